This is an optimization exercise on Yosys and OpenROAD, whose aim is small area, not a production implementation. Function was checked by simulation only, so behaviour that the tests miss may differ from the original. The runs stand in the order in which they began. Some may have run side by side, so a run need not build on the results above it, and the first need not be the original design. The series may have gaps, and a smaller design here may also do less where the tests do not look. Power is estimated from default activity; no workload was simulated.

### flow/config.mk
export PLATFORM = sky130hd
export DESIGN_NAME = slink_ll
export DESIGN_NICKNAME = slink_ll
export VERILOG_FILES = /design/flow/design.v
export SDC_FILE = /design/flow/constraint.sdc
export NUM_CORES = 4
export LEC_CHECK = 0
export CAP_MARGIN = 20
export CORE_MARGIN = 2
export CORE_UTILIZATION = 40
export SLEW_MARGIN = 20
### flow/design.v
localparam    TS1_BYTE0 = 8'h1e,
              TS1_BYTEX = 8'h55,  
              TS2_BYTE0 = 8'h2d,  
              TS2_BYTEX = 8'haa,  
              SDS_BYTE0 = 8'he1,  
              SDS_BYTEX = 8'hab;  
localparam    SNYC_B0   = 8'h00;
localparam    SNYC_B1   = 8'hff;
localparam    SH_DATA   = 2'b10;
localparam    SH_CTRL   = 2'b01;
localparam    P1_REQ_B0   = 8'hd1, 
              P2_REQ_B0   = 8'hd2,
              P3_REQ_B0   = 8'hd3,
              P_START_B0  = 8'hd8,
              PX_FILLER   = 8'h76;
localparam    ATTR_RD_B0  = 8'ha0,
              ATTR_WR_B0  = 8'ha1,
              ATTR_RSP_B0 = 8'ha3,
              ATTR_FILLER = 8'h17;
localparam    NOP_DATAID = 8'h01,
              NOP_WC0    = 8'hfe,
              NOP_WC1    = 8'hfd;
localparam    IDL_SYM    = 8'h00;
localparam    ONE_LANE       = 'd0,
              TWO_LANE       = 'd1,
              FOUR_LANE      = 'd2,
              EIGHT_LANE     = 'd3,
              SIXTEEN_LANE   = 'd4;
localparam    ATTR_ADDR       = 8'h02,
              ATTR_DATA       = 8'h03,
              ATTR_REQ        = 8'h04,
              ATTR_RSP        = 8'h05;
localparam    PX_REQ          = 8'h06,     
              PX_START        = 8'h08;     
localparam    ATTR_MAX_TXS    = 16'h0,
              ATTR_MAX_RXS    = 16'h1,
              ATTR_ACTIVE_TXS = 16'h2,
              ATTR_ACTIVE_RXS = 16'h3,
              ATTR_HARD_RESET_US  = 16'h8,
              ATTR_P1_TS1_TX  = 16'h20,
              ATTR_P1_TS1_RX  = 16'h21,
              ATTR_P1_TS2_TX  = 16'h22,
              ATTR_P1_TS2_RX  = 16'h23,
              ATTR_P2_TS1_TX  = 16'h24,
              ATTR_P2_TS1_RX  = 16'h25,
              ATTR_P2_TS2_TX  = 16'h26,
              ATTR_P2_TS2_RX  = 16'h27,
              ATTR_P3R_TS1_TX  = 16'h28,
              ATTR_P3R_TS1_RX  = 16'h29,
              ATTR_P3R_TS2_TX  = 16'h2a,
              ATTR_P3R_TS2_RX  = 16'h2b;
localparam    BIST_PAYLOAD_1010       = 4'h0,
              BIST_PAYLOAD_1100       = 4'h1,
              BIST_PAYLOAD_1111_0000  = 4'h2,
              BIST_PAYLOAD_COUNT      = 4'h8,
              BIST_PAYLOAD_PRBS9      = 4'h9,
              BIST_PAYLOAD_PRBS11     = 4'ha,
              BIST_PAYLOAD_PRBS18     = 4'hb;
module slink_crc_8_16bit_compute(
  input  wire           clk,
  input  wire           reset,
  input  wire [7:0]     data_in,
  input  wire           valid,
  input  wire           init,
  input  wire [15:0]    crc_prev,
  output wire [15:0]    crc_next,
  output reg  [15:0]    crc
);
wire  [15:0] crc_in16;
wire  [15:0] crc_in8;
reg   [15:0] crc_in8_xfix;
always @(posedge clk or posedge reset) begin
  if(reset) begin
    crc       <= 16'hffff;
  end else begin
    crc       <= init   ? 16'hffff : 
                 valid  ? crc_in8_xfix  : crc;
  end
end
assign crc_next = valid ? crc_in8_xfix  : 16'hffff;
assign crc_in8[15] = data_in[7] ^ data_in[3] ^ crc_prev[3] ^ crc_prev[7];
assign crc_in8[14] = data_in[6] ^ data_in[2] ^ crc_prev[2] ^ crc_prev[6];
assign crc_in8[13] = data_in[5] ^ data_in[1] ^ crc_prev[1] ^ crc_prev[5];
assign crc_in8[12] = data_in[4] ^ data_in[0] ^ crc_prev[0] ^ crc_prev[4];
assign crc_in8[11] = data_in[3] ^ crc_prev[3];
assign crc_in8[10] = data_in[7] ^ data_in[3] ^ crc_prev[3] ^ crc_prev[7] ^ data_in[2] ^ crc_prev[2];
assign crc_in8[ 9] = data_in[6] ^ data_in[2] ^ crc_prev[2] ^ crc_prev[6] ^ data_in[1] ^ crc_prev[1];
assign crc_in8[ 8] = data_in[5] ^ data_in[1] ^ crc_prev[1] ^ crc_prev[5] ^ data_in[0] ^ crc_prev[0];
assign crc_in8[ 7] = data_in[4] ^ data_in[0] ^ crc_prev[0] ^ crc_prev[4] ^ crc_prev[15];
assign crc_in8[ 6] = data_in[3] ^ crc_prev[3] ^ crc_prev[14];
assign crc_in8[ 5] = data_in[2] ^ crc_prev[2] ^ crc_prev[13];
assign crc_in8[ 4] = data_in[1] ^ crc_prev[1] ^ crc_prev[12];
assign crc_in8[ 3] = data_in[7] ^ data_in[3] ^ crc_prev[3] ^ crc_prev[7] ^ data_in[0] ^ crc_prev[0] ^ crc_prev[11];
assign crc_in8[ 2] = data_in[6] ^ data_in[2] ^ crc_prev[2] ^ crc_prev[6] ^ crc_prev[10];
assign crc_in8[ 1] = data_in[5] ^ data_in[1] ^ crc_prev[1] ^ crc_prev[5] ^ crc_prev[9];
assign crc_in8[ 0] = data_in[4] ^ data_in[0] ^ crc_prev[0] ^ crc_prev[4] ^ crc_prev[8];
always @(*) begin
  crc_in8_xfix  = crc_in8;
end
endmodule
module slink_ecc_syndrome(
  input  wire [23:0]      ph_in,             
  input  wire [7:0]       rx_ecc,            
  output wire [7:0]       calc_ecc,          
  output reg  [23:0]      corrected_ph,      
  output reg              corrected,         
  output reg              corrupt            
);
wire [7:0]      ecc;     
wire [7:0]      syndrome;
assign ecc[0]   = ph_in[0] ^ 
                  ph_in[1] ^ 
                  ph_in[2] ^ 
                  ph_in[4] ^ 
                  ph_in[5] ^ 
                  ph_in[7] ^ 
                  ph_in[10] ^ 
                  ph_in[11] ^ 
                  ph_in[13] ^ 
                  ph_in[16] ^ 
                  ph_in[20] ^ 
                  ph_in[21] ^ 
                  ph_in[22] ^ 
                  ph_in[23];
assign ecc[1]   = ph_in[0] ^ 
                  ph_in[1] ^ 
                  ph_in[3] ^ 
                  ph_in[4] ^ 
                  ph_in[6] ^ 
                  ph_in[8] ^ 
                  ph_in[10] ^ 
                  ph_in[12] ^ 
                  ph_in[14] ^ 
                  ph_in[17] ^ 
                  ph_in[20] ^ 
                  ph_in[21] ^ 
                  ph_in[22] ^ 
                  ph_in[23];
assign ecc[2]   = ph_in[0] ^ 
                  ph_in[2] ^ 
                  ph_in[3] ^ 
                  ph_in[5] ^ 
                  ph_in[6] ^ 
                  ph_in[9] ^ 
                  ph_in[11] ^ 
                  ph_in[12] ^ 
                  ph_in[15] ^ 
                  ph_in[18] ^ 
                  ph_in[20] ^ 
                  ph_in[21] ^ 
                  ph_in[22];
assign ecc[3]   = ph_in[1] ^ 
                  ph_in[2] ^ 
                  ph_in[3] ^ 
                  ph_in[7] ^ 
                  ph_in[8] ^ 
                  ph_in[9] ^ 
                  ph_in[13] ^ 
                  ph_in[14] ^ 
                  ph_in[15] ^ 
                  ph_in[19] ^ 
                  ph_in[20] ^ 
                  ph_in[21] ^ 
                  ph_in[23];
assign ecc[4]   = ph_in[4] ^ 
                  ph_in[5] ^ 
                  ph_in[6] ^ 
                  ph_in[7] ^ 
                  ph_in[8] ^ 
                  ph_in[9] ^ 
                  ph_in[16] ^ 
                  ph_in[17] ^ 
                  ph_in[18] ^ 
                  ph_in[19] ^ 
                  ph_in[20] ^ 
                  ph_in[22] ^ 
                  ph_in[23];
assign ecc[5]   = ph_in[10] ^ 
                  ph_in[11] ^ 
                  ph_in[12] ^ 
                  ph_in[13] ^ 
                  ph_in[14] ^ 
                  ph_in[15] ^ 
                  ph_in[16] ^ 
                  ph_in[17] ^ 
                  ph_in[18] ^ 
                  ph_in[19] ^ 
                  ph_in[21] ^ 
                  ph_in[22] ^ 
                  ph_in[23];
assign ecc[7:6] = 2'b00;
assign syndrome = ecc ^ rx_ecc;
assign calc_ecc = ecc;
always @(*) begin
  corrected = 1'b0; 
  corrupt   = 1'b0;
  case(syndrome[5:0])
    'h00 : corrected_ph = ph_in; 
    6'h07 : begin corrected_ph = {ph_in[23:1],  ~ph_in[0]              }; corrected = 1'b1; end
    6'h0B : begin corrected_ph = {ph_in[23:2],  ~ph_in[1],  ph_in[0]   }; corrected = 1'b1; end
    6'h0D : begin corrected_ph = {ph_in[23:3],  ~ph_in[2],  ph_in[1:0] }; corrected = 1'b1; end
    6'h0E : begin corrected_ph = {ph_in[23:4],  ~ph_in[3],  ph_in[2:0] }; corrected = 1'b1; end
    6'h13 : begin corrected_ph = {ph_in[23:5],  ~ph_in[4],  ph_in[3:0] }; corrected = 1'b1; end
    6'h15 : begin corrected_ph = {ph_in[23:6],  ~ph_in[5],  ph_in[4:0] }; corrected = 1'b1; end
    6'h16 : begin corrected_ph = {ph_in[23:7],  ~ph_in[6],  ph_in[5:0] }; corrected = 1'b1; end
    6'h19 : begin corrected_ph = {ph_in[23:8],  ~ph_in[7],  ph_in[6:0] }; corrected = 1'b1; end
    6'h1A : begin corrected_ph = {ph_in[23:9],  ~ph_in[8],  ph_in[7:0] }; corrected = 1'b1; end
    6'h1C : begin corrected_ph = {ph_in[23:10], ~ph_in[9],  ph_in[8:0] }; corrected = 1'b1; end
    6'h23 : begin corrected_ph = {ph_in[23:11], ~ph_in[10], ph_in[9:0] }; corrected = 1'b1; end
    6'h25 : begin corrected_ph = {ph_in[23:12], ~ph_in[11], ph_in[10:0]}; corrected = 1'b1; end
    6'h26 : begin corrected_ph = {ph_in[23:13], ~ph_in[12], ph_in[11:0]}; corrected = 1'b1; end
    6'h29 : begin corrected_ph = {ph_in[23:14], ~ph_in[13], ph_in[12:0]}; corrected = 1'b1; end
    6'h2A : begin corrected_ph = {ph_in[23:15], ~ph_in[14], ph_in[13:0]}; corrected = 1'b1; end
    6'h2C : begin corrected_ph = {ph_in[23:16], ~ph_in[15], ph_in[14:0]}; corrected = 1'b1; end
    6'h31 : begin corrected_ph = {ph_in[23:17], ~ph_in[16], ph_in[15:0]}; corrected = 1'b1; end
    6'h32 : begin corrected_ph = {ph_in[23:18], ~ph_in[17], ph_in[16:0]}; corrected = 1'b1; end
    6'h34 : begin corrected_ph = {ph_in[23:19], ~ph_in[18], ph_in[17:0]}; corrected = 1'b1; end
    6'h38 : begin corrected_ph = {ph_in[23:20], ~ph_in[19], ph_in[18:0]}; corrected = 1'b1; end
    6'h1F : begin corrected_ph = {ph_in[23:21], ~ph_in[20], ph_in[19:0]}; corrected = 1'b1; end
    6'h2F : begin corrected_ph = {ph_in[23:22], ~ph_in[21], ph_in[20:0]}; corrected = 1'b1; end
    6'h37 : begin corrected_ph = {ph_in[23],    ~ph_in[22], ph_in[21:0]}; corrected = 1'b1; end
    6'h3B : begin corrected_ph = {              ~ph_in[23], ph_in[22:0]}; corrected = 1'b1; end
    6'h01 : begin corrected_ph = ph_in; corrected = 1'b1; end
    6'h02 : begin corrected_ph = ph_in; corrected = 1'b1; end
    6'h04 : begin corrected_ph = ph_in; corrected = 1'b1; end
    6'h08 : begin corrected_ph = ph_in; corrected = 1'b1; end
    6'h10 : begin corrected_ph = ph_in; corrected = 1'b1; end
    6'h20 : begin corrected_ph = ph_in; corrected = 1'b1; end
    default : begin
      begin corrected_ph = ph_in; corrupt = 1'b1; end
    end
  endcase
end
endmodule
module slink_ll_rx_pkt_filt (
  input  wire             clk,
  input  wire             reset,
  input  wire             sop,
  input  wire [7:0]       data_id,
  input  wire [15:0]      word_count,
  input  wire             valid,
  output wire             sop_app,
  output wire             valid_app
);
localparam    TS1_BYTE0 = 8'h1e,
              TS1_BYTEX = 8'h55,  
              TS2_BYTE0 = 8'h2d,  
              TS2_BYTEX = 8'haa,  
              SDS_BYTE0 = 8'he1,  
              SDS_BYTEX = 8'hab;  
localparam    SNYC_B0   = 8'h00;
localparam    SNYC_B1   = 8'hff;
localparam    SH_DATA   = 2'b10;
localparam    SH_CTRL   = 2'b01;
localparam    P1_REQ_B0   = 8'hd1, 
              P2_REQ_B0   = 8'hd2,
              P3_REQ_B0   = 8'hd3,
              P_START_B0  = 8'hd8,
              PX_FILLER   = 8'h76;
localparam    ATTR_RD_B0  = 8'ha0,
              ATTR_WR_B0  = 8'ha1,
              ATTR_RSP_B0 = 8'ha3,
              ATTR_FILLER = 8'h17;
localparam    NOP_DATAID = 8'h01,
              NOP_WC0    = 8'hfe,
              NOP_WC1    = 8'hfd;
localparam    IDL_SYM    = 8'h00;
localparam    ONE_LANE       = 'd0,
              TWO_LANE       = 'd1,
              FOUR_LANE      = 'd2,
              EIGHT_LANE     = 'd3,
              SIXTEEN_LANE   = 'd4;
localparam    ATTR_ADDR       = 8'h02,
              ATTR_DATA       = 8'h03,
              ATTR_REQ        = 8'h04,
              ATTR_RSP        = 8'h05;
localparam    PX_REQ          = 8'h06,     
              PX_START        = 8'h08;     
localparam    ATTR_MAX_TXS    = 16'h0,
              ATTR_MAX_RXS    = 16'h1,
              ATTR_ACTIVE_TXS = 16'h2,
              ATTR_ACTIVE_RXS = 16'h3,
              ATTR_HARD_RESET_US  = 16'h8,
              ATTR_P1_TS1_TX  = 16'h20,
              ATTR_P1_TS1_RX  = 16'h21,
              ATTR_P1_TS2_TX  = 16'h22,
              ATTR_P1_TS2_RX  = 16'h23,
              ATTR_P2_TS1_TX  = 16'h24,
              ATTR_P2_TS1_RX  = 16'h25,
              ATTR_P2_TS2_TX  = 16'h26,
              ATTR_P2_TS2_RX  = 16'h27,
              ATTR_P3R_TS1_TX  = 16'h28,
              ATTR_P3R_TS1_RX  = 16'h29,
              ATTR_P3R_TS2_TX  = 16'h2a,
              ATTR_P3R_TS2_RX  = 16'h2b;
localparam    BIST_PAYLOAD_1010       = 4'h0,
              BIST_PAYLOAD_1100       = 4'h1,
              BIST_PAYLOAD_1111_0000  = 4'h2,
              BIST_PAYLOAD_COUNT      = 4'h8,
              BIST_PAYLOAD_PRBS9      = 4'h9,
              BIST_PAYLOAD_PRBS11     = 4'ha,
              BIST_PAYLOAD_PRBS18     = 4'hb;
wire  pkt_is_internal;
wire  attr_addr_pkt;
wire  attr_data_pkt;
wire  attr_req_pkt;
assign pkt_is_internal  = (data_id == NOP_DATAID)  ||
                          (data_id == IDL_SYM);
assign sop_app          = ~pkt_is_internal && sop;
assign valid_app        = ~pkt_is_internal && valid;
endmodule
module slink_ll_tx #(
  parameter     NUM_LANES             = 4,
  parameter     DATA_WIDTH            = 8,
  parameter     APP_DATA_WIDTH        = 32,          
  parameter     APP_DATA_BYTES        = APP_DATA_WIDTH >> 3,
  parameter     APP_DATA_BYTES_CLOG2  = APP_DATA_BYTES == 1 ? 1 : $clog2(APP_DATA_BYTES),  
  parameter     AUX_FIFO_ADDR_WIDTH   = 3
)(
  input  wire                                 clk,
  input  wire                                 reset,
  input  wire                                 enable,
  input  wire [7:0]                           swi_short_packet_max,
  input  wire                                 sop,
  input  wire [7:0]                           data_id,
  input  wire [15:0]                          word_count,
  input  wire [(APP_DATA_BYTES*8)-1:0]        app_data,
  input  wire                                 valid,
  output wire                                 advance,
  input  wire [1:0]                           delimeter,  
  input  wire [2:0]                           active_lanes,
  input  wire                                 sds_sent,
  input  wire                                 ll_tx_valid,
  output wire [(NUM_LANES*DATA_WIDTH)-1:0]    link_data,
  output reg                                  link_idle,
  output wire [3:0]                           ll_tx_state
);
localparam    TS1_BYTE0 = 8'h1e,
              TS1_BYTEX = 8'h55,  
              TS2_BYTE0 = 8'h2d,  
              TS2_BYTEX = 8'haa,  
              SDS_BYTE0 = 8'he1,  
              SDS_BYTEX = 8'hab;  
localparam    SNYC_B0   = 8'h00;
localparam    SNYC_B1   = 8'hff;
localparam    SH_DATA   = 2'b10;
localparam    SH_CTRL   = 2'b01;
localparam    P1_REQ_B0   = 8'hd1, 
              P2_REQ_B0   = 8'hd2,
              P3_REQ_B0   = 8'hd3,
              P_START_B0  = 8'hd8,
              PX_FILLER   = 8'h76;
localparam    ATTR_RD_B0  = 8'ha0,
              ATTR_WR_B0  = 8'ha1,
              ATTR_RSP_B0 = 8'ha3,
              ATTR_FILLER = 8'h17;
localparam    NOP_DATAID = 8'h01,
              NOP_WC0    = 8'hfe,
              NOP_WC1    = 8'hfd;
localparam    IDL_SYM    = 8'h00;
localparam    ONE_LANE       = 'd0,
              TWO_LANE       = 'd1,
              FOUR_LANE      = 'd2,
              EIGHT_LANE     = 'd3,
              SIXTEEN_LANE   = 'd4;
localparam    ATTR_ADDR       = 8'h02,
              ATTR_DATA       = 8'h03,
              ATTR_REQ        = 8'h04,
              ATTR_RSP        = 8'h05;
localparam    PX_REQ          = 8'h06,     
              PX_START        = 8'h08;     
localparam    ATTR_MAX_TXS    = 16'h0,
              ATTR_MAX_RXS    = 16'h1,
              ATTR_ACTIVE_TXS = 16'h2,
              ATTR_ACTIVE_RXS = 16'h3,
              ATTR_HARD_RESET_US  = 16'h8,
              ATTR_P1_TS1_TX  = 16'h20,
              ATTR_P1_TS1_RX  = 16'h21,
              ATTR_P1_TS2_TX  = 16'h22,
              ATTR_P1_TS2_RX  = 16'h23,
              ATTR_P2_TS1_TX  = 16'h24,
              ATTR_P2_TS1_RX  = 16'h25,
              ATTR_P2_TS2_TX  = 16'h26,
              ATTR_P2_TS2_RX  = 16'h27,
              ATTR_P3R_TS1_TX  = 16'h28,
              ATTR_P3R_TS1_RX  = 16'h29,
              ATTR_P3R_TS2_TX  = 16'h2a,
              ATTR_P3R_TS2_RX  = 16'h2b;
localparam    BIST_PAYLOAD_1010       = 4'h0,
              BIST_PAYLOAD_1100       = 4'h1,
              BIST_PAYLOAD_1111_0000  = 4'h2,
              BIST_PAYLOAD_COUNT      = 4'h8,
              BIST_PAYLOAD_PRBS9      = 4'h9,
              BIST_PAYLOAD_PRBS11     = 4'ha,
              BIST_PAYLOAD_PRBS18     = 4'hb;
localparam      WAIT_SDS      = 'd0,
                IDLE          = 'd1,
                HEADER_DI     = 'd2,
                HEADER_WC0    = 'd3,
                HEADER_WC1    = 'd4,
                HEADER_ECC    = 'd5,
                LONG_DATA     = 'd6,
                CRC0          = 'd7,
                CRC1          = 'd8,
                IDL_SYM_ST    = 'd9;
reg   [3:0]                               state, nstate;
wire  [3:0]                               nstate_idle_check;
reg   [(NUM_LANES*DATA_WIDTH)-1:0]        link_data_reg, link_data_reg_in;
reg   [15:0]                              byte_count, byte_count_in;
wire  [7:0]                               calculated_ecc;
reg   [23:0]                              packet_header_syn_in;
reg                                       advance_in;
reg   [15:0]                              word_count_reg, word_count_reg_in;
reg   [7:0]                               data_id_reg, data_id_reg_in;
wire                                      is_short_pkt;
reg                                       is_short_pkt_reg;
reg                                       is_short_pkt_reg_in;
reg                                           crc_init;
reg   [(NUM_LANES * (DATA_WIDTH/8))-1:0]      crc_valid;
wire  [((NUM_LANES * (DATA_WIDTH/8))*16)-1:0] crc_next, crc_prev, crc_reg;
reg   [(NUM_LANES * DATA_WIDTH)-1:0]          crc_input;
reg   [1:0]                               delim_count;
wire  [1:0]                               delim_count_in;
wire                                      delim_adv;
wire                                      delim_start;
localparam  APP_DATA_SAVED_SIZE = ((NUM_LANES*DATA_WIDTH) - 32) == 0 ? 1 : 32;
reg   [APP_DATA_SAVED_SIZE-1:0] app_data_saved, app_data_saved_in;
reg                             advance_prev;
always @(posedge clk or posedge reset) begin
  if(reset) begin
    state               <= WAIT_SDS;
    link_data_reg       <= {(NUM_LANES*DATA_WIDTH){1'b0}};
    byte_count          <= 16'd0;
    word_count_reg      <= 16'd0;
    data_id_reg         <= 8'd0;
    delim_count         <= 'd0;
    app_data_saved      <= {APP_DATA_SAVED_SIZE{1'b0}};
    advance_prev        <= 1'b0;
    is_short_pkt_reg    <= 1'b0;
  end else begin
    state               <= nstate;
    link_data_reg       <= link_data_reg_in;
    byte_count          <= byte_count_in;
    word_count_reg      <= word_count_reg_in;
    data_id_reg         <= data_id_reg_in;
    delim_count         <= delim_count_in;
    app_data_saved      <= app_data_saved_in;
    advance_prev        <= ~ll_tx_valid ? advance_prev : advance;  
    is_short_pkt_reg    <= is_short_pkt_reg_in;
  end
end
assign ll_tx_state        = state;
assign is_short_pkt       = data_id <= swi_short_packet_max;
assign delim_count_in     = enable ? ll_tx_valid ? (nstate == WAIT_SDS) || delim_adv ? 'd0 : delim_count + 'd1 : delim_count : 'd0;
assign delim_adv          = delim_count == delimeter;
assign nstate_idle_check  = delim_adv ? IDLE : IDL_SYM_ST;
assign delim_start        = delim_count == 'd0;
always @(*) begin
  nstate                  = state;
  link_data_reg_in        = link_data_reg;
  byte_count_in           = byte_count;
  advance_in              = 1'b0;
  word_count_reg_in       = word_count_reg;
  data_id_reg_in          = data_id_reg;
  crc_valid               = {(NUM_LANES * (DATA_WIDTH/8)){1'b0}};
  crc_init                = 1'b0;
  packet_header_syn_in    = {word_count_reg, data_id_reg};
  app_data_saved_in       = app_data_saved;
  crc_input               = {(NUM_LANES * DATA_WIDTH){1'b0}};
  link_idle               = 1'b0;
  is_short_pkt_reg_in     = is_short_pkt_reg;
  case(state)
    WAIT_SDS : begin      
      crc_init                        = 1'b1;
      packet_header_syn_in            = {NOP_WC1, NOP_WC0, NOP_DATAID};
      link_data_reg_in                = {(NUM_LANES * DATA_WIDTH){1'b0}};
      if(sds_sent) begin   
        nstate                        = IDLE;
        case(active_lanes)
          ONE_LANE : begin
            if(DATA_WIDTH==8) begin
              link_data_reg_in      = {NOP_DATAID};
              byte_count_in         = 'd1;
            end
            if(DATA_WIDTH==16) begin
              link_data_reg_in      = {NOP_WC0, NOP_DATAID};
              byte_count_in         = 'd2;
            end
          end
          TWO_LANE : begin
            if(NUM_LANES >= 2) begin
              if(DATA_WIDTH==8) begin
                link_data_reg_in      = {NOP_WC0, NOP_DATAID};
                byte_count_in         = 'd1;
              end
              if(DATA_WIDTH==16) begin
                link_data_reg_in      = {calculated_ecc, NOP_WC0, NOP_WC1, NOP_DATAID};
                byte_count_in         = 'd0;
              end
            end
          end
          FOUR_LANE : begin
            if(NUM_LANES >= 4) begin
              if(DATA_WIDTH==8) begin
                link_data_reg_in      = {calculated_ecc, NOP_WC1, NOP_WC0, NOP_DATAID};
                byte_count_in         = 'd0;
              end
              if(DATA_WIDTH==16) begin
                link_data_reg_in      = {{2{calculated_ecc}}, {2{NOP_WC1}}, {2{NOP_WC0}}, {2{NOP_DATAID}}};
                byte_count_in         = 'd0;
              end
            end
          end
          EIGHT_LANE : begin
            if(NUM_LANES >= 8) begin
              if(DATA_WIDTH==8) begin
                link_data_reg_in      = {{2{calculated_ecc, NOP_WC1, NOP_WC0, NOP_DATAID}}};
                byte_count_in         = 'd0;
              end
              if(DATA_WIDTH==16) begin
                link_data_reg_in      = {{2{calculated_ecc}}, {2{NOP_WC1}}, {2{NOP_WC0}}, {2{NOP_DATAID}},
                                                                             {2{calculated_ecc}}, {2{NOP_WC1}}, {2{NOP_WC0}}, {2{NOP_DATAID}}};
                byte_count_in         = 'd0;
              end
            end
          end                    
        endcase
      end
    end
    IDLE : begin
      crc_init                        = 1'b1;
      packet_header_syn_in            = {NOP_WC1, NOP_WC0, NOP_DATAID};
      if(ll_tx_valid) begin
        if(byte_count) begin
          case(active_lanes)
            ONE_LANE : begin
              if(DATA_WIDTH==8) begin
                case(byte_count)
                  'd1 : begin
                    link_data_reg_in = {NOP_WC0};
                    byte_count_in    = 'd2;
                  end
                  'd2 : begin
                    link_data_reg_in = {NOP_WC1};
                    byte_count_in    = 'd3;
                  end
                  'd3 : begin
                    link_data_reg_in = {calculated_ecc};
                    byte_count_in    = 'd0;
                  end
                endcase
              end
              if(DATA_WIDTH==16) begin
                case(byte_count)
                  'd2 : begin
                    link_data_reg_in = {calculated_ecc, NOP_WC1};
                    byte_count_in    = 'd0;
                  end
                endcase
              end              
            end
            TWO_LANE : begin
              if(NUM_LANES >= 2) begin
                if(DATA_WIDTH==8) begin
                  link_data_reg_in    = {calculated_ecc, NOP_WC1};
                  byte_count_in       = 'd0;
                end
              end
            end
          endcase
        end else if(sop && delim_start) begin
          data_id_reg_in                = data_id;
          word_count_reg_in             = word_count;
          crc_init                      = 1'b1;
          packet_header_syn_in          = {word_count_reg_in, data_id_reg_in};
          is_short_pkt_reg_in           = is_short_pkt;
          case(active_lanes)
            ONE_LANE : begin
              if(DATA_WIDTH==8) begin
                link_data_reg_in      = {data_id};
                byte_count_in         = 'd0;
                nstate                = HEADER_WC0;
              end
              if(DATA_WIDTH==16) begin
                link_data_reg_in      = {word_count[ 7: 0], data_id};
                byte_count_in         = 'd1;
                nstate                = HEADER_WC1;
              end
            end
            TWO_LANE : begin
              if(NUM_LANES >= 2) begin
                if(DATA_WIDTH==8) begin
                  link_data_reg_in      = {word_count[ 7: 0], data_id};
                  byte_count_in         = 'd1;
                  nstate                = HEADER_WC1;
                end
                if(DATA_WIDTH==16) begin
                  link_data_reg_in      = {calculated_ecc, word_count_reg_in[ 7: 0],   word_count_reg_in[15: 8],   data_id};
                  byte_count_in         = 'd0;
                  advance_in            = is_short_pkt;
                  nstate                = is_short_pkt ? IDLE : LONG_DATA;
                end
              end
            end
            FOUR_LANE : begin            
              if(NUM_LANES >= 4) begin
                if(DATA_WIDTH==8) begin
                  link_data_reg_in      = {calculated_ecc, word_count[15: 0],          data_id};
                  byte_count_in         = 'd0;
                  advance_in            = is_short_pkt;
                  nstate                = is_short_pkt ? IDLE : LONG_DATA;
                end
                if(DATA_WIDTH==16) begin
                  if(is_short_pkt) begin
                    link_data_reg_in    = {IDL_SYM, calculated_ecc, IDL_SYM, word_count[15: 8], IDL_SYM, word_count[ 7: 0], IDL_SYM, data_id};
                    advance_in          = 1'b1;
                    nstate              = IDLE;
                  end else begin
                    crc_init            = 1'b0;
                    byte_count_in       = 'd4;
                    advance_in          = (APP_DATA_BYTES - byte_count_in[APP_DATA_BYTES_CLOG2-1:0]) == 'd4;
                    crc_input           = {app_data[31:0], 32'h0};
                    if(byte_count_in >= word_count) begin
                      advance_in        = 1'b1;
                      case(word_count)
                        'd1 : begin
                          crc_valid         = 'h10;
                          link_data_reg_in  = {IDL_SYM,
                                                                                   calculated_ecc, 
                                                                                   crc_next  [79:72],
                                                                                   word_count[15: 8],  
                                                                                   crc_next  [71:64],  
                                                                                   word_count[ 7: 0],  
                                                                                   app_data  [ 7: 0],
                                                                                   data_id};
                          nstate            = nstate_idle_check;
                          byte_count_in     = 'd0;
                        end
                        'd2 : begin
                          crc_valid         = 'h30;
                          link_data_reg_in  = {crc_next  [95:88],
                                                                                   calculated_ecc, 
                                                                                   crc_next  [87:80],
                                                                                   word_count[15: 8],  
                                                                                   app_data  [15: 8], 
                                                                                   word_count[ 7: 0],  
                                                                                   app_data  [ 7: 0],
                                                                                   data_id};
                          nstate            = nstate_idle_check;
                          byte_count_in     = 'd0;
                        end
                        'd3 : begin
                          crc_valid         = 'h70;
                          link_data_reg_in  = {crc_next  [103:96],
                                                                                   calculated_ecc, 
                                                                                   app_data  [23:16],
                                                                                   word_count[15: 8],  
                                                                                   app_data  [15: 8], 
                                                                                   word_count[ 7: 0],  
                                                                                   app_data  [ 7: 0],
                                                                                   data_id};
                          nstate            = CRC1;
                        end
                        'd4 : begin
                          crc_valid         = 'hf0;
                          link_data_reg_in  = {app_data  [31:24],
                                                                                   calculated_ecc, 
                                                                                   app_data  [23:16],
                                                                                   word_count[15: 8],  
                                                                                   app_data  [15: 8], 
                                                                                   word_count[ 7: 0],  
                                                                                   app_data  [ 7: 0],
                                                                                   data_id};
                          nstate            = CRC0;
                        end
                      endcase
                    end else begin
                      crc_valid         = 'hf0;
                      link_data_reg_in  = {app_data  [31:24],
                                                                               calculated_ecc, 
                                                                               app_data  [23:16],
                                                                               word_count[15: 8],  
                                                                               app_data  [15: 8], 
                                                                               word_count[ 7: 0],  
                                                                               app_data  [ 7: 0],  
                                                                               data_id};
                      if(advance_in) begin
                        app_data_saved_in = app_data[APP_DATA_WIDTH-1 -: APP_DATA_SAVED_SIZE];
                      end
                      nstate            = LONG_DATA;
                    end
                  end
                end
              end
            end
            EIGHT_LANE : begin
              if(NUM_LANES >= 8) begin
                if(DATA_WIDTH==8) begin
                  if(is_short_pkt) begin
                    link_data_reg_in    = {{4{IDL_SYM}}, calculated_ecc, word_count, data_id};
                    advance_in          = 1'b1;
                    nstate              = IDLE;
                  end else begin
                    crc_init            = 1'b0;
                    byte_count_in       = 'd4;
                    advance_in          = (APP_DATA_BYTES - byte_count_in[APP_DATA_BYTES_CLOG2-1:0]) == 'd4;
                    crc_input           = {app_data[31:0], 32'h0};
                    if(word_count <= 'd4) begin
                      advance_in        = 1'b1;
                      case(word_count)
                        'd1 : begin
                          crc_valid         = 'h10;
                          link_data_reg_in  = {IDL_SYM,
                                                                                   crc_next  [79:72],
                                                                                   crc_next  [71:64],
                                                                                   app_data  [ 7: 0],
                                                                                   calculated_ecc, 
                                                                                   word_count[15: 8],  
                                                                                   word_count[ 7: 0], 
                                                                                   data_id};
                          nstate            = nstate_idle_check;
                          byte_count_in     = 'd0;
                        end
                        'd2 : begin
                          crc_valid         = 'h30;
                          link_data_reg_in  = {crc_next  [95:88],
                                                                                   crc_next  [87:80],
                                                                                   app_data  [15: 8],
                                                                                   app_data  [ 7: 0],
                                                                                   calculated_ecc, 
                                                                                   word_count[15: 8],  
                                                                                   word_count[ 7: 0], 
                                                                                   data_id};
                          nstate            = nstate_idle_check;
                          byte_count_in     = 'd0;
                        end
                        'd3 : begin
                          crc_valid         = 'h70;
                          link_data_reg_in  = {crc_next  [103:96],
                                                                                   app_data  [23:16],
                                                                                   app_data  [15: 8],
                                                                                   app_data  [ 7: 0],
                                                                                   calculated_ecc, 
                                                                                   word_count[15: 8],  
                                                                                   word_count[ 7: 0], 
                                                                                   data_id};
                          nstate            = CRC1;
                        end
                        'd4 : begin
                          crc_valid         = 'hf0;
                          link_data_reg_in  = {app_data  [31:24],
                                                                                   app_data  [23:16],
                                                                                   app_data  [15: 8],
                                                                                   app_data  [ 7: 0],
                                                                                   calculated_ecc, 
                                                                                   word_count[15: 8],  
                                                                                   word_count[ 7: 0], 
                                                                                   data_id};
                          nstate            = CRC0;
                        end
                      endcase
                    end else begin
                      crc_valid             = 'hff0;
                      link_data_reg_in      = {app_data  [31:24],
                                                                                   app_data  [23:16],
                                                                                   app_data  [15: 8],
                                                                                   app_data  [ 7: 0],
                                                                                   calculated_ecc, 
                                                                                   word_count[15: 8],  
                                                                                   word_count[ 7: 0], 
                                                                                   data_id};
                      app_data_saved_in = app_data[APP_DATA_WIDTH-1 -: APP_DATA_SAVED_SIZE];
                      nstate            = LONG_DATA;
                    end
                  end
                end
                if(DATA_WIDTH==16) begin
                  if(is_short_pkt) begin
                    link_data_reg_in    = {{5{IDL_SYM}}, calculated_ecc, IDL_SYM, word_count[15:8], IDL_SYM, word_count[7:0], IDL_SYM, data_id};
                    advance_in          = 1'b1;
                    nstate              = IDLE;
                  end else begin
                    crc_init            = 1'b0;
                    byte_count_in       = 'd12;
                    advance_in          = (APP_DATA_BYTES - byte_count_in[APP_DATA_BYTES_CLOG2-1:0]) == 'd4;
                    crc_input           = {app_data[95:0], 32'h0};
                    if(word_count <= 'd12) begin
                      advance_in        = 1'b1;
                      case(word_count) 
                        'd1 : begin
                          crc_valid         = 'h10;
                          link_data_reg_in  = {IDL_SYM,
                                                                                   IDL_SYM,
                                                                                   IDL_SYM,
                                                                                   crc_next[79:72],
                                                                                   IDL_SYM,
                                                                                   crc_next[71:64],
                                                                                   IDL_SYM,
                                                                                   app_data[ 7: 0],
                                                                                   IDL_SYM,
                                                                                   calculated_ecc, 
                                                                                   IDL_SYM,
                                                                                   word_count[15: 8],  
                                                                                   IDL_SYM,
                                                                                   word_count[ 7: 0], 
                                                                                   IDL_SYM,
                                                                                   data_id};
                          nstate            = nstate_idle_check;
                          byte_count_in     = 'd0;
                        end
                        'd2 : begin
                          crc_valid         = 'h30;
                          link_data_reg_in  = {IDL_SYM,
                                                                                   crc_next[95:88],
                                                                                   IDL_SYM,
                                                                                   crc_next[87:80],
                                                                                   IDL_SYM,
                                                                                   app_data[15: 8],
                                                                                   IDL_SYM,
                                                                                   app_data[ 7: 0],
                                                                                   IDL_SYM,
                                                                                   calculated_ecc, 
                                                                                   IDL_SYM,
                                                                                   word_count[15: 8],  
                                                                                   IDL_SYM,
                                                                                   word_count[ 7: 0], 
                                                                                   IDL_SYM,
                                                                                   data_id};
                          nstate            = nstate_idle_check;
                          byte_count_in     = 'd0;
                        end
                        'd3 : begin
                          crc_valid         = 'h70;
                          link_data_reg_in  = {IDL_SYM,
                                                                                   crc_next[103:96],
                                                                                   IDL_SYM,
                                                                                   app_data[23:16],
                                                                                   IDL_SYM,
                                                                                   app_data[15: 8],
                                                                                   IDL_SYM,
                                                                                   app_data[ 7: 0],
                                                                                   IDL_SYM,
                                                                                   calculated_ecc, 
                                                                                   IDL_SYM,
                                                                                   word_count[15: 8],  
                                                                                   IDL_SYM,
                                                                                   word_count[ 7: 0], 
                                                                                   crc_next[111:104],
                                                                                   data_id};
                          nstate            = nstate_idle_check;
                          byte_count_in     = 'd0;
                        end
                        'd4 : begin
                          crc_valid         = 'hf0;
                          link_data_reg_in  = {IDL_SYM,
                                                                                   app_data[31:24],
                                                                                   IDL_SYM,
                                                                                   app_data[23:16],
                                                                                   IDL_SYM,
                                                                                   app_data[15: 8],
                                                                                   IDL_SYM,
                                                                                   app_data[ 7: 0],
                                                                                   IDL_SYM,
                                                                                   calculated_ecc, 
                                                                                   IDL_SYM,
                                                                                   word_count[15: 8],  
                                                                                   crc_next[127:120],
                                                                                   word_count[ 7: 0], 
                                                                                   crc_next[119:112],
                                                                                   data_id};
                          nstate            = nstate_idle_check;
                          byte_count_in     = 'd0;
                        end
                        'd5 : begin
                          crc_valid         = 'h1f0;
                          link_data_reg_in  = {IDL_SYM,
                                                                                   app_data[31:24],
                                                                                   IDL_SYM,
                                                                                   app_data[23:16],
                                                                                   IDL_SYM,
                                                                                   app_data[15: 8],
                                                                                   IDL_SYM,
                                                                                   app_data[ 7: 0],
                                                                                   IDL_SYM,
                                                                                   calculated_ecc, 
                                                                                   crc_next[143:136],
                                                                                   word_count[15: 8],  
                                                                                   crc_next[135:128],
                                                                                   word_count[ 7: 0], 
                                                                                   app_data[39:32],
                                                                                   data_id};
                          nstate            = nstate_idle_check;
                          byte_count_in     = 'd0;
                        end
                        'd6 : begin
                          crc_valid         = 'h3f0;
                          link_data_reg_in  = {IDL_SYM,
                                                                                   app_data[31:24],
                                                                                   IDL_SYM,
                                                                                   app_data[23:16],
                                                                                   IDL_SYM,
                                                                                   app_data[15: 8],
                                                                                   IDL_SYM,
                                                                                   app_data[ 7: 0],
                                                                                   crc_next[159:152],
                                                                                   calculated_ecc, 
                                                                                   crc_next[151:144],
                                                                                   word_count[15: 8],  
                                                                                   app_data[47:40],
                                                                                   word_count[ 7: 0], 
                                                                                   app_data[39:32],
                                                                                   data_id};
                          nstate            = nstate_idle_check;
                          byte_count_in     = 'd0;
                        end
                        'd7 : begin
                          crc_valid         = 'h7f0;
                          link_data_reg_in  = {IDL_SYM,
                                                                                   app_data[31:24],
                                                                                   IDL_SYM,
                                                                                   app_data[23:16],
                                                                                   IDL_SYM,
                                                                                   app_data[15: 8],
                                                                                   crc_next[175:168],
                                                                                   app_data[ 7: 0],
                                                                                   crc_next[167:160],
                                                                                   calculated_ecc, 
                                                                                   app_data[55:48],
                                                                                   word_count[15: 8],  
                                                                                   app_data[47:40],
                                                                                   word_count[ 7: 0], 
                                                                                   app_data[39:32],
                                                                                   data_id};
                          nstate            = nstate_idle_check;
                          byte_count_in     = 'd0;
                        end
                        'd8 : begin
                          crc_valid         = 'hff0;
                          link_data_reg_in  = {IDL_SYM,
                                                                                   app_data[31:24],
                                                                                   IDL_SYM,
                                                                                   app_data[23:16],
                                                                                   crc_next[191:184],
                                                                                   app_data[15: 8],
                                                                                   crc_next[183:176],
                                                                                   app_data[ 7: 0],
                                                                                   app_data[63:56],
                                                                                   calculated_ecc, 
                                                                                   app_data[55:48],
                                                                                   word_count[15: 8],  
                                                                                   app_data[47:40],
                                                                                   word_count[ 7: 0], 
                                                                                   app_data[39:32],
                                                                                   data_id};
                          nstate            = nstate_idle_check;
                          byte_count_in     = 'd0;
                        end
                        'd9 : begin
                          crc_valid         = 'h1ff0;
                          link_data_reg_in  = {IDL_SYM,
                                                                                   app_data[31:24],
                                                                                   crc_next[207:200],
                                                                                   app_data[23:16],
                                                                                   crc_next[199:192],
                                                                                   app_data[15: 8],
                                                                                   app_data[71:64],
                                                                                   app_data[ 7: 0],
                                                                                   app_data[63:56],
                                                                                   calculated_ecc, 
                                                                                   app_data[55:48],
                                                                                   word_count[15: 8],  
                                                                                   app_data[47:40],
                                                                                   word_count[ 7: 0], 
                                                                                   app_data[39:32],
                                                                                   data_id};
                          nstate            = nstate_idle_check;
                          byte_count_in     = 'd0;
                        end
                        'd10 : begin
                          crc_valid         = 'h3ff0;
                          link_data_reg_in  = {crc_next[223:216],
                                                                                   app_data[31:24],
                                                                                   crc_next[215:208],
                                                                                   app_data[23:16],
                                                                                   app_data[79:72],
                                                                                   app_data[15: 8],
                                                                                   app_data[71:64],
                                                                                   app_data[ 7: 0],
                                                                                   app_data[63:56],
                                                                                   calculated_ecc, 
                                                                                   app_data[55:48],
                                                                                   word_count[15: 8],  
                                                                                   app_data[47:40],
                                                                                   word_count[ 7: 0], 
                                                                                   app_data[39:32],
                                                                                   data_id};
                          nstate            = nstate_idle_check;
                          byte_count_in     = 'd0;
                        end
                        'd11 : begin
                          crc_valid         = 'h7ff0;
                          link_data_reg_in  = {crc_next[231:224],
                                                                                   app_data[31:24],
                                                                                   app_data[87:80],
                                                                                   app_data[23:16],
                                                                                   app_data[79:72],
                                                                                   app_data[15: 8],
                                                                                   app_data[71:64],
                                                                                   app_data[ 7: 0],
                                                                                   app_data[63:56],
                                                                                   calculated_ecc, 
                                                                                   app_data[55:48],
                                                                                   word_count[15: 8],  
                                                                                   app_data[47:40],
                                                                                   word_count[ 7: 0], 
                                                                                   app_data[39:32],
                                                                                   data_id};
                          nstate            = CRC1;
                          byte_count_in     = 'd0;
                        end
                        'd12 : begin
                          crc_valid         = 'hfff0;
                          link_data_reg_in  = {app_data[95:88],
                                                                                   app_data[31:24],
                                                                                   app_data[87:80],
                                                                                   app_data[23:16],
                                                                                   app_data[79:72],
                                                                                   app_data[15: 8],
                                                                                   app_data[71:64],
                                                                                   app_data[ 7: 0],
                                                                                   app_data[63:56],
                                                                                   calculated_ecc, 
                                                                                   app_data[55:48],
                                                                                   word_count[15: 8],  
                                                                                   app_data[47:40],
                                                                                   word_count[ 7: 0], 
                                                                                   app_data[39:32],
                                                                                   data_id};
                          nstate            = CRC0;
                          byte_count_in     = 'd0;
                        end
                      endcase
                    end else begin
                      crc_valid         = 'hfff0;
                      link_data_reg_in  = {app_data[95:88],
                                                                               app_data[31:24],
                                                                               app_data[87:80],
                                                                               app_data[23:16],
                                                                               app_data[79:72],
                                                                               app_data[15: 8],
                                                                               app_data[71:64],
                                                                               app_data[ 7: 0],
                                                                               app_data[63:56],
                                                                               calculated_ecc, 
                                                                               app_data[55:48],
                                                                               word_count[15: 8],  
                                                                               app_data[47:40],
                                                                               word_count[ 7: 0], 
                                                                               app_data[39:32],
                                                                               data_id};
                      if(advance_in) begin
                        app_data_saved_in = app_data[APP_DATA_WIDTH-1 -: APP_DATA_SAVED_SIZE];
                      end
                      nstate            = LONG_DATA;
                    end
                  end
                end
              end
            end
          endcase
        end else begin
          link_idle                   = 1'b1;
          case(active_lanes)
            ONE_LANE : begin
              if(DATA_WIDTH==8) begin
                link_data_reg_in      = {NOP_DATAID};
                byte_count_in         = 'd1;
              end
              if(DATA_WIDTH==16) begin
                link_data_reg_in      = {NOP_WC0, NOP_DATAID};
                byte_count_in         = 'd2;
              end
            end
            TWO_LANE : begin
              if(NUM_LANES >= 2) begin
                if(DATA_WIDTH==8) begin
                  link_data_reg_in      = {NOP_WC0, NOP_DATAID};
                  byte_count_in         = 'd1;
                end
                if(DATA_WIDTH==16) begin
                  link_data_reg_in      = {calculated_ecc, NOP_WC0, NOP_WC1, NOP_DATAID};
                  byte_count_in         = 'd0;
                end
              end
            end    
            FOUR_LANE : begin
              if(NUM_LANES >= 4) begin
                if(DATA_WIDTH==8) begin
                  link_data_reg_in    = {calculated_ecc, NOP_WC1, NOP_WC0, NOP_DATAID};
                  byte_count_in       = 'd0;
                end
                if(DATA_WIDTH==16) begin
                  link_data_reg_in    = {{2{calculated_ecc}}, {2{NOP_WC1}}, {2{NOP_WC0}}, {2{NOP_DATAID}}};
                  byte_count_in       = 'd0;
                end
              end
            end        
            EIGHT_LANE : begin
              if(NUM_LANES >= 8) begin
                if(DATA_WIDTH==8) begin
                  link_data_reg_in      = {{2{calculated_ecc, NOP_WC1, NOP_WC0, NOP_DATAID}}};
                  byte_count_in         = 'd0;
                end
                if(DATA_WIDTH==16) begin
                  link_data_reg_in      = {{2{calculated_ecc}}, {2{NOP_WC1}}, {2{NOP_WC0}}, {2{NOP_DATAID}},
                                                                               {2{calculated_ecc}}, {2{NOP_WC1}}, {2{NOP_WC0}}, {2{NOP_DATAID}}};
                  byte_count_in         = 'd0;
                end
              end
            end
          endcase
        end
      end 
    end
    HEADER_WC0 : begin
      crc_init                  = 1'b1;
      if(ll_tx_valid) begin
        if(DATA_WIDTH==8) begin
          link_data_reg_in      = {word_count[ 7: 0]};
          nstate                = HEADER_WC1;
        end
      end
    end
    HEADER_WC1 : begin
      crc_init                  = 1'b1;
      if(ll_tx_valid) begin
        case(active_lanes)
          ONE_LANE : begin
            if(DATA_WIDTH==8) begin
              link_data_reg_in  = {word_count[15: 8]};
              nstate            = HEADER_ECC;
              advance_in        = is_short_pkt_reg;
            end
            if(DATA_WIDTH==16) begin
              link_data_reg_in  = {calculated_ecc, word_count[15: 8]};
              nstate            = is_short_pkt_reg ? IDLE : LONG_DATA;
              advance_in        = is_short_pkt_reg;
              byte_count_in     = 'd0;
            end
          end
          TWO_LANE : begin
            if(NUM_LANES >= 2) begin
              if(DATA_WIDTH==8) begin
                link_data_reg_in  = {calculated_ecc, word_count[15: 8]};
                nstate            = is_short_pkt_reg ? IDLE : LONG_DATA;
                advance_in        = is_short_pkt_reg;
                byte_count_in     = 'd0;
              end
            end
          end
        endcase
      end
    end
    HEADER_ECC : begin
      crc_init                  = 1'b1;
      if(ll_tx_valid) begin
        if(DATA_WIDTH==8) begin
          link_data_reg_in      = {calculated_ecc};
          nstate                = is_short_pkt_reg ? IDLE : (~(|word_count_reg) ? CRC0 : LONG_DATA);
          advance_in            = 1'b0;  
          byte_count_in         = 'd0;
        end
      end
    end
    LONG_DATA : begin
      if(ll_tx_valid) begin
        case(active_lanes)
          ONE_LANE : begin
            if(DATA_WIDTH==8) begin
              crc_valid         = 'd1;
              link_data_reg_in  = APP_DATA_BYTES == 1 ? {app_data[ 7: 0]} :
                                                        {app_data[(byte_count[APP_DATA_BYTES_CLOG2-1:0]*8) +: 8]};
              crc_input         = link_data_reg_in;
              byte_count_in     = byte_count + 'd1;
              advance_in        = APP_DATA_BYTES == 1 ? 1'b1 : &byte_count[APP_DATA_BYTES_CLOG2-1:0];  
              if(byte_count_in >= word_count_reg) begin
                nstate          = CRC0;
                advance_in      = 1'b1;
              end
            end
            if(DATA_WIDTH==16) begin
              crc_valid         = 'h3;
              link_data_reg_in  = {app_data[(byte_count[APP_DATA_BYTES_CLOG2-1:0]*8) +: 16]};
              crc_input         = link_data_reg_in;
              byte_count_in     = byte_count + 'd2;
              advance_in        = byte_count[APP_DATA_BYTES_CLOG2-1:0] == {{APP_DATA_BYTES_CLOG2-1{1'b1}}, 1'b0} ;
              if(byte_count_in >= word_count_reg) begin   
                advance_in      = 1'b1;
                nstate          = CRC0;
                if(word_count_reg[0]) begin  
                  link_data_reg_in  = {crc_next[ 7: 0], app_data[(byte_count[APP_DATA_BYTES_CLOG2-1:0]*8) +: 8]};
                  nstate            = CRC1;
                end
              end
            end
          end
          TWO_LANE : begin
            if(NUM_LANES >= 2) begin
              if(DATA_WIDTH==8) begin
                crc_valid         = 'h3;
                link_data_reg_in  = {app_data[(byte_count[APP_DATA_BYTES_CLOG2-1:0]*8) +: 16]};
                crc_input         = link_data_reg_in;
                byte_count_in     = byte_count + 'd2;
                advance_in        = byte_count[APP_DATA_BYTES_CLOG2-1:0] == {{APP_DATA_BYTES_CLOG2-1{1'b1}}, 1'b0} ; 
                if(byte_count_in >= word_count_reg) begin   
                  advance_in      = 1'b1;
                  nstate          = CRC0;
                  if(word_count_reg[0]) begin  
                    link_data_reg_in  = {crc_next[ 7: 0], app_data[(byte_count[APP_DATA_BYTES_CLOG2-1:0]*8) +: 8]};
                    nstate            = CRC1;
                  end
                end
              end
              if(DATA_WIDTH==16) begin
                crc_valid         = 'hf;
                link_data_reg_in  = {app_data[((byte_count[APP_DATA_BYTES_CLOG2-1:0]+3)*8) +: 8],
                                                                         app_data[((byte_count[APP_DATA_BYTES_CLOG2-1:0]+1)*8) +: 8],
                                                                         app_data[((byte_count[APP_DATA_BYTES_CLOG2-1:0]+2)*8) +: 8],
                                                                         app_data[((byte_count[APP_DATA_BYTES_CLOG2-1:0]+0)*8) +: 8]};
                crc_input         = {app_data[((byte_count[APP_DATA_BYTES_CLOG2-1:0]+3)*8) +: 8],    
                                                                         app_data[((byte_count[APP_DATA_BYTES_CLOG2-1:0]+2)*8) +: 8],
                                                                         app_data[((byte_count[APP_DATA_BYTES_CLOG2-1:0]+1)*8) +: 8],
                                                                         app_data[((byte_count[APP_DATA_BYTES_CLOG2-1:0]+0)*8) +: 8]};
                byte_count_in     = byte_count + 'd4;
                advance_in        = byte_count[APP_DATA_BYTES_CLOG2-1:0] == {{APP_DATA_BYTES_CLOG2-2{1'b1}}, 2'b00};
                if(byte_count_in >= word_count_reg) begin   
                  advance_in      = 1'b1;
                  nstate          = CRC0;
                  case(word_count_reg[1:0]) 
                    2'b00 : begin
                      link_data_reg_in  = {app_data[((byte_count[APP_DATA_BYTES_CLOG2-1:0]+3)*8) +: 8],
                                                                               app_data[((byte_count[APP_DATA_BYTES_CLOG2-1:0]+1)*8) +: 8],
                                                                               app_data[((byte_count[APP_DATA_BYTES_CLOG2-1:0]+2)*8) +: 8],
                                                                               app_data[((byte_count[APP_DATA_BYTES_CLOG2-1:0]+0)*8) +: 8]};
                      byte_count_in     = 'd0;
                      nstate            = CRC0;
                    end
                    2'b01 : begin  
                      crc_valid         = 'h1;
                      link_data_reg_in  = {IDL_SYM,
                                                                               crc_next[ 7: 0],
                                                                               crc_next[15: 8],
                                                                               app_data[((byte_count[APP_DATA_BYTES_CLOG2-1:0]+0)*8) +: 8]};
                      byte_count_in     = 'd0;
                      nstate            = nstate_idle_check;
                    end
                    2'b10 : begin  
                      crc_valid         = 'h3;
                      link_data_reg_in  = {crc_next[31:24],
                                                                               app_data[((byte_count[APP_DATA_BYTES_CLOG2-1:0]+1)*8) +: 8],
                                                                               crc_next[23:16],
                                                                               app_data[((byte_count[APP_DATA_BYTES_CLOG2-1:0]+0)*8) +: 8]};
                      byte_count_in     = 'd0;
                      nstate            = nstate_idle_check;
                    end
                    2'b11 : begin  
                      crc_valid         = 'h7;
                      link_data_reg_in  = {crc_next[39:32],
                                                                               app_data[((byte_count[APP_DATA_BYTES_CLOG2-1:0]+1)*8) +: 8],
                                                                               app_data[((byte_count[APP_DATA_BYTES_CLOG2-1:0]+2)*8) +: 8],
                                                                               app_data[((byte_count[APP_DATA_BYTES_CLOG2-1:0]+0)*8) +: 8]};
                      nstate            = CRC1;
                    end
                  endcase
                end 
              end
            end
          end
          FOUR_LANE : begin
            if(NUM_LANES >= 4) begin
              if(DATA_WIDTH==8) begin
                crc_valid         = 'hf;
                link_data_reg_in  = {app_data[(byte_count[APP_DATA_BYTES_CLOG2-1:0]*8) +: 32]};
                crc_input         = link_data_reg_in;
                byte_count_in     = byte_count + 'd4;
                advance_in        = byte_count[APP_DATA_BYTES_CLOG2-1:0] == {{APP_DATA_BYTES_CLOG2-2{1'b1}}, 2'b00};
                if(byte_count_in >= word_count_reg) begin   
                  advance_in      = 1'b1;
                  nstate          = CRC0;
                  case(word_count_reg[1:0])
                    2'b00 : begin
                      link_data_reg_in  = {app_data[(byte_count[APP_DATA_BYTES_CLOG2-1:0]*8) +: 32]};
                      byte_count_in     = 'd0;
                      nstate            = CRC0;
                    end
                    2'b01 : begin  
                      crc_valid         = 'h1;
                      link_data_reg_in  = {IDL_SYM, crc_next[15:0], app_data[(byte_count[APP_DATA_BYTES_CLOG2-1:0]*8) +: 8]};
                      byte_count_in     = 'd0;
                      nstate            = nstate_idle_check;
                    end
                    2'b10 : begin  
                      crc_valid         = 'h3;
                      link_data_reg_in  = {crc_next[31:16], app_data[(byte_count[APP_DATA_BYTES_CLOG2-1:0]*8) +: 16]};
                      byte_count_in     = 'd0;
                      nstate            = nstate_idle_check;
                    end
                    2'b11 : begin  
                      crc_valid         = 'h7;
                      link_data_reg_in  = {crc_next[39:32], app_data[(byte_count[APP_DATA_BYTES_CLOG2-1:0]*8) +: 24]};
                      nstate            = CRC1;
                    end
                  endcase
                end 
              end
              if(DATA_WIDTH==16) begin
                crc_valid         = 'hff;
                link_data_reg_in  = {(advance_prev ? app_data      [31:24] : app_data[((byte_count[APP_DATA_BYTES_CLOG2-1:0]+7)*8) +: 8]),
                                                                        (advance_prev ? app_data_saved[31:24] : app_data[((byte_count[APP_DATA_BYTES_CLOG2-1:0]+3)*8) +: 8]),
                                                                        (advance_prev ? app_data      [23:16] : app_data[((byte_count[APP_DATA_BYTES_CLOG2-1:0]+6)*8) +: 8]),
                                                                        (advance_prev ? app_data_saved[23:16] : app_data[((byte_count[APP_DATA_BYTES_CLOG2-1:0]+2)*8) +: 8]),
                                                                        (advance_prev ? app_data      [15: 8] : app_data[((byte_count[APP_DATA_BYTES_CLOG2-1:0]+5)*8) +: 8]),
                                                                        (advance_prev ? app_data_saved[15: 8] : app_data[((byte_count[APP_DATA_BYTES_CLOG2-1:0]+1)*8) +: 8]),
                                                                        (advance_prev ? app_data      [ 7: 0] : app_data[((byte_count[APP_DATA_BYTES_CLOG2-1:0]+4)*8) +: 8]),
                                                                        (advance_prev ? app_data_saved[ 7: 0] : app_data[((byte_count[APP_DATA_BYTES_CLOG2-1:0]+0)*8) +: 8])};
                crc_input         = {(advance_prev ? app_data      [31:24] : app_data[((byte_count[APP_DATA_BYTES_CLOG2-1:0]+7)*8) +: 8]),
                                                                        (advance_prev ? app_data      [23:16] : app_data[((byte_count[APP_DATA_BYTES_CLOG2-1:0]+6)*8) +: 8]),
                                                                        (advance_prev ? app_data      [15: 8] : app_data[((byte_count[APP_DATA_BYTES_CLOG2-1:0]+5)*8) +: 8]),
                                                                        (advance_prev ? app_data      [ 7: 0] : app_data[((byte_count[APP_DATA_BYTES_CLOG2-1:0]+4)*8) +: 8]),
                                                                        (advance_prev ? app_data_saved[31:24] : app_data[((byte_count[APP_DATA_BYTES_CLOG2-1:0]+3)*8) +: 8]),
                                                                        (advance_prev ? app_data_saved[23:16] : app_data[((byte_count[APP_DATA_BYTES_CLOG2-1:0]+2)*8) +: 8]),
                                                                        (advance_prev ? app_data_saved[15: 8] : app_data[((byte_count[APP_DATA_BYTES_CLOG2-1:0]+1)*8) +: 8]),
                                                                        (advance_prev ? app_data_saved[ 7: 0] : app_data[((byte_count[APP_DATA_BYTES_CLOG2-1:0]+0)*8) +: 8])};
                byte_count_in     = byte_count + 'd8;
                advance_in          = (APP_DATA_BYTES - byte_count_in[APP_DATA_BYTES_CLOG2-1:0]) == 'd4;
                if(advance_in) begin
                  app_data_saved_in = app_data[APP_DATA_WIDTH-1 -: APP_DATA_SAVED_SIZE];
                end
                if(byte_count_in >= word_count_reg) begin   
                  advance_in      = advance_prev && (word_count_reg - byte_count <= 'd4) ? 1'b0 : 1'b1;
                  case(byte_count_in - word_count_reg)     
                    'd0 : begin 
                      nstate                    = CRC0;
                    end
                    'd1 : begin
                      crc_input[63:56]          = 8'd0;
                      link_data_reg_in[63:56]   = crc_next[103:96];
                      nstate                    = CRC1;
                    end
                    'd2 : begin
                      crc_input[63:48]          = 16'd0;
                      link_data_reg_in[63:56]   = crc_next[95:88];
                      link_data_reg_in[47:40]   = crc_next[87:80];
                      byte_count_in             = 'd0;
                      nstate                    = IDLE;
                    end
                    'd3 : begin
                      crc_input[63:40]          = 24'd0;
                      link_data_reg_in[63:56]   = IDL_SYM;
                      link_data_reg_in[47:40]   = crc_next[79:72];
                      link_data_reg_in[31:24]   = crc_next[71:64];
                      byte_count_in             = 'd0;
                      nstate                    = IDLE;
                    end
                    'd4 : begin
                      crc_input[63:32]          = 32'd0;
                      link_data_reg_in[63:56]   = IDL_SYM;
                      link_data_reg_in[47:40]   = IDL_SYM;
                      link_data_reg_in[31:24]   = crc_next[63:56];
                      link_data_reg_in[15: 8]   = crc_next[55:48];
                      byte_count_in             = 'd0;
                      nstate                    = IDLE;
                    end
                    'd5 : begin
                      crc_input[63:24]          = 40'd0;
                      link_data_reg_in[63:56]   = IDL_SYM;
                      link_data_reg_in[47:40]   = IDL_SYM;
                      link_data_reg_in[31:24]   = IDL_SYM;
                      link_data_reg_in[15: 8]   = crc_next[47:40];
                      link_data_reg_in[55:48]   = crc_next[39:32];
                      byte_count_in             = 'd0;
                      nstate                    = IDLE;
                    end
                    'd6 : begin
                      crc_input[63:16]          = 48'd0;
                      link_data_reg_in[63:56]   = IDL_SYM;
                      link_data_reg_in[47:40]   = IDL_SYM;
                      link_data_reg_in[31:24]   = IDL_SYM;
                      link_data_reg_in[15: 8]   = IDL_SYM;
                      link_data_reg_in[55:48]   = crc_next[31:24];
                      link_data_reg_in[39:32]   = crc_next[23:16];
                      byte_count_in             = 'd0;
                      nstate                    = IDLE;
                    end
                    'd7 : begin
                      crc_input[63: 8]          = 56'd0;
                      link_data_reg_in[63:56]   = IDL_SYM;
                      link_data_reg_in[47:40]   = IDL_SYM;
                      link_data_reg_in[31:24]   = IDL_SYM;
                      link_data_reg_in[15: 8]   = IDL_SYM;
                      link_data_reg_in[55:48]   = IDL_SYM;
                      link_data_reg_in[39:32]   = crc_next[15: 8];
                      link_data_reg_in[23:16]   = crc_next[ 7: 0];
                      byte_count_in             = 'd0;
                      nstate                    = IDLE;
                    end
                  endcase
                end
              end
            end
          end
          EIGHT_LANE : begin
            if(NUM_LANES >= 8) begin
              if(DATA_WIDTH==8) begin
                crc_valid         = 'hff;
                link_data_reg_in  = {(advance_prev ? app_data      [31:24] : app_data[((byte_count[APP_DATA_BYTES_CLOG2-1:0]+7)*8) +: 8]),
                                                                        (advance_prev ? app_data      [23:16] : app_data[((byte_count[APP_DATA_BYTES_CLOG2-1:0]+6)*8) +: 8]),
                                                                        (advance_prev ? app_data      [15: 8] : app_data[((byte_count[APP_DATA_BYTES_CLOG2-1:0]+5)*8) +: 8]),
                                                                        (advance_prev ? app_data      [ 7: 0] : app_data[((byte_count[APP_DATA_BYTES_CLOG2-1:0]+4)*8) +: 8]),
                                                                        (advance_prev ? app_data_saved[31:24] : app_data[((byte_count[APP_DATA_BYTES_CLOG2-1:0]+3)*8) +: 8]),
                                                                        (advance_prev ? app_data_saved[23:16] : app_data[((byte_count[APP_DATA_BYTES_CLOG2-1:0]+2)*8) +: 8]),
                                                                        (advance_prev ? app_data_saved[15: 8] : app_data[((byte_count[APP_DATA_BYTES_CLOG2-1:0]+1)*8) +: 8]),
                                                                        (advance_prev ? app_data_saved[ 7: 0] : app_data[((byte_count[APP_DATA_BYTES_CLOG2-1:0]+0)*8) +: 8])};
                crc_input         = {(advance_prev ? app_data      [31:24] : app_data[((byte_count[APP_DATA_BYTES_CLOG2-1:0]+7)*8) +: 8]),
                                                                        (advance_prev ? app_data      [23:16] : app_data[((byte_count[APP_DATA_BYTES_CLOG2-1:0]+6)*8) +: 8]),
                                                                        (advance_prev ? app_data      [15: 8] : app_data[((byte_count[APP_DATA_BYTES_CLOG2-1:0]+5)*8) +: 8]),
                                                                        (advance_prev ? app_data      [ 7: 0] : app_data[((byte_count[APP_DATA_BYTES_CLOG2-1:0]+4)*8) +: 8]),
                                                                        (advance_prev ? app_data_saved[31:24] : app_data[((byte_count[APP_DATA_BYTES_CLOG2-1:0]+3)*8) +: 8]),
                                                                        (advance_prev ? app_data_saved[23:16] : app_data[((byte_count[APP_DATA_BYTES_CLOG2-1:0]+2)*8) +: 8]),
                                                                        (advance_prev ? app_data_saved[15: 8] : app_data[((byte_count[APP_DATA_BYTES_CLOG2-1:0]+1)*8) +: 8]),
                                                                        (advance_prev ? app_data_saved[ 7: 0] : app_data[((byte_count[APP_DATA_BYTES_CLOG2-1:0]+0)*8) +: 8])};
                byte_count_in     = byte_count + 'd8;
                advance_in          = (APP_DATA_BYTES - byte_count_in[APP_DATA_BYTES_CLOG2-1:0]) == 'd4;
                if(advance_in) begin
                  app_data_saved_in = app_data[APP_DATA_WIDTH-1 -: APP_DATA_SAVED_SIZE];
                end
                if(byte_count_in >= word_count_reg) begin   
                  advance_in      = advance_prev && (word_count_reg - byte_count <= 'd4) ? 1'b0 : 1'b1;
                  case(byte_count_in - word_count_reg)     
                    'd0 : begin 
                      nstate                    = CRC0;
                    end
                    'd1 : begin
                      crc_input[63:56]          = 8'd0;
                      link_data_reg_in[63:56]   = crc_next[103:96];
                      nstate                    = CRC1;
                    end
                    'd2 : begin
                      crc_input[63:48]          = 16'd0;
                      link_data_reg_in[63:56]   = crc_next[95:88];
                      link_data_reg_in[55:48]   = crc_next[87:80];
                      byte_count_in             = 'd0;
                      nstate                    = IDLE;
                    end
                    'd3 : begin
                      crc_input[63:40]          = 24'd0;
                      link_data_reg_in[63:56]   = IDL_SYM;
                      link_data_reg_in[55:48]   = crc_next[79:72];
                      link_data_reg_in[47:40]   = crc_next[71:64];
                      byte_count_in             = 'd0;
                      nstate                    = IDLE;
                    end
                    'd4 : begin
                      crc_input[63:32]          = 32'd0;
                      link_data_reg_in[63:56]   = IDL_SYM;
                      link_data_reg_in[55:48]   = IDL_SYM;
                      link_data_reg_in[47:40]   = crc_next[63:56];
                      link_data_reg_in[39:32]   = crc_next[55:48];
                      byte_count_in             = 'd0;
                      nstate                    = IDLE;
                    end
                    'd5 : begin
                      crc_input[63:24]          = 40'd0;
                      link_data_reg_in[63:56]   = IDL_SYM;
                      link_data_reg_in[55:48]   = IDL_SYM;
                      link_data_reg_in[47:40]   = IDL_SYM;
                      link_data_reg_in[39:32]   = crc_next[47:40];
                      link_data_reg_in[31:24]   = crc_next[39:32];
                      byte_count_in             = 'd0;
                      nstate                    = IDLE;
                    end
                    'd6 : begin
                      crc_input[63:16]          = 48'd0;
                      link_data_reg_in[63:56]   = IDL_SYM;
                      link_data_reg_in[55:48]   = IDL_SYM;
                      link_data_reg_in[47:40]   = IDL_SYM;
                      link_data_reg_in[39:32]   = IDL_SYM;
                      link_data_reg_in[31:24]   = crc_next[31:24];
                      link_data_reg_in[23:16]   = crc_next[23:16];
                      byte_count_in             = 'd0;
                      nstate                    = IDLE;
                    end
                    'd7 : begin
                      crc_input[63: 8]          = 56'd0;
                      link_data_reg_in[63:56]   = IDL_SYM;
                      link_data_reg_in[55:48]   = IDL_SYM;
                      link_data_reg_in[47:40]   = IDL_SYM;
                      link_data_reg_in[39:32]   = IDL_SYM;
                      link_data_reg_in[31:24]   = IDL_SYM;
                      link_data_reg_in[23:16]   = crc_next[15: 8];
                      link_data_reg_in[15: 8]   = crc_next[ 7: 0];
                      byte_count_in             = 'd0;
                      nstate                    = IDLE;
                    end
                  endcase
                end              
              end
              if(DATA_WIDTH==16) begin
                crc_valid         = 'hffff;
                link_data_reg_in  = {(advance_prev ? app_data      [95:88] : app_data[((byte_count[APP_DATA_BYTES_CLOG2-1:0]+15)*8) +: 8]),
                                                                        (advance_prev ? app_data      [31:24] : app_data[((byte_count[APP_DATA_BYTES_CLOG2-1:0]+ 7)*8) +: 8]),
                                                                        (advance_prev ? app_data      [87:80] : app_data[((byte_count[APP_DATA_BYTES_CLOG2-1:0]+14)*8) +: 8]),
                                                                        (advance_prev ? app_data      [23:16] : app_data[((byte_count[APP_DATA_BYTES_CLOG2-1:0]+ 6)*8) +: 8]),
                                                                        (advance_prev ? app_data      [79:72] : app_data[((byte_count[APP_DATA_BYTES_CLOG2-1:0]+13)*8) +: 8]),
                                                                        (advance_prev ? app_data      [15: 8] : app_data[((byte_count[APP_DATA_BYTES_CLOG2-1:0]+ 5)*8) +: 8]),
                                                                        (advance_prev ? app_data      [71:64] : app_data[((byte_count[APP_DATA_BYTES_CLOG2-1:0]+12)*8) +: 8]),
                                                                        (advance_prev ? app_data      [ 7: 0] : app_data[((byte_count[APP_DATA_BYTES_CLOG2-1:0]+ 4)*8) +: 8]),
                                                                        (advance_prev ? app_data      [63:56] : app_data[((byte_count[APP_DATA_BYTES_CLOG2-1:0]+11)*8) +: 8]),
                                                                        (advance_prev ? app_data_saved[31:24] : app_data[((byte_count[APP_DATA_BYTES_CLOG2-1:0]+ 3)*8) +: 8]),
                                                                        (advance_prev ? app_data      [55:48] : app_data[((byte_count[APP_DATA_BYTES_CLOG2-1:0]+10)*8) +: 8]),
                                                                        (advance_prev ? app_data_saved[23:16] : app_data[((byte_count[APP_DATA_BYTES_CLOG2-1:0]+ 2)*8) +: 8]),
                                                                        (advance_prev ? app_data      [47:40] : app_data[((byte_count[APP_DATA_BYTES_CLOG2-1:0]+ 9)*8) +: 8]),
                                                                        (advance_prev ? app_data_saved[15: 8] : app_data[((byte_count[APP_DATA_BYTES_CLOG2-1:0]+ 1)*8) +: 8]),
                                                                        (advance_prev ? app_data      [39:32] : app_data[((byte_count[APP_DATA_BYTES_CLOG2-1:0]+ 8)*8) +: 8]),
                                                                        (advance_prev ? app_data_saved[ 7: 0] : app_data[((byte_count[APP_DATA_BYTES_CLOG2-1:0]+ 0)*8) +: 8])};
                crc_input         = {(advance_prev ? app_data      [95:88] : app_data[((byte_count[APP_DATA_BYTES_CLOG2-1:0]+15)*8) +: 8]),
                                                                        (advance_prev ? app_data      [87:80] : app_data[((byte_count[APP_DATA_BYTES_CLOG2-1:0]+14)*8) +: 8]),
                                                                        (advance_prev ? app_data      [79:72] : app_data[((byte_count[APP_DATA_BYTES_CLOG2-1:0]+13)*8) +: 8]),
                                                                        (advance_prev ? app_data      [71:64] : app_data[((byte_count[APP_DATA_BYTES_CLOG2-1:0]+12)*8) +: 8]),
                                                                        (advance_prev ? app_data      [63:56] : app_data[((byte_count[APP_DATA_BYTES_CLOG2-1:0]+11)*8) +: 8]),
                                                                        (advance_prev ? app_data      [55:48] : app_data[((byte_count[APP_DATA_BYTES_CLOG2-1:0]+10)*8) +: 8]),
                                                                        (advance_prev ? app_data      [47:40] : app_data[((byte_count[APP_DATA_BYTES_CLOG2-1:0]+ 9)*8) +: 8]),
                                                                        (advance_prev ? app_data      [39:32] : app_data[((byte_count[APP_DATA_BYTES_CLOG2-1:0]+ 8)*8) +: 8]),
                                                                        (advance_prev ? app_data      [31:24] : app_data[((byte_count[APP_DATA_BYTES_CLOG2-1:0]+ 7)*8) +: 8]),
                                                                        (advance_prev ? app_data      [23:16] : app_data[((byte_count[APP_DATA_BYTES_CLOG2-1:0]+ 6)*8) +: 8]),
                                                                        (advance_prev ? app_data      [15: 8] : app_data[((byte_count[APP_DATA_BYTES_CLOG2-1:0]+ 5)*8) +: 8]),
                                                                        (advance_prev ? app_data      [ 7: 0] : app_data[((byte_count[APP_DATA_BYTES_CLOG2-1:0]+ 4)*8) +: 8]),
                                                                        (advance_prev ? app_data_saved[31:24] : app_data[((byte_count[APP_DATA_BYTES_CLOG2-1:0]+ 3)*8) +: 8]),
                                                                        (advance_prev ? app_data_saved[23:16] : app_data[((byte_count[APP_DATA_BYTES_CLOG2-1:0]+ 2)*8) +: 8]),
                                                                        (advance_prev ? app_data_saved[15: 8] : app_data[((byte_count[APP_DATA_BYTES_CLOG2-1:0]+ 1)*8) +: 8]),
                                                                        (advance_prev ? app_data_saved[ 7: 0] : app_data[((byte_count[APP_DATA_BYTES_CLOG2-1:0]+ 0)*8) +: 8])};
                byte_count_in     = byte_count + 'd16;
                advance_in          = (APP_DATA_BYTES - byte_count_in[APP_DATA_BYTES_CLOG2-1:0]) == 'd4;
                if(advance_in) begin
                  app_data_saved_in = app_data[APP_DATA_WIDTH-1 -: APP_DATA_SAVED_SIZE];
                end
                if(byte_count_in >= word_count_reg) begin
                  advance_in      = advance_prev && (word_count_reg - byte_count <= 'd4) ? 1'b0 : 1'b1;   
                  case(byte_count_in - word_count_reg)
                    'd0 : begin
                      nstate                    = CRC0;
                    end
                    'd1 : begin
                      crc_input[127:120]        = 8'd0;
                      link_data_reg_in[127:120] = crc_next[231:224];
                      nstate                    = CRC1;
                    end
                    'd2 : begin
                      crc_input[127:112]        = 16'd0;
                      link_data_reg_in[127:120] = crc_next[223:216];
                      link_data_reg_in[111:104] = crc_next[215:208];
                      byte_count_in             = 'd0;
                      nstate                    = IDLE;
                    end
                    'd3 : begin
                      crc_input[127:104]        = 24'd0;
                      link_data_reg_in[127:120] = IDL_SYM;
                      link_data_reg_in[111:104] = crc_next[207:200];
                      link_data_reg_in[ 95: 88] = crc_next[199:192];
                      byte_count_in             = 'd0;
                      nstate                    = IDLE;
                    end
                    'd4 : begin
                      crc_input[127: 96]        = 32'd0;
                      link_data_reg_in[127:120] = IDL_SYM;
                      link_data_reg_in[111:104] = IDL_SYM;
                      link_data_reg_in[ 95: 88] = crc_next[191:184];
                      link_data_reg_in[ 79: 72] = crc_next[183:176];
                      byte_count_in             = 'd0;
                      nstate                    = IDLE;
                    end
                    'd5 : begin
                      crc_input[127: 88]        = 40'd0;
                      link_data_reg_in[127:120] = IDL_SYM;
                      link_data_reg_in[111:104] = IDL_SYM;
                      link_data_reg_in[ 95: 88] = IDL_SYM;
                      link_data_reg_in[ 79: 72] = crc_next[175:168];
                      link_data_reg_in[ 63: 56] = crc_next[167:160];
                      byte_count_in             = 'd0;
                      nstate                    = IDLE;
                    end
                    'd6 : begin
                      crc_input[127: 80]        = 48'd0;
                      link_data_reg_in[127:120] = IDL_SYM;
                      link_data_reg_in[111:104] = IDL_SYM;
                      link_data_reg_in[ 95: 88] = IDL_SYM;
                      link_data_reg_in[ 79: 72] = IDL_SYM;
                      link_data_reg_in[ 63: 56] = crc_next[159:152];
                      link_data_reg_in[ 47: 40] = crc_next[151:144];
                      byte_count_in             = 'd0;
                      nstate                    = IDLE;
                    end
                    'd7 : begin
                      crc_input[127: 72]        = 56'd0;
                      link_data_reg_in[127:120] = IDL_SYM;
                      link_data_reg_in[111:104] = IDL_SYM;
                      link_data_reg_in[ 95: 88] = IDL_SYM;
                      link_data_reg_in[ 79: 72] = IDL_SYM;
                      link_data_reg_in[ 63: 56] = IDL_SYM;
                      link_data_reg_in[ 47: 40] = crc_next[143:136];
                      link_data_reg_in[ 31: 24] = crc_next[135:128];
                      byte_count_in             = 'd0;
                      nstate                    = IDLE;
                    end
                    'd8 : begin
                      crc_input[127: 64]        = 64'd0;
                      link_data_reg_in[127:120] = IDL_SYM;
                      link_data_reg_in[111:104] = IDL_SYM;
                      link_data_reg_in[ 95: 88] = IDL_SYM;
                      link_data_reg_in[ 79: 72] = IDL_SYM;
                      link_data_reg_in[ 63: 56] = IDL_SYM;
                      link_data_reg_in[ 47: 40] = IDL_SYM;
                      link_data_reg_in[ 31: 24] = crc_next[127:120];
                      link_data_reg_in[ 15:  8] = crc_next[119:112];
                      byte_count_in             = 'd0;
                      nstate                    = IDLE;
                    end
                    'd9 : begin
                      crc_input[127: 56]        = 72'd0;
                      link_data_reg_in[127:120] = IDL_SYM;
                      link_data_reg_in[111:104] = IDL_SYM;
                      link_data_reg_in[ 95: 88] = IDL_SYM;
                      link_data_reg_in[ 79: 72] = IDL_SYM;
                      link_data_reg_in[ 63: 56] = IDL_SYM;
                      link_data_reg_in[ 47: 40] = IDL_SYM;
                      link_data_reg_in[ 31: 24] = IDL_SYM;
                      link_data_reg_in[ 15:  8] = crc_next[111:104];
                      link_data_reg_in[119:112] = crc_next[103: 96];
                      byte_count_in             = 'd0;
                      nstate                    = IDLE;
                    end
                    'd10 : begin
                      crc_input[127: 48]        = 80'd0;
                      link_data_reg_in[127:120] = IDL_SYM;
                      link_data_reg_in[111:104] = IDL_SYM;
                      link_data_reg_in[ 95: 88] = IDL_SYM;
                      link_data_reg_in[ 79: 72] = IDL_SYM;
                      link_data_reg_in[ 63: 56] = IDL_SYM;
                      link_data_reg_in[ 47: 40] = IDL_SYM;
                      link_data_reg_in[ 31: 24] = IDL_SYM;
                      link_data_reg_in[ 15:  8] = IDL_SYM;
                      link_data_reg_in[119:112] = crc_next[ 95: 88];
                      link_data_reg_in[103: 96] = crc_next[ 87: 80];
                      byte_count_in             = 'd0;
                      nstate                    = IDLE;
                    end
                    'd11 : begin
                      crc_input[127: 40]        = 88'd0;
                      link_data_reg_in[127:120] = IDL_SYM;
                      link_data_reg_in[111:104] = IDL_SYM;
                      link_data_reg_in[ 95: 88] = IDL_SYM;
                      link_data_reg_in[ 79: 72] = IDL_SYM;
                      link_data_reg_in[ 63: 56] = IDL_SYM;
                      link_data_reg_in[ 47: 40] = IDL_SYM;
                      link_data_reg_in[ 31: 24] = IDL_SYM;
                      link_data_reg_in[ 15:  8] = IDL_SYM;
                      link_data_reg_in[119:112] = IDL_SYM;
                      link_data_reg_in[103: 96] = crc_next[ 79: 72];
                      link_data_reg_in[ 87: 80] = crc_next[ 71: 64];
                      byte_count_in             = 'd0;
                      nstate                    = IDLE;
                    end
                    'd12 : begin
                      crc_input[127: 32]        = 96'd0;
                      link_data_reg_in[127:120] = IDL_SYM;
                      link_data_reg_in[111:104] = IDL_SYM;
                      link_data_reg_in[ 95: 88] = IDL_SYM;
                      link_data_reg_in[ 79: 72] = IDL_SYM;
                      link_data_reg_in[ 63: 56] = IDL_SYM;
                      link_data_reg_in[ 47: 40] = IDL_SYM;
                      link_data_reg_in[ 31: 24] = IDL_SYM;
                      link_data_reg_in[ 15:  8] = IDL_SYM;
                      link_data_reg_in[119:112] = IDL_SYM;
                      link_data_reg_in[103: 96] = IDL_SYM;
                      link_data_reg_in[ 87: 80] = crc_next[ 63: 56];
                      link_data_reg_in[ 71: 64] = crc_next[ 55: 48];
                      byte_count_in             = 'd0;
                      nstate                    = IDLE;
                    end
                    'd13 : begin
                      crc_input[127: 24]        = 104'd0;
                      link_data_reg_in[127:120] = IDL_SYM;
                      link_data_reg_in[111:104] = IDL_SYM;
                      link_data_reg_in[ 95: 88] = IDL_SYM;
                      link_data_reg_in[ 79: 72] = IDL_SYM;
                      link_data_reg_in[ 63: 56] = IDL_SYM;
                      link_data_reg_in[ 47: 40] = IDL_SYM;
                      link_data_reg_in[ 31: 24] = IDL_SYM;
                      link_data_reg_in[ 15:  8] = IDL_SYM;
                      link_data_reg_in[119:112] = IDL_SYM;
                      link_data_reg_in[103: 96] = IDL_SYM;
                      link_data_reg_in[ 87: 80] = IDL_SYM;
                      link_data_reg_in[ 71: 64] = crc_next[ 47: 40];
                      link_data_reg_in[ 55: 48] = crc_next[ 39: 32];
                      byte_count_in             = 'd0;
                      nstate                    = IDLE;
                    end
                    'd14 : begin
                      crc_input[127: 16]        = 112'd0;
                      link_data_reg_in[127:120] = IDL_SYM;
                      link_data_reg_in[111:104] = IDL_SYM;
                      link_data_reg_in[ 95: 88] = IDL_SYM;
                      link_data_reg_in[ 79: 72] = IDL_SYM;
                      link_data_reg_in[ 63: 56] = IDL_SYM;
                      link_data_reg_in[ 47: 40] = IDL_SYM;
                      link_data_reg_in[ 31: 24] = IDL_SYM;
                      link_data_reg_in[ 15:  8] = IDL_SYM;
                      link_data_reg_in[119:112] = IDL_SYM;
                      link_data_reg_in[103: 96] = IDL_SYM;
                      link_data_reg_in[ 87: 80] = IDL_SYM;
                      link_data_reg_in[ 71: 64] = IDL_SYM;
                      link_data_reg_in[ 55: 48] = crc_next[ 31: 24];
                      link_data_reg_in[ 39: 32] = crc_next[ 23: 16];
                      byte_count_in             = 'd0;
                      nstate                    = IDLE;
                    end
                    'd15 : begin
                      crc_input[127:  8]        = 120'd0;
                      link_data_reg_in[127:120] = IDL_SYM;
                      link_data_reg_in[111:104] = IDL_SYM;
                      link_data_reg_in[ 95: 88] = IDL_SYM;
                      link_data_reg_in[ 79: 72] = IDL_SYM;
                      link_data_reg_in[ 63: 56] = IDL_SYM;
                      link_data_reg_in[ 47: 40] = IDL_SYM;
                      link_data_reg_in[ 31: 24] = IDL_SYM;
                      link_data_reg_in[ 15:  8] = IDL_SYM;
                      link_data_reg_in[119:112] = IDL_SYM;
                      link_data_reg_in[103: 96] = IDL_SYM;
                      link_data_reg_in[ 87: 80] = IDL_SYM;
                      link_data_reg_in[ 71: 64] = IDL_SYM;
                      link_data_reg_in[ 55: 48] = IDL_SYM;
                      link_data_reg_in[ 39: 32] = crc_next[ 15:  8];
                      link_data_reg_in[ 23: 16] = crc_next[  7:  0];
                      byte_count_in             = 'd0;
                      nstate                    = IDLE;
                    end
                  endcase
                end
              end
            end
          end
        endcase
      end
    end
    CRC0 : begin
      byte_count_in     = 'd0;
      if(ll_tx_valid) begin
        case(active_lanes)
          ONE_LANE : begin
            if(DATA_WIDTH==8) begin
              link_data_reg_in  = {crc_reg[7:0]};    
              nstate            = CRC1;
            end
            if(DATA_WIDTH==16) begin
              link_data_reg_in  = {crc_reg[31:16]}; 
              nstate            = nstate_idle_check;
            end
          end
          TWO_LANE : begin
            if(NUM_LANES >= 2) begin
              if(DATA_WIDTH==8) begin
                link_data_reg_in  = {crc_reg[31:16]}; 
                nstate            = nstate_idle_check;
              end
              if(DATA_WIDTH==16) begin
                link_data_reg_in  = {IDL_SYM, crc_reg[63:56], IDL_SYM, crc_reg[55:48]}; 
                nstate            = nstate_idle_check;
              end
            end
          end
          FOUR_LANE : begin
            if(NUM_LANES >= 4) begin
              if(DATA_WIDTH==8) begin
                link_data_reg_in  = {{2{IDL_SYM}}, crc_reg[63:48]}; 
                nstate            = nstate_idle_check;
              end
              if(DATA_WIDTH==16) begin
                link_data_reg_in  = {{4{IDL_SYM}}, IDL_SYM, crc_reg[127:120], IDL_SYM, crc_reg[119:112]}; 
                nstate            = nstate_idle_check;                
              end 
            end
          end
          EIGHT_LANE : begin
            if(NUM_LANES >= 8) begin
              if(DATA_WIDTH==8) begin
                link_data_reg_in  = {{6{IDL_SYM}}, crc_reg[127:112]}; 
                nstate            = nstate_idle_check;
              end
              if(DATA_WIDTH==16) begin
                link_data_reg_in  = {{13{IDL_SYM}}, crc_reg[255:248], IDL_SYM, crc_reg[247:240]}; 
                nstate            = nstate_idle_check;
              end
            end
          end
        endcase
      end
    end
    CRC1 : begin
      if(ll_tx_valid) begin
        case(active_lanes)
          ONE_LANE : begin
            if(DATA_WIDTH==8) begin
              link_data_reg_in    = {crc_reg[15:8]};  
              nstate              = nstate_idle_check;
              byte_count_in       = 'd0;
            end
            if(DATA_WIDTH==16) begin
              link_data_reg_in    = {crc_reg[15:8]};  
              nstate              = nstate_idle_check;
              byte_count_in       = 'd0;
            end
          end
          TWO_LANE : begin
            if(NUM_LANES >= 2) begin
              if(DATA_WIDTH==8) begin
                link_data_reg_in    = {crc_reg[15:8]};  
                nstate              = nstate_idle_check;
                byte_count_in       = 'd0;
              end
              if(DATA_WIDTH==16) begin
                link_data_reg_in    = {{3{IDL_SYM}}, crc_reg[47:40]};
                nstate              = nstate_idle_check;
                byte_count_in       = 'd0;
              end
            end
          end
          FOUR_LANE : begin
            if(NUM_LANES >= 4) begin
              if(DATA_WIDTH==8) begin
                link_data_reg_in    = {{3{IDL_SYM}}, crc_reg[47:40]};
                nstate              = nstate_idle_check;
                byte_count_in       = 'd0;
              end
              if(DATA_WIDTH==16) begin
                link_data_reg_in    = {{7{IDL_SYM}}, crc_reg[111:104]};
                nstate              = nstate_idle_check;
                byte_count_in       = 'd0;
              end
            end
          end
          EIGHT_LANE : begin
            if(NUM_LANES >= 8) begin
              if(DATA_WIDTH==8) begin
                link_data_reg_in    = {{7{IDL_SYM}}, crc_reg[111:104]};
                nstate              = nstate_idle_check;
                byte_count_in       = 'd0;
              end
              if(DATA_WIDTH==16) begin
                link_data_reg_in    = {{15{IDL_SYM}}, crc_reg[239:232]};
                nstate              = nstate_idle_check;
                byte_count_in       = 'd0;
              end
            end
          end
        endcase
      end
    end
    IDL_SYM_ST : begin
      if(ll_tx_valid) begin
        nstate                      = nstate_idle_check;
        link_data_reg_in            = {(NUM_LANES*(DATA_WIDTH/8)){IDL_SYM}};
      end
    end
    default : begin
      nstate              = WAIT_SDS;
    end
  endcase
  if(~enable) begin
    nstate                = WAIT_SDS;
  end
end
assign advance          = advance_in;
assign link_data        = link_data_reg;
slink_ecc_syndrome u_slink_ecc_syndrome (
  .ph_in           ( packet_header_syn_in ),     
  .rx_ecc          ( 8'd0                 ),    
  .calc_ecc        ( calculated_ecc       ),  
  .corrected_ph    (                      ),          
  .corrected       (                      ),   
  .corrupt         (                      )); 
genvar genloop;
generate
  for(genloop = 0; genloop < (NUM_LANES * (DATA_WIDTH/8)); genloop = genloop + 1) begin : crc_calc_gen
    slink_crc_8_16bit_compute u_slink_crc_8_16bit_compute (
      .clk         ( clk                                          ),  
      .reset       ( reset                                        ),  
      .data_in     ( crc_input[((genloop+1)*8)-1 : genloop*8]     ),  
      .valid       ( crc_valid[genloop]                           ),  
      .init        ( crc_init                                     ),  
      .crc_prev    ( crc_prev[((genloop+1)*16)-1 : (genloop*16)]  ),    
      .crc_next    ( crc_next[((genloop+1)*16)-1 : (genloop*16)]  ),    
      .crc         ( crc_reg [((genloop+1)*16)-1 : (genloop*16)]  )); 
    if(genloop == 0) begin
      assign crc_prev[15:0] = (state == IDLE) ? 16'hffff : crc_reg[(((DATA_WIDTH/8) << active_lanes)-1) * 16 +: 16];
    end else begin
      assign crc_prev[((genloop+1)*16)-1 : (genloop*16)] = crc_next[(genloop*16)-1 : ((genloop-1)*16)];
    end
  end
endgenerate
endmodule
module slink_ll_rx #(
  parameter     NUM_LANES             = 4,
  parameter     DATA_WIDTH            = 8,
  parameter     APP_DATA_WIDTH        = 32,          
  parameter     APP_DATA_BYTES        = APP_DATA_WIDTH >> 3,
  parameter     APP_DATA_BYTES_CLOG2  = APP_DATA_BYTES == 1 ? 1 : $clog2(APP_DATA_BYTES),
  parameter     AUX_FIFO_ADDR_WIDTH   = 3
)(
  input  wire                               clk,
  input  wire                               reset,
  input  wire                               enable,
  input  wire [7:0]                         swi_short_packet_max,
  output reg                                sop,
  output wire [7:0]                         data_id,
  output wire [15:0]                        word_count,
  output wire [(APP_DATA_BYTES*8)-1:0]      app_data,
  output reg                                valid,
  input  wire [2:0]                         active_lanes,
  input  wire [1:0]                         delimeter,
  input  wire                               swi_allow_ecc_corrected,
  input  wire                               swi_ecc_corrected_causes_reset,
  input  wire                               swi_ecc_corrupted_causes_reset,
  input  wire                               swi_crc_corrupted_causes_reset,
  input  wire                               sds_received,
  output wire                               ecc_corrected,
  output wire                               ecc_corrupted,
  output reg                                crc_corrupted,
  input  wire                               external_link_reset_condition,
  output reg                                link_reset_condition,
  input  wire [(NUM_LANES*DATA_WIDTH)-1:0]  link_data,
  input  wire                               ll_rx_valid,
  output wire [3:0]                         ll_rx_state
);
localparam    TS1_BYTE0 = 8'h1e,
              TS1_BYTEX = 8'h55,  
              TS2_BYTE0 = 8'h2d,  
              TS2_BYTEX = 8'haa,  
              SDS_BYTE0 = 8'he1,  
              SDS_BYTEX = 8'hab;  
localparam    SNYC_B0   = 8'h00;
localparam    SNYC_B1   = 8'hff;
localparam    SH_DATA   = 2'b10;
localparam    SH_CTRL   = 2'b01;
localparam    P1_REQ_B0   = 8'hd1, 
              P2_REQ_B0   = 8'hd2,
              P3_REQ_B0   = 8'hd3,
              P_START_B0  = 8'hd8,
              PX_FILLER   = 8'h76;
localparam    ATTR_RD_B0  = 8'ha0,
              ATTR_WR_B0  = 8'ha1,
              ATTR_RSP_B0 = 8'ha3,
              ATTR_FILLER = 8'h17;
localparam    NOP_DATAID = 8'h01,
              NOP_WC0    = 8'hfe,
              NOP_WC1    = 8'hfd;
localparam    IDL_SYM    = 8'h00;
localparam    ONE_LANE       = 'd0,
              TWO_LANE       = 'd1,
              FOUR_LANE      = 'd2,
              EIGHT_LANE     = 'd3,
              SIXTEEN_LANE   = 'd4;
localparam    ATTR_ADDR       = 8'h02,
              ATTR_DATA       = 8'h03,
              ATTR_REQ        = 8'h04,
              ATTR_RSP        = 8'h05;
localparam    PX_REQ          = 8'h06,     
              PX_START        = 8'h08;     
localparam    ATTR_MAX_TXS    = 16'h0,
              ATTR_MAX_RXS    = 16'h1,
              ATTR_ACTIVE_TXS = 16'h2,
              ATTR_ACTIVE_RXS = 16'h3,
              ATTR_HARD_RESET_US  = 16'h8,
              ATTR_P1_TS1_TX  = 16'h20,
              ATTR_P1_TS1_RX  = 16'h21,
              ATTR_P1_TS2_TX  = 16'h22,
              ATTR_P1_TS2_RX  = 16'h23,
              ATTR_P2_TS1_TX  = 16'h24,
              ATTR_P2_TS1_RX  = 16'h25,
              ATTR_P2_TS2_TX  = 16'h26,
              ATTR_P2_TS2_RX  = 16'h27,
              ATTR_P3R_TS1_TX  = 16'h28,
              ATTR_P3R_TS1_RX  = 16'h29,
              ATTR_P3R_TS2_TX  = 16'h2a,
              ATTR_P3R_TS2_RX  = 16'h2b;
localparam    BIST_PAYLOAD_1010       = 4'h0,
              BIST_PAYLOAD_1100       = 4'h1,
              BIST_PAYLOAD_1111_0000  = 4'h2,
              BIST_PAYLOAD_COUNT      = 4'h8,
              BIST_PAYLOAD_PRBS9      = 4'h9,
              BIST_PAYLOAD_PRBS11     = 4'ha,
              BIST_PAYLOAD_PRBS18     = 4'hb;
localparam    WAIT_SDS      = 'd0,
              IDLE          = 'd1,
              HEADER_DI     = 'd2,
              HEADER_WC0    = 'd3,
              HEADER_WC1    = 'd4,
              HEADER_ECC    = 'd5,
              LONG_DATA     = 'd6,
              CRC0          = 'd7,
              CRC1          = 'd8;
reg   [3:0]                           state, nstate;
reg   [(APP_DATA_BYTES*8)-1:0]        app_data_reg, app_data_reg_in;
reg   [15:0]                          byte_count, byte_count_in;
wire  [7:0]                           calculated_ecc;
reg   [7:0]                           data_id_reg, data_id_reg_in;
reg                                   is_short_pkt, is_short_pkt_in;
wire                                  short_pkt_check;
reg   [15:0]                          word_count_reg, word_count_reg_in;
reg   [7:0]                           rx_ecc;
reg   [23:0]                          ph_check;
wire  [23:0]                          corrected_ph;
wire                                  short_pkt_check_corrected;
wire                                  corrected;
wire                                  corrupt;
reg                                   sop_in;
reg                                   valid_in;
reg                                   sop_sent, sop_sent_in;
wire                                  sop_app;
wire                                  valid_app;
reg                                           crc_init;
reg   [(NUM_LANES * (DATA_WIDTH/8))-1:0]      crc_valid;
wire  [((NUM_LANES * (DATA_WIDTH/8))*16)-1:0] crc_next, crc_prev, crc_reg;
reg                                           crc_corr_prev, crc_corr_prev_in;
reg                                           crc_corrupted_in;
reg   [(NUM_LANES * DATA_WIDTH)-1:0]          crc_input;
wire                                  block_app_for_ecc_error;
wire                                  ecc_corrected_cond;
wire                                  link_reset_condition_in;
reg   [1:0]                           delim_count;
wire  [1:0]                           delim_count_in;
wire                                  delim_adv;
localparam  APP_DATA_SAVED_SIZE = ((NUM_LANES*DATA_WIDTH) - 32) <= 0 ? 1 : (NUM_LANES*DATA_WIDTH) - 32;
reg   [APP_DATA_SAVED_SIZE-1:0] app_data_saved, app_data_saved_in;
reg                             send_saved, send_saved_in;
reg                             send_saved_sop, send_saved_sop_in;
reg   [7:0]                     send_saved_di, send_saved_di_in;
reg   [15:0]                    send_saved_wc, send_saved_wc_in;
reg                             valid_prev;
wire                            valid_cond;
wire                            short_pkt_corrected_cond;
always @(posedge clk or posedge reset) begin
  if(reset) begin
    state               <= WAIT_SDS;
    app_data_reg        <= {(APP_DATA_BYTES*8){1'b0}};
    is_short_pkt        <= 1'b0;
    data_id_reg         <= 8'd0;
    word_count_reg      <= 16'd0;
    sop                 <= 1'b0;
    valid               <= 1'b0;
    byte_count          <= 16'd0;
    sop_sent            <= 1'b0;
    crc_corr_prev       <= 1'b0;
    crc_corrupted       <= 1'b0;
    link_reset_condition<= 1'b0;
    delim_count         <= 'd0;
    app_data_saved      <= {APP_DATA_SAVED_SIZE{1'b0}};
    send_saved          <= 1'b0;
    send_saved_sop      <= 1'b0;
    send_saved_di       <= 8'd0;
    send_saved_wc       <= 16'd0;
    valid_prev          <= 1'b0;
  end else begin
    state               <= nstate;
    app_data_reg        <= app_data_reg_in;
    is_short_pkt        <= is_short_pkt_in;
    data_id_reg         <= data_id_reg_in;
    word_count_reg      <= word_count_reg_in;
    sop                 <= sop_app;
    valid               <= valid_app;
    byte_count          <= byte_count_in;
    sop_sent            <= sop_sent_in;
    crc_corr_prev       <= crc_corr_prev_in;
    crc_corrupted       <= crc_corrupted_in;
    link_reset_condition<= link_reset_condition_in;
    delim_count         <= delim_count_in;
    app_data_saved      <= app_data_saved_in;
    send_saved          <= send_saved_in;
    send_saved_sop      <= send_saved_sop_in;
    send_saved_di       <= send_saved_di_in;
    send_saved_wc       <= send_saved_wc_in;
    valid_prev          <= ~ll_rx_valid ? valid_prev : valid_app;
  end
end
assign delim_count_in             = enable ? ll_rx_valid ? ((state == WAIT_SDS) || (delim_count == delimeter) ? 'd0 : delim_count + 'd1) : delim_count : 'd0;
assign delim_adv                  = delim_count == 'd0; 
assign ll_rx_state                = state;
assign short_pkt_check            = link_data[7:0]    <= swi_short_packet_max;
assign short_pkt_check_corrected  = corrected_ph[7:0] <= swi_short_packet_max;
assign block_app_for_ecc_error    = ecc_corrupted || (ecc_corrected && ~swi_allow_ecc_corrected);
assign ecc_corrected_cond         = ecc_corrected && swi_allow_ecc_corrected;
assign link_reset_condition_in    = (swi_ecc_corrected_causes_reset && ecc_corrected) ||
                                    (swi_ecc_corrupted_causes_reset && ecc_corrupted) ||
                                    (swi_crc_corrupted_causes_reset && crc_corrupted);
assign valid_cond                 = (state == LONG_DATA) && ((APP_DATA_BYTES - byte_count[APP_DATA_BYTES_CLOG2-1:0]) == 'd4);
assign short_pkt_corrected_cond   = short_pkt_check_corrected && ~block_app_for_ecc_error;
always @(*) begin
  nstate                = state;
  is_short_pkt_in       = is_short_pkt;
  app_data_reg_in       = app_data_reg;
  data_id_reg_in        = data_id_reg;
  word_count_reg_in     = word_count_reg;
  ph_check              = 24'd0;
  rx_ecc                = 8'd0;
  sop_in                = 1'b0;
  valid_in              = 1'b0;
  byte_count_in         = byte_count;
  sop_sent_in           = sop_sent;
  crc_init              = 1'b1;
  crc_valid             = {(NUM_LANES * (DATA_WIDTH/8)){1'b0}};
  crc_corrupted_in      = 1'b0;
  crc_corr_prev_in      = crc_corr_prev;
  app_data_saved_in     = app_data_saved;
  send_saved_in         = 1'b0;
  send_saved_sop_in     = 1'b0;
  send_saved_di_in      = send_saved_di;
  send_saved_wc_in      = send_saved_wc;
  crc_input             = {(NUM_LANES * DATA_WIDTH){1'b0}};
  case(state)
    WAIT_SDS : begin
      if(sds_received) begin
        nstate          = IDLE;
      end
    end
    IDLE : begin
      crc_corr_prev_in                = 1'b0;
      sop_sent_in                     = 1'b0;
      byte_count_in                   = 'd0;
      app_data_reg_in                 = {APP_DATA_BYTES{8'h00}};
      if(send_saved) begin
        valid_in                      = 1'b1;
        sop_in                        = send_saved_sop;
        crc_corrupted_in              = crc_corr_prev;
        case(active_lanes)
          FOUR_LANE : begin
            if(NUM_LANES >= 4) begin
              if(DATA_WIDTH==16) begin
                app_data_reg_in         = {APP_DATA_BYTES{8'h00}};
                app_data_reg_in[ 7: 0]  = app_data_saved[ 7: 0];
                app_data_reg_in[15: 8]  = app_data_saved[15: 8];
                app_data_reg_in[23:16]  = app_data_saved[23:16];
                app_data_reg_in[31:24]  = app_data_saved[31:24];
              end
            end
          end
          EIGHT_LANE : begin
            if(NUM_LANES >= 8) begin
              if(DATA_WIDTH==8) begin 
                app_data_reg_in         = {APP_DATA_BYTES{8'h00}};
                app_data_reg_in[ 7: 0]  = app_data_saved[ 7: 0];
                app_data_reg_in[15: 8]  = app_data_saved[15: 8];
                app_data_reg_in[23:16]  = app_data_saved[23:16];
                app_data_reg_in[31:24]  = app_data_saved[31:24];
              end
              if(DATA_WIDTH==16) begin
                app_data_reg_in         = {APP_DATA_BYTES{8'h00}};
                app_data_reg_in[ 7: 0]  = app_data_saved[ 7: 0];
                app_data_reg_in[15: 8]  = app_data_saved[15: 8];
                app_data_reg_in[23:16]  = app_data_saved[23:16];
                app_data_reg_in[31:24]  = app_data_saved[31:24];
                app_data_reg_in[39:32]  = app_data_saved[39:32];
                app_data_reg_in[47:40]  = app_data_saved[47:40];
                app_data_reg_in[55:48]  = app_data_saved[55:48];
                app_data_reg_in[63:56]  = app_data_saved[63:56];
                app_data_reg_in[71:64]  = app_data_saved[71:64];
                app_data_reg_in[79:72]  = app_data_saved[79:72];
                app_data_reg_in[87:80]  = app_data_saved[87:80];
                app_data_reg_in[95:88]  = app_data_saved[95:88];
              end
            end
          end
        endcase
      end
      if(delim_adv && ll_rx_valid) begin
        case(active_lanes)
          ONE_LANE : begin
            if(DATA_WIDTH==8) begin
              data_id_reg_in          = link_data[7:0];
              is_short_pkt_in         = short_pkt_check;
              nstate                  = HEADER_WC0;
            end
            if(DATA_WIDTH==16) begin
              data_id_reg_in          = link_data[7:0];
              word_count_reg_in       = {8'd0, link_data[15:8]};
              is_short_pkt_in         = short_pkt_check;
              nstate                  = HEADER_WC1;
            end
          end
          TWO_LANE : begin
            if(NUM_LANES >= 2) begin
              if(DATA_WIDTH==8) begin
                data_id_reg_in          = link_data[7:0];
                word_count_reg_in       = {8'd0, link_data[15:8]};
                is_short_pkt_in         = short_pkt_check;
                nstate                  = HEADER_WC1;
              end
              if(DATA_WIDTH==16) begin
                ph_check                = {link_data[15:8], link_data[23:16], link_data[7:0]};
                data_id_reg_in          = corrected_ph[ 7:0];
                word_count_reg_in       = corrected_ph[23:8];
                rx_ecc                  = link_data[31:24];
                is_short_pkt_in         = short_pkt_corrected_cond;
                sop_in                  = short_pkt_corrected_cond;
                valid_in                = short_pkt_corrected_cond;
                nstate                  = short_pkt_check_corrected ? IDLE : LONG_DATA;
              end
            end
          end
          FOUR_LANE : begin
            if(NUM_LANES >= 4) begin
              if(DATA_WIDTH==8) begin
                ph_check                = link_data[23:0];
                data_id_reg_in          = corrected_ph[ 7:0];
                word_count_reg_in       = corrected_ph[23:8];
                rx_ecc                  = link_data[31:24];
                is_short_pkt_in         = short_pkt_corrected_cond;
                sop_in                  = short_pkt_corrected_cond;
                valid_in                = short_pkt_corrected_cond;
                nstate                  = short_pkt_check_corrected ? IDLE : LONG_DATA;
              end
              if(DATA_WIDTH==16) begin
                ph_check                = {link_data[39:32], link_data[23:16], link_data[7:0]};
                rx_ecc                  = link_data[55:48];
                data_id_reg_in          = corrected_ph[ 7:0];
                word_count_reg_in       = corrected_ph[23:8];
                is_short_pkt_in         = short_pkt_corrected_cond;
                send_saved_di_in        = corrected_ph[ 7:0];
                send_saved_wc_in        = corrected_ph[23:8];
                if(send_saved) begin
                  send_saved_sop_in     = short_pkt_corrected_cond;
                  send_saved_in         = short_pkt_corrected_cond;
                end else begin
                  sop_in                = short_pkt_corrected_cond;
                  valid_in              = short_pkt_corrected_cond;
                end
                nstate                  = short_pkt_check_corrected ? IDLE : LONG_DATA;
                crc_input[63:32]        = {link_data[63:56],
                                           link_data[47:40],
                                           link_data[31:24],
                                           link_data[15: 8]};
                byte_count_in           = 'd4;
                if(~short_pkt_check_corrected) begin
                  crc_init              = 1'b0;
                  if(send_saved) begin
                    app_data_saved_in[ 7: 0] = link_data[15: 8];
                    app_data_saved_in[15: 8] = link_data[31:24];
                    app_data_saved_in[23:16] = link_data[47:40];
                    app_data_saved_in[31:24] = link_data[63:56];
                  end else begin
                    app_data_reg_in[ 7: 0] = link_data[15: 8];
                    app_data_reg_in[15: 8] = link_data[31:24];
                    app_data_reg_in[23:16] = link_data[47:40];
                    app_data_reg_in[31:24] = link_data[63:56];
                  end
                  case(word_count_reg_in)
                    'd1 : begin  
                      crc_valid           = 'h10;
                      if(send_saved) begin
                        send_saved_in     = 1'b1;
                        send_saved_sop_in = 1'b1;
                        crc_corr_prev_in  = crc_next[79:64] != {link_data[47:40], link_data[31:24]};
                      end else begin
                        valid_in          = 1'b1;
                        sop_in            = 1'b1;
                        crc_corrupted_in  = crc_next[79:64] != {link_data[47:40], link_data[31:24]};
                      end
                      nstate              = IDLE;
                    end
                    'd2 : begin  
                      crc_valid           = 'h30;
                      if(send_saved) begin
                        send_saved_in     = 1'b1;
                        send_saved_sop_in = 1'b1;
                        crc_corr_prev_in  = crc_next[95:80] != {link_data[63:56], link_data[47:40]};
                      end else begin
                        valid_in          = 1'b1;
                        sop_in            = 1'b1;
                        crc_corrupted_in  = crc_next[95:80] != {link_data[63:56], link_data[47:40]};
                      end
                      nstate              = IDLE;
                    end
                    'd3 : begin  
                      crc_valid           = 'h70;
                      crc_corr_prev_in    = crc_next[103:96] != link_data[63:56];
                      nstate              = CRC1;
                    end
                    'd4 : begin  
                      crc_valid           = 'hf0;
                      nstate              = CRC0;
                    end
                    default : begin
                      crc_valid         = 'hf0;
                    end
                  endcase
                end
              end
            end
          end
          EIGHT_LANE : begin
            if(NUM_LANES >= 8) begin
              if(DATA_WIDTH==8) begin
                ph_check                = link_data[23:0];
                data_id_reg_in          = corrected_ph[ 7:0];
                word_count_reg_in       = corrected_ph[23:8];
                rx_ecc                  = link_data[31:24];
                is_short_pkt_in         = short_pkt_corrected_cond;
                send_saved_di_in        = corrected_ph[ 7:0];
                send_saved_wc_in        = corrected_ph[23:8];
                if(send_saved) begin
                  send_saved_sop_in     = short_pkt_corrected_cond;
                  send_saved_in         = short_pkt_corrected_cond;
                end else begin
                  sop_in                = short_pkt_corrected_cond;
                  valid_in              = short_pkt_corrected_cond;
                end
                nstate                  = short_pkt_check_corrected ? IDLE : LONG_DATA;
                crc_input[63:32]        = {link_data[63:32]};
                byte_count_in           = 'd4;
                if(~short_pkt_check_corrected) begin
                  crc_init              = 1'b0;
                  crc_valid             = 'hf0;
                  if(send_saved) begin
                    app_data_saved_in [31: 0] = link_data[63:32];
                  end else begin
                    app_data_reg_in   [31: 0] = link_data[63:32];
                  end
                  case(word_count_reg_in)
                    'd1 : begin
                      crc_valid           = 'h10;
                      if(send_saved) begin
                        send_saved_in     = 1'b1;
                        send_saved_sop_in = 1'b1;
                        crc_corr_prev_in  = crc_next[79:64] != link_data[55:40];
                      end else begin
                        valid_in          = 1'b1;
                        sop_in            = 1'b1;
                        crc_corrupted_in  = crc_next[79:64] != link_data[55:40];
                      end
                      nstate              = IDLE;
                    end
                    'd2 : begin
                      crc_valid           = 'h30;
                      if(send_saved) begin
                        send_saved_in     = 1'b1;
                        send_saved_sop_in = 1'b1;
                        crc_corr_prev_in  = crc_next[95:80] != link_data[63:48];
                      end else begin
                        valid_in          = 1'b1;
                        sop_in            = 1'b1;
                        crc_corrupted_in  = crc_next[95:80] != link_data[63:48];
                      end
                      nstate              = IDLE;
                    end
                    'd3 : begin
                      crc_valid           = 'h70;
                      crc_corr_prev_in    = crc_next[103:96] != link_data[63:56];
                      nstate              = CRC1;
                    end
                    'd4 : begin
                      crc_valid           = 'hf0;
                      nstate              = CRC0;
                    end
                    default : begin
                      crc_valid           = 'hf0;
                    end
                  endcase
                end
              end
              if(DATA_WIDTH==16) begin
                ph_check                = {link_data[39:32], link_data[23:16], link_data[7:0]};
                rx_ecc                  = link_data[55:48];
                data_id_reg_in          = corrected_ph[ 7:0];
                word_count_reg_in       = corrected_ph[23:8];
                is_short_pkt_in         = short_pkt_corrected_cond;
                send_saved_di_in        = corrected_ph[ 7:0];
                send_saved_wc_in        = corrected_ph[23:8];
                if(send_saved) begin
                  send_saved_sop_in     = short_pkt_corrected_cond;
                  send_saved_in         = short_pkt_corrected_cond;
                end else begin
                  sop_in                = short_pkt_corrected_cond;
                  valid_in              = short_pkt_corrected_cond;
                end
                nstate                  = short_pkt_check_corrected ? IDLE : LONG_DATA;
                crc_input[127: 32]      = {link_data[127:120],
                                           link_data[111:104],
                                           link_data[ 95: 88],
                                           link_data[ 79: 72],
                                           link_data[ 63: 56],
                                           link_data[ 47: 40],
                                           link_data[ 31: 24],
                                           link_data[ 15:  8],
                                           link_data[119:112],
                                           link_data[103: 96],
                                           link_data[ 87: 80],
                                           link_data[ 71: 64]};
                byte_count_in           = 'd12;
                if(~short_pkt_check_corrected) begin
                  crc_init              = 1'b0;
                  if(send_saved) begin
                    app_data_saved_in[  7:  0]  = link_data[ 71: 64];
                    app_data_saved_in[ 15:  8]  = link_data[ 87: 80];
                    app_data_saved_in[ 23: 16]  = link_data[103: 96];
                    app_data_saved_in[ 31: 24]  = link_data[119:112];
                    app_data_saved_in[ 39: 32]  = link_data[ 15:  8];
                    app_data_saved_in[ 47: 40]  = link_data[ 31: 24];
                    app_data_saved_in[ 55: 48]  = link_data[ 47: 40];
                    app_data_saved_in[ 63: 56]  = link_data[ 63: 56];
                    app_data_saved_in[ 71: 64]  = link_data[ 79: 72];
                    app_data_saved_in[ 79: 72]  = link_data[ 95: 88];
                    app_data_saved_in[ 87: 80]  = link_data[111:104];
                    app_data_saved_in[ 95: 88]  = link_data[127:120];
                  end else begin
                    app_data_reg_in[  7:  0]    =                              link_data[ 71: 64];
                    app_data_reg_in[ 15:  8]    = (word_count_reg_in >  'd1) ? link_data[ 87: 80] : 8'd0;
                    app_data_reg_in[ 23: 16]    = (word_count_reg_in >  'd2) ? link_data[103: 96] : 8'd0;
                    app_data_reg_in[ 31: 24]    = (word_count_reg_in >  'd3) ? link_data[119:112] : 8'd0;
                    app_data_reg_in[ 39: 32]    = (word_count_reg_in >  'd4) ? link_data[ 15:  8] : 8'd0;
                    app_data_reg_in[ 47: 40]    = (word_count_reg_in >  'd5) ? link_data[ 31: 24] : 8'd0;
                    app_data_reg_in[ 55: 48]    = (word_count_reg_in >  'd6) ? link_data[ 47: 40] : 8'd0;
                    app_data_reg_in[ 63: 56]    = (word_count_reg_in >  'd7) ? link_data[ 63: 56] : 8'd0;
                    app_data_reg_in[ 71: 64]    = (word_count_reg_in >  'd8) ? link_data[ 79: 72] : 8'd0;
                    app_data_reg_in[ 79: 72]    = (word_count_reg_in >  'd9) ? link_data[ 95: 88] : 8'd0;
                    app_data_reg_in[ 87: 80]    = (word_count_reg_in >  'd0) ? link_data[111:104] : 8'd0;
                    app_data_reg_in[ 95: 88]    = (word_count_reg_in >  'd11)? link_data[127:120] : 8'd0;
                  end
                  case(word_count_reg_in) 
                    'd1 : begin
                      crc_valid                 = 'h10;
                      if(send_saved) begin
                        send_saved_in           = 1'b1;
                        send_saved_sop_in       = 1'b1;
                        crc_corr_prev_in        = crc_next[ 79: 64] != {link_data[103:96], link_data[ 87: 80]};
                      end else begin
                        valid_in                = 1'b1;
                        sop_in                  = 1'b1;
                        crc_corrupted_in        = crc_next[ 79: 64] != {link_data[103:96], link_data[ 87: 80]};
                      end
                      nstate                    = IDLE;                      
                    end
                    'd2 : begin
                      crc_valid                 = 'h30;
                      if(send_saved) begin
                        send_saved_in           = 1'b1;
                        send_saved_sop_in       = 1'b1;
                        crc_corr_prev_in        = crc_next[ 95: 80] != {link_data[119:112], link_data[103: 96]};
                      end else begin
                        valid_in                = 1'b1;
                        sop_in                  = 1'b1;
                        crc_corrupted_in        = crc_next[ 95: 80] != {link_data[119:112], link_data[103: 96]};
                      end
                      nstate                    = IDLE;                      
                    end
                    'd3 : begin
                      crc_valid                 = 'h70;
                      if(send_saved) begin
                        send_saved_in           = 1'b1;
                        send_saved_sop_in       = 1'b1;
                        crc_corr_prev_in        = crc_next[111: 96] != {link_data[ 15:  8], link_data[119:112]};
                      end else begin
                        valid_in                = 1'b1;
                        sop_in                  = 1'b1;
                        crc_corrupted_in        = crc_next[111: 96] != {link_data[ 15:  8], link_data[119:112]};
                      end
                      nstate                    = IDLE;                      
                    end
                    'd4 : begin
                      crc_valid                 = 'hf0;
                      if(send_saved) begin
                        send_saved_in           = 1'b1;
                        send_saved_sop_in       = 1'b1;
                        crc_corr_prev_in        = crc_next[127:112] != {link_data[ 31: 24], link_data[ 15:  8]};    
                      end else begin
                        valid_in                = 1'b1;
                        sop_in                  = 1'b1;
                        crc_corrupted_in        = crc_next[127:112] != {link_data[ 31: 24], link_data[ 15:  8]};                    
                      end
                      nstate                    = IDLE;                      
                    end
                    'd5 : begin
                      crc_valid                 = 'h1f0;
                      if(send_saved) begin
                        send_saved_in           = 1'b1;
                        send_saved_sop_in       = 1'b1;
                        crc_corr_prev_in        = crc_next[143:128] != {link_data[ 47: 40], link_data[ 31: 24]};                      
                      end else begin
                        valid_in                = 1'b1;
                        sop_in                  = 1'b1;
                        crc_corrupted_in        = crc_next[143:128] != {link_data[ 47: 40], link_data[ 31: 24]};
                      end
                      nstate                    = IDLE;                      
                    end
                    'd6 : begin
                      crc_valid                 = 'h3f0;
                      if(send_saved) begin
                        send_saved_in           = 1'b1;
                        send_saved_sop_in       = 1'b1;
                        crc_corr_prev_in        = crc_next[159:144] != {link_data[ 63: 56], link_data[ 47: 40]}; 
                      end else begin
                        valid_in                = 1'b1;
                        sop_in                  = 1'b1;
                        crc_corrupted_in        = crc_next[159:144] != {link_data[ 63: 56], link_data[ 47: 40]};                      
                      end                      
                      nstate                    = IDLE;                      
                    end
                    'd7 : begin
                      crc_valid                 = 'h7f0;
                      if(send_saved) begin
                        send_saved_in           = 1'b1;
                        send_saved_sop_in       = 1'b1;
                        crc_corr_prev_in        = crc_next[175:160] != {link_data[ 79: 72], link_data[ 63: 56]}; 
                      end else begin
                        valid_in                = 1'b1;
                        sop_in                  = 1'b1;
                        crc_corrupted_in        = crc_next[175:160] != {link_data[ 79: 72], link_data[ 63: 56]};
                      end
                      nstate                    = IDLE;                      
                    end
                    'd8 : begin
                      crc_valid                 = 'hff0;
                      if(send_saved) begin
                        send_saved_in           = 1'b1;
                        send_saved_sop_in       = 1'b1;
                        crc_corr_prev_in        = crc_next[191:176] != {link_data[ 95: 88], link_data[ 79: 72]};
                      end else begin
                        valid_in                = 1'b1;
                        sop_in                  = 1'b1;
                        crc_corrupted_in        = crc_next[191:176] != {link_data[ 95: 88], link_data[ 79: 72]};
                      end
                      nstate                    = IDLE;                      
                    end
                    'd9 : begin
                      crc_valid                 = 'h1ff0;
                      if(send_saved) begin
                        send_saved_in           = 1'b1;
                        send_saved_sop_in       = 1'b1;
                        crc_corr_prev_in        = crc_next[207:192] != {link_data[111:104], link_data[ 95: 88]};
                      end else begin
                        valid_in                = 1'b1;
                        sop_in                  = 1'b1;
                        crc_corrupted_in        = crc_next[207:192] != {link_data[111:104], link_data[ 95: 88]};
                      end
                      nstate                    = IDLE;                      
                    end
                    'd10 : begin
                      crc_valid                 = 'h3ff0;
                      if(send_saved) begin
                        send_saved_in           = 1'b1;
                        send_saved_sop_in       = 1'b1;
                        crc_corr_prev_in        = crc_next[223:208] != {link_data[127:120], link_data[111:104]};
                      end else begin
                        valid_in                = 1'b1;
                        sop_in                  = 1'b1;
                        crc_corrupted_in        = crc_next[223:208] != {link_data[127:120], link_data[111:104]};
                      end
                      nstate                    = IDLE;                      
                    end
                    'd11 : begin
                      crc_valid                 = 'h7ff0;
                      crc_corr_prev_in          = crc_next[231:224] != link_data[127:120];
                      nstate                    = CRC1;                      
                    end
                    'd12 : begin
                      crc_valid                 = 'hfff0;
                      nstate                    = CRC0;                      
                    end
                    default : begin
                      crc_valid                 = 'hfff0;
                      nstate                    = LONG_DATA;   
                    end
                  endcase
                end
              end
            end
          end
        endcase
      end
    end
    HEADER_WC0 : begin
      if(ll_rx_valid) begin
        case(active_lanes)
          ONE_LANE : begin
            if(DATA_WIDTH==8) begin
              word_count_reg_in       = {8'd0, link_data[7:0]};
              nstate                  = HEADER_WC1;
            end
          end
        endcase
      end
    end
    HEADER_WC1 : begin
      if(ll_rx_valid) begin
        case(active_lanes)
          ONE_LANE : begin
            if(DATA_WIDTH==8) begin
              word_count_reg_in       = {link_data[7:0], word_count_reg[7:0]};
              nstate                  = HEADER_ECC;
            end
            if(DATA_WIDTH==16) begin
              ph_check                = {link_data[7:0], word_count_reg[7:0], data_id_reg};
              rx_ecc                  = link_data[15:8];
              data_id_reg_in          = corrected_ph[7:0];
              word_count_reg_in       = corrected_ph[23:8];
              nstate                  = short_pkt_check_corrected ? IDLE : LONG_DATA;
              sop_in                  = short_pkt_corrected_cond;
              valid_in                = short_pkt_corrected_cond;
              byte_count_in           = 'd0;
            end
          end
          TWO_LANE : begin
            if(NUM_LANES >= 2) begin
              if(DATA_WIDTH==8) begin
                ph_check                = {link_data[7:0], word_count_reg[7:0], data_id_reg};
                rx_ecc                  = link_data[15:8];
                data_id_reg_in          = corrected_ph[7:0];
                word_count_reg_in       = corrected_ph[23:8];
                nstate                  = short_pkt_check_corrected ? IDLE : LONG_DATA;
                sop_in                  = short_pkt_corrected_cond;
                valid_in                = short_pkt_corrected_cond;
                byte_count_in           = 'd0;
              end
            end
          end
        endcase
      end
    end
    HEADER_ECC : begin
      if(ll_rx_valid) begin
        case(active_lanes)
          ONE_LANE : begin
            if(DATA_WIDTH==8) begin
              ph_check                = {word_count_reg, data_id_reg};
              rx_ecc                  = link_data[7:0];
              data_id_reg_in          = corrected_ph[7:0];
              word_count_reg_in       = corrected_ph[23:8];
              nstate                  = short_pkt_check_corrected ? IDLE : LONG_DATA;
              sop_in                  = short_pkt_corrected_cond;
              valid_in                = short_pkt_corrected_cond;
              byte_count_in           = 'd0;
            end
          end
        endcase
      end
    end
    LONG_DATA : begin
      crc_init                        = 1'b0;
      if(ll_rx_valid) begin
        case(active_lanes)
          ONE_LANE : begin
            if(DATA_WIDTH==8) begin
              crc_valid               = 'h1;
              if(APP_DATA_BYTES == 1) begin
                app_data_reg_in[7:0] = link_data[7:0];
              end else begin
                app_data_reg_in[(byte_count[APP_DATA_BYTES_CLOG2-1:0]*8) +: 8] = link_data[7:0];
              end
              crc_input[ 7: 0]        = link_data[7:0];
              valid_in                = APP_DATA_BYTES == 1 ? 1'b1 : &byte_count[APP_DATA_BYTES_CLOG2-1:0];
              byte_count_in           = byte_count + 'd1;
              if(byte_count_in >= word_count_reg) begin
                nstate                = CRC0;
                valid_in              = 1'b0;
              end
            end
            if(DATA_WIDTH==16) begin
              crc_valid               = 'h3;
              app_data_reg_in[(byte_count[APP_DATA_BYTES_CLOG2-1:0]*8) +: 16] = link_data[15:0];
              crc_input[15: 0]        = link_data[15:0];
              valid_in                = byte_count[APP_DATA_BYTES_CLOG2-1:0] == {{APP_DATA_BYTES_CLOG2-1{1'b1}}, 1'b0};
              byte_count_in           = byte_count + 'd2;
              if(byte_count_in >= word_count_reg) begin
                valid_in              = 1'b0;
                if(word_count_reg[0]) begin
                  nstate              = CRC1;
                  crc_corrupted_in    = link_data[15:8] != crc_next[7:0];
                end else begin
                  nstate              = CRC0;
                end
                byte_count_in         = 'd0;
              end
            end
          end
          TWO_LANE : begin
            if(NUM_LANES >= 2) begin
              if(DATA_WIDTH==8) begin
                crc_valid               = 'h3;
                app_data_reg_in[(byte_count[APP_DATA_BYTES_CLOG2-1:0]*8) +: 16] = link_data[15:0];
                crc_input[15: 0]        = link_data[15:0];
                valid_in                = byte_count[APP_DATA_BYTES_CLOG2-1:0] == {{APP_DATA_BYTES_CLOG2-1{1'b1}}, 1'b0}; 
                byte_count_in           = byte_count + 'd2;
                if(byte_count_in >= word_count_reg) begin
                  valid_in              = 1'b0;
                  if(word_count_reg[0]) begin
                    nstate              = CRC1;
                    crc_valid           = 'd1;
                    crc_corrupted_in    = link_data[15:8] != crc_next[7:0];
                  end else begin
                    nstate              = CRC0;
                  end
                  byte_count_in         = 'd0;
                end
              end
              if(DATA_WIDTH==16) begin
                crc_valid               = 'hf;
                app_data_reg_in[(byte_count[APP_DATA_BYTES_CLOG2-1:0]*8) +: 32] = {link_data[31:24],
                                                                                   link_data[15: 8],
                                                                                   link_data[23:16],
                                                                                   link_data[ 7: 0]};
                crc_input[31: 0]        = {link_data[31:24],
                                           link_data[15: 8],
                                           link_data[23:16],
                                           link_data[ 7: 0]};
                valid_in                = byte_count[APP_DATA_BYTES_CLOG2-1:0] == {{APP_DATA_BYTES_CLOG2-2{1'b1}}, 2'b00};
                byte_count_in           = byte_count + 'd4;
                if(byte_count_in >= word_count_reg) begin
                  case(word_count_reg[1:0]) 
                    2'b00 : begin    
                      nstate            = CRC0;
                      valid_in          = 1'b0;
                    end
                    2'b01 : begin    
                      crc_corrupted_in  = crc_next[15:0] != {link_data[15:8], link_data[23:16]};
                      valid_in          = 1'b1;
                      nstate            = IDLE;
                      app_data_reg_in[((byte_count[APP_DATA_BYTES_CLOG2-1:0]+1)*8) +: 8] = 8'd0;
                      app_data_reg_in[((byte_count[APP_DATA_BYTES_CLOG2-1:0]+2)*8) +: 8] = 8'd0;
                      app_data_reg_in[((byte_count[APP_DATA_BYTES_CLOG2-1:0]+3)*8) +: 8] = 8'd0;
                    end
                    2'b10 : begin    
                      crc_corrupted_in  = crc_next[31:16] != {link_data[31:24], link_data[15:8]};
                      valid_in          = 1'b1;
                      nstate            = IDLE;
                      app_data_reg_in[((byte_count[APP_DATA_BYTES_CLOG2-1:0]+2)*8) +: 8] = 8'd0;
                      app_data_reg_in[((byte_count[APP_DATA_BYTES_CLOG2-1:0]+3)*8) +: 8] = 8'd0;
                    end
                    2'b11 : begin    
                      crc_corr_prev_in  = crc_next[39:32] != link_data[31:24];
                      valid_in          = 1'b0;
                      nstate            = CRC1;
                      app_data_reg_in[((byte_count[APP_DATA_BYTES_CLOG2-1:0]+3)*8) +: 8] = 8'd0;
                    end
                  endcase 
                  byte_count_in         = 'd0;
                end
              end
            end
          end
          FOUR_LANE : begin
            if(NUM_LANES >= 4) begin
              if(DATA_WIDTH==8) begin
                crc_valid               = 'hf;
                app_data_reg_in[(byte_count[APP_DATA_BYTES_CLOG2-1:0]*8) +: 32] = link_data[31:0];
                crc_input[31: 0]        = link_data[31:0];
                valid_in                = byte_count[APP_DATA_BYTES_CLOG2-1:0] == {{APP_DATA_BYTES_CLOG2-2{1'b1}}, 2'b00};
                byte_count_in           = byte_count + 'd4;
                if(byte_count_in >= word_count_reg) begin
                  case(word_count_reg[1:0]) 
                    2'b00 : begin    
                      nstate            = CRC0;
                      valid_in          = 1'b0;
                    end
                    2'b01 : begin    
                      crc_corrupted_in  = crc_next[15:0] != link_data[23:8];
                      valid_in          = 1'b1;
                      nstate            = IDLE;
                      app_data_reg_in[(byte_count[APP_DATA_BYTES_CLOG2-1:0]*8) +: 32] = {24'd0, link_data[7:0]};
                    end
                    2'b10 : begin    
                      crc_corrupted_in  = crc_next[31:16] != link_data[31:16];
                      valid_in          = 1'b1;
                      nstate            = IDLE;
                      app_data_reg_in[(byte_count[APP_DATA_BYTES_CLOG2-1:0]*8) +: 32] = {16'd0, link_data[15:0]};
                    end
                    2'b11 : begin    
                      crc_corr_prev_in  = crc_next[39:32] != link_data[31:24];
                      valid_in          = 1'b0;
                      nstate            = CRC1;
                      app_data_reg_in[(byte_count[APP_DATA_BYTES_CLOG2-1:0]*8) +: 32] = {8'd0, link_data[23:0]};
                    end
                  endcase 
                  byte_count_in         = 'd0;
                end
              end
              if(DATA_WIDTH==16) begin
                crc_valid               = 'hff;
                byte_count_in           = byte_count + 'd8;
                crc_input[63: 0]        = {link_data[63:56],
                                           link_data[47:40],
                                           link_data[31:24],
                                           link_data[15: 8],
                                           link_data[55:48],
                                           link_data[39:32],
                                           link_data[23:16],
                                           link_data[ 7: 0]};
                valid_in                = (APP_DATA_BYTES - byte_count[APP_DATA_BYTES_CLOG2-1:0]) == 'd4;
                if(valid_prev) begin
                  app_data_reg_in        = {APP_DATA_BYTES{8'h00}};
                  app_data_reg_in[ 7: 0] = app_data_saved[ 7: 0];
                  app_data_reg_in[15: 8] = app_data_saved[15: 8];
                  app_data_reg_in[23:16] = app_data_saved[23:16];
                  app_data_reg_in[31:24] = app_data_saved[31:24];
                end 
                app_data_reg_in[((byte_count[APP_DATA_BYTES_CLOG2-1:0]+0)*8) +: 8] = link_data[ 7: 0];
                app_data_reg_in[((byte_count[APP_DATA_BYTES_CLOG2-1:0]+1)*8) +: 8] = link_data[23:16];
                app_data_reg_in[((byte_count[APP_DATA_BYTES_CLOG2-1:0]+2)*8) +: 8] = link_data[39:32];
                app_data_reg_in[((byte_count[APP_DATA_BYTES_CLOG2-1:0]+3)*8) +: 8] = link_data[55:48];
                app_data_reg_in[((byte_count[APP_DATA_BYTES_CLOG2-1:0]+4)*8) +: 8] = link_data[15: 8];  
                app_data_reg_in[((byte_count[APP_DATA_BYTES_CLOG2-1:0]+5)*8) +: 8] = link_data[31:24];
                app_data_reg_in[((byte_count[APP_DATA_BYTES_CLOG2-1:0]+6)*8) +: 8] = link_data[47:40];
                app_data_reg_in[((byte_count[APP_DATA_BYTES_CLOG2-1:0]+7)*8) +: 8] = link_data[63:56];
                if(valid_in) begin
                  app_data_saved_in[ 7: 0] = link_data[15: 8];
                  app_data_saved_in[15: 8] = link_data[31:24];
                  app_data_saved_in[23:16] = link_data[47:40];
                  app_data_saved_in[31:24] = link_data[63:56];
                end
                if(byte_count_in >= word_count_reg) begin
                  valid_in                  = 1'b1;
                  case(byte_count_in - word_count_reg)
                    'd0 : begin  
                      nstate                = CRC0;
                    end
                    'd1 : begin  
                      crc_corr_prev_in      = crc_next[103:96] != link_data[63:56];
                      nstate                = CRC1;
                    end
                    'd2 : begin
                      crc_corr_prev_in      = crc_next[95:80] != {link_data[63:56], link_data[47:40]};
                      nstate                = IDLE;
                      send_saved_in         = valid_cond;
                    end
                    'd3 : begin
                      crc_corr_prev_in      = crc_next[79:64] != {link_data[47:40], link_data[31:24]};
                      nstate                = IDLE;
                      send_saved_in         = valid_cond;
                    end
                    'd4 : begin
                      crc_corrupted_in      = crc_next[63:48] != {link_data[31:24], link_data[15: 8]};
                      nstate                = IDLE;
                    end
                    'd5 : begin
                      crc_corrupted_in      = crc_next[47:32] != {link_data[15: 8], link_data[55:48]};
                      nstate                = IDLE;
                    end
                    'd6 : begin
                      crc_corrupted_in      = crc_next[31:16] != {link_data[55:48], link_data[39:32]};
                      nstate                = IDLE;
                    end
                    'd7 : begin
                      crc_corrupted_in      = crc_next[15: 0] != {link_data[39:32], link_data[23:16]};
                      nstate                = IDLE;
                    end
                  endcase
                  byte_count_in             = 'd0;
                end
              end
            end
          end
          EIGHT_LANE : begin
            if(NUM_LANES >= 8) begin
              if(DATA_WIDTH==8) begin
                crc_valid               = 'hff;
                byte_count_in           = byte_count + 'd8;
                crc_input[63: 0]        = link_data[63: 0];
                valid_in                = (APP_DATA_BYTES - byte_count[APP_DATA_BYTES_CLOG2-1:0]) == 'd4;
                if(valid_prev) begin
                  app_data_reg_in        = {APP_DATA_BYTES{8'h00}};
                  app_data_reg_in[ 7: 0] = app_data_saved[ 7: 0];
                  app_data_reg_in[15: 8] = app_data_saved[15: 8];
                  app_data_reg_in[23:16] = app_data_saved[23:16];
                  app_data_reg_in[31:24] = app_data_saved[31:24];
                end 
                app_data_reg_in[((byte_count[APP_DATA_BYTES_CLOG2-1:0]+0)*8) +: 32] = link_data[31: 0];
                if(valid_in) begin
                  app_data_saved_in[31: 0] = link_data[63:32];
                end else begin
                  app_data_reg_in[((byte_count[APP_DATA_BYTES_CLOG2-1:0]+4)*8) +: 32] = link_data[63:32];
                end
                if(byte_count_in >= word_count_reg) begin
                  valid_in                  = 1'b1;
                  case(byte_count_in - word_count_reg)
                    'd0 : begin  
                      nstate                = CRC0;
                    end
                    'd1 : begin  
                      crc_corr_prev_in      = crc_next[103:96] != link_data[63:56];
                      nstate                = CRC1;
                    end
                    'd2 : begin
                      crc_corr_prev_in      = crc_next[95:80] != link_data[63:48];
                      nstate                = IDLE;
                      send_saved_in         = valid_cond;
                    end
                    'd3 : begin
                      crc_corr_prev_in      = crc_next[79:64] != link_data[55:40];
                      nstate                = IDLE;
                      send_saved_in         = valid_cond;
                    end
                    'd4 : begin
                      crc_corrupted_in      = crc_next[63:48] != link_data[47:32];
                      nstate                = IDLE;
                    end
                    'd5 : begin
                      crc_corrupted_in      = crc_next[47:32] != link_data[39:24];
                      nstate                = IDLE;
                    end
                    'd6 : begin
                      crc_corrupted_in      = crc_next[31:16] != link_data[31:16];
                      nstate                = IDLE;
                    end
                    'd7 : begin
                      crc_corrupted_in      = crc_next[15: 0] != link_data[23: 8];
                      nstate                = IDLE;
                    end
                  endcase
                  byte_count_in         = 'd0;
                end              
              end
              if(DATA_WIDTH==16) begin
                crc_valid               = 'hffff;
                byte_count_in           = byte_count + 'd16;
                crc_input[127:  0]      = {link_data[127:120],   
                                           link_data[111:104],   
                                           link_data[ 95: 88],   
                                           link_data[ 79: 72],   
                                           link_data[ 63: 56],   
                                           link_data[ 47: 40],   
                                           link_data[ 31: 24],   
                                           link_data[ 15:  8],   
                                           link_data[119:112],   
                                           link_data[103: 96],   
                                           link_data[ 87: 80],   
                                           link_data[ 71: 64],   
                                           link_data[ 55: 48],   
                                           link_data[ 39: 32],   
                                           link_data[ 23: 16],   
                                           link_data[  7:  0]};  
                valid_in                = (APP_DATA_BYTES - byte_count[APP_DATA_BYTES_CLOG2-1:0]) == 'd4;
                if(valid_prev) begin
                  app_data_reg_in        = {APP_DATA_BYTES{8'h00}};
                  app_data_reg_in[95: 0] = app_data_saved[95: 0];
                end
                app_data_reg_in[((byte_count[APP_DATA_BYTES_CLOG2-1:0]+ 0)*8) +: 8] = link_data[  7:  0];
                app_data_reg_in[((byte_count[APP_DATA_BYTES_CLOG2-1:0]+ 1)*8) +: 8] = link_data[ 23: 16];
                app_data_reg_in[((byte_count[APP_DATA_BYTES_CLOG2-1:0]+ 2)*8) +: 8] = link_data[ 39: 32];
                app_data_reg_in[((byte_count[APP_DATA_BYTES_CLOG2-1:0]+ 3)*8) +: 8] = link_data[ 55: 48];
                if(valid_in) begin
                  app_data_saved_in[ 7: 0]  = link_data[ 71: 64];
                  app_data_saved_in[15: 8]  = link_data[ 87: 80];
                  app_data_saved_in[23:16]  = link_data[103: 96];
                  app_data_saved_in[31:24]  = link_data[119:112];
                  app_data_saved_in[39:32]  = link_data[ 15:  8];
                  app_data_saved_in[47:40]  = link_data[ 31: 24];
                  app_data_saved_in[55:48]  = link_data[ 47: 40];
                  app_data_saved_in[63:56]  = link_data[ 63: 56];
                  app_data_saved_in[71:64]  = link_data[ 79: 72];
                  app_data_saved_in[79:72]  = link_data[ 95: 88];
                  app_data_saved_in[87:80]  = link_data[111:104];
                  app_data_saved_in[95:88]  = link_data[127:120];
                end else begin
                  app_data_reg_in[((byte_count[APP_DATA_BYTES_CLOG2-1:0]+ 4)*8) +: 8] = link_data[ 71: 64];  
                  app_data_reg_in[((byte_count[APP_DATA_BYTES_CLOG2-1:0]+ 5)*8) +: 8] = link_data[ 87: 80];
                  app_data_reg_in[((byte_count[APP_DATA_BYTES_CLOG2-1:0]+ 6)*8) +: 8] = link_data[103: 96];
                  app_data_reg_in[((byte_count[APP_DATA_BYTES_CLOG2-1:0]+ 7)*8) +: 8] = link_data[119:112];
                  app_data_reg_in[((byte_count[APP_DATA_BYTES_CLOG2-1:0]+ 8)*8) +: 8] = link_data[ 15:  8];
                  app_data_reg_in[((byte_count[APP_DATA_BYTES_CLOG2-1:0]+ 9)*8) +: 8] = link_data[ 31: 24];
                  app_data_reg_in[((byte_count[APP_DATA_BYTES_CLOG2-1:0]+10)*8) +: 8] = link_data[ 47: 40];
                  app_data_reg_in[((byte_count[APP_DATA_BYTES_CLOG2-1:0]+11)*8) +: 8] = link_data[ 63: 56];
                  app_data_reg_in[((byte_count[APP_DATA_BYTES_CLOG2-1:0]+12)*8) +: 8] = link_data[ 79: 72];
                  app_data_reg_in[((byte_count[APP_DATA_BYTES_CLOG2-1:0]+13)*8) +: 8] = link_data[ 95: 88];
                  app_data_reg_in[((byte_count[APP_DATA_BYTES_CLOG2-1:0]+14)*8) +: 8] = link_data[111:104];
                  app_data_reg_in[((byte_count[APP_DATA_BYTES_CLOG2-1:0]+15)*8) +: 8] = link_data[127:120];
                end
                if(byte_count_in >= word_count_reg) begin
                  valid_in                  = 1'b1;
                  case(byte_count_in - word_count_reg)
                    'd0 : begin
                      nstate                = CRC0;
                    end
                    'd1 : begin
                      crc_corr_prev_in      = crc_next[231:224] != link_data[127:120];
                      nstate                = CRC1;
                    end
                    'd2 : begin
                      crc_corr_prev_in      = crc_next[223:208] != {link_data[127:120], link_data[111:104]};
                      nstate                = IDLE;
                      send_saved_in         = valid_cond;
                    end
                    'd3 : begin
                      crc_corr_prev_in      = crc_next[207:192] != {link_data[111:104], link_data[ 95: 88]};
                      nstate                = IDLE;
                      send_saved_in         = valid_cond;
                    end
                    'd4 : begin
                      crc_corr_prev_in      = crc_next[191:176] != {link_data[ 95: 88], link_data[ 79: 72]};
                      nstate                = IDLE;
                      send_saved_in         = valid_cond;
                    end
                    'd5 : begin
                      crc_corr_prev_in      = crc_next[175:160] != {link_data[ 79: 72], link_data[ 63: 56]};
                      nstate                = IDLE;
                      send_saved_in         = valid_cond;
                    end
                    'd6 : begin
                      crc_corr_prev_in      = crc_next[159:144] != {link_data[ 63: 56], link_data[ 47: 40]};
                      nstate                = IDLE;
                      send_saved_in         = valid_cond;
                    end
                    'd7 : begin
                      crc_corr_prev_in      = crc_next[143:128] != {link_data[ 47: 40], link_data[ 31: 24]};
                      nstate                = IDLE;
                      send_saved_in         = valid_cond;
                    end
                    'd8 : begin
                      crc_corr_prev_in      = crc_next[127:112] != {link_data[ 31: 24], link_data[ 15:  8]};
                      nstate                = IDLE;
                      send_saved_in         = valid_cond;
                    end
                    'd9 : begin
                      crc_corr_prev_in      = crc_next[111: 96] != {link_data[ 15:  8], link_data[119:112]};
                      nstate                = IDLE;
                      send_saved_in         = valid_cond;
                    end
                    'd10 : begin
                      crc_corr_prev_in      = crc_next[ 95: 80] != {link_data[119:112], link_data[103: 96]};
                      nstate                = IDLE;
                      send_saved_in         = valid_cond;
                    end
                    'd11 : begin
                      crc_corr_prev_in      = crc_next[ 79: 64] != {link_data[103: 96], link_data[ 87: 80]};
                      nstate                = IDLE;
                      send_saved_in         = valid_cond;
                    end
                    'd12 : begin
                      crc_corrupted_in      = crc_next[ 63: 48] != {link_data[ 87: 80], link_data[ 71: 64]};
                      nstate                = IDLE;
                    end
                    'd13 : begin
                      crc_corrupted_in      = crc_next[ 47: 32] != {link_data[ 71: 64], link_data[ 55: 48]};
                      nstate                = IDLE;
                    end
                    'd14 : begin
                      crc_corrupted_in      = crc_next[ 31: 16] != {link_data[ 55: 48], link_data[ 39: 32]};
                      nstate                = IDLE;
                    end
                    'd15 : begin
                      crc_corrupted_in      = crc_next[ 15:  0] != {link_data[ 39: 32], link_data[ 23: 16]};
                      nstate                = IDLE;
                    end
                  endcase
                  byte_count_in             = 'd0;
                end
              end
            end
          end
        endcase
        sop_in                  = valid_in && ~sop_sent;
        sop_sent_in             = valid_in ? 1'b1 : sop_sent;
      end
    end
    CRC0 : begin
      crc_init                        = 1'b0;
      if(ll_rx_valid) begin
        case(active_lanes)
          ONE_LANE : begin
            if(DATA_WIDTH==8) begin
              nstate                  = CRC1;
              crc_corr_prev_in        = crc_reg[ 7: 0] != link_data[ 7: 0];
            end
            if(DATA_WIDTH==16) begin
              nstate                  = IDLE;
              crc_corrupted_in        = crc_reg[31:16] != link_data[15: 0];
              valid_in                = 1'b1;
            end
          end
          TWO_LANE : begin
            if(NUM_LANES >= 2) begin
              if(DATA_WIDTH==8) begin
                nstate                  = IDLE;
                crc_corrupted_in        = crc_reg[31:16] != link_data[15: 0];
                valid_in                = 1'b1;
              end
              if(DATA_WIDTH==16) begin
                nstate                  = IDLE;
                crc_corrupted_in        = crc_reg[63:48] != {link_data[23:16], link_data[7: 0]};
                valid_in                = 1'b1;
              end
            end
          end
          FOUR_LANE : begin
            if(NUM_LANES >= 4) begin
              if(DATA_WIDTH==8) begin
                nstate                    = IDLE;
                crc_corrupted_in          = crc_reg[63:48] != link_data[15: 0];
                valid_in                  = 1'b1;
              end
              if(DATA_WIDTH==16) begin
                nstate                    = IDLE;
                crc_corrupted_in          = crc_reg[127:112] != {link_data[23:16], link_data[7: 0]};
                valid_in                  = 1'b1;
                if(valid_prev) begin
                  app_data_reg_in         = {APP_DATA_BYTES{8'h00}};
                  app_data_reg_in[ 7: 0]  = app_data_saved[ 7: 0];
                  app_data_reg_in[15: 8]  = app_data_saved[15: 8];
                  app_data_reg_in[23:16]  = app_data_saved[23:16];
                  app_data_reg_in[31:24]  = app_data_saved[31:24];
                end
              end
            end
          end
          EIGHT_LANE : begin
            if(NUM_LANES >= 8) begin
              if(DATA_WIDTH==8) begin
                nstate                    = IDLE;
                crc_corrupted_in          = crc_reg[127:112] != link_data[15: 0];
                valid_in                  = 1'b1;
                if(valid_prev) begin
                  app_data_reg_in         = {APP_DATA_BYTES{8'h00}};
                  app_data_reg_in[ 7: 0]  = app_data_saved[ 7: 0];
                  app_data_reg_in[15: 8]  = app_data_saved[15: 8];
                  app_data_reg_in[23:16]  = app_data_saved[23:16];
                  app_data_reg_in[31:24]  = app_data_saved[31:24];
                end
              end
              if(DATA_WIDTH==16) begin
                nstate                    = IDLE;
                crc_corrupted_in          = crc_reg[255:240] != {link_data[23:16], link_data[ 7: 0]};
                valid_in                  = 1'b1;
                if(valid_prev) begin   
                  app_data_reg_in         = {APP_DATA_BYTES{8'h00}};
                  app_data_reg_in[ 7: 0]  = app_data_saved[ 7: 0];
                  app_data_reg_in[15: 8]  = app_data_saved[15: 8];
                  app_data_reg_in[23:16]  = app_data_saved[23:16];
                  app_data_reg_in[31:24]  = app_data_saved[31:24];
                  app_data_reg_in[39:32]  = app_data_saved[39:32];
                  app_data_reg_in[47:40]  = app_data_saved[47:40];
                  app_data_reg_in[55:48]  = app_data_saved[55:48];
                  app_data_reg_in[63:56]  = app_data_saved[63:56];
                  app_data_reg_in[71:64]  = app_data_saved[71:64];
                  app_data_reg_in[79:72]  = app_data_saved[79:72];
                  app_data_reg_in[87:80]  = app_data_saved[87:80];
                  app_data_reg_in[95:88]  = app_data_saved[95:88];
                end
              end
            end
          end
        endcase
        sop_in                  = valid_in && ~sop_sent;
        sop_sent_in             = valid_in ? 1'b1 : sop_sent;
      end else begin
        crc_init                = 1'b0;
      end
    end
    CRC1 : begin
      if(ll_rx_valid) begin
        case(active_lanes)
          ONE_LANE : begin
            if(DATA_WIDTH==8) begin
              nstate                  = IDLE;
              crc_corrupted_in        = (crc_reg[15: 8] != link_data[ 7: 0]) || crc_corr_prev;
              valid_in                = 1'b1;
            end
            if(DATA_WIDTH==16) begin
              nstate                  = IDLE;
              crc_corrupted_in        = (crc_reg[15: 8] != link_data[ 7: 0]) || crc_corr_prev;
              valid_in                = 1'b1;
            end
          end
          TWO_LANE : begin
            if(NUM_LANES >= 2) begin
              if(DATA_WIDTH==8) begin
                nstate                  = IDLE;
                crc_corrupted_in        = (crc_reg[15: 8] != link_data[ 7: 0]) || crc_corr_prev;
                valid_in                = 1'b1;
              end
              if(DATA_WIDTH==16) begin
                nstate                = IDLE;
                crc_corrupted_in      = (crc_reg[47:40] != link_data[ 7: 0]) || crc_corr_prev;
                valid_in              = 1'b1;
              end
            end
          end
          FOUR_LANE : begin
            if(NUM_LANES >= 4) begin
              if(DATA_WIDTH==8) begin
                nstate                = IDLE;
                crc_corrupted_in      = (crc_reg[47:40] != link_data[ 7: 0]) || crc_corr_prev;
                valid_in              = 1'b1;
              end
              if(DATA_WIDTH==16) begin
                nstate                = IDLE;
                crc_corrupted_in      = (crc_reg[111:104] != link_data[ 7: 0]) || crc_corr_prev;
                valid_in              = 1'b1;
                if(valid_prev) begin
                  app_data_reg_in         = {APP_DATA_BYTES{8'h00}};
                  app_data_reg_in[ 7: 0]  = app_data_saved[ 7: 0];
                  app_data_reg_in[15: 8]  = app_data_saved[15: 8];
                  app_data_reg_in[23:16]  = app_data_saved[23:16];
                  app_data_reg_in[31:24]  = app_data_saved[31:24];
                end
              end
            end
          end
          EIGHT_LANE : begin
            if(NUM_LANES >= 8) begin
              if(DATA_WIDTH==8) begin
                nstate                = IDLE;
                crc_corrupted_in      = (crc_reg[111:104] != link_data[ 7: 0]) || crc_corr_prev;      
                valid_in              = 1'b1;
                if(valid_prev) begin
                  app_data_reg_in         = {APP_DATA_BYTES{8'h00}};
                  app_data_reg_in[ 7: 0]  = app_data_saved[ 7: 0];
                  app_data_reg_in[15: 8]  = app_data_saved[15: 8];
                  app_data_reg_in[23:16]  = app_data_saved[23:16];
                  app_data_reg_in[31:24]  = app_data_saved[31:24];
                end
              end
              if(DATA_WIDTH==16) begin
                nstate                = IDLE;
                crc_corrupted_in      = (crc_reg[239:232] != link_data[ 7: 0]) || crc_corr_prev;
                valid_in              = 1'b1;
                if(valid_prev) begin
                  app_data_reg_in         = {APP_DATA_BYTES{8'h00}};
                  app_data_reg_in[ 7: 0]  = app_data_saved[ 7: 0];
                  app_data_reg_in[15: 8]  = app_data_saved[15: 8];
                  app_data_reg_in[23:16]  = app_data_saved[23:16];
                  app_data_reg_in[31:24]  = app_data_saved[31:24];
                  app_data_reg_in[39:32]  = app_data_saved[39:32];
                  app_data_reg_in[47:40]  = app_data_saved[47:40];
                  app_data_reg_in[55:48]  = app_data_saved[55:48];
                  app_data_reg_in[63:56]  = app_data_saved[63:56];
                  app_data_reg_in[71:64]  = app_data_saved[71:64];
                  app_data_reg_in[79:72]  = app_data_saved[79:72];
                  app_data_reg_in[87:80]  = app_data_saved[87:80];
                  app_data_reg_in[95:88]  = app_data_saved[95:88];
                end
              end
            end
          end
        endcase
        sop_in                  = valid_in && ~sop_sent;
        sop_sent_in             = valid_in ? 1'b1 : sop_sent;
      end else begin
        crc_init                = 1'b0;
      end
    end 
    default : begin
      nstate    = WAIT_SDS;
    end
  endcase
  if(link_reset_condition || external_link_reset_condition || ~enable) begin
    nstate      = WAIT_SDS;
  end
end
assign data_id        = data_id_reg;
assign word_count     = word_count_reg;
assign app_data       = app_data_reg;
wire [7:0]  data_id_sel;
wire [15:0] word_count_sel;
assign data_id_sel      = send_saved ? send_saved_di : data_id_reg_in;
assign word_count_sel   = send_saved ? send_saved_wc : word_count_reg_in;
slink_ll_rx_pkt_filt u_slink_ll_rx_pkt_filt (
  .clk                  ( clk             ),
  .reset                ( reset           ),
  .sop                  ( sop_in          ), 
  .data_id              ( data_id_sel     ),  
  .word_count           ( word_count_sel  ), 
  .valid                ( valid_in        ), 
  .sop_app              ( sop_app         ), 
  .valid_app            ( valid_app       ));
assign ecc_corrected  = active_lanes == ONE_LANE ? corrected && ((state == HEADER_ECC && DATA_WIDTH==8) || (state == HEADER_WC1 && DATA_WIDTH==16)) && (nstate != WAIT_SDS) :
                        active_lanes == TWO_LANE ? corrected && ((state == HEADER_WC1 && DATA_WIDTH==8) || (state == IDLE       && DATA_WIDTH==16)) && (nstate != WAIT_SDS) : corrected && (state == IDLE);
assign ecc_corrupted  = active_lanes == ONE_LANE ? corrupt   && ((state == HEADER_ECC && DATA_WIDTH==8) || (state == HEADER_WC1 && DATA_WIDTH==16)) && (nstate != WAIT_SDS) :
                        active_lanes == TWO_LANE ? corrupt   && ((state == HEADER_WC1 && DATA_WIDTH==8) || (state == IDLE       && DATA_WIDTH==16)) && (nstate != WAIT_SDS) : corrupt   && (state == IDLE);
slink_ecc_syndrome u_slink_ecc_syndrome (
  .ph_in           ( ph_check         ),               
  .rx_ecc          ( rx_ecc           ),              
  .calc_ecc        (                  ),              
  .corrected_ph    ( corrected_ph     ),  
  .corrected       ( corrected        ),  
  .corrupt         ( corrupt          )); 
genvar genloop;
generate
  for(genloop = 0; genloop < (NUM_LANES * (DATA_WIDTH/8)); genloop = genloop + 1) begin : crc_calc_gen
    slink_crc_8_16bit_compute u_slink_crc_8_16bit_compute (
      .clk         ( clk                                          ),  
      .reset       ( reset                                        ),  
      .data_in     ( crc_input[((genloop+1)*8)-1 : genloop*8]     ),  
      .valid       ( crc_valid[genloop]                           ),  
      .init        ( crc_init                                     ),  
      .crc_prev    ( crc_prev[((genloop+1)*16)-1 : (genloop*16)]  ),    
      .crc_next    ( crc_next[((genloop+1)*16)-1 : (genloop*16)]  ),    
      .crc         ( crc_reg [((genloop+1)*16)-1 : (genloop*16)]  )); 
    if(genloop == 0) begin
      if(DATA_WIDTH == 8) begin
        assign crc_prev[15:0] = crc_reg[((1 << active_lanes)-1) * 16 +: 16];
      end else begin
        assign crc_prev[15:0] = crc_reg[((2 << active_lanes)-1) * 16 +: 16];
      end
    end else begin
      assign crc_prev[((genloop+1)*16)-1 : (genloop*16)] = crc_next[(genloop*16)-1 : ((genloop-1)*16)];
    end
  end
endgenerate
endmodule
module slink_ll (
  input  wire         clk,
  input  wire         reset,
  input  wire         enable,
  input  wire [7:0]   swi_short_packet_max,
  input  wire [1:0]   delimeter,
  input  wire [2:0]   tx_active_lanes,
  input  wire [2:0]   rx_active_lanes,
  input  wire         swi_allow_ecc_corrected,
  input  wire         swi_ecc_corrected_causes_reset,
  input  wire         swi_ecc_corrupted_causes_reset,
  input  wire         swi_crc_corrupted_causes_reset,
  input  wire         tx_sop,
  input  wire [7:0]   tx_data_id,
  input  wire [15:0]  tx_word_count,
  input  wire [31:0]  tx_app_data,
  output wire         tx_advance,
  input  wire         tx_sds_sent,
  input  wire         tx_ll_valid,
  output wire [31:0]  tx_link_data,
  output wire         tx_link_idle,
  input  wire         rx_sds_received,
  input  wire         rx_ll_valid,
  input  wire [31:0]  rx_link_data,
  input  wire         external_link_reset_condition,
  output wire         rx_sop,
  output wire [7:0]   rx_data_id,
  output wire [15:0]  rx_word_count,
  output wire [31:0]  rx_app_data,
  output wire         rx_valid,
  output wire         rx_ecc_corrected,
  output wire         rx_ecc_corrupted,
  output wire         rx_crc_corrupted,
  output wire         link_reset_condition
);
slink_ll_tx #(
  .DATA_WIDTH         ( 8   ),
  .NUM_LANES          ( 4   ),
  .APP_DATA_WIDTH     ( 32  )
) u_slink_ll_tx (
  .clk                      ( clk                   ),
  .reset                    ( reset                 ),
  .enable                   ( enable                ),
  .swi_short_packet_max     ( swi_short_packet_max  ),
  .sop                      ( tx_sop                ),
  .data_id                  ( tx_data_id            ),
  .word_count               ( tx_word_count         ),
  .app_data                 ( tx_app_data           ),
  .valid                    ( 1'b0                  ),
  .advance                  ( tx_advance            ),
  .delimeter                ( delimeter             ),
  .active_lanes             ( tx_active_lanes       ),
  .sds_sent                 ( tx_sds_sent           ),
  .link_data                ( tx_link_data          ),
  .ll_tx_valid              ( tx_ll_valid           ),
  .link_idle                ( tx_link_idle          ),
  .ll_tx_state              (                       ));
slink_ll_rx #(
  .APP_DATA_WIDTH     ( 32  ),
  .NUM_LANES          ( 4   ),
  .DATA_WIDTH         ( 8   )
) u_slink_ll_rx (
  .clk                                ( clk                             ),
  .reset                              ( reset                           ),
  .enable                             ( enable                          ),
  .swi_short_packet_max               ( swi_short_packet_max            ),
  .sop                                ( rx_sop                          ),
  .data_id                            ( rx_data_id                      ),
  .word_count                         ( rx_word_count                   ),
  .app_data                           ( rx_app_data                     ),
  .valid                              ( rx_valid                        ),
  .active_lanes                       ( rx_active_lanes                 ),
  .delimeter                          ( delimeter                       ),
  .swi_allow_ecc_corrected            ( swi_allow_ecc_corrected         ),
  .swi_ecc_corrected_causes_reset     ( swi_ecc_corrected_causes_reset  ),
  .swi_ecc_corrupted_causes_reset     ( swi_ecc_corrupted_causes_reset  ),
  .swi_crc_corrupted_causes_reset     ( swi_crc_corrupted_causes_reset  ),
  .sds_received                       ( rx_sds_received                 ),
  .ecc_corrected                      ( rx_ecc_corrected                ),
  .ecc_corrupted                      ( rx_ecc_corrupted                ),
  .crc_corrupted                      ( rx_crc_corrupted                ),
  .external_link_reset_condition      ( external_link_reset_condition   ),
  .link_reset_condition               ( link_reset_condition            ),
  .link_data                          ( rx_link_data                    ),
  .ll_rx_valid                        ( rx_ll_valid                     ),
  .ll_rx_state                        (                                 ));
endmodule
### flow/run.sh
#!/bin/bash
# synth_recipe.tcl (not shown) runs the flow's synth.tcl, then flattens the netlist and writes it again
# the make line also repeats each setting of config.mk as NAME=value (left out here)
make -C /OpenROAD-flow-scripts/flow DESIGN_CONFIG=/design/flow/config.mk WORK_HOME=/design/flow/orfs CLKGATE_MAP_FILE= SYNTH_SCRIPT=/design/flow/synth_recipe.tcl finish
### flow/constraint.sdc
create_clock -name core_clock -period 12.0 [get_ports {clk}]
set_input_delay 2.4000 -clock core_clock [delete_from_list [all_inputs] [get_ports {clk}]]
set_output_delay 2.4000 -clock core_clock [all_outputs]
set_load 0.01 [all_outputs]
==> flow_summary.toml, run 1 <==
[placed_design]
numPortBuffers = 212
dp_hpwl_um = 110000
finalWeightedCongestion = 1.02

[die]
io_pins = 213
initial_core_util_pct = 40.5
dieWidth_um = 293
die_h_um = 293
core_area_sq_um = 82200
rows = 105
dieArea_sq_um = 85700

[logic_synthesis]
synth_top_area_share_pct = 12.2
synth_common_cells = "nand2_1 (465), nor2_1 (430), o21ai_0 (388)"
ys_ff_latch = 291
synthFlopType = "dfrtp_1"
yosysSeqAreaShare_pct = 22.3
ys_warn_count = 4
postSynthNetCount = 4625
synth_edf_count = 0
async_flop_share_pct = 100
yosysTopAreaCell = "dfrtp_1"
synth_area_per_cell_sq_um = 7.64
yosysMostFrequentCell = "nand2_1"
yosysUniqueCellTypes = 123
synth_cells = 4366
syn_area_sq_um = 33300
synth_area_leaders = "dfrtp_1 (12%), dfstp_2 (10%), xnor2_1 (6.4%), o21ai_0 (5.8%), ha_1 (5.3%)"

[routing]
first_iter_violations = 4511
drc_errors = 0
vias_per_cell = 6.50
wirelength_um = 149000
vias = 35700
wire_per_inst_um = 27.1
final_antenna_net_count = 0
drt_pass1_iterations = 9

[worst_setup_path]
cp_max_fo = 34
crit_arrival_ns = 8.53
cp-start-kind = "primary input"
critPathRequiredTime_ns = 9.60
worstSetupPathType = "in2out"
critPathCaptureType = "output pin"

[timing]
finalMaxSlewViolations = 0
hold_viol = 0
setup_tns_ns = 0
max_freq_mhz = 91.5
fin_skew_ns = 0.0634
tightest_slew_ns = 1.17
whs_ns = 0.492
rsz0062_at_grt = "no"
setup_viol = 0
max_slew_margin_pct = 21.9
period_needed_ns = 10.93
period_share_pct = 91.1

[clocking]
h-tree-depth = 2
post_cts_buffers = 0
root_buffer = "clkbuf_16"
clkSlewWorstSetupHoldPaths_ns = 0.06
clock-sinks = 291
cts_tree = "built"
cts_buffers = 41
cts_buffer_depth = 3
holdBufCountCts = 0
cts_resized = 0
clock_latency_ns = 0.61

[global_route]
first_global_vias = 33800
grt_first_pass_wirelength_um = 220000
grt_max_degree = 104
antenna_found_initial = 3
grt-ovfl-total = 0
grt_usage_pct = 33.6

[layout]
area_delta_synth_final_pct = 13.6
layout-drive-gt1-share_pct = 10.2
finalNetCount = 4648
num-fill-cells = 8251

[pwr]
intPower_w = 0.00265
p_comb_share_pct = 42.7
ir_worst_vdd_uv = 116
p_per_area_nw_per_um2 = 121
static-leakage-power_nw = 14.7
power_switching_share_pct = 42.1
seqPwrFrac_pct = 27.0
power_switching_w = 0.00193
power.clock.fraction_pct = 30.4

[status]
outcome = "finished clean"

[hold_path]
hold_class = "reg2reg"

[run]
max-cap-violations = 0
[cell families (layout without fill, tap and decap cells)]
family / after synthesis / count (layout) / synth area share (%)
AO/OA/AOI/OAI: 1413 / 1413 / 27.6
adder cells (fa/ha/maj): 142 / 142 / 5.33
XOR/XNOR: 432 / 432 / 13.3
AND/OR/NAND/NOR: 1457 / 1457 / 20.4
other: 0 / 3 / 0
flip-flops: 291 / 291 / 22.3
multiplexers: 156 / 156 / 5.33
buffers and inverters: 475 / 531 / 5.69
[area by class of cell]
class / count / area, sq um / share of cell area [%]
multi-input cells: 3600 / 24100 / 63.7
flip-flops and latches: 291 / 7440 / 19.7
repair buffers: 319 / 2940 / 7.75
well taps: 1070 / 1340 / 3.54
clock buffers: 50 / 1100 / 2.90
inverters: 136 / 518 / 1.37
clock inverters: 26 / 397 / 1.05
diodes: 3 / 7.51 / 0.0198
[worst max-delay path, stage by stage]
cell	delay [ns]
clkdlybuf4s50_1	1.00
nor3b_4	0.60
inv_2	0.10
nor3_4	0.43
buf_4	0.46
a221o_1	0.35
xor2_1	0.18
xnor3_1	0.26
xnor2_1	0.66
xnor2_1	0.39
nand3_1	0.18
nand4_1	0.16
a222oi_1	0.33
nand3_1	0.15
o31a_1	0.37
clkdlybuf4s50_1	0.49
[per-stage QoR]
| step | util (%) | total power (W) | std cells | area [sq um] | setup WS (ns) |
|---|---|---|---|---|---|
| floorplan | - | 0.00242 | 4366 | 33300 | 1.78 |
| global placement | 44.2 | 0.00313 | 5415 | 36300 | 1.34 |
| finish | 46.0 | 0.00458 | 5495 | 37900 | 1.07 |
| global route | 46.0 | 0.00478 | 5493 | 37900 | 0.790 |
| detailed placement | 44.2 | 0.00314 | 5415 | 36300 | 1.26 |
| CTS | 46.0 | 0.00454 | 5491 | 37800 | 1.26 |
[power by group through the flow]
stage | sequential [W] | clock, W | combinational, W
after floorplan | 0.00121 | 0 | 0.00120
after global placement | 0.00125 | 0 | 0.00188
after detailed placement | 0.00124 | 0 | 0.00189
after CTS | 0.00123 | 0.00141 | 0.00191
after global routing | 0.00125 | 0.00144 | 0.00209
final | 0.00124 | 0.00139 | 0.00196
[layer usage]
metal | share of wire (%) | track usage, %
met2 | 44 | 52.9
met4 | 7.0 | 20.3
met1 | 39 | 42.3
met5 | 0.015 | 0
met3 | 10 | 6.78
[cell usage in the layout, fill, tap and decap left out, types with 16 or more instances in the layout]
| cell | netlist | layout |
|---|---|---|
| o211ai_1 | 44 | 44 |
| nor4_1 | 29 | 29 |
| a31oi_1 | 55 | 54 |
| dfrtp_1 | 163 | 161 |
| a21o_1 | 41 | 41 |
| nor2b_1 | 47 | 47 |
| or2_2 | 17 | 17 |
| nand3_1 | 137 | 136 |
| o21a_1 | 40 | 40 |
| inv_1 | 126 | 125 |
| clkbuf_16 | 0 | 41 |
| ha_1 | 142 | 141 |
| o21ai_0 | 388 | 386 |
| a221oi_1 | 39 | 39 |
| and2_1 | 25 | 25 |
| xor2_1 | 138 | 138 |
| dfstp_2 | 128 | 128 |
| xnor2_1 | 244 | 244 |
| o31ai_1 | 27 | 26 |
| a21oi_1 | 312 | 309 |
| nor3_1 | 110 | 107 |
| a22oi_1 | 59 | 59 |
| buf_4 | 10 | 105 |
| mux2i_1 | 120 | 120 |
| nand2_1 | 465 | 465 |
| a222oi_1 | 28 | 28 |
| clkdlybuf4s50_1 | 0 | 212 |
| a211oi_1 | 54 | 53 |
| a22o_1 | 16 | 16 |
| nor2_1 | 430 | 425 |
| and3_1 | 38 | 38 |
| o22ai_1 | 80 | 80 |
| nand4_1 | 34 | 34 |
| xnor3_1 | 30 | 30 |
| nand2b_1 | 45 | 45 |
| or3_1 | 16 | 16 |
| mux2_2 | 18 | 18 |
[final timing paths]
| kind | depth (start not counted) | slack [ns] | to | from |
|---|---|---|---|---|
| max | 16 | 1.07 | rx_ecc_corrected | rx_active_lanes[1] |
| min | 2 | 0.49 | u_slink_ll_tx.data_id_reg[6] | u_slink_ll_tx.data_id_reg[6] |
| max reg2reg | 25 | 4.32 | u_slink_ll_rx.state[2] | u_slink_ll_rx.state[1] |
| min in group asynchronous | 2 | 2.39 | u_slink_ll_rx.app_data_reg[20] | reset |
| max in group asynchronous | 3 | 8.13 | u_slink_ll_tx.byte_count[0] | reset |
| min reg2reg | 2 | 0.49 | u_slink_ll_tx.data_id_reg[6] | u_slink_ll_tx.data_id_reg[6] |
==> run 2: changes to the inputs <==
==> flow/design.v (replaced) <==
localparam    TS1_BYTE0 = 8'h1e,
              TS1_BYTEX = 8'h55,  
              TS2_BYTE0 = 8'h2d,  
              TS2_BYTEX = 8'haa,  
              SDS_BYTE0 = 8'he1,  
              SDS_BYTEX = 8'hab;  
localparam    SNYC_B0   = 8'h00;
localparam    SNYC_B1   = 8'hff;
localparam    SH_DATA   = 2'b10;
localparam    SH_CTRL   = 2'b01;
localparam    P1_REQ_B0   = 8'hd1, 
              P2_REQ_B0   = 8'hd2,
              P3_REQ_B0   = 8'hd3,
              P_START_B0  = 8'hd8,
              PX_FILLER   = 8'h76;
localparam    ATTR_RD_B0  = 8'ha0,
              ATTR_WR_B0  = 8'ha1,
              ATTR_RSP_B0 = 8'ha3,
              ATTR_FILLER = 8'h17;
localparam    NOP_DATAID = 8'h01,
              NOP_WC0    = 8'hfe,
              NOP_WC1    = 8'hfd;
localparam    IDL_SYM    = 8'h00;
localparam    ONE_LANE       = 'd0,
              TWO_LANE       = 'd1,
              FOUR_LANE      = 'd2,
              EIGHT_LANE     = 'd3,
              SIXTEEN_LANE   = 'd4;
localparam    ATTR_ADDR       = 8'h02,
              ATTR_DATA       = 8'h03,
              ATTR_REQ        = 8'h04,
              ATTR_RSP        = 8'h05;
localparam    PX_REQ          = 8'h06,     
              PX_START        = 8'h08;     
localparam    ATTR_MAX_TXS    = 16'h0,
              ATTR_MAX_RXS    = 16'h1,
              ATTR_ACTIVE_TXS = 16'h2,
              ATTR_ACTIVE_RXS = 16'h3,
              ATTR_HARD_RESET_US  = 16'h8,
              ATTR_P1_TS1_TX  = 16'h20,
              ATTR_P1_TS1_RX  = 16'h21,
              ATTR_P1_TS2_TX  = 16'h22,
              ATTR_P1_TS2_RX  = 16'h23,
              ATTR_P2_TS1_TX  = 16'h24,
              ATTR_P2_TS1_RX  = 16'h25,
              ATTR_P2_TS2_TX  = 16'h26,
              ATTR_P2_TS2_RX  = 16'h27,
              ATTR_P3R_TS1_TX  = 16'h28,
              ATTR_P3R_TS1_RX  = 16'h29,
              ATTR_P3R_TS2_TX  = 16'h2a,
              ATTR_P3R_TS2_RX  = 16'h2b;
localparam    BIST_PAYLOAD_1010       = 4'h0,
              BIST_PAYLOAD_1100       = 4'h1,
              BIST_PAYLOAD_1111_0000  = 4'h2,
              BIST_PAYLOAD_COUNT      = 4'h8,
              BIST_PAYLOAD_PRBS9      = 4'h9,
              BIST_PAYLOAD_PRBS11     = 4'ha,
              BIST_PAYLOAD_PRBS18     = 4'hb;
module slink_crc_8_16bit_compute(
  input  wire [7:0]     data_in,
  input  wire [15:0]    crc_prev,
  output wire [15:0]    crc_next
);
wire [7:0] x = data_in ^ crc_prev[7:0];
assign crc_next[15] = x[7] ^ x[3];
assign crc_next[14] = x[6] ^ x[2];
assign crc_next[13] = x[5] ^ x[1];
assign crc_next[12] = x[4] ^ x[0];
assign crc_next[11] = x[3];
assign crc_next[10] = x[7] ^ x[3] ^ x[2];
assign crc_next[ 9] = x[6] ^ x[2] ^ x[1];
assign crc_next[ 8] = x[5] ^ x[1] ^ x[0];
assign crc_next[ 7] = x[4] ^ x[0] ^ crc_prev[15];
assign crc_next[ 6] = x[3] ^ crc_prev[14];
assign crc_next[ 5] = x[2] ^ crc_prev[13];
assign crc_next[ 4] = x[1] ^ crc_prev[12];
assign crc_next[ 3] = x[7] ^ x[3] ^ x[0] ^ crc_prev[11];
assign crc_next[ 2] = x[6] ^ x[2] ^ crc_prev[10];
assign crc_next[ 1] = x[5] ^ x[1] ^ crc_prev[9];
assign crc_next[ 0] = x[4] ^ x[0] ^ crc_prev[8];
endmodule
module slink_ecc_calc(
  input  wire [23:0]      ph_in,
  output wire [5:0]       ecc
);
assign ecc[0] = ph_in[0] ^ ph_in[1] ^ ph_in[2] ^ ph_in[4] ^ ph_in[5] ^ ph_in[7] ^ ph_in[10] ^
                ph_in[11] ^ ph_in[13] ^ ph_in[16] ^ ph_in[20] ^ ph_in[21] ^ ph_in[22] ^ ph_in[23];
assign ecc[1] = ph_in[0] ^ ph_in[1] ^ ph_in[3] ^ ph_in[4] ^ ph_in[6] ^ ph_in[8] ^ ph_in[10] ^
                ph_in[12] ^ ph_in[14] ^ ph_in[17] ^ ph_in[20] ^ ph_in[21] ^ ph_in[22] ^ ph_in[23];
assign ecc[2] = ph_in[0] ^ ph_in[2] ^ ph_in[3] ^ ph_in[5] ^ ph_in[6] ^ ph_in[9] ^ ph_in[11] ^
                ph_in[12] ^ ph_in[15] ^ ph_in[18] ^ ph_in[20] ^ ph_in[21] ^ ph_in[22];
assign ecc[3] = ph_in[1] ^ ph_in[2] ^ ph_in[3] ^ ph_in[7] ^ ph_in[8] ^ ph_in[9] ^ ph_in[13] ^
                ph_in[14] ^ ph_in[15] ^ ph_in[19] ^ ph_in[20] ^ ph_in[21] ^ ph_in[23];
assign ecc[4] = ph_in[4] ^ ph_in[5] ^ ph_in[6] ^ ph_in[7] ^ ph_in[8] ^ ph_in[9] ^ ph_in[16] ^
                ph_in[17] ^ ph_in[18] ^ ph_in[19] ^ ph_in[20] ^ ph_in[22] ^ ph_in[23];
assign ecc[5] = ph_in[10] ^ ph_in[11] ^ ph_in[12] ^ ph_in[13] ^ ph_in[14] ^ ph_in[15] ^ ph_in[16] ^
                ph_in[17] ^ ph_in[18] ^ ph_in[19] ^ ph_in[21] ^ ph_in[22] ^ ph_in[23];
endmodule
module slink_ecc_syndrome(
  input  wire [23:0]      ph_in,             
  input  wire [5:0]       rx_ecc,            
  output reg  [23:0]      corrected_ph,      
  output reg              corrected,         
  output wire             corrupt            
);
wire [5:0] ecc;
wire [5:0] syndrome;
slink_ecc_calc u_calc (.ph_in(ph_in), .ecc(ecc));
assign syndrome = ecc ^ rx_ecc;
reg [23:0] flip;
always @(*) begin
  flip = 24'd0;
  case(syndrome)
    6'h07 : flip[0]  = 1'b1;
    6'h0B : flip[1]  = 1'b1;
    6'h0D : flip[2]  = 1'b1;
    6'h0E : flip[3]  = 1'b1;
    6'h13 : flip[4]  = 1'b1;
    6'h15 : flip[5]  = 1'b1;
    6'h16 : flip[6]  = 1'b1;
    6'h19 : flip[7]  = 1'b1;
    6'h1A : flip[8]  = 1'b1;
    6'h1C : flip[9]  = 1'b1;
    6'h23 : flip[10] = 1'b1;
    6'h25 : flip[11] = 1'b1;
    6'h26 : flip[12] = 1'b1;
    6'h29 : flip[13] = 1'b1;
    6'h2A : flip[14] = 1'b1;
    6'h2C : flip[15] = 1'b1;
    6'h31 : flip[16] = 1'b1;
    6'h32 : flip[17] = 1'b1;
    6'h34 : flip[18] = 1'b1;
    6'h38 : flip[19] = 1'b1;
    6'h1F : flip[20] = 1'b1;
    6'h2F : flip[21] = 1'b1;
    6'h37 : flip[22] = 1'b1;
    6'h3B : flip[23] = 1'b1;
    default : ;
  endcase
  corrected_ph = ph_in ^ flip;
  corrected    = (|flip) || (syndrome == 6'h01) || (syndrome == 6'h02) || (syndrome == 6'h04) ||
                 (syndrome == 6'h08) || (syndrome == 6'h10) || (syndrome == 6'h20);
end
assign corrupt = (|syndrome) && ~corrected;
endmodule
module slink_ll_rx_pkt_filt (
  input  wire             sop,
  input  wire [7:0]       data_id,
  input  wire             valid,
  output wire             sop_app,
  output wire             valid_app
);
wire  pkt_is_internal = (data_id[7:1] == 7'd0);   
assign sop_app          = ~pkt_is_internal && sop;
assign valid_app        = ~pkt_is_internal && valid;
endmodule
module slink_ll_tx (
  input  wire         clk,
  input  wire         reset,
  input  wire         enable,
  input  wire [7:0]   swi_short_packet_max,
  input  wire         sop,
  input  wire [7:0]   data_id,
  input  wire [15:0]  word_count,
  input  wire [31:0]  app_data,
  output reg          advance,
  input  wire [1:0]   delimeter,
  input  wire [2:0]   active_lanes,
  input  wire         sds_sent,
  input  wire         ll_tx_valid,
  output wire [31:0]  link_data,
  output reg          link_idle
);
localparam    TS1_BYTE0 = 8'h1e,
              TS1_BYTEX = 8'h55,  
              TS2_BYTE0 = 8'h2d,  
              TS2_BYTEX = 8'haa,  
              SDS_BYTE0 = 8'he1,  
              SDS_BYTEX = 8'hab;  
localparam    SNYC_B0   = 8'h00;
localparam    SNYC_B1   = 8'hff;
localparam    SH_DATA   = 2'b10;
localparam    SH_CTRL   = 2'b01;
localparam    P1_REQ_B0   = 8'hd1, 
              P2_REQ_B0   = 8'hd2,
              P3_REQ_B0   = 8'hd3,
              P_START_B0  = 8'hd8,
              PX_FILLER   = 8'h76;
localparam    ATTR_RD_B0  = 8'ha0,
              ATTR_WR_B0  = 8'ha1,
              ATTR_RSP_B0 = 8'ha3,
              ATTR_FILLER = 8'h17;
localparam    NOP_DATAID = 8'h01,
              NOP_WC0    = 8'hfe,
              NOP_WC1    = 8'hfd;
localparam    IDL_SYM    = 8'h00;
localparam    ONE_LANE       = 'd0,
              TWO_LANE       = 'd1,
              FOUR_LANE      = 'd2,
              EIGHT_LANE     = 'd3,
              SIXTEEN_LANE   = 'd4;
localparam    ATTR_ADDR       = 8'h02,
              ATTR_DATA       = 8'h03,
              ATTR_REQ        = 8'h04,
              ATTR_RSP        = 8'h05;
localparam    PX_REQ          = 8'h06,     
              PX_START        = 8'h08;     
localparam    ATTR_MAX_TXS    = 16'h0,
              ATTR_MAX_RXS    = 16'h1,
              ATTR_ACTIVE_TXS = 16'h2,
              ATTR_ACTIVE_RXS = 16'h3,
              ATTR_HARD_RESET_US  = 16'h8,
              ATTR_P1_TS1_TX  = 16'h20,
              ATTR_P1_TS1_RX  = 16'h21,
              ATTR_P1_TS2_TX  = 16'h22,
              ATTR_P1_TS2_RX  = 16'h23,
              ATTR_P2_TS1_TX  = 16'h24,
              ATTR_P2_TS1_RX  = 16'h25,
              ATTR_P2_TS2_TX  = 16'h26,
              ATTR_P2_TS2_RX  = 16'h27,
              ATTR_P3R_TS1_TX  = 16'h28,
              ATTR_P3R_TS1_RX  = 16'h29,
              ATTR_P3R_TS2_TX  = 16'h2a,
              ATTR_P3R_TS2_RX  = 16'h2b;
localparam    BIST_PAYLOAD_1010       = 4'h0,
              BIST_PAYLOAD_1100       = 4'h1,
              BIST_PAYLOAD_1111_0000  = 4'h2,
              BIST_PAYLOAD_COUNT      = 4'h8,
              BIST_PAYLOAD_PRBS9      = 4'h9,
              BIST_PAYLOAD_PRBS11     = 4'ha,
              BIST_PAYLOAD_PRBS18     = 4'hb;
localparam      WAIT_SDS      = 4'd0,
                IDLE          = 4'd1,
                HEADER_WC0    = 4'd3,
                HEADER_WC1    = 4'd4,
                HEADER_ECC    = 4'd5,
                LONG_DATA     = 4'd6,
                CRC0          = 4'd7,
                CRC1          = 4'd8,
                IDL_SYM_ST    = 4'd9;
localparam [23:0] NOP_PH = {NOP_WC1, NOP_WC0, NOP_DATAID};
reg   [3:0]   state, nstate;
reg   [31:0]  link_data_reg, link_data_reg_in;
reg   [15:0]  byte_count, byte_count_in;
reg   [15:0]  word_count_reg;
reg   [5:0]   ecc_reg;
reg           is_short_pkt_reg;
reg   [1:0]   delim_count;
wire  [1:0]   delim_count_in;
reg   [15:0]  crc, crc_in;
reg           hdr_load;
wire lane1 = ~active_lanes[1] & ~active_lanes[0];
wire lane2 = active_lanes[0];
wire lane4 = active_lanes[1];
wire [5:0]  nop_ecc;
wire [5:0]  hdr_ecc;
slink_ecc_calc u_nop_ecc (.ph_in(NOP_PH),                  .ecc(nop_ecc));
slink_ecc_calc u_hdr_ecc (.ph_in({word_count, data_id}),   .ecc(hdr_ecc));
wire        is_short_pkt  = data_id <= swi_short_packet_max;
wire        delim_adv     = delim_count == delimeter;
wire        delim_start   = delim_count == 2'd0;
wire [3:0]  nstate_idle_check = delim_adv ? IDLE : IDL_SYM_ST;
assign delim_count_in = enable ? ll_tx_valid ? ((nstate == WAIT_SDS) || delim_adv ? 2'd0 : delim_count + 2'd1) : delim_count : 2'd0;
wire [31:0] nop_first = lane4 ? {2'b00, nop_ecc, NOP_WC1, NOP_WC0, NOP_DATAID} :
                        lane2 ? {16'd0, NOP_WC0, NOP_DATAID} : {24'd0, NOP_DATAID};
wire [7:0]  byte1 = app_data[byte_count[1:0]*8 +: 8];
wire [15:0] half2 = byte_count[1] ? app_data[31:16] : app_data[15:0];
wire [31:0] crc_data = lane4 ? app_data : lane2 ? {16'd0, half2} : {24'd0, byte1};
wire [15:0] crc_n0, crc_n1, crc_n2, crc_n3;
slink_crc_8_16bit_compute u_crc0 (.data_in(crc_data[ 7: 0]), .crc_prev(crc),    .crc_next(crc_n0));
slink_crc_8_16bit_compute u_crc1 (.data_in(crc_data[15: 8]), .crc_prev(crc_n0), .crc_next(crc_n1));
slink_crc_8_16bit_compute u_crc2 (.data_in(crc_data[23:16]), .crc_prev(crc_n1), .crc_next(crc_n2));
slink_crc_8_16bit_compute u_crc3 (.data_in(crc_data[31:24]), .crc_prev(crc_n2), .crc_next(crc_n3));
wire [15:0] byte_count_step = byte_count + (lane4 ? 16'd4 : lane2 ? 16'd2 : 16'd1);
wire        last_data       = byte_count_step >= word_count_reg;
always @(posedge clk or posedge reset) begin
  if(reset) begin
    state               <= WAIT_SDS;
    link_data_reg       <= 32'd0;
    byte_count          <= 16'd0;
    word_count_reg      <= 16'd0;
    ecc_reg             <= 6'd0;
    delim_count         <= 2'd0;
    is_short_pkt_reg    <= 1'b0;
    crc                 <= 16'hffff;
  end else begin
    state               <= nstate;
    link_data_reg       <= link_data_reg_in;
    byte_count          <= byte_count_in;
    delim_count         <= delim_count_in;
    crc                 <= crc_in;
    if(hdr_load) begin
      word_count_reg    <= word_count;
      ecc_reg           <= hdr_ecc;
      is_short_pkt_reg  <= is_short_pkt;
    end
  end
end
always @(*) begin
  nstate            = state;
  link_data_reg_in  = link_data_reg;
  byte_count_in     = byte_count;
  advance           = 1'b0;
  link_idle         = 1'b0;
  hdr_load          = 1'b0;
  crc_in            = crc;
  case(state)
    WAIT_SDS : begin
      link_data_reg_in  = 32'd0;
      if(sds_sent) begin
        nstate            = IDLE;
        link_data_reg_in  = nop_first;
        byte_count_in     = lane4 ? 16'd0 : 16'd1;
      end
    end
    IDLE : begin
      crc_in = 16'hffff;
      if(ll_tx_valid) begin
        if(|byte_count[1:0]) begin
          if(lane2) begin
            link_data_reg_in  = {16'd0, 2'b00, nop_ecc, NOP_WC1};
            byte_count_in     = 16'd0;
          end else if(lane1) begin
            link_data_reg_in  = {24'd0, (byte_count[1:0] == 2'd1) ? NOP_WC0 :
                                        (byte_count[1:0] == 2'd2) ? NOP_WC1 : {2'b00, nop_ecc}};
            byte_count_in     = {14'd0, byte_count[1:0] + 2'd1};
          end
        end else if(sop && delim_start) begin
          hdr_load = 1'b1;
          if(lane4) begin
            link_data_reg_in  = {2'b00, hdr_ecc, word_count, data_id};
            advance           = is_short_pkt;
            nstate            = is_short_pkt ? IDLE : LONG_DATA;
          end else if(lane2) begin
            link_data_reg_in  = {16'd0, word_count[7:0], data_id};
            byte_count_in     = 16'd1;
            nstate            = HEADER_WC1;
          end else begin
            link_data_reg_in  = {24'd0, data_id};
            nstate            = HEADER_WC0;
          end
        end else begin
          link_idle         = 1'b1;
          link_data_reg_in  = nop_first;
          byte_count_in     = lane4 ? 16'd0 : 16'd1;
        end
      end
    end
    HEADER_WC0 : begin
      if(ll_tx_valid) begin
        link_data_reg_in  = {24'd0, word_count[7:0]};
        nstate            = HEADER_WC1;
      end
    end
    HEADER_WC1 : begin
      if(ll_tx_valid) begin
        advance           = is_short_pkt_reg;
        if(lane2) begin
          link_data_reg_in  = {16'd0, 2'b00, ecc_reg, word_count[15:8]};
          nstate            = is_short_pkt_reg ? IDLE : LONG_DATA;
          byte_count_in     = 16'd0;
        end else begin
          link_data_reg_in  = {24'd0, word_count[15:8]};
          nstate            = HEADER_ECC;
        end
      end
    end
    HEADER_ECC : begin
      if(ll_tx_valid) begin
        link_data_reg_in  = {24'd0, 2'b00, ecc_reg};
        nstate            = is_short_pkt_reg ? IDLE : (~(|word_count_reg) ? CRC0 : LONG_DATA);
        byte_count_in     = 16'd0;
      end
    end
    LONG_DATA : begin
      if(ll_tx_valid) begin
        byte_count_in     = byte_count_step;
        if(lane4) begin
          link_data_reg_in  = app_data;
          advance           = 1'b1;
          crc_in            = crc_n3;
          if(last_data) begin
            case(word_count_reg[1:0])
              2'b00 : begin
                byte_count_in     = 16'd0;
                nstate            = CRC0;
              end
              2'b01 : begin
                link_data_reg_in  = {IDL_SYM, crc_n0, app_data[7:0]};
                byte_count_in     = 16'd0;
                nstate            = nstate_idle_check;
              end
              2'b10 : begin
                link_data_reg_in  = {crc_n1, app_data[15:0]};
                byte_count_in     = 16'd0;
                nstate            = nstate_idle_check;
              end
              2'b11 : begin
                link_data_reg_in  = {crc_n2[7:0], app_data[23:0]};
                crc_in            = crc_n2;
                nstate            = CRC1;
              end
            endcase
          end
        end else if(lane2) begin
          link_data_reg_in  = {16'd0, half2};
          advance           = byte_count[1];
          crc_in            = crc_n1;
          if(last_data) begin
            advance           = 1'b1;
            nstate            = CRC0;
            if(word_count_reg[0]) begin
              link_data_reg_in  = {16'd0, crc_n0[7:0], half2[7:0]};
              crc_in            = crc_n0;
              nstate            = CRC1;
            end
          end
        end else begin
          link_data_reg_in  = {24'd0, byte1};
          advance           = &byte_count[1:0];
          crc_in            = crc_n0;
          if(last_data) begin
            advance           = 1'b1;
            nstate            = CRC0;
          end
        end
      end
    end
    CRC0 : begin
      byte_count_in     = 16'd0;
      if(ll_tx_valid) begin
        if(lane1) begin
          link_data_reg_in  = {24'd0, crc[7:0]};
          nstate            = CRC1;
        end else begin
          link_data_reg_in  = {16'd0, crc};
          nstate            = nstate_idle_check;
        end
      end
    end
    CRC1 : begin
      if(ll_tx_valid) begin
        link_data_reg_in  = {24'd0, crc[15:8]};
        nstate            = nstate_idle_check;
        byte_count_in     = 16'd0;
      end
    end
    IDL_SYM_ST : begin
      if(ll_tx_valid) begin
        nstate            = nstate_idle_check;
        link_data_reg_in  = 32'd0;
      end
    end
    default : begin
      nstate            = WAIT_SDS;
    end
  endcase
  if(~enable) begin
    nstate            = WAIT_SDS;
  end
end
assign link_data = link_data_reg;
endmodule
module slink_ll_rx (
  input  wire         clk,
  input  wire         reset,
  input  wire         enable,
  input  wire [7:0]   swi_short_packet_max,
  output reg          sop,
  output wire [7:0]   data_id,
  output wire [15:0]  word_count,
  output wire [31:0]  app_data,
  output reg          valid,
  input  wire [2:0]   active_lanes,
  input  wire [1:0]   delimeter,
  input  wire         swi_allow_ecc_corrected,
  input  wire         swi_ecc_corrected_causes_reset,
  input  wire         swi_ecc_corrupted_causes_reset,
  input  wire         swi_crc_corrupted_causes_reset,
  input  wire         sds_received,
  output wire         ecc_corrected,
  output wire         ecc_corrupted,
  output reg          crc_corrupted,
  input  wire         external_link_reset_condition,
  output reg          link_reset_condition,
  input  wire [31:0]  link_data,
  input  wire         ll_rx_valid
);
localparam    WAIT_SDS      = 4'd0,
              IDLE          = 4'd1,
              HEADER_WC0    = 4'd3,
              HEADER_WC1    = 4'd4,
              HEADER_ECC    = 4'd5,
              LONG_DATA     = 4'd6,
              CRC0          = 4'd7,
              CRC1          = 4'd8;
reg   [3:0]   state, nstate;
reg   [31:0]  app_data_reg, app_data_reg_in;
reg   [15:0]  byte_count, byte_count_in;
reg   [7:0]   data_id_reg, data_id_reg_in;
reg   [15:0]  word_count_reg, word_count_reg_in;
reg           sop_in, valid_in;
reg           sop_sent, sop_sent_in;
reg           crc_corr_prev, crc_corr_prev_in;
reg           crc_corrupted_in;
reg   [15:0]  crc, crc_in;
reg   [1:0]   delim_count;
wire  [1:0]   delim_count_in;
wire lane1 = ~active_lanes[1] & ~active_lanes[0];
wire lane2 = active_lanes[0];
wire lane4 = active_lanes[1];
wire reset_cond = link_reset_condition || external_link_reset_condition || ~enable;
assign delim_count_in = enable ? ll_rx_valid ? ((state == WAIT_SDS) || (delim_count == delimeter) ? 2'd0 : delim_count + 2'd1) : delim_count : 2'd0;
wire   delim_adv      = delim_count == 2'd0;
wire [23:0] ph_check = lane4 ? link_data[23:0] :
                       lane2 ? {link_data[7:0], word_count_reg[7:0], data_id_reg} :
                               {word_count_reg, data_id_reg};
wire [5:0]  rx_ecc   = lane4 ? link_data[29:24] : lane2 ? link_data[13:8] : link_data[5:0];
wire [23:0] corrected_ph;
wire        corrected;
wire        corrupt;
slink_ecc_syndrome u_slink_ecc_syndrome (
  .ph_in           ( ph_check         ),
  .rx_ecc          ( rx_ecc           ),
  .corrected_ph    ( corrected_ph     ),
  .corrected       ( corrected        ),
  .corrupt         ( corrupt          ));
wire ecc_check = ll_rx_valid && (lane4 ? (state == IDLE) && delim_adv :
                                 lane2 ? (state == HEADER_WC1) && ~reset_cond :
                                         (state == HEADER_ECC) && ~reset_cond);
assign ecc_corrected = corrected && ecc_check;
assign ecc_corrupted = corrupt   && ecc_check;
wire block_app_for_ecc_error    = ecc_corrupted || (ecc_corrected && ~swi_allow_ecc_corrected);
wire short_pkt_check_corrected  = corrected_ph[7:0] <= swi_short_packet_max;
wire short_pkt_corrected_cond   = short_pkt_check_corrected && ~block_app_for_ecc_error;
wire link_reset_condition_in    = (swi_ecc_corrected_causes_reset && ecc_corrected) ||
                                  (swi_ecc_corrupted_causes_reset && ecc_corrupted) ||
                                  (swi_crc_corrupted_causes_reset && crc_corrupted);
wire [15:0] crc_n0, crc_n1, crc_n2, crc_n3;
slink_crc_8_16bit_compute u_crc0 (.data_in(link_data[ 7: 0]), .crc_prev(crc),    .crc_next(crc_n0));
slink_crc_8_16bit_compute u_crc1 (.data_in(link_data[15: 8]), .crc_prev(crc_n0), .crc_next(crc_n1));
slink_crc_8_16bit_compute u_crc2 (.data_in(link_data[23:16]), .crc_prev(crc_n1), .crc_next(crc_n2));
slink_crc_8_16bit_compute u_crc3 (.data_in(link_data[31:24]), .crc_prev(crc_n2), .crc_next(crc_n3));
wire [15:0] byte_count_step = byte_count + (lane4 ? 16'd4 : lane2 ? 16'd2 : 16'd1);
wire        last_data       = byte_count_step >= word_count_reg;
wire sop_app;
wire valid_app;
always @(posedge clk or posedge reset) begin
  if(reset) begin
    state               <= WAIT_SDS;
    app_data_reg        <= 32'd0;
    data_id_reg         <= 8'd0;
    word_count_reg      <= 16'd0;
    sop                 <= 1'b0;
    valid               <= 1'b0;
    byte_count          <= 16'd0;
    sop_sent            <= 1'b0;
    crc_corr_prev       <= 1'b0;
    crc_corrupted       <= 1'b0;
    link_reset_condition<= 1'b0;
    delim_count         <= 2'd0;
    crc                 <= 16'hffff;
  end else begin
    state               <= nstate;
    app_data_reg        <= app_data_reg_in;
    data_id_reg         <= data_id_reg_in;
    word_count_reg      <= word_count_reg_in;
    sop                 <= sop_app;
    valid               <= valid_app;
    byte_count          <= byte_count_in;
    sop_sent            <= sop_sent_in;
    crc_corr_prev       <= crc_corr_prev_in;
    crc_corrupted       <= crc_corrupted_in;
    link_reset_condition<= link_reset_condition_in;
    delim_count         <= delim_count_in;
    crc                 <= crc_in;
  end
end
always @(*) begin
  nstate                = state;
  app_data_reg_in       = app_data_reg;
  data_id_reg_in        = data_id_reg;
  word_count_reg_in     = word_count_reg;
  sop_in                = 1'b0;
  valid_in              = 1'b0;
  byte_count_in         = byte_count;
  sop_sent_in           = sop_sent;
  crc_in                = crc;
  crc_corrupted_in      = 1'b0;
  crc_corr_prev_in      = crc_corr_prev;
  case(state)
    WAIT_SDS : begin
      if(sds_received) begin
        nstate          = IDLE;
      end
    end
    IDLE : begin
      crc_corr_prev_in  = 1'b0;
      sop_sent_in       = 1'b0;
      byte_count_in     = 16'd0;
      app_data_reg_in   = 32'd0;
      crc_in            = 16'hffff;
      if(delim_adv && ll_rx_valid) begin
        if(lane4) begin
          data_id_reg_in    = corrected_ph[ 7:0];
          word_count_reg_in = corrected_ph[23:8];
          sop_in            = short_pkt_corrected_cond;
          valid_in          = short_pkt_corrected_cond;
          nstate            = short_pkt_check_corrected ? IDLE : LONG_DATA;
        end else if(lane2) begin
          data_id_reg_in    = link_data[7:0];
          word_count_reg_in = {8'd0, link_data[15:8]};
          nstate            = HEADER_WC1;
        end else begin
          data_id_reg_in    = link_data[7:0];
          nstate            = HEADER_WC0;
        end
      end
    end
    HEADER_WC0 : begin
      if(ll_rx_valid) begin
        word_count_reg_in = {8'd0, link_data[7:0]};
        nstate            = HEADER_WC1;
      end
    end
    HEADER_WC1 : begin
      if(ll_rx_valid) begin
        if(lane2) begin
          data_id_reg_in    = corrected_ph[7:0];
          word_count_reg_in = corrected_ph[23:8];
          nstate            = short_pkt_check_corrected ? IDLE : LONG_DATA;
          sop_in            = short_pkt_corrected_cond;
          valid_in          = short_pkt_corrected_cond;
          byte_count_in     = 16'd0;
        end else begin
          word_count_reg_in = {link_data[7:0], word_count_reg[7:0]};
          nstate            = HEADER_ECC;
        end
      end
    end
    HEADER_ECC : begin
      if(ll_rx_valid) begin
        data_id_reg_in    = corrected_ph[7:0];
        word_count_reg_in = corrected_ph[23:8];
        nstate            = short_pkt_check_corrected ? IDLE : LONG_DATA;
        sop_in            = short_pkt_corrected_cond;
        valid_in          = short_pkt_corrected_cond;
        byte_count_in     = 16'd0;
      end
    end
    LONG_DATA : begin
      if(ll_rx_valid) begin
        byte_count_in       = byte_count_step;
        if(lane4) begin
          app_data_reg_in   = link_data;
          valid_in          = 1'b1;
          crc_in            = crc_n3;
          if(last_data) begin
            byte_count_in   = 16'd0;
            case(word_count_reg[1:0])
              2'b00 : begin
                nstate            = CRC0;
                valid_in          = 1'b0;
              end
              2'b01 : begin
                crc_corrupted_in  = crc_n0 != link_data[23:8];
                nstate            = IDLE;
                app_data_reg_in   = {24'd0, link_data[7:0]};
              end
              2'b10 : begin
                crc_corrupted_in  = crc_n1 != link_data[31:16];
                nstate            = IDLE;
                app_data_reg_in   = {16'd0, link_data[15:0]};
              end
              2'b11 : begin
                crc_corr_prev_in  = crc_n2[7:0] != link_data[31:24];
                valid_in          = 1'b0;
                nstate            = CRC1;
                crc_in            = crc_n2;
                app_data_reg_in   = {8'd0, link_data[23:0]};
              end
            endcase
          end
        end else if(lane2) begin
          if(byte_count[1]) app_data_reg_in[31:16] = link_data[15:0];
          else              app_data_reg_in[15: 0] = link_data[15:0];
          valid_in          = byte_count[1];
          crc_in            = crc_n1;
          if(last_data) begin
            valid_in        = 1'b0;
            byte_count_in   = 16'd0;
            if(word_count_reg[0]) begin
              nstate            = CRC1;
              crc_in            = crc_n0;
              crc_corrupted_in  = link_data[15:8] != crc_n0[7:0];
            end else begin
              nstate            = CRC0;
            end
          end
        end else begin
          app_data_reg_in[byte_count[1:0]*8 +: 8] = link_data[7:0];
          valid_in          = &byte_count[1:0];
          crc_in            = crc_n0;
          if(last_data) begin
            nstate          = CRC0;
            valid_in        = 1'b0;
          end
        end
        sop_in          = valid_in && ~sop_sent;
        sop_sent_in     = valid_in || sop_sent;
      end
    end
    CRC0 : begin
      if(ll_rx_valid) begin
        if(lane1) begin
          nstate            = CRC1;
          crc_corr_prev_in  = crc[7:0] != link_data[7:0];
        end else begin
          nstate            = IDLE;
          crc_corrupted_in  = crc != link_data[15:0];
          valid_in          = 1'b1;
        end
        sop_in          = valid_in && ~sop_sent;
        sop_sent_in     = valid_in || sop_sent;
      end
    end
    CRC1 : begin
      if(ll_rx_valid) begin
        nstate            = IDLE;
        crc_corrupted_in  = (crc[15:8] != link_data[7:0]) || crc_corr_prev;
        valid_in          = 1'b1;
        sop_in            = ~sop_sent;
        sop_sent_in       = 1'b1;
      end
    end
    default : begin
      nstate    = WAIT_SDS;
    end
  endcase
  if(reset_cond) begin
    nstate      = WAIT_SDS;
  end
end
slink_ll_rx_pkt_filt u_slink_ll_rx_pkt_filt (
  .sop                  ( sop_in          ),
  .data_id              ( data_id_reg_in  ),
  .valid                ( valid_in        ),
  .sop_app              ( sop_app         ),
  .valid_app            ( valid_app       ));
assign data_id        = data_id_reg;
assign word_count     = word_count_reg;
assign app_data       = app_data_reg;
endmodule
module slink_ll (
  input  wire         clk,
  input  wire         reset,
  input  wire         enable,
  input  wire [7:0]   swi_short_packet_max,
  input  wire [1:0]   delimeter,
  input  wire [2:0]   tx_active_lanes,
  input  wire [2:0]   rx_active_lanes,
  input  wire         swi_allow_ecc_corrected,
  input  wire         swi_ecc_corrected_causes_reset,
  input  wire         swi_ecc_corrupted_causes_reset,
  input  wire         swi_crc_corrupted_causes_reset,
  input  wire         tx_sop,
  input  wire [7:0]   tx_data_id,
  input  wire [15:0]  tx_word_count,
  input  wire [31:0]  tx_app_data,
  output wire         tx_advance,
  input  wire         tx_sds_sent,
  input  wire         tx_ll_valid,
  output wire [31:0]  tx_link_data,
  output wire         tx_link_idle,
  input  wire         rx_sds_received,
  input  wire         rx_ll_valid,
  input  wire [31:0]  rx_link_data,
  input  wire         external_link_reset_condition,
  output wire         rx_sop,
  output wire [7:0]   rx_data_id,
  output wire [15:0]  rx_word_count,
  output wire [31:0]  rx_app_data,
  output wire         rx_valid,
  output wire         rx_ecc_corrected,
  output wire         rx_ecc_corrupted,
  output wire         rx_crc_corrupted,
  output wire         link_reset_condition
);
slink_ll_tx u_slink_ll_tx (
  .clk                      ( clk                   ),
  .reset                    ( reset                 ),
  .enable                   ( enable                ),
  .swi_short_packet_max     ( swi_short_packet_max  ),
  .sop                      ( tx_sop                ),
  .data_id                  ( tx_data_id            ),
  .word_count               ( tx_word_count         ),
  .app_data                 ( tx_app_data           ),
  .advance                  ( tx_advance            ),
  .delimeter                ( delimeter             ),
  .active_lanes             ( tx_active_lanes       ),
  .sds_sent                 ( tx_sds_sent           ),
  .link_data                ( tx_link_data          ),
  .ll_tx_valid              ( tx_ll_valid           ),
  .link_idle                ( tx_link_idle          ));
slink_ll_rx u_slink_ll_rx (
  .clk                                ( clk                             ),
  .reset                              ( reset                           ),
  .enable                             ( enable                          ),
  .swi_short_packet_max               ( swi_short_packet_max            ),
  .sop                                ( rx_sop                          ),
  .data_id                            ( rx_data_id                      ),
  .word_count                         ( rx_word_count                   ),
  .app_data                           ( rx_app_data                     ),
  .valid                              ( rx_valid                        ),
  .active_lanes                       ( rx_active_lanes                 ),
  .delimeter                          ( delimeter                       ),
  .swi_allow_ecc_corrected            ( swi_allow_ecc_corrected         ),
  .swi_ecc_corrected_causes_reset     ( swi_ecc_corrected_causes_reset  ),
  .swi_ecc_corrupted_causes_reset     ( swi_ecc_corrupted_causes_reset  ),
  .swi_crc_corrupted_causes_reset     ( swi_crc_corrupted_causes_reset  ),
  .sds_received                       ( rx_sds_received                 ),
  .ecc_corrected                      ( rx_ecc_corrected                ),
  .ecc_corrupted                      ( rx_ecc_corrupted                ),
  .crc_corrupted                      ( rx_crc_corrupted                ),
  .external_link_reset_condition      ( external_link_reset_condition   ),
  .link_reset_condition               ( link_reset_condition            ),
  .link_data                          ( rx_link_data                    ),
  .ll_rx_valid                        ( rx_ll_valid                     ));
endmodule
==> run 2 against run 1 <==
  * Combinational power grew 130%
  * Sequential share of layout area grew 1.4 points
  * Clock power shrank 55%
==> flow_summary.toml, run 2 <==
[logic_synthesis]
postSynthNetCount = 2520
synth_cells = 2327
yosysUniqueCellTypes = 80
yosysMostFrequentCell = "xnor2_1"
async_flop_share_pct = 100
synth_area_per_cell_sq_um = 8.47
synth_top_area_share_pct = 20.4
synthFlopType = "dfrtp_1"
synth_area_leaders = "dfrtp_1 (20%), xnor2_1 (11%), xor2_1 (6.5%), ha_1 (4.7%), dfstp_2 (4.3%)"
yosysSeqAreaShare_pct = 24.7
ys_warn_count = 3
yosysTopAreaCell = "dfrtp_1"
synth_common_cells = "xnor2_1 (239), nand2_1 (215), dfrtp_1 (161)"
synth_edf_count = 0
ys_ff_latch = 193
syn_area_sq_um = 19700

[die]
rows = 81
initial_core_util_pct = 40.4
dieArea_sq_um = 51100
io_pins = 213
core_area_sq_um = 48700
die_h_um = 226
dieWidth_um = 226

[global_route]
antenna_found_initial = 1
grt_first_pass_wirelength_um = 117000
first_global_vias = 18600
grt_max_degree = 130
grt_usage_pct = 30.6
grt-ovfl-total = 0

[routing]
vias = 19200
wirelength_um = 78300
final_antenna_net_count = 0
drt_pass1_iterations = 7
first_iter_violations = 2282
drc_errors = 0
wire_per_inst_um = 25.0
vias_per_cell = 6.15

[worst_setup_path]
slowest_stage = "clkdlybuf4s50_1"
crit_arrival_ns = 7.95
worstPathCellList = "clkdlybuf4s50_1, nand2_1, inv_1, ha_1, a21o_1, a21oi_1, nor2_1, nand2_1, nor2_1, nand4_1, xnor2_1, ha_1, a21o_1, a21o_1, a21oi_1, o21ai_0, a21oi_1, buf_4, o2111ai_1, o2111ai_1, a21boi_0, clkdlybuf4s50_1"
critPathRequiredTime_ns = 9.60
worstSetupPathType = "in2out"
cp-start-kind = "primary input"
cp_max_fo = 21
max_stage_delay_ns = 0.74
critPathCaptureType = "output pin"

[clocking]
h-tree-depth = 4
cts_tree = "built"
root_buffer = "clkbuf_16"
clock-sinks = 193
cts_buffer_depth = 2
cts_resized = 0
post_cts_buffers = 0
clock_latency_ns = 0.52
holdBufCountCts = 0
cts_buffers = 17
clkSlewWorstSetupHoldPaths_ns = 0.08

[layout]
antenna_cells = 0
most-common-layout-cells = "xnor2_1 (239), nand2_1 (215), clkdlybuf4s50_1 (208), dfrtp_1 (161), nor2_1 (155)"
area_delta_synth_final_pct = 17.1
post-route-util_pct = 47.3
finalNetCount = 2646
layout-drive-gt1-share_pct = 7.66
final_common_cell = "xnor2_1"
layout.cell_area.non_filler_sq_um = 23100

[run]
max-cap-violations = 0

[pwr]
static-leakage-power_nw = 9.77
ir_worst_vdd_uv = 290
p_per_area_nw_per_um2 = 263

[placed_design]
place_area_sq_um = 22400
dp_hpwl_um = 58800
finalWeightedCongestion = 1.02
dp_slack_ns = 1.79
numPortBuffers = 210

[timing]
fin_skew_ns = 0.0125
tightest_slew_ns = 1.18
setup_viol = 0
max_freq_mhz = 96.6
period_needed_ns = 10.35
finalWorstSetupSlack_ns = 1.65
max_slew_margin_pct = 20.8
period_share_pct = 86.3
finalMaxSlewViolations = 0
rsz0062_at_grt = "no"
setup_tns_ns = 0
hold_viol = 0

[status]
outcome = "finished clean"

[hold_path]
hold_class = "reg2reg"
run 2: cell types whose count changed in the layout (fill, tap and decap cells not counted), moves of 27 or more:
cell / change
o21ai_0: -232
dfstp_2: -96
a21oi_1: -206
nor2_1: -270
a31oi_1: -42
o22ai_1: -64
mux2i_1: -37
nand3_1: -82
a211oi_1: -27
nor3_1: -53
ha_1: -67
buf_4: -66
inv_1: -47
nand2_1: -250
run 2: stage by stage:
stage                     power [W]  hold slack (ns)  instances
after global placement      0.00532            0.471       3097
after global routing        0.00646            0.517       3130
after detailed placement    0.00535            0.479       3097
after CTS                   0.00601            0.497       3129
final                       0.00608            0.493       3130
after floorplan             0.00415            0.450       2327
run 2: logic make-up after synthesis:
family / count (synthesis) / share of synthesized area [%]
AOI/OAI and AO/OA: 613 / 21.1
xor gates and xnor gates: 434 / 22.3
adders and majority gates: 76 / 4.90
buffers and inverters: 224 / 4.35
DFF: 193 / 24.7
muxes: 126 / 6.67
and+or+nand+nor: 661 / 16.0
run 2: power by group:
part,switching (W),internal (W),leakage [nW]
Combinational,0.00260,0.00190,7.03
Sequential,0.000189,0.000765,2.45
Clock,0.000327,0.000299,0.292
Total,0.00312,0.00296,9.77
run 2: layout make-up:
type | instances | area (sq um)
sequential | 193 | 4870
fill | 4821 | 25700
clock inverter | 15 | 188
timing repair buffer | 249 | 2410
tap | 664 | 831
clock buffer | 17 | 425
multi-input combinational | 1910 | 14000
inverter | 82 | 315
run 2: metal layers:
layer	vias to the layer above	track usage, %	part of all wire [%]
met1	9353	41.2	42
met2	1076	46.6	44
li1	8607	-	-
met3	211	6.95	9.7
met4	2	14.2	4.3
met5	-	0	0.013
run 2: path summary, 6_finish.rpt:
path	startpoint	endpoint	slack, ns	cells past startpoint
setup / recovery	tx_active_lanes[0]	tx_advance	1.65	22
min in group asynchronous	reset	u_slink_ll_tx.byte_count[5]	2.25	2
setup reg to reg	u_slink_ll_tx.byte_count[1]	u_slink_ll_tx.crc[13]	6.14	12
hold reg to reg	u_slink_ll_tx.link_data_reg[4]	u_slink_ll_tx.link_data_reg[4]	0.49	2
max in group asynchronous	reset	u_slink_ll_tx.link_data_reg[26]	8.06	4
hold / removal	u_slink_ll_tx.link_data_reg[4]	u_slink_ll_tx.link_data_reg[4]	0.49	2
run 2: critical path, delay by kind of cell:
family | cells | cell delay [ns]
fa+ha+maj | 2 | 0.62
buf+inv | 4 | 1.78
xor+xnor | 1 | 0.27
compound gates | 10 | 1.49
simple gates | 5 | 1.36
==> run 3: changes to the inputs <==
--- a/flow/design.v
+++ b/flow/design.v
@@ -58,2 +58,54 @@
               BIST_PAYLOAD_PRBS18     = 4'hb;
+function [15:0] slink_add16;
+  input [15:0] a;
+  input [15:0] b;
+  integer i;
+  reg c;
+  begin
+    c = 1'b0;
+    for(i = 0; i < 16; i = i + 1) begin
+      slink_add16[i] = a[i] ^ b[i] ^ c;
+      c = (a[i] & b[i]) | (c & (a[i] ^ b[i]));
+    end
+  end
+endfunction
+function [15:0] slink_sub16;
+  input [15:0] a;
+  input [15:0] b;
+  integer i;
+  reg br;
+  begin
+    br = 1'b0;
+    for(i = 0; i < 16; i = i + 1) begin
+      slink_sub16[i] = a[i] ^ b[i] ^ br;
+      br = (~a[i] & b[i]) | (br & ~(a[i] ^ b[i]));
+    end
+  end
+endfunction
+function slink_ge16;
+  input [15:0] a;
+  input [15:0] b;
+  integer i;
+  reg br;
+  begin
+    br = 1'b0;
+    for(i = 0; i < 16; i = i + 1) begin
+      br = (~a[i] & b[i]) | (br & ~(a[i] ^ b[i]));
+    end
+    slink_ge16 = ~br;
+  end
+endfunction
+function slink_le8;
+  input [7:0] a;
+  input [7:0] b;
+  integer i;
+  reg br;
+  begin
+    br = 1'b0;
+    for(i = 0; i < 8; i = i + 1) begin
+      br = (~b[i] & a[i]) | (br & ~(a[i] ^ b[i]));
+    end
+    slink_le8 = ~br;
+  end
+endfunction
 module slink_crc_8_16bit_compute(
@@ -231,2 +283,54 @@
               BIST_PAYLOAD_PRBS18     = 4'hb;
+function [15:0] slink_add16;
+  input [15:0] a;
+  input [15:0] b;
+  integer i;
+  reg c;
+  begin
+    c = 1'b0;
+    for(i = 0; i < 16; i = i + 1) begin
+      slink_add16[i] = a[i] ^ b[i] ^ c;
+      c = (a[i] & b[i]) | (c & (a[i] ^ b[i]));
+    end
+  end
+endfunction
+function [15:0] slink_sub16;
+  input [15:0] a;
+  input [15:0] b;
+  integer i;
+  reg br;
+  begin
+    br = 1'b0;
+    for(i = 0; i < 16; i = i + 1) begin
+      slink_sub16[i] = a[i] ^ b[i] ^ br;
+      br = (~a[i] & b[i]) | (br & ~(a[i] ^ b[i]));
+    end
+  end
+endfunction
+function slink_ge16;
+  input [15:0] a;
+  input [15:0] b;
+  integer i;
+  reg br;
+  begin
+    br = 1'b0;
+    for(i = 0; i < 16; i = i + 1) begin
+      br = (~a[i] & b[i]) | (br & ~(a[i] ^ b[i]));
+    end
+    slink_ge16 = ~br;
+  end
+endfunction
+function slink_le8;
+  input [7:0] a;
+  input [7:0] b;
+  integer i;
+  reg br;
+  begin
+    br = 1'b0;
+    for(i = 0; i < 8; i = i + 1) begin
+      br = (~b[i] & a[i]) | (br & ~(a[i] ^ b[i]));
+    end
+    slink_le8 = ~br;
+  end
+endfunction
 localparam      WAIT_SDS      = 4'd0,
@@ -243,4 +347,5 @@
 reg   [31:0]  link_data_reg, link_data_reg_in;
-reg   [15:0]  byte_count, byte_count_in;
-reg   [15:0]  word_count_reg;
+reg   [1:0]   byte_count, byte_count_in;
+reg   [15:0]  remaining, remaining_in;
+reg           never;
 reg   [5:0]   ecc_reg;
@@ -258,3 +363,3 @@
 slink_ecc_calc u_hdr_ecc (.ph_in({word_count, data_id}),   .ecc(hdr_ecc));
-wire        is_short_pkt  = data_id <= swi_short_packet_max;
+wire        is_short_pkt  = slink_le8(data_id, swi_short_packet_max);
 wire        delim_adv     = delim_count == delimeter;
@@ -262,6 +367,7 @@
 wire [3:0]  nstate_idle_check = delim_adv ? IDLE : IDL_SYM_ST;
-assign delim_count_in = enable ? ll_tx_valid ? ((nstate == WAIT_SDS) || delim_adv ? 2'd0 : delim_count + 2'd1) : delim_count : 2'd0;
+assign delim_count_in = enable ? ll_tx_valid ? ((nstate == WAIT_SDS) || delim_adv ? 2'd0 : {delim_count[1] ^ delim_count[0], ~delim_count[0]}) : delim_count : 2'd0;
 wire [31:0] nop_first = lane4 ? {2'b00, nop_ecc, NOP_WC1, NOP_WC0, NOP_DATAID} :
                         lane2 ? {16'd0, NOP_WC0, NOP_DATAID} : {24'd0, NOP_DATAID};
-wire [7:0]  byte1 = app_data[byte_count[1:0]*8 +: 8];
+wire [7:0]  byte1 = byte_count[1] ? (byte_count[0] ? app_data[31:24] : app_data[23:16]) :
+                                   (byte_count[0] ? app_data[15: 8] : app_data[ 7: 0]);
 wire [15:0] half2 = byte_count[1] ? app_data[31:16] : app_data[15:0];
@@ -273,4 +379,9 @@
 slink_crc_8_16bit_compute u_crc3 (.data_in(crc_data[31:24]), .crc_prev(crc_n2), .crc_next(crc_n3));
-wire [15:0] byte_count_step = byte_count + (lane4 ? 16'd4 : lane2 ? 16'd2 : 16'd1);
-wire        last_data       = byte_count_step >= word_count_reg;
+wire [15:0] step      = {13'd0, lane4, lane2, lane1};
+wire        rem_hi0   = ~(|remaining[15:3]);
+wire        last_data = ~never && rem_hi0 &&
+                        (lane4 ? ~(remaining[2] & (remaining[1] | remaining[0])) :
+                         lane2 ? ~remaining[2] & ~(remaining[1] & remaining[0]) :
+                                 ~remaining[2] & ~remaining[1]);
+wire        never_in  = (&word_count[15:2]) && (lane4 ? (word_count[1] | word_count[0]) : lane2 && (word_count[1] & word_count[0]));
 always @(posedge clk or posedge reset) begin
@@ -279,8 +390,3 @@
     link_data_reg       <= 32'd0;
-    byte_count          <= 16'd0;
-    word_count_reg      <= 16'd0;
-    ecc_reg             <= 6'd0;
     delim_count         <= 2'd0;
-    is_short_pkt_reg    <= 1'b0;
-    crc                 <= 16'hffff;
   end else begin
@@ -288,10 +394,13 @@
     link_data_reg       <= link_data_reg_in;
-    byte_count          <= byte_count_in;
     delim_count         <= delim_count_in;
-    crc                 <= crc_in;
-    if(hdr_load) begin
-      word_count_reg    <= word_count;
-      ecc_reg           <= hdr_ecc;
-      is_short_pkt_reg  <= is_short_pkt;
-    end
+  end
+end
+always @(posedge clk) begin
+  byte_count          <= byte_count_in;
+  remaining           <= remaining_in;
+  crc                 <= crc_in;
+  if(hdr_load) begin
+    never             <= never_in;
+    ecc_reg           <= hdr_ecc;
+    is_short_pkt_reg  <= is_short_pkt;
   end
@@ -302,2 +411,3 @@
   byte_count_in     = byte_count;
+  remaining_in      = remaining;
   advance           = 1'b0;
@@ -312,3 +422,3 @@
         link_data_reg_in  = nop_first;
-        byte_count_in     = lane4 ? 16'd0 : 16'd1;
+        byte_count_in     = lane4 ? 2'd0 : 2'd1;
       end
@@ -321,3 +431,3 @@
             link_data_reg_in  = {16'd0, 2'b00, nop_ecc, NOP_WC1};
-            byte_count_in     = 16'd0;
+            byte_count_in     = 2'd0;
           end else if(lane1) begin
@@ -325,3 +435,3 @@
                                         (byte_count[1:0] == 2'd2) ? NOP_WC1 : {2'b00, nop_ecc}};
-            byte_count_in     = {14'd0, byte_count[1:0] + 2'd1};
+            byte_count_in     = {byte_count[1] ^ byte_count[0], ~byte_count[0]};
           end
@@ -329,2 +439,3 @@
           hdr_load = 1'b1;
+          remaining_in = word_count;
           if(lane4) begin
@@ -335,3 +446,3 @@
             link_data_reg_in  = {16'd0, word_count[7:0], data_id};
-            byte_count_in     = 16'd1;
+            byte_count_in     = 2'd1;
             nstate            = HEADER_WC1;
@@ -344,3 +455,3 @@
           link_data_reg_in  = nop_first;
-          byte_count_in     = lane4 ? 16'd0 : 16'd1;
+          byte_count_in     = lane4 ? 2'd0 : 2'd1;
         end
@@ -360,3 +471,3 @@
           nstate            = is_short_pkt_reg ? IDLE : LONG_DATA;
-          byte_count_in     = 16'd0;
+          byte_count_in     = 2'd0;
         end else begin
@@ -370,4 +481,4 @@
         link_data_reg_in  = {24'd0, 2'b00, ecc_reg};
-        nstate            = is_short_pkt_reg ? IDLE : (~(|word_count_reg) ? CRC0 : LONG_DATA);
-        byte_count_in     = 16'd0;
+        nstate            = is_short_pkt_reg ? IDLE : (~(|remaining) ? CRC0 : LONG_DATA);
+        byte_count_in     = 2'd0;
       end
@@ -376,3 +487,5 @@
       if(ll_tx_valid) begin
-        byte_count_in     = byte_count_step;
+        byte_count_in     = lane4 ? byte_count : lane2 ? {~byte_count[1], byte_count[0]} :
+                                                         {byte_count[1] ^ byte_count[0], ~byte_count[0]};
+        remaining_in      = slink_sub16(remaining, step);
         if(lane4) begin
@@ -382,5 +495,5 @@
           if(last_data) begin
-            case(word_count_reg[1:0])
+            case(remaining[1:0])
               2'b00 : begin
-                byte_count_in     = 16'd0;
+                byte_count_in     = 2'd0;
                 nstate            = CRC0;
@@ -389,3 +502,3 @@
                 link_data_reg_in  = {IDL_SYM, crc_n0, app_data[7:0]};
-                byte_count_in     = 16'd0;
+                byte_count_in     = 2'd0;
                 nstate            = nstate_idle_check;
@@ -394,3 +507,3 @@
                 link_data_reg_in  = {crc_n1, app_data[15:0]};
-                byte_count_in     = 16'd0;
+                byte_count_in     = 2'd0;
                 nstate            = nstate_idle_check;
@@ -411,3 +524,3 @@
             nstate            = CRC0;
-            if(word_count_reg[0]) begin
+            if(remaining[0]) begin
               link_data_reg_in  = {16'd0, crc_n0[7:0], half2[7:0]};
@@ -429,3 +542,3 @@
     CRC0 : begin
-      byte_count_in     = 16'd0;
+      byte_count_in     = 2'd0;
       if(ll_tx_valid) begin
@@ -444,3 +557,3 @@
         nstate            = nstate_idle_check;
-        byte_count_in     = 16'd0;
+        byte_count_in     = 2'd0;
       end
@@ -488,2 +601,112 @@
 );
+localparam    TS1_BYTE0 = 8'h1e,
+              TS1_BYTEX = 8'h55,  
+              TS2_BYTE0 = 8'h2d,  
+              TS2_BYTEX = 8'haa,  
+              SDS_BYTE0 = 8'he1,  
+              SDS_BYTEX = 8'hab;  
+localparam    SNYC_B0   = 8'h00;
+localparam    SNYC_B1   = 8'hff;
+localparam    SH_DATA   = 2'b10;
+localparam    SH_CTRL   = 2'b01;
+localparam    P1_REQ_B0   = 8'hd1, 
+              P2_REQ_B0   = 8'hd2,
+              P3_REQ_B0   = 8'hd3,
+              P_START_B0  = 8'hd8,
+              PX_FILLER   = 8'h76;
+localparam    ATTR_RD_B0  = 8'ha0,
+              ATTR_WR_B0  = 8'ha1,
+              ATTR_RSP_B0 = 8'ha3,
+              ATTR_FILLER = 8'h17;
+localparam    NOP_DATAID = 8'h01,
+              NOP_WC0    = 8'hfe,
+              NOP_WC1    = 8'hfd;
+localparam    IDL_SYM    = 8'h00;
+localparam    ONE_LANE       = 'd0,
+              TWO_LANE       = 'd1,
+              FOUR_LANE      = 'd2,
+              EIGHT_LANE     = 'd3,
+              SIXTEEN_LANE   = 'd4;
+localparam    ATTR_ADDR       = 8'h02,
+              ATTR_DATA       = 8'h03,
+              ATTR_REQ        = 8'h04,
+              ATTR_RSP        = 8'h05;
+localparam    PX_REQ          = 8'h06,     
+              PX_START        = 8'h08;     
+localparam    ATTR_MAX_TXS    = 16'h0,
+              ATTR_MAX_RXS    = 16'h1,
+              ATTR_ACTIVE_TXS = 16'h2,
+              ATTR_ACTIVE_RXS = 16'h3,
+              ATTR_HARD_RESET_US  = 16'h8,
+              ATTR_P1_TS1_TX  = 16'h20,
+              ATTR_P1_TS1_RX  = 16'h21,
+              ATTR_P1_TS2_TX  = 16'h22,
+              ATTR_P1_TS2_RX  = 16'h23,
+              ATTR_P2_TS1_TX  = 16'h24,
+              ATTR_P2_TS1_RX  = 16'h25,
+              ATTR_P2_TS2_TX  = 16'h26,
+              ATTR_P2_TS2_RX  = 16'h27,
+              ATTR_P3R_TS1_TX  = 16'h28,
+              ATTR_P3R_TS1_RX  = 16'h29,
+              ATTR_P3R_TS2_TX  = 16'h2a,
+              ATTR_P3R_TS2_RX  = 16'h2b;
+localparam    BIST_PAYLOAD_1010       = 4'h0,
+              BIST_PAYLOAD_1100       = 4'h1,
+              BIST_PAYLOAD_1111_0000  = 4'h2,
+              BIST_PAYLOAD_COUNT      = 4'h8,
+              BIST_PAYLOAD_PRBS9      = 4'h9,
+              BIST_PAYLOAD_PRBS11     = 4'ha,
+              BIST_PAYLOAD_PRBS18     = 4'hb;
+function [15:0] slink_add16;
+  input [15:0] a;
+  input [15:0] b;
+  integer i;
+  reg c;
+  begin
+    c = 1'b0;
+    for(i = 0; i < 16; i = i + 1) begin
+      slink_add16[i] = a[i] ^ b[i] ^ c;
+      c = (a[i] & b[i]) | (c & (a[i] ^ b[i]));
+    end
+  end
+endfunction
+function [15:0] slink_sub16;
+  input [15:0] a;
+  input [15:0] b;
+  integer i;
+  reg br;
+  begin
+    br = 1'b0;
+    for(i = 0; i < 16; i = i + 1) begin
+      slink_sub16[i] = a[i] ^ b[i] ^ br;
+      br = (~a[i] & b[i]) | (br & ~(a[i] ^ b[i]));
+    end
+  end
+endfunction
+function slink_ge16;
+  input [15:0] a;
+  input [15:0] b;
+  integer i;
+  reg br;
+  begin
+    br = 1'b0;
+    for(i = 0; i < 16; i = i + 1) begin
+      br = (~a[i] & b[i]) | (br & ~(a[i] ^ b[i]));
+    end
+    slink_ge16 = ~br;
+  end
+endfunction
+function slink_le8;
+  input [7:0] a;
+  input [7:0] b;
+  integer i;
+  reg br;
+  begin
+    br = 1'b0;
+    for(i = 0; i < 8; i = i + 1) begin
+      br = (~b[i] & a[i]) | (br & ~(a[i] ^ b[i]));
+    end
+    slink_le8 = ~br;
+  end
+endfunction
 localparam    WAIT_SDS      = 4'd0,
@@ -512,3 +735,3 @@
 wire reset_cond = link_reset_condition || external_link_reset_condition || ~enable;
-assign delim_count_in = enable ? ll_rx_valid ? ((state == WAIT_SDS) || (delim_count == delimeter) ? 2'd0 : delim_count + 2'd1) : delim_count : 2'd0;
+assign delim_count_in = enable ? ll_rx_valid ? ((state == WAIT_SDS) || (delim_count == delimeter) ? 2'd0 : {delim_count[1] ^ delim_count[0], ~delim_count[0]}) : delim_count : 2'd0;
 wire   delim_adv      = delim_count == 2'd0;
@@ -533,3 +756,3 @@
 wire block_app_for_ecc_error    = ecc_corrupted || (ecc_corrected && ~swi_allow_ecc_corrected);
-wire short_pkt_check_corrected  = corrected_ph[7:0] <= swi_short_packet_max;
+wire short_pkt_check_corrected  = slink_le8(corrected_ph[7:0], swi_short_packet_max);
 wire short_pkt_corrected_cond   = short_pkt_check_corrected && ~block_app_for_ecc_error;
@@ -543,4 +766,4 @@
 slink_crc_8_16bit_compute u_crc3 (.data_in(link_data[31:24]), .crc_prev(crc_n2), .crc_next(crc_n3));
-wire [15:0] byte_count_step = byte_count + (lane4 ? 16'd4 : lane2 ? 16'd2 : 16'd1);
-wire        last_data       = byte_count_step >= word_count_reg;
+wire [15:0] byte_count_step = slink_add16(byte_count, {13'd0, lane4, lane2, lane1});
+wire        last_data       = slink_ge16(byte_count_step, word_count_reg);
 wire sop_app;
@@ -550,10 +773,4 @@
     state               <= WAIT_SDS;
-    app_data_reg        <= 32'd0;
-    data_id_reg         <= 8'd0;
-    word_count_reg      <= 16'd0;
     sop                 <= 1'b0;
     valid               <= 1'b0;
-    byte_count          <= 16'd0;
-    sop_sent            <= 1'b0;
-    crc_corr_prev       <= 1'b0;
     crc_corrupted       <= 1'b0;
@@ -561,13 +778,6 @@
     delim_count         <= 2'd0;
-    crc                 <= 16'hffff;
   end else begin
     state               <= nstate;
-    app_data_reg        <= app_data_reg_in;
-    data_id_reg         <= data_id_reg_in;
-    word_count_reg      <= word_count_reg_in;
     sop                 <= sop_app;
     valid               <= valid_app;
-    byte_count          <= byte_count_in;
-    sop_sent            <= sop_sent_in;
-    crc_corr_prev       <= crc_corr_prev_in;
     crc_corrupted       <= crc_corrupted_in;
@@ -575,5 +785,13 @@
     delim_count         <= delim_count_in;
-    crc                 <= crc_in;
   end
 end
+always @(posedge clk) begin
+  app_data_reg        <= app_data_reg_in;
+  data_id_reg         <= data_id_reg_in;
+  word_count_reg      <= word_count_reg_in;
+  byte_count          <= byte_count_in;
+  sop_sent            <= sop_sent_in;
+  crc_corr_prev       <= crc_corr_prev_in;
+  crc                 <= crc_in;
+end
 always @(*) begin
@@ -700,3 +918,8 @@
         end else begin
-          app_data_reg_in[byte_count[1:0]*8 +: 8] = link_data[7:0];
+          case(byte_count[1:0])
+            2'd0 : app_data_reg_in[ 7: 0] = link_data[7:0];
+            2'd1 : app_data_reg_in[15: 8] = link_data[7:0];
+            2'd2 : app_data_reg_in[23:16] = link_data[7:0];
+            2'd3 : app_data_reg_in[31:24] = link_data[7:0];
+          endcase
           valid_in          = &byte_count[1:0];
==> flow/flow/run.sh (new file) <==
#!/bin/bash
# Standard layout, except: the combinational logic of the standard synthesis
# is re-mapped for area (registers untouched), the port buffers are buf_1,
# and the clock tree uses clkbuf_8 without dummy loads.
set -euo pipefail
W=$(pwd)
R=$W/orfs/results/$FLOW_PLATFORM/slink_ll/base
YOSYS=$FLOW_HOME/../tools/install/yosys/bin/yosys
bash standard.sh synth > log_1_standard_synth.txt 2>&1
cp $R/1_2_yosys.v $W/std_1_2_yosys.v
RS_LIB=$FLOW_HOME/platforms/$FLOW_PLATFORM/lib/sky130_fd_sc_hd__tt_025C_1v80.lib \
RS_IN=$W/std_1_2_yosys.v RS_OUT=$W/resynth.v RS_ABC=$W/flow/area.abc \
RS_STAT_IN=$W/stat_std.txt RS_STAT_OUT=$W/stat_resynth.txt \
  $YOSYS -c $W/flow/resynth.tcl > log_2_resynth.txt 2>&1
cp $W/resynth.v $R/1_2_yosys.v
bash standard.sh "BUFFER_PORTS_ARGS=-buffer_cell sky130_fd_sc_hd__buf_1" \
  "CTS_ARGS=-sink_clustering_enable -repair_clock_nets -buf_list sky130_fd_sc_hd__clkbuf_8 -sink_clustering_size 16 -dont_use_dummy_load" \
  finish > log_3_standard_finish.txt 2>&1
==> flow/flow/area.abc (new file) <==
strash
dc2
balance -l
resub -K 6 -l
rewrite -l
resub -K 6 -N 2 -l
refactor -l
resub -K 8 -l
balance -l
resub -K 8 -N 2 -l
rewrite -l
resub -K 10 -l
rewrite -z -l
resub -K 10 -N 2 -l
balance -l
resub -K 12 -l
refactor -z -l
resub -K 12 -N 2 -l
rewrite -z -l
balance -l
dc2
balance -l
resub -K 6 -l
rewrite -l
resub -K 6 -N 2 -l
refactor -l
resub -K 8 -l
balance -l
resub -K 8 -N 2 -l
rewrite -l
resub -K 10 -l
rewrite -z -l
resub -K 10 -N 2 -l
balance -l
resub -K 12 -l
refactor -z -l
resub -K 12 -N 2 -l
rewrite -z -l
balance -l
&get -n
&dch -f
&nf -p -R 1000
&put
==> flow/flow/resynth.tcl (new file) <==
# Re-map the combinational logic of the standard synthesis netlist for area.
# Every flip-flop instance is kept as it is (same name, same cell type); only
# the gates between them are re-optimized and re-mapped.
yosys -import
set lib     $::env(RS_LIB)
set in_v    $::env(RS_IN)
set out_v   $::env(RS_OUT)
set script  $::env(RS_ABC)

read_verilog $in_v
read_liberty -ignore_miss_func $lib
hierarchy -top slink_ll
# registers (and anything sequential) stay as black-box instances
blackbox sky130_fd_sc_hd__df* sky130_fd_sc_hd__edf* sky130_fd_sc_hd__sdf* sky130_fd_sc_hd__dl*
flatten
# the gates are inlined now: every library cell becomes a black box again
blackbox sky130_fd_sc_hd__*
opt_clean -purge
tee -o $::env(RS_STAT_IN) stat -liberty $lib
abc -liberty $lib -dont_use sky130_fd_sc_hd__lpflow_* -dont_use sky130_fd_sc_hd__probe* -script $script
setundef -zero
splitnets
opt_clean -purge
hilomap -singleton -hicell sky130_fd_sc_hd__conb_1 HI -locell sky130_fd_sc_hd__conb_1 LO
insbuf -buf sky130_fd_sc_hd__buf_4 A X
opt_clean -purge
tee -o $::env(RS_STAT_OUT) stat -liberty $lib
write_verilog -noattr -nohex -nodec $out_v
# the written netlist must read back cleanly against the library
design -reset
read_liberty -lib $lib
read_verilog $out_v
hierarchy -check -top slink_ll
check -assert -mapped
==> flow/standard.sh (new file) <==
#!/bin/bash
# synth_recipe.tcl (not shown) runs the flow's synth.tcl, then flattens the netlist and writes it again
# the make line also repeats each setting of config.mk as NAME=value (left out here)
make -C /OpenROAD-flow-scripts/flow DESIGN_CONFIG=/design/flow/config.mk WORK_HOME=/design/flow/orfs CLKGATE_MAP_FILE= SYNTH_SCRIPT=/design/flow/synth_recipe.tcl "${@:-finish}"
--- a/flow/config.mk
+++ b/flow/config.mk
@@ -9,3 +9,3 @@
 export CORE_MARGIN = 2
-export CORE_UTILIZATION = 40
+export CORE_UTILIZATION = 50
 export SLEW_MARGIN = 20
removed: flow/run.sh
==> run 3 against run 2 <==
  * Non-clock buffer count fell by 6
  * Maximum frequency is 13% higher
  * Critical path type unchanged
  * Die area shrank 36%
  * Still clean on timing, DRC and antenna
==> flow_summary.toml, run 3 <==
[global_route]
grt_max_degree = 56
first_global_vias = 14400
antenna_found_initial = 1
grt_first_pass_wirelength_um = 89900
grt_usage_pct = 36.2
grt-ovfl-total = 0

[logic_synthesis]
syn_area_sq_um = 15600
synth_area_per_cell_sq_um = 8.35
synth_cells = 1874
ys_warn_count = 3
postSynthNetCount = 1991

[worst_setup_path]
crit_cells = 15
max_stage_delay_ns = 0.57
worstPathCellList = "clkbuf_4, buf_4, mux2i_1, xor2_1, xnor2_1, xor2_1, clkinv_1, o21ai_0, nor2b_1, nor2b_1, nor3_1, o21ai_0, o41ai_1, and3_1, buf_1"
cp_max_fo = 55
crit_arrival_ns = 6.80
critPathRequiredTime_ns = 9.60
cp-start-kind = "primary input"
path_buf_inv = 4
worstSetupPathType = "in2out"
reg2reg_depth = 16
critPathCaptureType = "output pin"
cpLargestDelayFamily = "buffers and inverters"
slowest_stage = "o21ai_0"

[timing]
finalWorstSetupSlack_ns = 2.80
finalMaxSlewViolations = 0
hold_viol = 0
setup_viol = 0
period_share_pct = 76.6
max_freq_mhz = 109
period_needed_ns = 9.20
tightest_slew_ns = 1.10
max_slew_margin_pct = 25.8
rsz0062_at_grt = "no"
whs_ns = 0.489
setup_tns_ns = 0
fin_skew_ns = 0.0326

[run]
max-cap-violations = 0

[die]
dieArea_sq_um = 32700
die_h_um = 181
io_pins = 213
initial_core_util_pct = 51.0
dieWidth_um = 181
rows = 64
core_area_sq_um = 30700

[layout]
final_common_cell = "xnor2_1"
most-common-layout-cells = "xnor2_1 (246), nand2_1 (214), buf_1 (208), nor2_1 (202), o21ai_0 (185)"
layout-drive-gt1-share_pct = 2.69
multi_input_area_sq_um = 10000
finalNetCount = 2197
seq_area_sq_um = 5090
area_delta_synth_final_pct = 8.73
final_cells = 2474
antenna_cells = 0
num-fill-cells = 2980

[clocking]
cts_buffer_depth = 2
root_buffer = "clkbuf_8"
post_cts_buffers = 0
cts_resized = 0
cts_tree = "built"
clkSlewWorstSetupHoldPaths_ns = 0.08
clock-sinks = 180
cts_buffers = 17
holdBufCountCts = 0
clock_latency_ns = 0.52
h-tree-depth = 4

[hold_path]
whs_path_depth = 2
hold_class = "reg2reg"

[routing]
final_antenna_net_count = 0
drc_errors = 0
first_iter_violations = 1960
vias = 15700
wire_per_inst_um = 24.3
vias_per_cell = 6.35
drt_pass1_iterations = 6
wirelength_um = 60200

[status]
outcome = "finished clean"

[placed_design]
numPortBuffers = 210
finalWeightedCongestion = 1.02
dp_slack_ns = 2.92
dp_hpwl_um = 45800
dp.cells = 2457

[pwr]
total_power_w = 0.00337
ir_worst_vdd_uv = 212
p_per_area_nw_per_um2 = 198
static-leakage-power_nw = 5.69
## run 3: changes by cell type in the layout (fill, tap and decap cells not counted), sizes merged, moves of 26 or more
cell,change
mux2,-43
a21oi,+43
clkinv,+31
edfxtp,+125
ha,-74
o21ai,+26
clkdlybuf4s50,-208
xnor3,-29
dfstp,-32
mux2i,-54
buf,+200
inv,-86
nor2,+47
dfrtp,-113
## run 3: per-stage QoR
stage / util (%) / cell area, sq um
after detailed placement: 54.7 / 16800
after CTS: 55.5 / 17000
after global routing: 55.5 / 17000
after floorplan: - / 15600
final: 55.5 / 17000
after global placement: 54.7 / 16800
## run 3: power breakdown
part           internal, W  total (W)  switching, W  leakage, nW
clock network     0.000125   0.000344      0.000219        0.122
registers         0.000722   0.000773     0.0000508         1.77
logic             0.000837    0.00226       0.00142         3.80
## run 3: worst paths after layout
path | startpoint | endpoint | slack (ns)
max in group asynchronous | reset | u_slink_ll_rx.crc_corrupted | 9.44
hold / removal | u_slink_ll_tx.link_data_reg[30] | u_slink_ll_tx.link_data_reg[30] | 0.49
min in group asynchronous | reset | u_slink_ll_tx.link_data_reg[25] | 2.05
hold reg to reg | u_slink_ll_tx.link_data_reg[30] | u_slink_ll_tx.link_data_reg[30] | 0.49
setup reg to reg | u_slink_ll_tx.byte_count[0] | u_slink_ll_tx.crc[2] | 6.14
setup / recovery | rx_active_lanes[1] | rx_ecc_corrupted | 2.80
## run 3: metal layers
metal / vias up / GRT usage (%) / routed length (um)
li1: 7186 / - / -
met1: 7471 / 52.5 / 25900
met2: 927 / 51.2 / 24900
met3: 130 / 11.8 / 7740
met4: 2 / 10.5 / 1730
met5: - / 0 / 13
## run 3: final cells by class
class	instances	share of cell area, %
inverter	39	0.860
timing repair buffer	243	6.12
tap	396	2.91
clock buffer	17	1.38
multi-input combinational	1599	58.8
sequential	180	29.9
## run 3: tightest hold or removal path, stage by stage, from the launching register on
cell	delay, ns
dfrtp_1	0.36
nand2_1	0.05
nand2_1	0.05
==> run 4: changes to the inputs <==
--- a/flow/design.v
+++ b/flow/design.v
@@ -829,3 +829,3 @@
           data_id_reg_in    = link_data[7:0];
-          word_count_reg_in = {8'd0, link_data[15:8]};
+          word_count_reg_in[7:0] = link_data[15:8];    
           nstate            = HEADER_WC1;
@@ -839,3 +839,3 @@
       if(ll_rx_valid) begin
-        word_count_reg_in = {8'd0, link_data[7:0]};
+        word_count_reg_in[7:0] = link_data[7:0];       
         nstate            = HEADER_WC1;
@@ -883,3 +883,3 @@
               2'b01 : begin
-                crc_corrupted_in  = crc_n0 != link_data[23:8];
+                crc_corrupted_in  = |crc_n2;
                 nstate            = IDLE;
@@ -888,3 +888,3 @@
               2'b10 : begin
-                crc_corrupted_in  = crc_n1 != link_data[31:16];
+                crc_corrupted_in  = |crc_n3;
                 nstate            = IDLE;
@@ -893,3 +893,3 @@
               2'b11 : begin
-                crc_corr_prev_in  = crc_n2[7:0] != link_data[31:24];
+                crc_corr_prev_in  = |crc_n3[15:8];
                 valid_in          = 1'b0;
@@ -912,3 +912,3 @@
               crc_in            = crc_n0;
-              crc_corrupted_in  = link_data[15:8] != crc_n0[7:0];
+              crc_corrupted_in  = |crc_n1[15:8];
             end else begin
@@ -939,6 +939,6 @@
           nstate            = CRC1;
-          crc_corr_prev_in  = crc[7:0] != link_data[7:0];
+          crc_corr_prev_in  = |crc_n0[15:8];
         end else begin
           nstate            = IDLE;
-          crc_corrupted_in  = crc != link_data[15:0];
+          crc_corrupted_in  = |crc_n1;
           valid_in          = 1'b1;
==> flow/flow/area.abc (replaced) <==
strash
 &get -n
 &deepsyn -T 60
 &put
 &get -n
 &dch -f
 &nf -p -R 1000 -F 8 -A 4 -C 32
 &put
==> run 4 against run 3 <==
  * Register-to-register slack worse by 0.67 ns
  * Core utilization is 0.20 points higher
  * Design area is 5.6% lower
  * Global-route usage is 0.47 points higher
  * Largest power group unchanged
  * Highest routed layer is now met4
==> flow_summary.toml, run 4 <==
[clocking]
holdBufCountCts = 0
cts_buffers = 17
clkSlewWorstSetupHoldPaths_ns = 0.08
clock-sinks = 180
post_cts_buffers = 0
root_buffer = "clkbuf_8"
h-tree-depth = 4
cts_buffer_depth = 2
clock_latency_ns = 0.49
cts_tree = "built"
cts_resized = 0

[routing]
wirelength_um = 57200
drc_errors = 0
wire_per_inst_um = 25.3
first_iter_violations = 2089
vias = 14600
vias_per_cell = 6.45
drt_pass1_iterations = 8
final_antenna_net_count = 0

[die]
rows = 62
dieWidth_um = 176
core_area_sq_um = 28900
io_pins = 213
die_h_um = 176
dieArea_sq_um = 30800
initial_core_util_pct = 51.0

[timing]
rsz0062_at_grt = "no"
period_share_pct = 75.8
tightest_slew_ns = 1.13
hold_viol = 0
finalMaxSlewViolations = 0
max_slew_margin_pct = 22.8
fin_skew_ns = 0.0247
setup_tns_ns = 0
setup_viol = 0
finalWorstSetupSlack_ns = 2.90
period_needed_ns = 9.10
max_freq_mhz = 110

[logic_synthesis]
synth_cells = 1672
postSynthNetCount = 1789
synth_area_per_cell_sq_um = 8.81
ys_warn_count = 3
syn_area_sq_um = 14700

[run]
max-cap-violations = 0

[placed_design]
finalWeightedCongestion = 0.976
dp.cells = 2242
dp_hpwl_um = 43800
numPortBuffers = 210
dp_slack_ns = 3.06

[layout]
final_cells = 2261
final_common_cell = "xnor2_1"
finalNetCount = 1994
area_delta_synth_final_pct = 9.05
num-fill-cells = 2765
most-common-layout-cells = "xnor2_1 (231), buf_1 (209), nor2_1 (197), nand2_1 (158), xor2_1 (142)"
layout-drive-gt1-share_pct = 2.77

[global_route]
grt_usage_pct = 36.7
grt_first_pass_wirelength_um = 85000
antenna_found_initial = 0
grt_max_degree = 64
first_global_vias = 13600
grt-ovfl-total = 0

[worst_setup_path]
worstPathCellList = "buf_1, nor2b_1, a22oi_1, nand2_1, xor2_1, xnor2_1, xnor2_1, xnor2_1, o31ai_1, nor2_1, a21oi_1, and2_0, buf_1"
path_buf_inv = 2
crit_arrival_ns = 6.70
max_stage_delay_ns = 0.92
cpLargestDelayFamily = "simple AND/OR/NAND/NOR gates"
cp-start-kind = "primary input"
worstSetupPathType = "in2out"
slowest_stage = "nor2b_1"
critPathRequiredTime_ns = 9.60
cp_max_fo = 18
cpMostUsedCell = "xnor2_1"
critPathCaptureType = "output pin"

[pwr]
p_per_area_nw_per_um2 = 204
ir_worst_vdd_uv = 271
static-leakage-power_nw = 5.36

[hold_path]
hold_class = "reg2reg"

[status]
outcome = "finished clean"
[run 4: metal layers]
metal / track usage (%) / share of wire [%] / wire, um
met1: 54.6 / 44 / 25000
met2: 52.7 / 42 / 24200
met3: 8.87 / 12 / 6610
met4: 10.6 / 2.6 / 1470
met5: 0 / 0 / 0
[run 4: through the flow]
step | power (W) | utilization [%] | instance area, sq um | hold slack, ns
finish | 0.00327 | 55.7 | 16100 | 0.463
CTS | 0.00322 | 55.6 | 16100 | 0.469
global placement | 0.00287 | 54.8 | 15800 | 0.457
floorplan | 0.00240 | - | 14700 | 0.437
global route | 0.00346 | 55.6 | 16100 | 0.500
detailed placement | 0.00288 | 54.8 | 15800 | 0.458
[run 4: power by group]
part           switching, W  internal (W)
clock              0.000217      0.000126
combinational       0.00134      0.000781
sequential        0.0000674      0.000741
[run 4: area by class of cell]
type	instances	area, sq um	share of cell area [%]
Timing Repair Buffer	242	1030	6.41
Antenna cell	2	5.00	0.0312
Inverter	38	143	0.888
Multi-Input combinational cell	1398	9080	56.5
Tap cell	384	480	2.99
Sequential cell	180	5090	31.7
Clock buffer	17	234	1.46
[run 4: worst paths after layout]
kind | startpoint | endpoint | slack, ns | cells after the start
setup / recovery | rx_active_lanes[0] | rx_ecc_corrected | 2.90 | 13
hold / removal | u_slink_ll_rx.sop_sent | u_slink_ll_rx.sop | 0.46 | 1
setup reg to reg | u_slink_ll_tx.byte_count[1] | u_slink_ll_tx.crc[1] | 5.47 | 17
hold reg to reg | u_slink_ll_rx.sop_sent | u_slink_ll_rx.sop | 0.46 | 1
max in group asynchronous | reset | u_slink_ll_tx.link_data_reg[13] | 9.42 | 3
min in group asynchronous | reset | u_slink_ll_tx.link_data_reg[30] | 2.06 | 3
[run 4: worst reg2reg max path: cells and delay by family (launching register included)]
family	cells	cell delay [ns]
compound gates	2	0.78
xor+xnor	11	3.67
simple gates	3	1.03
flops	1	0.56
buf+inv	1	0.20
==> run 5: changes to the inputs <==
--- a/flow/config.mk
+++ b/flow/config.mk
@@ -10,2 +10,3 @@
 export CORE_UTILIZATION = 50
+export GPL_TIMING_DRIVEN = 0
 export SLEW_MARGIN = 20
==> run 5 against run 4 <==
  * Still clean
  * Non-clock buffer count up 32
  * Worst hold slack better by 0.0076 ns
  * Routed wire length up 0.46%
  * Synthesized area down 0.42%
  * Clock-buffer cell count unchanged
  * Critical endpoint is now u_slink_ll_tx.crc[10]
  * Largest cell class unchanged
  * Largest power group unchanged
==> flow_summary.toml, run 5 <==
[die]
die_h_um = 175
dieArea_sq_um = 30700
dieWidth_um = 175
rows = 62
initial_core_util_pct = 51.0
core_area_sq_um = 28800
io_pins = 213

[pwr]
p_per_area_nw_per_um2 = 188
ir_worst_vdd_uv = 145
static-leakage-power_nw = 5.51

[logic_synthesis]
synth_area_per_cell_sq_um = 8.85
postSynthNetCount = 1775
syn_area_sq_um = 14700
ys_warn_count = 3
synth_cells = 1658

[layout]
finalNetCount = 2012
final_common_cell = "xnor2_1"
antenna_cells = 0
multi_input_area_sq_um = 9080
seq_area_sq_um = 5090
most-common-layout-cells = "xnor2_1 (256), buf_1 (209), nor2_1 (187), nand2_1 (172)"
layout-drive-gt1-share_pct = 4.70
num-fill-cells = 2745
final_cells = 2277
layout.cell_area.non_filler_sq_um = 16300
area_delta_synth_final_pct = 11.2

[global_route]
first_global_vias = 14000
antenna_found_initial = 0
grt_max_degree = 42
grt_first_pass_wirelength_um = 85200
grt-ovfl-total = 0
grt_usage_pct = 37.1

[placed_design]
numPortBuffers = 210
dp_hpwl_um = 44800
place_area_sq_um = 16100
dp.cells = 2260
finalWeightedCongestion = 1.03

[routing]
wirelength_um = 57500
drc_errors = 0
final_antenna_net_count = 0
met2_length_um = 26300
wire_per_inst_um = 25.2
drt_pass1_iterations = 9
highest_layer = "met4"
vias = 14600
wl_met3_um = 5160
met1Wirelength_um = 21900
first_iter_violations = 1871
vias_per_cell = 6.42

[run]
max-cap-violations = 0

[clocking]
cts_tree = "built"
h-tree-depth = 4
clkSlewWorstSetupHoldPaths_ns = 0.09
cts_resized = 0
clock-sinks = 180
clock_latency_ns = 0.50
cts_buffers = 17
post_cts_buffers = 0
cts_buffer_depth = 2
holdBufCountCts = 0
root_buffer = "clkbuf_8"

[timing]
max_freq_mhz = 100
fin_skew_ns = 0.0412
period_needed_ns = 9.96
period_share_pct = 83.0
tightest_slew_ns = 1.24
setup_viol = 0
setup_tns_ns = 0
max_slew_margin_pct = 17.5
hold_viol = 0
whs_ns = 0.471
finalMaxSlewViolations = 0
rsz0062_at_grt = "no"

[hold_path]
hold_class = "reg2reg"

[status]
outcome = "finished clean"

[worst_setup_path]
crit_arrival_ns = 10.17
cp-start-kind = "primary input"
critPathRequiredTime_ns = 12.21
worstSetupPathType = "in2reg"
critPathCaptureType = "flop"
cp_max_fo = 20
[run 5: final cells by class]
type | count | area share [%]
sequential | 180 | 31.2
multi-input combinational | 1394 | 55.7
buffer | 56 | 2.58
timing repair buffer | 218 | 5.49
clock buffer | 17 | 1.43
tap | 384 | 2.95
inverter | 28 | 0.652
[run 5: critical path, cell delays in order]
cell and delay (ns):
buf_1 0.88, clkinv_1 0.73, nand2_1 0.71, mux2i_1 0.35, a211oi_1 0.81, xnor2_1 0.30
xnor2_1 0.78, xor2_1 0.35, xnor2_1 0.24, xnor2_1 0.85, xnor2_1 0.25, xnor2_1 0.63
xor2_1 0.20, xnor2_1 0.41, xnor2_1 0.16, o21ai_0 0.09
[run 5: per-stage QoR]
step                      worst slack, ns  utilization [%]  power, W
after CTS                            2.38             56.7   0.00304
after detailed placement             1.89             55.9   0.00270
after floorplan                      4.43                -   0.00222
after global routing                 1.94             56.7   0.00325
final                                2.04             56.7   0.00307
after global placement              0.277             55.4   0.00269
[run 5: routing by layer]
metal  vias to the layer above  track usage [%]
li1                       6490                -
met5                         -                0
met2                       961             59.7
met4                         0             24.1
met1                      6923             46.6
met3                       234             5.45
[run 5: worst paths after layout]
path | to | slack (ns) | from | cells past startpoint
max | u_slink_ll_tx.crc[10] | 2.04 | tx_active_lanes[1] | 16
min | u_slink_ll_rx.sop | 0.47 | u_slink_ll_rx.sop_sent | 1
max reg2reg | u_slink_ll_tx.crc[10] | 5.19 | u_slink_ll_tx.byte_count[1] | 14
min reg2reg | u_slink_ll_rx.sop | 0.47 | u_slink_ll_rx.sop_sent | 1
max in group asynchronous | u_slink_ll_rx.crc_corrupted | 9.67 | reset | 3
min in group asynchronous | u_slink_ll_tx.link_data_reg[30] | 1.83 | reset | 2
[run 5: report_power, final]
group / total [W] / switching, W / internal [W] / leakage [nW]
clock network: 0.000342 / 0.000216 / 0.000126 / 0.122
logic: 0.00192 / 0.00120 / 0.000727 / 3.64
registers: 0.000803 / 0.0000628 / 0.000740 / 1.75
==> run 6: changes to the inputs <==
--- a/flow/config.mk
+++ b/flow/config.mk
@@ -9,3 +9,3 @@
 export CORE_MARGIN = 2
-export CORE_UTILIZATION = 50
+export CORE_UTILIZATION = 60
 export GPL_TIMING_DRIVEN = 0
==> run 6 against run 5 <==
  * Still clean on timing, DRC and antenna
  * Via count rose by 3.1%
  * Register-to-register slack improved by 0.28 ns
  * Clock skew up 0.015 ns
  * Synthesized area unchanged
  * Design area decreased by 0.49%
  * Clock-buffer cell count is the same
  * Sequential share of layout area is 0.15 points higher
  * Global-route usage grew 6.2 points
  * Final cell count decreased by 2.7%
  * Clock power decreased by 1%
  * Maximum frequency down 0.22%
  * Sequential power is essentially flat
  * Largest power group unchanged
==> flow_summary.toml, run 6 <==
[worst_setup_path]
max_stage_delay_ns = 0.77
path_buf_inv = 3
cp_max_fo = 27
cpMostUsedCell = "xnor2_1"
slowest_stage = "o31ai_1"
critPathCaptureType = "output pin"
cp-start-kind = "primary input"
cpLargestDelayFamily = "simple AND/OR/NAND/NOR gates"
critPathRequiredTime_ns = 9.60
worstSetupPathType = "in2out"
crit_arrival_ns = 7.58
worstPathCellList = "buf_2, clkinv_1, nand2_1, o22ai_1, nor2_1, xor2_1, xnor2_1, xnor2_1, xnor2_1, o31ai_1, mux2i_1, nor3b_1, buf_1"

[clocking]
holdBufCountCts = 0
root_buffer = "clkbuf_8"
clock-sinks = 180
cts_buffer_depth = 2
cts_tree = "built"
post_cts_buffers = 0
clock_latency_ns = 0.48
cts_buffers = 17
clkSlewWorstSetupHoldPaths_ns = 0.09
cts_resized = 0
h-tree-depth = 4

[global_route]
antenna_found_initial = 1
grt_first_pass_wirelength_um = 84500
first_global_vias = 14200
grt_max_degree = 38
grt-ovfl-total = 0
grt_usage_pct = 43.3

[layout]
antenna_cells = 0
finalNetCount = 2011
layout-drive-gt1-share_pct = 4.65
multi_input_area_sq_um = 9080
final_common_cell = "xnor2_1"
most-common-layout-cells = "xnor2_1 (256), buf_1 (208), nor2_1 (187), nand2_1 (172)"
area_delta_synth_final_pct = 10.7
num-fill-cells = 2045
seq_area_sq_um = 5090
post-route-util_pct = 67.1

[logic_synthesis]
syn_area_sq_um = 14700
synth_cells = 1658
postSynthNetCount = 1775
synth_area_per_cell_sq_um = 8.85
ys_warn_count = 3

[die]
core_area_sq_um = 24200
rows = 57
die_h_um = 160
dieWidth_um = 160
initial_core_util_pct = 60.7
io_pins = 213
dieArea_sq_um = 25700

[timing]
period_share_pct = 83.2
max_slew_margin_pct = 17.7
fin_skew_ns = 0.0563
rsz0062_at_grt = "no"
tightest_slew_ns = 1.23
period_needed_ns = 9.98
setup_tns_ns = 0
finalMaxSlewViolations = 0
setup_viol = 0
max_freq_mhz = 100
hold_viol = 0

[status]
outcome = "finished clean"

[placed_design]
dp_hpwl_um = 43300
numPortBuffers = 210
finalWeightedCongestion = 1.02

[pwr]
ir_worst_vdd_uv = 386
p_per_area_nw_per_um2 = 191
power.clock.fraction_pct = 10.9
seqPwrFrac_pct = 25.9
power_switching_share_pct = 48.7
p_comb_share_pct = 63.2
static-leakage-power_nw = 5.51
power_switching_w = 0.00151
intPower_w = 0.00159

[routing]
drc_errors = 0
first_iter_violations = 2538
final_antenna_net_count = 0
wire_per_inst_um = 25.6
wirelength_um = 56700
vias = 15100
drt_pass1_iterations = 9
vias_per_cell = 6.80

[run]
max-cap-violations = 0

[hold_path]
hold_class = "reg2reg"
run 6: stage by stage:
stage	cells	hold WS, ns	power [W]	worst slack [ns]	instance area (sq um)
global route	2216	0.493	0.00326	1.86	16200
floorplan	1658	0.438	0.00222	4.43	14700
finish	2216	0.466	0.00310	2.02	16200
global placement	2192	0.457	0.00270	0.401	15900
CTS	2216	0.461	0.00304	2.37	16200
detailed placement	2199	0.457	0.00271	2.28	16000
run 6: metal layers:
layer	global-route usage [%]	up-vias	routed length, um
met1	52.8	7032	19500
met2	70.4	1245	26000
met5	0	-	0
met4	27.4	0	4320
met3	9.01	300	6830
li1	-	6485	-
run 6: power by group through the flow:
stage	clock, W	sequential (W)	combinational [W]
4_1_cts	0.000333	0.000800	0.00191
3_3_place_gp	0	0.000812	0.00188
5_1_grt	0.000354	0.000807	0.00210
2_1_floorplan	0	0.000794	0.00142
3_5_place_dp	0	0.000814	0.00189
6_report	0.000338	0.000803	0.00196
run 6: path summary, 6_finish.rpt:
| kind | startpoint | cells after the start | to | slack [ns] |
|---|---|---|---|---|
| worst min-delay path | u_slink_ll_rx.sop_sent | 1 | u_slink_ll_rx.sop | 0.47 |
| min in group asynchronous | reset | 2 | u_slink_ll_tx.link_data_reg[14] | 1.83 |
| worst min register to register | u_slink_ll_rx.sop_sent | 1 | u_slink_ll_rx.sop | 0.47 |
| worst max-delay path | rx_active_lanes[1] | 13 | rx_ecc_corrupted | 2.02 |
| max in group asynchronous | reset | 3 | u_slink_ll_rx.state[3] | 9.63 |
| worst max register to register | u_slink_ll_rx.byte_count[0] | 22 | u_slink_ll_rx.crc[12] | 5.47 |
run 6: area by class of cell:
type	count	area share [%]
timing repair buffer	217	5.53
inverter	28	0.655
tap	324	2.50
buffer	56	2.59
clock buffer	17	1.44
multi-input combinational	1394	55.9
sequential	180	31.4
==> run 7: changes to the inputs <==
--- a/flow/design.v
+++ b/flow/design.v
@@ -390,3 +390,9 @@
     link_data_reg       <= 32'd0;
+    byte_count          <= 2'd0;
+    remaining           <= 16'd0;
+    never               <= 1'b0;
+    ecc_reg             <= 6'd0;
     delim_count         <= 2'd0;
+    is_short_pkt_reg    <= 1'b0;
+    crc                 <= 16'hffff;
   end else begin
@@ -394,13 +400,11 @@
     link_data_reg       <= link_data_reg_in;
+    byte_count          <= byte_count_in;
+    remaining           <= remaining_in;
     delim_count         <= delim_count_in;
-  end
-end
-always @(posedge clk) begin
-  byte_count          <= byte_count_in;
-  remaining           <= remaining_in;
-  crc                 <= crc_in;
-  if(hdr_load) begin
-    never             <= never_in;
-    ecc_reg           <= hdr_ecc;
-    is_short_pkt_reg  <= is_short_pkt;
+    crc                 <= crc_in;
+    if(hdr_load) begin
+      never             <= never_in;
+      ecc_reg           <= hdr_ecc;
+      is_short_pkt_reg  <= is_short_pkt;
+    end
   end
@@ -773,4 +777,10 @@
     state               <= WAIT_SDS;
+    app_data_reg        <= 32'd0;
+    data_id_reg         <= 8'd0;
+    word_count_reg      <= 16'd0;
     sop                 <= 1'b0;
     valid               <= 1'b0;
+    byte_count          <= 16'd0;
+    sop_sent            <= 1'b0;
+    crc_corr_prev       <= 1'b0;
     crc_corrupted       <= 1'b0;
@@ -778,6 +788,13 @@
     delim_count         <= 2'd0;
+    crc                 <= 16'hffff;
   end else begin
     state               <= nstate;
+    app_data_reg        <= app_data_reg_in;
+    data_id_reg         <= data_id_reg_in;
+    word_count_reg      <= word_count_reg_in;
     sop                 <= sop_app;
     valid               <= valid_app;
+    byte_count          <= byte_count_in;
+    sop_sent            <= sop_sent_in;
+    crc_corr_prev       <= crc_corr_prev_in;
     crc_corrupted       <= crc_corrupted_in;
@@ -785,13 +802,5 @@
     delim_count         <= delim_count_in;
+    crc                 <= crc_in;
   end
 end
-always @(posedge clk) begin
-  app_data_reg        <= app_data_reg_in;
-  data_id_reg         <= data_id_reg_in;
-  word_count_reg      <= word_count_reg_in;
-  byte_count          <= byte_count_in;
-  sop_sent            <= sop_sent_in;
-  crc_corr_prev       <= crc_corr_prev_in;
-  crc                 <= crc_in;
-end
 always @(*) begin
--- a/flow/config.mk
+++ b/flow/config.mk
@@ -9,4 +9,3 @@
 export CORE_MARGIN = 2
-export CORE_UTILIZATION = 60
-export GPL_TIMING_DRIVEN = 0
+export CORE_UTILIZATION = 50
 export SLEW_MARGIN = 20
==> run 7 against run 6 <==
  * Still clean on timing, DRC and antenna
  * Worst hold slack gained 0.011 ns
  * Worst setup slack better by 0.46 ns
  * Critical path depth rose by 7
  * Via count is 2.1% higher
  * Combinational power grew 93%
  * Critical path type is now in2reg
==> flow_summary.toml, run 7 <==
[timing]
period_share_pct = 79.4
period_needed_ns = 9.52
rsz0062_at_grt = "no"
fin_skew_ns = 0.0382
max_freq_mhz = 105
setup_viol = 0
setup_tns_ns = 0
max_slew_margin_pct = 20.3
hold_viol = 0
finalMaxSlewViolations = 0
tightest_slew_ns = 1.19

[global_route]
grt_first_pass_wirelength_um = 91500
grt-ovfl-total = 0
antenna_found_initial = 1
grt_usage_pct = 39.2
grt_max_degree = 116
first_global_vias = 14400

[logic_synthesis]
postSynthNetCount = 1913
synth_area_per_cell_sq_um = 8.34
ys_warn_count = 3
syn_area_sq_um = 15000
synth_cells = 1796

[layout]
layout-drive-gt1-share_pct = 4.61
area_delta_synth_final_pct = 7.65
finalNetCount = 2091
final_cells = 2362
antenna_cells = 0
final_common_cell = "xnor2_1"
most-common-layout-cells = "xnor2_1 (252), buf_1 (209), nor2_1 (183), nand2_1 (173), dfrtp_1 (148)"

[die]
dieWidth_um = 177
rows = 63
core_area_sq_um = 29600
initial_core_util_pct = 50.7
io_pins = 213
die_h_um = 177
dieArea_sq_um = 31400

[worst_setup_path]
critPathCaptureType = "flop"
r2r_end = "u_slink_ll_tx.crc[3]"
cpLargestDelayFamily = "XOR/XNOR gates"
path_buf_inv = 3
cp_max_fo = 23
worstSetupPathType = "in2reg"
slowest_stage = "xnor2_1"
crit_arrival_ns = 9.95
worstPathCellList = "buf_1, buf_4, clkinv_1, nand2_1, mux2i_1, a211oi_1, xnor2_1, xnor2_1, xor2_1, xor2_1, xnor2_1, xor2_1, xor2_1, xnor2_1, xnor2_1, xor2_1, xnor2_1, nand2b_1, nor2_1, o32a_1"
r2r_start = "u_slink_ll_tx.byte_count[1]"
r2r_setup_slack_ns = 4.75
cpMostUsedCell = "xnor2_1"
max_stage_delay_ns = 0.78
reg2reg_depth = 17
critPathRequiredTime_ns = 12.43
cp-start-kind = "primary input"

[clocking]
clkSlewWorstSetupHoldPaths_ns = 0.09
root_buffer = "clkbuf_8"
cts_tree = "built"
clock_latency_ns = 0.52
cts_buffer_depth = 2
holdBufCountCts = 0
clock-sinks = 180
h-tree-depth = 4
post_cts_buffers = 0
cts_resized = 0
cts_buffers = 17

[routing]
wire_per_inst_um = 25.9
vias_per_cell = 6.51
first_iter_violations = 1983
final_antenna_net_count = 0
drc_errors = 0
wirelength_um = 61100
vias = 15400
drt_pass1_iterations = 9

[pwr]
power_switching_share_pct = 55.2
seqPwrFrac_pct = 18.9
static-leakage-power_nw = 5.93
power.clock.fraction_pct = 6.7
p_per_area_nw_per_um2 = 316
p_comb_share_pct = 74.4
ir_worst_vdd_uv = 310
intPower_w = 0.00228
power_switching_w = 0.00281

[hold_path]
min_to = "u_slink_ll_rx.app_data_reg[24]"
min_from = "u_slink_ll_rx.app_data_reg[24]"
whs_path_depth = 2
hold_class = "reg2reg"

[run]
max-cap-violations = 0

[placed_design]
numPortBuffers = 210
finalWeightedCongestion = 1.02
dp_hpwl_um = 46200
dp.cells = 2345

[status]
outcome = "finished clean"
-- run 7: layout make-up --
type | instances | area [sq um]
clock buffers | 17 | 234
inverters | 62 | 240
repair buffers | 247 | 1070
multi-input cells | 1466 | 9560
well taps | 390 | 488
fillers | 2924 | 13400
flip-flops and latches | 180 | 4540
-- run 7: power by group through the flow --
stage / registers, W / clock network [W] / logic [W]
CTS: 0.000957 / 0.000348 / 0.00369
global route: 0.000982 / 0.000371 / 0.00406
detailed placement: 0.000969 / 0 / 0.00367
finish: 0.000964 / 0.000341 / 0.00379
floorplan: 0.000882 / 0 / 0.00291
global placement: 0.000963 / 0 / 0.00366
-- run 7: worst max-delay path by stage --
stage                            start                     to  slack [ns]  depth (start not counted)
global placement    tx_active_lanes[1]   u_slink_ll_tx.crc[3]        2.49                         20
finish              tx_active_lanes[1]   u_slink_ll_tx.crc[3]        2.48                         20
floorplan           rx_active_lanes[1]  u_slink_ll_rx.crc[11]        4.15                         31
global route        rx_active_lanes[1]  u_slink_ll_rx.crc[12]        2.31                         34
detailed placement  tx_active_lanes[1]   u_slink_ll_tx.crc[3]        2.41                         20
CTS                 tx_active_lanes[1]   u_slink_ll_tx.crc[3]        2.92                         20
-- run 7: layer usage --
metal	vias to the layer above	part of all wire, %	GRT usage, %	wire length [um]
li1	6804	-	-	-
met1	7443	43	56.7	26000
met2	962	41	54.6	25200
met3	161	13	11.5	7660
met4	2	3.7	14.7	2250
met5	-	0.021	0	13
-- run 7: metrics by stage --
step	setup slack [ns]	hold WS (ns)	utilization, %	power, W	cell area, sq um
2_1_floorplan	4.15	0.440	-	0.00379	15000
3_3_place_gp	2.49	0.454	53.8	0.00462	15900
3_5_place_dp	2.41	0.460	53.8	0.00464	15900
4_1_cts	2.92	0.481	54.6	0.00499	16100
5_1_grt	2.31	0.525	54.6	0.00542	16100
6_report	2.48	0.477	54.6	0.00510	16100
-- run 7: worst register-to-register path: stages, from the launching register on --
cell and delay, ns:
dfrtp_1 0.52, nand2_1 0.53, mux2i_1 0.32, a211oi_1 0.45, xnor2_1 0.25, xnor2_1 0.68
xor2_1 0.43, xor2_1 0.32, xnor2_1 0.78, xor2_1 0.30, xor2_1 0.53, xnor2_1 0.33
xnor2_1 0.49, xor2_1 0.44, xnor2_1 0.20, nand2b_1 0.19, nor2_1 0.07, o32a_1 0.33
==> run 8: changes to the inputs <==
--- a/flow/design.v
+++ b/flow/design.v
@@ -390,9 +390,3 @@
     link_data_reg       <= 32'd0;
-    byte_count          <= 2'd0;
-    remaining           <= 16'd0;
-    never               <= 1'b0;
-    ecc_reg             <= 6'd0;
     delim_count         <= 2'd0;
-    is_short_pkt_reg    <= 1'b0;
-    crc                 <= 16'hffff;
   end else begin
@@ -400,11 +394,13 @@
     link_data_reg       <= link_data_reg_in;
-    byte_count          <= byte_count_in;
-    remaining           <= remaining_in;
     delim_count         <= delim_count_in;
-    crc                 <= crc_in;
-    if(hdr_load) begin
-      never             <= never_in;
-      ecc_reg           <= hdr_ecc;
-      is_short_pkt_reg  <= is_short_pkt;
-    end
+  end
+end
+always @(posedge clk) begin
+  byte_count          <= byte_count_in;
+  remaining           <= remaining_in;
+  crc                 <= crc_in;
+  if(hdr_load) begin
+    never             <= never_in;
+    ecc_reg           <= hdr_ecc;
+    is_short_pkt_reg  <= is_short_pkt;
   end
@@ -777,10 +773,4 @@
     state               <= WAIT_SDS;
-    app_data_reg        <= 32'd0;
-    data_id_reg         <= 8'd0;
-    word_count_reg      <= 16'd0;
     sop                 <= 1'b0;
     valid               <= 1'b0;
-    byte_count          <= 16'd0;
-    sop_sent            <= 1'b0;
-    crc_corr_prev       <= 1'b0;
     crc_corrupted       <= 1'b0;
@@ -788,13 +778,6 @@
     delim_count         <= 2'd0;
-    crc                 <= 16'hffff;
   end else begin
     state               <= nstate;
-    app_data_reg        <= app_data_reg_in;
-    data_id_reg         <= data_id_reg_in;
-    word_count_reg      <= word_count_reg_in;
     sop                 <= sop_app;
     valid               <= valid_app;
-    byte_count          <= byte_count_in;
-    sop_sent            <= sop_sent_in;
-    crc_corr_prev       <= crc_corr_prev_in;
     crc_corrupted       <= crc_corrupted_in;
@@ -802,5 +785,13 @@
     delim_count         <= delim_count_in;
-    crc                 <= crc_in;
   end
 end
+always @(posedge clk) begin
+  app_data_reg        <= app_data_reg_in;
+  data_id_reg         <= data_id_reg_in;
+  word_count_reg      <= word_count_reg_in;
+  byte_count          <= byte_count_in;
+  sop_sent            <= sop_sent_in;
+  crc_corr_prev       <= crc_corr_prev_in;
+  crc                 <= crc_in;
+end
 always @(*) begin
--- a/flow/config.mk
+++ b/flow/config.mk
@@ -9,3 +9,3 @@
 export CORE_MARGIN = 2
-export CORE_UTILIZATION = 50
+export CORE_UTILIZATION = 60
 export SLEW_MARGIN = 20
==> run 8 against run 7 <==
  * Largest cell class unchanged
  * Still clean
  * Worst setup slack gained 0.57 ns
  * Combinational power shrank 44%
  * Non-clock buffer count shrank 16
  * Maximum frequency grew 6.3%
  * Final cell count shrank 7.3%
  * Sequential power shrank 16%
  * Via count shrank 2.6%
  * Global-route usage grew 2.3 points
==> flow_summary.toml, run 8 <==
[pwr]
static-leakage-power_nw = 5.30
ir_worst_vdd_uv = 296
p_per_area_nw_per_um2 = 206

[placed_design]
finalWeightedCongestion = 0.999
numPortBuffers = 210
dp_hpwl_um = 41700

[timing]
max_slew_margin_pct = 24.5
rsz0062_at_grt = "no"
whs_ns = 0.463
period_needed_ns = 8.96
fin_skew_ns = 0.0400
tightest_slew_ns = 1.12
hold_viol = 0
finalMaxSlewViolations = 0
setup_viol = 0
setup_tns_ns = 0
period_share_pct = 74.7
max_freq_mhz = 112

[die]
dieArea_sq_um = 25800
core_area_sq_um = 24200
initial_core_util_pct = 60.9
rows = 57
die_h_um = 161
dieWidth_um = 161
io_pins = 213

[clocking]
clock-sinks = 180
holdBufCountCts = 0
h-tree-depth = 4
cts_buffer_depth = 2
cts_buffers = 17
cts_tree = "built"
post_cts_buffers = 0
root_buffer = "clkbuf_8"
clock_latency_ns = 0.49
clkSlewWorstSetupHoldPaths_ns = 0.08
cts_resized = 0

[layout]
multi_input_area_sq_um = 9080
finalNetCount = 1983
num-fill-cells = 2135
most-common-layout-cells = "xnor2_1 (231), buf_1 (209), nor2_1 (197), nand2_1 (158), xor2_1 (142)"
final_common_cell = "xnor2_1"
area_delta_synth_final_pct = 8.02
seq_area_sq_um = 5090
layout-drive-gt1-share_pct = 2.25

[worst_setup_path]
critPathRequiredTime_ns = 12.31
cp-start-kind = "primary input"
worstSetupPathType = "in2reg"
critPathCaptureType = "flop"
cp_max_fo = 63
crit_arrival_ns = 9.27

[routing]
first_iter_violations = 2708
wirelength_um = 55400
final_antenna_net_count = 0
drc_errors = 0
vias = 15000
drt_pass1_iterations = 9
wire_per_inst_um = 25.3
vias_per_cell = 6.84

[hold_path]
hold_class = "reg2reg"

[global_route]
first_global_vias = 13700
grt_max_degree = 64
grt-ovfl-total = 0
grt_usage_pct = 41.5
grt_first_pass_wirelength_um = 81500
antenna_found_initial = 3

[logic_synthesis]
ys_warn_count = 3
synth_area_per_cell_sq_um = 8.81
syn_area_sq_um = 14700
postSynthNetCount = 1789
synth_cells = 1672

[status]
outcome = "finished clean"

[run]
max-cap-violations = 0
run 8: power breakdown:
part | switching (W) | internal (W) | leakage [nW] | total [W]
combinational | 0.00136 | 0.000774 | 3.41 | 0.00213
clock | 0.000213 | 0.000126 | 0.122 | 0.000339
sequential | 0.0000643 | 0.000741 | 1.76 | 0.000805
total | 0.00163 | 0.00164 | 5.30 | 0.00328
run 8: routing by layer:
metal	vias up	global-route usage (%)	wire, um
li1	6480	-	-
met1	7017	59.0	21200
met2	1253	58.8	23000
met3	216	14.2	9050
met4	4	14.4	2140
met5	-	0	14
run 8: layout make-up:
type	count	share of cell area (%)
inverters	38	0.904
diodes	2	0.0315
flip-flops and latches	180	32.0
multi-input cells	1398	57.1
clock buffers	17	1.47
well taps	324	2.55
repair buffers	231	5.95
run 8: worst paths after layout:
check	from	cells after the start	to	slack (ns)
worst min register to register	u_slink_ll_rx.sop_sent	1	u_slink_ll_rx.sop	0.46
min in group asynchronous	reset	2	u_slink_ll_tx.link_data_reg[24]	2.03
worst min-delay path	u_slink_ll_rx.sop_sent	1	u_slink_ll_rx.sop	0.46
worst max register to register	u_slink_ll_tx.byte_count[1]	14	u_slink_ll_tx.crc[8]	5.41
worst max-delay path	rx_active_lanes[1]	23	u_slink_ll_rx.app_data_reg[17]	3.04
max in group asynchronous	reset	2	u_slink_ll_rx.crc_corrupted	9.35
run 8: worst max-delay path, stage by stage:
cell	delay [ns]
clkbuf_2	0.08
buf_4	0.57
clkinv_1	0.65
o21a_1	0.33
a31oi_1	0.25
a32o_1	0.28
nand4_1	0.20
nor2b_1	0.30
nand3_1	0.18
nor2b_1	0.25
nand3_1	0.17
nor2b_1	0.24
a21o_1	0.15
nand2_1	0.07
a22oi_1	0.14
a21oi_1	0.09
maj3_1	0.55
nor2b_1	0.36
and2_0	0.44
nand3_1	0.64
o21ai_0	0.67
nand2_1	0.11
o21ai_0	0.12
run 8: per-stage QoR:
stage	setup slack (ns)	util (%)	area [sq um]	std cells	total power, W
3_3_place_gp	2.87	64.8	15700	2171	0.00285
2_1_floorplan	4.61	-	14700	1672	0.00240
6_report	3.04	65.8	15900	2190	0.00328
3_5_place_dp	2.78	64.8	15700	2171	0.00286
4_1_cts	3.26	65.8	15900	2188	0.00320
5_1_grt	2.54	65.8	15900	2189	0.00343
==> run 9: changes to the inputs <==
==> flow/flow/run.sh (replaced) <==
#!/bin/bash
# Standard layout, except: the combinational logic of the standard synthesis
# is re-mapped for area (registers untouched; the smallest of four ABC runs
# with different seeds is kept), the port buffers are buf_1, and the clock
# tree uses clkbuf_8 without dummy loads.
set -euo pipefail
W=$(pwd)
R=$W/orfs/results/$FLOW_PLATFORM/slink_ll/base
YOSYS=$FLOW_HOME/../tools/install/yosys/bin/yosys
LIB=$FLOW_HOME/platforms/$FLOW_PLATFORM/lib/sky130_fd_sc_hd__tt_025C_1v80.lib
bash standard.sh synth > log_1_standard_synth.txt 2>&1
cp $R/1_2_yosys.v $W/std_1_2_yosys.v
for S in 0 1 2 3; do
  sed "s/-S 0/-S $S/" $W/flow/area.abc > $W/area_S$S.abc
  ( RS_LIB=$LIB RS_IN=$W/std_1_2_yosys.v RS_OUT=$W/resynth_S$S.v RS_ABC=$W/area_S$S.abc \
    RS_STAT_IN=$W/stat_std_S$S.txt RS_STAT_OUT=$W/stat_resynth_S$S.txt \
    $YOSYS -c $W/flow/resynth.tcl > log_2_resynth_S$S.txt 2>&1 || rm -f $W/resynth_S$S.v ) &
done
wait
best=""; best_area=""
for S in 0 1 2 3; do
  [[ -s $W/resynth_S$S.v && -s $W/stat_resynth_S$S.txt ]] || continue
  a=$(awk '/Chip area/ {print $NF}' $W/stat_resynth_S$S.txt)
  if [[ -z "$best" ]] || awk -v a="$a" -v b="$best_area" 'BEGIN {exit !(a < b)}'; then
    best=$S; best_area=$a
  fi
done
echo "resynth seeds: kept S=$best (area $best_area)" > log_2_resynth_choice.txt
cp $W/resynth_S$best.v $R/1_2_yosys.v
bash standard.sh "BUFFER_PORTS_ARGS=-buffer_cell sky130_fd_sc_hd__buf_1" \
  "CTS_ARGS=-sink_clustering_enable -repair_clock_nets -buf_list sky130_fd_sc_hd__clkbuf_8 -sink_clustering_size 16 -dont_use_dummy_load" \
  finish > log_3_standard_finish.txt 2>&1
==> flow/flow/area.abc (replaced) <==
strash
 &get -n
 &deepsyn -T 120 -S 0
 &put
 &get -n
 &dch -f
 &nf -p -R 1000 -F 8 -A 4 -C 32
 &put
--- a/flow/config.mk
+++ b/flow/config.mk
@@ -9,3 +9,3 @@
 export CORE_MARGIN = 2
-export CORE_UTILIZATION = 60
+export CORE_UTILIZATION = 50
 export SLEW_MARGIN = 20
==> run 9 against run 8 <==
  * Still clean
  * Worst hold slack worse by 0.0011 ns
  * Global-route usage down 4.7 points
  * Maximum frequency down 0.59%
  * Routed wire length up 3.5%
  * Design area up 0.35%
  * Sequential share of layout area down 0.11 points
==> flow_summary.toml, run 9 <==
[worst_setup_path]
cp_max_fo = 55
crit_arrival_ns = 6.61
cpMostUsedCell = "xnor2_1"
critPathRequiredTime_ns = 9.60
worstPathCellList = "clkbuf_2, buf_4, nor2b_1, a22oi_1, a21boi_0, xnor2_1, xnor2_1, xnor2_1, xnor2_1, xnor2_1, o31ai_1, nand2_1, nor3b_1, nor3b_1, buf_1"
critPathCaptureType = "output pin"
worstSetupPathType = "in2out"
slowest_stage = "o31ai_1"
max_stage_delay_ns = 0.65
cp-start-kind = "primary input"

[logic_synthesis]
ys_warn_count = 3
postSynthNetCount = 1775
synth_area_per_cell_sq_um = 8.85
synth_cells = 1658
syn_area_sq_um = 14700

[timing]
setup_tns_ns = 0
hold_viol = 0
rsz0062_at_grt = "no"
max_freq_mhz = 111
max_slew_margin_pct = 24.7
setup_viol = 0
fin_skew_ns = 0.0440
period_needed_ns = 9.01
finalMaxSlewViolations = 0
tightest_slew_ns = 1.12
period_share_pct = 75.1
finalWorstSetupSlack_ns = 2.99

[global_route]
grt-ovfl-total = 0
grt_first_pass_wirelength_um = 84300
grt_usage_pct = 36.8
first_global_vias = 13500
grt_max_degree = 56
antenna_found_initial = 0

[routing]
vias = 14400
first_iter_violations = 2057
drt_pass1_iterations = 12
wirelength_um = 57400
drc_errors = 0
final_antenna_net_count = 0
vias_per_cell = 6.44
wire_per_inst_um = 25.6

[layout]
most-common-layout-cells = "xnor2_1 (256), buf_1 (209), nor2_1 (187), nand2_1 (172)"
antenna_cells = 0
finalNetCount = 1975
final_common_cell = "xnor2_1"
layout-drive-gt1-share_pct = 2.64
area_delta_synth_final_pct = 8.85
num-fill-cells = 2775
layout.cell_area.non_filler_sq_um = 16000

[die]
rows = 62
die_h_um = 175
dieArea_sq_um = 30700
initial_core_util_pct = 51.0
dieWidth_um = 175
io_pins = 213
core_area_sq_um = 28800

[pwr]
ir_worst_vdd_uv = 177
p_per_area_nw_per_um2 = 190
total_power_w = 0.00304
static-leakage-power_nw = 5.30

[placed_design]
place_area_sq_um = 15700
numPortBuffers = 210
dp_hpwl_um = 44500
finalWeightedCongestion = 1.01
dp_slack_ns = 3.07

[hold_path]
hold_class = "reg2reg"

[clocking]
root_buffer = "clkbuf_8"
holdBufCountCts = 0
cts_buffer_depth = 2
clock-sinks = 180
cts_resized = 0
clkSlewWorstSetupHoldPaths_ns = 0.08
clock_latency_ns = 0.51
cts_buffers = 17
h-tree-depth = 4
cts_tree = "built"
post_cts_buffers = 0

[status]
outcome = "finished clean"

[run]
max-cap-violations = 0
## run 9: per-stage QoR
stage / hold WS (ns) / instances / utilization [%]
final: 0.462 / 2240 / 55.5
after global routing: 0.518 / 2240 / 55.5
after CTS: 0.463 / 2240 / 55.5
after detailed placement: 0.463 / 2223 / 54.7
after global placement: 0.450 / 2223 / 54.7
after floorplan: 0.438 / 1658 / -
## run 9: layer usage
metal	vias up	track usage, %	share of wire (%)
met3	211	4.76	9.2
met4	0	20.5	6.5
met1	6827	46.5	38
met2	978	61.1	46
met5	-	0	0
li1	6403	-	-
## run 9: final cells by class
type / count / area, sq um / share of cell area [%]
multi-input cells: 1394 / 9060 / 56.7
well taps: 384 / 480 / 3.01
clock buffers: 17 / 234 / 1.47
flip-flops and latches: 180 / 5090 / 31.9
inverters: 28 / 105 / 0.658
repair buffers: 237 / 992 / 6.21
## run 9: worst max-delay path, delay by kind of cell
family	cells	cell delay, ns
AO/OA/AOI/OAI	3	1.29
XOR/XNOR	5	1.02
AND/OR/NAND/NOR	4	1.10
buffers and inverters	3	0.78
## run 9: final timing paths
kind,from,endpoint,slack (ns),cells after the start
worst max register to register,u_slink_ll_tx.byte_count[1],u_slink_ll_tx.crc[10],5.50,16
min in group asynchronous,reset,u_slink_ll_tx.state[1],2.08,3
worst max-delay path,rx_active_lanes[1],rx_ecc_corrupted,2.99,15
worst min-delay path,u_slink_ll_rx.sop_sent,u_slink_ll_rx.sop,0.46,1
max in group asynchronous,reset,u_slink_ll_tx.delim_count[0],9.43,3
worst min register to register,u_slink_ll_rx.sop_sent,u_slink_ll_rx.sop,0.46,1
## run 9: power breakdown
| group | switching [W] | total (W) | leakage, nW | internal (W) |
|---|---|---|---|---|
| registers | 0.0000644 | 0.000805 | 1.75 | 0.000740 |
| clock network | 0.000217 | 0.000343 | 0.122 | 0.000126 |
| logic | 0.00120 | 0.00189 | 3.44 | 0.000693 |
| total | 0.00148 | 0.00304 | 5.30 | 0.00156 |
==> run 10: changes to the inputs <==
--- a/flow/design.v
+++ b/flow/design.v
@@ -390,3 +390,9 @@
     link_data_reg       <= 32'd0;
+    byte_count          <= 2'd0;
+    remaining           <= 16'd0;
+    never               <= 1'b0;
+    ecc_reg             <= 6'd0;
     delim_count         <= 2'd0;
+    is_short_pkt_reg    <= 1'b0;
+    crc                 <= 16'hffff;
   end else begin
@@ -394,13 +400,11 @@
     link_data_reg       <= link_data_reg_in;
+    byte_count          <= byte_count_in;
+    remaining           <= remaining_in;
     delim_count         <= delim_count_in;
-  end
-end
-always @(posedge clk) begin
-  byte_count          <= byte_count_in;
-  remaining           <= remaining_in;
-  crc                 <= crc_in;
-  if(hdr_load) begin
-    never             <= never_in;
-    ecc_reg           <= hdr_ecc;
-    is_short_pkt_reg  <= is_short_pkt;
+    crc                 <= crc_in;
+    if(hdr_load) begin
+      never             <= never_in;
+      ecc_reg           <= hdr_ecc;
+      is_short_pkt_reg  <= is_short_pkt;
+    end
   end
@@ -773,4 +777,10 @@
     state               <= WAIT_SDS;
+    app_data_reg        <= 32'd0;
+    data_id_reg         <= 8'd0;
+    word_count_reg      <= 16'd0;
     sop                 <= 1'b0;
     valid               <= 1'b0;
+    byte_count          <= 16'd0;
+    sop_sent            <= 1'b0;
+    crc_corr_prev       <= 1'b0;
     crc_corrupted       <= 1'b0;
@@ -778,6 +788,13 @@
     delim_count         <= 2'd0;
+    crc                 <= 16'hffff;
   end else begin
     state               <= nstate;
+    app_data_reg        <= app_data_reg_in;
+    data_id_reg         <= data_id_reg_in;
+    word_count_reg      <= word_count_reg_in;
     sop                 <= sop_app;
     valid               <= valid_app;
+    byte_count          <= byte_count_in;
+    sop_sent            <= sop_sent_in;
+    crc_corr_prev       <= crc_corr_prev_in;
     crc_corrupted       <= crc_corrupted_in;
@@ -785,13 +802,5 @@
     delim_count         <= delim_count_in;
+    crc                 <= crc_in;
   end
 end
-always @(posedge clk) begin
-  app_data_reg        <= app_data_reg_in;
-  data_id_reg         <= data_id_reg_in;
-  word_count_reg      <= word_count_reg_in;
-  byte_count          <= byte_count_in;
-  sop_sent            <= sop_sent_in;
-  crc_corr_prev       <= crc_corr_prev_in;
-  crc                 <= crc_in;
-end
 always @(*) begin
--- a/flow/config.mk
+++ b/flow/config.mk
@@ -9,3 +9,3 @@
 export CORE_MARGIN = 2
-export CORE_UTILIZATION = 50
+export CORE_UTILIZATION = 60
 export SLEW_MARGIN = 20
==> run 10 against run 9 <==
  * Still clean
  * Worst setup slack got worse by 0.58 ns
  * Worst hold slack improved by 0.020 ns
  * Routed wire length rose by 3.4%
  * Design area is 0.87% lower
  * Sequential share of layout area is 3.2 points lower
  * Synthesized cell count is 7.5% higher
  * Critical path type unchanged
==> flow_summary.toml, run 10 <==
[status]
outcome = "finished clean"

[global_route]
grt_usage_pct = 44.8
grt_max_degree = 107
antenna_found_initial = 2
grt_first_pass_wirelength_um = 88300
first_global_vias = 14600
grt-ovfl-total = 0

[routing]
vias = 15800
wirelength_um = 59300
vias_per_cell = 6.96
final_antenna_net_count = 0
first_iter_violations = 2752
drc_errors = 0
drt_pass1_iterations = 10
wire_per_inst_um = 26.2

[worst_setup_path]
slowest_stage = "or2_0"
critPathRequiredTime_ns = 9.60
cp_max_fo = 40
max_stage_delay_ns = 0.70
critPathCaptureType = "output pin"
cpMostUsedCell = "xnor2_1"
cpLargestDelayFamily = "compound AO/OA/AOI/OAI gates"
worstSetupPathType = "in2out"
path_buf_inv = 3
worstPathCellList = "clkbuf_2, buf_4, or2_0, o22ai_1, a21oi_1, xnor2_1, xnor2_1, xor2_1, xnor2_1, or2_0, nand2_1, o21ai_0, o21ai_0, a211oi_1, buf_1"
crit_arrival_ns = 7.19
cp-start-kind = "primary input"

[clocking]
post_cts_buffers = 0
cts_buffer_depth = 2
cts_resized = 0
cts_buffers = 17
clock_latency_ns = 0.49
root_buffer = "clkbuf_8"
clock-sinks = 180
holdBufCountCts = 0
clkSlewWorstSetupHoldPaths_ns = 0.08
cts_tree = "built"
h-tree-depth = 4

[pwr]
p_per_area_nw_per_um2 = 279
ir_worst_vdd_uv = 302
total_power_w = 0.00441
static-leakage-power_nw = 5.86

[die]
die_h_um = 161
core_area_sq_um = 24300
dieArea_sq_um = 26100
dieWidth_um = 161
io_pins = 213
initial_core_util_pct = 61.1
rows = 57

[layout]
final_common_cell = "xnor2_1"
post-route-util_pct = 65.1
most-common-layout-cells = "xnor2_1 (225), buf_1 (209), nand2_1 (185), nor2_1 (158), dfrtp_1 (148)"
finalNetCount = 2062
layout-drive-gt1-share_pct = 3.91
area_delta_synth_final_pct = 6.44

[timing]
finalWorstSetupSlack_ns = 2.41
whs_ns = 0.482
fin_skew_ns = 0.0434
setup_viol = 0
max_freq_mhz = 104
rsz0062_at_grt = "no"
period_needed_ns = 9.59
hold_viol = 0
tightest_slew_ns = 1.16
max_slew_margin_pct = 21.9
setup_tns_ns = 0
period_share_pct = 79.9
finalMaxSlewViolations = 0

[placed_design]
finalWeightedCongestion = 1.04
numPortBuffers = 210
dp_hpwl_um = 45300
dp_slack_ns = 2.36

[logic_synthesis]
postSynthNetCount = 1899
ys_warn_count = 3
synth_cells = 1782
syn_area_sq_um = 14900
synth_area_per_cell_sq_um = 8.34

[run]
max-cap-violations = 0

[hold_path]
hold_class = "reg2reg"
run 10: tightest hold or removal path, delay by kind of cell, from the launching register on:
family             cells  cell delay [ns]
AOI/OAI and AO/OA      1             0.06
DFF                    1             0.35
and+or+nand+nor        1             0.05
run 10: final timing paths:
check / start / to / slack [ns] / depth (start not counted)
worst min-delay path: u_slink_ll_tx.link_data_reg[8] / u_slink_ll_tx.link_data_reg[8] / 0.48 / 2
worst max-delay path: rx_active_lanes[1] / rx_ecc_corrected / 2.41 / 15
max in group asynchronous: reset / u_slink_ll_rx.data_id_reg[5] / 8.48 / 3
worst min register to register: u_slink_ll_tx.link_data_reg[8] / u_slink_ll_tx.link_data_reg[8] / 0.48 / 2
worst max register to register: u_slink_ll_tx.byte_count[1] / u_slink_ll_tx.crc[10] / 4.56 / 18
min in group asynchronous: reset / u_slink_ll_tx.link_data_reg[8] / 2.07 / 2
run 10: power breakdown:
group | switching (W) | total [W] | internal [W] | leakage (nW)
Combinational | 0.00200 | 0.00312 | 0.00112 | 3.48
Sequential | 0.000202 | 0.000944 | 0.000743 | 2.26
Clock | 0.000217 | 0.000343 | 0.000126 | 0.122
Total | 0.00242 | 0.00441 | 0.00199 | 5.86
run 10: layout make-up:
cell class,instances,area (sq um)
Timing Repair Buffer,232,955
Tap cell,324,405
Sequential cell,180,4540
Antenna cell,2,5.00
Clock buffer,17,234
Multi-Input combinational cell,1450,9440
Inverter,64,248
Fill cell,2187,8490
run 10: metrics by stage:
stage | cell area [sq um] | instances
floorplan | 14900 | 1782
finish | 15800 | 2269
detailed placement | 15600 | 2250
global route | 15800 | 2267
CTS | 15800 | 2267
global placement | 15600 | 2250
run 10: metal layers:
layer | global-route usage [%] | wire length [um] | up-vias
met5 | 0 | 0 | -
met4 | 17.0 | 2610 | 0
met3 | 15.1 | 9610 | 215
met2 | 63.1 | 24100 | 1369
li1 | - | - | 6754
met1 | 63.5 | 23000 | 7464
==> run 11: changes to the inputs <==
--- a/flow/design.v
+++ b/flow/design.v
@@ -390,9 +390,3 @@
     link_data_reg       <= 32'd0;
-    byte_count          <= 2'd0;
-    remaining           <= 16'd0;
-    never               <= 1'b0;
-    ecc_reg             <= 6'd0;
     delim_count         <= 2'd0;
-    is_short_pkt_reg    <= 1'b0;
-    crc                 <= 16'hffff;
   end else begin
@@ -400,11 +394,13 @@
     link_data_reg       <= link_data_reg_in;
-    byte_count          <= byte_count_in;
-    remaining           <= remaining_in;
     delim_count         <= delim_count_in;
-    crc                 <= crc_in;
-    if(hdr_load) begin
-      never             <= never_in;
-      ecc_reg           <= hdr_ecc;
-      is_short_pkt_reg  <= is_short_pkt;
-    end
+  end
+end
+always @(posedge clk) begin
+  byte_count          <= byte_count_in;
+  remaining           <= remaining_in;
+  crc                 <= crc_in;
+  if(hdr_load) begin
+    never             <= never_in;
+    ecc_reg           <= hdr_ecc;
+    is_short_pkt_reg  <= is_short_pkt;
   end
@@ -777,10 +773,4 @@
     state               <= WAIT_SDS;
-    app_data_reg        <= 32'd0;
-    data_id_reg         <= 8'd0;
-    word_count_reg      <= 16'd0;
     sop                 <= 1'b0;
     valid               <= 1'b0;
-    byte_count          <= 16'd0;
-    sop_sent            <= 1'b0;
-    crc_corr_prev       <= 1'b0;
     crc_corrupted       <= 1'b0;
@@ -788,13 +778,6 @@
     delim_count         <= 2'd0;
-    crc                 <= 16'hffff;
   end else begin
     state               <= nstate;
-    app_data_reg        <= app_data_reg_in;
-    data_id_reg         <= data_id_reg_in;
-    word_count_reg      <= word_count_reg_in;
     sop                 <= sop_app;
     valid               <= valid_app;
-    byte_count          <= byte_count_in;
-    sop_sent            <= sop_sent_in;
-    crc_corr_prev       <= crc_corr_prev_in;
     crc_corrupted       <= crc_corrupted_in;
@@ -802,5 +785,13 @@
     delim_count         <= delim_count_in;
-    crc                 <= crc_in;
   end
 end
+always @(posedge clk) begin
+  app_data_reg        <= app_data_reg_in;
+  data_id_reg         <= data_id_reg_in;
+  word_count_reg      <= word_count_reg_in;
+  byte_count          <= byte_count_in;
+  sop_sent            <= sop_sent_in;
+  crc_corr_prev       <= crc_corr_prev_in;
+  crc                 <= crc_in;
+end
 always @(*) begin
--- a/flow/flow/run.sh
+++ b/flow/flow/run.sh
@@ -30,3 +30,3 @@
 bash standard.sh "BUFFER_PORTS_ARGS=-buffer_cell sky130_fd_sc_hd__buf_1" \
-  "CTS_ARGS=-sink_clustering_enable -repair_clock_nets -buf_list sky130_fd_sc_hd__clkbuf_8 -sink_clustering_size 16 -dont_use_dummy_load" \
+  "CTS_ARGS=-sink_clustering_enable -repair_clock_nets -buf_list sky130_fd_sc_hd__clkbuf_8 -sink_clustering_size 14 -dont_use_dummy_load" \
   finish > log_3_standard_finish.txt 2>&1
==> run 11 against run 10 <==
  * Worst setup slack got worse by 0.032 ns
  * Highest routed layer unchanged
  * Non-clock buffer count decreased by 3
  * Clock skew is 0.0094 ns higher
==> flow_summary.toml, run 11 <==
[timing]
setup_tns_ns = 0
finalMaxSlewViolations = 0
rsz0062_at_grt = "no"
fin_skew_ns = 0.0527
max_slew_margin_pct = 18.8
hold_viol = 0
setup_viol = 0
tightest_slew_ns = 1.22
period_needed_ns = 9.62
period_share_pct = 80.2
whs_ns = 0.467
max_freq_mhz = 104

[global_route]
grt_first_pass_wirelength_um = 83000
grt_max_degree = 49
antenna_found_initial = 0
first_global_vias = 14000
grt_usage_pct = 42.7
grt-ovfl-total = 0

[pwr]
power_switching_w = 0.00147
p_per_area_nw_per_um2 = 191
p_comb_share_pct = 62.2
seqPwrFrac_pct = 26.6
intPower_w = 0.00156
power_switching_share_pct = 48.6
power.clock.fraction_pct = 11.2
ir_worst_vdd_uv = 286
static-leakage-power_nw = 5.26

[worst_setup_path]
crit_arrival_ns = 7.22
cp_max_fo = 35
crit_start = "rx_active_lanes[1]"
cp-start-kind = "primary input"
critPathCaptureType = "output pin"
r2r_start = "u_slink_ll_rx.byte_count[0]"
worstSetupPathType = "in2out"
critPathRequiredTime_ns = 9.60
reg2reg_depth = 23

[clocking]
clock-sinks = 180
cts_resized = 0
cts_tree = "built"
root_buffer = "clkbuf_8"
post_cts_buffers = 0
clock_latency_ns = 0.50
cts_buffer_depth = 2
clkSlewWorstSetupHoldPaths_ns = 0.07
holdBufCountCts = 0
h-tree-depth = 4
cts_buffers = 17

[status]
outcome = "finished clean"

[placed_design]
finalWeightedCongestion = 1.04
dp_hpwl_um = 42500
numPortBuffers = 210
place_area_sq_um = 15600

[hold_path]
whs_path_depth = 1
min_from = "u_slink_ll_rx.sop_sent"
hold_class = "reg2reg"

[layout]
area_delta_synth_final_pct = 7.92
num-fill-cells = 2104
layout.cell_area.non_filler_sq_um = 15800
layout-drive-gt1-share_pct = 2.22
most-common-layout-cells = "xnor2_1 (256), buf_1 (209), nor2_1 (187), nand2_1 (172)"
multi_input_area_sq_um = 9060
antenna_cells = 0
finalNetCount = 1967
final_common_cell = "xnor2_1"
post-route-util_pct = 65.5
seq_area_sq_um = 5090

[routing]
wire_per_inst_um = 25.6
wirelength_um = 55700
vias = 14800
final_antenna_net_count = 0
drc_errors = 0
drt_pass1_iterations = 9
vias_per_cell = 6.81
first_iter_violations = 2256

[die]
dieWidth_um = 160
die_h_um = 160
dieArea_sq_um = 25700
io_pins = 213
core_area_sq_um = 24200
initial_core_util_pct = 60.7
rows = 57

[logic_synthesis]
synth_area_per_cell_sq_um = 8.85
syn_area_sq_um = 14700
postSynthNetCount = 1775
ys_warn_count = 3
synth_cells = 1658

[run]
max-cap-violations = 0
-- run 11: final timing paths --
path                       slack [ns]                            endpoint
max in group asynchronous        9.41  u_slink_ll_rx.link_reset_condition
hold / removal                   0.47                   u_slink_ll_rx.sop
min in group asynchronous        2.07     u_slink_ll_tx.link_data_reg[15]
setup / recovery                 2.38                    rx_ecc_corrupted
hold reg to reg                  0.47                   u_slink_ll_rx.sop
setup reg to reg                 5.72                u_slink_ll_rx.crc[0]
-- run 11: area by class of cell --
cell class              count  area share, %
multi-input cells        1394           57.2
clock buffers              17           1.48
repair buffers            229           5.89
flip-flops and latches    180           32.2
inverters                  28          0.664
well taps                 324           2.56
-- run 11: metal layers --
layer | track usage [%] | vias up | part of all wire, %
met5 | 0 | - | 0
met2 | 68.4 | 1161 | 45
met1 | 52.1 | 6930 | 35
met4 | 29.8 | 0 | 8.4
li1 | - | 6392 | -
met3 | 8.32 | 303 | 12
-- run 11: power by group through the flow --
stage	Sequential (W)	Clock [W]	Combinational [W]
floorplan	0.000794	0	0.00142
global placement	0.000813	0	0.00181
detailed placement	0.000815	0	0.00183
CTS	0.000801	0.000336	0.00184
global route	0.000810	0.000357	0.00203
finish	0.000805	0.000340	0.00189
-- run 11: worst max-delay path, cell delays in order --
cell and delay [ns]:
clkbuf_2 0.41, buf_4 0.45, or2_0 0.90, o22ai_1 0.17
a21oi_1 0.39, xnor2_1 0.24, xor2_1 0.32, xnor2_1 0.15
xnor2_1 0.40, xor2_1 0.21, xnor2_1 0.10, o21ai_0 0.07
mux2i_1 0.16, nor3b_1 0.62, buf_1 0.21
-- run 11: through the flow --
stage	setup slack, ns	power [W]	std cells
2_1_floorplan	4.43	0.00222	1658
3_3_place_gp	2.79	0.00262	2155
3_5_place_dp	2.65	0.00264	2155
4_1_cts	2.65	0.00297	2172
5_1_grt	2.16	0.00320	2172
6_report	2.38	0.00303	2172
==> run 12: changes to the inputs <==
--- a/flow/design.v
+++ b/flow/design.v
@@ -390,3 +390,9 @@
     link_data_reg       <= 32'd0;
+    byte_count          <= 2'd0;
+    remaining           <= 16'd0;
+    never               <= 1'b0;
+    ecc_reg             <= 6'd0;
     delim_count         <= 2'd0;
+    is_short_pkt_reg    <= 1'b0;
+    crc                 <= 16'hffff;
   end else begin
@@ -394,13 +400,11 @@
     link_data_reg       <= link_data_reg_in;
+    byte_count          <= byte_count_in;
+    remaining           <= remaining_in;
     delim_count         <= delim_count_in;
-  end
-end
-always @(posedge clk) begin
-  byte_count          <= byte_count_in;
-  remaining           <= remaining_in;
-  crc                 <= crc_in;
-  if(hdr_load) begin
-    never             <= never_in;
-    ecc_reg           <= hdr_ecc;
-    is_short_pkt_reg  <= is_short_pkt;
+    crc                 <= crc_in;
+    if(hdr_load) begin
+      never             <= never_in;
+      ecc_reg           <= hdr_ecc;
+      is_short_pkt_reg  <= is_short_pkt;
+    end
   end
@@ -773,4 +777,10 @@
     state               <= WAIT_SDS;
+    app_data_reg        <= 32'd0;
+    data_id_reg         <= 8'd0;
+    word_count_reg      <= 16'd0;
     sop                 <= 1'b0;
     valid               <= 1'b0;
+    byte_count          <= 16'd0;
+    sop_sent            <= 1'b0;
+    crc_corr_prev       <= 1'b0;
     crc_corrupted       <= 1'b0;
@@ -778,6 +788,13 @@
     delim_count         <= 2'd0;
+    crc                 <= 16'hffff;
   end else begin
     state               <= nstate;
+    app_data_reg        <= app_data_reg_in;
+    data_id_reg         <= data_id_reg_in;
+    word_count_reg      <= word_count_reg_in;
     sop                 <= sop_app;
     valid               <= valid_app;
+    byte_count          <= byte_count_in;
+    sop_sent            <= sop_sent_in;
+    crc_corr_prev       <= crc_corr_prev_in;
     crc_corrupted       <= crc_corrupted_in;
@@ -785,13 +802,5 @@
     delim_count         <= delim_count_in;
+    crc                 <= crc_in;
   end
 end
-always @(posedge clk) begin
-  app_data_reg        <= app_data_reg_in;
-  data_id_reg         <= data_id_reg_in;
-  word_count_reg      <= word_count_reg_in;
-  byte_count          <= byte_count_in;
-  sop_sent            <= sop_sent_in;
-  crc_corr_prev       <= crc_corr_prev_in;
-  crc                 <= crc_in;
-end
 always @(*) begin
==> run 12 against run 11 <==
  * Maximum frequency grew 0.33%
  * Clock skew shrank 0.0094 ns
  * Power grew 46%
  * Die area grew 1.3%
  * Clock-buffer cell count is the same
  * Sequential power grew 17%
  * Sequential cell count is the same
  * Sequential share of layout area shrank 3.5 points
  * Routed wire length grew 6.6%
  * Still clean
  * Final cell count grew 4.5%
  * Non-clock buffer count grew 3
  * Synthesized area grew 1.4%
==> flow_summary.toml, run 12 <==
[global_route]
grt_usage_pct = 44.8
grt_first_pass_wirelength_um = 88300
first_global_vias = 14600
antenna_found_initial = 2
grt_max_degree = 107
grt-ovfl-total = 0

[worst_setup_path]
max_stage_delay_ns = 0.70
slowest_stage = "or2_0"
cpLargestDelayFamily = "compound AO/OA/AOI/OAI gates"
cp_max_fo = 40
cp-start-kind = "primary input"
cpMostUsedCell = "xnor2_1"
critPathCaptureType = "output pin"
r2r_setup_slack_ns = 4.56
critPathRequiredTime_ns = 9.60
crit_arrival_ns = 7.19
path_buf_inv = 3
worstSetupPathType = "in2out"
worstPathCellList = "clkbuf_2, buf_4, or2_0, o22ai_1, a21oi_1, xnor2_1, xnor2_1, xor2_1, xnor2_1, or2_0, nand2_1, o21ai_0, o21ai_0, a211oi_1, buf_1"

[clocking]
holdBufCountCts = 0
h-tree-depth = 4
root_buffer = "clkbuf_8"
cts_buffers = 17
clock-sinks = 180
clkSlewWorstSetupHoldPaths_ns = 0.08
cts_buffer_depth = 2
cts_tree = "built"
cts_resized = 0
post_cts_buffers = 0
clock_latency_ns = 0.49

[layout]
most-common-layout-cells = "xnor2_1 (225), buf_1 (209), nand2_1 (185), nor2_1 (158), dfrtp_1 (148)"
area_delta_synth_final_pct = 6.44
final_common_cell = "xnor2_1"
finalNetCount = 2062
layout.cell_area.non_filler_sq_um = 15800
post-route-util_pct = 65.1
layout-drive-gt1-share_pct = 3.91

[timing]
setup_viol = 0
fin_skew_ns = 0.0434
finalMaxSlewViolations = 0
hold_viol = 0
period_needed_ns = 9.59
tightest_slew_ns = 1.16
period_share_pct = 79.9
max_freq_mhz = 104
rsz0062_at_grt = "no"
setup_tns_ns = 0
max_slew_margin_pct = 21.9

[die]
dieArea_sq_um = 26100
core_area_sq_um = 24300
die_h_um = 161
initial_core_util_pct = 61.1
dieWidth_um = 161
rows = 57
io_pins = 213

[logic_synthesis]
synth_area_per_cell_sq_um = 8.34
postSynthNetCount = 1899
ys_warn_count = 3
syn_area_sq_um = 14900
synth_cells = 1782

[hold_path]
hold_class = "reg2reg"

[routing]
first_iter_violations = 2752
wire_per_inst_um = 26.2
wirelength_um = 59300
drt_pass1_iterations = 10
vias_per_cell = 6.96
drc_errors = 0
final_antenna_net_count = 0
vias = 15800

[pwr]
intPower_w = 0.00199
p_comb_share_pct = 70.8
p_per_area_nw_per_um2 = 279
static-leakage-power_nw = 5.86
power.clock.fraction_pct = 7.8
ir_worst_vdd_uv = 302
power_switching_w = 0.00242
power_switching_share_pct = 54.8
seqPwrFrac_pct = 21.4
total_power_w = 0.00441

[placed_design]
dp_hpwl_um = 45300
place_area_sq_um = 15600
numPortBuffers = 210
finalWeightedCongestion = 1.04

[status]
outcome = "finished clean"

[run]
max-cap-violations = 0
## run 12: changes by cell type in the layout (fill, tap and decap cells not counted), moves of 29 or more
cell      change
edfxtp_1    -125
nor2_1       -29
a21oi_1      +30
xnor2_1      -31
dfrtp_1     +100
dfstp_2      +32
clkinv_1     +36
## run 12: worst register-to-register path, cell delays in order, from the launching register on
cell,delay [ns]
dfrtp_1,0.64
nand2_1,0.46
mux2_1,0.53
a222oi_1,0.50
xnor2_1,0.35
xnor2_1,0.64
xnor2_1,0.31
xor2_1,0.29
xnor2_1,0.72
xor2_1,0.35
xor2_1,0.42
xnor2_1,0.14
xnor2_1,0.48
xor2_1,0.18
xnor2_1,0.39
xnor2_1,0.18
nand2b_1,0.22
o21ai_0,0.39
o21a_1,0.19
## run 12: metal layers
layer	global-route usage [%]	routed length, um	part of all wire (%)	vias up
met5	0	0	0	-
met4	17.0	2610	4.4	0
met2	63.1	24100	41	1369
met1	63.5	23000	39	7464
li1	-	-	-	6754
met3	15.1	9610	16	215
## run 12: area by class of cell
type / count / area (sq um)
Tap cell: 324 / 405
Timing Repair Buffer: 232 / 955
Multi-Input combinational cell: 1450 / 9440
Antenna cell: 2 / 5.00
Clock buffer: 17 / 234
Sequential cell: 180 / 4540
Inverter: 64 / 248
Fill cell: 2187 / 8490
## run 12: stage by stage
stage | cells | hold WS (ns) | setup slack (ns)
after floorplan | 1782 | 0.451 | 4.20
after global placement | 2250 | 0.464 | 2.43
after detailed placement | 2250 | 0.472 | 2.36
after CTS | 2267 | 0.489 | 2.68
after global routing | 2267 | 0.513 | 1.91
final | 2269 | 0.482 | 2.41
## run 12: power groups by stage
stage          Sequential, W  Combinational (W)  Clock [W]
2_1_floorplan       0.000864            0.00237          0
3_3_place_gp        0.000933            0.00300          0
3_5_place_dp        0.000943            0.00300          0
4_1_cts             0.000931            0.00302   0.000340
5_1_grt             0.000954            0.00333   0.000359
6_report            0.000944            0.00312   0.000343
## run 12: final timing paths
kind / start / end / cells past startpoint
max: rx_active_lanes[1] / rx_ecc_corrected / 15
min: u_slink_ll_tx.link_data_reg[8] / u_slink_ll_tx.link_data_reg[8] / 2
max reg2reg: u_slink_ll_tx.byte_count[1] / u_slink_ll_tx.crc[10] / 18
min reg2reg: u_slink_ll_tx.link_data_reg[8] / u_slink_ll_tx.link_data_reg[8] / 2
max in group asynchronous: reset / u_slink_ll_rx.data_id_reg[5] / 3
min in group asynchronous: reset / u_slink_ll_tx.link_data_reg[8] / 2
==> run 13: changes to the inputs <==
--- a/flow/design.v
+++ b/flow/design.v
@@ -396,3 +396,3 @@
     is_short_pkt_reg    <= 1'b0;
-    crc                 <= 16'hffff;
+    crc                 <= 16'h0000;    
   end else begin
@@ -788,3 +788,3 @@
     delim_count         <= 2'd0;
-    crc                 <= 16'hffff;
+    crc                 <= 16'h0000;    
   end else begin
==> run 13 against run 12 <==
  * Clock power increased by 3%
  * Critical path depth increased by 7
  * Final cell count about the same
  * Worst setup slack improved by 0.080 ns
  * Non-clock buffer count increased by 3
  * Register-to-register slack got worse by 0.02 ns
  * Via count increased by 0.44%
  * Core utilization about the same
  * Synthesized area decreased by 0.27%
  * Clock skew decreased by 0.0054 ns
  * Combinational power increased by 4%
  * Maximum frequency increased by 0.84%
==> flow_summary.toml, run 13 <==
[placed_design]
dp.cells = 2253
place_area_sq_um = 15600
dp_hpwl_um = 46100
finalWeightedCongestion = 1.06
numPortBuffers = 210

[clocking]
clock-sinks = 180
clock_latency_ns = 0.49
holdBufCountCts = 0
root_buffer = "clkbuf_8"
clkSlewWorstSetupHoldPaths_ns = 0.08
cts_buffers = 17
cts_resized = 0
h-tree-depth = 4
post_cts_buffers = 0
cts_tree = "built"
cts_buffer_depth = 2

[routing]
first_iter_violations = 2768
vias = 15900
drt_pass1_iterations = 12
vias_per_cell = 6.99
final_antenna_net_count = 0
wire_per_inst_um = 27.0
wirelength_um = 61200
drc_errors = 0

[timing]
setup_viol = 0
setup_tns_ns = 0
max_freq_mhz = 105
tightest_slew_ns = 1.13
period_needed_ns = 9.51
rsz0062_at_grt = "no"
hold_viol = 0
fin_skew_ns = 0.0380
period_share_pct = 79.3
finalMaxSlewViolations = 0
max_slew_margin_pct = 24.3

[layout]
layout-drive-gt1-share_pct = 2.42
layout.cell_area.non_filler_sq_um = 15800
antenna_cells = 0
final_common_cell = "xnor2_1"
finalNetCount = 2065
post-route-util_pct = 65.0
area_delta_synth_final_pct = 6.66
most-common-layout-cells = "xnor2_1 (225), buf_1 (209), nand2_1 (185), dfrtp_1 (180), nor2_1 (159)"
final_cells = 2270

[pwr]
power.clock.fraction_pct = 7.8
power_switching_w = 0.00253
ir_worst_vdd_uv = 236
seqPwrFrac_pct = 21.0
intPower_w = 0.00200
p_comb_share_pct = 71.2
power_switching_share_pct = 55.9
static-leakage-power_nw = 5.82
p_per_area_nw_per_um2 = 287

[hold_path]
hold_class = "reg2reg"
min_from = "u_slink_ll_rx.crc_corr_prev"

[die]
dieWidth_um = 161
core_area_sq_um = 24300
rows = 57
io_pins = 213
die_h_um = 161
initial_core_util_pct = 61.0
dieArea_sq_um = 26000

[status]
outcome = "finished clean"

[worst_setup_path]
critPathCaptureType = "flop"
cp_max_fo = 21
crit_start = "tx_active_lanes[1]"
r2r_start = "u_slink_ll_tx.byte_count[1]"
cp-start-kind = "primary input"
critPathRequiredTime_ns = 12.40
crit_arrival_ns = 9.91
worstSetupPathType = "in2reg"

[run]
max-cap-violations = 0

[global_route]
first_global_vias = 14900
antenna_found_initial = 1
grt-ovfl-total = 0
grt_max_degree = 106
grt_usage_pct = 46.3
grt_first_pass_wirelength_um = 90600

[logic_synthesis]
ys_warn_count = 3
synth_area_per_cell_sq_um = 8.32
postSynthNetCount = 1899
syn_area_sq_um = 14800
synth_cells = 1782
run 13: worst max-delay path, stage by stage:
cell	delay, ns
buf_1	0.07
buf_4	0.28
clkinv_1	0.36
nand2_1	0.60
mux2i_1	0.66
nor2_1	0.09
a221oi_1	0.72
xor2_1	0.16
xnor2_1	0.56
xor2_1	0.31
xor2_1	0.13
xnor2_1	0.69
xor2_1	0.32
xor2_1	0.43
xnor2_1	0.14
xnor2_1	0.57
xor2_1	0.21
xnor2_1	0.38
xnor2_1	0.17
nand2b_1	0.23
o211ai_1	0.25
o22a_1	0.16
run 13: routing by layer:
| layer | track usage, % | wire length (um) | vias up |
|---|---|---|---|
| met5 | 0 | 9 | - |
| met3 | 17.0 | 10600 | 255 |
| met2 | 64.9 | 24900 | 1369 |
| met4 | 17.1 | 2510 | 2 |
| li1 | - | - | 6757 |
| met1 | 65.3 | 23200 | 7489 |
run 13: power by group through the flow:
stage | clock network, W | logic [W] | registers (W)
4_1_cts | 0.000348 | 0.00310 | 0.000934
2_1_floorplan | 0 | 0.00237 | 0.000863
5_1_grt | 0.000369 | 0.00342 | 0.000958
3_3_place_gp | 0 | 0.00308 | 0.000937
6_report | 0.000354 | 0.00323 | 0.000952
3_5_place_dp | 0 | 0.00308 | 0.000946
run 13: worst paths after layout:
path                                                   end  slack [ns]  depth (start not counted)
max                                   u_slink_ll_tx.crc[3]        2.49                         22
min                            u_slink_ll_rx.crc_corr_prev        0.49                          1
max reg2reg                           u_slink_ll_tx.crc[3]        4.54                         18
min reg2reg                    u_slink_ll_rx.crc_corr_prev        0.49                          1
max in group asynchronous  u_slink_ll_tx.link_data_reg[20]        8.45                          3
min in group asynchronous  u_slink_ll_tx.link_data_reg[31]        2.05                          2
run 13: through the flow:
step	setup WS (ns)	power [W]	hold WS, ns
2_1_floorplan	4.20	0.00323	0.451
3_3_place_gp	2.44	0.00402	0.464
3_5_place_dp	2.39	0.00403	0.470
4_1_cts	2.81	0.00438	0.488
5_1_grt	2.12	0.00475	0.518
6_report	2.49	0.00453	0.491
run 13: area by class of cell:
type | instances | area, sq um
Multi-Input combinational cell | 1450 | 9450
Fill cell | 2150 | 8500
Clock buffer | 17 | 234
Inverter | 64 | 248
Tap cell | 324 | 405
Timing Repair Buffer | 235 | 977
Sequential cell | 180 | 4500

## what the ideal ports hide
In the flow no input, the clock included, has a driving cell. The finished layouts below were timed again as built, in two steps. Step 1 sets driving cells, clkbuf_16 on the clock port and buf_2 on the other inputs (assumed; they add their load-dependent delay and slew). Step 2, shift: input delay + t, output delay - t, t = (earliest + latest rising clock arrival at the registers) / 2. This alone moves slack from input paths to output paths. Three values: no drivers, after step 1, after step 2; two values: the first two.
| run | t (ns) | slack for setup (ns) | hold slack, ns | slew at the worst register clock pin (ns) |
|---|---|---|---|---|
| run 1 | 0.645 | 1.066 / 0.969 / 0.969 | 0.492 / 0.492 / 0.492 | 0.07 / 0.07 |
| run 2 | 0.573 | 1.650 / 1.627 / 1.627 | 0.493 / 0.493 / 0.493 | 0.09 / 0.09 |
| run 3 | 0.555 | 2.804 / 2.767 / 2.767 | 0.489 / 0.489 / 0.489 | 0.11 / 0.11 |
| run 4 | 0.528 | 2.901 / 2.867 / 2.867 | 0.463 / 0.463 / 0.463 | 0.10 / 0.10 |
| run 5 | 0.530 | 2.040 / 2.058 / 1.528 | 0.471 / 0.471 / 0.471 | 0.12 / 0.12 |
| run 6 | 0.506 | 2.019 / 1.996 / 1.996 | 0.466 / 0.466 / 0.466 | 0.12 / 0.12 |
| run 7 | 0.548 | 2.476 / 2.499 / 1.951 | 0.477 / 0.477 / 0.477 | 0.11 / 0.11 |
| run 8 | 0.520 | 3.042 / 3.063 / 2.543 | 0.463 / 0.463 / 0.463 | 0.12 / 0.12 |
| run 9 | 0.532 | 2.989 / 2.956 / 2.834 | 0.462 / 0.462 / 0.462 | 0.12 / 0.12 |
| run 10 | 0.514 | 2.408 / 2.386 / 1.969 | 0.482 / 0.482 / 0.482 | 0.12 / 0.12 |
| run 11 | 0.524 | 2.376 / 2.347 / 2.347 | 0.467 / 0.467 / 0.467 | 0.12 / 0.12 |
| run 12 | 0.514 | 2.408 / 2.386 / 1.969 | 0.482 / 0.482 / 0.482 | 0.12 / 0.12 |
| run 13 | 0.519 | 2.487 / 2.509 / 1.990 | 0.491 / 0.491 / 0.491 | 0.12 / 0.12 |
After both steps setup and hold are still met in every run listed. The setup slack of run 7, which loses most, moves by +0.023 ns with the drivers and by -0.525 ns with both steps.
